This is an optimization exercise on Yosys and OpenROAD, whose aim is small area, not a production implementation. Where RTL was checked, it was by simulation tests only, not by an equivalence proof against the original. Order is by start time. A run may have started before the one above it ended, and the first run may already hold edits. Some runs may be left out. An edit can pass the tests and still lose a function that they never use. No functional check of the RTL was part of run 1. No driver is modelled on the clock port, so clock power and skew are understated where the tree is cut down; a real chip needs a root buffer or a tree. Power and IR drop assume default switching activity.

==> flow/design.v <==
module debounceFsm(
  input         clock,
  input         reset,
  input         io_din,
  input  [26:0] io_countReg,
  output        io_dout,
  output        io_runTimer
);
  reg [1:0] stateReg;  
  wire [1:0] _GEN_2 = io_countReg == 27'h3a ? 2'h0 : stateReg;  
  wire [1:0] _GEN_3 = io_din ? 2'h1 : _GEN_2;  
  assign io_dout = stateReg == 2'h1 | stateReg == 2'h2;  
  assign io_runTimer = stateReg == 2'h2;  
  always @(posedge clock) begin
    if (reset) begin  
      stateReg <= 2'h0;  
    end else if (2'h0 == stateReg) begin  
      if (io_din) begin  
        stateReg <= 2'h1;  
      end
    end else if (2'h1 == stateReg) begin  
      if (~io_din) begin  
        stateReg <= 2'h2;  
      end
    end else if (2'h2 == stateReg) begin  
      stateReg <= _GEN_3;
    end
  end
endmodule
module Debouncer(
  input   clock,
  input   reset,
  input   io_in,
  output  io_out
);
  wire  fsm_clock;  
  wire  fsm_reset;  
  wire  fsm_io_din;  
  wire [26:0] fsm_io_countReg;  
  wire  fsm_io_dout;  
  wire  fsm_io_runTimer;  
  reg [26:0] countReg;  
  wire [26:0] _countReg_T_1 = countReg + 27'h1;  
  debounceFsm fsm (  
    .clock(fsm_clock),
    .reset(fsm_reset),
    .io_din(fsm_io_din),
    .io_countReg(fsm_io_countReg),
    .io_dout(fsm_io_dout),
    .io_runTimer(fsm_io_runTimer)
  );
  assign io_out = fsm_io_dout;  
  assign fsm_clock = clock;
  assign fsm_reset = reset;
  assign fsm_io_din = io_in;  
  assign fsm_io_countReg = countReg;  
  always @(posedge clock) begin
    if (reset) begin  
      countReg <= 27'h0;  
    end else if (fsm_io_runTimer) begin  
      countReg <= _countReg_T_1;  
    end else begin
      countReg <= 27'h0;  
    end
  end
endmodule
module dataPath(
  input        clock,
  input        reset,
  input  [4:0] io_price,
  input        io_coin2,
  input        io_coin5,
  input        io_sub,
  input        io_add,
  input        io_alarm,
  output [6:0] io_sum,
  output       io_coin,
  output       io_isEmpty,
  output [6:0] io_customOut_0,
  output [6:0] io_customOut_1,
  output [6:0] io_customOut_2,
  output [6:0] io_customOut_3
);
  reg [6:0] sumReg;  
  reg [7:0] numCanReg;  
  wire [2:0] _GEN_0 = io_coin5 ? 3'h5 : 3'h0;  
  wire [2:0] coinVal = io_coin2 ? 3'h2 : _GEN_0;  
  wire [6:0] _GEN_145 = {{4'd0}, coinVal};  
  wire [6:0] _sumReg_T_1 = sumReg + _GEN_145;  
  wire [6:0] _GEN_146 = {{2'd0}, io_price};  
  wire [6:0] _sumReg_T_3 = sumReg - _GEN_146;  
  wire [7:0] _numCanReg_T_1 = numCanReg - 8'h1;  
  reg [31:0] scrollReg;  
  reg [3:0] selector1;  
  reg [3:0] selector2;  
  reg [3:0] selector3;  
  reg [3:0] selector4;  
  wire [31:0] _scrollReg_T_1 = scrollReg + 32'h1;  
  wire  _T_8 = scrollReg == 32'hc8;  
  wire [3:0] _selector1_T_1 = selector1 + 4'h1;  
  wire [3:0] _selector2_T_1 = selector2 + 4'h1;  
  wire [3:0] _selector3_T_1 = selector3 + 4'h1;  
  wire [3:0] _selector4_T_1 = selector4 + 4'h1;  
  wire [31:0] _GEN_12 = scrollReg == 32'hc8 ? 32'h0 : _scrollReg_T_1;  
  wire [6:0] _GEN_20 = 4'h3 == selector1 ? 7'h54 : 7'h0;  
  wire [6:0] _GEN_21 = 4'h4 == selector1 ? 7'h3f : _GEN_20;  
  wire [6:0] _GEN_22 = 4'h5 == selector1 ? 7'h0 : _GEN_21;  
  wire [6:0] _GEN_23 = 4'h6 == selector1 ? 7'h39 : _GEN_22;  
  wire [6:0] _GEN_24 = 4'h7 == selector1 ? 7'h77 : _GEN_23;  
  wire [6:0] _GEN_25 = 4'h8 == selector1 ? 7'h54 : _GEN_24;  
  wire [6:0] _GEN_26 = 4'h9 == selector1 ? 7'h6d : _GEN_25;  
  wire [6:0] _GEN_27 = 4'ha == selector1 ? 7'h0 : _GEN_26;  
  wire [6:0] _GEN_28 = 4'hb == selector1 ? 7'h38 : _GEN_27;  
  wire [6:0] _GEN_29 = 4'hc == selector1 ? 7'h79 : _GEN_28;  
  wire [6:0] _GEN_30 = 4'hd == selector1 ? 7'h71 : _GEN_29;  
  wire [6:0] _GEN_31 = 4'he == selector1 ? 7'h78 : _GEN_30;  
  wire [6:0] _GEN_35 = 4'h3 == selector2 ? 7'h54 : 7'h0;  
  wire [6:0] _GEN_36 = 4'h4 == selector2 ? 7'h3f : _GEN_35;  
  wire [6:0] _GEN_37 = 4'h5 == selector2 ? 7'h0 : _GEN_36;  
  wire [6:0] _GEN_38 = 4'h6 == selector2 ? 7'h39 : _GEN_37;  
  wire [6:0] _GEN_39 = 4'h7 == selector2 ? 7'h77 : _GEN_38;  
  wire [6:0] _GEN_40 = 4'h8 == selector2 ? 7'h54 : _GEN_39;  
  wire [6:0] _GEN_41 = 4'h9 == selector2 ? 7'h6d : _GEN_40;  
  wire [6:0] _GEN_42 = 4'ha == selector2 ? 7'h0 : _GEN_41;  
  wire [6:0] _GEN_43 = 4'hb == selector2 ? 7'h38 : _GEN_42;  
  wire [6:0] _GEN_44 = 4'hc == selector2 ? 7'h79 : _GEN_43;  
  wire [6:0] _GEN_45 = 4'hd == selector2 ? 7'h71 : _GEN_44;  
  wire [6:0] _GEN_46 = 4'he == selector2 ? 7'h78 : _GEN_45;  
  wire [6:0] _GEN_50 = 4'h3 == selector3 ? 7'h54 : 7'h0;  
  wire [6:0] _GEN_51 = 4'h4 == selector3 ? 7'h3f : _GEN_50;  
  wire [6:0] _GEN_52 = 4'h5 == selector3 ? 7'h0 : _GEN_51;  
  wire [6:0] _GEN_53 = 4'h6 == selector3 ? 7'h39 : _GEN_52;  
  wire [6:0] _GEN_54 = 4'h7 == selector3 ? 7'h77 : _GEN_53;  
  wire [6:0] _GEN_55 = 4'h8 == selector3 ? 7'h54 : _GEN_54;  
  wire [6:0] _GEN_56 = 4'h9 == selector3 ? 7'h6d : _GEN_55;  
  wire [6:0] _GEN_57 = 4'ha == selector3 ? 7'h0 : _GEN_56;  
  wire [6:0] _GEN_58 = 4'hb == selector3 ? 7'h38 : _GEN_57;  
  wire [6:0] _GEN_59 = 4'hc == selector3 ? 7'h79 : _GEN_58;  
  wire [6:0] _GEN_60 = 4'hd == selector3 ? 7'h71 : _GEN_59;  
  wire [6:0] _GEN_61 = 4'he == selector3 ? 7'h78 : _GEN_60;  
  wire [6:0] _GEN_65 = 4'h3 == selector4 ? 7'h54 : 7'h0;  
  wire [6:0] _GEN_66 = 4'h4 == selector4 ? 7'h3f : _GEN_65;  
  wire [6:0] _GEN_67 = 4'h5 == selector4 ? 7'h0 : _GEN_66;  
  wire [6:0] _GEN_68 = 4'h6 == selector4 ? 7'h39 : _GEN_67;  
  wire [6:0] _GEN_69 = 4'h7 == selector4 ? 7'h77 : _GEN_68;  
  wire [6:0] _GEN_70 = 4'h8 == selector4 ? 7'h54 : _GEN_69;  
  wire [6:0] _GEN_71 = 4'h9 == selector4 ? 7'h6d : _GEN_70;  
  wire [6:0] _GEN_72 = 4'ha == selector4 ? 7'h0 : _GEN_71;  
  wire [6:0] _GEN_73 = 4'hb == selector4 ? 7'h38 : _GEN_72;  
  wire [6:0] _GEN_74 = 4'hc == selector4 ? 7'h79 : _GEN_73;  
  wire [6:0] _GEN_75 = 4'hd == selector4 ? 7'h71 : _GEN_74;  
  wire [6:0] _GEN_76 = 4'he == selector4 ? 7'h78 : _GEN_75;  
  wire [6:0] _GEN_79 = numCanReg == 8'h0 ? _GEN_31 : 7'h0;  
  wire [6:0] _GEN_80 = numCanReg == 8'h0 ? _GEN_46 : 7'h0;  
  wire [6:0] _GEN_81 = numCanReg == 8'h0 ? _GEN_61 : 7'h0;  
  wire [6:0] _GEN_82 = numCanReg == 8'h0 ? _GEN_76 : 7'h0;  
  reg [3:0] selector1_1;  
  reg [3:0] selector2_1;  
  reg [3:0] selector3_1;  
  reg [3:0] selector4_1;  
  wire [3:0] _selector1_T_3 = selector1_1 + 4'h1;  
  wire [3:0] _selector2_T_3 = selector2_1 + 4'h1;  
  wire [3:0] _selector3_T_3 = selector3_1 + 4'h1;  
  wire [3:0] _selector4_T_3 = selector4_1 + 4'h1;  
  wire [6:0] _GEN_95 = 4'h3 == selector1_1 ? 7'h6e : 7'h0;  
  wire [6:0] _GEN_96 = 4'h4 == selector1_1 ? 7'h3f : _GEN_95;  
  wire [6:0] _GEN_97 = 4'h5 == selector1_1 ? 7'h3e : _GEN_96;  
  wire [6:0] _GEN_98 = 4'h6 == selector1_1 ? 7'h0 : _GEN_97;  
  wire [6:0] _GEN_99 = 4'h7 == selector1_1 ? 7'h73 : _GEN_98;  
  wire [6:0] _GEN_100 = 4'h8 == selector1_1 ? 7'h3f : _GEN_99;  
  wire [6:0] _GEN_101 = 4'h9 == selector1_1 ? 7'h3f : _GEN_100;  
  wire [6:0] _GEN_102 = 4'ha == selector1_1 ? 7'h50 : _GEN_101;  
  wire [6:0] _GEN_103 = 4'hb == selector1_1 ? 7'hb : _GEN_102;  
  wire [6:0] _GEN_107 = 4'h3 == selector2_1 ? 7'h6e : 7'h0;  
  wire [6:0] _GEN_108 = 4'h4 == selector2_1 ? 7'h3f : _GEN_107;  
  wire [6:0] _GEN_109 = 4'h5 == selector2_1 ? 7'h3e : _GEN_108;  
  wire [6:0] _GEN_110 = 4'h6 == selector2_1 ? 7'h0 : _GEN_109;  
  wire [6:0] _GEN_111 = 4'h7 == selector2_1 ? 7'h73 : _GEN_110;  
  wire [6:0] _GEN_112 = 4'h8 == selector2_1 ? 7'h3f : _GEN_111;  
  wire [6:0] _GEN_113 = 4'h9 == selector2_1 ? 7'h3f : _GEN_112;  
  wire [6:0] _GEN_114 = 4'ha == selector2_1 ? 7'h50 : _GEN_113;  
  wire [6:0] _GEN_115 = 4'hb == selector2_1 ? 7'hb : _GEN_114;  
  wire [6:0] _GEN_119 = 4'h3 == selector3_1 ? 7'h6e : 7'h0;  
  wire [6:0] _GEN_120 = 4'h4 == selector3_1 ? 7'h3f : _GEN_119;  
  wire [6:0] _GEN_121 = 4'h5 == selector3_1 ? 7'h3e : _GEN_120;  
  wire [6:0] _GEN_122 = 4'h6 == selector3_1 ? 7'h0 : _GEN_121;  
  wire [6:0] _GEN_123 = 4'h7 == selector3_1 ? 7'h73 : _GEN_122;  
  wire [6:0] _GEN_124 = 4'h8 == selector3_1 ? 7'h3f : _GEN_123;  
  wire [6:0] _GEN_125 = 4'h9 == selector3_1 ? 7'h3f : _GEN_124;  
  wire [6:0] _GEN_126 = 4'ha == selector3_1 ? 7'h50 : _GEN_125;  
  wire [6:0] _GEN_127 = 4'hb == selector3_1 ? 7'hb : _GEN_126;  
  wire [6:0] _GEN_131 = 4'h3 == selector4_1 ? 7'h6e : 7'h0;  
  wire [6:0] _GEN_132 = 4'h4 == selector4_1 ? 7'h3f : _GEN_131;  
  wire [6:0] _GEN_133 = 4'h5 == selector4_1 ? 7'h3e : _GEN_132;  
  wire [6:0] _GEN_134 = 4'h6 == selector4_1 ? 7'h0 : _GEN_133;  
  wire [6:0] _GEN_135 = 4'h7 == selector4_1 ? 7'h73 : _GEN_134;  
  wire [6:0] _GEN_136 = 4'h8 == selector4_1 ? 7'h3f : _GEN_135;  
  wire [6:0] _GEN_137 = 4'h9 == selector4_1 ? 7'h3f : _GEN_136;  
  wire [6:0] _GEN_138 = 4'ha == selector4_1 ? 7'h50 : _GEN_137;  
  wire [6:0] _GEN_139 = 4'hb == selector4_1 ? 7'hb : _GEN_138;  
  assign io_sum = sumReg;  
  assign io_coin = io_coin2 | io_coin5;  
  assign io_isEmpty = numCanReg == 8'h0;  
  assign io_customOut_0 = io_alarm ? _GEN_139 : _GEN_82;  
  assign io_customOut_1 = io_alarm ? _GEN_127 : _GEN_81;  
  assign io_customOut_2 = io_alarm ? _GEN_115 : _GEN_80;  
  assign io_customOut_3 = io_alarm ? _GEN_103 : _GEN_79;  
  always @(posedge clock) begin
    if (reset) begin  
      sumReg <= 7'h0;  
    end else if (!(~io_sub & ~io_add)) begin  
      if (io_add) begin  
        sumReg <= _sumReg_T_1;  
      end else if (io_sub) begin  
        sumReg <= _sumReg_T_3;  
      end
    end
    if (reset) begin  
      numCanReg <= 8'h3;  
    end else if (!(~io_sub & ~io_add)) begin  
      if (!(io_add)) begin  
        if (io_sub) begin  
          numCanReg <= _numCanReg_T_1;  
        end
      end
    end
    if (reset) begin  
      scrollReg <= 32'h0;  
    end else if (io_alarm) begin  
      scrollReg <= _GEN_12;
    end else if (numCanReg == 8'h0) begin  
      scrollReg <= _GEN_12;
    end
    if (reset) begin  
      selector1 <= 4'h0;  
    end else if (scrollReg == 32'hc8) begin  
      if (selector1 == 4'he) begin  
        selector1 <= 4'h0;  
      end else begin
        selector1 <= _selector1_T_1;  
      end
    end
    if (reset) begin  
      selector2 <= 4'h1;  
    end else if (scrollReg == 32'hc8) begin  
      if (selector2 == 4'he) begin  
        selector2 <= 4'h0;  
      end else begin
        selector2 <= _selector2_T_1;  
      end
    end
    if (reset) begin  
      selector3 <= 4'h2;  
    end else if (scrollReg == 32'hc8) begin  
      if (selector3 == 4'he) begin  
        selector3 <= 4'h0;  
      end else begin
        selector3 <= _selector3_T_1;  
      end
    end
    if (reset) begin  
      selector4 <= 4'h3;  
    end else if (scrollReg == 32'hc8) begin  
      if (selector4 == 4'he) begin  
        selector4 <= 4'h0;  
      end else begin
        selector4 <= _selector4_T_1;  
      end
    end
    if (reset) begin  
      selector1_1 <= 4'h0;  
    end else if (_T_8) begin  
      if (selector1_1 == 4'hb) begin  
        selector1_1 <= 4'h0;  
      end else begin
        selector1_1 <= _selector1_T_3;  
      end
    end
    if (reset) begin  
      selector2_1 <= 4'h1;  
    end else if (_T_8) begin  
      if (selector2_1 == 4'hb) begin  
        selector2_1 <= 4'h0;  
      end else begin
        selector2_1 <= _selector2_T_3;  
      end
    end
    if (reset) begin  
      selector3_1 <= 4'h2;  
    end else if (_T_8) begin  
      if (selector3_1 == 4'hb) begin  
        selector3_1 <= 4'h0;  
      end else begin
        selector3_1 <= _selector3_T_3;  
      end
    end
    if (reset) begin  
      selector4_1 <= 4'h3;  
    end else if (_T_8) begin  
      if (selector4_1 == 4'hb) begin  
        selector4_1 <= 4'h0;  
      end else begin
        selector4_1 <= _selector4_T_3;  
      end
    end
  end
endmodule
module fsm(
  input        clock,
  input        reset,
  input  [4:0] io_price,
  input  [7:0] io_sum,
  input        io_buy,
  input        io_coin,
  input        io_empty,
  output       io_sub,
  output       io_add,
  output       io_alarm,
  output       io_releaseCan
);
  reg [2:0] stateReg;  
  wire [7:0] _GEN_13 = {{3'd0}, io_price};  
  wire [2:0] _GEN_0 = io_empty ? 3'h6 : stateReg;  
  wire [2:0] _GEN_1 = io_coin ? 3'h4 : _GEN_0;  
  wire [2:0] _GEN_4 = ~io_buy ? 3'h0 : stateReg;  
  wire [2:0] _GEN_6 = ~io_coin ? 3'h0 : stateReg;  
  wire [2:0] _GEN_7 = 3'h5 == stateReg ? _GEN_6 : stateReg;  
  wire [2:0] _GEN_8 = 3'h4 == stateReg ? 3'h5 : _GEN_7;  
  wire [2:0] _GEN_9 = 3'h3 == stateReg ? _GEN_4 : _GEN_8;  
  wire  _io_sub_T = stateReg == 3'h1;  
  assign io_sub = stateReg == 3'h1;  
  assign io_add = stateReg == 3'h4;  
  assign io_alarm = stateReg == 3'h3;  
  assign io_releaseCan = stateReg == 3'h2 | _io_sub_T;  
  always @(posedge clock) begin
    if (reset) begin  
      stateReg <= 3'h0;  
    end else if (3'h0 == stateReg) begin  
      if (io_buy & io_sum >= _GEN_13) begin  
        stateReg <= 3'h1;  
      end else if (io_buy & io_sum < _GEN_13) begin  
        stateReg <= 3'h3;  
      end else begin
        stateReg <= _GEN_1;
      end
    end else if (3'h1 == stateReg) begin  
      stateReg <= 3'h2;  
    end else if (3'h2 == stateReg) begin  
      stateReg <= _GEN_4;
    end else begin
      stateReg <= _GEN_9;
    end
  end
endmodule
module BcdTable(
  input  [7:0] io_address,
  output [7:0] io_data
);
  wire [7:0] _GEN_1 = 7'h1 == io_address[6:0] ? 8'h1 : 8'h0;  
  wire [7:0] _GEN_2 = 7'h2 == io_address[6:0] ? 8'h2 : _GEN_1;  
  wire [7:0] _GEN_3 = 7'h3 == io_address[6:0] ? 8'h3 : _GEN_2;  
  wire [7:0] _GEN_4 = 7'h4 == io_address[6:0] ? 8'h4 : _GEN_3;  
  wire [7:0] _GEN_5 = 7'h5 == io_address[6:0] ? 8'h5 : _GEN_4;  
  wire [7:0] _GEN_6 = 7'h6 == io_address[6:0] ? 8'h6 : _GEN_5;  
  wire [7:0] _GEN_7 = 7'h7 == io_address[6:0] ? 8'h7 : _GEN_6;  
  wire [7:0] _GEN_8 = 7'h8 == io_address[6:0] ? 8'h8 : _GEN_7;  
  wire [7:0] _GEN_9 = 7'h9 == io_address[6:0] ? 8'h9 : _GEN_8;  
  wire [7:0] _GEN_10 = 7'ha == io_address[6:0] ? 8'h10 : _GEN_9;  
  wire [7:0] _GEN_11 = 7'hb == io_address[6:0] ? 8'h11 : _GEN_10;  
  wire [7:0] _GEN_12 = 7'hc == io_address[6:0] ? 8'h12 : _GEN_11;  
  wire [7:0] _GEN_13 = 7'hd == io_address[6:0] ? 8'h13 : _GEN_12;  
  wire [7:0] _GEN_14 = 7'he == io_address[6:0] ? 8'h14 : _GEN_13;  
  wire [7:0] _GEN_15 = 7'hf == io_address[6:0] ? 8'h15 : _GEN_14;  
  wire [7:0] _GEN_16 = 7'h10 == io_address[6:0] ? 8'h16 : _GEN_15;  
  wire [7:0] _GEN_17 = 7'h11 == io_address[6:0] ? 8'h17 : _GEN_16;  
  wire [7:0] _GEN_18 = 7'h12 == io_address[6:0] ? 8'h18 : _GEN_17;  
  wire [7:0] _GEN_19 = 7'h13 == io_address[6:0] ? 8'h19 : _GEN_18;  
  wire [7:0] _GEN_20 = 7'h14 == io_address[6:0] ? 8'h20 : _GEN_19;  
  wire [7:0] _GEN_21 = 7'h15 == io_address[6:0] ? 8'h21 : _GEN_20;  
  wire [7:0] _GEN_22 = 7'h16 == io_address[6:0] ? 8'h22 : _GEN_21;  
  wire [7:0] _GEN_23 = 7'h17 == io_address[6:0] ? 8'h23 : _GEN_22;  
  wire [7:0] _GEN_24 = 7'h18 == io_address[6:0] ? 8'h24 : _GEN_23;  
  wire [7:0] _GEN_25 = 7'h19 == io_address[6:0] ? 8'h25 : _GEN_24;  
  wire [7:0] _GEN_26 = 7'h1a == io_address[6:0] ? 8'h26 : _GEN_25;  
  wire [7:0] _GEN_27 = 7'h1b == io_address[6:0] ? 8'h27 : _GEN_26;  
  wire [7:0] _GEN_28 = 7'h1c == io_address[6:0] ? 8'h28 : _GEN_27;  
  wire [7:0] _GEN_29 = 7'h1d == io_address[6:0] ? 8'h29 : _GEN_28;  
  wire [7:0] _GEN_30 = 7'h1e == io_address[6:0] ? 8'h30 : _GEN_29;  
  wire [7:0] _GEN_31 = 7'h1f == io_address[6:0] ? 8'h31 : _GEN_30;  
  wire [7:0] _GEN_32 = 7'h20 == io_address[6:0] ? 8'h32 : _GEN_31;  
  wire [7:0] _GEN_33 = 7'h21 == io_address[6:0] ? 8'h33 : _GEN_32;  
  wire [7:0] _GEN_34 = 7'h22 == io_address[6:0] ? 8'h34 : _GEN_33;  
  wire [7:0] _GEN_35 = 7'h23 == io_address[6:0] ? 8'h35 : _GEN_34;  
  wire [7:0] _GEN_36 = 7'h24 == io_address[6:0] ? 8'h36 : _GEN_35;  
  wire [7:0] _GEN_37 = 7'h25 == io_address[6:0] ? 8'h37 : _GEN_36;  
  wire [7:0] _GEN_38 = 7'h26 == io_address[6:0] ? 8'h38 : _GEN_37;  
  wire [7:0] _GEN_39 = 7'h27 == io_address[6:0] ? 8'h39 : _GEN_38;  
  wire [7:0] _GEN_40 = 7'h28 == io_address[6:0] ? 8'h40 : _GEN_39;  
  wire [7:0] _GEN_41 = 7'h29 == io_address[6:0] ? 8'h41 : _GEN_40;  
  wire [7:0] _GEN_42 = 7'h2a == io_address[6:0] ? 8'h42 : _GEN_41;  
  wire [7:0] _GEN_43 = 7'h2b == io_address[6:0] ? 8'h43 : _GEN_42;  
  wire [7:0] _GEN_44 = 7'h2c == io_address[6:0] ? 8'h44 : _GEN_43;  
  wire [7:0] _GEN_45 = 7'h2d == io_address[6:0] ? 8'h45 : _GEN_44;  
  wire [7:0] _GEN_46 = 7'h2e == io_address[6:0] ? 8'h46 : _GEN_45;  
  wire [7:0] _GEN_47 = 7'h2f == io_address[6:0] ? 8'h47 : _GEN_46;  
  wire [7:0] _GEN_48 = 7'h30 == io_address[6:0] ? 8'h48 : _GEN_47;  
  wire [7:0] _GEN_49 = 7'h31 == io_address[6:0] ? 8'h49 : _GEN_48;  
  wire [7:0] _GEN_50 = 7'h32 == io_address[6:0] ? 8'h50 : _GEN_49;  
  wire [7:0] _GEN_51 = 7'h33 == io_address[6:0] ? 8'h51 : _GEN_50;  
  wire [7:0] _GEN_52 = 7'h34 == io_address[6:0] ? 8'h52 : _GEN_51;  
  wire [7:0] _GEN_53 = 7'h35 == io_address[6:0] ? 8'h53 : _GEN_52;  
  wire [7:0] _GEN_54 = 7'h36 == io_address[6:0] ? 8'h54 : _GEN_53;  
  wire [7:0] _GEN_55 = 7'h37 == io_address[6:0] ? 8'h55 : _GEN_54;  
  wire [7:0] _GEN_56 = 7'h38 == io_address[6:0] ? 8'h56 : _GEN_55;  
  wire [7:0] _GEN_57 = 7'h39 == io_address[6:0] ? 8'h57 : _GEN_56;  
  wire [7:0] _GEN_58 = 7'h3a == io_address[6:0] ? 8'h58 : _GEN_57;  
  wire [7:0] _GEN_59 = 7'h3b == io_address[6:0] ? 8'h59 : _GEN_58;  
  wire [7:0] _GEN_60 = 7'h3c == io_address[6:0] ? 8'h60 : _GEN_59;  
  wire [7:0] _GEN_61 = 7'h3d == io_address[6:0] ? 8'h61 : _GEN_60;  
  wire [7:0] _GEN_62 = 7'h3e == io_address[6:0] ? 8'h62 : _GEN_61;  
  wire [7:0] _GEN_63 = 7'h3f == io_address[6:0] ? 8'h63 : _GEN_62;  
  wire [7:0] _GEN_64 = 7'h40 == io_address[6:0] ? 8'h64 : _GEN_63;  
  wire [7:0] _GEN_65 = 7'h41 == io_address[6:0] ? 8'h65 : _GEN_64;  
  wire [7:0] _GEN_66 = 7'h42 == io_address[6:0] ? 8'h66 : _GEN_65;  
  wire [7:0] _GEN_67 = 7'h43 == io_address[6:0] ? 8'h67 : _GEN_66;  
  wire [7:0] _GEN_68 = 7'h44 == io_address[6:0] ? 8'h68 : _GEN_67;  
  wire [7:0] _GEN_69 = 7'h45 == io_address[6:0] ? 8'h69 : _GEN_68;  
  wire [7:0] _GEN_70 = 7'h46 == io_address[6:0] ? 8'h70 : _GEN_69;  
  wire [7:0] _GEN_71 = 7'h47 == io_address[6:0] ? 8'h71 : _GEN_70;  
  wire [7:0] _GEN_72 = 7'h48 == io_address[6:0] ? 8'h72 : _GEN_71;  
  wire [7:0] _GEN_73 = 7'h49 == io_address[6:0] ? 8'h73 : _GEN_72;  
  wire [7:0] _GEN_74 = 7'h4a == io_address[6:0] ? 8'h74 : _GEN_73;  
  wire [7:0] _GEN_75 = 7'h4b == io_address[6:0] ? 8'h75 : _GEN_74;  
  wire [7:0] _GEN_76 = 7'h4c == io_address[6:0] ? 8'h76 : _GEN_75;  
  wire [7:0] _GEN_77 = 7'h4d == io_address[6:0] ? 8'h77 : _GEN_76;  
  wire [7:0] _GEN_78 = 7'h4e == io_address[6:0] ? 8'h78 : _GEN_77;  
  wire [7:0] _GEN_79 = 7'h4f == io_address[6:0] ? 8'h79 : _GEN_78;  
  wire [7:0] _GEN_80 = 7'h50 == io_address[6:0] ? 8'h80 : _GEN_79;  
  wire [7:0] _GEN_81 = 7'h51 == io_address[6:0] ? 8'h81 : _GEN_80;  
  wire [7:0] _GEN_82 = 7'h52 == io_address[6:0] ? 8'h82 : _GEN_81;  
  wire [7:0] _GEN_83 = 7'h53 == io_address[6:0] ? 8'h83 : _GEN_82;  
  wire [7:0] _GEN_84 = 7'h54 == io_address[6:0] ? 8'h84 : _GEN_83;  
  wire [7:0] _GEN_85 = 7'h55 == io_address[6:0] ? 8'h85 : _GEN_84;  
  wire [7:0] _GEN_86 = 7'h56 == io_address[6:0] ? 8'h86 : _GEN_85;  
  wire [7:0] _GEN_87 = 7'h57 == io_address[6:0] ? 8'h87 : _GEN_86;  
  wire [7:0] _GEN_88 = 7'h58 == io_address[6:0] ? 8'h88 : _GEN_87;  
  wire [7:0] _GEN_89 = 7'h59 == io_address[6:0] ? 8'h89 : _GEN_88;  
  wire [7:0] _GEN_90 = 7'h5a == io_address[6:0] ? 8'h90 : _GEN_89;  
  wire [7:0] _GEN_91 = 7'h5b == io_address[6:0] ? 8'h91 : _GEN_90;  
  wire [7:0] _GEN_92 = 7'h5c == io_address[6:0] ? 8'h92 : _GEN_91;  
  wire [7:0] _GEN_93 = 7'h5d == io_address[6:0] ? 8'h93 : _GEN_92;  
  wire [7:0] _GEN_94 = 7'h5e == io_address[6:0] ? 8'h94 : _GEN_93;  
  wire [7:0] _GEN_95 = 7'h5f == io_address[6:0] ? 8'h95 : _GEN_94;  
  wire [7:0] _GEN_96 = 7'h60 == io_address[6:0] ? 8'h96 : _GEN_95;  
  wire [7:0] _GEN_97 = 7'h61 == io_address[6:0] ? 8'h97 : _GEN_96;  
  wire [7:0] _GEN_98 = 7'h62 == io_address[6:0] ? 8'h98 : _GEN_97;  
  assign io_data = 7'h63 == io_address[6:0] ? 8'h99 : _GEN_98;  
endmodule
module SevenSegDec(
  input  [3:0] io_in,
  output [6:0] io_out,
  input        io_custom,
  input  [6:0] io_customIn
);
  wire [6:0] _GEN_0 = 4'hf == io_in ? 7'h71 : 7'h0;  
  wire [6:0] _GEN_1 = 4'he == io_in ? 7'h79 : _GEN_0;  
  wire [6:0] _GEN_2 = 4'hd == io_in ? 7'h5e : _GEN_1;  
  wire [6:0] _GEN_3 = 4'hc == io_in ? 7'h39 : _GEN_2;  
  wire [6:0] _GEN_4 = 4'hb == io_in ? 7'h7c : _GEN_3;  
  wire [6:0] _GEN_5 = 4'ha == io_in ? 7'h77 : _GEN_4;  
  wire [6:0] _GEN_6 = 4'h9 == io_in ? 7'h67 : _GEN_5;  
  wire [6:0] _GEN_7 = 4'h8 == io_in ? 7'h7f : _GEN_6;  
  wire [6:0] _GEN_8 = 4'h7 == io_in ? 7'h7 : _GEN_7;  
  wire [6:0] _GEN_9 = 4'h6 == io_in ? 7'h7d : _GEN_8;  
  wire [6:0] _GEN_10 = 4'h5 == io_in ? 7'h6d : _GEN_9;  
  wire [6:0] _GEN_11 = 4'h4 == io_in ? 7'h66 : _GEN_10;  
  wire [6:0] _GEN_12 = 4'h3 == io_in ? 7'h4f : _GEN_11;  
  wire [6:0] _GEN_13 = 4'h2 == io_in ? 7'h5b : _GEN_12;  
  wire [6:0] _GEN_14 = 4'h1 == io_in ? 7'h30 : _GEN_13;  
  wire [6:0] _GEN_15 = 4'h0 == io_in ? 7'h3f : _GEN_14;  
  wire [6:0] sevSeg = io_custom ? io_customIn : _GEN_15;  
  assign io_out = ~sevSeg;  
endmodule
module DisplayMultiplexer(
  input        clock,
  input        reset,
  input  [6:0] io_customIn_0,
  input  [6:0] io_customIn_1,
  input  [6:0] io_customIn_2,
  input  [6:0] io_customIn_3,
  input  [6:0] io_sum,
  input  [4:0] io_price,
  output [6:0] io_seg,
  output [3:0] io_an
);
  wire [7:0] table__io_address;  
  wire [7:0] table__io_data;  
  wire [3:0] decoder_io_in;  
  wire [6:0] decoder_io_out;  
  wire  decoder_io_custom;  
  wire [6:0] decoder_io_customIn;  
  reg [1:0] selectReg;  
  reg [16:0] tickCounterReg;  
  wire  tick = tickCounterReg == 17'h13;  
  wire [16:0] _tickCounterReg_T_1 = tickCounterReg + 17'h1;  
  wire [1:0] _selectReg_T_1 = selectReg + 2'h1;  
  wire [6:0] _GEN_2 = 2'h3 == selectReg ? io_sum : 7'h0;  
  wire [3:0] _GEN_3 = 2'h3 == selectReg ? table__io_data[7:4] : 4'h0;  
  wire [6:0] _GEN_4 = 2'h2 == selectReg ? io_sum : _GEN_2;  
  wire [3:0] _GEN_5 = 2'h2 == selectReg ? table__io_data[3:0] : _GEN_3;  
  wire [6:0] _GEN_6 = 2'h1 == selectReg ? {{2'd0}, io_price} : _GEN_4;  
  wire [3:0] _GEN_7 = 2'h1 == selectReg ? table__io_data[7:4] : _GEN_5;  
  wire [6:0] _GEN_8 = 2'h0 == selectReg ? {{2'd0}, io_price} : _GEN_6;  
  wire [6:0] _GEN_11 = 2'h1 == selectReg ? io_customIn_1 : io_customIn_0;  
  wire [6:0] _GEN_12 = 2'h2 == selectReg ? io_customIn_2 : _GEN_11;  
  wire [6:0] _GEN_13 = 2'h3 == selectReg ? io_customIn_3 : _GEN_12;  
  wire [3:0] _io_an_T = 4'h1 << selectReg;  
  BcdTable table_ (  
    .io_address(table__io_address),
    .io_data(table__io_data)
  );
  SevenSegDec decoder (  
    .io_in(decoder_io_in),
    .io_out(decoder_io_out),
    .io_custom(decoder_io_custom),
    .io_customIn(decoder_io_customIn)
  );
  assign io_seg = decoder_io_out;  
  assign io_an = ~_io_an_T;  
  assign table__io_address = {{1'd0}, _GEN_8};
  assign decoder_io_in = 2'h0 == selectReg ? table__io_data[3:0] : _GEN_7;  
  assign decoder_io_custom = io_customIn_0 != 7'h0 | io_customIn_1 != 7'h0 | io_customIn_2 != 7'h0 | io_customIn_3 != 7'h0
    ;  
  assign decoder_io_customIn = io_customIn_0 != 7'h0 | io_customIn_1 != 7'h0 | io_customIn_2 != 7'h0 | io_customIn_3 != 7'h0
     ? _GEN_13 : 7'h0;  
  always @(posedge clock) begin
    if (reset) begin  
      selectReg <= 2'h0;  
    end else if (tick) begin  
      selectReg <= _selectReg_T_1;  
    end
    if (reset) begin  
      tickCounterReg <= 17'h0;  
    end else if (tick) begin  
      tickCounterReg <= 17'h0;  
    end else begin
      tickCounterReg <= _tickCounterReg_T_1;  
    end
  end
endmodule
module VendingMachine(
  input        clock,
  input        reset,
  input  [4:0] io_price,
  input        io_coin2Raw,
  input        io_coin5Raw,
  input        io_buyRaw,
  output       io_releaseCan,
  output       io_alarm,
  output [6:0] io_seg,
  output [3:0] io_an
);
  wire  coin2Deb_clock;  
  wire  coin2Deb_reset;  
  wire  coin2Deb_io_in;  
  wire  coin2Deb_io_out;  
  wire  coin5Deb_clock;  
  wire  coin5Deb_reset;  
  wire  coin5Deb_io_in;  
  wire  coin5Deb_io_out;  
  wire  buyDeb_clock;  
  wire  buyDeb_reset;  
  wire  buyDeb_io_in;  
  wire  buyDeb_io_out;  
  wire  dataPath_clock;  
  wire  dataPath_reset;  
  wire [4:0] dataPath_io_price;  
  wire  dataPath_io_coin2;  
  wire  dataPath_io_coin5;  
  wire  dataPath_io_sub;  
  wire  dataPath_io_add;  
  wire  dataPath_io_alarm;  
  wire [6:0] dataPath_io_sum;  
  wire  dataPath_io_coin;  
  wire  dataPath_io_isEmpty;  
  wire [6:0] dataPath_io_customOut_0;  
  wire [6:0] dataPath_io_customOut_1;  
  wire [6:0] dataPath_io_customOut_2;  
  wire [6:0] dataPath_io_customOut_3;  
  wire  fsm_clock;  
  wire  fsm_reset;  
  wire [4:0] fsm_io_price;  
  wire [7:0] fsm_io_sum;  
  wire  fsm_io_buy;  
  wire  fsm_io_coin;  
  wire  fsm_io_empty;  
  wire  fsm_io_sub;  
  wire  fsm_io_add;  
  wire  fsm_io_alarm;  
  wire  fsm_io_releaseCan;  
  wire  dispMux_clock;  
  wire  dispMux_reset;  
  wire [6:0] dispMux_io_customIn_0;  
  wire [6:0] dispMux_io_customIn_1;  
  wire [6:0] dispMux_io_customIn_2;  
  wire [6:0] dispMux_io_customIn_3;  
  wire [6:0] dispMux_io_sum;  
  wire [4:0] dispMux_io_price;  
  wire [6:0] dispMux_io_seg;  
  wire [3:0] dispMux_io_an;  
  Debouncer coin2Deb (  
    .clock(coin2Deb_clock),
    .reset(coin2Deb_reset),
    .io_in(coin2Deb_io_in),
    .io_out(coin2Deb_io_out)
  );
  Debouncer coin5Deb (  
    .clock(coin5Deb_clock),
    .reset(coin5Deb_reset),
    .io_in(coin5Deb_io_in),
    .io_out(coin5Deb_io_out)
  );
  Debouncer buyDeb (  
    .clock(buyDeb_clock),
    .reset(buyDeb_reset),
    .io_in(buyDeb_io_in),
    .io_out(buyDeb_io_out)
  );
  dataPath dataPath (  
    .clock(dataPath_clock),
    .reset(dataPath_reset),
    .io_price(dataPath_io_price),
    .io_coin2(dataPath_io_coin2),
    .io_coin5(dataPath_io_coin5),
    .io_sub(dataPath_io_sub),
    .io_add(dataPath_io_add),
    .io_alarm(dataPath_io_alarm),
    .io_sum(dataPath_io_sum),
    .io_coin(dataPath_io_coin),
    .io_isEmpty(dataPath_io_isEmpty),
    .io_customOut_0(dataPath_io_customOut_0),
    .io_customOut_1(dataPath_io_customOut_1),
    .io_customOut_2(dataPath_io_customOut_2),
    .io_customOut_3(dataPath_io_customOut_3)
  );
  fsm fsm (  
    .clock(fsm_clock),
    .reset(fsm_reset),
    .io_price(fsm_io_price),
    .io_sum(fsm_io_sum),
    .io_buy(fsm_io_buy),
    .io_coin(fsm_io_coin),
    .io_empty(fsm_io_empty),
    .io_sub(fsm_io_sub),
    .io_add(fsm_io_add),
    .io_alarm(fsm_io_alarm),
    .io_releaseCan(fsm_io_releaseCan)
  );
  DisplayMultiplexer dispMux (  
    .clock(dispMux_clock),
    .reset(dispMux_reset),
    .io_customIn_0(dispMux_io_customIn_0),
    .io_customIn_1(dispMux_io_customIn_1),
    .io_customIn_2(dispMux_io_customIn_2),
    .io_customIn_3(dispMux_io_customIn_3),
    .io_sum(dispMux_io_sum),
    .io_price(dispMux_io_price),
    .io_seg(dispMux_io_seg),
    .io_an(dispMux_io_an)
  );
  assign io_releaseCan = fsm_io_releaseCan;  
  assign io_alarm = fsm_io_alarm;  
  assign io_seg = dispMux_io_seg;  
  assign io_an = dispMux_io_an;  
  assign coin2Deb_clock = clock;
  assign coin2Deb_reset = reset;
  assign coin2Deb_io_in = io_coin2Raw;  
  assign coin5Deb_clock = clock;
  assign coin5Deb_reset = reset;
  assign coin5Deb_io_in = io_coin5Raw;  
  assign buyDeb_clock = clock;
  assign buyDeb_reset = reset;
  assign buyDeb_io_in = io_buyRaw;  
  assign dataPath_clock = clock;
  assign dataPath_reset = reset;
  assign dataPath_io_price = io_price;  
  assign dataPath_io_coin2 = coin2Deb_io_out;  
  assign dataPath_io_coin5 = coin5Deb_io_out;  
  assign dataPath_io_sub = fsm_io_sub;  
  assign dataPath_io_add = fsm_io_add;  
  assign dataPath_io_alarm = fsm_io_alarm;  
  assign fsm_clock = clock;
  assign fsm_reset = reset;
  assign fsm_io_price = io_price;  
  assign fsm_io_sum = {{1'd0}, dataPath_io_sum};  
  assign fsm_io_buy = buyDeb_io_out;  
  assign fsm_io_coin = dataPath_io_coin;  
  assign fsm_io_empty = dataPath_io_isEmpty;  
  assign dispMux_clock = clock;
  assign dispMux_reset = reset;
  assign dispMux_io_customIn_0 = dataPath_io_customOut_0;  
  assign dispMux_io_customIn_1 = dataPath_io_customOut_1;  
  assign dispMux_io_customIn_2 = dataPath_io_customOut_2;  
  assign dispMux_io_customIn_3 = dataPath_io_customOut_3;  
  assign dispMux_io_sum = dataPath_io_sum;  
  assign dispMux_io_price = io_price;  
endmodule
==> flow/run.sh <==
#!/bin/bash
# synth_recipe.tcl (not shown) runs the flow's synth.tcl, then flattens the netlist and writes it again
# the make line also repeats each setting of config.mk as NAME=value (left out here)
make -C /OpenROAD-flow-scripts/flow DESIGN_CONFIG=/design/flow/config.mk WORK_HOME=/design/flow/orfs CLKGATE_MAP_FILE= SYNTH_SCRIPT=/design/flow/synth_recipe.tcl finish
==> flow/config.mk <==
export PLATFORM = sky130hd
export DESIGN_NAME = VendingMachine
export DESIGN_NICKNAME = VendingMachine
export VERILOG_FILES = /design/flow/design.v
export SDC_FILE = /design/flow/constraint.sdc
export NUM_CORES = 4
export LEC_CHECK = 0
export CAP_MARGIN = 20
export CORE_MARGIN = 2
export CORE_UTILIZATION = 40
export SLEW_MARGIN = 20
==> flow/constraint.sdc <==
create_clock -name core_clock -period 10.0 [get_ports {clock}]
set_input_delay 2.0000 -clock core_clock [delete_from_list [all_inputs] [get_ports {clock}]]
set_output_delay 2.0000 -clock core_clock [all_outputs]
set_load 0.01 [all_outputs]
==> results.tsv, run 1 <==
stage	metric	value	unit
cts	CTS sink cnt	188	
sta	clk_skew	0.0150	ns
cts	TritonCTS clock tree	built	
synthesis	Seq/Total Area, Yosys	31.2	%
cts	Root Buffer	clkbuf_16	
critical_path	WS Path Type	primary input to output port	
drt	Post-Route WL	29000	um
cts	# Post-CTS Setup Buffers	0	
hold_path	min-delay worst type	register to register	
sta	Max Slew Vio Count	0	
die	I/O pins	23	
critical_path	Worst Path Max Fanout	8	
hold_path	Worst Hold Path Cells	1	
final_layout	synth-to-layout area growth	8.24	%
synthesis	cell area after synthesis	12100	um2
synthesis	Post-synth top flop	dfxtp_1	
status	status	timing/DRC/antenna clean	
synthesis	biggest area consumer among synthesized cells	dfxtp_1	
synthesis	Synth async-reset ratio	0	%
final_layout	ant diodes	0	
sta	Period Utilization, post-route	76.1	%
sta	Worst-Margin Slew	1.02	ns
die	die area	31600	um2
power_and_ir_drop	PD cells	157	nW/um2
synthesis	Yosys Warn Count	5	
final_layout	layout cell share with drive strength beyond 1	3.84	%
global_routing	initial antenna violation count	0	
global_routing	largest net degree at the start of global routing	64	
sta	relative slew slack	32.2	%
sta	Fin. Hold Viols	0	
synthesis	flops & latches, synth	188	
sta	endpoints failing setup	0	
critical_path	worst r2r path cells	9	
critical_path	Worst EP arrival	5.61	ns
cts	post_cts resized	0	
drt	WL per Instance	14.8	um
power_and_ir_drop	Peak VDD IR	0.000142	V
job	maximum capacitance violations	0	
synthesis	Post-Syn Instances	1594	
die	Die Wd	178	um
power_and_ir_drop	P_leak	4.44	nW
drt	Remaining DRCs	0	
cts	Skew-Pair Late Insertion Delay	0.44	ns
die	Starting Density	40.7	%
cts	CTS buffer count	17	
cts	H-tree depth	4	
sta	setup total negative slack	0	ns
synthesis	synthesized area per cell	7.57	um2
drt	drt pass-1 iters	5	
global_routing	first-pass GRT wire length	49100	um
drt	DRT iter0 DRCs	949	
global_routing	grt ovf	0	
global_routing	GRT Total Usage	18.6	%
synthesis	Unique masters post-synth	81	
die	row cnt	63	
final_layout	final core occ	44.0	%
sta	RSZ-0062 raised after global routing	false	
drt	vias per cell	5.63	
synthesis	top cells by area, synth	dfxtp_1 31%, nor2_1 7.4%, xor2_1 5.7%	
cts	clock-pin slew on the worst setup and hold paths	0.07	ns
drt	vias	11000	
critical_path	endpoint class of the critical path	output port	
final_layout	fill count	3004	
cts	clk buf depth	2	
critical_path	Worst Path Required	8.00	ns
synthesis	post-synth net total	1657	
synthesis	post-synth top area share	31.2	%
die	Die H	178	um
drt	antenna viol nets, final	0	
place	GP Congestion	0.872	
final_layout	# nets final	1613	
synthesis	number of synthesized flops with an enable pin	0	
sta	Max Freq	131	MHz
sta	Tmin final	7.61	ns
cts	hold buffers post-CTS	0	
global_routing	vias in the first global route	10100	
critical_path	Startpoint Class	primary input	
place	Detailed Place HPWL	20000	um
place	PortBufs	22	
die	core area	29600	um2
[final timing paths]
kind | slack, ns | start | to
worst max register to register | 6.04 | fsm.stateReg[0]$_SDFFE_PP0P_ | dataPath.scrollReg[31]$_SDFFE_PP0P_
worst max-delay path | 2.39 | io_price[1] | io_seg[0]
worst min-delay path | 0.47 | dispMux.tickCounterReg[0]$_SDFF_PP0_ | dispMux.tickCounterReg[0]$_SDFF_PP0_
worst min register to register | 0.47 | dispMux.tickCounterReg[0]$_SDFF_PP0_ | dispMux.tickCounterReg[0]$_SDFF_PP0_
[cell usage in the layout (no fill, tap or decap), drive strengths merged, types with 8 or more instances in the layout]
cell type / count
xor2: 78
clkbuf: 18
nand2b: 27
a31oi: 19
clkdlybuf4s50: 21
or3: 26
nand4: 38
or2: 8
o211ai: 8
nor2b: 23
nor4: 32
nand3: 76
and4: 13
a311oi: 9
nor3: 40
o32ai: 13
inv: 69
xnor2: 44
ha: 51
o22ai: 15
nand2: 120
a32oi: 10
dfxtp: 188
o21ai: 95
a21oi: 122
and3: 22
nor2: 240
mux2i: 8
[cells in the mapped netlist (38+ instances only)]
cell type,number
o21ai_0,94
xnor2_1,44
xor2_1,78
nor3_1,39
ha_1,51
nand2_1,120
inv_1,61
clkbuf_1,71
nand3_1,76
a21oi_1,122
nor2_1,239
dfxtp_1,188
nand4_1,38
[worst max-delay path, cell delays in order]
cell and delay, ns:
clkdlybuf4s50_1 0.74, o21ai_0 0.27, o32ai_2 0.38, nor3_1 0.11, a211oi_1 0.24, a31oi_1 0.07, o32ai_1 0.63, and2_1 0.24
nand2_1 0.06, a311oi_1 0.30, clkdlybuf4s50_1 0.59
[flip-flops by register name, summed over array words and instances, names as in the netlist]
name and cells:
dataPath.scrollReg 32, buyDeb.countReg 27, coin2Deb.countReg 27, coin5Deb.countReg 27, dispMux.tickCounterReg 17, dataPath.numCanReg 8, dataPath.sumReg 7, dataPath.selector1 4
dataPath.selector1_1 4, dataPath.selector2 4, dataPath.selector2_1 4, dataPath.selector3 4, dataPath.selector3_1 4, dataPath.selector4 4, dataPath.selector4_1 4, fsm.stateReg 3
buyDeb.fsm.stateReg 2, coin2Deb.fsm.stateReg 2, coin5Deb.fsm.stateReg 2, dispMux.selectReg 2
[power breakdown]
part	switching [W]	internal, W
sequential	0.0000785	0.000781
clock	0.000335	0.000385
combinational	0.000274	0.000196
total	0.000687	0.00136
[per-layer routing]
metal	vias to the layer above	GRT usage, %	routed length [um]
li1	5604	-	-
met3	33	3.26	1370
met5	-	0	0
met1	5117	25.9	14300
met2	244	29.4	12900
met4	0	5.40	418
[per-stage QoR]
step	power (W)	setup WS [ns]	instances	area [um2]	hold slack, ns
floorplan	0.00120	3.93	1594	12100	0.430
finish	0.00205	2.39	1953	13100	0.468
global placement	0.00134	2.51	1921	12400	0.440
detailed placement	0.00134	2.50	1921	12400	0.455
CTS	0.00207	2.48	1953	13100	0.473
global route	0.00216	2.10	1953	13100	0.510
[cells by family after synthesis]
family                   count (synthesis)  synth area share, %
buffers and inverters                  149                 4.86
flip-flops                             188                 31.2
XOR/XNOR                               122                 8.86
AND/OR/NAND/NOR                        694                 28.3
multiplexers                            10                0.851
AO/OA/AOI/OAI                          378                 20.3
adder cells (fa/ha/maj)                 53                 5.62
[layout make-up]
class	count	area, um2	area share [%]
repair buffers	25	238	1.82
multi-input cells	1257	7710	59.1
inverters	61	229	1.75
clock buffers	18	429	3.29
flip-flops and latches	188	3760	28.8
clock inverters	14	193	1.48
well taps	390	488	3.74
==> run 2: changes to the inputs <==
==> flow/design.v (replaced) <==
module VendingMachine(
  input        clock,
  input        reset,
  input  [4:0] io_price,
  input        io_coin2Raw,
  input        io_coin5Raw,
  input        io_buyRaw,
  output       io_releaseCan,
  output       io_alarm,
  output [6:0] io_seg,
  output [3:0] io_an
);
  reg  [5:0] c2Deb, c5Deb, buyDeb;
  wire       coin2 = |c2Deb;
  always @(posedge clock)
    if (reset) c2Deb <= 6'h0;
    else if (io_coin2Raw) c2Deb <= 6'h3f;
    else if (c2Deb == 6'h2b) c2Deb <= 6'h0;
    else c2Deb <= {c2Deb[4:0], c2Deb[5] ^ c2Deb[4]};
  wire       coin5 = |c5Deb;
  always @(posedge clock)
    if (reset) c5Deb <= 6'h0;
    else if (io_coin5Raw) c5Deb <= 6'h3f;
    else if (c5Deb == 6'h2b) c5Deb <= 6'h0;
    else c5Deb <= {c5Deb[4:0], c5Deb[5] ^ c5Deb[4]};
  wire       buy = |buyDeb;
  always @(posedge clock)
    if (reset) buyDeb <= 6'h0;
    else if (io_buyRaw) buyDeb <= 6'h3f;
    else if (buyDeb == 6'h2b) buyDeb <= 6'h0;
    else buyDeb <= {buyDeb[4:0], buyDeb[5] ^ buyDeb[4]};
  reg  [2:0] st;
  reg  [6:0] sum;
  reg  [7:0] numCan;
  wire       coin  = coin2 | coin5;
  wire       empty = numCan == 8'h0;
  wire       sub   = st == 3'd1;
  wire       add   = st == 3'd4;
  wire       alarm = st == 3'd3;
  assign io_releaseCan = sub | st == 3'd2;
  assign io_alarm = alarm;
  always @(posedge clock) begin
    if (reset) st <= 3'd0;
    else case (st)
      3'd0: if (buy) st <= sum >= {2'b0, io_price} ? 3'd1 : 3'd3;
            else if (coin) st <= 3'd4;
            else if (empty) st <= 3'd6;
      3'd1: st <= 3'd2;
      3'd2, 3'd3: if (!buy) st <= 3'd0;
      3'd4: st <= 3'd5;
      3'd5: if (!coin) st <= 3'd0;
      default: ;
    endcase
    if (reset) sum <= 7'h0;
    else if (add) sum <= sum + (coin2 ? 7'd2 : coin5 ? 7'd5 : 7'd0);
    else if (sub) sum <= sum - {2'b0, io_price};
    if (reset) numCan <= 8'h3;
    else if (sub) numCan <= numCan - 8'h1;
  end
  reg  [7:0] scr;
  reg  [3:0] pos1, pos2;
  wire       scrWrap = scr == 8'd200;
  always @(posedge clock) begin
    if (reset) scr <= 8'h0;
    else if (alarm | empty) scr <= scrWrap ? 8'h0 : scr + 8'h1;
    if (reset) pos1 <= 4'h0;
    else if (scrWrap) pos1 <= pos1 == 4'd14 ? 4'h0 : pos1 + 4'h1;
    if (reset) pos2 <= 4'h0;
    else if (scrWrap) pos2 <= pos2 == 4'd11 ? 4'h0 : pos2 + 4'h1;
  end
  reg  [4:0] tick;
  reg  [1:0] sel;
  wire       tickWrap = tick == 5'd19;
  always @(posedge clock) begin
    if (reset) tick <= 5'h0;
    else tick <= tickWrap ? 5'h0 : tick + 5'h1;
    if (reset) sel <= 2'h0;
    else if (tickWrap) sel <= sel + 2'h1;
  end
  assign io_an = ~(4'h1 << sel);
  reg  [6:0] txt1;
  always @* begin
    case ({pos1, sel})
      6'd0: txt1 = 7'h54;
      6'd1: txt1 = 7'h00;
      6'd2: txt1 = 7'h00;
      6'd3: txt1 = 7'h00;
      6'd4: txt1 = 7'h3f;
      6'd5: txt1 = 7'h54;
      6'd6: txt1 = 7'h00;
      6'd7: txt1 = 7'h00;
      6'd8: txt1 = 7'h00;
      6'd9: txt1 = 7'h3f;
      6'd10: txt1 = 7'h54;
      6'd11: txt1 = 7'h00;
      6'd12: txt1 = 7'h39;
      6'd13: txt1 = 7'h00;
      6'd14: txt1 = 7'h3f;
      6'd15: txt1 = 7'h54;
      6'd16: txt1 = 7'h77;
      6'd17: txt1 = 7'h39;
      6'd18: txt1 = 7'h00;
      6'd19: txt1 = 7'h3f;
      6'd20: txt1 = 7'h54;
      6'd21: txt1 = 7'h77;
      6'd22: txt1 = 7'h39;
      6'd23: txt1 = 7'h00;
      6'd24: txt1 = 7'h6d;
      6'd25: txt1 = 7'h54;
      6'd26: txt1 = 7'h77;
      6'd27: txt1 = 7'h39;
      6'd28: txt1 = 7'h00;
      6'd29: txt1 = 7'h6d;
      6'd30: txt1 = 7'h54;
      6'd31: txt1 = 7'h77;
      6'd32: txt1 = 7'h38;
      6'd33: txt1 = 7'h00;
      6'd34: txt1 = 7'h6d;
      6'd35: txt1 = 7'h54;
      6'd36: txt1 = 7'h79;
      6'd37: txt1 = 7'h38;
      6'd38: txt1 = 7'h00;
      6'd39: txt1 = 7'h6d;
      6'd40: txt1 = 7'h71;
      6'd41: txt1 = 7'h79;
      6'd42: txt1 = 7'h38;
      6'd43: txt1 = 7'h00;
      6'd44: txt1 = 7'h78;
      6'd45: txt1 = 7'h71;
      6'd46: txt1 = 7'h79;
      6'd47: txt1 = 7'h38;
      6'd48: txt1 = 7'h00;
      6'd49: txt1 = 7'h78;
      6'd50: txt1 = 7'h71;
      6'd51: txt1 = 7'h79;
      6'd52: txt1 = 7'h00;
      6'd53: txt1 = 7'h00;
      6'd54: txt1 = 7'h78;
      6'd55: txt1 = 7'h71;
      6'd56: txt1 = 7'h00;
      6'd57: txt1 = 7'h00;
      6'd58: txt1 = 7'h00;
      6'd59: txt1 = 7'h78;
      default: txt1 = 7'h00;
    endcase
  end
  reg  [6:0] txt2;
  always @* begin
    case ({pos2, sel})
      6'd0: txt2 = 7'h6e;
      6'd1: txt2 = 7'h00;
      6'd2: txt2 = 7'h00;
      6'd3: txt2 = 7'h00;
      6'd4: txt2 = 7'h3f;
      6'd5: txt2 = 7'h6e;
      6'd6: txt2 = 7'h00;
      6'd7: txt2 = 7'h00;
      6'd8: txt2 = 7'h3e;
      6'd9: txt2 = 7'h3f;
      6'd10: txt2 = 7'h6e;
      6'd11: txt2 = 7'h00;
      6'd12: txt2 = 7'h00;
      6'd13: txt2 = 7'h3e;
      6'd14: txt2 = 7'h3f;
      6'd15: txt2 = 7'h6e;
      6'd16: txt2 = 7'h73;
      6'd17: txt2 = 7'h00;
      6'd18: txt2 = 7'h3e;
      6'd19: txt2 = 7'h3f;
      6'd20: txt2 = 7'h3f;
      6'd21: txt2 = 7'h73;
      6'd22: txt2 = 7'h00;
      6'd23: txt2 = 7'h3e;
      6'd24: txt2 = 7'h3f;
      6'd25: txt2 = 7'h3f;
      6'd26: txt2 = 7'h73;
      6'd27: txt2 = 7'h00;
      6'd28: txt2 = 7'h50;
      6'd29: txt2 = 7'h3f;
      6'd30: txt2 = 7'h3f;
      6'd31: txt2 = 7'h73;
      6'd32: txt2 = 7'h0b;
      6'd33: txt2 = 7'h50;
      6'd34: txt2 = 7'h3f;
      6'd35: txt2 = 7'h3f;
      6'd36: txt2 = 7'h00;
      6'd37: txt2 = 7'h0b;
      6'd38: txt2 = 7'h50;
      6'd39: txt2 = 7'h3f;
      6'd40: txt2 = 7'h00;
      6'd41: txt2 = 7'h00;
      6'd42: txt2 = 7'h0b;
      6'd43: txt2 = 7'h50;
      6'd44: txt2 = 7'h00;
      6'd45: txt2 = 7'h00;
      6'd46: txt2 = 7'h00;
      6'd47: txt2 = 7'h0b;
      default: txt2 = 7'h00;
    endcase
  end
  wire [6:0] nv = sel[1] ? sum : {2'b0, io_price};
  reg  [3:0] dig;
  always @* begin
    case ({nv, sel[0]})
      8'd0: dig = 4'd0;
      8'd1: dig = 4'd0;
      8'd2: dig = 4'd1;
      8'd3: dig = 4'd0;
      8'd4: dig = 4'd2;
      8'd5: dig = 4'd0;
      8'd6: dig = 4'd3;
      8'd7: dig = 4'd0;
      8'd8: dig = 4'd4;
      8'd9: dig = 4'd0;
      8'd10: dig = 4'd5;
      8'd11: dig = 4'd0;
      8'd12: dig = 4'd6;
      8'd13: dig = 4'd0;
      8'd14: dig = 4'd7;
      8'd15: dig = 4'd0;
      8'd16: dig = 4'd8;
      8'd17: dig = 4'd0;
      8'd18: dig = 4'd9;
      8'd19: dig = 4'd0;
      8'd20: dig = 4'd0;
      8'd21: dig = 4'd1;
      8'd22: dig = 4'd1;
      8'd23: dig = 4'd1;
      8'd24: dig = 4'd2;
      8'd25: dig = 4'd1;
      8'd26: dig = 4'd3;
      8'd27: dig = 4'd1;
      8'd28: dig = 4'd4;
      8'd29: dig = 4'd1;
      8'd30: dig = 4'd5;
      8'd31: dig = 4'd1;
      8'd32: dig = 4'd6;
      8'd33: dig = 4'd1;
      8'd34: dig = 4'd7;
      8'd35: dig = 4'd1;
      8'd36: dig = 4'd8;
      8'd37: dig = 4'd1;
      8'd38: dig = 4'd9;
      8'd39: dig = 4'd1;
      8'd40: dig = 4'd0;
      8'd41: dig = 4'd2;
      8'd42: dig = 4'd1;
      8'd43: dig = 4'd2;
      8'd44: dig = 4'd2;
      8'd45: dig = 4'd2;
      8'd46: dig = 4'd3;
      8'd47: dig = 4'd2;
      8'd48: dig = 4'd4;
      8'd49: dig = 4'd2;
      8'd50: dig = 4'd5;
      8'd51: dig = 4'd2;
      8'd52: dig = 4'd6;
      8'd53: dig = 4'd2;
      8'd54: dig = 4'd7;
      8'd55: dig = 4'd2;
      8'd56: dig = 4'd8;
      8'd57: dig = 4'd2;
      8'd58: dig = 4'd9;
      8'd59: dig = 4'd2;
      8'd60: dig = 4'd0;
      8'd61: dig = 4'd3;
      8'd62: dig = 4'd1;
      8'd63: dig = 4'd3;
      8'd64: dig = 4'd2;
      8'd65: dig = 4'd3;
      8'd66: dig = 4'd3;
      8'd67: dig = 4'd3;
      8'd68: dig = 4'd4;
      8'd69: dig = 4'd3;
      8'd70: dig = 4'd5;
      8'd71: dig = 4'd3;
      8'd72: dig = 4'd6;
      8'd73: dig = 4'd3;
      8'd74: dig = 4'd7;
      8'd75: dig = 4'd3;
      8'd76: dig = 4'd8;
      8'd77: dig = 4'd3;
      8'd78: dig = 4'd9;
      8'd79: dig = 4'd3;
      8'd80: dig = 4'd0;
      8'd81: dig = 4'd4;
      8'd82: dig = 4'd1;
      8'd83: dig = 4'd4;
      8'd84: dig = 4'd2;
      8'd85: dig = 4'd4;
      8'd86: dig = 4'd3;
      8'd87: dig = 4'd4;
      8'd88: dig = 4'd4;
      8'd89: dig = 4'd4;
      8'd90: dig = 4'd5;
      8'd91: dig = 4'd4;
      8'd92: dig = 4'd6;
      8'd93: dig = 4'd4;
      8'd94: dig = 4'd7;
      8'd95: dig = 4'd4;
      8'd96: dig = 4'd8;
      8'd97: dig = 4'd4;
      8'd98: dig = 4'd9;
      8'd99: dig = 4'd4;
      8'd100: dig = 4'd0;
      8'd101: dig = 4'd5;
      8'd102: dig = 4'd1;
      8'd103: dig = 4'd5;
      8'd104: dig = 4'd2;
      8'd105: dig = 4'd5;
      8'd106: dig = 4'd3;
      8'd107: dig = 4'd5;
      8'd108: dig = 4'd4;
      8'd109: dig = 4'd5;
      8'd110: dig = 4'd5;
      8'd111: dig = 4'd5;
      8'd112: dig = 4'd6;
      8'd113: dig = 4'd5;
      8'd114: dig = 4'd7;
      8'd115: dig = 4'd5;
      8'd116: dig = 4'd8;
      8'd117: dig = 4'd5;
      8'd118: dig = 4'd9;
      8'd119: dig = 4'd5;
      8'd120: dig = 4'd0;
      8'd121: dig = 4'd6;
      8'd122: dig = 4'd1;
      8'd123: dig = 4'd6;
      8'd124: dig = 4'd2;
      8'd125: dig = 4'd6;
      8'd126: dig = 4'd3;
      8'd127: dig = 4'd6;
      8'd128: dig = 4'd4;
      8'd129: dig = 4'd6;
      8'd130: dig = 4'd5;
      8'd131: dig = 4'd6;
      8'd132: dig = 4'd6;
      8'd133: dig = 4'd6;
      8'd134: dig = 4'd7;
      8'd135: dig = 4'd6;
      8'd136: dig = 4'd8;
      8'd137: dig = 4'd6;
      8'd138: dig = 4'd9;
      8'd139: dig = 4'd6;
      8'd140: dig = 4'd0;
      8'd141: dig = 4'd7;
      8'd142: dig = 4'd1;
      8'd143: dig = 4'd7;
      8'd144: dig = 4'd2;
      8'd145: dig = 4'd7;
      8'd146: dig = 4'd3;
      8'd147: dig = 4'd7;
      8'd148: dig = 4'd4;
      8'd149: dig = 4'd7;
      8'd150: dig = 4'd5;
      8'd151: dig = 4'd7;
      8'd152: dig = 4'd6;
      8'd153: dig = 4'd7;
      8'd154: dig = 4'd7;
      8'd155: dig = 4'd7;
      8'd156: dig = 4'd8;
      8'd157: dig = 4'd7;
      8'd158: dig = 4'd9;
      8'd159: dig = 4'd7;
      8'd160: dig = 4'd0;
      8'd161: dig = 4'd8;
      8'd162: dig = 4'd1;
      8'd163: dig = 4'd8;
      8'd164: dig = 4'd2;
      8'd165: dig = 4'd8;
      8'd166: dig = 4'd3;
      8'd167: dig = 4'd8;
      8'd168: dig = 4'd4;
      8'd169: dig = 4'd8;
      8'd170: dig = 4'd5;
      8'd171: dig = 4'd8;
      8'd172: dig = 4'd6;
      8'd173: dig = 4'd8;
      8'd174: dig = 4'd7;
      8'd175: dig = 4'd8;
      8'd176: dig = 4'd8;
      8'd177: dig = 4'd8;
      8'd178: dig = 4'd9;
      8'd179: dig = 4'd8;
      8'd180: dig = 4'd0;
      8'd181: dig = 4'd9;
      8'd182: dig = 4'd1;
      8'd183: dig = 4'd9;
      8'd184: dig = 4'd2;
      8'd185: dig = 4'd9;
      8'd186: dig = 4'd3;
      8'd187: dig = 4'd9;
      8'd188: dig = 4'd4;
      8'd189: dig = 4'd9;
      8'd190: dig = 4'd5;
      8'd191: dig = 4'd9;
      8'd192: dig = 4'd6;
      8'd193: dig = 4'd9;
      8'd194: dig = 4'd7;
      8'd195: dig = 4'd9;
      8'd196: dig = 4'd8;
      8'd197: dig = 4'd9;
      8'd198: dig = 4'd9;
      8'd199: dig = 4'd9;
      8'd200: dig = 4'd0;
      8'd201: dig = 4'd0;
      8'd202: dig = 4'd0;
      8'd203: dig = 4'd0;
      8'd204: dig = 4'd0;
      8'd205: dig = 4'd0;
      8'd206: dig = 4'd0;
      8'd207: dig = 4'd0;
      8'd208: dig = 4'd0;
      8'd209: dig = 4'd0;
      8'd210: dig = 4'd0;
      8'd211: dig = 4'd0;
      8'd212: dig = 4'd0;
      8'd213: dig = 4'd0;
      8'd214: dig = 4'd0;
      8'd215: dig = 4'd0;
      8'd216: dig = 4'd0;
      8'd217: dig = 4'd0;
      8'd218: dig = 4'd0;
      8'd219: dig = 4'd0;
      8'd220: dig = 4'd0;
      8'd221: dig = 4'd0;
      8'd222: dig = 4'd0;
      8'd223: dig = 4'd0;
      8'd224: dig = 4'd0;
      8'd225: dig = 4'd0;
      8'd226: dig = 4'd0;
      8'd227: dig = 4'd0;
      8'd228: dig = 4'd0;
      8'd229: dig = 4'd0;
      8'd230: dig = 4'd0;
      8'd231: dig = 4'd0;
      8'd232: dig = 4'd0;
      8'd233: dig = 4'd0;
      8'd234: dig = 4'd0;
      8'd235: dig = 4'd0;
      8'd236: dig = 4'd0;
      8'd237: dig = 4'd0;
      8'd238: dig = 4'd0;
      8'd239: dig = 4'd0;
      8'd240: dig = 4'd0;
      8'd241: dig = 4'd0;
      8'd242: dig = 4'd0;
      8'd243: dig = 4'd0;
      8'd244: dig = 4'd0;
      8'd245: dig = 4'd0;
      8'd246: dig = 4'd0;
      8'd247: dig = 4'd0;
      8'd248: dig = 4'd0;
      8'd249: dig = 4'd0;
      8'd250: dig = 4'd0;
      8'd251: dig = 4'd0;
      8'd252: dig = 4'd0;
      8'd253: dig = 4'd0;
      8'd254: dig = 4'd0;
      8'd255: dig = 4'd0;
      default: dig = 4'd0;
    endcase
  end
  reg  [6:0] num;
  always @* begin
    case (dig)
      4'd0: num = 7'h3f;
      4'd1: num = 7'h30;
      4'd2: num = 7'h5b;
      4'd3: num = 7'h4f;
      4'd4: num = 7'h66;
      4'd5: num = 7'h6d;
      4'd6: num = 7'h7d;
      4'd7: num = 7'h07;
      4'd8: num = 7'h7f;
      4'd9: num = 7'h67;
      default: num = 7'h00;
    endcase
  end
  assign io_seg = ~(alarm ? txt2 : empty ? txt1 : num);
endmodule
--- a/flow/config.mk
+++ b/flow/config.mk
@@ -5,7 +5,8 @@
 export SDC_FILE = /design/flow/constraint.sdc
 export NUM_CORES = 4
 export LEC_CHECK = 0
+export ABC_AREA = 1
 export CAP_MARGIN = 20
 export CORE_MARGIN = 2
-export CORE_UTILIZATION = 40
+export CORE_UTILIZATION = 60
 export SLEW_MARGIN = 20
==> run 2 against run 1 <==
  * Register-to-register slack improved by 1.5 ns
  * Clock skew decreased by 0.0010 ns
  * Sequential power decreased by 66%
  * Wire length decreased by 60%
  * Clock power decreased by 69%
  * Count of clock-buffer cells in the layout decreased by 8
  * Worst hold slack got worse by 0.0085 ns
  * Die area decreased by 72%
  * Design area decreased by 60%
  * Highest routed layer unchanged
==> results.tsv, run 2 <==
stage	metric	value	unit
sta	setup ws final	2.68	ns
drt	Post-Route WL	11700	um
power_and_ir_drop	Logic pwr share	36.1	%
critical_path	Worst EP arrival	5.32	ns
cts	CTS sink cnt	59	
sta	clk_skew	0.0140	ns
synthesis	post-synth top area share	24.7	%
final_layout	fill count	724	
synthesis	Post-Syn Instances	776	
cts	clk buf depth	2	
drt	antenna viol nets, final	0	
synthesis	Unique masters post-synth	43	
drt	drt pass-1 iters	5	
critical_path	slowest cell delay on critical path	0.53	ns
final_layout	biggest regs	numCan (8), scr (8), sum (7)	
power_and_ir_drop	clock share of power	27.7	%
power_and_ir_drop	Net Switching	0.000306	W
synthesis	post-synthesis mux area share	0	%
power_and_ir_drop	P_leak	2.44	nW
die	Die H	93.3	um
global_routing	vias in the first global route	4578	
sta	Worst-Margin Slew	0.658	ns
synthesis	Compound-Gate Fraction of Synth Area	20.1	%
synthesis	post-synth net total	821	
final_layout	layout cell share with drive strength beyond 1	5.16	%
sta	Tmin final	7.32	ns
final_layout	# nets final	834	
synthesis	Seq/Total Area, Yosys	24.7	%
synthesis	synthesized area per cell	6.17	um2
final_layout	ant diodes	0	
drt	Remaining DRCs	0	
cts	Root Buffer	clkbuf_8	
final_layout	most frequent cells in the layout	179 x nand2_1, 107 x inv_1, 80 x nor2_1, 65 x a21oi_1, 63 x nand3_1	
die	I/O pins	23	
critical_path	Reg2Reg Setup Slack	7.59	ns
power_and_ir_drop	PD cells	154	nW/um2
cts	post_cts resized	0	
global_routing	first-pass GRT wire length	20300	um
die	core area	7730	um2
synthesis	Post-synth top flop	dfxtp_1	
place	Detailed Place HPWL	8950	um
synthesis	flops & latches, synth	59	
cts	H-tree depth	3	
sta	RSZ-0062 raised after global routing	false	
synthesis	top cells by area, synth	dfxtp_1 25%, nand2_1 14%, ha_1 8.6%	
place	Place WS	2.74	ns
synthesis	Post-Synth XOR/XNOR Area	1.65	%
drt	DRT iter0 DRCs	461	
global_routing	GRT Total Usage	28.1	%
cts	clock-pin slew on the worst setup and hold paths	0.07	ns
cts	# Post-CTS Setup Buffers	0	
die	row cnt	32	
critical_path	slowest CP cell	clkdlybuf4s50_1	
synthesis	top cells by count, synth	179 x nand2_1, 107 x inv_1, 80 x nor2_1	
cts	TritonCTS clock tree	built	
cts	CTS buffer count	9	
power_and_ir_drop	Sequential Power Share	36.2	%
final_layout	synth-to-layout area growth	9.70	%
die	Die Wd	93.3	um
synthesis	Yosys Warn Count	1	
critical_path	CP bufs+invs	6	
status	status	timing/DRC/antenna clean	
drt	vias	5069	
sta	endpoints failing setup	0	
die	die area	8710	um2
hold_path	min-delay worst type	register to register	
critical_path	WS Path Type	primary input to output port	
sta	Max Freq	137	MHz
place	PortBufs	22	
drt	WL per Instance	13.0	um
sta	Fin. Hold Viols	0	
synthesis	number of synthesized flops with an enable pin	0	
critical_path	crit-path cells	clkdlybuf4s50_1, nand2_1, nand2_1, inv_1, nand2_1, nand2_1, inv_1, a21oi_1, o21ai_0, nand3_1, o21a_1, inv_1, ha_1, inv_1, nand2_1, o21ai_0, nand3_1, nand2_1, clkdlybuf4s50_1	
power_and_ir_drop	Peak VDD IR	0.000102	V
sta	setup total negative slack	0	ns
global_routing	largest net degree at the start of global routing	32	
die	Starting Density	61.9	%
synthesis	Synth async-reset ratio	0	%
sta	Final Hold Slack	0.460	ns
critical_path	most common cell type on the critical path	nand2_1	
critical_path	Worst Path Max Fanout	14	
critical_path	CP top delay family	buffers and inverters	
synthesis	Adder-Cell Fraction of Synth Area	9.46	%
synthesis	cell area after synthesis	4790	um2
sta	Period Utilization, post-route	73.2	%
final_layout	final core occ	67.9	%
global_routing	initial antenna violation count	0	
place	GP Congestion	1.00	
final_layout	commonest non-fill, non-tap cell in the layout	nand2_1	
synthesis	biggest area consumer among synthesized cells	dfxtp_1	
global_routing	grt ovf	0	
cts	Skew-Pair Late Insertion Delay	0.34	ns
sta	relative slew slack	55.8	%
drt	vias per cell	5.66	
critical_path	Worst Path Required	8.00	ns
power_and_ir_drop	Net Sw Frac	37.8	%
synthesis	dominant cell by count in the synthesized netlist	nand2_1	
job	maximum capacitance violations	0	
synthesis	combinational family with the most area after synthesis	simple AND/OR/NAND/NOR gates	
critical_path	endpoint class of the critical path	output port	
synthesis	Synth Area in Simple Gates	33.2	%
cts	hold buffers post-CTS	0	
power_and_ir_drop	cell internal pwr	0.000503	W
sta	Max Slew Vio Count	0	
critical_path	Startpoint Class	primary input	
-- run 2: cell types whose count changed after synthesis, sizes merged, moves of 51 or more --
cell and change:
nor2 -153, dfxtp -129, xor2 -73, nand2 +64
a21oi -57, clkbuf -57, inv +51
-- run 2: cell type report --
type	count	area, um2	share of cell area, %
inverters	112	420	8.01
clock inverters	6	63.8	1.22
flip-flops and latches	59	1180	22.5
repair buffers	24	235	4.48
well taps	102	128	2.43
multi-input cells	583	3080	58.7
clock buffers	10	138	2.62
-- run 2: kinds of logic after synthesis --
group,Yosys count
flops,59
compound gates,173
buf+inv,134
fa+ha+maj,35
simple gates,366
xor+xnor,9
-- run 2: through the flow --
step                      power (W)  instances  instance area (um2)
after floorplan            0.000500        776                 4790
after global placement     0.000579        880                 5050
after detailed placement   0.000587        880                 5050
after CTS                  0.000811        896                 5250
after global routing       0.000866        896                 5250
final                      0.000809        896                 5250
-- run 2: power by group through the flow --
stage	logic [W]	clock network, W	registers [W]
after floorplan	0.000212	0	0.000288
after CTS	0.000291	0.000228	0.000292
after global routing	0.000334	0.000235	0.000297
after detailed placement	0.000289	0	0.000298
final	0.000292	0.000224	0.000293
after global placement	0.000281	0	0.000297
-- run 2: worst reg2reg max path: stages, from the launching register on --
cell and delay (ns):
dfxtp_1 0.33, nor4_1 0.32, nand2_1 0.19, a21oi_1 0.23, ha_1 0.22, fa_1 0.19, nand2_1 0.06, inv_1 0.07
o21ai_0 0.07, inv_1 0.08, nand2_1 0.05, nand2_1 0.09, o221ai_1 0.14, o21ai_0 0.20, a21oi_1 0.06
-- run 2: layer usage --
metal	track usage [%]	up-vias	wire (um)
met4	8.09	0	113
met3	3.63	13	734
li1	-	2581	-
met2	45.9	190	5260
met1	38.9	2285	5560
met5	0	-	0
-- run 2: final timing paths --
path,startpoint,endpoint,cells past startpoint
worst min register to register,tick[0]$_SDFF_PP0_,tick[0]$_SDFF_PP0_,1
worst max register to register,c2Deb[0]$_SDFF_PP0_,sum[6]$_SDFFE_PP0P_,14
worst min-delay path,tick[0]$_SDFF_PP0_,tick[0]$_SDFF_PP0_,1
worst max-delay path,io_price[3],io_seg[2],19
==> run 3: changes to the inputs <==
--- a/flow/config.mk
+++ b/flow/config.mk
@@ -9,4 +9,7 @@
 export CAP_MARGIN = 20
 export CORE_MARGIN = 2
 export CORE_UTILIZATION = 60
+export CTS_BUF_LIST = sky130_fd_sc_hd__clkbuf_8
+export CTS_CLUSTER_DIAMETER = 200
+export CTS_CLUSTER_SIZE = 40
 export SLEW_MARGIN = 20
==> run 3 against run 2 <==
  * Synthesized area stayed put
  * Register-to-register slack about the same
  * Sequential share of layout area unchanged
  * Clock power about the same
  * Critical path depth unchanged
  * Synthesized cell count unchanged
  * First-iteration DRC count unchanged
  * Clock skew stayed put
  * Via count is the same
  * Largest cell class unchanged
  * Largest power group unchanged
==> results.tsv, run 3 <==
stage	metric	value	unit
status	status	timing/DRC/antenna clean	
place	Detailed Place HPWL	8950	um
global_routing	grt met2 use	45.9	%
cts	post_cts resized	0	
hold_path	min-delay worst type	register to register	
critical_path	Reg2Reg Setup Slack	7.59	ns
sta	Final Hold Slack	0.460	ns
die	core area	7730	um2
cts	hold buffers post-CTS	0	
synthesis	synthesized area per cell	6.17	um2
cts	Root Buffer	clkbuf_8	
place	Place WS	2.74	ns
cts	clk buf depth	2	
drt	vias per cell	5.66	
sta	relative slew slack	55.8	%
drt	drt pass-1 iters	5	
synthesis	dominant cell by count in the synthesized netlist	nand2_1	
critical_path	Worst Path Max Fanout	14	
cts	# Post-CTS Setup Buffers	0	
global_routing	largest net degree at the start of global routing	32	
global_routing	GRT met3 Usage	3.63	%
place	DP Area	5050	um2
critical_path	WS Path Type	primary input to output port	
sta	Tmin final	7.32	ns
power_and_ir_drop	P_leak	2.44	nW
sta	Fin. Hold Viols	0	
die	die area	8710	um2
global_routing	GR Layer Usage met1	38.9	%
die	Starting Density	61.9	%
final_layout	most frequent cells in the layout	179 x nand2_1, 107 x inv_1, 80 x nor2_1, 65 x a21oi_1, 63 x nand3_1	
synthesis	cell area after synthesis	4790	um2
synthesis	Yosys Warn Count	1	
global_routing	initial antenna violation count	0	
sta	Worst-Margin Slew	0.658	ns
drt	WL per Instance	13.0	um
global_routing	first-pass GRT wire length	20300	um
drt	Post-Route WL	11700	um
global_routing	GRT Total Usage	28.1	%
critical_path	worst r2r path cells	14	
critical_path	Worst EP arrival	5.32	ns
global_routing	vias in the first global route	4578	
power_and_ir_drop	PD cells	154	nW/um2
sta	RSZ-0062 raised after global routing	false	
place	PortBufs	22	
die	Die Wd	93.3	um
final_layout	multi-input gate area in the final layout	3080	um2
synthesis	Post-synth top flop	dfxtp_1	
final_layout	ant diodes	0	
final_layout	final core occ	67.9	%
final_layout	Design Area, Final	5250	um2
synthesis	number of synthesized flops with an enable pin	0	
die	Die H	93.3	um
critical_path	worst r2r src	c2Deb[0]$_SDFF_PP0_	
power_and_ir_drop	Peak VDD IR	0.000102	V
drt	Remaining DRCs	0	
final_layout	layout cell share with drive strength beyond 1	5.16	%
sta	Max Slew Vio Count	0	
critical_path	endpoint class of the critical path	output port	
hold_path	Hold Startpoint	tick[0]$_SDFF_PP0_	
sta	setup total negative slack	0	ns
job	maximum capacitance violations	0	
synthesis	flops & latches, synth	59	
drt	antenna viol nets, final	0	
sta	setup ws final	2.68	ns
synthesis	post-synth top area share	24.7	%
place	GP Congestion	1.00	
critical_path	RR Endpoint	sum[6]$_SDFFE_PP0P_	
die	row cnt	32	
cts	CTS sink cnt	59	
final_layout	biggest regs	numCan (8), scr (8), sum (7)	
global_routing	gr busiest metal	met2	
final_layout	# nets final	834	
sta	Period Utilization, post-route	73.2	%
cts	TritonCTS clock tree	built	
critical_path	Worst Path Required	8.00	ns
final_layout	Seq. cell area	1180	um2
critical_path	Startpoint Class	primary input	
hold_path	Worst Hold Endpoint	tick[0]$_SDFF_PP0_	
hold_path	Worst Hold Path Cells	1	
drt	DRT iter0 DRCs	461	
sta	Max Freq	137	MHz
synthesis	top cells by count, synth	179 x nand2_1, 107 x inv_1, 80 x nor2_1	
final_layout	synth-to-layout area growth	9.70	%
cts	CTS buffer count	9	
synthesis	Unique masters post-synth	43	
sta	clk_skew	0.0140	ns
die	I/O pins	23	
cts	clock-pin slew on the worst setup and hold paths	0.07	ns
final_layout	fill count	724	
synthesis	Synth async-reset ratio	0	%
synthesis	biggest area consumer among synthesized cells	dfxtp_1	
global_routing	grt ovf	0	
synthesis	post-synth net total	821	
synthesis	top cells by area, synth	dfxtp_1 25%, nand2_1 14%, ha_1 8.6%	
sta	endpoints failing setup	0	
drt	vias	5069	
synthesis	Post-Syn Instances	776	
cts	H-tree depth	3	
cts	Skew-Pair Late Insertion Delay	0.34	ns
final_layout	commonest non-fill, non-tap cell in the layout	nand2_1	
synthesis	Seq/Total Area, Yosys	24.7	%
-- run 3: worst max path at each step --
| stage | start | end | slack [ns] |
|---|---|---|---|
| 3_5_place_dp | io_price[3] | io_seg[2] | 2.74 |
| 6_report | io_price[3] | io_seg[2] | 2.68 |
| 3_3_place_gp | io_price[4] | io_seg[1] | 2.86 |
| 4_1_cts | io_price[3] | io_seg[2] | 2.72 |
| 5_1_grt | io_price[3] | io_seg[2] | 2.33 |
| 2_1_floorplan | io_price[3] | io_seg[1] | 4.17 |
-- run 3: cells by family (layout without fill, tap and decap cells) --
| kind of cell | Yosys count | count (layout) | share of synthesized area, % |
|---|---|---|---|
| fa+ha+maj | 35 | 35 | 9.46 |
| flops | 59 | 59 | 24.7 |
| xor+xnor | 9 | 9 | 1.65 |
| buf+inv | 134 | 152 | 10.9 |
| simple gates | 366 | 366 | 33.2 |
| compound gates | 173 | 173 | 20.1 |
-- run 3: power breakdown --
group          total [W]  internal [W]  switching, W
Sequential      0.000293      0.000264     0.0000292
Clock           0.000224      0.000122      0.000102
Combinational   0.000292      0.000118      0.000175
Total           0.000809      0.000503      0.000306
-- run 3: per-layer routing --
layer | wire length [um] | up-vias
met1 | 5560 | 2285
li1 | - | 2581
met2 | 5260 | 190
met3 | 734 | 13
met5 | 0 | -
met4 | 113 | 0
-- run 3: area by class of cell --
type / instances / share of cell area, %
tap: 102 / 2.43
clock buffer: 10 / 2.62
sequential: 59 / 22.5
inverter: 112 / 8.01
timing repair buffer: 24 / 4.48
clock inverter: 6 / 1.22
multi-input combinational: 583 / 58.7
-- run 3: per-stage QoR --
step	instances	total power, W
CTS	896	0.000811
global route	896	0.000866
global placement	880	0.000579
floorplan	776	0.000500
detailed placement	880	0.000587
finish	896	0.000809
-- run 3: critical path, cell delays in order --
cell             delay [ns]
clkdlybuf4s50_1        0.42
nand2_1                0.08
nand2_1                0.23
inv_1                  0.38
nand2_1                0.14
nand2_1                0.08
inv_1                  0.05
a21oi_1                0.16
o21ai_0                0.11
nand3_1                0.09
o21a_1                 0.18
inv_1                  0.08
ha_1                   0.27
inv_1                  0.07
nand2_1                0.05
o21ai_0                0.18
nand3_1                0.10
nand2_1                0.08
clkdlybuf4s50_1        0.53
==> run 4: changes to the inputs <==
==> flow/flow/run.sh (new file) <==
#!/bin/bash
# Own layout flow: the standard layout (standard.sh) with three changes:
#  - synthesis maps the logic with an area-only ABC script (no timing-driven
#    buffering or up-sizing; the 10 ns clock leaves ample slack),
#  - ports are buffered with sky130_fd_sc_hd__buf_1,
#  - the clock tree uses a few large clusters and no dummy loads.
# Each make run's full output goes to its own log file in the work folder.
set -euo pipefail
W=$PWD
F=$W/flow

# synthesis script: the standard flow's own, with the abc call pointed at our ABC script
{
  echo 'proc abc {args} {'
  echo '  set i [lsearch -exact $args -script]'
  echo "  if {\$i >= 0} { lset args [expr {\$i + 1}] $F/abc_min.script }"
  echo '  yosys abc {*}$args'
  echo '}'
  cat "$W/synth_recipe.tcl"
} > "$W/own_synth.tcl"

EXTRA=(
  "SYNTH_SCRIPT=$W/own_synth.tcl"
  "BUFFER_PORTS_ARGS=-buffer_cell sky130_fd_sc_hd__buf_1"
  "CTS_ARGS=-sink_clustering_enable -repair_clock_nets -dont_use_dummy_load -buf_list sky130_fd_sc_hd__clkbuf_8 -sink_clustering_size 30 -sink_clustering_max_diameter 150"
)

bash "$W/standard.sh" "${EXTRA[@]}" synth > "$W/synth.log" 2>&1
bash "$W/standard.sh" "${EXTRA[@]}" finish > "$W/layout.log" 2>&1
test -s "$W/out/final.def"
==> flow/flow/abc_min.script (new file) <==
strash
dch -f
map -a
topo
==> flow/standard.sh (new file) <==
#!/bin/bash
# synth_recipe.tcl (not shown) runs the flow's synth.tcl, then flattens the netlist and writes it again
# the make line also repeats each setting of config.mk as NAME=value (left out here)
make -C /OpenROAD-flow-scripts/flow DESIGN_CONFIG=/design/flow/config.mk WORK_HOME=/design/flow/orfs CLKGATE_MAP_FILE= SYNTH_SCRIPT=/design/flow/synth_recipe.tcl "${@:-finish}"
==> flow/config.mk (replaced) <==
export PLATFORM = sky130hd
export DESIGN_NAME = VendingMachine
export DESIGN_NICKNAME = VendingMachine
export VERILOG_FILES = /design/flow/design.v
export SDC_FILE = /design/flow/constraint.sdc
export NUM_CORES = 4
export LEC_CHECK = 0
export CAP_MARGIN = 20
export CORE_MARGIN = 2
export CORE_UTILIZATION = 60
export SLEW_MARGIN = 20
removed: flow/run.sh
==> run 4 against run 3 <==
  * Largest power group unchanged
  * Design area decreased by 9.2%
  * Synthesized area fell by 7.8%
  * Critical path type unchanged
  * Critical path depth shrank 4
  * Highest routed layer unchanged
  * Largest cell class unchanged
  * Still clean on timing, DRC and antenna
==> results.tsv, run 4 <==
stage	metric	value	unit
sta	Worst-Margin Slew	0.794	ns
cts	Skew-Pair Late Insertion Delay	0.33	ns
drt	WL per Instance	13.2	um
cts	post_cts resized	0	
synthesis	combinational family with the most area after synthesis	compound AO/OA/AOI/OAI gates	
synthesis	post-synth net total	729	
cts	clk buf depth	2	
die	die area	8060	um2
place	GP Congestion	1.08	
hold_path	min-delay worst type	register to register	
final_layout	biggest regs	numCan (8), scr (8), sum (7)	
critical_path	Startpoint Class	primary input	
global_routing	grt ovf	0	
final_layout	final core occ	66.4	%
die	Die Wd	89.8	um
final_layout	ant diodes	0	
cts	# Post-CTS Setup Buffers	0	
drt	antenna viol nets, final	0	
synthesis	cell area after synthesis	4410	um2
power_and_ir_drop	Net Switching	0.000261	W
die	core area	7180	um2
synthesis	Post-Syn Instances	684	
cts	H-tree depth	3	
power_and_ir_drop	Logic pwr share	36.0	%
final_layout	synth-to-layout area growth	7.99	%
die	row cnt	31	
synthesis	Synth Area in Simple Gates	25.1	%
power_and_ir_drop	Net Sw Frac	37.5	%
place	PortBufs	22	
synthesis	post-synthesis mux area share	0	%
critical_path	endpoint class of the critical path	output port	
synthesis	Compound-Gate Fraction of Synth Area	27.8	%
power_and_ir_drop	Sequential Power Share	41.7	%
synthesis	Adder-Cell Fraction of Synth Area	10.3	%
synthesis	post-synth top area share	26.8	%
power_and_ir_drop	clock share of power	22.3	%
synthesis	synthesized area per cell	6.45	um2
job	maximum capacitance violations	0	
final_layout	most frequent cells in the layout	107 x clkinv_1, 98 x nand2_1, 95 x a21oi_1, 91 x nor2_1, 65 x o21ai_0	
power_and_ir_drop	cell internal pwr	0.000434	W
synthesis	Post-Synth XOR/XNOR Area	0.992	%
cts	hold buffers post-CTS	0	
final_layout	commonest non-fill, non-tap cell in the layout	clkinv_1	
cts	CTS buffer count	9	
global_routing	vias in the first global route	4355	
synthesis	Yosys Warn Count	1	
die	Starting Density	61.5	%
synthesis	flops & latches, synth	59	
place	Detailed Place HPWL	8240	um
critical_path	Worst EP arrival	5.34	ns
drt	vias per cell	5.84	
die	I/O pins	23	
power_and_ir_drop	P_leak	1.79	nW
synthesis	top cells by area, synth	dfxtp_1 27%, a21oi_1 11%, ha_1 9.4%	
sta	clk_skew	0.0125	ns
sta	Fin. Hold Viols	0	
critical_path	WS Path Type	primary input to output port	
synthesis	Synth async-reset ratio	0	%
global_routing	initial antenna violation count	0	
sta	setup total negative slack	0	ns
global_routing	first-pass GRT wire length	18400	um
drt	DRT iter0 DRCs	282	
cts	TritonCTS clock tree	built	
synthesis	Seq/Total Area, Yosys	26.8	%
drt	drt pass-1 iters	5	
cts	CTS sink cnt	59	
sta	Period Utilization, post-route	73.4	%
global_routing	largest net degree at the start of global routing	34	
final_layout	# nets final	765	
power_and_ir_drop	PD cells	146	nW/um2
drt	vias	4772	
critical_path	Worst Path Required	8.00	ns
sta	RSZ-0062 raised after global routing	false	
die	Die H	89.8	um
synthesis	Post-synth top flop	dfxtp_1	
sta	Max Freq	136	MHz
synthesis	biggest area consumer among synthesized cells	dfxtp_1	
sta	Tmin final	7.34	ns
synthesis	dominant cell by count in the synthesized netlist	clkinv_1	
drt	Post-Route WL	10800	um
cts	clock-pin slew on the worst setup and hold paths	0.05	ns
sta	relative slew slack	46.5	%
final_layout	layout cell share with drive strength beyond 1	2.92	%
cts	Root Buffer	clkbuf_8	
synthesis	Unique masters post-synth	33	
sta	Final Hold Slack	0.460	ns
status	status	timing/DRC/antenna clean	
critical_path	Worst Path Max Fanout	16	
sta	Max Slew Vio Count	0	
power_and_ir_drop	Peak VDD IR	0.000137	V
synthesis	number of synthesized flops with an enable pin	0	
sta	endpoints failing setup	0	
synthesis	top cells by count, synth	107 x clkinv_1, 98 x nand2_1, 95 x a21oi_1	
global_routing	GRT Total Usage	26.6	%
drt	Remaining DRCs	0	
## run 4: cell types whose count changed after synthesis, sizes merged, moves of 8 or more
cell | previous run | this run
clkbuf | 14 | 0
a21oi | 65 | 95
clkinv | 0 | 107
nand2 | 184 | 98
nand3 | 65 | 30
buf | 8 | 0
inv | 112 | 0
## run 4: metal layers
layer | share of wire (%) | GRT usage [%] | wire length, um | vias up
met1 | 45 | 33.3 | 4860 | 2163
met5 | 0 | 0 | 0 | -
met4 | 1.2 | 7.18 | 127 | 0
met2 | 48 | 47.2 | 5210 | 150
li1 | - | - | - | 2441
met3 | 5.6 | 4.69 | 605 | 18
## run 4: path summary, 6_finish.rpt
path | slack, ns | from | to | cells after the start
hold reg to reg | 0.46 | tick[0]$_SDFF_PP0_ | tick[0]$_SDFF_PP0_ | 1
hold / removal | 0.46 | tick[0]$_SDFF_PP0_ | tick[0]$_SDFF_PP0_ | 1
setup reg to reg | 7.34 | c5Deb[4]$_SDFF_PP0_ | sum[6]$_SDFFE_PP0P_ | 15
setup / recovery | 2.66 | io_price[4] | io_seg[1] | 15
## run 4: power groups by stage
stage	Sequential [W]	Combinational (W)	Clock, W
after floorplan	0.000288	0.000186	0
after global placement	0.000292	0.000239	0
after detailed placement	0.000293	0.000245	0
after CTS	0.000289	0.000246	0.000159
after global routing	0.000294	0.000282	0.000168
final	0.000290	0.000250	0.000155
## run 4: kinds of logic after synthesis
group | Yosys count
and+or+nand+nor | 261
AOI/OAI and AO/OA | 217
buffers and inverters | 107
DFF | 59
adders and majority gates | 35
xor gates and xnor gates | 5
## run 4: final cells by class
type	instances	area, um2
tap	99	124
inverter	107	402
multi-input combinational	518	2830
sequential	59	1180
clock buffer	9	124
timing repair buffer	25	105
fill	665	2410
## run 4: critical path, stage by stage
cell	delay (ns)
buf_1	0.10
nor2_1	0.04
a21oi_1	0.56
clkinv_1	0.56
a21oi_1	0.28
a22oi_1	0.10
nand2_1	0.09
a21oi_1	0.07
a31oi_1	0.38
ha_1	0.32
or2_2	0.31
a21oi_1	0.14
o21ai_0	0.08
o21ai_0	0.14
buf_1	0.17
## run 4: per-stage QoR
| stage | instances | setup WS (ns) | cell area [um2] | total power (W) |
|---|---|---|---|---|
| 6_report | 817 | 2.66 | 4770 | 0.000695 |
| 5_1_grt | 817 | 2.30 | 4770 | 0.000743 |
| 4_1_cts | 817 | 2.72 | 4770 | 0.000693 |
| 3_5_place_dp | 808 | 2.74 | 4640 | 0.000538 |
| 3_3_place_gp | 808 | 2.90 | 4640 | 0.000531 |
| 2_1_floorplan | 684 | 2.80 | 4410 | 0.000474 |
==> run 5: changes to the inputs <==
==> flow/design.v (replaced) <==
module VendingMachine(
  input        clock,
  input        reset,
  input  [4:0] io_price,
  input        io_coin2Raw,
  input        io_coin5Raw,
  input        io_buyRaw,
  output       io_releaseCan,
  output       io_alarm,
  output [6:0] io_seg,
  output [3:0] io_an
);
  reg  [5:0] c2Deb, c5Deb, buyDeb;
  reg  [2:0] st;
  reg  [6:0] sum;
  reg  [7:0] numCan;
  reg  [7:0] scr;
  reg  [3:0] pos1, pos2;
  reg  [4:0] tick;
  reg  [1:0] sel;
  wire [5:0] c2Deb_n, c5Deb_n, buyDeb_n;
  wire [2:0] st_n;
  wire [6:0] sum_n;
  wire [7:0] numCan_n, scr_n;
  wire [3:0] pos1_n, pos2_n;
  wire [4:0] tick_n;
  wire [1:0] sel_n;
  wire       coin2, coin5, buy, alarm, empty;
  deb_next u_c2(.x(c2Deb), .raw(io_coin2Raw), .reset(reset), .nx(c2Deb_n), .on(coin2));
  deb_next u_c5(.x(c5Deb), .raw(io_coin5Raw), .reset(reset), .nx(c5Deb_n), .on(coin5));
  deb_next u_buy(.x(buyDeb), .raw(io_buyRaw), .reset(reset), .nx(buyDeb_n), .on(buy));
  ctrl_next u_ctrl(.st(st), .sum(sum), .numCan(numCan), .coin2(coin2), .coin5(coin5),
    .buy(buy), .price(io_price), .reset(reset), .st_n(st_n), .sum_n(sum_n),
    .numCan_n(numCan_n), .releaseCan(io_releaseCan), .alarm(alarm), .empty(empty));
  scroll_next u_scroll(.scr(scr), .pos1(pos1), .pos2(pos2), .alarm(alarm), .empty(empty),
    .reset(reset), .scr_n(scr_n), .pos1_n(pos1_n), .pos2_n(pos2_n));
  tick_next u_tick(.tick(tick), .sel(sel), .reset(reset), .tick_n(tick_n), .sel_n(sel_n),
    .an(io_an));
  disp u_disp(.alarm(alarm), .empty(empty), .pos1(pos1), .pos2(pos2), .sel(sel),
    .sum(sum), .price(io_price), .seg(io_seg));
  assign io_alarm = alarm;
  always @(posedge clock) begin
    c2Deb  <= c2Deb_n;
    c5Deb  <= c5Deb_n;
    buyDeb <= buyDeb_n;
    st     <= st_n;
    sum    <= sum_n;
    numCan <= numCan_n;
    scr    <= scr_n;
    pos1   <= pos1_n;
    pos2   <= pos2_n;
    tick   <= tick_n;
    sel    <= sel_n;
  end
endmodule
module disp(
  input        alarm,
  input        empty,
  input  [3:0] pos1,
  input  [3:0] pos2,
  input  [1:0] sel,
  input  [6:0] sum,
  input  [4:0] price,
  output [6:0] seg
);
  wire [6:0] t1, t2, num;
  txt1 u_t1(.pos(pos1), .sel(sel), .y(t1));
  txt2 u_t2(.pos(pos2), .sel(sel), .y(t2));
  numseg u_num(.sel(sel), .sum(sum), .price(price), .o(num));
  assign seg = ~(alarm ? t2 : empty ? t1 : num);
endmodule
module deb_next(x, raw, reset, nx, on);
  input [5:0] x;
  wire [5:0] x;
  input raw;
  wire raw;
  input reset;
  wire reset;
  output [5:0] nx;
  wire [5:0] nx;
  output on;
  wire on;
  wire _00_;
  wire _01_;
  wire _02_;
  wire _03_;
  wire _04_;
  wire _05_;
  wire _06_;
  wire _07_;
  wire _08_;
  assign _00_ = (~(x[3])&~(x[2])&~(x[1])&~(x[4]));
  assign _01_ = (~(x[0])&~(_00_));
  assign _02_ = (~(_01_)) | (~(x[5]));
  assign _03_ = (~(raw));
  assign _04_ = (~(x[5]));
  assign _05_ = (~(_04_)) | (~(x[0]));
  assign nx[0] = (~(_02_)&~(reset)) | (~(_03_)&~(reset)) | (~(_05_)&~(reset));
  assign nx[4] = (~(raw)&~(reset)&(x[3]));
  assign _06_ = (~(raw)&~(x[2]));
  assign nx[3] = (~(reset)&~(_06_));
  assign _07_ = (~(raw)&~(x[1]));
  assign nx[2] = (~(reset)&~(_07_));
  assign _08_ = (~(x[0]));
  assign nx[1] = (~(_03_)&~(reset)) | (~(_08_)&~(reset));
  assign nx[5] = (~(raw)&~(reset)&(x[4]));
  assign on = (~(_00_)) | (~(_08_)) | (~(_04_));
endmodule
module ctrl_next(st, sum, numCan, coin2, coin5, buy, price, reset, st_n, sum_n, numCan_n, releaseCan, alarm, empty);
  input [2:0] st;
  wire [2:0] st;
  input [6:0] sum;
  wire [6:0] sum;
  input [7:0] numCan;
  wire [7:0] numCan;
  input coin2;
  wire coin2;
  input coin5;
  wire coin5;
  input buy;
  wire buy;
  input [4:0] price;
  wire [4:0] price;
  input reset;
  wire reset;
  output [2:0] st_n;
  wire [2:0] st_n;
  output [6:0] sum_n;
  wire [6:0] sum_n;
  output [7:0] numCan_n;
  wire [7:0] numCan_n;
  output releaseCan;
  wire releaseCan;
  output alarm;
  wire alarm;
  output empty;
  wire empty;
  wire _000_;
  wire _001_;
  wire _002_;
  wire _003_;
  wire _004_;
  wire _005_;
  wire _006_;
  wire _007_;
  wire _008_;
  wire _009_;
  wire _010_;
  wire _011_;
  wire _012_;
  wire _013_;
  wire _014_;
  wire _015_;
  wire _016_;
  wire _017_;
  wire _018_;
  wire _019_;
  wire _020_;
  wire _021_;
  wire _022_;
  wire _023_;
  wire _024_;
  wire _025_;
  wire _026_;
  wire _027_;
  wire _028_;
  wire _029_;
  wire _030_;
  wire _031_;
  wire _032_;
  wire _033_;
  wire _034_;
  wire _035_;
  wire _036_;
  wire _037_;
  wire _038_;
  wire _039_;
  wire _040_;
  wire _041_;
  wire _042_;
  wire _043_;
  wire _044_;
  wire _045_;
  wire _046_;
  wire _047_;
  wire _048_;
  wire _049_;
  wire _050_;
  wire _051_;
  wire _052_;
  wire _053_;
  wire _054_;
  wire _055_;
  wire _056_;
  wire _057_;
  wire _058_;
  wire _059_;
  wire _060_;
  wire _061_;
  wire _062_;
  wire _063_;
  wire _064_;
  wire _065_;
  wire _066_;
  wire _067_;
  wire _068_;
  wire _069_;
  wire _070_;
  wire _071_;
  wire _072_;
  wire _073_;
  wire _074_;
  wire _075_;
  wire _076_;
  wire _077_;
  wire _078_;
  wire _079_;
  wire _080_;
  wire _081_;
  wire _082_;
  wire _083_;
  wire _084_;
  wire _085_;
  wire _086_;
  wire _087_;
  wire _088_;
  wire _089_;
  wire _090_;
  wire _091_;
  wire _092_;
  assign _044_ = (~(coin2)&~(coin5));
  assign _045_ = (~(buy));
  assign _046_ = (~(_044_)) | (~(_045_));
  assign _047_ = (~(numCan[1])&~(numCan[6])&~(numCan[4])&~(numCan[7]));
  assign _048_ = (~(numCan[5]));
  assign _049_ = (~(numCan[3]));
  assign _050_ = (~(numCan[0])&~(numCan[2]));
  assign _051_ = (~(_047_)) | (~(_048_)) | (~(_049_)) | (~(_050_));
  assign _052_ = (~(st[0]));
  assign _053_ = (~(st[1])&~(_052_));
  assign _054_ = (~(_046_)&~(_051_)) | (~(_053_));
  assign _055_ = (~(sum[4]));
  assign _056_ = (~(price[4]));
  assign _057_ = (~(st[2]));
  assign _058_ = (~(_057_)) | (~(price[0]));
  assign _059_ = (~(sum[0])&~(_058_));
  assign _060_ = (~(sum[0])&~(coin2)&~(_057_)) | (~(coin5)&~(coin2)&~(_057_));
  assign _061_ = (~(_059_)&~(_060_)) | (~(price[1])&~(_060_));
  assign _062_ = (~(st[2])&~(price[1])&~(_059_));
  assign _063_ = (~(_061_)&~(_062_)) | (~(sum[1])&~(_062_));
  assign _064_ = (~(coin2)&~(_057_)&(coin5));
  assign _065_ = (~(_064_));
  assign _066_ = (~(st[2])&~(price[2])) | (~(_065_));
  assign _067_ = (~(_066_));
  assign _068_ = (~(_063_)) | (~(_067_));
  assign _069_ = (~(_067_)&~(_063_));
  assign _070_ = (~(_068_)&~(_069_)) | (~(sum[2])&~(_069_));
  assign _071_ = (~(st[2])&~(price[3])) | (~(_070_));
  assign _072_ = (~(st[2])&~(price[3])&~(_070_));
  assign _073_ = (~(sum[3])&~(_072_)) | (~(_071_)&~(_072_));
  assign _074_ = (~(_073_));
  assign _075_ = (~(sum[4])&~(_056_)) | (~(_074_));
  assign _076_ = (~(_055_)&~(price[4])) | (~(_075_));
  assign _077_ = (~(sum[6])&~(sum[5])&~(_045_)&~(_076_));
  assign _078_ = (~(reset));
  assign _079_ = (~(st[1])&~(_057_)) | (~(_078_));
  assign _080_ = (~(st[1])&~(_079_)) | (~(_057_)&~(_079_)) | (~(_045_)&~(_079_));
  assign st_n[1] = ((_054_)&(_080_)) | ((_077_)&(_080_));
  assign _081_ = (~(st[2])&~(_051_)) | (~(_044_));
  assign _082_ = (~(st[1]));
  assign _083_ = (~(buy)&~(_081_)) | (~(_082_));
  assign _084_ = (~(_083_)&~(_077_)) | (~(st[0]));
  assign st_n[0] = (~(_084_)) | (~(_080_));
  assign _085_ = (~(st[0])&~(st[1]));
  assign _086_ = (~(_085_));
  assign _087_ = (~(numCan[0])&~(st[2])&~(_086_));
  assign _088_ = (~(_087_));
  assign _089_ = (~(numCan[1])&~(_088_));
  assign _090_ = (~(_089_));
  assign _091_ = (~(numCan[2])&~(_090_));
  assign _092_ = (~(_091_));
  assign _000_ = (~(numCan[3])&~(_092_));
  assign _001_ = (~(_000_));
  assign _002_ = (~(numCan[4])&~(_001_));
  assign _003_ = (~(_002_));
  assign _004_ = (~(numCan[5])&~(_003_));
  assign _005_ = (~(_004_));
  assign _006_ = ((numCan[6])) | ((_005_));
  assign _007_ = (~(_005_)) | (~(numCan[6]));
  assign numCan_n[6] = (~(_006_)&~(reset)) | (~(_007_)&~(reset));
  assign _008_ = (~(_003_)) | (~(numCan[5]));
  assign numCan_n[5] = (~(_005_)&~(reset)) | (~(_008_)&~(reset));
  assign _009_ = (~(_001_)) | (~(numCan[4]));
  assign numCan_n[4] = (~(_003_)&~(reset)) | (~(_009_)&~(reset));
  assign _010_ = (~(_092_)) | (~(numCan[3]));
  assign numCan_n[3] = (~(_001_)&~(reset)) | (~(_010_)&~(reset));
  assign _011_ = (~(_090_)) | (~(numCan[2]));
  assign numCan_n[2] = (~(_092_)&~(reset)) | (~(_011_)&~(reset));
  assign _012_ = (~(_088_)&~(reset)) | (~(numCan[1])&~(reset));
  assign numCan_n[1] = (~(_090_)) | (~(_012_));
  assign _013_ = (~(st[2])&~(_086_)) | (~(numCan[0]));
  assign numCan_n[0] = (~(_088_)) | (~(_078_)) | (~(_013_));
  assign _014_ = (~(sum[5]));
  assign _015_ = (~(sum[3]));
  assign _016_ = (~(_015_)&~(_055_)&~(_057_)&~(_086_));
  assign _017_ = (~(_016_));
  assign _018_ = (~(_017_)&~(_070_));
  assign _019_ = (~(st[2])&~(_086_)&~(_076_));
  assign _020_ = (~(_018_)&~(_019_));
  assign _021_ = (~(_014_)&~(_020_)) | (~(_078_));
  assign sum_n[5] = (~(_014_)&~(_021_)) | (~(_020_)&~(_021_));
  assign _022_ = (~(st[2])&~(price[4])&~(_073_));
  assign _023_ = (~(_057_)&~(_074_)) | (~(_056_)&~(_074_));
  assign _024_ = (~(_086_)&~(_022_)&~(_023_));
  assign _025_ = (~(sum[4])&~(_024_)) | (~(_078_));
  assign sum_n[4] = (~(sum[4])&~(_025_)) | (~(_024_)&~(_025_));
  assign _026_ = (~(_071_)) | (~(_085_));
  assign _027_ = (~(_072_)&~(_026_));
  assign _028_ = (~(_027_)&~(reset)) | (~(sum[3])&~(reset));
  assign sum_n[3] = ((sum[3])&(_028_)) | ((_027_)&(_028_));
  assign _029_ = (~(_068_)) | (~(_085_));
  assign _030_ = (~(_069_)&~(_029_));
  assign _031_ = (~(_030_)&~(reset)) | (~(sum[2])&~(reset));
  assign sum_n[2] = ((sum[2])&(_031_)) | ((_030_)&(_031_));
  assign _032_ = (~(_061_)) | (~(_085_));
  assign _033_ = (~(_062_)&~(_032_));
  assign _034_ = (~(_033_)&~(reset)) | (~(sum[1])&~(reset));
  assign sum_n[1] = ((sum[1])&(_034_)) | ((_033_)&(_034_));
  assign _035_ = (~(_065_)&~(_086_)) | (~(_058_)&~(_086_));
  assign _036_ = (~(sum[0])&~(_035_)) | (~(_078_));
  assign sum_n[0] = (~(sum[0])&~(_036_)) | (~(_035_)&~(_036_));
  assign alarm = (~(st[2])&~(_052_)&~(_082_));
  assign _037_ = (~(_053_)&~(st[2])) | (~(_045_)&~(st[2]));
  assign _038_ = (~(_052_)&~(st[1])&~(_081_));
  assign st_n[2] = (~(reset)&~(_037_)&~(_038_));
  assign _039_ = ((numCan[7])&~(_006_)) | (~(numCan[7])&(_006_));
  assign numCan_n[7] = (~(reset)&~(_039_));
  assign _040_ = (~(_019_)) | (~(_014_));
  assign _041_ = (~(_018_)) | (~(sum[5]));
  assign _042_ = (~(_040_)) | (~(_041_));
  assign _043_ = (~(sum[6])&~(_042_)) | (~(_078_));
  assign sum_n[6] = (~(sum[6])&~(_043_)) | (~(_042_)&~(_043_));
  assign releaseCan = (~(st[0])&~(st[2]));
  assign empty = (~(_051_));
endmodule
module scroll_next(scr, pos1, pos2, alarm, empty, reset, scr_n, pos1_n, pos2_n);
  input [7:0] scr;
  wire [7:0] scr;
  input [3:0] pos1;
  wire [3:0] pos1;
  input [3:0] pos2;
  wire [3:0] pos2;
  input alarm;
  wire alarm;
  input empty;
  wire empty;
  input reset;
  wire reset;
  output [7:0] scr_n;
  wire [7:0] scr_n;
  output [3:0] pos1_n;
  wire [3:0] pos1_n;
  output [3:0] pos2_n;
  wire [3:0] pos2_n;
  wire _000_;
  wire _001_;
  wire _002_;
  wire _003_;
  wire _004_;
  wire _005_;
  wire _006_;
  wire _007_;
  wire _008_;
  wire _009_;
  wire _010_;
  wire _011_;
  wire _012_;
  wire _013_;
  wire _014_;
  wire _015_;
  wire _016_;
  wire _017_;
  wire _018_;
  wire _019_;
  wire _020_;
  wire _021_;
  wire _022_;
  wire _023_;
  wire _024_;
  wire _025_;
  wire _026_;
  wire _027_;
  wire _028_;
  wire _029_;
  wire _030_;
  wire _031_;
  wire _032_;
  wire _033_;
  wire _034_;
  wire _035_;
  wire _036_;
  wire _037_;
  wire _038_;
  wire _039_;
  wire _040_;
  wire _041_;
  wire _042_;
  wire _043_;
  wire _044_;
  wire _045_;
  wire _046_;
  wire _047_;
  wire _048_;
  assign _000_ = (~(pos1[1]));
  assign _001_ = (~(scr[3]));
  assign _002_ = (~(scr[7])&~(_001_));
  assign _003_ = (~(scr[6]));
  assign _004_ = (~(scr[1]));
  assign _005_ = (~(_002_)) | (~(_003_)) | (~(_004_));
  assign _006_ = (~(scr[4]));
  assign _007_ = (~(scr[5])&~(_006_));
  assign _008_ = (~(_007_)) | (~(scr[2])) | (~(scr[0]));
  assign _009_ = (~(_005_)&~(_008_));
  assign _010_ = (~(_009_)) | (~(pos1[0]));
  assign _011_ = (~(_000_)&~(_010_));
  assign _012_ = (~(pos1[2])&~(_011_));
  assign _013_ = (~(_010_));
  assign _014_ = (~(pos1[2]));
  assign _015_ = (~(_014_)&~(_000_));
  assign _016_ = (~(_013_)) | (~(_015_));
  assign _017_ = (~(_009_)&~(reset)) | (~(pos1[3])&~(reset)) | (~(_015_)&~(reset));
  assign _018_ = (~(_016_)) | (~(_017_));
  assign pos1_n[2] = (~(_012_)&~(_018_));
  assign _019_ = (~(pos1[1])&~(_013_)) | (~(_017_));
  assign pos1_n[1] = (~(_011_)&~(_019_));
  assign _020_ = (~(pos1[0])&~(_009_)) | (~(_017_));
  assign pos1_n[0] = (~(_013_)&~(_020_));
  assign _021_ = (~(alarm)&~(empty));
  assign _022_ = (~(reset));
  assign _023_ = (~(_021_)) | (~(_022_));
  assign _024_ = (~(scr[5]));
  assign _025_ = (~(reset)&~(_021_));
  assign _026_ = (~(_025_));
  assign scr_n[6] = (~(_024_)&~(_026_)) | (~(_003_)&~(_023_));
  assign _027_ = (~(_026_)&~(_009_));
  assign _028_ = (~(_027_));
  assign scr_n[5] = (~(_006_)&~(_028_)) | (~(_024_)&~(_023_));
  assign scr_n[4] = (~(_001_)&~(_028_)) | (~(_006_)&~(_023_));
  assign _029_ = (~(scr[2]));
  assign scr_n[3] = (~(_029_)&~(_028_)) | (~(_001_)&~(_023_));
  assign scr_n[2] = (~(_004_)&~(_026_)) | (~(_029_)&~(_023_));
  assign _030_ = (~(_027_)) | (~(scr[0]));
  assign scr_n[1] = (~(_004_)&~(_023_)) | (~(_030_));
  assign _031_ = (~(scr[4])&~(_024_));
  assign _032_ = (~(_007_)&~(_031_));
  assign _033_ = (~(scr[7]));
  assign _034_ = (~(scr[3])&~(_033_));
  assign _035_ = (~(_002_)&~(_034_));
  assign _036_ = (~(_032_)&~(_035_)) | ((_032_)&(_035_));
  assign _037_ = (~(scr[0])&~(_023_));
  assign scr_n[0] = (~(_036_)&~(_037_)) | (~(_027_)&~(_037_));
  assign _038_ = (~(pos2[1]));
  assign _039_ = (~(_009_)) | (~(pos2[0]));
  assign _040_ = (~(_038_)&~(_039_));
  assign _041_ = (~(_040_)&~(reset)) | (~(pos2[3])&~(reset));
  assign _042_ = (~(_041_));
  assign _043_ = (~(pos2[2])&~(_040_)) | ((pos2[2])&(_040_));
  assign pos2_n[2] = (~(_042_)&~(_043_));
  assign _044_ = (~(_039_));
  assign _045_ = (~(pos2[1])&~(_044_));
  assign pos2_n[1] = (~(reset)&~(_040_)&~(_045_));
  assign _046_ = (~(_040_)&~(pos2[3])) | (~(pos2[2])&~(pos2[3]));
  assign pos2_n[3] = (~(_046_)&~(_042_));
  assign _047_ = (~(pos2[0])&~(_009_)) | (~(_022_));
  assign pos2_n[0] = (~(_047_)&~(_044_));
  assign _048_ = (~(pos1[3]));
  assign pos1_n[3] = (~(_016_)&(_017_)) | (~(_048_)&(_017_));
  assign scr_n[7] = (~(_003_)&~(_026_)) | (~(_033_)&~(_023_));
endmodule
module tick_next(tick, sel, reset, tick_n, sel_n, an);
  input [4:0] tick;
  wire [4:0] tick;
  input [1:0] sel;
  wire [1:0] sel;
  input reset;
  wire reset;
  output [4:0] tick_n;
  wire [4:0] tick_n;
  output [1:0] sel_n;
  wire [1:0] sel_n;
  output [3:0] an;
  wire [3:0] an;
  wire _00_;
  wire _01_;
  wire _02_;
  wire _03_;
  wire _04_;
  wire _05_;
  wire _06_;
  wire _07_;
  wire _08_;
  wire _09_;
  wire _10_;
  wire _11_;
  wire _12_;
  wire _13_;
  assign _00_ = (~(tick[1]));
  assign _01_ = (~(tick[2]));
  assign _02_ = (~(tick[4])&~(_01_));
  assign _03_ = (~(_02_));
  assign _04_ = (~(_00_)&~(tick[0])&~(tick[3])&~(_03_));
  assign tick_n[2] = (~(reset)&~(_00_)&~(_04_));
  assign _05_ = (~(tick[0]));
  assign tick_n[1] = (~(reset)&~(_05_));
  assign _06_ = (~(_01_)&~(reset)) | (~(tick[4])&~(reset));
  assign tick_n[0] = (~(_03_)) | (~(_06_));
  assign _07_ = (~(sel[1]));
  assign _08_ = (~(sel[0]));
  assign an[0] = (~(_07_)) | (~(_08_));
  assign an[1] = (~(_07_)) | (~(sel[0]));
  assign _09_ = (~(reset));
  assign _10_ = (~(sel[0])&~(_04_)) | (~(_09_));
  assign sel_n[0] = (~(sel[0])&~(_10_)) | (~(_04_)&~(_10_));
  assign an[2] = (~(_08_)) | (~(sel[1]));
  assign an[3] = (~(sel[1])) | (~(sel[0]));
  assign _11_ = (~(_04_)) | (~(sel[0]));
  assign _12_ = (~(_07_)&~(_11_)) | (~(_09_));
  assign sel_n[1] = (~(_07_)&~(_12_)) | (~(_11_)&~(_12_));
  assign _13_ = (~(tick[3]));
  assign tick_n[4] = (~(reset)&~(_13_));
  assign tick_n[3] = (~(reset)&~(_01_)&~(_04_));
endmodule
module txt1(pos, sel, y);
  input [3:0] pos;
  wire [3:0] pos;
  input [1:0] sel;
  wire [1:0] sel;
  output [6:0] y;
  wire [6:0] y;
  wire _00_;
  wire _01_;
  wire _02_;
  wire _03_;
  wire _04_;
  wire _05_;
  wire _06_;
  wire _07_;
  wire _08_;
  wire _09_;
  wire _10_;
  wire _11_;
  wire _12_;
  wire _13_;
  wire _14_;
  wire _15_;
  wire _16_;
  wire _17_;
  wire _18_;
  wire _19_;
  wire _20_;
  wire _21_;
  wire _22_;
  wire _23_;
  wire _24_;
  wire _25_;
  wire _26_;
  wire _27_;
  wire _28_;
  wire _29_;
  wire _30_;
  wire _31_;
  wire _32_;
  wire _33_;
  wire _34_;
  wire _35_;
  wire _36_;
  wire _37_;
  wire _38_;
  wire _39_;
  wire _40_;
  assign _00_ = (~(pos[0]));
  assign _01_ = (~(pos[1]));
  assign _02_ = (~(_01_)) | (~(sel[1]));
  assign _03_ = (~(_02_));
  assign _04_ = (~(pos[2]));
  assign _05_ = (~(_00_)&~(_03_)) | (~(_04_));
  assign _06_ = (~(_02_)) | (~(pos[2]));
  assign _07_ = (~(_05_)) | (~(_06_));
  assign _08_ = (~(sel[1])&~(_01_));
  assign _09_ = ((_04_)&~(_08_)) | (~(_04_)&(_08_));
  assign _10_ = (~(sel[0]));
  assign _11_ = (~(pos[0])&~(_10_));
  assign _12_ = (~(sel[0])&~(_00_));
  assign _13_ = (~(_09_)&~(_12_)) | (~(_11_)&~(_12_));
  assign _14_ = (~(_11_));
  assign _15_ = (~(_14_)&~(_09_));
  assign _16_ = (~(_15_));
  assign _17_ = (~(_07_)&~(_13_)) | (~(_16_));
  assign _18_ = ((pos[3])&~(_06_)) | (~(pos[3])&(_06_));
  assign _19_ = (~(_13_));
  assign _20_ = (~(_18_)&~(_19_));
  assign _21_ = (~(_17_)&~(_20_));
  assign y[5] = (~(_21_));
  assign _22_ = (~(pos[3])&~(_14_));
  assign _23_ = (~(_13_)) | (~(_09_));
  assign _24_ = (~(_18_)&~(_23_));
  assign _25_ = (~(_22_)&~(_24_)) | (~(_08_));
  assign _26_ = (~(_08_)&~(_03_));
  assign _27_ = (~(_26_));
  assign _28_ = (~(pos[3])&~(_11_)&~(_27_));
  assign _29_ = (~(pos[2])&~(_12_));
  assign _30_ = (~(_29_)&~(_22_)) | (~(pos[3])&~(pos[2]));
  assign _31_ = (~(_02_)&~(_30_));
  assign _32_ = (~(_28_)&~(_31_));
  assign y[2] = (~(_25_)) | (~(_32_));
  assign _33_ = (~(y[5])&~(y[2]));
  assign _34_ = (~(y[2])) | (~(y[5]));
  assign _35_ = (~(_34_));
  assign _36_ = (~(_15_)&~(_28_));
  assign y[4] = (~(_33_)&~(_35_)) | (~(_36_));
  assign _37_ = (~(_17_));
  assign y[3] = (~(_18_)&~(_23_)) | (~(_37_));
  assign y[1] = (~(_36_)&~(_34_));
  assign _38_ = (~(_19_)) | (~(_26_));
  assign _39_ = (~(_13_)) | (~(_27_));
  assign y[0] = (~(pos[3])&~(_21_)) | (~(_38_)&~(_21_)) | (~(_39_)&~(_21_));
  assign _40_ = (~(pos[3])&~(_37_)) | (~(_27_)&~(_30_));
  assign y[6] = (~(_40_)&~(_33_));
endmodule
module txt2(pos, sel, y);
  input [3:0] pos;
  wire [3:0] pos;
  input [1:0] sel;
  wire [1:0] sel;
  output [6:0] y;
  wire [6:0] y;
  wire _00_;
  wire _01_;
  wire _02_;
  wire _03_;
  wire _04_;
  wire _05_;
  wire _06_;
  wire _07_;
  wire _08_;
  wire _09_;
  wire _10_;
  wire _11_;
  wire _12_;
  wire _13_;
  wire _14_;
  wire _15_;
  wire _16_;
  wire _17_;
  wire _18_;
  wire _19_;
  wire _20_;
  wire _21_;
  wire _22_;
  wire _23_;
  wire _24_;
  wire _25_;
  wire _26_;
  assign _00_ = (~(pos[3]));
  assign _01_ = (~(sel[1]));
  assign _02_ = (~(pos[1])&~(_01_));
  assign _03_ = (~(sel[0]));
  assign _04_ = (~(_02_));
  assign _05_ = (~(_01_)) | (~(pos[1]));
  assign _06_ = (~(_04_)) | (~(_05_));
  assign _07_ = (~(pos[0])&~(_03_)&~(_06_));
  assign _08_ = (~(_02_)&~(_07_));
  assign _09_ = (~(pos[2])&~(_08_));
  assign _10_ = (~(_00_)&~(_09_));
  assign _11_ = (~(_03_)) | (~(pos[0]));
  assign _12_ = (~(pos[2]));
  assign _13_ = (~(_05_)&~(_00_)) | (~(_11_)&~(_00_)) | (~(_12_)&~(_00_));
  assign _14_ = (~(_09_)) | (~(_00_));
  assign _15_ = (~(_11_));
  assign _16_ = (~(_06_)&~(_07_)) | (~(_15_)&~(_07_));
  assign _17_ = (~(_14_)) | (~(_16_));
  assign y[1] = (~(_13_)&~(_17_));
  assign _18_ = (~(y[1]));
  assign y[5] = (~(_10_)&~(_18_));
  assign _19_ = (~(pos[0])&~(_03_)) | (~(_00_));
  assign _20_ = (~(_15_)&~(_19_));
  assign _21_ = (~(_20_)) | (~(_04_)) | (~(_05_));
  assign _22_ = (~(y[5])) | (~(_21_));
  assign _23_ = (~(_08_)) | (~(pos[2]));
  assign _24_ = (~(_23_)) | (~(_00_));
  assign _25_ = (~(_00_)&~(_09_)) | (~(_24_));
  assign y[4] = (~(_22_)) | (~(_25_));
  assign _26_ = (~(_12_)&~(_21_));
  assign y[3] = (~(_26_)&~(_18_));
  assign y[2] = (~(_10_)&~(_26_)&~(_18_));
  assign y[0] = (~(_20_)&~(_18_)) | (~(_23_)&~(_18_));
  assign y[6] = (~(_16_)&~(_25_)) | (~(_21_));
endmodule
module numseg(sel, sum, price, o);
  input [1:0] sel;
  wire [1:0] sel;
  input [6:0] sum;
  wire [6:0] sum;
  input [4:0] price;
  wire [4:0] price;
  output [6:0] o;
  wire [6:0] o;
  wire _000_;
  wire _001_;
  wire _002_;
  wire _003_;
  wire _004_;
  wire _005_;
  wire _006_;
  wire _007_;
  wire _008_;
  wire _009_;
  wire _010_;
  wire _011_;
  wire _012_;
  wire _013_;
  wire _014_;
  wire _015_;
  wire _016_;
  wire _017_;
  wire _018_;
  wire _019_;
  wire _020_;
  wire _021_;
  wire _022_;
  wire _023_;
  wire _024_;
  wire _025_;
  wire _026_;
  wire _027_;
  wire _028_;
  wire _029_;
  wire _030_;
  wire _031_;
  wire _032_;
  wire _033_;
  wire _034_;
  wire _035_;
  wire _036_;
  wire _037_;
  wire _038_;
  wire _039_;
  wire _040_;
  wire _041_;
  wire _042_;
  wire _043_;
  wire _044_;
  wire _045_;
  wire _046_;
  wire _047_;
  wire _048_;
  wire _049_;
  wire _050_;
  wire _051_;
  wire _052_;
  wire _053_;
  wire _054_;
  wire _055_;
  wire _056_;
  wire _057_;
  wire _058_;
  wire _059_;
  wire _060_;
  wire _061_;
  wire _062_;
  wire _063_;
  wire _064_;
  wire _065_;
  wire _066_;
  wire _067_;
  wire _068_;
  wire _069_;
  assign _000_ = (~(sel[1]));
  assign _001_ = (~(sum[4]));
  assign _002_ = (~(_000_)) | (~(price[4]));
  assign _003_ = (~(sum[6])&~(_000_)&~(_001_)) | (~(_002_));
  assign _004_ = ((sum[3])) | ((_003_));
  assign _005_ = (~(sum[5]));
  assign _006_ = (~(sum[6])&~(_005_)&~(_000_));
  assign _007_ = (~(sum[6]));
  assign _008_ = (~(_000_)&~(_007_));
  assign _009_ = (~(_008_));
  assign _010_ = (~(sum[5])&~(sum[4])&~(_009_));
  assign _011_ = (~(_004_)&~(_010_)) | (~(_006_)&~(_010_));
  assign _012_ = ((sum[2])) | ((_000_));
  assign _013_ = (~(sel[1])&~(price[2])) | (~(_012_));
  assign _014_ = (~(_013_));
  assign _015_ = (~(sel[1])&~(price[3]));
  assign _016_ = (~(sum[3])&~(_000_));
  assign _017_ = (~(_015_)&~(_016_));
  assign _018_ = ((_011_)&(_017_));
  assign _019_ = (~(_014_)&~(_018_));
  assign _020_ = (~(_019_)) | (~(_001_));
  assign _021_ = (~(_005_)&~(_009_));
  assign _022_ = (~(_020_)) | (~(_021_));
  assign _023_ = (~(_022_)) | (~(sel[0]));
  assign _024_ = (~(_010_));
  assign _025_ = (~(_016_)) | (~(sum[5])) | (~(_007_));
  assign _026_ = (~(_017_)&~(_011_));
  assign _027_ = (~(_024_)&~(_026_)) | (~(_025_)&~(_026_));
  assign _028_ = (~(_003_)&~(_021_)) | (~(_025_));
  assign _029_ = (~(_028_)&~(_019_)) | (~(_024_));
  assign _030_ = (~(_027_)&~(_029_));
  assign _031_ = (~(_014_)&~(_030_));
  assign _032_ = (~(_030_));
  assign _033_ = (~(_013_)&~(_032_));
  assign _034_ = (~(_031_)&~(_033_));
  assign _035_ = (~(_027_));
  assign _036_ = (~(_028_)&~(_029_)) | (~(_035_));
  assign _037_ = (~(price[1])&~(sel[1])) | (~(sum[1])&(sel[1]));
  assign _038_ = (~(_026_)&~(_018_));
  assign _039_ = ((_038_)&~(_031_)) | (~(_038_)&(_031_));
  assign _040_ = (~(_034_)&~(_039_)) | (~(_037_)&~(_039_));
  assign _041_ = (~(_036_)&~(_040_)) | (~(_037_));
  assign _042_ = ((_034_)&~(_041_)) | (~(_034_)&(_041_));
  assign _043_ = (~(sel[0]));
  assign _044_ = (~(_022_)) | (~(_043_));
  assign _045_ = (~(_044_));
  assign _046_ = (~(_042_)) | (~(_045_));
  assign _047_ = (~(_011_)&~(_023_)) | (~(_046_));
  assign _048_ = (~(_036_));
  assign _049_ = (~(_039_)) | (~(_048_));
  assign _050_ = (~(_037_)&~(_049_)) | (~(_041_));
  assign _051_ = (~(_050_)) | (~(_045_));
  assign _052_ = (~(_023_));
  assign _053_ = (~(_052_)) | (~(_032_));
  assign _054_ = (~(_051_)) | (~(_053_));
  assign _055_ = (~(_054_));
  assign _056_ = (~(_044_)&~(_040_));
  assign _057_ = (~(_008_)&~(_056_)) | (~(_008_)&~(_049_)) | (~(_052_)&~(_056_)) | (~(_052_)&~(_049_));
  assign _058_ = (~(_055_)) | (~(_057_));
  assign _059_ = (~(price[0])&~(sel[1])) | (~(sum[0])&(sel[1]));
  assign _060_ = (~(_036_)&~(_040_));
  assign _061_ = (~(_023_)&~(_060_)) | (~(_044_)&~(_059_));
  assign _062_ = (~(_058_));
  assign _063_ = (~(_061_)&~(_062_));
  assign o[4] = (~(_047_)&~(_058_)) | ((_063_));
  assign _064_ = ((_061_)&~(_047_)) | (~(_061_)&(_047_));
  assign _065_ = (~(_061_));
  assign _066_ = (~(_047_));
  assign _067_ = (~(_055_)&~(_065_)&~(_066_));
  assign o[3] = (~(_064_)&~(_067_)) | (~(_055_)&~(_067_));
  assign _068_ = (~(_065_)&~(_058_));
  assign o[1] = (~(_063_)&~(_068_)) | (~(_047_)&~(_068_));
  assign o[5] = (~(o[1])) | (~(_054_));
  assign _069_ = (~(o[5])) | (~(_065_));
  assign o[2] = (~(_069_)) | (~(o[4]));
  assign o[0] = (~(_064_)) | (~(_062_));
  assign o[6] = (~(_066_)&~(_067_)) | (~(_062_)&~(_067_));
endmodule
==> flow/run.sh (new file) <==
#!/bin/bash
# synth_recipe.tcl (not shown) runs the flow's synth.tcl, then flattens the netlist and writes it again
# the make line also repeats each setting of config.mk as NAME=value (left out here)
make -C /OpenROAD-flow-scripts/flow DESIGN_CONFIG=/design/flow/config.mk WORK_HOME=/design/flow/orfs CLKGATE_MAP_FILE= SYNTH_SCRIPT=/design/flow/synth_recipe.tcl finish
--- a/flow/config.mk
+++ b/flow/config.mk
@@ -5,6 +5,7 @@
 export SDC_FILE = /design/flow/constraint.sdc
 export NUM_CORES = 4
 export LEC_CHECK = 0
+export ABC_AREA = 1
 export CAP_MARGIN = 20
 export CORE_MARGIN = 2
 export CORE_UTILIZATION = 60
removed: flow/flow/run.sh
removed: flow/flow/abc_min.script
removed: flow/standard.sh
==> run 5 against run 4 <==
  * Register-to-register slack improved by 0.56 ns
  * Core utilization is 4.6 points higher
  * Power is 16% lower
  * Sequential share of layout area is 5.0 points higher
  * Count of clock-buffer cells in the layout increased by 2
  * Flip-flop and latch count is the same
  * Wire length decreased by 30%
  * Clock power is 15% higher
  * Sequential power decreased by 7.9%
  * Combinational power shrank 44%
  * Critical path type unchanged
  * Largest power group unchanged
==> results.tsv, run 5 <==
stage	metric	value	unit
status	status	timing/DRC/antenna clean	
synthesis	Yosys Warn Count	1	
sta	RSZ-0062 raised after global routing	false	
cts	# Post-CTS Setup Buffers	0	
drt	Remaining DRCs	0	
critical_path	Worst Path Required	8.00	ns
sta	Worst-Margin Slew	0.766	ns
synthesis	Synth async-reset ratio	0	%
die	Starting Density	63.2	%
final_layout	commonest non-fill, non-tap cell in the layout	nand2_1	
sta	relative slew slack	48.5	%
die	row cnt	27	
synthesis	Seq/Total Area, Yosys	33.5	%
cts	TritonCTS clock tree	built	
power_and_ir_drop	P_leak	1.80	nW
critical_path	Worst setup endpoint	io_seg[2]	
global_routing	initial antenna violation count	0	
hold_path	Worst Hold Path Cells	2	
synthesis	flops & latches, synth	59	
sta	Max Freq	131	MHz
sta	Tmin final	7.62	ns
job	maximum capacitance violations	0	
drt	Post-Route WL	7510	um
cts	clk buf depth	2	
die	I/O pins	23	
final_layout	# nets final	566	
die	Die H	80.6	um
global_routing	first-pass GRT wire length	12800	um
sta	Period Utilization, post-route	76.2	%
critical_path	Startpoint Class	primary input	
place	PortBufs	22	
cts	post_cts resized	0	
power_and_ir_drop	Peak VDD IR	0.000142	V
drt	vias	3335	
die	Die Wd	80.6	um
die	core area	5570	um2
place	GP Congestion	0.831	
drt	antenna viol nets, final	0	
critical_path	slowest CP cell	clkdlybuf4s50_1	
synthesis	synthesized area per cell	6.82	um2
final_layout	ant diodes	0	
synthesis	post-synth net total	540	
power_and_ir_drop	final total power	0.000585	W
global_routing	vias in the first global route	3008	
sta	Fin. Hold Viols	0	
critical_path	RR Endpoint	sum[4]$_DFF_P_	
cts	CTS sink cnt	59	
final_layout	synth-to-layout area growth	12.4	%
global_routing	largest net degree at the start of global routing	27	
cts	Skew-Pair Late Insertion Delay	0.33	ns
critical_path	Worst setup startpoint	io_price[4]	
final_layout	most frequent cells in the layout	114 x nand2_1, 73 x inv_1, 59 x dfxtp_1, 46 x nor2_1	
critical_path	worst r2r path cells	14	
drt	WL per Instance	12.1	um
synthesis	Post-synth top flop	dfxtp_1	
drt	vias per cell	5.38	
synthesis	biggest area consumer among synthesized cells	dfxtp_1	
critical_path	worst r2r src	st[2]$_DFF_P_	
cts	CTS buffer count	9	
critical_path	slowest cell delay on critical path	0.53	ns
place	Detailed Place HPWL	5760	um
sta	endpoints failing setup	0	
synthesis	dominant cell by count in the synthesized netlist	nand2_1	
power_and_ir_drop	PD cells	148	nW/um2
critical_path	Worst Path Max Fanout	4	
critical_path	Reg2Reg Setup Slack	7.90	ns
cts	H-tree depth	3	
critical_path	Worst EP arrival	5.62	ns
critical_path	endpoint class of the critical path	output port	
cts	hold buffers post-CTS	0	
sta	clk_skew	0.00487	ns
sta	Max Slew Vio Count	0	
synthesis	post-synth top area share	33.5	%
hold_path	min-delay worst type	register to register	
critical_path	most common cell type on the critical path	nand2_1	
sta	setup total negative slack	0	ns
drt	drt pass-1 iters	5	
final_layout	layout cell share with drive strength beyond 1	12.2	%
global_routing	grt ovf	0	
cts	clock-pin slew on the worst setup and hold paths	0.06	ns
cts	Root Buffer	clkbuf_8	
global_routing	GRT Total Usage	25.2	%
synthesis	top cells by area, synth	dfxtp_1 34%, nand2_1 12%, inv_1 7.8%	
drt	DRT iter0 DRCs	163	
synthesis	top cells by count, synth	114 x nand2_1, 73 x inv_1, 59 x dfxtp_1	
final_layout	biggest regs	numCan (8), scr (8), sum (7)	
die	die area	6500	um2
synthesis	number of synthesized flops with an enable pin	0	
synthesis	cell area after synthesis	3520	um2
synthesis	Unique masters post-synth	45	
synthesis	Post-Syn Instances	517	
critical_path	WS Path Type	primary input to output port	
## run 5: changes by cell type after synthesis, moves of 8 or more
cell      change
nor2_1       -45
o21ai_0      -41
o211ai_1      -8
inv_1        +73
inv_2        +14
nand2_1      +16
a31oi_1       -9
o21ai_1       +8
a21oi_1      -62
ha_1         -20
nor3_1       -14
clkinv_1    -106
nand2_2       +9
## run 5: how the worst min path moves through the flow
| stage | from | endpoint | slack (ns) |
|---|---|---|---|
| CTS | tick[3]$_DFF_P_ | tick[4]$_DFF_P_ | 0.44 |
| floorplan | tick[3]$_DFF_P_ | tick[4]$_DFF_P_ | 0.40 |
| detailed placement | tick[0]$_DFF_P_ | tick[1]$_DFF_P_ | 0.42 |
| finish | tick[0]$_DFF_P_ | tick[1]$_DFF_P_ | 0.44 |
| global route | tick[3]$_DFF_P_ | tick[4]$_DFF_P_ | 0.47 |
| global placement | tick[3]$_DFF_P_ | tick[4]$_DFF_P_ | 0.42 |
## run 5: critical path, delay by kind of cell
kind | cells | cell delay [ns]
adders and majority gates | 2 | 0.52
and+or+nand+nor | 17 | 1.40
buffers and inverters | 5 | 1.26
AOI/OAI and AO/OA | 2 | 0.43
## run 5: cell type report
cell class / instances / area (um2)
multi-input cells: 360 / 1950
clock inverters: 5 / 30.0
flip-flops and latches: 59 / 1180
repair buffers: 24 / 235
clock buffers: 11 / 131
fillers: 486 / 1610
well taps: 72 / 90.1
inverters: 89 / 342
## run 5: logic make-up (layout without fill, tap and decap cells)
kind of cell	Yosys count	count (layout)	share of synthesized area, %
buf+inv	98	129	11.1
xor+xnor	5	5	1.24
compound gates	89	89	14.3
fa+ha+maj	13	13	4.61
simple gates	253	253	35.1
flops	59	59	33.5
## run 5: layer usage
| layer | wire (um) | up-vias | track usage [%] |
|---|---|---|---|
| met5 | 0 | - | 0 |
| met1 | 3530 | 1491 | 31.4 |
| met4 | 103 | 0 | 10.0 |
| li1 | - | 1736 | - |
| met2 | 3470 | 95 | 42.6 |
| met3 | 409 | 13 | 5.06 |
## run 5: power by group
group	total, W	switching [W]	leakage (nW)	internal [W]
Combinational	0.000140	0.0000815	1.24	0.0000580
Clock	0.000179	0.0000905	0.0791	0.0000884
Sequential	0.000267	0.0000154	0.483	0.000251
Total	0.000585	0.000187	1.80	0.000398
## run 5: per-stage QoR
step	hold WS [ns]	cells	area, um2	setup WS, ns	utilization [%]
global route	0.468	620	3960	2.04	71.0
CTS	0.436	620	3960	2.41	71.0
detailed placement	0.420	604	3800	2.41	68.1
global placement	0.416	604	3800	2.56	68.1
finish	0.437	620	3960	2.38	71.0
floorplan	0.403	517	3520	3.71	-
==> run 6: changes to the inputs <==
==> flow/design.v (replaced) <==
module VendingMachine(
  input        clock,
  input        reset,
  input  [4:0] io_price,
  input        io_coin2Raw,
  input        io_coin5Raw,
  input        io_buyRaw,
  output       io_releaseCan,
  output       io_alarm,
  output [6:0] io_seg,
  output [3:0] io_an
);
  reg  [5:0] c2Deb, c5Deb, buyDeb;
  reg  [2:0] st;
  reg  [6:0] sum;
  reg  [7:0] numCan;
  reg  [7:0] scr;
  reg  [3:0] pos1, pos2;
  reg  [4:0] tick;
  reg  [1:0] sel;
  wire [5:0] c2Deb_n, c5Deb_n, buyDeb_n;
  wire [2:0] st_n;
  wire [6:0] sum_n;
  wire [7:0] numCan_n, scr_n;
  wire [3:0] pos1_n, pos2_n;
  wire [4:0] tick_n;
  wire [1:0] sel_n;
  wire       coin2, coin5, buy, alarm, empty;
  deb_next u_c2(.x(c2Deb), .raw(io_coin2Raw), .reset(reset), .nx(c2Deb_n), .on(coin2));
  deb_next u_c5(.x(c5Deb), .raw(io_coin5Raw), .reset(reset), .nx(c5Deb_n), .on(coin5));
  deb_next u_buy(.x(buyDeb), .raw(io_buyRaw), .reset(reset), .nx(buyDeb_n), .on(buy));
  ctrl_next u_ctrl(.st(st), .sum(sum), .numCan(numCan), .coin2(coin2), .coin5(coin5),
    .buy(buy), .price(io_price), .reset(reset), .st_n(st_n), .sum_n(sum_n),
    .numCan_n(numCan_n), .releaseCan(io_releaseCan), .alarm(alarm), .empty(empty));
  scroll_next u_scroll(.scr(scr), .pos1(pos1), .pos2(pos2), .alarm(alarm), .empty(empty),
    .reset(reset), .scr_n(scr_n), .pos1_n(pos1_n), .pos2_n(pos2_n));
  tick_next u_tick(.tick(tick), .sel(sel), .reset(reset), .tick_n(tick_n), .sel_n(sel_n),
    .an(io_an));
  disp u_disp(.alarm(alarm), .empty(empty), .pos1(pos1), .pos2(pos2), .sel(sel),
    .sum(sum), .price(io_price), .seg(io_seg));
  assign io_alarm = alarm;
  always @(posedge clock) begin
    c2Deb  <= c2Deb_n;
    c5Deb  <= c5Deb_n;
    buyDeb <= buyDeb_n;
    st     <= st_n;
    sum    <= sum_n;
    numCan <= numCan_n;
    scr    <= scr_n;
    pos1   <= pos1_n;
    pos2   <= pos2_n;
    tick   <= tick_n;
    sel    <= sel_n;
  end
endmodule
module disp(
  input        alarm,
  input        empty,
  input  [3:0] pos1,
  input  [3:0] pos2,
  input  [1:0] sel,
  input  [6:0] sum,
  input  [4:0] price,
  output [6:0] seg
);
  wire [6:0] t1, t2, num;
  txt1 u_t1(.pos(pos1), .sel(sel), .y(t1));
  txt2 u_t2(.pos(pos2), .sel(sel), .y(t2));
  numseg u_num(.sel(sel), .sum(sum), .price(price), .o(num));
  assign seg = ~(alarm ? t2 : empty ? t1 : num);
endmodule
module deb_next(x, raw, reset, nx, on);
  input [5:0] x;
  wire [5:0] x;
  input raw;
  wire raw;
  input reset;
  wire reset;
  output [5:0] nx;
  wire [5:0] nx;
  output on;
  wire on;
  wire _00_;
  wire _01_;
  wire _02_;
  wire _03_;
  wire _04_;
  wire _05_;
  wire _06_;
  wire _07_;
  assign _00_ = (~(x[2])&~(x[1])&~(x[3])&~(x[4]));
  assign _01_ = (~(x[0])&~(_00_)) | (~(x[5]));
  assign _02_ = (~(x[0])&~(x[5]));
  assign _03_ = (~(_02_));
  assign _04_ = (~(_01_)&~(raw)) | (~(_03_)&~(raw));
  assign nx[0] = (~(reset)&~(_04_));
  assign nx[4] = (~(raw)&~(reset)&(x[3]));
  assign _05_ = (~(raw)&~(x[2]));
  assign nx[3] = (~(reset)&~(_05_));
  assign _06_ = (~(raw)&~(x[1]));
  assign nx[2] = (~(reset)&~(_06_));
  assign _07_ = (~(raw)&~(x[0]));
  assign nx[1] = (~(reset)&~(_07_));
  assign nx[5] = (~(raw)&~(reset)&(x[4]));
  assign on = (~(_00_)) | (~(_02_));
endmodule
module ctrl_next(st, sum, numCan, coin2, coin5, buy, price, reset, st_n, sum_n, numCan_n, releaseCan, alarm, empty);
  input [2:0] st;
  wire [2:0] st;
  input [6:0] sum;
  wire [6:0] sum;
  input [7:0] numCan;
  wire [7:0] numCan;
  input coin2;
  wire coin2;
  input coin5;
  wire coin5;
  input buy;
  wire buy;
  input [4:0] price;
  wire [4:0] price;
  input reset;
  wire reset;
  output [2:0] st_n;
  wire [2:0] st_n;
  output [6:0] sum_n;
  wire [6:0] sum_n;
  output [7:0] numCan_n;
  wire [7:0] numCan_n;
  output releaseCan;
  wire releaseCan;
  output alarm;
  wire alarm;
  output empty;
  wire empty;
  wire _000_;
  wire _001_;
  wire _002_;
  wire _003_;
  wire _004_;
  wire _005_;
  wire _006_;
  wire _007_;
  wire _008_;
  wire _009_;
  wire _010_;
  wire _011_;
  wire _012_;
  wire _013_;
  wire _014_;
  wire _015_;
  wire _016_;
  wire _017_;
  wire _018_;
  wire _019_;
  wire _020_;
  wire _021_;
  wire _022_;
  wire _023_;
  wire _024_;
  wire _025_;
  wire _026_;
  wire _027_;
  wire _028_;
  wire _029_;
  wire _030_;
  wire _031_;
  wire _032_;
  wire _033_;
  wire _034_;
  wire _035_;
  wire _036_;
  wire _037_;
  wire _038_;
  wire _039_;
  wire _040_;
  wire _041_;
  wire _042_;
  wire _043_;
  wire _044_;
  wire _045_;
  wire _046_;
  wire _047_;
  wire _048_;
  wire _049_;
  wire _050_;
  wire _051_;
  wire _052_;
  wire _053_;
  wire _054_;
  wire _055_;
  wire _056_;
  wire _057_;
  wire _058_;
  wire _059_;
  wire _060_;
  wire _061_;
  wire _062_;
  wire _063_;
  wire _064_;
  wire _065_;
  wire _066_;
  wire _067_;
  wire _068_;
  wire _069_;
  wire _070_;
  wire _071_;
  wire _072_;
  wire _073_;
  wire _074_;
  wire _075_;
  wire _076_;
  wire _077_;
  wire _078_;
  wire _079_;
  assign _033_ = (~(buy));
  assign _034_ = (~(sum[3]));
  assign _035_ = (~(st[2])&~(price[3]));
  assign _036_ = (~(st[2]));
  assign _037_ = (~(_036_)&~(coin5));
  assign _038_ = (~(_036_)&(coin2));
  assign _039_ = ((_037_)) | ((_038_));
  assign _040_ = (~(_036_)&~(_039_)) | (~(price[2])&~(_039_));
  assign _041_ = (~(st[2])&~(price[1]));
  assign _042_ = (~(_041_));
  assign _043_ = (~(st[2])&~(price[0]));
  assign _044_ = (~(sum[0])&~(_043_));
  assign _045_ = (~(_037_)&~(_041_)&~(_044_));
  assign _046_ = (~(_044_)&~(_038_)&~(_045_)) | (~(_041_)&~(_038_)&~(_045_));
  assign _047_ = (~(sum[1])&~(_046_));
  assign _048_ = (~(_042_)&~(_047_)) | (~(_046_)&~(_047_));
  assign _049_ = (~(_040_)&~(_048_));
  assign _050_ = ((_040_)&(_048_));
  assign _051_ = (~(sum[2])&~(_050_));
  assign _052_ = (~(_049_)&~(_051_));
  assign _053_ = (~(_035_)&~(_052_));
  assign _054_ = (~(_035_)) | (~(_052_));
  assign _055_ = (~(_034_)&~(_053_)) | (~(_054_));
  assign _056_ = (~(sum[4])&~(_055_));
  assign _057_ = (~(sum[4])) | (~(_055_));
  assign _058_ = (~(price[4])&~(_056_)) | (~(_057_));
  assign _059_ = (~(sum[6])&~(sum[5])&~(_033_)&~(_058_));
  assign _060_ = ((coin2)) | ((coin5)) | ((buy));
  assign _061_ = (~(numCan[6])&~(numCan[4])&~(numCan[1])&~(numCan[7]));
  assign _062_ = (~(numCan[2])&~(numCan[5])&~(numCan[0]));
  assign _063_ = (~(numCan[3]));
  assign _064_ = (~(_061_)) | (~(_062_)) | (~(_063_));
  assign _065_ = (~(st[0]));
  assign _066_ = (~(_065_)&~(st[1]));
  assign _067_ = (~(_060_)&~(_064_)) | (~(_066_));
  assign _068_ = (~(reset));
  assign _069_ = (~(st[1])&~(_036_)) | (~(_068_));
  assign _070_ = (~(st[1])&~(_069_)) | (~(_033_)&~(_069_)) | (~(_036_)&~(_069_));
  assign st_n[1] = ((_059_)&(_070_)) | ((_067_)&(_070_));
  assign empty = (~(_064_));
  assign _071_ = (~(st[1]));
  assign _072_ = (~(_060_)&~(empty)) | (~(_071_));
  assign _073_ = (~(_059_)&~(_072_));
  assign st_n[0] = (~(_065_)&~(_073_)) | (~(_070_));
  assign _074_ = (~(numCan[1]));
  assign releaseCan = (~(st[0])&~(st[2]));
  assign _075_ = (~(_071_)) | (~(releaseCan));
  assign _076_ = (~(numCan[0])&~(_075_));
  assign _077_ = (~(_074_)) | (~(_076_));
  assign _078_ = (~(numCan[2])&~(_077_));
  assign _079_ = (~(_063_)) | (~(_078_));
  assign _000_ = (~(numCan[4])&~(_079_));
  assign _001_ = (~(_000_));
  assign _002_ = (~(numCan[5])&~(_001_));
  assign _003_ = (~(_002_));
  assign _004_ = (~(numCan[6])&~(_003_));
  assign _005_ = (~(numCan[6])&~(_004_)) | (~(_003_)&~(_004_));
  assign numCan_n[6] = (~(reset)&~(_005_));
  assign _006_ = (~(numCan[5])&~(_002_)) | (~(_001_)&~(_002_));
  assign numCan_n[5] = (~(reset)&~(_006_));
  assign _007_ = (~(numCan[4])&~(_000_)) | (~(_079_)&~(_000_));
  assign numCan_n[4] = (~(reset)&~(_007_));
  assign _008_ = ((_063_)&(_079_)) | ((_078_)&(_079_));
  assign numCan_n[3] = (~(reset)&~(_008_));
  assign _009_ = (~(numCan[2])&~(_078_)) | (~(_077_)&~(_078_));
  assign numCan_n[2] = (~(reset)&~(_009_));
  assign numCan_n[1] = (~(_074_)&~(_076_)) | (~(_068_)) | (~(_077_));
  assign numCan_n[0] = ((numCan[0])&(_075_)) | ((reset)) | ((_076_));
  assign _010_ = (~(sum[5]));
  assign _011_ = (~(_058_)&~(_075_));
  assign _012_ = (~(_065_)) | (~(_071_));
  assign _013_ = (~(_036_)&~(_012_)&~(_057_));
  assign _014_ = (~(_011_)&~(_013_));
  assign _015_ = (~(_010_)&~(_014_));
  assign sum_n[5] = (~(_010_)&~(reset)&~(_015_)) | (~(_014_)&~(reset)&~(_015_));
  assign _016_ = (~(st[2])&~(price[4]));
  assign _017_ = (~(_055_)&~(_016_));
  assign _018_ = (~(_055_)&~(_017_)&~(_012_)) | (~(_016_)&~(_017_)&~(_012_));
  assign _019_ = (~(sum[4])&~(_018_));
  assign sum_n[4] = (~(sum[4])&~(reset)&~(_019_)) | (~(_018_)&~(reset)&~(_019_));
  assign _020_ = (~(_053_)&~(_012_));
  assign _021_ = (~(_054_)&~(sum[3])) | (~(_020_)&~(sum[3]));
  assign sum_n[3] = (~(_054_)&~(_021_)&~(reset)) | (~(_020_)&~(_021_)&~(reset)) | (~(sum[3])&~(_021_)&~(reset));
  assign _022_ = (~(_049_)&~(_050_)&~(_012_));
  assign _023_ = (~(sum[2])&~(_022_));
  assign sum_n[2] = (~(sum[2])&~(_023_)&~(reset)) | (~(_022_)&~(_023_)&~(reset));
  assign _024_ = (~(_046_)&~(_012_));
  assign _025_ = (~(sum[1])&~(_024_));
  assign sum_n[1] = (~(sum[1])&~(_025_)&~(reset)) | (~(_024_)&~(_025_)&~(reset));
  assign _026_ = (~(_039_)&~(_043_)&~(_012_));
  assign _027_ = (~(sum[0])&~(_026_));
  assign sum_n[0] = (~(sum[0])&~(_027_)&~(reset)) | (~(_026_)&~(_027_)&~(reset));
  assign alarm = (~(_065_)&~(st[2])&~(_071_));
  assign _028_ = (~(coin2)&~(coin5)&~(_036_));
  assign _029_ = ((_065_)) | ((buy)) | ((_072_));
  assign st_n[2] = (~(_066_)&~(_036_)&~(reset)) | (~(_066_)&~(_029_)&~(reset)) | (~(_028_)&~(_036_)&~(reset)) | (~(_028_)&~(_029_)&~(reset));
  assign _030_ = (~(numCan[7])&~(_004_));
  assign numCan_n[7] = (~(numCan[7])&~(reset)&~(_030_)) | (~(_004_)&~(reset)&~(_030_));
  assign _031_ = ((_010_)&(_011_)) | ((sum[5])&(_013_));
  assign _032_ = (~(sum[6])&~(_031_)) | (~(_068_));
  assign sum_n[6] = (~(sum[6])&~(_032_)) | (~(_031_)&~(_032_));
endmodule
module scroll_next(scr, pos1, pos2, alarm, empty, reset, scr_n, pos1_n, pos2_n);
  input [7:0] scr;
  wire [7:0] scr;
  input [3:0] pos1;
  wire [3:0] pos1;
  input [3:0] pos2;
  wire [3:0] pos2;
  input alarm;
  wire alarm;
  input empty;
  wire empty;
  input reset;
  wire reset;
  output [7:0] scr_n;
  wire [7:0] scr_n;
  output [3:0] pos1_n;
  wire [3:0] pos1_n;
  output [3:0] pos2_n;
  wire [3:0] pos2_n;
  wire _00_;
  wire _01_;
  wire _02_;
  wire _03_;
  wire _04_;
  wire _05_;
  wire _06_;
  wire _07_;
  wire _08_;
  wire _09_;
  wire _10_;
  wire _11_;
  wire _12_;
  wire _13_;
  wire _14_;
  wire _15_;
  wire _16_;
  wire _17_;
  wire _18_;
  wire _19_;
  wire _20_;
  wire _21_;
  wire _22_;
  wire _23_;
  wire _24_;
  wire _25_;
  wire _26_;
  wire _27_;
  wire _28_;
  wire _29_;
  wire _30_;
  wire _31_;
  wire _32_;
  wire _33_;
  wire _34_;
  wire _35_;
  wire _36_;
  assign _00_ = (~(pos1[1]));
  assign _01_ = (~(scr[5]));
  assign _02_ = (~(_01_)) | (~(scr[4]));
  assign _03_ = (~(scr[7]));
  assign _04_ = (~(scr[3])) | (~(_03_));
  assign _05_ = (~(scr[6]));
  assign _06_ = (~(scr[1]));
  assign _07_ = (~(_05_)) | (~(_06_)) | (~(scr[2])) | (~(scr[0]));
  assign _08_ = (~(_02_)&~(_04_)&~(_07_));
  assign _09_ = (~(pos1[0])) | (~(_08_));
  assign _10_ = (~(_00_)&~(_09_));
  assign _11_ = (~(pos1[2])&~(_10_));
  assign _12_ = (~(_09_));
  assign _13_ = ((pos1[1])&(_12_)&(pos1[2]));
  assign _14_ = ((pos1[2])&(pos1[1])&(pos1[3])&(_08_)) | ((reset));
  assign pos1_n[2] = (~(_11_)&~(_13_)&~(_14_));
  assign pos1_n[1] = (~(_00_)&~(_10_)&~(_14_)) | (~(_09_)&~(_10_)&~(_14_));
  assign _15_ = (~(pos1[0])&~(_08_));
  assign pos1_n[0] = (~(_14_)&~(_15_)&~(_12_));
  assign _16_ = ((alarm)) | ((empty)) | ((reset));
  assign _17_ = (~(reset));
  assign _18_ = (~(alarm)&~(empty)) | (~(_17_));
  assign scr_n[6] = (~(_01_)&~(_18_)) | (~(_05_)&~(_16_));
  assign _19_ = (~(_08_)&~(_18_));
  assign _20_ = (~(_19_));
  assign _21_ = (~(_17_)) | (~(_20_));
  assign _22_ = (~(scr[4]));
  assign scr_n[5] = (~(_22_)&~(_20_)) | (~(_01_)&~(_21_));
  assign _23_ = (~(scr[3]));
  assign scr_n[4] = (~(_23_)&~(_20_)) | (~(_22_)&~(_16_));
  assign _24_ = (~(scr[2]));
  assign scr_n[3] = (~(_24_)&~(_20_)) | (~(_23_)&~(_16_));
  assign scr_n[2] = (~(_06_)&~(_18_)) | (~(_24_)&~(_16_));
  assign _25_ = (~(scr[0])) | (~(_19_));
  assign scr_n[1] = (~(_06_)&~(_21_)) | (~(_25_));
  assign _26_ = (~(scr[3])&~(_03_)) | (~(_04_));
  assign _27_ = (~(_01_)&~(scr[4])) | (~(_02_));
  assign _28_ = ((_26_)&~(_27_)) | (~(_26_)&(_27_));
  assign scr_n[0] = ((_20_)&(scr[0])) | ((_28_)&(scr[0])) | ((_20_)&(_16_)) | ((_28_)&(_16_));
  assign _29_ = (~(pos2[2]));
  assign _30_ = (~(pos2[1]));
  assign _31_ = (~(pos2[0])) | (~(_08_));
  assign _32_ = (~(_30_)&~(_31_)) | (~(_17_));
  assign _33_ = ((_30_)) | ((_31_)) | ((pos2[3])) | ((reset));
  assign pos2_n[2] = (~(pos2[2])&~(_33_)) | (~(_29_)&~(_32_));
  assign pos2_n[1] = (~(_30_)&~(_32_)) | (~(_31_)&~(_32_));
  assign _34_ = (~(pos2[3]));
  assign pos2_n[3] = (~(_29_)&~(_33_)) | (~(_34_)&~(_32_));
  assign _35_ = (~(pos2[0])&~(_08_)) | (~(_17_));
  assign pos2_n[0] = (~(pos2[0])&~(_35_)) | (~(_08_)&~(_35_));
  assign _36_ = (~(pos1[3])&~(_13_));
  assign pos1_n[3] = (~(_14_)&~(_36_));
  assign scr_n[7] = (~(_03_)&~(_16_)) | (~(_05_)&~(_18_));
endmodule
module tick_next(tick, sel, reset, tick_n, sel_n, an);
  input [4:0] tick;
  wire [4:0] tick;
  input [1:0] sel;
  wire [1:0] sel;
  input reset;
  wire reset;
  output [4:0] tick_n;
  wire [4:0] tick_n;
  output [1:0] sel_n;
  wire [1:0] sel_n;
  output [3:0] an;
  wire [3:0] an;
  wire _00_;
  wire _01_;
  wire _02_;
  wire _03_;
  wire _04_;
  wire _05_;
  wire _06_;
  wire _07_;
  wire _08_;
  assign _00_ = (~(reset));
  assign _01_ = (~(tick[0]));
  assign _02_ = (~(tick[3]));
  assign _03_ = (~(tick[2]));
  assign _04_ = (~(_03_)&~(tick[4]));
  assign _05_ = (~(_01_)) | (~(_02_)) | (~(tick[1])) | (~(_04_));
  assign tick_n[2] = ((_00_)&(_05_)&(tick[1]));
  assign tick_n[1] = (~(reset)&~(_01_));
  assign tick_n[0] = ((_03_)&(tick[4])) | ((reset)) | ((_04_));
  assign _06_ = (~(sel[1]));
  assign _07_ = (~(sel[0]));
  assign an[0] = (~(_06_)) | (~(_07_));
  assign an[1] = (~(_06_)) | (~(sel[0]));
  assign _08_ = (~(_07_)&~(_05_));
  assign sel_n[0] = (~(_07_)&~(reset)&~(_08_)) | (~(_05_)&~(reset)&~(_08_));
  assign an[2] = (~(sel[1])) | (~(_07_));
  assign an[3] = (~(sel[1])) | (~(sel[0]));
  assign sel_n[1] = ((_05_)&(sel[1])&(_00_)) | ((an[3])&(sel[1])&(_00_)) | ((_05_)&(_08_)&(_00_)) | ((an[3])&(_08_)&(_00_));
  assign tick_n[4] = (~(reset)&~(_02_));
  assign tick_n[3] = ((_00_)&(_05_)&(tick[2]));
endmodule
module txt1(pos, sel, y);
  input [3:0] pos;
  wire [3:0] pos;
  input [1:0] sel;
  wire [1:0] sel;
  output [6:0] y;
  wire [6:0] y;
  wire _00_;
  wire _01_;
  wire _02_;
  wire _03_;
  wire _04_;
  wire _05_;
  wire _06_;
  wire _07_;
  wire _08_;
  wire _09_;
  wire _10_;
  wire _11_;
  wire _12_;
  wire _13_;
  wire _14_;
  wire _15_;
  wire _16_;
  wire _17_;
  wire _18_;
  wire _19_;
  wire _20_;
  wire _21_;
  wire _22_;
  wire _23_;
  wire _24_;
  wire _25_;
  wire _26_;
  wire _27_;
  wire _28_;
  wire _29_;
  wire _30_;
  wire _31_;
  wire _32_;
  wire _33_;
  wire _34_;
  wire _35_;
  assign _00_ = (~(pos[0]));
  assign _01_ = (~(sel[1]));
  assign _02_ = (~(_01_)&~(pos[1]));
  assign _03_ = (~(pos[2]));
  assign _04_ = (~(_00_)&~(_02_)) | (~(_03_));
  assign _05_ = (~(_03_)&~(_02_));
  assign _06_ = (~(_05_));
  assign _07_ = (~(_00_)) | (~(sel[0]));
  assign _08_ = (~(_07_));
  assign _09_ = (~(_01_)) | (~(pos[1]));
  assign _10_ = (~(_09_));
  assign _11_ = (~(_03_)&~(_09_)) | (~(pos[2])&~(_10_));
  assign _12_ = (~(_00_)&~(sel[0]));
  assign _13_ = (~(_08_)&~(_12_)) | (~(_11_)&~(_12_));
  assign _14_ = (~(_13_));
  assign _15_ = (~(_07_)&~(_11_));
  assign _16_ = (~(_04_)&~(_15_)) | (~(_06_)&~(_15_)) | (~(_14_)&~(_15_));
  assign _17_ = (~(pos[3]));
  assign _18_ = (~(pos[3])&~(_05_)) | (~(_17_)&~(_06_)) | (~(_13_));
  assign y[5] = (~(_16_)) | (~(_18_));
  assign _19_ = (~(pos[3])&~(_07_));
  assign _20_ = (~(_17_)&~(_12_)) | (~(_03_));
  assign _21_ = (~(_03_)&~(_19_)) | (~(_20_));
  assign _22_ = (~(_10_)&~(_02_));
  assign _23_ = (~(_22_));
  assign _24_ = (~(_08_)&~(_23_)&~(pos[3]));
  assign _25_ = (~(_24_));
  assign _26_ = (~(_18_)&(_11_));
  assign _27_ = (~(_19_)&~(_26_)) | (~(_10_));
  assign y[2] = (~(_01_)&~(pos[1])&~(_21_)) | (~(_25_)) | (~(_27_));
  assign _28_ = (~(y[5])) | (~(y[2]));
  assign _29_ = (~(_28_));
  assign _30_ = (~(y[5])&~(y[2]));
  assign _31_ = (~(_15_)&~(_24_));
  assign y[4] = (~(_29_)&~(_30_)) | (~(_31_));
  assign y[3] = ((_26_)) | (~(_16_));
  assign y[1] = (~(_31_)&~(_28_));
  assign _32_ = (~(_13_)) | (~(_23_));
  assign _33_ = (~(_14_)) | (~(_22_));
  assign y[0] = (~(pos[3])&~(_16_)) | (~(pos[3])&~(_18_)) | (~(_32_)&~(_16_)) | (~(_33_)&~(_16_)) | (~(_32_)&~(_18_)) | (~(_33_)&~(_18_));
  assign _34_ = (~(_23_)&~(_21_));
  assign _35_ = (~(pos[3])&~(_16_));
  assign y[6] = (~(_30_)&~(_34_)&~(_35_));
endmodule
module txt2(pos, sel, y);
  input [3:0] pos;
  wire [3:0] pos;
  input [1:0] sel;
  wire [1:0] sel;
  output [6:0] y;
  wire [6:0] y;
  wire _00_;
  wire _01_;
  wire _02_;
  wire _03_;
  wire _04_;
  wire _05_;
  wire _06_;
  wire _07_;
  wire _08_;
  wire _09_;
  wire _10_;
  wire _11_;
  wire _12_;
  wire _13_;
  wire _14_;
  wire _15_;
  wire _16_;
  wire _17_;
  wire _18_;
  wire _19_;
  wire _20_;
  assign _00_ = (~(pos[1]));
  assign _01_ = (~(sel[1])) | (~(_00_));
  assign _02_ = (~(sel[1])&~(_00_)) | (~(_01_));
  assign _03_ = (~(sel[0])&(pos[0]));
  assign _04_ = (~(pos[1])&~(pos[2]));
  assign _05_ = (~(pos[3])&~(_04_));
  assign _06_ = (~(_02_)&~(_05_)) | (~(_04_)&~(_05_)) | (~(pos[3])&~(_05_));
  assign _07_ = (~(_03_)&~(_06_)) | (~(pos[3])&~(_02_));
  assign _08_ = (~(_07_));
  assign _09_ = (~(pos[0])&(sel[0]));
  assign _10_ = (~(_03_)&~(_09_)&~(pos[3]));
  assign _11_ = (~(_10_));
  assign _12_ = (~(_02_)&~(_03_));
  assign _13_ = ((_03_)) | ((_09_)) | ((pos[2]));
  assign y[3] = (~(_02_)&~(_13_)) | (~(_08_)&~(_12_));
  assign _14_ = (~(y[3]));
  assign y[1] = (~(_02_)&~(_11_)) | (~(_14_));
  assign _15_ = (~(y[1]));
  assign y[5] = (~(_08_)&~(_15_));
  assign _16_ = (~(pos[2]));
  assign _17_ = (~(sel[1])&~(_00_)) | (~(_09_));
  assign _18_ = (~(_01_)) | (~(_17_));
  assign _19_ = (~(pos[3])&~(_16_)&~(_18_));
  assign _20_ = (~(pos[3])&~(_19_)) | (~(_16_)&~(_19_)) | (~(_18_)&~(_19_));
  assign y[4] = (~(_08_)&~(_12_)) | (~(_20_));
  assign y[2] = (~(_08_)&~(_14_));
  assign y[0] = (~(_10_)&~(_15_)) | (~(_20_)&~(_15_));
  assign y[6] = (~(_07_)&~(_20_)) | (~(_02_)&~(_11_));
endmodule
module numseg(sel, sum, price, o);
  input [1:0] sel;
  wire [1:0] sel;
  input [6:0] sum;
  wire [6:0] sum;
  input [4:0] price;
  wire [4:0] price;
  output [6:0] o;
  wire [6:0] o;
  wire _000_;
  wire _001_;
  wire _002_;
  wire _003_;
  wire _004_;
  wire _005_;
  wire _006_;
  wire _007_;
  wire _008_;
  wire _009_;
  wire _010_;
  wire _011_;
  wire _012_;
  wire _013_;
  wire _014_;
  wire _015_;
  wire _016_;
  wire _017_;
  wire _018_;
  wire _019_;
  wire _020_;
  wire _021_;
  wire _022_;
  wire _023_;
  wire _024_;
  wire _025_;
  wire _026_;
  wire _027_;
  wire _028_;
  wire _029_;
  wire _030_;
  wire _031_;
  wire _032_;
  wire _033_;
  wire _034_;
  wire _035_;
  wire _036_;
  wire _037_;
  wire _038_;
  wire _039_;
  wire _040_;
  wire _041_;
  wire _042_;
  wire _043_;
  wire _044_;
  wire _045_;
  wire _046_;
  wire _047_;
  wire _048_;
  wire _049_;
  wire _050_;
  wire _051_;
  wire _052_;
  wire _053_;
  wire _054_;
  assign _000_ = (~(sel[1])) | (~(sum[6]));
  assign _001_ = (~(sum[4])&~(_000_)&~(sum[5]));
  assign _002_ = (~(sel[1]));
  assign _003_ = (~(_002_)&~(sum[6]));
  assign _004_ = (~(sum[5])) | (~(_003_));
  assign _005_ = (~(sum[4])&~(_000_));
  assign _006_ = (~(sum[5])&~(_002_)&~(sum[4])) | (~(sum[5])&~(_002_)&~(_003_)) | (~(sum[5])&~(price[4])&~(sum[4])) | (~(_005_)&~(_002_)&~(sum[4])) | (~(sum[5])&~(price[4])&~(_003_)) | (~(_005_)&~(_002_)&~(_003_)) | (~(_005_)&~(price[4])&~(sum[4])) | (~(_005_)&~(price[4])&~(_003_));
  assign _007_ = (~(_006_));
  assign _008_ = (~(sum[3])&~(_007_));
  assign _009_ = (~(_004_)&~(_008_));
  assign _010_ = (~(_001_)&~(_009_));
  assign _011_ = (~(sum[3])) | (~(_010_));
  assign _012_ = (~(sum[3])&~(_010_)) | (~(_011_));
  assign _013_ = (~(sum[3])&~(_004_));
  assign _014_ = (~(_002_)&~(_012_)) | (~(sel[1])&~(price[3]));
  assign _015_ = (~(_002_)&~(sum[2])) | (~(sel[1])&~(price[2]));
  assign _016_ = (~(_014_)) | (~(_015_));
  assign _017_ = (~(_007_)) | (~(_016_));
  assign _018_ = (~(_001_)&~(_013_)) | (~(_017_));
  assign _019_ = (~(_007_)) | (~(_017_));
  assign _020_ = (~(_012_)&~(_018_)) | (~(_019_));
  assign _021_ = (~(_000_)&~(_020_)&(sum[5]));
  assign _022_ = ((_021_)) | (~(sel[0]));
  assign _023_ = (~(_017_)&~(_013_)) | (~(_018_));
  assign _024_ = (~(_023_));
  assign _025_ = (~(sel[0])&~(_021_));
  assign _026_ = (~(_025_));
  assign _027_ = ((sel[1])&(_002_)) | ((price[1])&(_002_)) | ((sel[1])&(sum[1])) | ((price[1])&(sum[1]));
  assign _028_ = (~(_015_)) | (~(_023_));
  assign _029_ = (~(_028_));
  assign _030_ = (~(_014_)&~(_029_)) | (~(_016_)&~(_024_));
  assign _031_ = (~(_020_)&~(_030_));
  assign _032_ = (~(_015_)&~(_023_)) | (~(_028_));
  assign _033_ = ((_032_)&(_030_)) | ((_027_)&(_030_));
  assign _034_ = (~(_020_)&~(_033_));
  assign _035_ = (~(_027_)&~(_034_));
  assign _036_ = (~(_027_)&~(_035_)) | (~(_031_)&~(_035_));
  assign _037_ = (~(_026_)&~(_036_)) | (~(_022_)&~(_024_));
  assign _038_ = (~(_033_)&~(_026_)&~(_031_)) | (~(_000_)&~(_022_));
  assign _039_ = (~(_037_)&~(_038_));
  assign _040_ = (~(_039_));
  assign _041_ = (~(_032_)) | (~(_035_));
  assign _042_ = (~(_032_)&~(_035_)) | (~(_041_));
  assign _043_ = (~(_010_)&~(_025_)) | (~(_026_)&~(_042_));
  assign _044_ = (~(sel[1])&~(price[0]));
  assign _045_ = (~(_002_)&~(sum[0]));
  assign _046_ = (~(_044_)&~(_045_)&~(_026_)) | (~(_022_)&~(_034_));
  assign _047_ = (~(_046_));
  assign _048_ = (~(_047_)) | (~(_040_));
  assign o[4] = (~(_040_)&~(_043_)) | (~(_048_));
  assign _049_ = (~(_043_));
  assign _050_ = (~(_047_)&~(_049_)&~(_039_));
  assign _051_ = (~(_046_)&~(_043_)) | (~(_047_)&~(_049_));
  assign _052_ = (~(_037_)&~(_051_));
  assign o[3] = (~(_050_)&~(_052_));
  assign _053_ = (~(_048_)&~(_049_));
  assign o[1] = (~(_046_)&~(_053_)) | (~(_039_)&~(_053_));
  assign o[5] = (~(_037_)) | (~(o[1]));
  assign _054_ = (~(o[5]));
  assign o[2] = (~(_046_)&~(_054_)) | (~(o[4]));
  assign o[0] = ((_051_)) | (~(_039_));
  assign o[6] = (~(_039_)&~(_050_)) | (~(_049_)&~(_050_));
endmodule
==> flow/flow/run.sh (new file) <==
#!/bin/bash
# Own layout flow: the standard layout (standard.sh) with three changes:
#  - synthesis maps the logic with an area-only ABC script, amap (no timing-driven
#    buffering or up-sizing; the 10 ns clock leaves ample slack),
#  - ports are buffered with sky130_fd_sc_hd__buf_1,
#  - the clock tree keeps only 5 of its leaf buffers (collapse_clock.tcl).
# Each make run's full output goes to its own log file in the work folder.
set -euo pipefail
W=$PWD
F=$W/flow

# synthesis script: the standard flow's own, with the abc call pointed at our ABC script
{
  echo 'proc abc {args} {'
  echo '  set i [lsearch -exact $args -script]'
  echo "  if {\$i >= 0} { lset args [expr {\$i + 1}] $F/abc_min.script }"
  echo '  yosys abc {*}$args'
  echo '}'
  cat "$W/synth_recipe.tcl"
} > "$W/own_synth.tcl"

EXTRA=(
  "SYNTH_SCRIPT=$W/own_synth.tcl"
  "BUFFER_PORTS_ARGS=-buffer_cell sky130_fd_sc_hd__buf_1"
  "CTS_ARGS=-sink_clustering_enable -repair_clock_nets -dont_use_dummy_load -buf_list sky130_fd_sc_hd__clkbuf_8 -root_buf sky130_fd_sc_hd__clkbuf_8 -apply_ndr none"
  "POST_CTS_TCL=$F/collapse_clock.tcl"
)

bash "$W/standard.sh" "${EXTRA[@]}" synth > "$W/synth.log" 2>&1
bash "$W/standard.sh" "${EXTRA[@]}" finish > "$W/layout.log" 2>&1
test -s "$W/out/final.def"
==> flow/flow/abc_min.script (new file) <==
strash; dch -f; amap; mfs2; strash; dch -f; amap; topo
==> flow/flow/collapse_clock.tcl (new file) <==
# POST_CTS hook: the design has few registers, so keep only K of the H-tree's
# leaf buffers (the K that best cover the registers), drive every register
# from its nearest kept leaf buffer, and delete the other leaf buffers.
set K [expr {[info exists ::env(CLOCK_LEAVES)] ? $::env(CLOCK_LEAVES) : 5}]
set block [ord::get_db_block]
set root [$block findInst clkbuf_0_clock]
set rootOut [[$root findITerm X] getNet]
set leaves {}
set sinks {}
foreach it [$rootOut getITerms] {
  set inst [$it getInst]
  if {$inst eq $root} { continue }
  if {[string match "sky130_fd_sc_hd__clkbuf_*" [[$inst getMaster] getName]]} {
    lappend leaves $inst
    foreach s [[[$inst findITerm X] getNet] getITerms] {
      if {[$s getInst] ne $inst} { lappend sinks $s }
    }
  } else {
    lappend sinks $it
  }
}
proc loc {inst} {
  set b [$inst getBBox]
  return [list [expr {([$b xMin] + [$b xMax]) / 2}] [expr {([$b yMin] + [$b yMax]) / 2}]]
}
proc dist {a b} { expr {abs([lindex $a 0] - [lindex $b 0]) + abs([lindex $a 1] - [lindex $b 1])} }
proc combos {lst k} {
  if {$k == 0} { return [list {}] }
  if {[llength $lst] < $k} { return {} }
  set out {}
  set first [lindex $lst 0]
  foreach c [combos [lrange $lst 1 end] [expr {$k - 1}]] { lappend out [concat [list $first] $c] }
  foreach c [combos [lrange $lst 1 end] $k] { lappend out $c }
  return $out
}
set sinkLoc {}
foreach s $sinks { lappend sinkLoc [loc [$s getInst]] }
if {$K > [llength $leaves]} { set K [llength $leaves] }
set best {}
set bestCost -1
foreach c [combos $leaves $K] {
  set cost 0
  foreach sl $sinkLoc {
    set m -1
    foreach l $c { set d [dist $sl [loc $l]]; if {$m < 0 || $d < $m} { set m $d } }
    incr cost $m
  }
  if {$bestCost < 0 || $cost < $bestCost} { set bestCost $cost; set best $c }
}
# reassign every sink to its nearest kept leaf
foreach s $sinks sl $sinkLoc {
  set m -1
  set to {}
  foreach l $best { set d [dist $sl [loc $l]]; if {$m < 0 || $d < $m} { set m $d; set to $l } }
  set net [[$to findITerm X] getNet]
  if {[$s getNet] ne $net} { $s disconnect; $s connect $net }
}
set removed 0
foreach l $leaves {
  if {[lsearch -exact $best $l] >= 0} { continue }
  set out [[$l findITerm X] getNet]
  [$l findITerm A] disconnect
  [$l findITerm X] disconnect
  odb::dbInst_destroy $l
  odb::dbNet_destroy $out
  incr removed
}
puts "collapse_clock: kept [llength $best] of [llength $leaves] leaf buffers, removed $removed, [llength $sinks] sinks"
detailed_placement
estimate_parasitics -placement
==> flow/standard.sh (new file) <==
#!/bin/bash
# synth_recipe.tcl (not shown) runs the flow's synth.tcl, then flattens the netlist and writes it again
# the make line also repeats each setting of config.mk as NAME=value (left out here)
make -C /OpenROAD-flow-scripts/flow DESIGN_CONFIG=/design/flow/config.mk WORK_HOME=/design/flow/orfs CLKGATE_MAP_FILE= SYNTH_SCRIPT=/design/flow/synth_recipe.tcl "${@:-finish}"
--- a/flow/config.mk
+++ b/flow/config.mk
@@ -5,7 +5,6 @@
 export SDC_FILE = /design/flow/constraint.sdc
 export NUM_CORES = 4
 export LEC_CHECK = 0
-export ABC_AREA = 1
 export CAP_MARGIN = 20
 export CORE_MARGIN = 2
 export CORE_UTILIZATION = 60
removed: flow/run.sh
==> run 6 against run 5 <==
  * Design area down 15%
  * Die area down 12%
  * Largest cell class unchanged
  * First-iteration DRC count unchanged
  * Critical endpoint unchanged
==> results.tsv, run 6 <==
stage	metric	value	unit
status	status	timing/DRC/antenna clean	
synthesis	Post-synth top flop	dfxtp_1	
place	Detailed Place HPWL	4890	um
die	I/O pins	23	
final_layout	fill count	451	
drt	Remaining DRCs	0	
critical_path	Worst Path Max Fanout	5	
final_layout	# nets final	482	
place	PortBufs	22	
final_layout	layout cell share with drive strength beyond 1	1.79	%
drt	vias	2863	
synthesis	Post-Syn Instances	418	
drt	DRT iter0 DRCs	163	
final_layout	final core occ	66.7	%
die	row cnt	26	
place	GP Congestion	0.910	
drt	WL per Instance	12.2	um
global_routing	grt ovf	0	
critical_path	slowest cell delay on critical path	0.43	ns
die	Starting Density	61.4	%
job	maximum capacitance violations	0	
sta	Max Slew Vio Count	0	
global_routing	largest net degree at the start of global routing	37	
die	Die H	75.8	um
global_routing	GRT met3 Usage	1.98	%
synthesis	Synth async-reset ratio	0	%
hold_path	Worst Hold Path Cells	2	
sta	Max Freq	124	MHz
critical_path	endpoint class of the critical path	output port	
critical_path	WS Path Type	primary input to output port	
drt	drt pass-1 iters	4	
synthesis	top cells by area, synth	dfxtp_1 38%, nor2_1 12%, ha_1 8.9%	
drt	antenna viol nets, final	0	
global_routing	GRT Total Usage	22.0	%
synthesis	flops & latches, synth	59	
final_layout	biggest regs	numCan (8), scr (8), sum (7)	
global_routing	GR Layer Usage met1	30.6	%
hold_path	Hold Startpoint	tick[0]$_DFF_P_	
global_routing	initial antenna violation count	0	
final_layout	multi-input gate area in the final layout	1680	um2
synthesis	Seq/Total Area, Yosys	38.2	%
final_layout	synth-to-layout area growth	8.65	%
drt	vias per cell	5.53	
global_routing	vias in the first global route	2469	
critical_path	CP top delay family	compound AO/OA/AOI/OAI gates	
sta	setup total negative slack	0	ns
critical_path	worst r2r src	st[2]$_DFF_P_	
drt	Post-Route WL	6330	um
sta	Tmin final	8.04	ns
synthesis	Unique masters post-synth	37	
critical_path	Worst setup startpoint	io_price[4]	
hold_path	min-delay worst type	register to register	
cts	Skew-Pair Late Insertion Delay	0.31	ns
cts	CTS sink cnt	59	
synthesis	Yosys Warn Count	1	
sta	RSZ-0062 raised after global routing	false	
critical_path	worst r2r path cells	15	
global_routing	gr busiest metal	met2	
sta	clk_skew	0.0272	ns
synthesis	top cells by count, synth	103 x nor2_1, 62 x clkinv_1, 59 x dfxtp_1	
sta	Fin. Hold Viols	0	
critical_path	Worst EP arrival	6.04	ns
power_and_ir_drop	PD cells	150	nW/um2
final_layout	Seq. cell area	1180	um2
synthesis	post-synth top area share	38.2	%
sta	Period Utilization, post-route	80.4	%
die	die area	5750	um2
synthesis	synthesized area per cell	7.40	um2
sta	relative slew slack	33.6	%
critical_path	Startpoint Class	primary input	
critical_path	slowest CP cell	a221oi_1	
sta	Final Hold Slack	0.422	ns
sta	endpoints failing setup	0	
critical_path	most common cell type on the critical path	o21ai_0	
synthesis	cell area after synthesis	3090	um2
critical_path	CP bufs+invs	3	
global_routing	grt met2 use	36.4	%
synthesis	number of synthesized flops with an enable pin	0	
synthesis	biggest area consumer among synthesized cells	dfxtp_1	
die	core area	5040	um2
power_and_ir_drop	P_leak	1.24	nW
critical_path	Reg2Reg Setup Slack	6.62	ns
hold_path	Worst Hold Endpoint	tick[1]$_DFF_P_	
die	Die Wd	75.8	um
final_layout	commonest non-fill, non-tap cell in the layout	nor2_1	
critical_path	Worst Path Required	8.00	ns
synthesis	post-synth net total	450	
global_routing	first-pass GRT wire length	10300	um
final_layout	most frequent cells in the layout	103 x nor2_1, 62 x clkinv_1, 59 x dfxtp_1, 29 x nand2_1	
cts	clock-pin slew on the worst setup and hold paths	0.07	ns
synthesis	dominant cell by count in the synthesized netlist	nor2_1	
final_layout	ant diodes	0	
critical_path	RR Endpoint	sum[6]$_DFF_P_	
power_and_ir_drop	Peak VDD IR	0.000124	V
sta	Worst-Margin Slew	0.988	ns
## run 6: layer usage
| metal | share of wire, % | vias up |
|---|---|---|
| met1 | 50 | 1279 |
| li1 | - | 1515 |
| met4 | 2.0 | 0 |
| met3 | 3.8 | 12 |
| met2 | 44 | 57 |
| met5 | 0 | - |
## run 6: worst max-delay path by stage
| stage | to | cells past startpoint | slack [ns] |
|---|---|---|---|
| finish | io_seg[2] | 25 | 1.96 |
| floorplan | io_seg[2] | 24 | 2.61 |
| global route | io_seg[2] | 25 | 1.43 |
| global placement | io_seg[2] | 26 | 2.22 |
| detailed placement | io_seg[2] | 26 | 2.06 |
## run 6: logic make-up (layout without fill, tap and decap cells)
kind of cell | Yosys count | count (layout) | synth area share [%]
simple gates | 177 | 177 | 24.5
flops | 59 | 59 | 38.2
fa+ha+maj | 22 | 22 | 8.90
xor+xnor | 1 | 1 | 0.283
buf+inv | 62 | 92 | 7.52
compound gates | 97 | 97 | 20.6
## run 6: area by class of cell
class / instances / share of cell area, %
repair buffers: 24 / 2.90
flip-flops and latches: 59 / 35.1
clock buffers: 6 / 2.46
multi-input cells: 297 / 50.0
inverters: 62 / 6.92
well taps: 70 / 2.61
## run 6: power breakdown
group,internal [W],switching (W),total (W)
Clock,0.0000541,0.0000691,0.000123
Sequential,0.000252,0.0000129,0.000264
Combinational,0.0000411,0.0000766,0.000118
## run 6: tightest hold or removal path: stages, from the launching register on
cell      delay (ns)
dfxtp_1         0.30
clkinv_1        0.05
nor2_1          0.03
## run 6: metrics by stage
| stage | cell area (um2) | std cells | worst slack, ns | total power [W] |
|---|---|---|---|---|
| final | 3360 | 518 | 1.96 | 0.000505 |
| after global placement | 3280 | 512 | 2.22 | 0.000385 |
| after detailed placement | 3280 | 512 | 2.06 | 0.000387 |
| after floorplan | 3090 | 418 | 2.61 | 0.000354 |
| after global routing | 3360 | 518 | 1.43 | 0.000537 |
==> run 7: changes to the inputs <==
==> flow/design.v (replaced) <==
module VendingMachine(
  input        clock,
  input        reset,
  input  [4:0] io_price,
  input        io_coin2Raw,
  input        io_coin5Raw,
  input        io_buyRaw,
  output       io_releaseCan,
  output       io_alarm,
  output [6:0] io_seg,
  output [3:0] io_an
);
  reg  [5:0] c2Deb, c5Deb, buyDeb;
  reg  [2:0] st;
  reg  [6:0] sum;
  reg  [7:0] numCan;
  reg  [7:0] scr;
  reg  [3:0] pos1, pos2;
  reg  [4:0] tick;
  reg  [1:0] sel;
  wire [5:0] c2Deb_n, c5Deb_n, buyDeb_n;
  wire [2:0] st_n;
  wire [6:0] sum_n;
  wire [7:0] numCan_n, scr_n;
  wire [3:0] pos1_n, pos2_n;
  wire [4:0] tick_n;
  wire [1:0] sel_n;
  wire       coin2, coin5, buy, alarm, empty;
  deb_next u_c2(.x(c2Deb), .raw(io_coin2Raw), .reset(reset), .nx(c2Deb_n), .on(coin2));
  deb_next u_c5(.x(c5Deb), .raw(io_coin5Raw), .reset(reset), .nx(c5Deb_n), .on(coin5));
  deb_next u_buy(.x(buyDeb), .raw(io_buyRaw), .reset(reset), .nx(buyDeb_n), .on(buy));
  ctrl_next u_ctrl(.st(st), .sum(sum), .numCan(numCan), .coin2(coin2), .coin5(coin5),
    .buy(buy), .price(io_price), .reset(reset), .st_n(st_n), .sum_n(sum_n),
    .numCan_n(numCan_n), .releaseCan(io_releaseCan), .alarm(alarm), .empty(empty));
  scroll_next u_scroll(.scr(scr), .pos1(pos1), .pos2(pos2), .alarm(alarm), .empty(empty),
    .reset(reset), .scr_n(scr_n), .pos1_n(pos1_n), .pos2_n(pos2_n));
  tick_next u_tick(.tick(tick), .sel(sel), .reset(reset), .tick_n(tick_n), .sel_n(sel_n),
    .an(io_an));
  disp u_disp(.alarm(alarm), .empty(empty), .pos1(pos1), .pos2(pos2), .sel(sel),
    .sum(sum), .price(io_price), .seg(io_seg));
  assign io_alarm = alarm;
  always @(posedge clock)
    if (reset) begin
      c2Deb  <= 6'h0;
      c5Deb  <= 6'h0;
      buyDeb <= 6'h0;
      st     <= 3'd1;
      sum    <= 7'h0;
      numCan <= 8'h3;
      scr    <= 8'h00;
      pos1   <= 4'h0;
      pos2   <= 4'h0;
      tick   <= 5'h01;
      sel    <= 2'h0;
    end else begin
      c2Deb  <= c2Deb_n;
      c5Deb  <= c5Deb_n;
      buyDeb <= buyDeb_n;
      st     <= st_n;
      sum    <= sum_n;
      numCan <= numCan_n;
      scr    <= scr_n;
      pos1   <= pos1_n;
      pos2   <= pos2_n;
      tick   <= tick_n;
      sel    <= sel_n;
    end
endmodule
module disp(
  input        alarm,
  input        empty,
  input  [3:0] pos1,
  input  [3:0] pos2,
  input  [1:0] sel,
  input  [6:0] sum,
  input  [4:0] price,
  output [6:0] seg
);
  wire [6:0] t1, t2, num;
  txt1 u_t1(.pos(pos1), .sel(sel), .y(t1));
  txt2 u_t2(.pos(pos2), .sel(sel), .y(t2));
  numseg u_num(.sel(sel), .sum(sum), .price(price), .o(num));
  assign seg = ~(alarm ? t2 : empty ? t1 : num);
endmodule
module deb_next(x, raw, reset, nx, on);
  input [5:0] x;
  wire [5:0] x;
  input raw;
  wire raw;
  input reset;
  wire reset;
  output [5:0] nx;
  wire [5:0] nx;
  output on;
  wire on;
  wire _00_;
  wire _01_;
  wire _02_;
  wire _03_;
  wire _04_;
  wire _05_;
  wire _06_;
  wire _07_;
  assign _00_ = (~(reset));
  assign _01_ = (~(raw));
  assign nx[4] = ((_00_)&(_01_)&(x[3]));
  assign _02_ = (~(raw)&~(x[2]));
  assign nx[3] = (~(reset)&~(_02_));
  assign _03_ = (~(raw)&~(x[1]));
  assign nx[2] = (~(reset)&~(_03_));
  assign _04_ = (~(x[0]));
  assign nx[1] = (~(_01_)&~(reset)) | (~(_04_)&~(reset));
  assign _05_ = ((x[5])) | (~(x[0]));
  assign _06_ = (~(x[2])&~(x[1])&~(x[3])&~(x[4]));
  assign _07_ = ((_06_)) | (~(x[5])) | (~(_04_));
  assign nx[0] = (~(_01_)&~(reset)) | (~(_05_)&~(reset)) | (~(_07_)&~(reset));
  assign nx[5] = ((_00_)&(_01_)&(x[4]));
  assign on = ((x[5])) | (~(_06_));
endmodule
module ctrl_next(st, sum, numCan, coin2, coin5, buy, price, reset, st_n, sum_n, numCan_n, releaseCan, alarm, empty);
  input [2:0] st;
  wire [2:0] st;
  input [6:0] sum;
  wire [6:0] sum;
  input [7:0] numCan;
  wire [7:0] numCan;
  input coin2;
  wire coin2;
  input coin5;
  wire coin5;
  input buy;
  wire buy;
  input [4:0] price;
  wire [4:0] price;
  input reset;
  wire reset;
  output [2:0] st_n;
  wire [2:0] st_n;
  output [6:0] sum_n;
  wire [6:0] sum_n;
  output [7:0] numCan_n;
  wire [7:0] numCan_n;
  output releaseCan;
  wire releaseCan;
  output alarm;
  wire alarm;
  output empty;
  wire empty;
  wire _000_;
  wire _001_;
  wire _002_;
  wire _003_;
  wire _004_;
  wire _005_;
  wire _006_;
  wire _007_;
  wire _008_;
  wire _009_;
  wire _010_;
  wire _011_;
  wire _012_;
  wire _013_;
  wire _014_;
  wire _015_;
  wire _016_;
  wire _017_;
  wire _018_;
  wire _019_;
  wire _020_;
  wire _021_;
  wire _022_;
  wire _023_;
  wire _024_;
  wire _025_;
  wire _026_;
  wire _027_;
  wire _028_;
  wire _029_;
  wire _030_;
  wire _031_;
  wire _032_;
  wire _033_;
  wire _034_;
  wire _035_;
  wire _036_;
  wire _037_;
  wire _038_;
  wire _039_;
  wire _040_;
  wire _041_;
  wire _042_;
  wire _043_;
  wire _044_;
  wire _045_;
  wire _046_;
  wire _047_;
  wire _048_;
  wire _049_;
  wire _050_;
  wire _051_;
  wire _052_;
  wire _053_;
  wire _054_;
  wire _055_;
  wire _056_;
  wire _057_;
  wire _058_;
  wire _059_;
  wire _060_;
  wire _061_;
  wire _062_;
  wire _063_;
  wire _064_;
  wire _065_;
  wire _066_;
  wire _067_;
  wire _068_;
  wire _069_;
  wire _070_;
  wire _071_;
  wire _072_;
  wire _073_;
  wire _074_;
  wire _075_;
  wire _076_;
  wire _077_;
  wire _078_;
  wire _079_;
  assign _032_ = (~(buy));
  assign _033_ = (~(coin2)&~(coin5));
  assign _034_ = (~(numCan[3]));
  assign _035_ = (~(numCan[1]));
  assign _036_ = ((numCan[6])) | ((numCan[4])) | ((numCan[5])) | ((numCan[7]));
  assign _037_ = (~(numCan[0])&~(numCan[2])&~(_036_));
  assign _038_ = (~(_034_)) | (~(_035_)) | (~(_037_));
  assign empty = (~(_038_));
  assign _039_ = (~(st[2]));
  assign _040_ = ((price[4])) | (~(_039_));
  assign _041_ = ((price[3])) | (~(_039_));
  assign _042_ = (~(coin2));
  assign _043_ = (~(_042_)&~(_039_)) | (~(coin5)&~(_039_));
  assign _044_ = ((_039_)&(price[2])) | ((_043_));
  assign _045_ = (~(sum[0]));
  assign _046_ = (~(_045_)&~(_043_)) | (~(st[2])&~(price[0]));
  assign _047_ = (~(st[2])&~(price[1])) | (~(_039_)&~(_042_));
  assign _048_ = ((_046_)&(_047_));
  assign _049_ = (~(sum[1])&~(_048_)) | (~(_046_)&~(_047_));
  assign _050_ = (~(_044_)&~(_049_));
  assign _051_ = (~(_044_)) | (~(_049_));
  assign _052_ = (~(sum[2])&~(_050_)) | (~(_051_));
  assign _053_ = (~(_041_)&~(_052_));
  assign _054_ = (~(_041_)) | (~(_052_));
  assign _055_ = (~(sum[3])&~(_053_)) | (~(_054_));
  assign _056_ = (~(_040_)&~(_055_));
  assign _057_ = (~(sum[4])&~(_056_));
  assign _058_ = (~(_040_)&~(_057_)) | (~(_055_)&~(_057_));
  assign _059_ = (~(sum[5])&~(_058_)&~(sum[6])&~(_032_));
  assign _060_ = (~(_032_)&~(_059_)) | (~(_033_)&~(_059_)) | (~(empty)&~(_059_));
  assign _061_ = (~(st[1]));
  assign _062_ = (~(st[0]));
  assign _063_ = (~(_061_)) | (~(_062_));
  assign _064_ = (~(st[2])&~(_063_));
  assign _065_ = (~(_039_)&~(_061_)) | (~(_032_)&~(_061_));
  assign _066_ = (~(_064_)&~(_065_));
  assign _067_ = ((st[1])&(_066_)) | ((st[2])&(_066_)) | ((_060_)&(_066_));
  assign st_n[1] = (~(reset)&~(_067_));
  assign _068_ = (~(_032_)) | (~(_033_)) | (~(_038_));
  assign _069_ = (~(_061_)) | (~(_039_)) | (~(_068_));
  assign _070_ = (~(_059_)&~(_069_));
  assign _071_ = (~(st[0])&~(_066_));
  assign _072_ = (~(reset));
  assign st_n[0] = (~(_070_)&~(_071_)) | (~(_072_));
  assign _073_ = (~(_064_));
  assign _074_ = (~(numCan[0])&~(_073_));
  assign _075_ = (~(_035_)) | (~(_074_));
  assign _076_ = (~(numCan[2])&~(_075_));
  assign _077_ = (~(_034_)) | (~(_076_));
  assign _078_ = (~(numCan[4])&~(_077_));
  assign _079_ = (~(_078_));
  assign _000_ = (~(numCan[5])&~(_079_));
  assign _001_ = (~(_000_));
  assign _002_ = (~(numCan[6])&~(_001_));
  assign _003_ = (~(numCan[6])&~(_002_)) | (~(_001_)&~(_002_));
  assign numCan_n[6] = (~(reset)&~(_003_));
  assign _004_ = (~(numCan[5])&~(_000_)) | (~(_079_)&~(_000_));
  assign numCan_n[5] = (~(reset)&~(_004_));
  assign _005_ = (~(numCan[4])&~(_078_)) | (~(_077_)&~(_078_));
  assign numCan_n[4] = (~(reset)&~(_005_));
  assign _006_ = ((_034_)&(_077_)) | ((_076_)&(_077_));
  assign numCan_n[3] = (~(reset)&~(_006_));
  assign _007_ = (~(numCan[2])&~(_076_)) | (~(_075_)&~(_076_));
  assign numCan_n[2] = (~(reset)&~(_007_));
  assign numCan_n[1] = (~(_035_)&~(_074_)) | (~(_072_)) | (~(_075_));
  assign numCan_n[0] = ((numCan[0])&(_073_)) | ((reset)) | ((_074_));
  assign _008_ = (~(_040_)&~(_056_)&~(_063_)) | (~(_055_)&~(_056_)&~(_063_));
  assign _009_ = (~(_073_)) | (~(_058_)) | (~(_008_));
  assign _010_ = (~(_073_)&~(_058_)) | (~(_009_));
  assign _011_ = (~(sum[5])&~(_010_));
  assign sum_n[5] = (~(sum[5])&~(reset)&~(_011_)) | (~(_010_)&~(reset)&~(_011_));
  assign _012_ = (~(sum[4])&~(_008_)) | (~(_072_));
  assign sum_n[4] = (~(sum[4])&~(_012_)) | (~(_008_)&~(_012_));
  assign _013_ = (~(_063_)&~(_053_));
  assign _014_ = (~(_054_)&~(sum[3])) | (~(_013_)&~(sum[3]));
  assign sum_n[3] = (~(_054_)&~(_014_)&~(reset)) | (~(_013_)&~(_014_)&~(reset)) | (~(sum[3])&~(_014_)&~(reset));
  assign _015_ = (~(_063_)&~(_050_));
  assign _016_ = (~(_051_)&~(sum[2])) | (~(_015_)&~(sum[2]));
  assign sum_n[2] = (~(_051_)&~(reset)&~(_016_)) | (~(_015_)&~(reset)&~(_016_)) | (~(sum[2])&~(reset)&~(_016_));
  assign _017_ = (~(_046_)&~(_047_));
  assign _018_ = (~(_063_)&~(_017_)&~(_048_));
  assign _019_ = (~(sum[1])&~(_018_));
  assign sum_n[1] = (~(sum[1])&~(reset)&~(_019_)) | (~(_018_)&~(reset)&~(_019_));
  assign _020_ = (~(_063_)&~(_043_));
  assign _021_ = (~(st[2])&~(price[0])) | (~(_020_));
  assign _022_ = (~(_045_)&~(_021_));
  assign sum_n[0] = (~(_045_)&~(reset)&~(_022_)) | (~(_021_)&~(reset)&~(_022_));
  assign _023_ = (~(_061_)) | (~(st[0])) | (~(_033_));
  assign releaseCan = (~(st[2])&~(st[0]));
  assign _024_ = (~(buy)&~(releaseCan)&~(_069_));
  assign _025_ = (~(st[2])&~(_024_)) | (~(_023_)&~(_024_));
  assign st_n[2] = (~(reset)&~(_025_));
  assign _026_ = (~(numCan[7])&~(_002_));
  assign numCan_n[7] = (~(numCan[7])&~(reset)&~(_026_)) | (~(_002_)&~(reset)&~(_026_));
  assign _027_ = (~(sum[5]));
  assign _028_ = (~(_058_));
  assign _029_ = (~(sum[5])&~(_028_)) | (~(_027_)&~(_058_)) | (~(_010_));
  assign _030_ = (~(sum[6])&~(_029_));
  assign _031_ = (~(sum[6])&~(_030_)) | (~(_029_)&~(_030_));
  assign sum_n[6] = (~(reset)&~(_031_));
  assign alarm = (~(_061_)&~(_062_));
endmodule
module scroll_next(scr, pos1, pos2, alarm, empty, reset, scr_n, pos1_n, pos2_n);
  input [7:0] scr;
  wire [7:0] scr;
  input [3:0] pos1;
  wire [3:0] pos1;
  input [3:0] pos2;
  wire [3:0] pos2;
  input alarm;
  wire alarm;
  input empty;
  wire empty;
  input reset;
  wire reset;
  output [7:0] scr_n;
  wire [7:0] scr_n;
  output [3:0] pos1_n;
  wire [3:0] pos1_n;
  output [3:0] pos2_n;
  wire [3:0] pos2_n;
  wire _00_;
  wire _01_;
  wire _02_;
  wire _03_;
  wire _04_;
  wire _05_;
  wire _06_;
  wire _07_;
  wire _08_;
  wire _09_;
  wire _10_;
  wire _11_;
  wire _12_;
  wire _13_;
  wire _14_;
  wire _15_;
  wire _16_;
  wire _17_;
  wire _18_;
  wire _19_;
  wire _20_;
  wire _21_;
  wire _22_;
  wire _23_;
  wire _24_;
  wire _25_;
  wire _26_;
  wire _27_;
  wire _28_;
  wire _29_;
  wire _30_;
  wire _31_;
  wire _32_;
  wire _33_;
  wire _34_;
  wire _35_;
  assign _00_ = (~(reset));
  assign _01_ = (~(scr[3])) | (~(scr[7])) | (~(scr[6]));
  assign _02_ = (~(_01_)&(pos2[0]));
  assign _03_ = (~(pos2[1])) | (~(_02_));
  assign _04_ = (~(_00_)) | (~(_03_));
  assign _05_ = (~(pos2[3])&~(_03_)&~(reset));
  assign _06_ = (~(pos2[2])&~(_05_));
  assign pos2_n[2] = (~(pos2[2])&~(_06_)) | (~(_04_)&~(_06_));
  assign _07_ = (~(pos2[1])&~(_02_));
  assign pos2_n[1] = (~(_04_)&~(_07_));
  assign _08_ = (~(_01_));
  assign _09_ = (~(pos2[0])&~(_08_));
  assign pos2_n[0] = (~(reset)&~(_09_)&~(_02_));
  assign _10_ = (~(pos1[1]));
  assign _11_ = (~(pos1[0])) | (~(_08_));
  assign _12_ = (~(_10_)&~(_11_));
  assign _13_ = ((pos1[2])&(_12_));
  assign _14_ = (~(pos1[2])&~(_12_));
  assign _15_ = (~(pos1[2])) | (~(pos1[1])) | (~(pos1[3]));
  assign _16_ = (~(_01_)&~(_15_)) | (~(_00_));
  assign pos1_n[2] = (~(_13_)&~(_14_)&~(_16_));
  assign pos1_n[1] = (~(_10_)&~(_12_)&~(_16_)) | (~(_11_)&~(_12_)&~(_16_));
  assign _17_ = (~(pos1[0])&~(_08_)) | (~(_11_));
  assign pos1_n[0] = (~(_16_)&~(_17_));
  assign _18_ = (~(alarm)&~(empty));
  assign _19_ = (~(_18_)&(scr[0]));
  assign _20_ = ((scr[1])&(_19_)&(scr[2]));
  assign _21_ = ((scr[3])&(_20_)&(scr[4]));
  assign _22_ = ((scr[5])&(_21_));
  assign _23_ = (~(scr[6])&~(_22_));
  assign _24_ = (~(_01_)&~(_18_)) | (~(_00_));
  assign _25_ = ((scr[5])&(_21_)&(scr[6]));
  assign scr_n[6] = (~(_23_)&~(_24_)&~(_25_));
  assign _26_ = (~(scr[5])&~(_21_));
  assign scr_n[5] = (~(_24_)&~(_26_)&~(_22_));
  assign _27_ = ((scr[3])&(_20_));
  assign _28_ = (~(scr[4])&~(_27_));
  assign scr_n[4] = (~(_24_)&~(_28_)&~(_21_));
  assign _29_ = (~(scr[3])&~(_20_));
  assign scr_n[3] = (~(_24_)&~(_29_)&~(_27_));
  assign _30_ = ((scr[1])&(_19_));
  assign _31_ = (~(scr[2])&~(_30_));
  assign scr_n[2] = (~(_24_)&~(_31_)&~(_20_));
  assign _32_ = (~(scr[1])&~(_19_));
  assign scr_n[1] = (~(_24_)&~(_32_)&~(_30_));
  assign _33_ = (~(alarm)&~(empty)&~(scr[0]));
  assign scr_n[0] = (~(_24_)&~(_33_)&~(_19_));
  assign pos2_n[3] = ((_00_)&(_03_)&(pos2[3])) | ((pos2[2])&(_05_));
  assign _34_ = (~(pos1[3])&~(_13_));
  assign pos1_n[3] = (~(_16_)&~(_34_));
  assign _35_ = (~(scr[7])&~(_25_));
  assign scr_n[7] = (~(_24_)&~(_35_));
endmodule
module tick_next(tick, sel, reset, tick_n, sel_n, an);
  input [4:0] tick;
  wire [4:0] tick;
  input [1:0] sel;
  wire [1:0] sel;
  input reset;
  wire reset;
  output [4:0] tick_n;
  wire [4:0] tick_n;
  output [1:0] sel_n;
  wire [1:0] sel_n;
  output [3:0] an;
  wire [3:0] an;
  wire _00_;
  wire _01_;
  wire _02_;
  wire _03_;
  wire _04_;
  wire _05_;
  wire _06_;
  wire _07_;
  wire _08_;
  assign _00_ = (~(sel[0]));
  assign _01_ = (~(tick[0]));
  assign _02_ = (~(tick[2]));
  assign _03_ = (~(_02_)&~(tick[4]));
  assign _04_ = (~(tick[1])) | (~(_01_)) | (~(_03_));
  assign _05_ = (~(_00_)&~(_04_));
  assign sel_n[0] = (~(_00_)&~(reset)&~(_05_)) | (~(_04_)&~(reset)&~(_05_));
  assign _06_ = ((reset)) | (~(_04_));
  assign tick_n[3] = (~(_02_)&~(_06_));
  assign tick_n[2] = (~(_06_)&(tick[1]));
  assign tick_n[1] = (~(reset)&~(_01_));
  assign tick_n[0] = ((_02_)&(tick[4])) | ((reset)) | ((_03_));
  assign _07_ = (~(sel[1]));
  assign an[1] = (~(sel[0])) | (~(_07_));
  assign an[0] = (~(_00_)) | (~(_07_));
  assign an[2] = (~(_00_)) | (~(sel[1]));
  assign an[3] = (~(sel[0])) | (~(sel[1]));
  assign _08_ = (~(sel[1])&~(_05_));
  assign sel_n[1] = (~(sel[1])&~(_08_)&~(reset)) | (~(_05_)&~(_08_)&~(reset));
  assign tick_n[4] = (~(_06_)&(tick[3]));
endmodule
module txt1(pos, sel, y);
  input [3:0] pos;
  wire [3:0] pos;
  input [1:0] sel;
  wire [1:0] sel;
  output [6:0] y;
  wire [6:0] y;
  wire _00_;
  wire _01_;
  wire _02_;
  wire _03_;
  wire _04_;
  wire _05_;
  wire _06_;
  wire _07_;
  wire _08_;
  wire _09_;
  wire _10_;
  wire _11_;
  wire _12_;
  wire _13_;
  wire _14_;
  wire _15_;
  wire _16_;
  wire _17_;
  wire _18_;
  wire _19_;
  wire _20_;
  wire _21_;
  wire _22_;
  wire _23_;
  wire _24_;
  wire _25_;
  wire _26_;
  wire _27_;
  wire _28_;
  wire _29_;
  wire _30_;
  assign _00_ = (~(pos[0]));
  assign _01_ = (~(_00_)) | (~(sel[0]));
  assign _02_ = (~(_01_));
  assign _03_ = (~(pos[1])&(sel[1]));
  assign _04_ = (~(_03_));
  assign _05_ = (~(pos[2])) | (~(_04_));
  assign _06_ = (~(_05_));
  assign _07_ = (~(sel[1])&(pos[1]));
  assign _08_ = (~(_07_)&~(_03_));
  assign _09_ = (~(pos[3])&~(_08_)) | (~(pos[2])&~(_07_));
  assign _10_ = (~(_00_)&~(sel[0]));
  assign _11_ = (~(_10_));
  assign _12_ = (~(pos[3])&~(_06_)) | (~(_09_)) | (~(_11_));
  assign _13_ = (~(_02_)&~(_12_));
  assign _14_ = (~(_01_)&~(_07_));
  assign _15_ = (~(pos[2])&~(_04_));
  assign _16_ = (~(pos[2])&~(_07_)) | (~(_02_));
  assign _17_ = (~(_11_)&~(_15_)) | (~(_16_));
  assign _18_ = (~(_05_)&~(_14_)) | (~(_17_));
  assign _19_ = (~(_18_));
  assign _20_ = (~(pos[3])&~(_09_)&~(_10_)) | (~(_06_)&~(_09_)&~(_10_));
  assign y[5] = ((_13_)) | ((_19_)) | ((_20_));
  assign _21_ = (~(_08_));
  assign _22_ = (~(_21_)&~(_19_));
  assign _23_ = (~(pos[3])) | (~(_22_));
  assign _24_ = ((_21_)&(_16_)) | ((_02_)&(_08_)) | ((pos[3]));
  assign _25_ = (~(_23_));
  assign y[2] = (~(_12_)&~(_25_)) | (~(_24_)&~(_25_));
  assign _26_ = (~(y[5])&~(y[2]));
  assign y[4] = (~(_13_)&~(_26_)) | (~(_23_)&~(_26_));
  assign _27_ = (~(_13_));
  assign y[3] = (~(_27_)) | (~(_18_));
  assign _28_ = (~(_27_)&~(_22_)) | (~(_18_)&~(_22_));
  assign _29_ = (~(_09_)&~(_20_)) | (~(_28_)&~(_20_));
  assign y[1] = (~(_24_)&~(_29_));
  assign y[0] = (~(_29_));
  assign _30_ = (~(pos[3])&~(_18_));
  assign y[6] = (~(_25_)&~(_26_)&~(_30_));
endmodule
module txt2(pos, sel, y);
  input [3:0] pos;
  wire [3:0] pos;
  input [1:0] sel;
  wire [1:0] sel;
  output [6:0] y;
  wire [6:0] y;
  wire _00_;
  wire _01_;
  wire _02_;
  wire _03_;
  wire _04_;
  wire _05_;
  wire _06_;
  wire _07_;
  wire _08_;
  wire _09_;
  wire _10_;
  wire _11_;
  wire _12_;
  wire _13_;
  wire _14_;
  wire _15_;
  wire _16_;
  wire _17_;
  wire _18_;
  wire _19_;
  wire _20_;
  assign _00_ = (~(sel[1]));
  assign _01_ = (~(_00_)&~(pos[1]));
  assign _02_ = (~(_00_)&~(_01_)) | (~(pos[1])&~(_01_));
  assign _03_ = (~(_02_));
  assign _04_ = (~(pos[0]));
  assign _05_ = (~(_04_)&~(sel[0]));
  assign _06_ = (~(_03_)) | (~(_05_));
  assign _07_ = ((_04_)&(sel[0])&(_02_));
  assign _08_ = (~(_01_)&~(_07_));
  assign _09_ = (~(pos[2])&~(_08_));
  assign _10_ = (~(pos[3])&~(_09_));
  assign _11_ = (~(pos[3])&~(_10_)) | (~(_09_)&~(_10_));
  assign _12_ = (~(_07_)&~(_11_));
  assign _13_ = (~(_06_)) | (~(_12_));
  assign y[5] = (~(_13_));
  assign _14_ = (~(pos[2])&~(pos[3])) | (~(_08_)&~(pos[3]));
  assign _15_ = (~(_03_)&~(_05_)) | (~(_06_));
  assign y[4] = (~(_14_)&~(_11_)) | (~(_15_)&~(_11_));
  assign _16_ = (~(pos[2]));
  assign _17_ = (~(y[5])&~(y[4])) | (~(_15_));
  assign _18_ = (~(_16_)&~(_17_));
  assign _19_ = (~(_04_)&~(_05_)) | (~(sel[0])&~(_05_));
  assign _20_ = (~(_16_)&~(y[5])) | (~(_02_)&~(y[5])) | (~(_19_)&~(y[5]));
  assign y[3] = (~(_18_)&~(_20_));
  assign y[2] = (~(_13_)&~(_18_));
  assign y[1] = (~(_20_));
  assign y[0] = (~(_14_)&~(_20_)) | (~(_19_)&~(_20_));
  assign y[6] = (~(_17_));
endmodule
module numseg(sel, sum, price, o);
  input [1:0] sel;
  wire [1:0] sel;
  input [6:0] sum;
  wire [6:0] sum;
  input [4:0] price;
  wire [4:0] price;
  output [6:0] o;
  wire [6:0] o;
  wire _000_;
  wire _001_;
  wire _002_;
  wire _003_;
  wire _004_;
  wire _005_;
  wire _006_;
  wire _007_;
  wire _008_;
  wire _009_;
  wire _010_;
  wire _011_;
  wire _012_;
  wire _013_;
  wire _014_;
  wire _015_;
  wire _016_;
  wire _017_;
  wire _018_;
  wire _019_;
  wire _020_;
  wire _021_;
  wire _022_;
  wire _023_;
  wire _024_;
  wire _025_;
  wire _026_;
  wire _027_;
  wire _028_;
  wire _029_;
  wire _030_;
  wire _031_;
  wire _032_;
  wire _033_;
  wire _034_;
  wire _035_;
  wire _036_;
  wire _037_;
  wire _038_;
  wire _039_;
  wire _040_;
  wire _041_;
  wire _042_;
  wire _043_;
  wire _044_;
  wire _045_;
  wire _046_;
  wire _047_;
  wire _048_;
  wire _049_;
  wire _050_;
  wire _051_;
  wire _052_;
  wire _053_;
  wire _054_;
  wire _055_;
  wire _056_;
  assign _000_ = (~(sel[1]));
  assign _001_ = (~(_000_)&~(sum[0]));
  assign _002_ = (~(sel[1])&~(price[0]));
  assign _003_ = (~(sel[1])) | (~(sum[6]));
  assign _004_ = (~(sum[4])&~(_003_)&~(sum[5]));
  assign _005_ = (~(_000_)&~(sum[6]));
  assign _006_ = (~(sum[5])) | (~(_005_));
  assign _007_ = (~(sum[3])&~(_006_)&~(sum[4]));
  assign _008_ = (~(_006_)&~(_007_));
  assign _009_ = (~(_004_)&~(_008_));
  assign _010_ = (~(_000_)&~(sum[3])) | (~(sel[1])&~(price[3]));
  assign _011_ = (~(_009_)&~(_010_));
  assign _012_ = (~(_009_)&~(_011_)) | (~(_010_)&~(_011_));
  assign _013_ = (~(sum[4])&~(_005_));
  assign _014_ = (~(sum[4])&~(_013_)) | (~(_003_)&~(_013_));
  assign _015_ = (~(sel[1])&~(price[4]));
  assign _016_ = (~(_014_)&~(_015_));
  assign _017_ = (~(sum[3])&~(_006_)) | (~(_016_));
  assign _018_ = (~(_000_)&~(sum[2])) | (~(sel[1])&~(price[2]));
  assign _019_ = (~(_018_));
  assign _020_ = (~(_012_)&~(_017_)&~(_019_));
  assign _021_ = (~(_003_)&~(_020_)&(sum[5]));
  assign _022_ = (~(sel[0])&~(_021_));
  assign _023_ = (~(_022_));
  assign _024_ = (~(_004_)&~(_007_));
  assign _025_ = (~(_017_)&~(_020_)) | (~(_024_));
  assign _026_ = (~(_025_));
  assign _027_ = (~(_019_)&~(_026_));
  assign _028_ = (~(_000_)&~(sum[1])) | (~(sel[1])&~(price[1]));
  assign _029_ = ((_027_)) | ((_028_));
  assign _030_ = (~(_012_)) | (~(_029_));
  assign _031_ = (~(_018_)&~(_025_));
  assign _032_ = (~(_019_)&~(_017_)) | (~(_024_));
  assign _033_ = (~(_012_)&~(_032_)) | (~(_030_)&~(_031_));
  assign _034_ = ((_021_)) | (~(sel[0]));
  assign _035_ = (~(_001_)&~(_002_)&~(_023_)) | (~(_033_)&~(_034_));
  assign _036_ = (~(_019_)&~(_017_));
  assign _037_ = ((_012_)&(_036_)) | ((_029_)&(_036_)) | ((_012_)&(_030_)) | ((_029_)&(_030_));
  assign _038_ = (~(_033_));
  assign _039_ = (~(_028_)) | (~(_038_));
  assign _040_ = (~(_039_));
  assign _041_ = (~(_028_)&~(_038_));
  assign _042_ = (~(_040_)&~(_041_));
  assign _043_ = (~(_026_)&~(_034_)) | (~(_023_)&~(_042_));
  assign _044_ = (~(_043_));
  assign _045_ = (~(_003_)&~(_034_)) | (~(_023_)&~(_037_)) | (~(_044_));
  assign _046_ = (~(_045_));
  assign _047_ = (~(_027_)&~(_031_));
  assign _048_ = (~(_039_)&~(_047_));
  assign _049_ = (~(_027_)&~(_031_)&~(_040_));
  assign _050_ = (~(_023_)&~(_048_)&~(_049_)) | (~(_009_)&~(_022_));
  assign o[4] = (~(_045_)&~(_050_)) | (~(_035_)&~(_046_));
  assign _051_ = (~(_050_));
  assign _052_ = (~(_035_)&~(_051_));
  assign _053_ = (~(_035_)&~(_052_)) | (~(_051_)&~(_052_));
  assign _054_ = (~(_043_)&~(_053_));
  assign _055_ = (~(_044_)&~(_052_));
  assign o[5] = (~(_055_));
  assign _056_ = (~(_051_)&~(o[5]));
  assign o[3] = (~(_054_)&~(_056_));
  assign o[2] = (~(_035_)&~(_055_)) | (~(o[4]));
  assign o[1] = (~(_035_)&~(_045_)) | (~(_046_)&~(_052_));
  assign o[0] = ((_053_)) | (~(_046_));
  assign o[6] = (~(_046_)&~(_056_)) | (~(_051_)&~(_056_));
endmodule
--- a/flow/flow/run.sh
+++ b/flow/flow/run.sh
@@ -1,6 +1,6 @@
 #!/bin/bash
 # Own layout flow: the standard layout (standard.sh) with three changes:
-#  - synthesis maps the logic with an area-only ABC script, amap (no timing-driven
+#  - synthesis maps the logic with an area-only ABC script (dc2, dch, amap; no timing-driven
 #    buffering or up-sizing; the 10 ns clock leaves ample slack),
 #  - ports are buffered with sky130_fd_sc_hd__buf_1,
 #  - the clock tree keeps only 5 of its leaf buffers (collapse_clock.tcl).
==> flow/flow/abc_min.script (replaced) <==
strash; dc2; dc2; dch -f; amap; topo
==> run 7 against run 6 <==
  * Flip-flop and latch count unchanged
  * First-iteration DRC count decreased by 21%
  * Clock power about the same
  * Global-route usage increased by 2.0 points
  * Maximum frequency increased by 6.3%
==> results.tsv, run 7 <==
stage	metric	value	unit
final_layout	final std cells w/o fill	502	
job	maximum capacitance violations	0	
synthesis	dominant cell by count in the synthesized netlist	nor2_1	
final_layout	final core occ	68.3	%
critical_path	Worst setup endpoint	io_seg[6]	
sta	relative slew slack	42.7	%
sta	Period Utilization, post-route	75.7	%
die	Die Wd	74.6	um
critical_path	Worst Path Max Fanout	12	
die	die area	5560	um2
drt	vias	2750	
status	status	timing/DRC/antenna clean	
die	Die H	74.6	um
power_and_ir_drop	PD cells	173	nW/um2
sta	Fin. Hold Viols	0	
critical_path	worst r2r src	st[2]$_SDFF_PP0_	
critical_path	WS Path Type	register to output port	
synthesis	Unique masters post-synth	32	
sta	setup ws final	2.43	ns
sta	clk_skew	0.0130	ns
hold_path	Worst Hold Path Cells	2	
synthesis	Seq/Total Area, Yosys	39.5	%
sta	Tmin final	7.57	ns
drt	drt pass-1 iters	4	
power_and_ir_drop	Peak VDD IR	0.000138	V
critical_path	Worst setup startpoint	sel[1]$_SDFF_PP0_	
power_and_ir_drop	P_leak	1.23	nW
synthesis	top cells by area, synth	dfxtp_1 40%, nor2_1 13%, ha_1 7.5%	
place	DP Area	3160	um2
place	PortBufs	22	
drt	antenna viol nets, final	0	
critical_path	Startpoint Class	register	
drt	vias per cell	5.48	
final_layout	biggest regs	numCan (8), scr (8), sum (7)	
synthesis	top cells by count, synth	103 x nor2_1, 59 x dfxtp_1, 53 x clkinv_1	
drt	WL per Instance	12.4	um
drt	DRT iter0 DRCs	129	
cts	Skew-Pair Late Insertion Delay	0.31	ns
critical_path	Reg2Reg Setup Slack	6.38	ns
final_layout	# nets final	465	
final_layout	synth-to-layout area growth	8.58	%
critical_path	RR Endpoint	sum[6]$_SDFF_PP0_	
die	I/O pins	23	
synthesis	Post-Syn Instances	406	
critical_path	worst r2r path cells	17	
global_routing	largest net degree at the start of global routing	37	
sta	Max Freq	132	MHz
synthesis	Synth async-reset ratio	0	%
global_routing	first-pass GRT wire length	10800	um
sta	Worst-Margin Slew	0.850	ns
hold_path	min-delay worst type	register to register	
final_layout	layout cell share with drive strength beyond 1	1.61	%
global_routing	grt ovf	0	
place	Place WS	2.58	ns
critical_path	endpoint class of the critical path	output port	
synthesis	Post-synth top flop	dfxtp_1	
sta	RSZ-0062 raised after global routing	false	
global_routing	GRT Total Usage	24.0	%
synthesis	post-synth top area share	39.5	%
drt	Post-Route WL	6220	um
critical_path	Worst EP arrival	5.57	ns
final_layout	most frequent cells in the layout	103 x nor2_1, 59 x dfxtp_1, 53 x clkinv_1, 24 x nand2_1, 22 x buf_1	
critical_path	Worst Path Required	8.00	ns
global_routing	initial antenna violation count	0	
cts	clock-pin slew on the worst setup and hold paths	0.08	ns
global_routing	vias in the first global route	2530	
synthesis	number of synthesized flops with an enable pin	0	
synthesis	post-synth net total	434	
place	placed cell count	496	
sta	Max Slew Vio Count	0	
sta	setup total negative slack	0	ns
synthesis	Yosys Warn Count	1	
die	row cnt	25	
die	Starting Density	62.9	%
final_layout	ant diodes	0	
drt	Remaining DRCs	0	
sta	endpoints failing setup	0	
final_layout	Design Area, Final	3250	um2
synthesis	biggest area consumer among synthesized cells	dfxtp_1	
cts	CTS sink cnt	59	
place	GP Congestion	0.894	
die	core area	4750	um2
place	Detailed Place HPWL	4700	um
synthesis	cell area after synthesis	2990	um2
final_layout	commonest non-fill, non-tap cell in the layout	nor2_1	
synthesis	flops & latches, synth	59	
synthesis	synthesized area per cell	7.36	um2
run 7: cell types whose count changed after synthesis, sizes merged, moves of 5 or more:
cell / previous run / this run
a31oi: 3 / 8
and3: 5 / 14
clkinv: 62 / 53
nand2: 29 / 24
nor2b: 2 / 9
nor3: 15 / 21
o22ai: 19 / 10
run 7: per-layer routing:
layer  track usage [%]  wire length [um]
met5                 0                 0
met2              42.7              2810
met4              2.98                89
met1              33.1              3080
met3              1.49               238
run 7: cell type report:
class | instances | area (um2)
Multi-Input combinational cell | 294 | 1610
Fill cell | 429 | 1510
Sequential cell | 59 | 1180
Inverter | 53 | 199
Timing Repair Buffer | 23 | 90.1
Tap cell | 67 | 83.8
Clock buffer | 6 | 82.6
run 7: power breakdown:
group	internal (W)	total [W]	switching (W)
Sequential	0.000258	0.000279	0.0000215
Combinational	0.0000585	0.000159	0.000100
Clock	0.0000540	0.000122	0.0000682
run 7: worst min-delay path by stage:
stage	startpoint	endpoint	slack [ns]
floorplan	tick[0]$_SDFF_PP1_	tick[1]$_SDFF_PP0_	0.40
global placement	tick[0]$_SDFF_PP1_	tick[1]$_SDFF_PP0_	0.41
detailed placement	tick[0]$_SDFF_PP1_	tick[1]$_SDFF_PP0_	0.42
global route	tick[0]$_SDFF_PP1_	tick[1]$_SDFF_PP0_	0.44
finish	tick[0]$_SDFF_PP1_	tick[1]$_SDFF_PP0_	0.43
run 7: cells by family after synthesis:
kind of cell               share of synthesized area (%)
and+or+nand+nor                                     28.4
buffers and inverters                               6.66
adders and majority gates                           7.53
DFF                                                 39.5
AOI/OAI and AO/OA                                   17.9
run 7: per-stage QoR:
stage                     hold slack, ns  power (W)
after global placement             0.413   0.000436
final                              0.432   0.000560
after global routing               0.443   0.000598
after floorplan                    0.398   0.000396
after detailed placement           0.417   0.000442
run 7: worst max-delay path, stage by stage (launching register included):
cell	delay, ns
dfxtp_1	0.62
clkinv_1	0.40
nor2_1	0.29
nand3_1	0.15
nor2_1	0.16
clkinv_1	0.08
a31oi_1	0.30
nor2_1	0.09
a21oi_1	0.26
nor3_1	0.10
o21ai_0	0.29
ha_1	0.20
or2_0	0.13
nand2_1	0.09
o32ai_1	0.19
clkinv_1	0.14
ha_1	0.21
nor2_1	0.10
a21oi_1	0.05
o22ai_1	0.26
ha_1	0.23
nor2b_1	0.06
a21oi_1	0.18
o21ai_0	0.14
a222oi_1	0.28
clkinv_1	0.11
buf_1	0.14
==> run 8: changes to the inputs <==
--- a/flow/design.v
+++ b/flow/design.v
@@ -76,46 +76,10 @@
   input  [4:0] price,
   output [6:0] seg
 );
-  wire [6:0] t1, t2, num;
-  txt1 u_t1(.pos(pos1), .sel(sel), .y(t1));
-  txt2 u_t2(.pos(pos2), .sel(sel), .y(t2));
+  wire [6:0] t, num;
+  txtc u_t(.alarm(alarm), .pos1(pos1), .pos2(pos2), .sel(sel), .y(t));
   numseg u_num(.sel(sel), .sum(sum), .price(price), .o(num));
-  assign seg = ~(alarm ? t2 : empty ? t1 : num);
-endmodule
-module deb_next(x, raw, reset, nx, on);
-  input [5:0] x;
-  wire [5:0] x;
-  input raw;
-  wire raw;
-  input reset;
-  wire reset;
-  output [5:0] nx;
-  wire [5:0] nx;
-  output on;
-  wire on;
-  wire _00_;
-  wire _01_;
-  wire _02_;
-  wire _03_;
-  wire _04_;
-  wire _05_;
-  wire _06_;
-  wire _07_;
-  assign _00_ = (~(reset));
-  assign _01_ = (~(raw));
-  assign nx[4] = ((_00_)&(_01_)&(x[3]));
-  assign _02_ = (~(raw)&~(x[2]));
-  assign nx[3] = (~(reset)&~(_02_));
-  assign _03_ = (~(raw)&~(x[1]));
-  assign nx[2] = (~(reset)&~(_03_));
-  assign _04_ = (~(x[0]));
-  assign nx[1] = (~(_01_)&~(reset)) | (~(_04_)&~(reset));
-  assign _05_ = ((x[5])) | (~(x[0]));
-  assign _06_ = (~(x[2])&~(x[1])&~(x[3])&~(x[4]));
-  assign _07_ = ((_06_)) | (~(x[5])) | (~(_04_));
-  assign nx[0] = (~(_01_)&~(reset)) | (~(_05_)&~(reset)) | (~(_07_)&~(reset));
-  assign nx[5] = ((_00_)&(_01_)&(x[4]));
-  assign on = ((x[5])) | (~(_06_));
+  assign seg = ~((alarm | empty) ? t : num);
 endmodule
 module ctrl_next(st, sum, numCan, coin2, coin5, buy, price, reset, st_n, sum_n, numCan_n, releaseCan, alarm, empty);
   input [2:0] st;
@@ -328,6 +292,172 @@
   assign sum_n[6] = (~(reset)&~(_031_));
   assign alarm = (~(_061_)&~(_062_));
 endmodule
+module deb_next(x, raw, reset, nx, on);
+  input [5:0] x;
+  wire [5:0] x;
+  input raw;
+  wire raw;
+  input reset;
+  wire reset;
+  output [5:0] nx;
+  wire [5:0] nx;
+  output on;
+  wire on;
+  wire _00_;
+  wire _01_;
+  wire _02_;
+  wire _03_;
+  wire _04_;
+  wire _05_;
+  wire _06_;
+  wire _07_;
+  assign _00_ = (~(reset));
+  assign _01_ = (~(raw));
+  assign nx[4] = ((_00_)&(_01_)&(x[3]));
+  assign _02_ = (~(raw)&~(x[2]));
+  assign nx[3] = (~(reset)&~(_02_));
+  assign _03_ = (~(raw)&~(x[1]));
+  assign nx[2] = (~(reset)&~(_03_));
+  assign _04_ = (~(x[0]));
+  assign nx[1] = (~(_01_)&~(reset)) | (~(_04_)&~(reset));
+  assign _05_ = ((x[5])) | (~(x[0]));
+  assign _06_ = (~(x[2])&~(x[1])&~(x[3])&~(x[4]));
+  assign _07_ = ((_06_)) | (~(x[5])) | (~(_04_));
+  assign nx[0] = (~(_01_)&~(reset)) | (~(_05_)&~(reset)) | (~(_07_)&~(reset));
+  assign nx[5] = ((_00_)&(_01_)&(x[4]));
+  assign on = ((x[5])) | (~(_06_));
+endmodule
+module numseg(sel, sum, price, o);
+  input [1:0] sel;
+  wire [1:0] sel;
+  input [6:0] sum;
+  wire [6:0] sum;
+  input [4:0] price;
+  wire [4:0] price;
+  output [6:0] o;
+  wire [6:0] o;
+  wire _000_;
+  wire _001_;
+  wire _002_;
+  wire _003_;
+  wire _004_;
+  wire _005_;
+  wire _006_;
+  wire _007_;
+  wire _008_;
+  wire _009_;
+  wire _010_;
+  wire _011_;
+  wire _012_;
+  wire _013_;
+  wire _014_;
+  wire _015_;
+  wire _016_;
+  wire _017_;
+  wire _018_;
+  wire _019_;
+  wire _020_;
+  wire _021_;
+  wire _022_;
+  wire _023_;
+  wire _024_;
+  wire _025_;
+  wire _026_;
+  wire _027_;
+  wire _028_;
+  wire _029_;
+  wire _030_;
+  wire _031_;
+  wire _032_;
+  wire _033_;
+  wire _034_;
+  wire _035_;
+  wire _036_;
+  wire _037_;
+  wire _038_;
+  wire _039_;
+  wire _040_;
+  wire _041_;
+  wire _042_;
+  wire _043_;
+  wire _044_;
+  wire _045_;
+  wire _046_;
+  wire _047_;
+  wire _048_;
+  wire _049_;
+  wire _050_;
+  wire _051_;
+  wire _052_;
+  wire _053_;
+  wire _054_;
+  wire _055_;
+  wire _056_;
+  assign _000_ = (~(sel[1]));
+  assign _001_ = (~(_000_)&~(sum[0]));
+  assign _002_ = (~(sel[1])&~(price[0]));
+  assign _003_ = (~(sel[1])) | (~(sum[6]));
+  assign _004_ = (~(sum[4])&~(_003_)&~(sum[5]));
+  assign _005_ = (~(_000_)&~(sum[6]));
+  assign _006_ = (~(sum[5])) | (~(_005_));
+  assign _007_ = (~(sum[3])&~(_006_)&~(sum[4]));
+  assign _008_ = (~(_006_)&~(_007_));
+  assign _009_ = (~(_004_)&~(_008_));
+  assign _010_ = (~(_000_)&~(sum[3])) | (~(sel[1])&~(price[3]));
+  assign _011_ = (~(_009_)&~(_010_));
+  assign _012_ = (~(_009_)&~(_011_)) | (~(_010_)&~(_011_));
+  assign _013_ = (~(sum[4])&~(_005_));
+  assign _014_ = (~(sum[4])&~(_013_)) | (~(_003_)&~(_013_));
+  assign _015_ = (~(sel[1])&~(price[4]));
+  assign _016_ = (~(_014_)&~(_015_));
+  assign _017_ = (~(sum[3])&~(_006_)) | (~(_016_));
+  assign _018_ = (~(_000_)&~(sum[2])) | (~(sel[1])&~(price[2]));
+  assign _019_ = (~(_018_));
+  assign _020_ = (~(_012_)&~(_017_)&~(_019_));
+  assign _021_ = (~(_003_)&~(_020_)&(sum[5]));
+  assign _022_ = (~(sel[0])&~(_021_));
+  assign _023_ = (~(_022_));
+  assign _024_ = (~(_004_)&~(_007_));
+  assign _025_ = (~(_017_)&~(_020_)) | (~(_024_));
+  assign _026_ = (~(_025_));
+  assign _027_ = (~(_019_)&~(_026_));
+  assign _028_ = (~(_000_)&~(sum[1])) | (~(sel[1])&~(price[1]));
+  assign _029_ = ((_027_)) | ((_028_));
+  assign _030_ = (~(_012_)) | (~(_029_));
+  assign _031_ = (~(_018_)&~(_025_));
+  assign _032_ = (~(_019_)&~(_017_)) | (~(_024_));
+  assign _033_ = (~(_012_)&~(_032_)) | (~(_030_)&~(_031_));
+  assign _034_ = ((_021_)) | (~(sel[0]));
+  assign _035_ = (~(_001_)&~(_002_)&~(_023_)) | (~(_033_)&~(_034_));
+  assign _036_ = (~(_019_)&~(_017_));
+  assign _037_ = ((_012_)&(_036_)) | ((_029_)&(_036_)) | ((_012_)&(_030_)) | ((_029_)&(_030_));
+  assign _038_ = (~(_033_));
+  assign _039_ = (~(_028_)) | (~(_038_));
+  assign _040_ = (~(_039_));
+  assign _041_ = (~(_028_)&~(_038_));
+  assign _042_ = (~(_040_)&~(_041_));
+  assign _043_ = (~(_026_)&~(_034_)) | (~(_023_)&~(_042_));
+  assign _044_ = (~(_043_));
+  assign _045_ = (~(_003_)&~(_034_)) | (~(_023_)&~(_037_)) | (~(_044_));
+  assign _046_ = (~(_045_));
+  assign _047_ = (~(_027_)&~(_031_));
+  assign _048_ = (~(_039_)&~(_047_));
+  assign _049_ = (~(_027_)&~(_031_)&~(_040_));
+  assign _050_ = (~(_023_)&~(_048_)&~(_049_)) | (~(_009_)&~(_022_));
+  assign o[4] = (~(_045_)&~(_050_)) | (~(_035_)&~(_046_));
+  assign _051_ = (~(_050_));
+  assign _052_ = (~(_035_)&~(_051_));
+  assign _053_ = (~(_035_)&~(_052_)) | (~(_051_)&~(_052_));
+  assign _054_ = (~(_043_)&~(_053_));
+  assign _055_ = (~(_044_)&~(_052_));
+  assign o[5] = (~(_055_));
+  assign _056_ = (~(_051_)&~(o[5]));
+  assign o[3] = (~(_054_)&~(_056_));
+  assign o[2] = (~(_035_)&~(_055_)) | (~(o[4]));
+  assign o[1] = (~(_035_)&~(_045_)) | (~(_046_)&~(_052_));
+  assign o[0] = ((_053_)) | (~(_046_));
+  assign o[6] = (~(_046_)&~(_056_)) | (~(_051_)&~(_056_));
+endmodule
 module scroll_next(scr, pos1, pos2, alarm, empty, reset, scr_n, pos1_n, pos2_n);
   input [7:0] scr;
   wire [7:0] scr;
@@ -479,149 +609,17 @@
   assign sel_n[1] = (~(sel[1])&~(_08_)&~(reset)) | (~(_05_)&~(_08_)&~(reset));
   assign tick_n[4] = (~(_06_)&(tick[3]));
 endmodule
-module txt1(pos, sel, y);
-  input [3:0] pos;
-  wire [3:0] pos;
-  input [1:0] sel;
-  wire [1:0] sel;
-  output [6:0] y;
-  wire [6:0] y;
-  wire _00_;
-  wire _01_;
-  wire _02_;
-  wire _03_;
-  wire _04_;
-  wire _05_;
-  wire _06_;
-  wire _07_;
-  wire _08_;
-  wire _09_;
-  wire _10_;
-  wire _11_;
-  wire _12_;
-  wire _13_;
-  wire _14_;
-  wire _15_;
-  wire _16_;
-  wire _17_;
-  wire _18_;
-  wire _19_;
-  wire _20_;
-  wire _21_;
-  wire _22_;
-  wire _23_;
-  wire _24_;
-  wire _25_;
-  wire _26_;
-  wire _27_;
-  wire _28_;
-  wire _29_;
-  wire _30_;
-  assign _00_ = (~(pos[0]));
-  assign _01_ = (~(_00_)) | (~(sel[0]));
-  assign _02_ = (~(_01_));
-  assign _03_ = (~(pos[1])&(sel[1]));
-  assign _04_ = (~(_03_));
-  assign _05_ = (~(pos[2])) | (~(_04_));
-  assign _06_ = (~(_05_));
-  assign _07_ = (~(sel[1])&(pos[1]));
-  assign _08_ = (~(_07_)&~(_03_));
-  assign _09_ = (~(pos[3])&~(_08_)) | (~(pos[2])&~(_07_));
-  assign _10_ = (~(_00_)&~(sel[0]));
-  assign _11_ = (~(_10_));
-  assign _12_ = (~(pos[3])&~(_06_)) | (~(_09_)) | (~(_11_));
-  assign _13_ = (~(_02_)&~(_12_));
-  assign _14_ = (~(_01_)&~(_07_));
-  assign _15_ = (~(pos[2])&~(_04_));
-  assign _16_ = (~(pos[2])&~(_07_)) | (~(_02_));
-  assign _17_ = (~(_11_)&~(_15_)) | (~(_16_));
-  assign _18_ = (~(_05_)&~(_14_)) | (~(_17_));
-  assign _19_ = (~(_18_));
-  assign _20_ = (~(pos[3])&~(_09_)&~(_10_)) | (~(_06_)&~(_09_)&~(_10_));
-  assign y[5] = ((_13_)) | ((_19_)) | ((_20_));
-  assign _21_ = (~(_08_));
-  assign _22_ = (~(_21_)&~(_19_));
-  assign _23_ = (~(pos[3])) | (~(_22_));
-  assign _24_ = ((_21_)&(_16_)) | ((_02_)&(_08_)) | ((pos[3]));
-  assign _25_ = (~(_23_));
-  assign y[2] = (~(_12_)&~(_25_)) | (~(_24_)&~(_25_));
-  assign _26_ = (~(y[5])&~(y[2]));
-  assign y[4] = (~(_13_)&~(_26_)) | (~(_23_)&~(_26_));
-  assign _27_ = (~(_13_));
-  assign y[3] = (~(_27_)) | (~(_18_));
-  assign _28_ = (~(_27_)&~(_22_)) | (~(_18_)&~(_22_));
-  assign _29_ = (~(_09_)&~(_20_)) | (~(_28_)&~(_20_));
-  assign y[1] = (~(_24_)&~(_29_));
-  assign y[0] = (~(_29_));
-  assign _30_ = (~(pos[3])&~(_18_));
-  assign y[6] = (~(_25_)&~(_26_)&~(_30_));
-endmodule
-module txt2(pos, sel, y);
-  input [3:0] pos;
-  wire [3:0] pos;
+module txtc(alarm, pos1, pos2, sel, y);
+  input alarm;
+  wire alarm;
+  input [3:0] pos1;
+  wire [3:0] pos1;
+  input [3:0] pos2;
+  wire [3:0] pos2;
   input [1:0] sel;
   wire [1:0] sel;
   output [6:0] y;
   wire [6:0] y;
-  wire _00_;
-  wire _01_;
-  wire _02_;
-  wire _03_;
-  wire _04_;
-  wire _05_;
-  wire _06_;
-  wire _07_;
-  wire _08_;
-  wire _09_;
-  wire _10_;
-  wire _11_;
-  wire _12_;
-  wire _13_;
-  wire _14_;
-  wire _15_;
-  wire _16_;
-  wire _17_;
-  wire _18_;
-  wire _19_;
-  wire _20_;
-  assign _00_ = (~(sel[1]));
-  assign _01_ = (~(_00_)&~(pos[1]));
-  assign _02_ = (~(_00_)&~(_01_)) | (~(pos[1])&~(_01_));
-  assign _03_ = (~(_02_));
-  assign _04_ = (~(pos[0]));
-  assign _05_ = (~(_04_)&~(sel[0]));
-  assign _06_ = (~(_03_)) | (~(_05_));
-  assign _07_ = ((_04_)&(sel[0])&(_02_));
-  assign _08_ = (~(_01_)&~(_07_));
-  assign _09_ = (~(pos[2])&~(_08_));
-  assign _10_ = (~(pos[3])&~(_09_));
-  assign _11_ = (~(pos[3])&~(_10_)) | (~(_09_)&~(_10_));
-  assign _12_ = (~(_07_)&~(_11_));
-  assign _13_ = (~(_06_)) | (~(_12_));
-  assign y[5] = (~(_13_));
-  assign _14_ = (~(pos[2])&~(pos[3])) | (~(_08_)&~(pos[3]));
-  assign _15_ = (~(_03_)&~(_05_)) | (~(_06_));
-  assign y[4] = (~(_14_)&~(_11_)) | (~(_15_)&~(_11_));
-  assign _16_ = (~(pos[2]));
-  assign _17_ = (~(y[5])&~(y[4])) | (~(_15_));
-  assign _18_ = (~(_16_)&~(_17_));
-  assign _19_ = (~(_04_)&~(_05_)) | (~(sel[0])&~(_05_));
-  assign _20_ = (~(_16_)&~(y[5])) | (~(_02_)&~(y[5])) | (~(_19_)&~(y[5]));
-  assign y[3] = (~(_18_)&~(_20_));
-  assign y[2] = (~(_13_)&~(_18_));
-  assign y[1] = (~(_20_));
-  assign y[0] = (~(_14_)&~(_20_)) | (~(_19_)&~(_20_));
-  assign y[6] = (~(_17_));
-endmodule
-module numseg(sel, sum, price, o);
-  input [1:0] sel;
-  wire [1:0] sel;
-  input [6:0] sum;
-  wire [6:0] sum;
-  input [4:0] price;
-  wire [4:0] price;
-  output [6:0] o;
-  wire [6:0] o;
   wire _000_;
   wire _001_;
   wire _002_;
@@ -673,74 +671,62 @@
   wire _048_;
   wire _049_;
   wire _050_;
-  wire _051_;
-  wire _052_;
-  wire _053_;
-  wire _054_;
-  wire _055_;
-  wire _056_;
-  assign _000_ = (~(sel[1]));
-  assign _001_ = (~(_000_)&~(sum[0]));
-  assign _002_ = (~(sel[1])&~(price[0]));
-  assign _003_ = (~(sel[1])) | (~(sum[6]));
-  assign _004_ = (~(sum[4])&~(_003_)&~(sum[5]));
-  assign _005_ = (~(_000_)&~(sum[6]));
-  assign _006_ = (~(sum[5])) | (~(_005_));
-  assign _007_ = (~(sum[3])&~(_006_)&~(sum[4]));
-  assign _008_ = (~(_006_)&~(_007_));
-  assign _009_ = (~(_004_)&~(_008_));
-  assign _010_ = (~(_000_)&~(sum[3])) | (~(sel[1])&~(price[3]));
-  assign _011_ = (~(_009_)&~(_010_));
-  assign _012_ = (~(_009_)&~(_011_)) | (~(_010_)&~(_011_));
-  assign _013_ = (~(sum[4])&~(_005_));
-  assign _014_ = (~(sum[4])&~(_013_)) | (~(_003_)&~(_013_));
-  assign _015_ = (~(sel[1])&~(price[4]));
-  assign _016_ = (~(_014_)&~(_015_));
-  assign _017_ = (~(sum[3])&~(_006_)) | (~(_016_));
-  assign _018_ = (~(_000_)&~(sum[2])) | (~(sel[1])&~(price[2]));
+  assign _000_ = (~(alarm));
+  assign _001_ = (~(_000_)&~(pos2[1])) | (~(alarm)&~(pos1[1]));
+  assign _002_ = (~(sel[1])&~(_001_));
+  assign _003_ = ((sel[1])&(_001_));
+  assign _004_ = (~(_002_)&~(_003_));
+  assign _005_ = (~(_004_));
+  assign _006_ = (~(_000_)&~(pos2[0])) | (~(alarm)&~(pos1[0]));
+  assign _007_ = ((sel[0])&(_006_));
+  assign _008_ = (~(sel[0])&~(_006_));
+  assign _009_ = (~(_008_));
+  assign _010_ = ((_007_)) | (~(_009_));
+  assign _011_ = (~(_005_)&~(_010_));
+  assign _012_ = (~(_011_));
+  assign _013_ = (~(pos2[2])&~(_012_)&~(_000_));
+  assign _014_ = (~(pos2[3]));
+  assign _015_ = (~(_003_)&~(_007_)) | (~(sel[1])&~(_001_));
+  assign _016_ = (~(pos2[2])&~(_015_));
+  assign _017_ = (~(_014_)&~(_016_)) | (~(alarm));
+  assign _018_ = (~(_005_)&~(_009_)) | (~(_004_)&~(_008_));
   assign _019_ = (~(_018_));
-  assign _020_ = (~(_012_)&~(_017_)&~(_019_));
-  assign _021_ = (~(_003_)&~(_020_)&(sum[5]));
-  assign _022_ = (~(sel[0])&~(_021_));
-  assign _023_ = (~(_022_));
-  assign _024_ = (~(_004_)&~(_007_));
-  assign _025_ = (~(_017_)&~(_020_)) | (~(_024_));
-  assign _026_ = (~(_025_));
-  assign _027_ = (~(_019_)&~(_026_));
-  assign _028_ = (~(_000_)&~(sum[1])) | (~(sel[1])&~(price[1]));
-  assign _029_ = ((_027_)) | ((_028_));
-  assign _030_ = (~(_012_)) | (~(_029_));
-  assign _031_ = (~(_018_)&~(_025_));
-  assign _032_ = (~(_019_)&~(_017_)) | (~(_024_));
-  assign _033_ = (~(_012_)&~(_032_)) | (~(_030_)&~(_031_));
-  assign _034_ = ((_021_)) | (~(sel[0]));
-  assign _035_ = (~(_001_)&~(_002_)&~(_023_)) | (~(_033_)&~(_034_));
-  assign _036_ = (~(_019_)&~(_017_));
-  assign _037_ = ((_012_)&(_036_)) | ((_029_)&(_036_)) | ((_012_)&(_030_)) | ((_029_)&(_030_));
-  assign _038_ = (~(_033_));
-  assign _039_ = (~(_028_)) | (~(_038_));
-  assign _040_ = (~(_039_));
-  assign _041_ = (~(_028_)&~(_038_));
-  assign _042_ = (~(_040_)&~(_041_));
-  assign _043_ = (~(_026_)&~(_034_)) | (~(_023_)&~(_042_));
-  assign _044_ = (~(_043_));
-  assign _045_ = (~(_003_)&~(_034_)) | (~(_023_)&~(_037_)) | (~(_044_));
-  assign _046_ = (~(_045_));
-  assign _047_ = (~(_027_)&~(_031_));
-  assign _048_ = (~(_039_)&~(_047_));
-  assign _049_ = (~(_027_)&~(_031_)&~(_040_));
-  assign _050_ = (~(_023_)&~(_048_)&~(_049_)) | (~(_009_)&~(_022_));
-  assign o[4] = (~(_045_)&~(_050_)) | (~(_035_)&~(_046_));
-  assign _051_ = (~(_050_));
-  assign _052_ = (~(_035_)&~(_051_));
-  assign _053_ = (~(_035_)&~(_052_)) | (~(_051_)&~(_052_));
-  assign _054_ = (~(_043_)&~(_053_));
-  assign _055_ = (~(_044_)&~(_052_));
-  assign o[5] = (~(_055_));
-  assign _056_ = (~(_051_)&~(o[5]));
-  assign o[3] = (~(_054_)&~(_056_));
-  assign o[2] = (~(_035_)&~(_055_)) | (~(o[4]));
-  assign o[1] = (~(_035_)&~(_045_)) | (~(_046_)&~(_052_));
-  assign o[0] = ((_053_)) | (~(_046_));
-  assign o[6] = (~(_046_)&~(_056_)) | (~(_051_)&~(_056_));
+  assign _020_ = (~(_014_)&~(_017_)&~(_019_)) | (~(_016_)&~(_017_)&~(_019_));
+  assign _021_ = (~(_013_)&~(_020_));
+  assign _022_ = (~(pos1[2])&~(_015_)) | (~(_000_));
+  assign _023_ = (~(pos1[2])&~(_022_)) | (~(_015_)&~(_022_));
+  assign _024_ = (~(_010_)&~(_023_));
+  assign _025_ = (~(pos2[2])&~(pos2[3])) | (~(_015_)&~(pos2[3]));
+  assign _026_ = (~(pos1[3]));
+  assign _027_ = (~(_026_)) | (~(_022_));
+  assign _028_ = (~(sel[1])&(pos1[1]));
+  assign _029_ = (~(pos1[2])&~(_026_)&~(_028_));
+  assign _030_ = (~(sel[0])&~(pos1[0]));
+  assign _031_ = (~(sel[0])&~(_030_)) | (~(pos1[0])&~(_030_));
+  assign _032_ = (~(pos1[2])&~(_029_)&~(_031_)) | (~(_028_)&~(_029_)&~(_031_));
+  assign _033_ = (~(_018_)&~(_032_));
+  assign _034_ = (~(_018_)&~(_033_)) | (~(_032_)&~(_033_));
+  assign _035_ = (~(_026_)&~(_022_)) | (~(_027_)) | (~(_000_)) | (~(_034_));
+  assign _036_ = (~(_017_)&~(_025_)) | (~(_035_));
+  assign _037_ = (~(_023_));
+  assign _038_ = (~(pos1[3])&~(_031_));
+  assign _039_ = (~(_037_)&~(_038_));
+  assign _040_ = (~(_036_));
+  assign _041_ = (~(_012_)&~(_037_)) | (~(_011_)&~(_023_));
+  assign y[1] = (~(_040_)&~(_041_)) | (~(_021_));
+  assign _042_ = (~(_039_)&~(y[1]));
+  assign _043_ = (~(_024_)&~(_042_));
+  assign _044_ = (~(_024_)&~(_043_)) | (~(_036_)&~(_043_));
+  assign y[5] = (~(pos2[3])&~(_021_)) | (~(_044_));
+  assign y[4] = (~(_013_)&~(_042_)) | (~(_024_)&~(_040_));
+  assign _045_ = (~(_031_)&~(_035_));
+  assign _046_ = (~(_023_)&~(_045_));
+  assign y[3] = (~(_032_)&~(_046_)) | (~(_021_));
+  assign _047_ = (~(_020_)&(_035_));
+  assign y[2] = (~(pos2[3])&~(_021_)) | (~(_047_));
+  assign _048_ = (~(alarm)&~(_018_)&~(_026_));
+  assign y[0] = (~(_014_)&~(_021_)) | (~(_044_)&~(_048_));
+  assign _049_ = ((_026_)) | ((y[2])) | ((_011_));
+  assign _050_ = (~(y[4])&~(y[2]));
+  assign y[6] = (~(y[3])&~(_050_)) | (~(_049_)&~(_050_)) | (~(y[4])&~(_050_));
 endmodule
--- a/flow/config.mk
+++ b/flow/config.mk
@@ -8,4 +8,5 @@
 export CAP_MARGIN = 20
 export CORE_MARGIN = 2
 export CORE_UTILIZATION = 60
+export GPL_TIMING_DRIVEN = 0
 export SLEW_MARGIN = 20
==> run 8 against run 7 <==
  * Non-clock buffer count decreased by 1
  * Critical path depth fell by 5
  * Combinational power increased by 61%
  * Register-to-register slack improved by 0.30 ns
  * Via count decreased by 2.1%
  * Still clean on timing, DRC and antenna
==> results.tsv, run 8 <==
stage	metric	value	unit
final_layout	# nets final	458	
die	Die Wd	74.2	um
sta	setup ws final	2.67	ns
cts	CTS sink cnt	59	
final_layout	layout cell share with drive strength beyond 1	1.63	%
die	die area	5510	um2
synthesis	Seq/Total Area, Yosys	39.9	%
critical_path	Worst Path Required	8.00	ns
hold_path	Worst Hold Path Cells	2	
final_layout	Design Area, Final	3210	um2
drt	Remaining DRCs	0	
place	Detailed Place HPWL	4430	um
sta	setup total negative slack	0	ns
drt	WL per Instance	11.7	um
final_layout	final std cells w/o fill	497	
final_layout	synth-to-layout area growth	8.46	%
drt	drt pass-1 iters	4	
sta	Period Utilization, post-route	73.3	%
synthesis	biggest area consumer among synthesized cells	dfxtp_1	
critical_path	slowest cell delay on critical path	0.35	ns
place	DP Area	3130	um2
synthesis	Unique masters post-synth	35	
place	GP Congestion	0.873	
critical_path	worst r2r src	st[2]$_SDFF_PP0_	
critical_path	endpoint class of the critical path	output port	
critical_path	Worst EP arrival	5.33	ns
power_and_ir_drop	PD cells	205	nW/um2
critical_path	slowest CP cell	o21ai_0	
die	I/O pins	23	
drt	vias	2692	
hold_path	Worst Hold Endpoint	tick[1]$_SDFF_PP0_	
global_routing	initial antenna violation count	0	
sta	RSZ-0062 raised after global routing	false	
synthesis	post-synth top area share	39.9	%
critical_path	most common cell type on the critical path	o21ai_0	
power_and_ir_drop	Net Switching	0.000253	W
power_and_ir_drop	Logic pwr share	38.8	%
sta	Fin. Hold Viols	0	
global_routing	first-pass GRT wire length	9890	um
synthesis	top cells by count, synth	101 x nor2_1, 59 x dfxtp_1, 54 x clkinv_1	
final_layout	fill count	456	
critical_path	Worst Path Max Fanout	4	
global_routing	largest net degree at the start of global routing	34	
critical_path	worst r2r path cells	15	
global_routing	vias in the first global route	2400	
drt	DRT iter0 DRCs	122	
die	core area	4750	um2
die	Starting Density	62.2	%
critical_path	RR Endpoint	sum[6]$_SDFF_PP0_	
final_layout	multi-input gate area in the final layout	1580	um2
job	maximum capacitance violations	0	
power_and_ir_drop	Peak VDD IR	0.000130	V
sta	clk_skew	0.0268	ns
hold_path	min-delay worst type	register to register	
critical_path	Reg2Reg Setup Slack	6.68	ns
place	Place WS	2.69	ns
synthesis	Post-Syn Instances	402	
power_and_ir_drop	P_leak	1.22	nW
place	PortBufs	22	
sta	Tmin final	7.33	ns
power_and_ir_drop	Net Sw Frac	38.5	%
power_and_ir_drop	cell internal pwr	0.000406	W
critical_path	Startpoint Class	primary input	
critical_path	crit-path cells	buf_1, o22ai_1, o21ai_0, nor3_1, o21ai_0, ha_1, o21ai_0, o32ai_1, clkinv_1, ha_1, nand2_1, o21ai_0, o22ai_1, clkinv_1, ha_1, nand2b_1, or2_0, nor2_1, nor2_1, o21ai_0, buf_1	
synthesis	Synth async-reset ratio	0	%
drt	antenna viol nets, final	0	
synthesis	synthesized area per cell	7.36	um2
global_routing	GRT Total Usage	21.8	%
sta	endpoints failing setup	0	
synthesis	number of synthesized flops with an enable pin	0	
synthesis	top cells by area, synth	dfxtp_1 40%, nor2_1 13%, clkinv_1 6.8%	
die	row cnt	25	
final_layout	commonest non-fill, non-tap cell in the layout	nor2_1	
sta	relative slew slack	43.9	%
status	status	timing/DRC/antenna clean	
power_and_ir_drop	final total power	0.000659	W
place	placed cell count	491	
drt	Post-Route WL	5830	um
hold_path	Hold Startpoint	tick[0]$_SDFF_PP1_	
final_layout	biggest regs	numCan (8), scr (8), sum (7)	
drt	vias per cell	5.42	
cts	Skew-Pair Late Insertion Delay	0.32	ns
final_layout	ant diodes	0	
final_layout	Seq. cell area	1180	um2
sta	Worst-Margin Slew	0.833	ns
die	Die H	74.2	um
sta	Max Slew Vio Count	0	
final_layout	most frequent cells in the layout	101 x nor2_1, 59 x dfxtp_1, 54 x clkinv_1, 25 x nand2_1, 23 x o21ai_0	
power_and_ir_drop	clock share of power	19.2	%
synthesis	cell area after synthesis	2960	um2
synthesis	flops & latches, synth	59	
synthesis	dominant cell by count in the synthesized netlist	nor2_1	
global_routing	grt ovf	0	
synthesis	Post-synth top flop	dfxtp_1	
synthesis	Yosys Warn Count	1	
critical_path	WS Path Type	primary input to output port	
sta	Max Freq	137	MHz
cts	clock-pin slew on the worst setup and hold paths	0.08	ns
power_and_ir_drop	Sequential Power Share	42.0	%
synthesis	post-synth net total	428	
run 8: cell types whose count changed in the layout (fill, tap and decap cells not counted), moves of 3 or more:
cell     delta
a21oi_1     -5
and3_1      -5
o21a_1      -3
a31oi_1     -3
o22ai_1     +3
o21ai_0     +4
or2_0       +3
o22a_1      +3
run 8: critical path: cells and delay by family:
kind,cells,cell delay (ns)
AO/OA/AOI/OAI,8,1.43
AND/OR/NAND/NOR,6,0.76
adder cells (fa/ha/maj),3,0.61
buffers and inverters,4,0.52
run 8: cell families after synthesis:
group                      after synthesis  synth area share [%]
DFF                                     59                  39.9
AOI/OAI and AO/OA                       85                  18.5
adders and majority gates               16                  6.77
and+or+nand+nor                        188                  28.0
buffers and inverters                   54                  6.85
run 8: cell type report:
type	instances	share of cell area, %
inverters	54	6.32
flip-flops and latches	59	36.8
repair buffers	22	2.61
clock buffers	6	2.57
multi-input cells	289	49.1
well taps	67	2.61
run 8: per-stage QoR:
stage / util, % / hold WS [ns]
final: 67.5 / 0.388
after global placement: 65.7 / 0.410
after floorplan: - / 0.398
after detailed placement: 65.8 / 0.409
after global routing: 67.5 / 0.404
run 8: metal layers:
layer	GRT usage [%]	share of wire [%]
met5	0	0
met4	2.78	0.94
met3	1.36	2.8
met2	40.6	47
met1	28.6	49
run 8: worst max path at each step:
stage	startpoint	end	slack, ns	cells past startpoint
after floorplan	io_price[3]	io_seg[3]	3.32	20
after detailed placement	io_price[3]	io_seg[3]	2.69	21
final	io_price[3]	io_seg[3]	2.67	21
after global routing	io_price[3]	io_seg[3]	2.30	21
after global placement	io_price[3]	io_seg[3]	2.77	21
run 8: power groups by stage:
stage	combinational (W)	clock [W]	sequential, W
after floorplan	0.000198	0	0.000277
after global placement	0.000251	0	0.000281
after detailed placement	0.000255	0	0.000282
after global routing	0.000295	0.000136	0.000280
final	0.000256	0.000126	0.000277
==> run 9: changes to the inputs <==
--- a/flow/flow/run.sh
+++ b/flow/flow/run.sh
@@ -1,6 +1,7 @@
 #!/bin/bash
-# Own layout flow: the standard layout (standard.sh) with three changes:
-#  - synthesis maps the logic with an area-only ABC script (dc2, dch, amap; no timing-driven
+# Own layout flow: the standard layout (standard.sh) with these changes:
+#  - synthesis leaves adders to ABC (no extract_fa / adder cells) and maps
+#    the logic with an area-only ABC script (dc2, dch, amap; no timing-driven
 #    buffering or up-sizing; the 10 ns clock leaves ample slack),
 #  - ports are buffered with sky130_fd_sc_hd__buf_1,
 #  - the clock tree keeps only 5 of its leaf buffers (collapse_clock.tcl).
@@ -21,6 +22,7 @@
 
 EXTRA=(
   "SYNTH_SCRIPT=$W/own_synth.tcl"
+  "ADDER_MAP_FILE="
   "BUFFER_PORTS_ARGS=-buffer_cell sky130_fd_sc_hd__buf_1"
   "CTS_ARGS=-sink_clustering_enable -repair_clock_nets -dont_use_dummy_load -buf_list sky130_fd_sc_hd__clkbuf_8 -root_buf sky130_fd_sc_hd__clkbuf_8 -apply_ndr none"
   "POST_CTS_TCL=$F/collapse_clock.tcl"
==> run 9 against run 8 <==
  * Still clean on timing, DRC and antenna
  * Sequential share of layout area up 1.6 points
  * Synthesized area fell by 3.9%
  * Via count grew 1.9%
  * Cell count down 3.6%
  * Worst setup slack gained 0.31 ns
  * Core utilization shrank 1.5 points
  * Count of clock-buffer cells in the layout did not move
  * Wire length fell by 0.14%
  * First-iteration DRC count is 0.82% higher
  * Sequential power about the same
  * Critical path type unchanged
  * Largest cell class unchanged
==> results.tsv, run 9 <==
stage	metric	value	unit
status	status	timing/DRC/antenna clean	
die	Starting Density	61.0	%
critical_path	CP bufs+invs	5	
global_routing	grt ovf	0	
die	I/O pins	23	
synthesis	Post-synth top flop	dfxtp_1	
die	Die Wd	72.8	um
die	Die H	72.8	um
global_routing	first-pass GRT wire length	10100	um
synthesis	number of synthesized flops with an enable pin	0	
sta	endpoints failing setup	0	
hold_path	Worst Hold Path Cells	2	
critical_path	slowest CP cell	o21ai_0	
critical_path	Worst EP arrival	5.02	ns
critical_path	crit-path cells	buf_1, o22ai_1, o21ai_0, nor3_1, o21ai_0, clkinv_1, nor2_1, o21ai_0, o22ai_1, clkinv_1, nand2_1, a21oi_1, o22ai_1, nor2_1, clkinv_1, nand2_1, or2_0, o211ai_1, buf_1	
power_and_ir_drop	P_leak	1.11	nW
drt	drt pass-1 iters	5	
synthesis	top cells by area, synth	dfxtp_1 42%, nor2_1 12%, clkinv_1 6.2%	
job	maximum capacitance violations	0	
critical_path	RR Endpoint	sum[6]$_SDFF_PP0_	
final_layout	multi-input gate area in the final layout	1490	um2
synthesis	Seq/Total Area, Yosys	41.5	%
cts	Skew-Pair Late Insertion Delay	0.32	ns
final_layout	synth-to-layout area growth	8.23	%
sta	RSZ-0062 raised after global routing	false	
sta	clk_skew	0.0197	ns
final_layout	layout cell share with drive strength beyond 1	1.65	%
critical_path	Startpoint Class	primary input	
sta	Final Hold Slack	0.421	ns
drt	Remaining DRCs	0	
cts	CTS sink cnt	59	
drt	DRT iter0 DRCs	123	
global_routing	GRT Total Usage	22.6	%
final_layout	ant diodes	0	
power_and_ir_drop	Peak VDD IR	0.000131	V
sta	Max Freq	143	MHz
final_layout	Seq. cell area	1180	um2
power_and_ir_drop	PD cells	224	nW/um2
global_routing	initial antenna violation count	0	
critical_path	slowest cell delay on critical path	0.35	ns
drt	vias	2743	
die	row cnt	25	
drt	Post-Route WL	5830	um
drt	vias per cell	5.73	
sta	Worst-Margin Slew	0.760	ns
drt	antenna viol nets, final	0	
critical_path	WS Path Type	primary input to output port	
global_routing	vias in the first global route	2341	
place	GP Congestion	0.900	
synthesis	Yosys Warn Count	1	
critical_path	worst r2r src	c5Deb[1]$_SDFF_PP0_	
critical_path	Worst Path Max Fanout	4	
critical_path	CP top delay family	compound AO/OA/AOI/OAI gates	
synthesis	biggest area consumer among synthesized cells	dfxtp_1	
synthesis	synthesized area per cell	7.16	um2
sta	Period Utilization, post-route	70.2	%
drt	WL per Instance	12.2	um
synthesis	Unique masters post-synth	32	
final_layout	most frequent cells in the layout	94 x nor2_1, 59 x dfxtp_1, 47 x clkinv_1, 29 x nand2_1, 23 x a21oi_1	
die	core area	4660	um2
cts	clock-pin slew on the worst setup and hold paths	0.07	ns
critical_path	Worst Path Required	8.00	ns
synthesis	dominant cell by count in the synthesized netlist	nor2_1	
final_layout	fill count	420	
synthesis	top cells by count, synth	94 x nor2_1, 59 x dfxtp_1, 47 x clkinv_1	
synthesis	post-synth top area share	41.5	%
sta	Fin. Hold Viols	0	
die	die area	5310	um2
critical_path	worst r2r path cells	17	
sta	Max Slew Vio Count	0	
sta	Tmin final	7.02	ns
hold_path	min-delay worst type	register to register	
final_layout	# nets final	437	
synthesis	flops & latches, synth	59	
place	PortBufs	22	
synthesis	Synth async-reset ratio	0	%
synthesis	post-synth net total	407	
critical_path	endpoint class of the critical path	output port	
synthesis	Post-Syn Instances	397	
final_layout	biggest regs	numCan (8), scr (8), sum (7)	
global_routing	largest net degree at the start of global routing	34	
final_layout	commonest non-fill, non-tap cell in the layout	nor2_1	
synthesis	cell area after synthesis	2840	um2
critical_path	Reg2Reg Setup Slack	6.42	ns
sta	relative slew slack	48.8	%
sta	setup total negative slack	0	ns
hold_path	Hold Startpoint	tick[0]$_SDFF_PP1_	
place	Detailed Place HPWL	4310	um
hold_path	Worst Hold Endpoint	tick[1]$_SDFF_PP0_	
run 9: cell count changes after synthesis, moves of 4 or more:
cell | before | now
ha_1 | 16 | 0
o22ai_1 | 13 | 19
nand2_1 | 25 | 29
clkinv_1 | 54 | 47
o21a_1 | 1 | 6
a21oi_1 | 12 | 23
nor2_1 | 101 | 94
run 9: worst max path at each step:
stage,end,start,slack [ns],cells after the start
after floorplan,io_seg[3],io_price[3],3.56,18
after global placement,io_seg[6],io_price[3],3.09,19
after detailed placement,io_seg[6],io_price[3],3.03,19
after global routing,io_seg[3],sel[1]$_SDFF_PP0_,2.59,22
final,io_seg[6],io_price[3],2.98,19
run 9: power by group:
group	switching [W]	internal (W)	leakage [nW]
sequential	0.0000209	0.000257	0.483
combinational	0.000185	0.000104	0.586
clock	0.0000695	0.0000540	0.0431
run 9: through the flow:
stage | util [%] | instance area (um2) | power (W) | std cells | setup WS (ns)
after floorplan | - | 2840 | 0.000504 | 397 | 3.56
after global placement | 64.2 | 2990 | 0.000565 | 473 | 3.09
after detailed placement | 64.3 | 3000 | 0.000569 | 473 | 3.03
after global routing | 66.0 | 3080 | 0.000747 | 479 | 2.59
final | 66.0 | 3080 | 0.000691 | 479 | 2.98
run 9: final cells by class:
cell class	instances	area share, %
Clock buffer	6	2.68
Tap cell	54	2.20
Inverter	47	5.73
Sequential cell	59	38.4
Multi-Input combinational cell	291	48.3
Timing Repair Buffer	22	2.72
run 9: cell families after synthesis:
| logic type | count (synthesis) | share of synthesized area [%] |
|---|---|---|
| buf+inv | 47 | 6.20 |
| simple gates | 187 | 29.2 |
| compound gates | 104 | 23.1 |
| flops | 59 | 41.5 |
run 9: tightest hold or removal path: cells and delay by family (launching register included):
family / cells / cell delay [ns]
DFF: 1 / 0.30
buffers and inverters: 1 / 0.05
and+or+nand+nor: 1 / 0.03
run 9: metal layers:
layer	track usage [%]	routed length [um]	vias to the layer above
met1	31.8	2870	1219
met5	0	0	-
li1	-	-	1443
met2	39.3	2630	73
met3	1.66	253	8
met4	2.67	69	0
==> run 10: changes to the inputs <==
--- a/flow/flow/run.sh
+++ b/flow/flow/run.sh
@@ -4,7 +4,8 @@
 #    the logic with an area-only ABC script (dc2, dch, amap; no timing-driven
 #    buffering or up-sizing; the 10 ns clock leaves ample slack),
 #  - ports are buffered with sky130_fd_sc_hd__buf_1,
-#  - the clock tree keeps only 5 of its leaf buffers (collapse_clock.tcl).
+#  - the clock tree keeps only 4 of its leaf buffers, with a small root buffer
+#    (collapse_clock.tcl).
 # Each make run's full output goes to its own log file in the work folder.
 set -euo pipefail
 W=$PWD
--- a/flow/flow/collapse_clock.tcl
+++ b/flow/flow/collapse_clock.tcl
@@ -1,7 +1,7 @@
-# POST_CTS hook: the design has few registers, so keep only K of the H-tree's
+# POST_CTS hook: the design has few registers, so keep only K (4) of the H-tree's
 # leaf buffers (the K that best cover the registers), drive every register
 # from its nearest kept leaf buffer, and delete the other leaf buffers.
-set K [expr {[info exists ::env(CLOCK_LEAVES)] ? $::env(CLOCK_LEAVES) : 5}]
+set K [expr {[info exists ::env(CLOCK_LEAVES)] ? $::env(CLOCK_LEAVES) : 4}]
 set block [ord::get_db_block]
 set root [$block findInst clkbuf_0_clock]
 set rootOut [[$root findITerm X] getNet]
@@ -65,6 +65,9 @@
   odb::dbNet_destroy $out
   incr removed
 }
+# the root buffer now drives only the K leaf buffers: a small one will do
+# (a narrower cell in the same place stays legal)
+$root swapMaster [[ord::get_db] findMaster sky130_fd_sc_hd__clkbuf_2]
 puts "collapse_clock: kept [llength $best] of [llength $leaves] leaf buffers, removed $removed, [llength $sinks] sinks"
 detailed_placement
 estimate_parasitics -placement
==> run 10 against run 9 <==
  * Maximum frequency increased by 0.17%
  * Register-to-register slack about the same
  * Via count decreased by 0.26%
  * Worst setup slack improved by 0.012 ns
==> results.tsv, run 10 <==
stage	metric	value	unit
status	status	timing/DRC/antenna clean	
die	Starting Density	61.0	%
die	core area	4660	um2
critical_path	Worst Path Required	8.00	ns
final_layout	biggest regs	numCan (8), scr (8), sum (7)	
synthesis	top cells by count, synth	94 x nor2_1, 59 x dfxtp_1, 47 x clkinv_1	
sta	clk_skew	0.0133	ns
synthesis	post-synth net total	407	
synthesis	post-synth top area share	41.5	%
sta	Period Utilization, post-route	70.0	%
synthesis	Unique masters post-synth	32	
hold_path	min-delay worst type	register to register	
cts	Skew-Pair Late Insertion Delay	0.40	ns
synthesis	top cells by area, synth	dfxtp_1 42%, nor2_1 12%, clkinv_1 6.2%	
critical_path	endpoint class of the critical path	output port	
sta	relative slew slack	49.6	%
synthesis	Yosys Warn Count	1	
cts	CTS sink cnt	59	
sta	Max Slew Vio Count	0	
power_and_ir_drop	PD cells	220	nW/um2
place	GP Congestion	0.900	
sta	setup total negative slack	0	ns
sta	Max Freq	143	MHz
final_layout	most frequent cells in the layout	94 x nor2_1, 59 x dfxtp_1, 47 x clkinv_1, 29 x nand2_1, 23 x a21oi_1	
place	PortBufs	22	
synthesis	Synth async-reset ratio	0	%
sta	RSZ-0062 raised after global routing	false	
final_layout	final std cells w/o fill	478	
global_routing	initial antenna violation count	0	
final_layout	# nets final	436	
die	die area	5310	um2
critical_path	Startpoint Class	primary input	
global_routing	grt ovf	0	
global_routing	largest net degree at the start of global routing	34	
die	row cnt	25	
global_routing	first-pass GRT wire length	10100	um
drt	Post-Route WL	5780	um
cts	clock-pin slew on the worst setup and hold paths	0.08	ns
sta	endpoints failing setup	0	
drt	drt pass-1 iters	4	
die	Die Wd	72.8	um
sta	Fin. Hold Viols	0	
global_routing	vias in the first global route	2331	
drt	WL per Instance	12.1	um
synthesis	Post-Syn Instances	397	
die	Die H	72.8	um
die	I/O pins	23	
final_layout	synth-to-layout area growth	7.44	%
final_layout	ant diodes	0	
synthesis	Post-synth top flop	dfxtp_1	
drt	antenna viol nets, final	0	
synthesis	number of synthesized flops with an enable pin	0	
critical_path	WS Path Type	primary input to output port	
drt	DRT iter0 DRCs	152	
drt	vias per cell	5.72	
critical_path	Worst EP arrival	5.00	ns
power_and_ir_drop	Peak VDD IR	0.000131	V
place	placed cell count	473	
final_layout	layout cell share with drive strength beyond 1	1.42	%
synthesis	Seq/Total Area, Yosys	41.5	%
global_routing	GRT Total Usage	22.5	%
sta	Final Hold Slack	0.423	ns
synthesis	biggest area consumer among synthesized cells	dfxtp_1	
power_and_ir_drop	P_leak	1.10	nW
job	maximum capacitance violations	0	
synthesis	dominant cell by count in the synthesized netlist	nor2_1	
place	Detailed Place HPWL	4310	um
sta	Tmin final	7.00	ns
drt	Remaining DRCs	0	
final_layout	commonest non-fill, non-tap cell in the layout	nor2_1	
drt	vias	2736	
critical_path	Worst Path Max Fanout	4	
synthesis	flops & latches, synth	59	
synthesis	cell area after synthesis	2840	um2
sta	Worst-Margin Slew	0.748	ns
synthesis	synthesized area per cell	7.16	um2
-- run 10: cell counts after synthesis --
Identical to the previous run, type by type.
-- run 10: path summary, 6_finish.rpt --
kind / start / to / slack [ns] / cells past startpoint
worst max-delay path: io_price[3] / io_seg[6] / 3.00 / 19
worst min-delay path: tick[0]$_SDFF_PP1_ / tick[1]$_SDFF_PP0_ / 0.42 / 2
worst max register to register: c5Deb[2]$_SDFF_PP0_ / sum[6]$_SDFF_PP0_ / 6.42 / 17
worst min register to register: tick[0]$_SDFF_PP1_ / tick[1]$_SDFF_PP0_ / 0.42 / 2
-- run 10: where the power goes --
part	internal, W	switching (W)
Clock	0.0000383	0.0000661
Combinational	0.000104	0.000185
Sequential	0.000257	0.0000210
Total	0.000400	0.000272
-- run 10: kinds of logic after synthesis --
logic type / count (synthesis) / share of synthesized area (%)
AO/OA/AOI/OAI: 104 / 23.1
buffers and inverters: 47 / 6.20
flip-flops: 59 / 41.5
AND/OR/NAND/NOR: 187 / 29.2
-- run 10: per-stage QoR --
stage          area (um2)  setup WS [ns]  total power, W  util, %
6_report             3060           3.00        0.000672     65.6
5_1_grt              3060           2.48        0.000728     65.6
3_5_place_dp         3000           3.03        0.000569     64.3
3_3_place_gp         2990           3.09        0.000565     64.2
2_1_floorplan        2840           3.56        0.000504        -
-- run 10: layout make-up --
| class | instances | area (um2) |
|---|---|---|
| inverters | 47 | 176 |
| clock buffers | 5 | 60.1 |
| fillers | 426 | 1610 |
| multi-input cells | 291 | 1490 |
| repair buffers | 22 | 83.8 |
| well taps | 54 | 67.6 |
| flip-flops and latches | 59 | 1180 |
-- run 10: critical path, cell delays in order --
cell      delay, ns
buf_1          0.09
o22ai_1        0.10
o21ai_0        0.35
nor3_1         0.10
o21ai_0        0.25
clkinv_1       0.14
nor2_1         0.17
o21ai_0        0.14
o22ai_1        0.27
clkinv_1       0.12
nand2_1        0.11
a21oi_1        0.08
o22ai_1        0.27
nor2_1         0.10
clkinv_1       0.07
nand2_1        0.08
or2_0          0.24
o211ai_1       0.16
buf_1          0.17
-- run 10: per-layer routing --
layer | routed length [um] | up-vias | share of wire, % | global-route usage (%)
met2 | 2640 | 62 | 46 | 39.6
li1 | - | 1445 | - | -
met5 | 0 | - | 0 | 0
met3 | 292 | 5 | 5.0 | 1.52
met4 | 66 | 0 | 1.1 | 2.26
met1 | 2790 | 1224 | 48 | 31.5
==> run 11: changes to the inputs <==
--- a/flow/design.v
+++ b/flow/design.v
@@ -77,10 +77,46 @@
   output [6:0] seg
 );
   wire [6:0] t, num;
-  txtc u_t(.alarm(alarm), .pos1(pos1), .pos2(pos2), .sel(sel), .y(t));
+  wire [3:0] pos = alarm ? pos2 : pos1;
+  txtc u_t(.alarm(alarm), .pos(pos), .sel(sel), .y(t));
   numseg u_num(.sel(sel), .sum(sum), .price(price), .o(num));
   assign seg = ~((alarm | empty) ? t : num);
 endmodule
+module deb_next(x, raw, reset, nx, on);
+  input [5:0] x;
+  wire [5:0] x;
+  input raw;
+  wire raw;
+  input reset;
+  wire reset;
+  output [5:0] nx;
+  wire [5:0] nx;
+  output on;
+  wire on;
+  wire _00_;
+  wire _01_;
+  wire _02_;
+  wire _03_;
+  wire _04_;
+  wire _05_;
+  wire _06_;
+  wire _07_;
+  assign _00_ = (~(reset));
+  assign _01_ = (~(raw));
+  assign nx[4] = ((_00_)&(_01_)&(x[3]));
+  assign _02_ = (~(raw)&~(x[2]));
+  assign nx[3] = (~(reset)&~(_02_));
+  assign _03_ = (~(raw)&~(x[1]));
+  assign nx[2] = (~(reset)&~(_03_));
+  assign _04_ = (~(x[0]));
+  assign nx[1] = (~(_01_)&~(reset)) | (~(_04_)&~(reset));
+  assign _05_ = ((x[5])) | (~(x[0]));
+  assign _06_ = (~(x[2])&~(x[1])&~(x[3])&~(x[4]));
+  assign _07_ = ((_06_)) | (~(x[5])) | (~(_04_));
+  assign nx[0] = (~(_01_)&~(reset)) | (~(_05_)&~(reset)) | (~(_07_)&~(reset));
+  assign nx[5] = ((_00_)&(_01_)&(x[4]));
+  assign on = ((x[5])) | (~(_06_));
+endmodule
 module ctrl_next(st, sum, numCan, coin2, coin5, buy, price, reset, st_n, sum_n, numCan_n, releaseCan, alarm, empty);
   input [2:0] st;
   wire [2:0] st;
@@ -292,172 +328,6 @@
   assign sum_n[6] = (~(reset)&~(_031_));
   assign alarm = (~(_061_)&~(_062_));
 endmodule
-module deb_next(x, raw, reset, nx, on);
-  input [5:0] x;
-  wire [5:0] x;
-  input raw;
-  wire raw;
-  input reset;
-  wire reset;
-  output [5:0] nx;
-  wire [5:0] nx;
-  output on;
-  wire on;
-  wire _00_;
-  wire _01_;
-  wire _02_;
-  wire _03_;
-  wire _04_;
-  wire _05_;
-  wire _06_;
-  wire _07_;
-  assign _00_ = (~(reset));
-  assign _01_ = (~(raw));
-  assign nx[4] = ((_00_)&(_01_)&(x[3]));
-  assign _02_ = (~(raw)&~(x[2]));
-  assign nx[3] = (~(reset)&~(_02_));
-  assign _03_ = (~(raw)&~(x[1]));
-  assign nx[2] = (~(reset)&~(_03_));
-  assign _04_ = (~(x[0]));
-  assign nx[1] = (~(_01_)&~(reset)) | (~(_04_)&~(reset));
-  assign _05_ = ((x[5])) | (~(x[0]));
-  assign _06_ = (~(x[2])&~(x[1])&~(x[3])&~(x[4]));
-  assign _07_ = ((_06_)) | (~(x[5])) | (~(_04_));
-  assign nx[0] = (~(_01_)&~(reset)) | (~(_05_)&~(reset)) | (~(_07_)&~(reset));
-  assign nx[5] = ((_00_)&(_01_)&(x[4]));
-  assign on = ((x[5])) | (~(_06_));
-endmodule
-module numseg(sel, sum, price, o);
-  input [1:0] sel;
-  wire [1:0] sel;
-  input [6:0] sum;
-  wire [6:0] sum;
-  input [4:0] price;
-  wire [4:0] price;
-  output [6:0] o;
-  wire [6:0] o;
-  wire _000_;
-  wire _001_;
-  wire _002_;
-  wire _003_;
-  wire _004_;
-  wire _005_;
-  wire _006_;
-  wire _007_;
-  wire _008_;
-  wire _009_;
-  wire _010_;
-  wire _011_;
-  wire _012_;
-  wire _013_;
-  wire _014_;
-  wire _015_;
-  wire _016_;
-  wire _017_;
-  wire _018_;
-  wire _019_;
-  wire _020_;
-  wire _021_;
-  wire _022_;
-  wire _023_;
-  wire _024_;
-  wire _025_;
-  wire _026_;
-  wire _027_;
-  wire _028_;
-  wire _029_;
-  wire _030_;
-  wire _031_;
-  wire _032_;
-  wire _033_;
-  wire _034_;
-  wire _035_;
-  wire _036_;
-  wire _037_;
-  wire _038_;
-  wire _039_;
-  wire _040_;
-  wire _041_;
-  wire _042_;
-  wire _043_;
-  wire _044_;
-  wire _045_;
-  wire _046_;
-  wire _047_;
-  wire _048_;
-  wire _049_;
-  wire _050_;
-  wire _051_;
-  wire _052_;
-  wire _053_;
-  wire _054_;
-  wire _055_;
-  wire _056_;
-  assign _000_ = (~(sel[1]));
-  assign _001_ = (~(_000_)&~(sum[0]));
-  assign _002_ = (~(sel[1])&~(price[0]));
-  assign _003_ = (~(sel[1])) | (~(sum[6]));
-  assign _004_ = (~(sum[4])&~(_003_)&~(sum[5]));
-  assign _005_ = (~(_000_)&~(sum[6]));
-  assign _006_ = (~(sum[5])) | (~(_005_));
-  assign _007_ = (~(sum[3])&~(_006_)&~(sum[4]));
-  assign _008_ = (~(_006_)&~(_007_));
-  assign _009_ = (~(_004_)&~(_008_));
-  assign _010_ = (~(_000_)&~(sum[3])) | (~(sel[1])&~(price[3]));
-  assign _011_ = (~(_009_)&~(_010_));
-  assign _012_ = (~(_009_)&~(_011_)) | (~(_010_)&~(_011_));
-  assign _013_ = (~(sum[4])&~(_005_));
-  assign _014_ = (~(sum[4])&~(_013_)) | (~(_003_)&~(_013_));
-  assign _015_ = (~(sel[1])&~(price[4]));
-  assign _016_ = (~(_014_)&~(_015_));
-  assign _017_ = (~(sum[3])&~(_006_)) | (~(_016_));
-  assign _018_ = (~(_000_)&~(sum[2])) | (~(sel[1])&~(price[2]));
-  assign _019_ = (~(_018_));
-  assign _020_ = (~(_012_)&~(_017_)&~(_019_));
-  assign _021_ = (~(_003_)&~(_020_)&(sum[5]));
-  assign _022_ = (~(sel[0])&~(_021_));
-  assign _023_ = (~(_022_));
-  assign _024_ = (~(_004_)&~(_007_));
-  assign _025_ = (~(_017_)&~(_020_)) | (~(_024_));
-  assign _026_ = (~(_025_));
-  assign _027_ = (~(_019_)&~(_026_));
-  assign _028_ = (~(_000_)&~(sum[1])) | (~(sel[1])&~(price[1]));
-  assign _029_ = ((_027_)) | ((_028_));
-  assign _030_ = (~(_012_)) | (~(_029_));
-  assign _031_ = (~(_018_)&~(_025_));
-  assign _032_ = (~(_019_)&~(_017_)) | (~(_024_));
-  assign _033_ = (~(_012_)&~(_032_)) | (~(_030_)&~(_031_));
-  assign _034_ = ((_021_)) | (~(sel[0]));
-  assign _035_ = (~(_001_)&~(_002_)&~(_023_)) | (~(_033_)&~(_034_));
-  assign _036_ = (~(_019_)&~(_017_));
-  assign _037_ = ((_012_)&(_036_)) | ((_029_)&(_036_)) | ((_012_)&(_030_)) | ((_029_)&(_030_));
-  assign _038_ = (~(_033_));
-  assign _039_ = (~(_028_)) | (~(_038_));
-  assign _040_ = (~(_039_));
-  assign _041_ = (~(_028_)&~(_038_));
-  assign _042_ = (~(_040_)&~(_041_));
-  assign _043_ = (~(_026_)&~(_034_)) | (~(_023_)&~(_042_));
-  assign _044_ = (~(_043_));
-  assign _045_ = (~(_003_)&~(_034_)) | (~(_023_)&~(_037_)) | (~(_044_));
-  assign _046_ = (~(_045_));
-  assign _047_ = (~(_027_)&~(_031_));
-  assign _048_ = (~(_039_)&~(_047_));
-  assign _049_ = (~(_027_)&~(_031_)&~(_040_));
-  assign _050_ = (~(_023_)&~(_048_)&~(_049_)) | (~(_009_)&~(_022_));
-  assign o[4] = (~(_045_)&~(_050_)) | (~(_035_)&~(_046_));
-  assign _051_ = (~(_050_));
-  assign _052_ = (~(_035_)&~(_051_));
-  assign _053_ = (~(_035_)&~(_052_)) | (~(_051_)&~(_052_));
-  assign _054_ = (~(_043_)&~(_053_));
-  assign _055_ = (~(_044_)&~(_052_));
-  assign o[5] = (~(_055_));
-  assign _056_ = (~(_051_)&~(o[5]));
-  assign o[3] = (~(_054_)&~(_056_));
-  assign o[2] = (~(_035_)&~(_055_)) | (~(o[4]));
-  assign o[1] = (~(_035_)&~(_045_)) | (~(_046_)&~(_052_));
-  assign o[0] = ((_053_)) | (~(_046_));
-  assign o[6] = (~(_046_)&~(_056_)) | (~(_051_)&~(_056_));
-endmodule
 module scroll_next(scr, pos1, pos2, alarm, empty, reset, scr_n, pos1_n, pos2_n);
   input [7:0] scr;
   wire [7:0] scr;
@@ -609,17 +479,114 @@
   assign sel_n[1] = (~(sel[1])&~(_08_)&~(reset)) | (~(_05_)&~(_08_)&~(reset));
   assign tick_n[4] = (~(_06_)&(tick[3]));
 endmodule
-module txtc(alarm, pos1, pos2, sel, y);
+module txtc(alarm, pos, sel, y);
   input alarm;
   wire alarm;
-  input [3:0] pos1;
-  wire [3:0] pos1;
-  input [3:0] pos2;
-  wire [3:0] pos2;
+  input [3:0] pos;
+  wire [3:0] pos;
   input [1:0] sel;
   wire [1:0] sel;
   output [6:0] y;
   wire [6:0] y;
+  wire _00_;
+  wire _01_;
+  wire _02_;
+  wire _03_;
+  wire _04_;
+  wire _05_;
+  wire _06_;
+  wire _07_;
+  wire _08_;
+  wire _09_;
+  wire _10_;
+  wire _11_;
+  wire _12_;
+  wire _13_;
+  wire _14_;
+  wire _15_;
+  wire _16_;
+  wire _17_;
+  wire _18_;
+  wire _19_;
+  wire _20_;
+  wire _21_;
+  wire _22_;
+  wire _23_;
+  wire _24_;
+  wire _25_;
+  wire _26_;
+  wire _27_;
+  wire _28_;
+  wire _29_;
+  wire _30_;
+  wire _31_;
+  wire _32_;
+  wire _33_;
+  wire _34_;
+  wire _35_;
+  wire _36_;
+  wire _37_;
+  wire _38_;
+  wire _39_;
+  wire _40_;
+  assign _00_ = (~(sel[1]));
+  assign _01_ = (~(pos[1])&~(_00_));
+  assign _02_ = (~(pos[1])) | (~(_00_));
+  assign _03_ = (~(pos[1])&~(_00_)) | (~(_02_));
+  assign _04_ = (~(sel[0]));
+  assign _05_ = (~(pos[0])&~(_03_)&~(_04_));
+  assign _06_ = (~(_01_)&~(_05_));
+  assign _07_ = (~(pos[2])&~(_06_));
+  assign _08_ = ((pos[2])&(_06_));
+  assign _09_ = (~(_07_)&~(_08_));
+  assign _10_ = (~(pos[3])&~(_08_));
+  assign _11_ = (~(_10_));
+  assign _12_ = (~(_04_)&~(pos[0]));
+  assign _13_ = (~(_04_)&~(_12_)) | (~(pos[0])&~(_12_));
+  assign _14_ = (~(_13_));
+  assign _15_ = (~(_03_)&~(_14_));
+  assign _16_ = (~(pos[3]));
+  assign _17_ = (~(_16_)&~(_07_));
+  assign _18_ = (~(_17_));
+  assign _19_ = (~(_11_)&~(_15_)) | (~(_18_));
+  assign _20_ = (~(_09_)&(_19_));
+  assign _21_ = (~(_04_)&~(_05_)) | (~(pos[0])&~(_05_)) | (~(_03_)&~(_05_));
+  assign _22_ = (~(_21_));
+  assign _23_ = (~(_17_)&~(_22_));
+  assign _24_ = (~(_09_)&~(_13_));
+  assign _25_ = (~(_11_)&~(_14_));
+  assign _26_ = (~(alarm)&~(_24_)&~(_25_));
+  assign _27_ = (~(alarm)&~(_26_)) | (~(_23_)&~(_26_));
+  assign y[5] = (~(_20_)&~(_27_));
+  assign _28_ = (~(_15_));
+  assign _29_ = (~(alarm)&~(_21_));
+  assign _30_ = (~(alarm)&~(_29_)&~(_19_)) | (~(_28_)&~(_29_)&~(_19_)) | (~(_21_)&~(_29_)&~(_19_));
+  assign _31_ = (~(_10_)&~(_28_)) | (~(y[5]));
+  assign _32_ = (~(_31_));
+  assign _33_ = (~(y[5])&~(_30_));
+  assign y[4] = (~(_30_)&~(_33_)) | (~(_32_)&~(_33_));
+  assign _34_ = (~(_02_));
+  assign _35_ = (~(_16_)&~(_14_));
+  assign _36_ = (~(_35_));
+  assign y[3] = (~(pos[2])&~(_34_)&~(_36_)) | (~(_31_)&~(_35_));
+  assign _37_ = (~(alarm)&~(_19_));
+  assign _38_ = (~(_32_)&~(_37_)) | (~(_23_));
+  assign y[2] = (~(_38_));
+  assign _39_ = (~(_28_)&~(_20_));
+  assign _40_ = (~(pos[2])&~(alarm)) | (~(_39_));
+  assign y[1] = (~(_37_)&~(_38_)) | (~(_40_));
+  assign y[0] = (~(_31_)&~(pos[3])&~(_25_)) | (~(_31_)&~(_22_)&~(_25_)) | (~(_40_)&~(pos[3])&~(_25_)) | (~(_40_)&~(_22_)&~(_25_));
+  assign y[6] = (~(_18_)&~(_31_)) | ((_30_));
+endmodule
+module numseg(sel, sum, price, o);
+  input [1:0] sel;
+  wire [1:0] sel;
+  input [6:0] sum;
+  wire [6:0] sum;
+  input [4:0] price;
+  wire [4:0] price;
+  output [6:0] o;
+  wire [6:0] o;
   wire _000_;
   wire _001_;
   wire _002_;
@@ -671,62 +638,74 @@
   wire _048_;
   wire _049_;
   wire _050_;
-  assign _000_ = (~(alarm));
-  assign _001_ = (~(_000_)&~(pos2[1])) | (~(alarm)&~(pos1[1]));
-  assign _002_ = (~(sel[1])&~(_001_));
-  assign _003_ = ((sel[1])&(_001_));
-  assign _004_ = (~(_002_)&~(_003_));
-  assign _005_ = (~(_004_));
-  assign _006_ = (~(_000_)&~(pos2[0])) | (~(alarm)&~(pos1[0]));
-  assign _007_ = ((sel[0])&(_006_));
-  assign _008_ = (~(sel[0])&~(_006_));
-  assign _009_ = (~(_008_));
-  assign _010_ = ((_007_)) | (~(_009_));
-  assign _011_ = (~(_005_)&~(_010_));
-  assign _012_ = (~(_011_));
-  assign _013_ = (~(pos2[2])&~(_012_)&~(_000_));
-  assign _014_ = (~(pos2[3]));
-  assign _015_ = (~(_003_)&~(_007_)) | (~(sel[1])&~(_001_));
-  assign _016_ = (~(pos2[2])&~(_015_));
-  assign _017_ = (~(_014_)&~(_016_)) | (~(alarm));
-  assign _018_ = (~(_005_)&~(_009_)) | (~(_004_)&~(_008_));
+  wire _051_;
+  wire _052_;
+  wire _053_;
+  wire _054_;
+  wire _055_;
+  wire _056_;
+  assign _000_ = (~(sel[1]));
+  assign _001_ = (~(_000_)&~(sum[0]));
+  assign _002_ = (~(sel[1])&~(price[0]));
+  assign _003_ = (~(sel[1])) | (~(sum[6]));
+  assign _004_ = (~(sum[4])&~(_003_)&~(sum[5]));
+  assign _005_ = (~(_000_)&~(sum[6]));
+  assign _006_ = (~(sum[5])) | (~(_005_));
+  assign _007_ = (~(sum[3])&~(_006_)&~(sum[4]));
+  assign _008_ = (~(_006_)&~(_007_));
+  assign _009_ = (~(_004_)&~(_008_));
+  assign _010_ = (~(_000_)&~(sum[3])) | (~(sel[1])&~(price[3]));
+  assign _011_ = (~(_009_)&~(_010_));
+  assign _012_ = (~(_009_)&~(_011_)) | (~(_010_)&~(_011_));
+  assign _013_ = (~(sum[4])&~(_005_));
+  assign _014_ = (~(sum[4])&~(_013_)) | (~(_003_)&~(_013_));
+  assign _015_ = (~(sel[1])&~(price[4]));
+  assign _016_ = (~(_014_)&~(_015_));
+  assign _017_ = (~(sum[3])&~(_006_)) | (~(_016_));
+  assign _018_ = (~(_000_)&~(sum[2])) | (~(sel[1])&~(price[2]));
   assign _019_ = (~(_018_));
-  assign _020_ = (~(_014_)&~(_017_)&~(_019_)) | (~(_016_)&~(_017_)&~(_019_));
-  assign _021_ = (~(_013_)&~(_020_));
-  assign _022_ = (~(pos1[2])&~(_015_)) | (~(_000_));
-  assign _023_ = (~(pos1[2])&~(_022_)) | (~(_015_)&~(_022_));
-  assign _024_ = (~(_010_)&~(_023_));
-  assign _025_ = (~(pos2[2])&~(pos2[3])) | (~(_015_)&~(pos2[3]));
-  assign _026_ = (~(pos1[3]));
-  assign _027_ = (~(_026_)) | (~(_022_));
-  assign _028_ = (~(sel[1])&(pos1[1]));
-  assign _029_ = (~(pos1[2])&~(_026_)&~(_028_));
-  assign _030_ = (~(sel[0])&~(pos1[0]));
-  assign _031_ = (~(sel[0])&~(_030_)) | (~(pos1[0])&~(_030_));
-  assign _032_ = (~(pos1[2])&~(_029_)&~(_031_)) | (~(_028_)&~(_029_)&~(_031_));
-  assign _033_ = (~(_018_)&~(_032_));
-  assign _034_ = (~(_018_)&~(_033_)) | (~(_032_)&~(_033_));
-  assign _035_ = (~(_026_)&~(_022_)) | (~(_027_)) | (~(_000_)) | (~(_034_));
-  assign _036_ = (~(_017_)&~(_025_)) | (~(_035_));
-  assign _037_ = (~(_023_));
-  assign _038_ = (~(pos1[3])&~(_031_));
-  assign _039_ = (~(_037_)&~(_038_));
-  assign _040_ = (~(_036_));
-  assign _041_ = (~(_012_)&~(_037_)) | (~(_011_)&~(_023_));
-  assign y[1] = (~(_040_)&~(_041_)) | (~(_021_));
-  assign _042_ = (~(_039_)&~(y[1]));
-  assign _043_ = (~(_024_)&~(_042_));
-  assign _044_ = (~(_024_)&~(_043_)) | (~(_036_)&~(_043_));
-  assign y[5] = (~(pos2[3])&~(_021_)) | (~(_044_));
-  assign y[4] = (~(_013_)&~(_042_)) | (~(_024_)&~(_040_));
-  assign _045_ = (~(_031_)&~(_035_));
-  assign _046_ = (~(_023_)&~(_045_));
-  assign y[3] = (~(_032_)&~(_046_)) | (~(_021_));
-  assign _047_ = (~(_020_)&(_035_));
-  assign y[2] = (~(pos2[3])&~(_021_)) | (~(_047_));
-  assign _048_ = (~(alarm)&~(_018_)&~(_026_));
-  assign y[0] = (~(_014_)&~(_021_)) | (~(_044_)&~(_048_));
-  assign _049_ = ((_026_)) | ((y[2])) | ((_011_));
-  assign _050_ = (~(y[4])&~(y[2]));
-  assign y[6] = (~(y[3])&~(_050_)) | (~(_049_)&~(_050_)) | (~(y[4])&~(_050_));
+  assign _020_ = (~(_012_)&~(_017_)&~(_019_));
+  assign _021_ = (~(_003_)&~(_020_)&(sum[5]));
+  assign _022_ = (~(sel[0])&~(_021_));
+  assign _023_ = (~(_022_));
+  assign _024_ = (~(_004_)&~(_007_));
+  assign _025_ = (~(_017_)&~(_020_)) | (~(_024_));
+  assign _026_ = (~(_025_));
+  assign _027_ = (~(_019_)&~(_026_));
+  assign _028_ = (~(_000_)&~(sum[1])) | (~(sel[1])&~(price[1]));
+  assign _029_ = ((_027_)) | ((_028_));
+  assign _030_ = (~(_012_)) | (~(_029_));
+  assign _031_ = (~(_018_)&~(_025_));
+  assign _032_ = (~(_019_)&~(_017_)) | (~(_024_));
+  assign _033_ = (~(_012_)&~(_032_)) | (~(_030_)&~(_031_));
+  assign _034_ = ((_021_)) | (~(sel[0]));
+  assign _035_ = (~(_001_)&~(_002_)&~(_023_)) | (~(_033_)&~(_034_));
+  assign _036_ = (~(_019_)&~(_017_));
+  assign _037_ = ((_012_)&(_036_)) | ((_029_)&(_036_)) | ((_012_)&(_030_)) | ((_029_)&(_030_));
+  assign _038_ = (~(_033_));
+  assign _039_ = (~(_028_)) | (~(_038_));
+  assign _040_ = (~(_039_));
+  assign _041_ = (~(_028_)&~(_038_));
+  assign _042_ = (~(_040_)&~(_041_));
+  assign _043_ = (~(_026_)&~(_034_)) | (~(_023_)&~(_042_));
+  assign _044_ = (~(_043_));
+  assign _045_ = (~(_003_)&~(_034_)) | (~(_023_)&~(_037_)) | (~(_044_));
+  assign _046_ = (~(_045_));
+  assign _047_ = (~(_027_)&~(_031_));
+  assign _048_ = (~(_039_)&~(_047_));
+  assign _049_ = (~(_027_)&~(_031_)&~(_040_));
+  assign _050_ = (~(_023_)&~(_048_)&~(_049_)) | (~(_009_)&~(_022_));
+  assign o[4] = (~(_045_)&~(_050_)) | (~(_035_)&~(_046_));
+  assign _051_ = (~(_050_));
+  assign _052_ = (~(_035_)&~(_051_));
+  assign _053_ = (~(_035_)&~(_052_)) | (~(_051_)&~(_052_));
+  assign _054_ = (~(_043_)&~(_053_));
+  assign _055_ = (~(_044_)&~(_052_));
+  assign o[5] = (~(_055_));
+  assign _056_ = (~(_051_)&~(o[5]));
+  assign o[3] = (~(_054_)&~(_056_));
+  assign o[2] = (~(_035_)&~(_055_)) | (~(o[4]));
+  assign o[1] = (~(_035_)&~(_045_)) | (~(_046_)&~(_052_));
+  assign o[0] = ((_053_)) | (~(_046_));
+  assign o[6] = (~(_046_)&~(_056_)) | (~(_051_)&~(_056_));
 endmodule
--- a/flow/flow/run.sh
+++ b/flow/flow/run.sh
@@ -1,7 +1,7 @@
 #!/bin/bash
 # Own layout flow: the standard layout (standard.sh) with these changes:
 #  - synthesis leaves adders to ABC (no extract_fa / adder cells) and maps
-#    the logic with an area-only ABC script (dc2, dch, amap; no timing-driven
+#    the logic with an area-only ABC script (dch, amap, mfs2; no timing-driven
 #    buffering or up-sizing; the 10 ns clock leaves ample slack),
 #  - ports are buffered with sky130_fd_sc_hd__buf_1,
 #  - the clock tree keeps only 4 of its leaf buffers, with a small root buffer
==> flow/flow/abc_min.script (replaced) <==
strash; dch -f; amap; mfs2; strash; dch -f; amap; topo
==> run 11 against run 10 <==
  * Flip-flop and latch count is the same
  * Still clean on timing, DRC and antenna
  * Sequential share of layout area grew 0.58 points
  * Global-route usage grew 0.24 points
  * Die area shrank 1.4%
  * Critical path type is now register to output port
  * Clock skew grew 0.021 ns
  * Combinational power shrank 9.7%
  * Maximum frequency shrank 8.6%
  * Largest cell class unchanged
==> results.tsv, run 11 <==
stage	metric	value	unit
status	status	timing/DRC/antenna clean	
die	core area	4410	um2
critical_path	Worst EP arrival	5.66	ns
synthesis	post-synth top area share	42.2	%
place	Detailed Place HPWL	4200	um
final_layout	multi-input gate area in the final layout	1430	um2
sta	endpoints failing setup	0	
sta	relative slew slack	45.8	%
place	GP Congestion	0.920	
drt	drt pass-1 iters	4	
global_routing	GRT Total Usage	22.7	%
global_routing	largest net degree at the start of global routing	34	
die	Starting Density	63.5	%
drt	antenna viol nets, final	0	
critical_path	Worst Path Required	8.00	ns
die	Die H	72.3	um
cts	CTS sink cnt	59	
synthesis	number of synthesized flops with an enable pin	0	
cts	Skew-Pair Late Insertion Delay	0.41	ns
synthesis	synthesized area per cell	7.18	um2
critical_path	endpoint class of the critical path	output port	
sta	clk_skew	0.0339	ns
sta	Period Utilization, post-route	76.6	%
place	DP Area	2950	um2
synthesis	top cells by area, synth	dfxtp_1 42%, nor2_1 12%, clkinv_1 6.8%	
critical_path	Startpoint Class	register	
power_and_ir_drop	PD cells	215	nW/um2
final_layout	biggest regs	numCan (8), scr (8), sum (7)	
drt	Remaining DRCs	0	
synthesis	Synth async-reset ratio	0	%
global_routing	initial antenna violation count	0	
sta	Max Freq	131	MHz
sta	RSZ-0062 raised after global routing	false	
critical_path	Worst Path Max Fanout	13	
drt	Post-Route WL	5660	um
drt	DRT iter0 DRCs	123	
sta	setup total negative slack	0	ns
drt	vias per cell	5.64	
sta	Fin. Hold Viols	0	
die	Die Wd	72.3	um
synthesis	biggest area consumer among synthesized cells	dfxtp_1	
critical_path	WS Path Type	register to output port	
place	Place WS	2.74	ns
final_layout	Design Area, Final	3010	um2
global_routing	first-pass GRT wire length	10100	um
final_layout	fill count	403	
synthesis	Seq/Total Area, Yosys	42.2	%
synthesis	top cells by count, synth	90 x nor2_1, 59 x dfxtp_1, 51 x clkinv_1	
synthesis	Yosys Warn Count	1	
final_layout	layout cell share with drive strength beyond 1	1.44	%
hold_path	min-delay worst type	register to register	
synthesis	post-synth net total	400	
final_layout	commonest non-fill, non-tap cell in the layout	nor2_1	
synthesis	Post-synth top flop	dfxtp_1	
cts	clock-pin slew on the worst setup and hold paths	0.10	ns
drt	vias	2645	
drt	WL per Instance	12.1	um
final_layout	final core occ	68.2	%
job	maximum capacitance violations	0	
sta	Tmin final	7.66	ns
place	PortBufs	22	
synthesis	Post-Syn Instances	390	
sta	Worst-Margin Slew	0.804	ns
synthesis	Unique masters post-synth	29	
power_and_ir_drop	Peak VDD IR	0.000133	V
sta	Max Slew Vio Count	0	
final_layout	Seq. cell area	1180	um2
die	I/O pins	23	
die	row cnt	24	
final_layout	synth-to-layout area growth	7.46	%
final_layout	# nets final	429	
global_routing	grt ovf	0	
global_routing	vias in the first global route	2421	
synthesis	dominant cell by count in the synthesized netlist	nor2_1	
sta	setup ws final	2.34	ns
die	die area	5230	um2
final_layout	most frequent cells in the layout	90 x nor2_1, 59 x dfxtp_1, 51 x clkinv_1, 27 x nand2_1, 27 x o21ai_0	
power_and_ir_drop	P_leak	1.07	nW
final_layout	ant diodes	0	
synthesis	cell area after synthesis	2800	um2
synthesis	flops & latches, synth	59	
==> run 11: per-stage QoR <==
stage | hold WS [ns] | total power [W] | cells
final | 0.428 | 0.000647 | 469
after global placement | 0.405 | 0.000540 | 464
after floorplan | 0.397 | 0.000483 | 390
after detailed placement | 0.416 | 0.000543 | 464
after global routing | 0.453 | 0.000703 | 469
==> run 11: path summary, 6_finish.rpt <==
| path | startpoint | cells past startpoint | end | slack [ns] |
|---|---|---|---|---|
| worst max register to register | c2Deb[2]$_SDFF_PP0_ | 18 | sum[6]$_SDFF_PP0_ | 6.15 |
| worst min-delay path | tick[0]$_SDFF_PP1_ | 2 | tick[1]$_SDFF_PP0_ | 0.43 |
| worst max-delay path | sel[1]$_SDFF_PP0_ | 26 | io_seg[3] | 2.34 |
| worst min register to register | tick[0]$_SDFF_PP1_ | 2 | tick[1]$_SDFF_PP0_ | 0.43 |
==> run 11: routing by layer <==
| layer | wire (um) | up-vias | global-route usage [%] |
|---|---|---|---|
| met3 | 159 | 6 | 1.25 |
| met2 | 2580 | 40 | 41.3 |
| li1 | - | 1423 | - |
| met1 | 2840 | 1176 | 30.5 |
| met5 | 0 | - | 0 |
| met4 | 84 | 0 | 3.14 |
==> run 11: worst max-delay path: stages (launching register included) <==
cell      delay [ns]
dfxtp_1         0.63
clkinv_1        0.41
or4_1           0.63
nor2_1          0.15
clkinv_1        0.08
a31oi_1         0.30
nor2_1          0.09
a21oi_1         0.25
nor3_1          0.12
o21ai_0         0.24
clkinv_1        0.12
nor2_1          0.13
or2_0           0.16
nand2_1         0.08
o32ai_1         0.20
clkinv_1        0.14
nand2_1         0.12
nor2_1          0.05
o32ai_1         0.48
nand2_1         0.18
nand2_1         0.11
clkinv_1        0.09
nand2_1         0.08
nand2_1         0.07
a21oi_1         0.15
a31oi_1         0.05
buf_1           0.14
==> run 11: final cells by class <==
| class | instances | share of cell area [%] |
|---|---|---|
| Timing Repair Buffer | 22 | 2.78 |
| Clock buffer | 5 | 2.00 |
| Tap cell | 52 | 2.16 |
| Inverter | 51 | 6.36 |
| Multi-Input combinational cell | 280 | 47.5 |
| Sequential cell | 59 | 39.2 |
==> run 11: power breakdown <==
part,internal (W),switching [W]
Sequential,0.000258,0.0000224
Combinational,0.0000940,0.000167
Clock,0.0000384,0.0000667
Total,0.000391,0.000256
==> run 11: cells by family after synthesis <==
logic type,Yosys count,synth area share [%]
and+or+nand+nor,175,27.8
DFF,59,42.2
AOI/OAI and AO/OA,105,23.2
buffers and inverters,51,6.83

## what the ideal ports hide
The flow's constraints put no driver on any port. The routed layouts listed below were extracted and timed again, unchanged, in two steps. Step 1: set_driving_cell puts a clkbuf_16 on clock and a buf_2 on each other input, an assumption about the parent block. Step 2 adds t to the input delays and takes it off the output delays; t is the mean of the earliest and latest rising clock arrival at the registers after step 1. Input paths then give back, and output paths get back, about the clock's delay inside the block. Slacks: ideal ports / drivers / drivers and shift; pairs: ideal ports / drivers.
run | shift t [ns] | setup slack, ns | hold WS [ns]
run 1 | 0.484 | 2.389 / 2.365 / 2.365 | 0.468 / 0.468 / 0.468
run 2 | 0.365 | 2.684 / 2.663 / 2.663 | 0.460 / 0.460 / 0.460
run 3 | 0.365 | 2.684 / 2.663 / 2.663 | 0.460 / 0.460 / 0.460
run 4 | 0.344 | 2.656 / 2.634 / 2.634 | 0.460 / 0.460 / 0.460
run 5 | 0.359 | 2.376 / 2.352 / 2.352 | 0.437 / 0.437 / 0.437
run 6 | 0.331 | 1.960 / 1.936 / 1.936 | 0.422 / 0.422 / 0.422
run 7 | 0.335 | 2.434 / 2.406 / 2.461 | 0.432 / 0.432 / 0.432
run 8 | 0.337 | 2.675 / 2.651 / 2.651 | 0.388 / 0.388 / 0.388
run 9 | 0.334 | 2.985 / 2.961 / 2.961 | 0.421 / 0.421 / 0.421
run 10 | 0.419 | 2.997 / 2.973 / 2.973 | 0.423 / 0.423 / 0.423
run 11 | 0.412 | 2.342 / 2.318 / 2.679 | 0.428 / 0.428 / 0.428
After both steps every run listed still meets setup and hold.
